This design comes from an exercise in tuning for small area on the open sky130 flow, not from production work. Only simulation tests tie the RTL to the original design; equivalence was not proved. The runs stand in the order in which they began. Some may have run side by side, so a run need not build on the results above it, and the first need not be the original design. The series may have gaps, and a smaller design here may also do less where the tests do not look. The clock port is modelled as an ideal driver; clocking choices that lean on that would not hold on a real chip.

`flow/run.sh`:
```
#!/bin/bash
# synth_recipe.tcl (not shown) runs the flow's synth.tcl, then flattens the netlist and writes it again
# the make line also repeats each setting of config.mk as NAME=value (left out here)
make -C /OpenROAD-flow-scripts/flow DESIGN_CONFIG=/design/flow/config.mk WORK_HOME=/design/flow/orfs CLKGATE_MAP_FILE= SYNTH_SCRIPT=/design/flow/synth_recipe.tcl finish
```
`flow/config.mk`:
```
export PLATFORM = sky130hd
export DESIGN_NAME = LeNet_C1_layer
export DESIGN_NICKNAME = LeNet_C1_layer
export VERILOG_FILES = /design/flow/design.v
export SDC_FILE = /design/flow/constraint.sdc
export NUM_CORES = 4
export LEC_CHECK = 0
export CAP_MARGIN = 20
export CORE_MARGIN = 2
export CORE_UTILIZATION = 40
export PLACE_DENSITY = 0.6
export SLEW_MARGIN = 20
export SYNTH_HIERARCHICAL = 1
```
`flow/constraint.sdc`:
```
create_clock -name core_clock -period 6.0 [get_ports {i_sclk}]
set_input_delay 1.2000 -clock core_clock [delete_from_list [all_inputs] [get_ports {i_sclk}]]
set_output_delay 1.2000 -clock core_clock [all_outputs]
set_load 0.01 [all_outputs]
```
`flow/design.v`:
```
module LeNet_C1_layer(
	input	wire		i_sclk,
	input	wire		i_rstn,
	input	wire		i_vsync,
	input	wire		i_hsync,
	input	wire		i_valid,
	input	wire		i_tdata,
	input	wire[5:0]	i_W_en,
	input	wire[7:0]	i_Weight_1,
	input	wire[7:0]	i_Weight_2,
	input	wire[7:0]	i_Weight_3,
	input	wire[7:0]	i_Weight_4,
	input	wire[7:0]	i_Weight_5,
	input	wire[7:0]	i_Weight_6,
	input	wire[4:0]	i_W_addr,
	input	wire[7:0]	i_Bias_1,
	input	wire[7:0]	i_Bias_2,
	input	wire[7:0]	i_Bias_3,
	input	wire[7:0]	i_Bias_4,
	input	wire[7:0]	i_Bias_5,
	input	wire[7:0]	i_Bias_6,
	output	reg 		o_hsync,
	output	reg 		o_valid,
	output	reg [5:0]	o_tdata
);
wire[7:0]	wt[5:0];
wire[7:0]	bs[5:0];
assign wt[0] = i_Weight_1;
assign wt[1] = i_Weight_2;
assign wt[2] = i_Weight_3;
assign wt[3] = i_Weight_4;
assign wt[4] = i_Weight_5;
assign wt[5] = i_Weight_6;
assign bs[0] = i_Bias_1;
assign bs[1] = i_Bias_2;
assign bs[2] = i_Bias_3;
assign bs[3] = i_Bias_4;
assign bs[4] = i_Bias_5;
assign bs[5] = i_Bias_6;
reg		hs_d1, hs_d2;
reg [2:0]	rows;
always @(posedge i_sclk) begin
	hs_d1 <= i_hsync;
	hs_d2 <= hs_d1;
end
always @(posedge i_sclk)
	if (!i_rstn || i_vsync)		rows <= 3'd0;
	else if (hs_d2 && rows != 3'd5)	rows <= rows + 3'd1;
always @(posedge i_sclk)
	o_hsync <= hs_d2 && (rows > 3'd3);
reg [5:1]	pix_d;
reg [7:1]	val_d;
always @(posedge i_sclk) begin
	pix_d <= {pix_d[4:1], i_tdata};
	val_d <= {val_d[6:1], i_valid};
end
reg [6:4]	res_d;
always @(posedge i_sclk) begin
	res_d[4] <= val_d[3] && val_d[7] && (rows == 3'd5) && i_rstn;
	res_d[5] <= res_d[4];
	res_d[6] <= res_d[5];
	o_valid  <= res_d[6];
end
reg [116:0]	lb;
always @(posedge i_sclk)
	if (val_d[5])	lb <= {lb[115:0], pix_d[5]};
wire[7:0]	wd[5:0];
reg [1199:0]	wr;	 
genvar g, a;
generate
	for (g = 0; g < 6; g = g + 1) begin: wgt
		assign wd[g] = wt[g] & {8{i_rstn}};
		for (a = 0; a < 25; a = a + 1) begin: adr
			always @(posedge i_sclk)
				if (!i_rstn || (i_W_en[g] && i_W_addr == a))
					wr[8*(25*g+a) +: 8] <= wd[g];
		end
	end
endgenerate
wire m0_1 = ~(wr[0] & lb[116]);
wire m0_2 = ~(wr[1] & lb[116]);
wire m0_3 = ~(wr[2] & lb[116]);
wire m0_4 = ~(wr[3] & lb[116]);
wire m0_5 = ~(wr[4] & lb[116]);
wire m0_6 = ~(wr[5] & lb[116]);
wire m0_7 = ~(wr[6] & lb[116]);
wire m0_8 = wr[7] & lb[116];
wire m0_9 = ~(wr[8] & lb[115]);
wire m0_10 = ~(wr[9] & lb[115]);
wire m0_11 = ~(wr[10] & lb[115]);
wire m0_12 = ~(wr[11] & lb[115]);
wire m0_13 = ~(wr[12] & lb[115]);
wire m0_14 = ~(wr[13] & lb[115]);
wire m0_15 = ~(wr[14] & lb[115]);
wire m0_16 = wr[15] & lb[115];
wire m0_17 = ~(wr[16] & lb[114]);
wire m0_18 = ~(wr[17] & lb[114]);
wire m0_19 = ~(wr[18] & lb[114]);
wire m0_20 = ~(wr[19] & lb[114]);
wire m0_21 = ~(wr[20] & lb[114]);
wire m0_22 = ~(wr[21] & lb[114]);
wire m0_23 = ~(wr[22] & lb[114]);
wire m0_24 = wr[23] & lb[114];
wire m0_25 = ~(wr[24] & lb[113]);
wire m0_26 = ~(wr[25] & lb[113]);
wire m0_27 = ~(wr[26] & lb[113]);
wire m0_28 = ~(wr[27] & lb[113]);
wire m0_29 = ~(wr[28] & lb[113]);
wire m0_30 = ~(wr[29] & lb[113]);
wire m0_31 = ~(wr[30] & lb[113]);
wire m0_32 = wr[31] & lb[113];
wire m0_33 = ~(wr[32] & lb[112]);
wire m0_34 = ~(wr[33] & lb[112]);
wire m0_35 = ~(wr[34] & lb[112]);
wire m0_36 = ~(wr[35] & lb[112]);
wire m0_37 = ~(wr[36] & lb[112]);
wire m0_38 = ~(wr[37] & lb[112]);
wire m0_39 = ~(wr[38] & lb[112]);
wire m0_40 = wr[39] & lb[112];
wire m0_41 = ~(wr[40] & lb[88]);
wire m0_42 = ~(wr[41] & lb[88]);
wire m0_43 = ~(wr[42] & lb[88]);
wire m0_44 = ~(wr[43] & lb[88]);
wire m0_45 = ~(wr[44] & lb[88]);
wire m0_46 = ~(wr[45] & lb[88]);
wire m0_47 = ~(wr[46] & lb[88]);
wire m0_48 = wr[47] & lb[88];
wire m0_49 = ~(wr[48] & lb[87]);
wire m0_50 = ~(wr[49] & lb[87]);
wire m0_51 = ~(wr[50] & lb[87]);
wire m0_52 = ~(wr[51] & lb[87]);
wire m0_53 = ~(wr[52] & lb[87]);
wire m0_54 = ~(wr[53] & lb[87]);
wire m0_55 = ~(wr[54] & lb[87]);
wire m0_56 = wr[55] & lb[87];
wire m0_57 = ~(wr[56] & lb[86]);
wire m0_58 = ~(wr[57] & lb[86]);
wire m0_59 = ~(wr[58] & lb[86]);
wire m0_60 = ~(wr[59] & lb[86]);
wire m0_61 = ~(wr[60] & lb[86]);
wire m0_62 = ~(wr[61] & lb[86]);
wire m0_63 = ~(wr[62] & lb[86]);
wire m0_64 = wr[63] & lb[86];
wire m0_65 = ~(wr[64] & lb[85]);
wire m0_66 = ~(wr[65] & lb[85]);
wire m0_67 = ~(wr[66] & lb[85]);
wire m0_68 = ~(wr[67] & lb[85]);
wire m0_69 = ~(wr[68] & lb[85]);
wire m0_70 = ~(wr[69] & lb[85]);
wire m0_71 = ~(wr[70] & lb[85]);
wire m0_72 = wr[71] & lb[85];
wire m0_73 = ~(wr[72] & lb[84]);
wire m0_74 = ~(wr[73] & lb[84]);
wire m0_75 = ~(wr[74] & lb[84]);
wire m0_76 = ~(wr[75] & lb[84]);
wire m0_77 = ~(wr[76] & lb[84]);
wire m0_78 = ~(wr[77] & lb[84]);
wire m0_79 = ~(wr[78] & lb[84]);
wire m0_80 = wr[79] & lb[84];
wire m0_81 = ~(wr[80] & lb[60]);
wire m0_82 = ~(wr[81] & lb[60]);
wire m0_83 = ~(wr[82] & lb[60]);
wire m0_84 = ~(wr[83] & lb[60]);
wire m0_85 = ~(wr[84] & lb[60]);
wire m0_86 = ~(wr[85] & lb[60]);
wire m0_87 = ~(wr[86] & lb[60]);
wire m0_88 = wr[87] & lb[60];
wire m0_89 = ~(wr[88] & lb[59]);
wire m0_90 = ~(wr[89] & lb[59]);
wire m0_91 = ~(wr[90] & lb[59]);
wire m0_92 = ~(wr[91] & lb[59]);
wire m0_93 = ~(wr[92] & lb[59]);
wire m0_94 = ~(wr[93] & lb[59]);
wire m0_95 = ~(wr[94] & lb[59]);
wire m0_96 = wr[95] & lb[59];
wire m0_97 = ~(wr[96] & lb[58]);
wire m0_98 = ~(wr[97] & lb[58]);
wire m0_99 = ~(wr[98] & lb[58]);
wire m0_100 = ~(wr[99] & lb[58]);
wire m0_101 = ~(wr[100] & lb[58]);
wire m0_102 = ~(wr[101] & lb[58]);
wire m0_103 = ~(wr[102] & lb[58]);
wire m0_104 = wr[103] & lb[58];
wire m0_105 = ~(wr[104] & lb[57]);
wire m0_106 = ~(wr[105] & lb[57]);
wire m0_107 = ~(wr[106] & lb[57]);
wire m0_108 = ~(wr[107] & lb[57]);
wire m0_109 = ~(wr[108] & lb[57]);
wire m0_110 = ~(wr[109] & lb[57]);
wire m0_111 = ~(wr[110] & lb[57]);
wire m0_112 = wr[111] & lb[57];
wire m0_113 = ~(wr[112] & lb[56]);
wire m0_114 = ~(wr[113] & lb[56]);
wire m0_115 = ~(wr[114] & lb[56]);
wire m0_116 = ~(wr[115] & lb[56]);
wire m0_117 = ~(wr[116] & lb[56]);
wire m0_118 = ~(wr[117] & lb[56]);
wire m0_119 = ~(wr[118] & lb[56]);
wire m0_120 = wr[119] & lb[56];
wire m0_121 = ~(wr[120] & lb[32]);
wire m0_122 = ~(wr[121] & lb[32]);
wire m0_123 = ~(wr[122] & lb[32]);
wire m0_124 = ~(wr[123] & lb[32]);
wire m0_125 = ~(wr[124] & lb[32]);
wire m0_126 = ~(wr[125] & lb[32]);
wire m0_127 = ~(wr[126] & lb[32]);
wire m0_128 = wr[127] & lb[32];
wire m0_129 = ~(wr[128] & lb[31]);
wire m0_130 = ~(wr[129] & lb[31]);
wire m0_131 = ~(wr[130] & lb[31]);
wire m0_132 = ~(wr[131] & lb[31]);
wire m0_133 = ~(wr[132] & lb[31]);
wire m0_134 = ~(wr[133] & lb[31]);
wire m0_135 = ~(wr[134] & lb[31]);
wire m0_136 = wr[135] & lb[31];
wire m0_137 = ~(wr[136] & lb[30]);
wire m0_138 = ~(wr[137] & lb[30]);
wire m0_139 = ~(wr[138] & lb[30]);
wire m0_140 = ~(wr[139] & lb[30]);
wire m0_141 = ~(wr[140] & lb[30]);
wire m0_142 = ~(wr[141] & lb[30]);
wire m0_143 = ~(wr[142] & lb[30]);
wire m0_144 = wr[143] & lb[30];
wire m0_145 = ~(wr[144] & lb[29]);
wire m0_146 = ~(wr[145] & lb[29]);
wire m0_147 = ~(wr[146] & lb[29]);
wire m0_148 = ~(wr[147] & lb[29]);
wire m0_149 = ~(wr[148] & lb[29]);
wire m0_150 = ~(wr[149] & lb[29]);
wire m0_151 = ~(wr[150] & lb[29]);
wire m0_152 = wr[151] & lb[29];
wire m0_153 = ~(wr[152] & lb[28]);
wire m0_154 = ~(wr[153] & lb[28]);
wire m0_155 = ~(wr[154] & lb[28]);
wire m0_156 = ~(wr[155] & lb[28]);
wire m0_157 = ~(wr[156] & lb[28]);
wire m0_158 = ~(wr[157] & lb[28]);
wire m0_159 = ~(wr[158] & lb[28]);
wire m0_160 = wr[159] & lb[28];
wire m0_161 = ~(wr[160] & lb[4]);
wire m0_162 = ~(wr[161] & lb[4]);
wire m0_163 = ~(wr[162] & lb[4]);
wire m0_164 = ~(wr[163] & lb[4]);
wire m0_165 = ~(wr[164] & lb[4]);
wire m0_166 = ~(wr[165] & lb[4]);
wire m0_167 = ~(wr[166] & lb[4]);
wire m0_168 = wr[167] & lb[4];
wire m0_169 = ~(wr[168] & lb[3]);
wire m0_170 = ~(wr[169] & lb[3]);
wire m0_171 = ~(wr[170] & lb[3]);
wire m0_172 = ~(wr[171] & lb[3]);
wire m0_173 = ~(wr[172] & lb[3]);
wire m0_174 = ~(wr[173] & lb[3]);
wire m0_175 = ~(wr[174] & lb[3]);
wire m0_176 = wr[175] & lb[3];
wire m0_177 = ~(wr[176] & lb[2]);
wire m0_178 = ~(wr[177] & lb[2]);
wire m0_179 = ~(wr[178] & lb[2]);
wire m0_180 = ~(wr[179] & lb[2]);
wire m0_181 = ~(wr[180] & lb[2]);
wire m0_182 = ~(wr[181] & lb[2]);
wire m0_183 = ~(wr[182] & lb[2]);
wire m0_184 = wr[183] & lb[2];
wire m0_185 = ~(wr[184] & lb[1]);
wire m0_186 = ~(wr[185] & lb[1]);
wire m0_187 = ~(wr[186] & lb[1]);
wire m0_188 = ~(wr[187] & lb[1]);
wire m0_189 = ~(wr[188] & lb[1]);
wire m0_190 = ~(wr[189] & lb[1]);
wire m0_191 = ~(wr[190] & lb[1]);
wire m0_192 = wr[191] & lb[1];
wire m0_193 = ~(wr[192] & lb[0]);
wire m0_194 = ~(wr[193] & lb[0]);
wire m0_195 = ~(wr[194] & lb[0]);
wire m0_196 = ~(wr[195] & lb[0]);
wire m0_197 = ~(wr[196] & lb[0]);
wire m0_198 = ~(wr[197] & lb[0]);
wire m0_199 = ~(wr[198] & lb[0]);
wire m0_200 = wr[199] & lb[0];
wire m0_201, m0_202;
c1_fa um0_201 (.a(m0_1), .b(m0_105), .c(m0_113), .s(m0_201), .co(m0_202));
wire m0_203, m0_204;
c1_fa um0_203 (.a(m0_121), .b(m0_129), .c(m0_137), .s(m0_203), .co(m0_204));
wire m0_205, m0_206;
c1_fa um0_205 (.a(m0_145), .b(m0_153), .c(m0_161), .s(m0_205), .co(m0_206));
wire m0_207, m0_208;
c1_fa um0_207 (.a(m0_169), .b(m0_17), .c(m0_177), .s(m0_207), .co(m0_208));
wire m0_209, m0_210;
c1_fa um0_209 (.a(m0_185), .b(m0_193), .c(m0_25), .s(m0_209), .co(m0_210));
wire m0_211, m0_212;
c1_fa um0_211 (.a(m0_33), .b(m0_41), .c(m0_49), .s(m0_211), .co(m0_212));
wire m0_213, m0_214;
c1_fa um0_213 (.a(m0_57), .b(m0_65), .c(m0_73), .s(m0_213), .co(m0_214));
wire m0_215, m0_216;
c1_fa um0_215 (.a(m0_81), .b(m0_89), .c(m0_9), .s(m0_215), .co(m0_216));
wire m0_217, m0_218;
c1_fa um0_217 (.a(m0_97), .b(m0_201), .c(m0_203), .s(m0_217), .co(m0_218));
wire m0_219, m0_220;
c1_fa um0_219 (.a(m0_205), .b(m0_207), .c(m0_209), .s(m0_219), .co(m0_220));
wire m0_221, m0_222;
c1_fa um0_221 (.a(m0_211), .b(m0_213), .c(m0_215), .s(m0_221), .co(m0_222));
wire m0_223, m0_224;
c1_fa um0_223 (.a(~bs[0][0]), .b(m0_217), .c(m0_219), .s(m0_223), .co(m0_224));
wire m0_225, m0_226;
c1_fa um0_225 (.a(m0_10), .b(m0_106), .c(m0_114), .s(m0_225), .co(m0_226));
wire m0_227, m0_228;
c1_fa um0_227 (.a(m0_122), .b(m0_130), .c(m0_138), .s(m0_227), .co(m0_228));
wire m0_229, m0_230;
c1_fa um0_229 (.a(m0_146), .b(m0_154), .c(m0_162), .s(m0_229), .co(m0_230));
wire m0_231, m0_232;
c1_fa um0_231 (.a(m0_170), .b(m0_178), .c(m0_18), .s(m0_231), .co(m0_232));
wire m0_233, m0_234;
c1_fa um0_233 (.a(m0_186), .b(m0_194), .c(m0_2), .s(m0_233), .co(m0_234));
wire m0_235, m0_236;
c1_fa um0_235 (.a(m0_26), .b(m0_34), .c(m0_42), .s(m0_235), .co(m0_236));
wire m0_237, m0_238;
c1_fa um0_237 (.a(m0_50), .b(m0_58), .c(m0_66), .s(m0_237), .co(m0_238));
wire m0_239, m0_240;
c1_fa um0_239 (.a(m0_74), .b(m0_82), .c(m0_90), .s(m0_239), .co(m0_240));
wire m0_241, m0_242;
c1_fa um0_241 (.a(m0_98), .b(m0_202), .c(m0_204), .s(m0_241), .co(m0_242));
wire m0_243, m0_244;
c1_fa um0_243 (.a(m0_206), .b(m0_208), .c(m0_210), .s(m0_243), .co(m0_244));
wire m0_245, m0_246;
c1_fa um0_245 (.a(m0_212), .b(m0_214), .c(m0_216), .s(m0_245), .co(m0_246));
wire m0_247, m0_248;
c1_fa um0_247 (.a(m0_225), .b(m0_227), .c(m0_229), .s(m0_247), .co(m0_248));
wire m0_249, m0_250;
c1_fa um0_249 (.a(m0_231), .b(m0_233), .c(m0_235), .s(m0_249), .co(m0_250));
wire m0_251, m0_252;
c1_fa um0_251 (.a(m0_237), .b(m0_239), .c(~bs[0][1]), .s(m0_251), .co(m0_252));
wire m0_253, m0_254;
c1_fa um0_253 (.a(m0_218), .b(m0_220), .c(m0_222), .s(m0_253), .co(m0_254));
wire m0_255, m0_256;
c1_fa um0_255 (.a(m0_241), .b(m0_243), .c(m0_245), .s(m0_255), .co(m0_256));
wire m0_257, m0_258;
c1_fa um0_257 (.a(m0_247), .b(m0_249), .c(m0_251), .s(m0_257), .co(m0_258));
wire m0_259, m0_260;
c1_fa um0_259 (.a(m0_224), .b(m0_253), .c(m0_255), .s(m0_259), .co(m0_260));
wire m0_261, m0_262;
c1_fa um0_261 (.a(m0_107), .b(m0_11), .c(m0_115), .s(m0_261), .co(m0_262));
wire m0_263, m0_264;
c1_fa um0_263 (.a(m0_123), .b(m0_131), .c(m0_139), .s(m0_263), .co(m0_264));
wire m0_265, m0_266;
c1_fa um0_265 (.a(m0_147), .b(m0_155), .c(m0_163), .s(m0_265), .co(m0_266));
wire m0_267, m0_268;
c1_fa um0_267 (.a(m0_171), .b(m0_179), .c(m0_187), .s(m0_267), .co(m0_268));
wire m0_269, m0_270;
c1_fa um0_269 (.a(m0_19), .b(m0_195), .c(m0_27), .s(m0_269), .co(m0_270));
wire m0_271, m0_272;
c1_fa um0_271 (.a(m0_3), .b(m0_35), .c(m0_43), .s(m0_271), .co(m0_272));
wire m0_273, m0_274;
c1_fa um0_273 (.a(m0_51), .b(m0_59), .c(m0_67), .s(m0_273), .co(m0_274));
wire m0_275, m0_276;
c1_fa um0_275 (.a(m0_75), .b(m0_83), .c(m0_91), .s(m0_275), .co(m0_276));
wire m0_277, m0_278;
c1_fa um0_277 (.a(m0_99), .b(m0_226), .c(m0_228), .s(m0_277), .co(m0_278));
wire m0_279, m0_280;
c1_fa um0_279 (.a(m0_230), .b(m0_232), .c(m0_234), .s(m0_279), .co(m0_280));
wire m0_281, m0_282;
c1_fa um0_281 (.a(m0_236), .b(m0_238), .c(m0_240), .s(m0_281), .co(m0_282));
wire m0_283, m0_284;
c1_fa um0_283 (.a(m0_261), .b(m0_263), .c(m0_265), .s(m0_283), .co(m0_284));
wire m0_285, m0_286;
c1_fa um0_285 (.a(m0_267), .b(m0_269), .c(m0_271), .s(m0_285), .co(m0_286));
wire m0_287, m0_288;
c1_fa um0_287 (.a(m0_273), .b(m0_275), .c(~bs[0][2]), .s(m0_287), .co(m0_288));
wire m0_289, m0_290;
c1_fa um0_289 (.a(m0_242), .b(m0_244), .c(m0_246), .s(m0_289), .co(m0_290));
wire m0_291, m0_292;
c1_fa um0_291 (.a(m0_248), .b(m0_250), .c(m0_277), .s(m0_291), .co(m0_292));
wire m0_293, m0_294;
c1_fa um0_293 (.a(m0_279), .b(m0_281), .c(m0_283), .s(m0_293), .co(m0_294));
wire m0_295, m0_296;
c1_fa um0_295 (.a(m0_285), .b(m0_252), .c(m0_287), .s(m0_295), .co(m0_296));
wire m0_297, m0_298;
c1_fa um0_297 (.a(m0_254), .b(m0_256), .c(m0_289), .s(m0_297), .co(m0_298));
wire m0_299, m0_300;
c1_fa um0_299 (.a(m0_291), .b(m0_293), .c(m0_258), .s(m0_299), .co(m0_300));
wire m0_301, m0_302;
c1_fa um0_301 (.a(m0_295), .b(m0_260), .c(m0_297), .s(m0_301), .co(m0_302));
wire m0_303, m0_304;
c1_fa um0_303 (.a(m0_100), .b(m0_108), .c(m0_116), .s(m0_303), .co(m0_304));
wire m0_305, m0_306;
c1_fa um0_305 (.a(m0_12), .b(m0_124), .c(m0_132), .s(m0_305), .co(m0_306));
wire m0_307, m0_308;
c1_fa um0_307 (.a(m0_140), .b(m0_148), .c(m0_156), .s(m0_307), .co(m0_308));
wire m0_309, m0_310;
c1_fa um0_309 (.a(m0_164), .b(m0_172), .c(m0_180), .s(m0_309), .co(m0_310));
wire m0_311, m0_312;
c1_fa um0_311 (.a(m0_188), .b(m0_196), .c(m0_20), .s(m0_311), .co(m0_312));
wire m0_313, m0_314;
c1_fa um0_313 (.a(m0_28), .b(m0_36), .c(m0_4), .s(m0_313), .co(m0_314));
wire m0_315, m0_316;
c1_fa um0_315 (.a(m0_44), .b(m0_52), .c(m0_60), .s(m0_315), .co(m0_316));
wire m0_317, m0_318;
c1_fa um0_317 (.a(m0_68), .b(m0_76), .c(m0_84), .s(m0_317), .co(m0_318));
wire m0_319, m0_320;
c1_fa um0_319 (.a(m0_92), .b(m0_262), .c(m0_264), .s(m0_319), .co(m0_320));
wire m0_321, m0_322;
c1_fa um0_321 (.a(m0_266), .b(m0_268), .c(m0_270), .s(m0_321), .co(m0_322));
wire m0_323, m0_324;
c1_fa um0_323 (.a(m0_272), .b(m0_274), .c(m0_276), .s(m0_323), .co(m0_324));
wire m0_325, m0_326;
c1_fa um0_325 (.a(m0_303), .b(m0_305), .c(m0_307), .s(m0_325), .co(m0_326));
wire m0_327, m0_328;
c1_fa um0_327 (.a(m0_309), .b(m0_311), .c(m0_313), .s(m0_327), .co(m0_328));
wire m0_329, m0_330;
c1_fa um0_329 (.a(m0_315), .b(m0_317), .c(~bs[0][3]), .s(m0_329), .co(m0_330));
wire m0_331, m0_332;
c1_fa um0_331 (.a(m0_278), .b(m0_280), .c(m0_282), .s(m0_331), .co(m0_332));
wire m0_333, m0_334;
c1_fa um0_333 (.a(m0_284), .b(m0_286), .c(m0_319), .s(m0_333), .co(m0_334));
wire m0_335, m0_336;
c1_fa um0_335 (.a(m0_321), .b(m0_323), .c(m0_325), .s(m0_335), .co(m0_336));
wire m0_337, m0_338;
c1_fa um0_337 (.a(m0_327), .b(m0_288), .c(m0_329), .s(m0_337), .co(m0_338));
wire m0_339, m0_340;
c1_fa um0_339 (.a(m0_290), .b(m0_292), .c(m0_331), .s(m0_339), .co(m0_340));
wire m0_341, m0_342;
c1_fa um0_341 (.a(m0_294), .b(m0_333), .c(m0_335), .s(m0_341), .co(m0_342));
wire m0_343, m0_344;
c1_fa um0_343 (.a(m0_296), .b(m0_337), .c(m0_298), .s(m0_343), .co(m0_344));
wire m0_345, m0_346;
c1_fa um0_345 (.a(m0_339), .b(m0_341), .c(m0_300), .s(m0_345), .co(m0_346));
wire m0_347, m0_348;
c1_fa um0_347 (.a(m0_302), .b(m0_343), .c(m0_345), .s(m0_347), .co(m0_348));
wire m0_349, m0_350;
c1_fa um0_349 (.a(m0_101), .b(m0_109), .c(m0_117), .s(m0_349), .co(m0_350));
wire m0_351, m0_352;
c1_fa um0_351 (.a(m0_125), .b(m0_13), .c(m0_133), .s(m0_351), .co(m0_352));
wire m0_353, m0_354;
c1_fa um0_353 (.a(m0_141), .b(m0_149), .c(m0_157), .s(m0_353), .co(m0_354));
wire m0_355, m0_356;
c1_fa um0_355 (.a(m0_165), .b(m0_173), .c(m0_181), .s(m0_355), .co(m0_356));
wire m0_357, m0_358;
c1_fa um0_357 (.a(m0_189), .b(m0_197), .c(m0_21), .s(m0_357), .co(m0_358));
wire m0_359, m0_360;
c1_fa um0_359 (.a(m0_29), .b(m0_37), .c(m0_45), .s(m0_359), .co(m0_360));
wire m0_361, m0_362;
c1_fa um0_361 (.a(m0_5), .b(m0_53), .c(m0_61), .s(m0_361), .co(m0_362));
wire m0_363, m0_364;
c1_fa um0_363 (.a(m0_69), .b(m0_77), .c(m0_85), .s(m0_363), .co(m0_364));
wire m0_365, m0_366;
c1_fa um0_365 (.a(m0_93), .b(m0_304), .c(m0_306), .s(m0_365), .co(m0_366));
wire m0_367, m0_368;
c1_fa um0_367 (.a(m0_308), .b(m0_310), .c(m0_312), .s(m0_367), .co(m0_368));
wire m0_369, m0_370;
c1_fa um0_369 (.a(m0_314), .b(m0_316), .c(m0_318), .s(m0_369), .co(m0_370));
wire m0_371, m0_372;
c1_fa um0_371 (.a(m0_349), .b(m0_351), .c(m0_353), .s(m0_371), .co(m0_372));
wire m0_373, m0_374;
c1_fa um0_373 (.a(m0_355), .b(m0_357), .c(m0_359), .s(m0_373), .co(m0_374));
wire m0_375, m0_376;
c1_fa um0_375 (.a(m0_361), .b(m0_363), .c(~bs[0][4]), .s(m0_375), .co(m0_376));
wire m0_377, m0_378;
c1_fa um0_377 (.a(m0_320), .b(m0_322), .c(m0_324), .s(m0_377), .co(m0_378));
wire m0_379, m0_380;
c1_fa um0_379 (.a(m0_326), .b(m0_328), .c(m0_365), .s(m0_379), .co(m0_380));
wire m0_381, m0_382;
c1_fa um0_381 (.a(m0_367), .b(m0_369), .c(m0_371), .s(m0_381), .co(m0_382));
wire m0_383, m0_384;
c1_fa um0_383 (.a(m0_373), .b(m0_330), .c(m0_375), .s(m0_383), .co(m0_384));
wire m0_385, m0_386;
c1_fa um0_385 (.a(m0_332), .b(m0_334), .c(m0_377), .s(m0_385), .co(m0_386));
wire m0_387, m0_388;
c1_fa um0_387 (.a(m0_336), .b(m0_379), .c(m0_381), .s(m0_387), .co(m0_388));
wire m0_389, m0_390;
c1_fa um0_389 (.a(m0_338), .b(m0_383), .c(m0_340), .s(m0_389), .co(m0_390));
wire m0_391, m0_392;
c1_fa um0_391 (.a(m0_385), .b(m0_342), .c(m0_387), .s(m0_391), .co(m0_392));
wire m0_393, m0_394;
c1_fa um0_393 (.a(m0_344), .b(m0_389), .c(m0_391), .s(m0_393), .co(m0_394));
wire m0_395, m0_396;
c1_fa um0_395 (.a(m0_346), .b(m0_393), .c(m0_348), .s(m0_395), .co(m0_396));
wire m0_397, m0_398;
c1_fa um0_397 (.a(m0_102), .b(m0_110), .c(m0_118), .s(m0_397), .co(m0_398));
wire m0_399, m0_400;
c1_fa um0_399 (.a(m0_126), .b(m0_134), .c(m0_14), .s(m0_399), .co(m0_400));
wire m0_401, m0_402;
c1_fa um0_401 (.a(m0_142), .b(m0_150), .c(m0_158), .s(m0_401), .co(m0_402));
wire m0_403, m0_404;
c1_fa um0_403 (.a(m0_166), .b(m0_174), .c(m0_182), .s(m0_403), .co(m0_404));
wire m0_405, m0_406;
c1_fa um0_405 (.a(m0_190), .b(m0_198), .c(m0_22), .s(m0_405), .co(m0_406));
wire m0_407, m0_408;
c1_fa um0_407 (.a(m0_30), .b(m0_38), .c(m0_46), .s(m0_407), .co(m0_408));
wire m0_409, m0_410;
c1_fa um0_409 (.a(m0_54), .b(m0_6), .c(m0_62), .s(m0_409), .co(m0_410));
wire m0_411, m0_412;
c1_fa um0_411 (.a(m0_70), .b(m0_78), .c(m0_86), .s(m0_411), .co(m0_412));
wire m0_413, m0_414;
c1_fa um0_413 (.a(m0_94), .b(m0_350), .c(m0_352), .s(m0_413), .co(m0_414));
wire m0_415, m0_416;
c1_fa um0_415 (.a(m0_354), .b(m0_356), .c(m0_358), .s(m0_415), .co(m0_416));
wire m0_417, m0_418;
c1_fa um0_417 (.a(m0_360), .b(m0_362), .c(m0_364), .s(m0_417), .co(m0_418));
wire m0_419, m0_420;
c1_fa um0_419 (.a(m0_397), .b(m0_399), .c(m0_401), .s(m0_419), .co(m0_420));
wire m0_421, m0_422;
c1_fa um0_421 (.a(m0_403), .b(m0_405), .c(m0_407), .s(m0_421), .co(m0_422));
wire m0_423, m0_424;
c1_fa um0_423 (.a(m0_409), .b(m0_411), .c(~bs[0][5]), .s(m0_423), .co(m0_424));
wire m0_425, m0_426;
c1_fa um0_425 (.a(m0_366), .b(m0_368), .c(m0_370), .s(m0_425), .co(m0_426));
wire m0_427, m0_428;
c1_fa um0_427 (.a(m0_372), .b(m0_374), .c(m0_413), .s(m0_427), .co(m0_428));
wire m0_429, m0_430;
c1_fa um0_429 (.a(m0_415), .b(m0_417), .c(m0_419), .s(m0_429), .co(m0_430));
wire m0_431, m0_432;
c1_fa um0_431 (.a(m0_421), .b(m0_376), .c(m0_423), .s(m0_431), .co(m0_432));
wire m0_433, m0_434;
c1_fa um0_433 (.a(m0_378), .b(m0_380), .c(m0_425), .s(m0_433), .co(m0_434));
wire m0_435, m0_436;
c1_fa um0_435 (.a(m0_382), .b(m0_427), .c(m0_429), .s(m0_435), .co(m0_436));
wire m0_437, m0_438;
c1_fa um0_437 (.a(m0_384), .b(m0_431), .c(m0_386), .s(m0_437), .co(m0_438));
wire m0_439, m0_440;
c1_fa um0_439 (.a(m0_433), .b(m0_388), .c(m0_435), .s(m0_439), .co(m0_440));
wire m0_441, m0_442;
c1_fa um0_441 (.a(m0_390), .b(m0_437), .c(m0_392), .s(m0_441), .co(m0_442));
wire m0_443, m0_444;
c1_fa um0_443 (.a(m0_439), .b(m0_394), .c(m0_441), .s(m0_443), .co(m0_444));
wire m0_445, m0_446;
c1_fa um0_445 (.a(m0_103), .b(m0_111), .c(m0_119), .s(m0_445), .co(m0_446));
wire m0_447, m0_448;
c1_fa um0_447 (.a(m0_127), .b(m0_135), .c(m0_143), .s(m0_447), .co(m0_448));
wire m0_449, m0_450;
c1_fa um0_449 (.a(m0_15), .b(m0_151), .c(m0_159), .s(m0_449), .co(m0_450));
wire m0_451, m0_452;
c1_fa um0_451 (.a(m0_167), .b(m0_175), .c(m0_183), .s(m0_451), .co(m0_452));
wire m0_453, m0_454;
c1_fa um0_453 (.a(m0_191), .b(m0_199), .c(m0_23), .s(m0_453), .co(m0_454));
wire m0_455, m0_456;
c1_fa um0_455 (.a(m0_31), .b(m0_39), .c(m0_47), .s(m0_455), .co(m0_456));
wire m0_457, m0_458;
c1_fa um0_457 (.a(m0_55), .b(m0_63), .c(m0_7), .s(m0_457), .co(m0_458));
wire m0_459, m0_460;
c1_fa um0_459 (.a(m0_71), .b(m0_79), .c(m0_87), .s(m0_459), .co(m0_460));
wire m0_461, m0_462;
c1_fa um0_461 (.a(m0_95), .b(m0_398), .c(m0_400), .s(m0_461), .co(m0_462));
wire m0_463, m0_464;
c1_fa um0_463 (.a(m0_402), .b(m0_404), .c(m0_406), .s(m0_463), .co(m0_464));
wire m0_465, m0_466;
c1_fa um0_465 (.a(m0_408), .b(m0_410), .c(m0_412), .s(m0_465), .co(m0_466));
wire m0_467, m0_468;
c1_fa um0_467 (.a(m0_445), .b(m0_447), .c(m0_449), .s(m0_467), .co(m0_468));
wire m0_469, m0_470;
c1_fa um0_469 (.a(m0_451), .b(m0_453), .c(m0_455), .s(m0_469), .co(m0_470));
wire m0_471, m0_472;
c1_fa um0_471 (.a(m0_457), .b(m0_459), .c(~bs[0][6]), .s(m0_471), .co(m0_472));
wire m0_473, m0_474;
c1_fa um0_473 (.a(m0_414), .b(m0_416), .c(m0_418), .s(m0_473), .co(m0_474));
wire m0_475, m0_476;
c1_fa um0_475 (.a(m0_420), .b(m0_422), .c(m0_461), .s(m0_475), .co(m0_476));
wire m0_477, m0_478;
c1_fa um0_477 (.a(m0_463), .b(m0_465), .c(m0_467), .s(m0_477), .co(m0_478));
wire m0_479, m0_480;
c1_fa um0_479 (.a(m0_469), .b(m0_424), .c(m0_471), .s(m0_479), .co(m0_480));
wire m0_481, m0_482;
c1_fa um0_481 (.a(m0_426), .b(m0_428), .c(m0_473), .s(m0_481), .co(m0_482));
wire m0_483, m0_484;
c1_fa um0_483 (.a(m0_430), .b(m0_475), .c(m0_477), .s(m0_483), .co(m0_484));
wire m0_485, m0_486;
c1_fa um0_485 (.a(m0_432), .b(m0_479), .c(m0_434), .s(m0_485), .co(m0_486));
wire m0_487, m0_488;
c1_fa um0_487 (.a(m0_481), .b(m0_436), .c(m0_483), .s(m0_487), .co(m0_488));
wire m0_489, m0_490;
c1_fa um0_489 (.a(m0_438), .b(m0_485), .c(m0_440), .s(m0_489), .co(m0_490));
wire m0_491, m0_492;
c1_fa um0_491 (.a(m0_487), .b(m0_442), .c(m0_489), .s(m0_491), .co(m0_492));
wire m0_493, m0_494;
c1_fa um0_493 (.a(m0_104), .b(m0_112), .c(m0_120), .s(m0_493), .co(m0_494));
wire m0_495, m0_496;
c1_fa um0_495 (.a(m0_128), .b(m0_136), .c(m0_144), .s(m0_495), .co(m0_496));
wire m0_497, m0_498;
c1_fa um0_497 (.a(m0_152), .b(m0_16), .c(m0_160), .s(m0_497), .co(m0_498));
wire m0_499, m0_500;
c1_fa um0_499 (.a(m0_168), .b(m0_176), .c(m0_184), .s(m0_499), .co(m0_500));
wire m0_501, m0_502;
c1_fa um0_501 (.a(m0_192), .b(m0_200), .c(m0_24), .s(m0_501), .co(m0_502));
wire m0_503, m0_504;
c1_fa um0_503 (.a(m0_32), .b(m0_40), .c(m0_48), .s(m0_503), .co(m0_504));
wire m0_505, m0_506;
c1_fa um0_505 (.a(m0_56), .b(m0_64), .c(m0_72), .s(m0_505), .co(m0_506));
wire m0_507, m0_508;
c1_fa um0_507 (.a(m0_8), .b(m0_80), .c(m0_88), .s(m0_507), .co(m0_508));
wire m0_509, m0_510;
c1_fa um0_509 (.a(m0_96), .b(m0_446), .c(m0_448), .s(m0_509), .co(m0_510));
wire m0_511, m0_512;
c1_fa um0_511 (.a(m0_450), .b(m0_452), .c(m0_454), .s(m0_511), .co(m0_512));
wire m0_513, m0_514;
c1_fa um0_513 (.a(m0_456), .b(m0_458), .c(m0_460), .s(m0_513), .co(m0_514));
wire m0_515, m0_516;
c1_fa um0_515 (.a(m0_493), .b(m0_495), .c(m0_497), .s(m0_515), .co(m0_516));
wire m0_517, m0_518;
c1_fa um0_517 (.a(m0_499), .b(m0_501), .c(m0_503), .s(m0_517), .co(m0_518));
wire m0_519, m0_520;
c1_fa um0_519 (.a(m0_505), .b(m0_507), .c(bs[0][7]), .s(m0_519), .co(m0_520));
wire m0_521, m0_522;
c1_fa um0_521 (.a(m0_462), .b(m0_464), .c(m0_466), .s(m0_521), .co(m0_522));
wire m0_523, m0_524;
c1_fa um0_523 (.a(m0_468), .b(m0_470), .c(m0_509), .s(m0_523), .co(m0_524));
wire m0_525, m0_526;
c1_fa um0_525 (.a(m0_511), .b(m0_513), .c(m0_515), .s(m0_525), .co(m0_526));
wire m0_527, m0_528;
c1_fa um0_527 (.a(m0_517), .b(m0_472), .c(m0_519), .s(m0_527), .co(m0_528));
wire m0_529, m0_530;
c1_fa um0_529 (.a(m0_474), .b(m0_476), .c(m0_521), .s(m0_529), .co(m0_530));
wire m0_531, m0_532;
c1_fa um0_531 (.a(m0_478), .b(m0_523), .c(m0_525), .s(m0_531), .co(m0_532));
wire m0_533, m0_534;
c1_fa um0_533 (.a(m0_480), .b(m0_527), .c(m0_482), .s(m0_533), .co(m0_534));
wire m0_535, m0_536;
c1_fa um0_535 (.a(m0_529), .b(m0_484), .c(m0_531), .s(m0_535), .co(m0_536));
wire m0_537, m0_538;
c1_fa um0_537 (.a(m0_486), .b(m0_533), .c(m0_488), .s(m0_537), .co(m0_538));
wire m0_539, m0_540;
c1_fa um0_539 (.a(m0_535), .b(m0_490), .c(m0_537), .s(m0_539), .co(m0_540));
wire m0_541, m0_542;
c1_fa um0_541 (.a(m0_494), .b(m0_496), .c(m0_498), .s(m0_541), .co(m0_542));
wire m0_543, m0_544;
c1_fa um0_543 (.a(m0_500), .b(m0_502), .c(m0_504), .s(m0_543), .co(m0_544));
wire m0_545, m0_546;
c1_fa um0_545 (.a(m0_506), .b(m0_508), .c(m0_510), .s(m0_545), .co(m0_546));
wire m0_547, m0_548;
c1_fa um0_547 (.a(m0_512), .b(m0_514), .c(m0_516), .s(m0_547), .co(m0_548));
wire m0_549, m0_550;
c1_fa um0_549 (.a(m0_518), .b(m0_541), .c(m0_543), .s(m0_549), .co(m0_550));
wire m0_551, m0_552;
c1_fa um0_551 (.a(m0_520), .b(m0_522), .c(m0_524), .s(m0_551), .co(m0_552));
wire m0_553, m0_554;
c1_fa um0_553 (.a(m0_545), .b(m0_526), .c(m0_547), .s(m0_553), .co(m0_554));
wire m0_555, m0_556;
c1_fa um0_555 (.a(m0_549), .b(m0_528), .c(m0_530), .s(m0_555), .co(m0_556));
wire m0_557, m0_558;
c1_fa um0_557 (.a(m0_551), .b(m0_532), .c(m0_553), .s(m0_557), .co(m0_558));
wire m0_559, m0_560;
c1_fa um0_559 (.a(m0_534), .b(m0_555), .c(m0_536), .s(m0_559), .co(m0_560));
wire m0_561, m0_562;
c1_fa um0_561 (.a(m0_557), .b(m0_538), .c(m0_559), .s(m0_561), .co(m0_562));
wire m0_563 = m0_540 ^ m0_561;
wire m0_564 = m0_540 & m0_561;
wire m0_565, m0_566;
c1_fa um0_565 (.a(m0_542), .b(m0_544), .c(m0_546), .s(m0_565), .co(m0_566));
wire m0_567, m0_568;
c1_fa um0_567 (.a(m0_548), .b(m0_550), .c(m0_552), .s(m0_567), .co(m0_568));
wire m0_569, m0_570;
c1_fa um0_569 (.a(m0_565), .b(m0_554), .c(m0_556), .s(m0_569), .co(m0_570));
wire m0_571, m0_572;
c1_fa um0_571 (.a(m0_567), .b(m0_558), .c(m0_569), .s(m0_571), .co(m0_572));
wire m0_573, m0_574;
c1_fa um0_573 (.a(m0_560), .b(m0_571), .c(m0_562), .s(m0_573), .co(m0_574));
wire m0_575 = m0_564 ^ m0_573;
wire m0_576 = m0_564 & m0_573;
wire m0_577, m0_578;
c1_fa um0_577 (.a(m0_566), .b(m0_568), .c(m0_570), .s(m0_577), .co(m0_578));
wire m0_579, m0_580;
c1_fa um0_579 (.a(m0_572), .b(m0_577), .c(m0_574), .s(m0_579), .co(m0_580));
wire m0_581 = ~(m0_221 | m0_223);
wire m0_582 = ~(m0_221 & m0_223);
wire m0_583 = ~(m0_257 | m0_259);
wire m0_584 = ~(m0_257 & m0_259);
wire m0_585 = ~(m0_299 | m0_301);
wire m0_586 = ~(m0_299 & m0_301);
wire m0_587 = ~m0_347;
wire m0_588 = ~m0_395;
wire m0_589 = ~(m0_396 | m0_443);
wire m0_590 = ~(m0_396 & m0_443);
wire m0_591 = ~(m0_444 | m0_491);
wire m0_592 = ~(m0_444 & m0_491);
wire m0_593 = ~(m0_492 | m0_539);
wire m0_594 = ~(m0_492 & m0_539);
wire m0_595 = ~m0_563;
wire m0_596 = ~m0_575;
wire m0_597 = ~(m0_576 | m0_579);
wire m0_598 = ~(m0_576 & m0_579);
wire m0_599 = ~(m0_578 | m0_580);
wire m0_600 = ~(m0_578 & m0_580);
wire m0_601 = m0_583 | (m0_584 & m0_581);
wire m0_602 = m0_585 | (m0_586 & m0_601);
wire m0_603 = 1'b0 | (m0_587 & m0_602);
wire m0_604 = 1'b0 | (m0_588 & m0_603);
wire m0_605 = m0_593 | (m0_594 & m0_591);
wire m0_606 = m0_594 & m0_592;
wire m0_607 = m0_589 | (m0_590 & m0_604);
wire m0_608 = 1'b0 | (m0_595 & m0_605);
wire m0_609 = m0_595 & m0_606;
wire m0_610 = m0_608 | (m0_609 & m0_607);
wire m0_611 = 1'b0 | (m0_596 & m0_610);
wire m0_612 = 1'b0 | (1'b1 & m0_599);
wire m0_613 = 1'b1 & m0_600;
wire m0_614 = m0_597 | (m0_598 & m0_611);
wire m0_615 = m0_612 | (m0_613 & m0_614);
wire res_0 = (m0_615);
wire m1_1 = ~(wr[200] & lb[116]);
wire m1_2 = ~(wr[201] & lb[116]);
wire m1_3 = ~(wr[202] & lb[116]);
wire m1_4 = ~(wr[203] & lb[116]);
wire m1_5 = ~(wr[204] & lb[116]);
wire m1_6 = ~(wr[205] & lb[116]);
wire m1_7 = ~(wr[206] & lb[116]);
wire m1_8 = wr[207] & lb[116];
wire m1_9 = ~(wr[208] & lb[115]);
wire m1_10 = ~(wr[209] & lb[115]);
wire m1_11 = ~(wr[210] & lb[115]);
wire m1_12 = ~(wr[211] & lb[115]);
wire m1_13 = ~(wr[212] & lb[115]);
wire m1_14 = ~(wr[213] & lb[115]);
wire m1_15 = ~(wr[214] & lb[115]);
wire m1_16 = wr[215] & lb[115];
wire m1_17 = ~(wr[216] & lb[114]);
wire m1_18 = ~(wr[217] & lb[114]);
wire m1_19 = ~(wr[218] & lb[114]);
wire m1_20 = ~(wr[219] & lb[114]);
wire m1_21 = ~(wr[220] & lb[114]);
wire m1_22 = ~(wr[221] & lb[114]);
wire m1_23 = ~(wr[222] & lb[114]);
wire m1_24 = wr[223] & lb[114];
wire m1_25 = ~(wr[224] & lb[113]);
wire m1_26 = ~(wr[225] & lb[113]);
wire m1_27 = ~(wr[226] & lb[113]);
wire m1_28 = ~(wr[227] & lb[113]);
wire m1_29 = ~(wr[228] & lb[113]);
wire m1_30 = ~(wr[229] & lb[113]);
wire m1_31 = ~(wr[230] & lb[113]);
wire m1_32 = wr[231] & lb[113];
wire m1_33 = ~(wr[232] & lb[112]);
wire m1_34 = ~(wr[233] & lb[112]);
wire m1_35 = ~(wr[234] & lb[112]);
wire m1_36 = ~(wr[235] & lb[112]);
wire m1_37 = ~(wr[236] & lb[112]);
wire m1_38 = ~(wr[237] & lb[112]);
wire m1_39 = ~(wr[238] & lb[112]);
wire m1_40 = wr[239] & lb[112];
wire m1_41 = ~(wr[240] & lb[88]);
wire m1_42 = ~(wr[241] & lb[88]);
wire m1_43 = ~(wr[242] & lb[88]);
wire m1_44 = ~(wr[243] & lb[88]);
wire m1_45 = ~(wr[244] & lb[88]);
wire m1_46 = ~(wr[245] & lb[88]);
wire m1_47 = ~(wr[246] & lb[88]);
wire m1_48 = wr[247] & lb[88];
wire m1_49 = ~(wr[248] & lb[87]);
wire m1_50 = ~(wr[249] & lb[87]);
wire m1_51 = ~(wr[250] & lb[87]);
wire m1_52 = ~(wr[251] & lb[87]);
wire m1_53 = ~(wr[252] & lb[87]);
wire m1_54 = ~(wr[253] & lb[87]);
wire m1_55 = ~(wr[254] & lb[87]);
wire m1_56 = wr[255] & lb[87];
wire m1_57 = ~(wr[256] & lb[86]);
wire m1_58 = ~(wr[257] & lb[86]);
wire m1_59 = ~(wr[258] & lb[86]);
wire m1_60 = ~(wr[259] & lb[86]);
wire m1_61 = ~(wr[260] & lb[86]);
wire m1_62 = ~(wr[261] & lb[86]);
wire m1_63 = ~(wr[262] & lb[86]);
wire m1_64 = wr[263] & lb[86];
wire m1_65 = ~(wr[264] & lb[85]);
wire m1_66 = ~(wr[265] & lb[85]);
wire m1_67 = ~(wr[266] & lb[85]);
wire m1_68 = ~(wr[267] & lb[85]);
wire m1_69 = ~(wr[268] & lb[85]);
wire m1_70 = ~(wr[269] & lb[85]);
wire m1_71 = ~(wr[270] & lb[85]);
wire m1_72 = wr[271] & lb[85];
wire m1_73 = ~(wr[272] & lb[84]);
wire m1_74 = ~(wr[273] & lb[84]);
wire m1_75 = ~(wr[274] & lb[84]);
wire m1_76 = ~(wr[275] & lb[84]);
wire m1_77 = ~(wr[276] & lb[84]);
wire m1_78 = ~(wr[277] & lb[84]);
wire m1_79 = ~(wr[278] & lb[84]);
wire m1_80 = wr[279] & lb[84];
wire m1_81 = ~(wr[280] & lb[60]);
wire m1_82 = ~(wr[281] & lb[60]);
wire m1_83 = ~(wr[282] & lb[60]);
wire m1_84 = ~(wr[283] & lb[60]);
wire m1_85 = ~(wr[284] & lb[60]);
wire m1_86 = ~(wr[285] & lb[60]);
wire m1_87 = ~(wr[286] & lb[60]);
wire m1_88 = wr[287] & lb[60];
wire m1_89 = ~(wr[288] & lb[59]);
wire m1_90 = ~(wr[289] & lb[59]);
wire m1_91 = ~(wr[290] & lb[59]);
wire m1_92 = ~(wr[291] & lb[59]);
wire m1_93 = ~(wr[292] & lb[59]);
wire m1_94 = ~(wr[293] & lb[59]);
wire m1_95 = ~(wr[294] & lb[59]);
wire m1_96 = wr[295] & lb[59];
wire m1_97 = ~(wr[296] & lb[58]);
wire m1_98 = ~(wr[297] & lb[58]);
wire m1_99 = ~(wr[298] & lb[58]);
wire m1_100 = ~(wr[299] & lb[58]);
wire m1_101 = ~(wr[300] & lb[58]);
wire m1_102 = ~(wr[301] & lb[58]);
wire m1_103 = ~(wr[302] & lb[58]);
wire m1_104 = wr[303] & lb[58];
wire m1_105 = ~(wr[304] & lb[57]);
wire m1_106 = ~(wr[305] & lb[57]);
wire m1_107 = ~(wr[306] & lb[57]);
wire m1_108 = ~(wr[307] & lb[57]);
wire m1_109 = ~(wr[308] & lb[57]);
wire m1_110 = ~(wr[309] & lb[57]);
wire m1_111 = ~(wr[310] & lb[57]);
wire m1_112 = wr[311] & lb[57];
wire m1_113 = ~(wr[312] & lb[56]);
wire m1_114 = ~(wr[313] & lb[56]);
wire m1_115 = ~(wr[314] & lb[56]);
wire m1_116 = ~(wr[315] & lb[56]);
wire m1_117 = ~(wr[316] & lb[56]);
wire m1_118 = ~(wr[317] & lb[56]);
wire m1_119 = ~(wr[318] & lb[56]);
wire m1_120 = wr[319] & lb[56];
wire m1_121 = ~(wr[320] & lb[32]);
wire m1_122 = ~(wr[321] & lb[32]);
wire m1_123 = ~(wr[322] & lb[32]);
wire m1_124 = ~(wr[323] & lb[32]);
wire m1_125 = ~(wr[324] & lb[32]);
wire m1_126 = ~(wr[325] & lb[32]);
wire m1_127 = ~(wr[326] & lb[32]);
wire m1_128 = wr[327] & lb[32];
wire m1_129 = ~(wr[328] & lb[31]);
wire m1_130 = ~(wr[329] & lb[31]);
wire m1_131 = ~(wr[330] & lb[31]);
wire m1_132 = ~(wr[331] & lb[31]);
wire m1_133 = ~(wr[332] & lb[31]);
wire m1_134 = ~(wr[333] & lb[31]);
wire m1_135 = ~(wr[334] & lb[31]);
wire m1_136 = wr[335] & lb[31];
wire m1_137 = ~(wr[336] & lb[30]);
wire m1_138 = ~(wr[337] & lb[30]);
wire m1_139 = ~(wr[338] & lb[30]);
wire m1_140 = ~(wr[339] & lb[30]);
wire m1_141 = ~(wr[340] & lb[30]);
wire m1_142 = ~(wr[341] & lb[30]);
wire m1_143 = ~(wr[342] & lb[30]);
wire m1_144 = wr[343] & lb[30];
wire m1_145 = ~(wr[344] & lb[29]);
wire m1_146 = ~(wr[345] & lb[29]);
wire m1_147 = ~(wr[346] & lb[29]);
wire m1_148 = ~(wr[347] & lb[29]);
wire m1_149 = ~(wr[348] & lb[29]);
wire m1_150 = ~(wr[349] & lb[29]);
wire m1_151 = ~(wr[350] & lb[29]);
wire m1_152 = wr[351] & lb[29];
wire m1_153 = ~(wr[352] & lb[28]);
wire m1_154 = ~(wr[353] & lb[28]);
wire m1_155 = ~(wr[354] & lb[28]);
wire m1_156 = ~(wr[355] & lb[28]);
wire m1_157 = ~(wr[356] & lb[28]);
wire m1_158 = ~(wr[357] & lb[28]);
wire m1_159 = ~(wr[358] & lb[28]);
wire m1_160 = wr[359] & lb[28];
wire m1_161 = ~(wr[360] & lb[4]);
wire m1_162 = ~(wr[361] & lb[4]);
wire m1_163 = ~(wr[362] & lb[4]);
wire m1_164 = ~(wr[363] & lb[4]);
wire m1_165 = ~(wr[364] & lb[4]);
wire m1_166 = ~(wr[365] & lb[4]);
wire m1_167 = ~(wr[366] & lb[4]);
wire m1_168 = wr[367] & lb[4];
wire m1_169 = ~(wr[368] & lb[3]);
wire m1_170 = ~(wr[369] & lb[3]);
wire m1_171 = ~(wr[370] & lb[3]);
wire m1_172 = ~(wr[371] & lb[3]);
wire m1_173 = ~(wr[372] & lb[3]);
wire m1_174 = ~(wr[373] & lb[3]);
wire m1_175 = ~(wr[374] & lb[3]);
wire m1_176 = wr[375] & lb[3];
wire m1_177 = ~(wr[376] & lb[2]);
wire m1_178 = ~(wr[377] & lb[2]);
wire m1_179 = ~(wr[378] & lb[2]);
wire m1_180 = ~(wr[379] & lb[2]);
wire m1_181 = ~(wr[380] & lb[2]);
wire m1_182 = ~(wr[381] & lb[2]);
wire m1_183 = ~(wr[382] & lb[2]);
wire m1_184 = wr[383] & lb[2];
wire m1_185 = ~(wr[384] & lb[1]);
wire m1_186 = ~(wr[385] & lb[1]);
wire m1_187 = ~(wr[386] & lb[1]);
wire m1_188 = ~(wr[387] & lb[1]);
wire m1_189 = ~(wr[388] & lb[1]);
wire m1_190 = ~(wr[389] & lb[1]);
wire m1_191 = ~(wr[390] & lb[1]);
wire m1_192 = wr[391] & lb[1];
wire m1_193 = ~(wr[392] & lb[0]);
wire m1_194 = ~(wr[393] & lb[0]);
wire m1_195 = ~(wr[394] & lb[0]);
wire m1_196 = ~(wr[395] & lb[0]);
wire m1_197 = ~(wr[396] & lb[0]);
wire m1_198 = ~(wr[397] & lb[0]);
wire m1_199 = ~(wr[398] & lb[0]);
wire m1_200 = wr[399] & lb[0];
wire m1_201, m1_202;
c1_fa um1_201 (.a(m1_1), .b(m1_105), .c(m1_113), .s(m1_201), .co(m1_202));
wire m1_203, m1_204;
c1_fa um1_203 (.a(m1_121), .b(m1_129), .c(m1_137), .s(m1_203), .co(m1_204));
wire m1_205, m1_206;
c1_fa um1_205 (.a(m1_145), .b(m1_153), .c(m1_161), .s(m1_205), .co(m1_206));
wire m1_207, m1_208;
c1_fa um1_207 (.a(m1_169), .b(m1_17), .c(m1_177), .s(m1_207), .co(m1_208));
wire m1_209, m1_210;
c1_fa um1_209 (.a(m1_185), .b(m1_193), .c(m1_25), .s(m1_209), .co(m1_210));
wire m1_211, m1_212;
c1_fa um1_211 (.a(m1_33), .b(m1_41), .c(m1_49), .s(m1_211), .co(m1_212));
wire m1_213, m1_214;
c1_fa um1_213 (.a(m1_57), .b(m1_65), .c(m1_73), .s(m1_213), .co(m1_214));
wire m1_215, m1_216;
c1_fa um1_215 (.a(m1_81), .b(m1_89), .c(m1_9), .s(m1_215), .co(m1_216));
wire m1_217, m1_218;
c1_fa um1_217 (.a(m1_97), .b(m1_201), .c(m1_203), .s(m1_217), .co(m1_218));
wire m1_219, m1_220;
c1_fa um1_219 (.a(m1_205), .b(m1_207), .c(m1_209), .s(m1_219), .co(m1_220));
wire m1_221, m1_222;
c1_fa um1_221 (.a(m1_211), .b(m1_213), .c(m1_215), .s(m1_221), .co(m1_222));
wire m1_223, m1_224;
c1_fa um1_223 (.a(~bs[1][0]), .b(m1_217), .c(m1_219), .s(m1_223), .co(m1_224));
wire m1_225, m1_226;
c1_fa um1_225 (.a(m1_10), .b(m1_106), .c(m1_114), .s(m1_225), .co(m1_226));
wire m1_227, m1_228;
c1_fa um1_227 (.a(m1_122), .b(m1_130), .c(m1_138), .s(m1_227), .co(m1_228));
wire m1_229, m1_230;
c1_fa um1_229 (.a(m1_146), .b(m1_154), .c(m1_162), .s(m1_229), .co(m1_230));
wire m1_231, m1_232;
c1_fa um1_231 (.a(m1_170), .b(m1_178), .c(m1_18), .s(m1_231), .co(m1_232));
wire m1_233, m1_234;
c1_fa um1_233 (.a(m1_186), .b(m1_194), .c(m1_2), .s(m1_233), .co(m1_234));
wire m1_235, m1_236;
c1_fa um1_235 (.a(m1_26), .b(m1_34), .c(m1_42), .s(m1_235), .co(m1_236));
wire m1_237, m1_238;
c1_fa um1_237 (.a(m1_50), .b(m1_58), .c(m1_66), .s(m1_237), .co(m1_238));
wire m1_239, m1_240;
c1_fa um1_239 (.a(m1_74), .b(m1_82), .c(m1_90), .s(m1_239), .co(m1_240));
wire m1_241, m1_242;
c1_fa um1_241 (.a(m1_98), .b(m1_202), .c(m1_204), .s(m1_241), .co(m1_242));
wire m1_243, m1_244;
c1_fa um1_243 (.a(m1_206), .b(m1_208), .c(m1_210), .s(m1_243), .co(m1_244));
wire m1_245, m1_246;
c1_fa um1_245 (.a(m1_212), .b(m1_214), .c(m1_216), .s(m1_245), .co(m1_246));
wire m1_247, m1_248;
c1_fa um1_247 (.a(m1_225), .b(m1_227), .c(m1_229), .s(m1_247), .co(m1_248));
wire m1_249, m1_250;
c1_fa um1_249 (.a(m1_231), .b(m1_233), .c(m1_235), .s(m1_249), .co(m1_250));
wire m1_251, m1_252;
c1_fa um1_251 (.a(m1_237), .b(m1_239), .c(~bs[1][1]), .s(m1_251), .co(m1_252));
wire m1_253, m1_254;
c1_fa um1_253 (.a(m1_218), .b(m1_220), .c(m1_222), .s(m1_253), .co(m1_254));
wire m1_255, m1_256;
c1_fa um1_255 (.a(m1_241), .b(m1_243), .c(m1_245), .s(m1_255), .co(m1_256));
wire m1_257, m1_258;
c1_fa um1_257 (.a(m1_247), .b(m1_249), .c(m1_251), .s(m1_257), .co(m1_258));
wire m1_259, m1_260;
c1_fa um1_259 (.a(m1_224), .b(m1_253), .c(m1_255), .s(m1_259), .co(m1_260));
wire m1_261, m1_262;
c1_fa um1_261 (.a(m1_107), .b(m1_11), .c(m1_115), .s(m1_261), .co(m1_262));
wire m1_263, m1_264;
c1_fa um1_263 (.a(m1_123), .b(m1_131), .c(m1_139), .s(m1_263), .co(m1_264));
wire m1_265, m1_266;
c1_fa um1_265 (.a(m1_147), .b(m1_155), .c(m1_163), .s(m1_265), .co(m1_266));
wire m1_267, m1_268;
c1_fa um1_267 (.a(m1_171), .b(m1_179), .c(m1_187), .s(m1_267), .co(m1_268));
wire m1_269, m1_270;
c1_fa um1_269 (.a(m1_19), .b(m1_195), .c(m1_27), .s(m1_269), .co(m1_270));
wire m1_271, m1_272;
c1_fa um1_271 (.a(m1_3), .b(m1_35), .c(m1_43), .s(m1_271), .co(m1_272));
wire m1_273, m1_274;
c1_fa um1_273 (.a(m1_51), .b(m1_59), .c(m1_67), .s(m1_273), .co(m1_274));
wire m1_275, m1_276;
c1_fa um1_275 (.a(m1_75), .b(m1_83), .c(m1_91), .s(m1_275), .co(m1_276));
wire m1_277, m1_278;
c1_fa um1_277 (.a(m1_99), .b(m1_226), .c(m1_228), .s(m1_277), .co(m1_278));
wire m1_279, m1_280;
c1_fa um1_279 (.a(m1_230), .b(m1_232), .c(m1_234), .s(m1_279), .co(m1_280));
wire m1_281, m1_282;
c1_fa um1_281 (.a(m1_236), .b(m1_238), .c(m1_240), .s(m1_281), .co(m1_282));
wire m1_283, m1_284;
c1_fa um1_283 (.a(m1_261), .b(m1_263), .c(m1_265), .s(m1_283), .co(m1_284));
wire m1_285, m1_286;
c1_fa um1_285 (.a(m1_267), .b(m1_269), .c(m1_271), .s(m1_285), .co(m1_286));
wire m1_287, m1_288;
c1_fa um1_287 (.a(m1_273), .b(m1_275), .c(~bs[1][2]), .s(m1_287), .co(m1_288));
wire m1_289, m1_290;
c1_fa um1_289 (.a(m1_242), .b(m1_244), .c(m1_246), .s(m1_289), .co(m1_290));
wire m1_291, m1_292;
c1_fa um1_291 (.a(m1_248), .b(m1_250), .c(m1_277), .s(m1_291), .co(m1_292));
wire m1_293, m1_294;
c1_fa um1_293 (.a(m1_279), .b(m1_281), .c(m1_283), .s(m1_293), .co(m1_294));
wire m1_295, m1_296;
c1_fa um1_295 (.a(m1_285), .b(m1_252), .c(m1_287), .s(m1_295), .co(m1_296));
wire m1_297, m1_298;
c1_fa um1_297 (.a(m1_254), .b(m1_256), .c(m1_289), .s(m1_297), .co(m1_298));
wire m1_299, m1_300;
c1_fa um1_299 (.a(m1_291), .b(m1_293), .c(m1_258), .s(m1_299), .co(m1_300));
wire m1_301, m1_302;
c1_fa um1_301 (.a(m1_295), .b(m1_260), .c(m1_297), .s(m1_301), .co(m1_302));
wire m1_303, m1_304;
c1_fa um1_303 (.a(m1_100), .b(m1_108), .c(m1_116), .s(m1_303), .co(m1_304));
wire m1_305, m1_306;
c1_fa um1_305 (.a(m1_12), .b(m1_124), .c(m1_132), .s(m1_305), .co(m1_306));
wire m1_307, m1_308;
c1_fa um1_307 (.a(m1_140), .b(m1_148), .c(m1_156), .s(m1_307), .co(m1_308));
wire m1_309, m1_310;
c1_fa um1_309 (.a(m1_164), .b(m1_172), .c(m1_180), .s(m1_309), .co(m1_310));
wire m1_311, m1_312;
c1_fa um1_311 (.a(m1_188), .b(m1_196), .c(m1_20), .s(m1_311), .co(m1_312));
wire m1_313, m1_314;
c1_fa um1_313 (.a(m1_28), .b(m1_36), .c(m1_4), .s(m1_313), .co(m1_314));
wire m1_315, m1_316;
c1_fa um1_315 (.a(m1_44), .b(m1_52), .c(m1_60), .s(m1_315), .co(m1_316));
wire m1_317, m1_318;
c1_fa um1_317 (.a(m1_68), .b(m1_76), .c(m1_84), .s(m1_317), .co(m1_318));
wire m1_319, m1_320;
c1_fa um1_319 (.a(m1_92), .b(m1_262), .c(m1_264), .s(m1_319), .co(m1_320));
wire m1_321, m1_322;
c1_fa um1_321 (.a(m1_266), .b(m1_268), .c(m1_270), .s(m1_321), .co(m1_322));
wire m1_323, m1_324;
c1_fa um1_323 (.a(m1_272), .b(m1_274), .c(m1_276), .s(m1_323), .co(m1_324));
wire m1_325, m1_326;
c1_fa um1_325 (.a(m1_303), .b(m1_305), .c(m1_307), .s(m1_325), .co(m1_326));
wire m1_327, m1_328;
c1_fa um1_327 (.a(m1_309), .b(m1_311), .c(m1_313), .s(m1_327), .co(m1_328));
wire m1_329, m1_330;
c1_fa um1_329 (.a(m1_315), .b(m1_317), .c(~bs[1][3]), .s(m1_329), .co(m1_330));
wire m1_331, m1_332;
c1_fa um1_331 (.a(m1_278), .b(m1_280), .c(m1_282), .s(m1_331), .co(m1_332));
wire m1_333, m1_334;
c1_fa um1_333 (.a(m1_284), .b(m1_286), .c(m1_319), .s(m1_333), .co(m1_334));
wire m1_335, m1_336;
c1_fa um1_335 (.a(m1_321), .b(m1_323), .c(m1_325), .s(m1_335), .co(m1_336));
wire m1_337, m1_338;
c1_fa um1_337 (.a(m1_327), .b(m1_288), .c(m1_329), .s(m1_337), .co(m1_338));
wire m1_339, m1_340;
c1_fa um1_339 (.a(m1_290), .b(m1_292), .c(m1_331), .s(m1_339), .co(m1_340));
wire m1_341, m1_342;
c1_fa um1_341 (.a(m1_294), .b(m1_333), .c(m1_335), .s(m1_341), .co(m1_342));
wire m1_343, m1_344;
c1_fa um1_343 (.a(m1_296), .b(m1_337), .c(m1_298), .s(m1_343), .co(m1_344));
wire m1_345, m1_346;
c1_fa um1_345 (.a(m1_339), .b(m1_341), .c(m1_300), .s(m1_345), .co(m1_346));
wire m1_347, m1_348;
c1_fa um1_347 (.a(m1_302), .b(m1_343), .c(m1_345), .s(m1_347), .co(m1_348));
wire m1_349, m1_350;
c1_fa um1_349 (.a(m1_101), .b(m1_109), .c(m1_117), .s(m1_349), .co(m1_350));
wire m1_351, m1_352;
c1_fa um1_351 (.a(m1_125), .b(m1_13), .c(m1_133), .s(m1_351), .co(m1_352));
wire m1_353, m1_354;
c1_fa um1_353 (.a(m1_141), .b(m1_149), .c(m1_157), .s(m1_353), .co(m1_354));
wire m1_355, m1_356;
c1_fa um1_355 (.a(m1_165), .b(m1_173), .c(m1_181), .s(m1_355), .co(m1_356));
wire m1_357, m1_358;
c1_fa um1_357 (.a(m1_189), .b(m1_197), .c(m1_21), .s(m1_357), .co(m1_358));
wire m1_359, m1_360;
c1_fa um1_359 (.a(m1_29), .b(m1_37), .c(m1_45), .s(m1_359), .co(m1_360));
wire m1_361, m1_362;
c1_fa um1_361 (.a(m1_5), .b(m1_53), .c(m1_61), .s(m1_361), .co(m1_362));
wire m1_363, m1_364;
c1_fa um1_363 (.a(m1_69), .b(m1_77), .c(m1_85), .s(m1_363), .co(m1_364));
wire m1_365, m1_366;
c1_fa um1_365 (.a(m1_93), .b(m1_304), .c(m1_306), .s(m1_365), .co(m1_366));
wire m1_367, m1_368;
c1_fa um1_367 (.a(m1_308), .b(m1_310), .c(m1_312), .s(m1_367), .co(m1_368));
wire m1_369, m1_370;
c1_fa um1_369 (.a(m1_314), .b(m1_316), .c(m1_318), .s(m1_369), .co(m1_370));
wire m1_371, m1_372;
c1_fa um1_371 (.a(m1_349), .b(m1_351), .c(m1_353), .s(m1_371), .co(m1_372));
wire m1_373, m1_374;
c1_fa um1_373 (.a(m1_355), .b(m1_357), .c(m1_359), .s(m1_373), .co(m1_374));
wire m1_375, m1_376;
c1_fa um1_375 (.a(m1_361), .b(m1_363), .c(~bs[1][4]), .s(m1_375), .co(m1_376));
wire m1_377, m1_378;
c1_fa um1_377 (.a(m1_320), .b(m1_322), .c(m1_324), .s(m1_377), .co(m1_378));
wire m1_379, m1_380;
c1_fa um1_379 (.a(m1_326), .b(m1_328), .c(m1_365), .s(m1_379), .co(m1_380));
wire m1_381, m1_382;
c1_fa um1_381 (.a(m1_367), .b(m1_369), .c(m1_371), .s(m1_381), .co(m1_382));
wire m1_383, m1_384;
c1_fa um1_383 (.a(m1_373), .b(m1_330), .c(m1_375), .s(m1_383), .co(m1_384));
wire m1_385, m1_386;
c1_fa um1_385 (.a(m1_332), .b(m1_334), .c(m1_377), .s(m1_385), .co(m1_386));
wire m1_387, m1_388;
c1_fa um1_387 (.a(m1_336), .b(m1_379), .c(m1_381), .s(m1_387), .co(m1_388));
wire m1_389, m1_390;
c1_fa um1_389 (.a(m1_338), .b(m1_383), .c(m1_340), .s(m1_389), .co(m1_390));
wire m1_391, m1_392;
c1_fa um1_391 (.a(m1_385), .b(m1_342), .c(m1_387), .s(m1_391), .co(m1_392));
wire m1_393, m1_394;
c1_fa um1_393 (.a(m1_344), .b(m1_389), .c(m1_391), .s(m1_393), .co(m1_394));
wire m1_395, m1_396;
c1_fa um1_395 (.a(m1_346), .b(m1_393), .c(m1_348), .s(m1_395), .co(m1_396));
wire m1_397, m1_398;
c1_fa um1_397 (.a(m1_102), .b(m1_110), .c(m1_118), .s(m1_397), .co(m1_398));
wire m1_399, m1_400;
c1_fa um1_399 (.a(m1_126), .b(m1_134), .c(m1_14), .s(m1_399), .co(m1_400));
wire m1_401, m1_402;
c1_fa um1_401 (.a(m1_142), .b(m1_150), .c(m1_158), .s(m1_401), .co(m1_402));
wire m1_403, m1_404;
c1_fa um1_403 (.a(m1_166), .b(m1_174), .c(m1_182), .s(m1_403), .co(m1_404));
wire m1_405, m1_406;
c1_fa um1_405 (.a(m1_190), .b(m1_198), .c(m1_22), .s(m1_405), .co(m1_406));
wire m1_407, m1_408;
c1_fa um1_407 (.a(m1_30), .b(m1_38), .c(m1_46), .s(m1_407), .co(m1_408));
wire m1_409, m1_410;
c1_fa um1_409 (.a(m1_54), .b(m1_6), .c(m1_62), .s(m1_409), .co(m1_410));
wire m1_411, m1_412;
c1_fa um1_411 (.a(m1_70), .b(m1_78), .c(m1_86), .s(m1_411), .co(m1_412));
wire m1_413, m1_414;
c1_fa um1_413 (.a(m1_94), .b(m1_350), .c(m1_352), .s(m1_413), .co(m1_414));
wire m1_415, m1_416;
c1_fa um1_415 (.a(m1_354), .b(m1_356), .c(m1_358), .s(m1_415), .co(m1_416));
wire m1_417, m1_418;
c1_fa um1_417 (.a(m1_360), .b(m1_362), .c(m1_364), .s(m1_417), .co(m1_418));
wire m1_419, m1_420;
c1_fa um1_419 (.a(m1_397), .b(m1_399), .c(m1_401), .s(m1_419), .co(m1_420));
wire m1_421, m1_422;
c1_fa um1_421 (.a(m1_403), .b(m1_405), .c(m1_407), .s(m1_421), .co(m1_422));
wire m1_423, m1_424;
c1_fa um1_423 (.a(m1_409), .b(m1_411), .c(~bs[1][5]), .s(m1_423), .co(m1_424));
wire m1_425, m1_426;
c1_fa um1_425 (.a(m1_366), .b(m1_368), .c(m1_370), .s(m1_425), .co(m1_426));
wire m1_427, m1_428;
c1_fa um1_427 (.a(m1_372), .b(m1_374), .c(m1_413), .s(m1_427), .co(m1_428));
wire m1_429, m1_430;
c1_fa um1_429 (.a(m1_415), .b(m1_417), .c(m1_419), .s(m1_429), .co(m1_430));
wire m1_431, m1_432;
c1_fa um1_431 (.a(m1_421), .b(m1_376), .c(m1_423), .s(m1_431), .co(m1_432));
wire m1_433, m1_434;
c1_fa um1_433 (.a(m1_378), .b(m1_380), .c(m1_425), .s(m1_433), .co(m1_434));
wire m1_435, m1_436;
c1_fa um1_435 (.a(m1_382), .b(m1_427), .c(m1_429), .s(m1_435), .co(m1_436));
wire m1_437, m1_438;
c1_fa um1_437 (.a(m1_384), .b(m1_431), .c(m1_386), .s(m1_437), .co(m1_438));
wire m1_439, m1_440;
c1_fa um1_439 (.a(m1_433), .b(m1_388), .c(m1_435), .s(m1_439), .co(m1_440));
wire m1_441, m1_442;
c1_fa um1_441 (.a(m1_390), .b(m1_437), .c(m1_392), .s(m1_441), .co(m1_442));
wire m1_443, m1_444;
c1_fa um1_443 (.a(m1_439), .b(m1_394), .c(m1_441), .s(m1_443), .co(m1_444));
wire m1_445, m1_446;
c1_fa um1_445 (.a(m1_103), .b(m1_111), .c(m1_119), .s(m1_445), .co(m1_446));
wire m1_447, m1_448;
c1_fa um1_447 (.a(m1_127), .b(m1_135), .c(m1_143), .s(m1_447), .co(m1_448));
wire m1_449, m1_450;
c1_fa um1_449 (.a(m1_15), .b(m1_151), .c(m1_159), .s(m1_449), .co(m1_450));
wire m1_451, m1_452;
c1_fa um1_451 (.a(m1_167), .b(m1_175), .c(m1_183), .s(m1_451), .co(m1_452));
wire m1_453, m1_454;
c1_fa um1_453 (.a(m1_191), .b(m1_199), .c(m1_23), .s(m1_453), .co(m1_454));
wire m1_455, m1_456;
c1_fa um1_455 (.a(m1_31), .b(m1_39), .c(m1_47), .s(m1_455), .co(m1_456));
wire m1_457, m1_458;
c1_fa um1_457 (.a(m1_55), .b(m1_63), .c(m1_7), .s(m1_457), .co(m1_458));
wire m1_459, m1_460;
c1_fa um1_459 (.a(m1_71), .b(m1_79), .c(m1_87), .s(m1_459), .co(m1_460));
wire m1_461, m1_462;
c1_fa um1_461 (.a(m1_95), .b(m1_398), .c(m1_400), .s(m1_461), .co(m1_462));
wire m1_463, m1_464;
c1_fa um1_463 (.a(m1_402), .b(m1_404), .c(m1_406), .s(m1_463), .co(m1_464));
wire m1_465, m1_466;
c1_fa um1_465 (.a(m1_408), .b(m1_410), .c(m1_412), .s(m1_465), .co(m1_466));
wire m1_467, m1_468;
c1_fa um1_467 (.a(m1_445), .b(m1_447), .c(m1_449), .s(m1_467), .co(m1_468));
wire m1_469, m1_470;
c1_fa um1_469 (.a(m1_451), .b(m1_453), .c(m1_455), .s(m1_469), .co(m1_470));
wire m1_471, m1_472;
c1_fa um1_471 (.a(m1_457), .b(m1_459), .c(~bs[1][6]), .s(m1_471), .co(m1_472));
wire m1_473, m1_474;
c1_fa um1_473 (.a(m1_414), .b(m1_416), .c(m1_418), .s(m1_473), .co(m1_474));
wire m1_475, m1_476;
c1_fa um1_475 (.a(m1_420), .b(m1_422), .c(m1_461), .s(m1_475), .co(m1_476));
wire m1_477, m1_478;
c1_fa um1_477 (.a(m1_463), .b(m1_465), .c(m1_467), .s(m1_477), .co(m1_478));
wire m1_479, m1_480;
c1_fa um1_479 (.a(m1_469), .b(m1_424), .c(m1_471), .s(m1_479), .co(m1_480));
wire m1_481, m1_482;
c1_fa um1_481 (.a(m1_426), .b(m1_428), .c(m1_473), .s(m1_481), .co(m1_482));
wire m1_483, m1_484;
c1_fa um1_483 (.a(m1_430), .b(m1_475), .c(m1_477), .s(m1_483), .co(m1_484));
wire m1_485, m1_486;
c1_fa um1_485 (.a(m1_432), .b(m1_479), .c(m1_434), .s(m1_485), .co(m1_486));
wire m1_487, m1_488;
c1_fa um1_487 (.a(m1_481), .b(m1_436), .c(m1_483), .s(m1_487), .co(m1_488));
wire m1_489, m1_490;
c1_fa um1_489 (.a(m1_438), .b(m1_485), .c(m1_440), .s(m1_489), .co(m1_490));
wire m1_491, m1_492;
c1_fa um1_491 (.a(m1_487), .b(m1_442), .c(m1_489), .s(m1_491), .co(m1_492));
wire m1_493, m1_494;
c1_fa um1_493 (.a(m1_104), .b(m1_112), .c(m1_120), .s(m1_493), .co(m1_494));
wire m1_495, m1_496;
c1_fa um1_495 (.a(m1_128), .b(m1_136), .c(m1_144), .s(m1_495), .co(m1_496));
wire m1_497, m1_498;
c1_fa um1_497 (.a(m1_152), .b(m1_16), .c(m1_160), .s(m1_497), .co(m1_498));
wire m1_499, m1_500;
c1_fa um1_499 (.a(m1_168), .b(m1_176), .c(m1_184), .s(m1_499), .co(m1_500));
wire m1_501, m1_502;
c1_fa um1_501 (.a(m1_192), .b(m1_200), .c(m1_24), .s(m1_501), .co(m1_502));
wire m1_503, m1_504;
c1_fa um1_503 (.a(m1_32), .b(m1_40), .c(m1_48), .s(m1_503), .co(m1_504));
wire m1_505, m1_506;
c1_fa um1_505 (.a(m1_56), .b(m1_64), .c(m1_72), .s(m1_505), .co(m1_506));
wire m1_507, m1_508;
c1_fa um1_507 (.a(m1_8), .b(m1_80), .c(m1_88), .s(m1_507), .co(m1_508));
wire m1_509, m1_510;
c1_fa um1_509 (.a(m1_96), .b(m1_446), .c(m1_448), .s(m1_509), .co(m1_510));
wire m1_511, m1_512;
c1_fa um1_511 (.a(m1_450), .b(m1_452), .c(m1_454), .s(m1_511), .co(m1_512));
wire m1_513, m1_514;
c1_fa um1_513 (.a(m1_456), .b(m1_458), .c(m1_460), .s(m1_513), .co(m1_514));
wire m1_515, m1_516;
c1_fa um1_515 (.a(m1_493), .b(m1_495), .c(m1_497), .s(m1_515), .co(m1_516));
wire m1_517, m1_518;
c1_fa um1_517 (.a(m1_499), .b(m1_501), .c(m1_503), .s(m1_517), .co(m1_518));
wire m1_519, m1_520;
c1_fa um1_519 (.a(m1_505), .b(m1_507), .c(bs[1][7]), .s(m1_519), .co(m1_520));
wire m1_521, m1_522;
c1_fa um1_521 (.a(m1_462), .b(m1_464), .c(m1_466), .s(m1_521), .co(m1_522));
wire m1_523, m1_524;
c1_fa um1_523 (.a(m1_468), .b(m1_470), .c(m1_509), .s(m1_523), .co(m1_524));
wire m1_525, m1_526;
c1_fa um1_525 (.a(m1_511), .b(m1_513), .c(m1_515), .s(m1_525), .co(m1_526));
wire m1_527, m1_528;
c1_fa um1_527 (.a(m1_517), .b(m1_472), .c(m1_519), .s(m1_527), .co(m1_528));
wire m1_529, m1_530;
c1_fa um1_529 (.a(m1_474), .b(m1_476), .c(m1_521), .s(m1_529), .co(m1_530));
wire m1_531, m1_532;
c1_fa um1_531 (.a(m1_478), .b(m1_523), .c(m1_525), .s(m1_531), .co(m1_532));
wire m1_533, m1_534;
c1_fa um1_533 (.a(m1_480), .b(m1_527), .c(m1_482), .s(m1_533), .co(m1_534));
wire m1_535, m1_536;
c1_fa um1_535 (.a(m1_529), .b(m1_484), .c(m1_531), .s(m1_535), .co(m1_536));
wire m1_537, m1_538;
c1_fa um1_537 (.a(m1_486), .b(m1_533), .c(m1_488), .s(m1_537), .co(m1_538));
wire m1_539, m1_540;
c1_fa um1_539 (.a(m1_535), .b(m1_490), .c(m1_537), .s(m1_539), .co(m1_540));
wire m1_541, m1_542;
c1_fa um1_541 (.a(m1_494), .b(m1_496), .c(m1_498), .s(m1_541), .co(m1_542));
wire m1_543, m1_544;
c1_fa um1_543 (.a(m1_500), .b(m1_502), .c(m1_504), .s(m1_543), .co(m1_544));
wire m1_545, m1_546;
c1_fa um1_545 (.a(m1_506), .b(m1_508), .c(m1_510), .s(m1_545), .co(m1_546));
wire m1_547, m1_548;
c1_fa um1_547 (.a(m1_512), .b(m1_514), .c(m1_516), .s(m1_547), .co(m1_548));
wire m1_549, m1_550;
c1_fa um1_549 (.a(m1_518), .b(m1_541), .c(m1_543), .s(m1_549), .co(m1_550));
wire m1_551, m1_552;
c1_fa um1_551 (.a(m1_520), .b(m1_522), .c(m1_524), .s(m1_551), .co(m1_552));
wire m1_553, m1_554;
c1_fa um1_553 (.a(m1_545), .b(m1_526), .c(m1_547), .s(m1_553), .co(m1_554));
wire m1_555, m1_556;
c1_fa um1_555 (.a(m1_549), .b(m1_528), .c(m1_530), .s(m1_555), .co(m1_556));
wire m1_557, m1_558;
c1_fa um1_557 (.a(m1_551), .b(m1_532), .c(m1_553), .s(m1_557), .co(m1_558));
wire m1_559, m1_560;
c1_fa um1_559 (.a(m1_534), .b(m1_555), .c(m1_536), .s(m1_559), .co(m1_560));
wire m1_561, m1_562;
c1_fa um1_561 (.a(m1_557), .b(m1_538), .c(m1_559), .s(m1_561), .co(m1_562));
wire m1_563 = m1_540 ^ m1_561;
wire m1_564 = m1_540 & m1_561;
wire m1_565, m1_566;
c1_fa um1_565 (.a(m1_542), .b(m1_544), .c(m1_546), .s(m1_565), .co(m1_566));
wire m1_567, m1_568;
c1_fa um1_567 (.a(m1_548), .b(m1_550), .c(m1_552), .s(m1_567), .co(m1_568));
wire m1_569, m1_570;
c1_fa um1_569 (.a(m1_565), .b(m1_554), .c(m1_556), .s(m1_569), .co(m1_570));
wire m1_571, m1_572;
c1_fa um1_571 (.a(m1_567), .b(m1_558), .c(m1_569), .s(m1_571), .co(m1_572));
wire m1_573, m1_574;
c1_fa um1_573 (.a(m1_560), .b(m1_571), .c(m1_562), .s(m1_573), .co(m1_574));
wire m1_575 = m1_564 ^ m1_573;
wire m1_576 = m1_564 & m1_573;
wire m1_577, m1_578;
c1_fa um1_577 (.a(m1_566), .b(m1_568), .c(m1_570), .s(m1_577), .co(m1_578));
wire m1_579, m1_580;
c1_fa um1_579 (.a(m1_572), .b(m1_577), .c(m1_574), .s(m1_579), .co(m1_580));
wire m1_581 = ~(m1_221 | m1_223);
wire m1_582 = ~(m1_221 & m1_223);
wire m1_583 = ~(m1_257 | m1_259);
wire m1_584 = ~(m1_257 & m1_259);
wire m1_585 = ~(m1_299 | m1_301);
wire m1_586 = ~(m1_299 & m1_301);
wire m1_587 = ~m1_347;
wire m1_588 = ~m1_395;
wire m1_589 = ~(m1_396 | m1_443);
wire m1_590 = ~(m1_396 & m1_443);
wire m1_591 = ~(m1_444 | m1_491);
wire m1_592 = ~(m1_444 & m1_491);
wire m1_593 = ~(m1_492 | m1_539);
wire m1_594 = ~(m1_492 & m1_539);
wire m1_595 = ~m1_563;
wire m1_596 = ~m1_575;
wire m1_597 = ~(m1_576 | m1_579);
wire m1_598 = ~(m1_576 & m1_579);
wire m1_599 = ~(m1_578 | m1_580);
wire m1_600 = ~(m1_578 & m1_580);
wire m1_601 = m1_583 | (m1_584 & m1_581);
wire m1_602 = m1_585 | (m1_586 & m1_601);
wire m1_603 = 1'b0 | (m1_587 & m1_602);
wire m1_604 = 1'b0 | (m1_588 & m1_603);
wire m1_605 = m1_593 | (m1_594 & m1_591);
wire m1_606 = m1_594 & m1_592;
wire m1_607 = m1_589 | (m1_590 & m1_604);
wire m1_608 = 1'b0 | (m1_595 & m1_605);
wire m1_609 = m1_595 & m1_606;
wire m1_610 = m1_608 | (m1_609 & m1_607);
wire m1_611 = 1'b0 | (m1_596 & m1_610);
wire m1_612 = 1'b0 | (1'b1 & m1_599);
wire m1_613 = 1'b1 & m1_600;
wire m1_614 = m1_597 | (m1_598 & m1_611);
wire m1_615 = m1_612 | (m1_613 & m1_614);
wire res_1 = (m1_615);
wire m2_1 = ~(wr[400] & lb[116]);
wire m2_2 = ~(wr[401] & lb[116]);
wire m2_3 = ~(wr[402] & lb[116]);
wire m2_4 = ~(wr[403] & lb[116]);
wire m2_5 = ~(wr[404] & lb[116]);
wire m2_6 = ~(wr[405] & lb[116]);
wire m2_7 = ~(wr[406] & lb[116]);
wire m2_8 = wr[407] & lb[116];
wire m2_9 = ~(wr[408] & lb[115]);
wire m2_10 = ~(wr[409] & lb[115]);
wire m2_11 = ~(wr[410] & lb[115]);
wire m2_12 = ~(wr[411] & lb[115]);
wire m2_13 = ~(wr[412] & lb[115]);
wire m2_14 = ~(wr[413] & lb[115]);
wire m2_15 = ~(wr[414] & lb[115]);
wire m2_16 = wr[415] & lb[115];
wire m2_17 = ~(wr[416] & lb[114]);
wire m2_18 = ~(wr[417] & lb[114]);
wire m2_19 = ~(wr[418] & lb[114]);
wire m2_20 = ~(wr[419] & lb[114]);
wire m2_21 = ~(wr[420] & lb[114]);
wire m2_22 = ~(wr[421] & lb[114]);
wire m2_23 = ~(wr[422] & lb[114]);
wire m2_24 = wr[423] & lb[114];
wire m2_25 = ~(wr[424] & lb[113]);
wire m2_26 = ~(wr[425] & lb[113]);
wire m2_27 = ~(wr[426] & lb[113]);
wire m2_28 = ~(wr[427] & lb[113]);
wire m2_29 = ~(wr[428] & lb[113]);
wire m2_30 = ~(wr[429] & lb[113]);
wire m2_31 = ~(wr[430] & lb[113]);
wire m2_32 = wr[431] & lb[113];
wire m2_33 = ~(wr[432] & lb[112]);
wire m2_34 = ~(wr[433] & lb[112]);
wire m2_35 = ~(wr[434] & lb[112]);
wire m2_36 = ~(wr[435] & lb[112]);
wire m2_37 = ~(wr[436] & lb[112]);
wire m2_38 = ~(wr[437] & lb[112]);
wire m2_39 = ~(wr[438] & lb[112]);
wire m2_40 = wr[439] & lb[112];
wire m2_41 = ~(wr[440] & lb[88]);
wire m2_42 = ~(wr[441] & lb[88]);
wire m2_43 = ~(wr[442] & lb[88]);
wire m2_44 = ~(wr[443] & lb[88]);
wire m2_45 = ~(wr[444] & lb[88]);
wire m2_46 = ~(wr[445] & lb[88]);
wire m2_47 = ~(wr[446] & lb[88]);
wire m2_48 = wr[447] & lb[88];
wire m2_49 = ~(wr[448] & lb[87]);
wire m2_50 = ~(wr[449] & lb[87]);
wire m2_51 = ~(wr[450] & lb[87]);
wire m2_52 = ~(wr[451] & lb[87]);
wire m2_53 = ~(wr[452] & lb[87]);
wire m2_54 = ~(wr[453] & lb[87]);
wire m2_55 = ~(wr[454] & lb[87]);
wire m2_56 = wr[455] & lb[87];
wire m2_57 = ~(wr[456] & lb[86]);
wire m2_58 = ~(wr[457] & lb[86]);
wire m2_59 = ~(wr[458] & lb[86]);
wire m2_60 = ~(wr[459] & lb[86]);
wire m2_61 = ~(wr[460] & lb[86]);
wire m2_62 = ~(wr[461] & lb[86]);
wire m2_63 = ~(wr[462] & lb[86]);
wire m2_64 = wr[463] & lb[86];
wire m2_65 = ~(wr[464] & lb[85]);
wire m2_66 = ~(wr[465] & lb[85]);
wire m2_67 = ~(wr[466] & lb[85]);
wire m2_68 = ~(wr[467] & lb[85]);
wire m2_69 = ~(wr[468] & lb[85]);
wire m2_70 = ~(wr[469] & lb[85]);
wire m2_71 = ~(wr[470] & lb[85]);
wire m2_72 = wr[471] & lb[85];
wire m2_73 = ~(wr[472] & lb[84]);
wire m2_74 = ~(wr[473] & lb[84]);
wire m2_75 = ~(wr[474] & lb[84]);
wire m2_76 = ~(wr[475] & lb[84]);
wire m2_77 = ~(wr[476] & lb[84]);
wire m2_78 = ~(wr[477] & lb[84]);
wire m2_79 = ~(wr[478] & lb[84]);
wire m2_80 = wr[479] & lb[84];
wire m2_81 = ~(wr[480] & lb[60]);
wire m2_82 = ~(wr[481] & lb[60]);
wire m2_83 = ~(wr[482] & lb[60]);
wire m2_84 = ~(wr[483] & lb[60]);
wire m2_85 = ~(wr[484] & lb[60]);
wire m2_86 = ~(wr[485] & lb[60]);
wire m2_87 = ~(wr[486] & lb[60]);
wire m2_88 = wr[487] & lb[60];
wire m2_89 = ~(wr[488] & lb[59]);
wire m2_90 = ~(wr[489] & lb[59]);
wire m2_91 = ~(wr[490] & lb[59]);
wire m2_92 = ~(wr[491] & lb[59]);
wire m2_93 = ~(wr[492] & lb[59]);
wire m2_94 = ~(wr[493] & lb[59]);
wire m2_95 = ~(wr[494] & lb[59]);
wire m2_96 = wr[495] & lb[59];
wire m2_97 = ~(wr[496] & lb[58]);
wire m2_98 = ~(wr[497] & lb[58]);
wire m2_99 = ~(wr[498] & lb[58]);
wire m2_100 = ~(wr[499] & lb[58]);
wire m2_101 = ~(wr[500] & lb[58]);
wire m2_102 = ~(wr[501] & lb[58]);
wire m2_103 = ~(wr[502] & lb[58]);
wire m2_104 = wr[503] & lb[58];
wire m2_105 = ~(wr[504] & lb[57]);
wire m2_106 = ~(wr[505] & lb[57]);
wire m2_107 = ~(wr[506] & lb[57]);
wire m2_108 = ~(wr[507] & lb[57]);
wire m2_109 = ~(wr[508] & lb[57]);
wire m2_110 = ~(wr[509] & lb[57]);
wire m2_111 = ~(wr[510] & lb[57]);
wire m2_112 = wr[511] & lb[57];
wire m2_113 = ~(wr[512] & lb[56]);
wire m2_114 = ~(wr[513] & lb[56]);
wire m2_115 = ~(wr[514] & lb[56]);
wire m2_116 = ~(wr[515] & lb[56]);
wire m2_117 = ~(wr[516] & lb[56]);
wire m2_118 = ~(wr[517] & lb[56]);
wire m2_119 = ~(wr[518] & lb[56]);
wire m2_120 = wr[519] & lb[56];
wire m2_121 = ~(wr[520] & lb[32]);
wire m2_122 = ~(wr[521] & lb[32]);
wire m2_123 = ~(wr[522] & lb[32]);
wire m2_124 = ~(wr[523] & lb[32]);
wire m2_125 = ~(wr[524] & lb[32]);
wire m2_126 = ~(wr[525] & lb[32]);
wire m2_127 = ~(wr[526] & lb[32]);
wire m2_128 = wr[527] & lb[32];
wire m2_129 = ~(wr[528] & lb[31]);
wire m2_130 = ~(wr[529] & lb[31]);
wire m2_131 = ~(wr[530] & lb[31]);
wire m2_132 = ~(wr[531] & lb[31]);
wire m2_133 = ~(wr[532] & lb[31]);
wire m2_134 = ~(wr[533] & lb[31]);
wire m2_135 = ~(wr[534] & lb[31]);
wire m2_136 = wr[535] & lb[31];
wire m2_137 = ~(wr[536] & lb[30]);
wire m2_138 = ~(wr[537] & lb[30]);
wire m2_139 = ~(wr[538] & lb[30]);
wire m2_140 = ~(wr[539] & lb[30]);
wire m2_141 = ~(wr[540] & lb[30]);
wire m2_142 = ~(wr[541] & lb[30]);
wire m2_143 = ~(wr[542] & lb[30]);
wire m2_144 = wr[543] & lb[30];
wire m2_145 = ~(wr[544] & lb[29]);
wire m2_146 = ~(wr[545] & lb[29]);
wire m2_147 = ~(wr[546] & lb[29]);
wire m2_148 = ~(wr[547] & lb[29]);
wire m2_149 = ~(wr[548] & lb[29]);
wire m2_150 = ~(wr[549] & lb[29]);
wire m2_151 = ~(wr[550] & lb[29]);
wire m2_152 = wr[551] & lb[29];
wire m2_153 = ~(wr[552] & lb[28]);
wire m2_154 = ~(wr[553] & lb[28]);
wire m2_155 = ~(wr[554] & lb[28]);
wire m2_156 = ~(wr[555] & lb[28]);
wire m2_157 = ~(wr[556] & lb[28]);
wire m2_158 = ~(wr[557] & lb[28]);
wire m2_159 = ~(wr[558] & lb[28]);
wire m2_160 = wr[559] & lb[28];
wire m2_161 = ~(wr[560] & lb[4]);
wire m2_162 = ~(wr[561] & lb[4]);
wire m2_163 = ~(wr[562] & lb[4]);
wire m2_164 = ~(wr[563] & lb[4]);
wire m2_165 = ~(wr[564] & lb[4]);
wire m2_166 = ~(wr[565] & lb[4]);
wire m2_167 = ~(wr[566] & lb[4]);
wire m2_168 = wr[567] & lb[4];
wire m2_169 = ~(wr[568] & lb[3]);
wire m2_170 = ~(wr[569] & lb[3]);
wire m2_171 = ~(wr[570] & lb[3]);
wire m2_172 = ~(wr[571] & lb[3]);
wire m2_173 = ~(wr[572] & lb[3]);
wire m2_174 = ~(wr[573] & lb[3]);
wire m2_175 = ~(wr[574] & lb[3]);
wire m2_176 = wr[575] & lb[3];
wire m2_177 = ~(wr[576] & lb[2]);
wire m2_178 = ~(wr[577] & lb[2]);
wire m2_179 = ~(wr[578] & lb[2]);
wire m2_180 = ~(wr[579] & lb[2]);
wire m2_181 = ~(wr[580] & lb[2]);
wire m2_182 = ~(wr[581] & lb[2]);
wire m2_183 = ~(wr[582] & lb[2]);
wire m2_184 = wr[583] & lb[2];
wire m2_185 = ~(wr[584] & lb[1]);
wire m2_186 = ~(wr[585] & lb[1]);
wire m2_187 = ~(wr[586] & lb[1]);
wire m2_188 = ~(wr[587] & lb[1]);
wire m2_189 = ~(wr[588] & lb[1]);
wire m2_190 = ~(wr[589] & lb[1]);
wire m2_191 = ~(wr[590] & lb[1]);
wire m2_192 = wr[591] & lb[1];
wire m2_193 = ~(wr[592] & lb[0]);
wire m2_194 = ~(wr[593] & lb[0]);
wire m2_195 = ~(wr[594] & lb[0]);
wire m2_196 = ~(wr[595] & lb[0]);
wire m2_197 = ~(wr[596] & lb[0]);
wire m2_198 = ~(wr[597] & lb[0]);
wire m2_199 = ~(wr[598] & lb[0]);
wire m2_200 = wr[599] & lb[0];
wire m2_201, m2_202;
c1_fa um2_201 (.a(m2_1), .b(m2_105), .c(m2_113), .s(m2_201), .co(m2_202));
wire m2_203, m2_204;
c1_fa um2_203 (.a(m2_121), .b(m2_129), .c(m2_137), .s(m2_203), .co(m2_204));
wire m2_205, m2_206;
c1_fa um2_205 (.a(m2_145), .b(m2_153), .c(m2_161), .s(m2_205), .co(m2_206));
wire m2_207, m2_208;
c1_fa um2_207 (.a(m2_169), .b(m2_17), .c(m2_177), .s(m2_207), .co(m2_208));
wire m2_209, m2_210;
c1_fa um2_209 (.a(m2_185), .b(m2_193), .c(m2_25), .s(m2_209), .co(m2_210));
wire m2_211, m2_212;
c1_fa um2_211 (.a(m2_33), .b(m2_41), .c(m2_49), .s(m2_211), .co(m2_212));
wire m2_213, m2_214;
c1_fa um2_213 (.a(m2_57), .b(m2_65), .c(m2_73), .s(m2_213), .co(m2_214));
wire m2_215, m2_216;
c1_fa um2_215 (.a(m2_81), .b(m2_89), .c(m2_9), .s(m2_215), .co(m2_216));
wire m2_217, m2_218;
c1_fa um2_217 (.a(m2_97), .b(m2_201), .c(m2_203), .s(m2_217), .co(m2_218));
wire m2_219, m2_220;
c1_fa um2_219 (.a(m2_205), .b(m2_207), .c(m2_209), .s(m2_219), .co(m2_220));
wire m2_221, m2_222;
c1_fa um2_221 (.a(m2_211), .b(m2_213), .c(m2_215), .s(m2_221), .co(m2_222));
wire m2_223, m2_224;
c1_fa um2_223 (.a(~bs[2][0]), .b(m2_217), .c(m2_219), .s(m2_223), .co(m2_224));
wire m2_225, m2_226;
c1_fa um2_225 (.a(m2_10), .b(m2_106), .c(m2_114), .s(m2_225), .co(m2_226));
wire m2_227, m2_228;
c1_fa um2_227 (.a(m2_122), .b(m2_130), .c(m2_138), .s(m2_227), .co(m2_228));
wire m2_229, m2_230;
c1_fa um2_229 (.a(m2_146), .b(m2_154), .c(m2_162), .s(m2_229), .co(m2_230));
wire m2_231, m2_232;
c1_fa um2_231 (.a(m2_170), .b(m2_178), .c(m2_18), .s(m2_231), .co(m2_232));
wire m2_233, m2_234;
c1_fa um2_233 (.a(m2_186), .b(m2_194), .c(m2_2), .s(m2_233), .co(m2_234));
wire m2_235, m2_236;
c1_fa um2_235 (.a(m2_26), .b(m2_34), .c(m2_42), .s(m2_235), .co(m2_236));
wire m2_237, m2_238;
c1_fa um2_237 (.a(m2_50), .b(m2_58), .c(m2_66), .s(m2_237), .co(m2_238));
wire m2_239, m2_240;
c1_fa um2_239 (.a(m2_74), .b(m2_82), .c(m2_90), .s(m2_239), .co(m2_240));
wire m2_241, m2_242;
c1_fa um2_241 (.a(m2_98), .b(m2_202), .c(m2_204), .s(m2_241), .co(m2_242));
wire m2_243, m2_244;
c1_fa um2_243 (.a(m2_206), .b(m2_208), .c(m2_210), .s(m2_243), .co(m2_244));
wire m2_245, m2_246;
c1_fa um2_245 (.a(m2_212), .b(m2_214), .c(m2_216), .s(m2_245), .co(m2_246));
wire m2_247, m2_248;
c1_fa um2_247 (.a(m2_225), .b(m2_227), .c(m2_229), .s(m2_247), .co(m2_248));
wire m2_249, m2_250;
c1_fa um2_249 (.a(m2_231), .b(m2_233), .c(m2_235), .s(m2_249), .co(m2_250));
wire m2_251, m2_252;
c1_fa um2_251 (.a(m2_237), .b(m2_239), .c(~bs[2][1]), .s(m2_251), .co(m2_252));
wire m2_253, m2_254;
c1_fa um2_253 (.a(m2_218), .b(m2_220), .c(m2_222), .s(m2_253), .co(m2_254));
wire m2_255, m2_256;
c1_fa um2_255 (.a(m2_241), .b(m2_243), .c(m2_245), .s(m2_255), .co(m2_256));
wire m2_257, m2_258;
c1_fa um2_257 (.a(m2_247), .b(m2_249), .c(m2_251), .s(m2_257), .co(m2_258));
wire m2_259, m2_260;
c1_fa um2_259 (.a(m2_224), .b(m2_253), .c(m2_255), .s(m2_259), .co(m2_260));
wire m2_261, m2_262;
c1_fa um2_261 (.a(m2_107), .b(m2_11), .c(m2_115), .s(m2_261), .co(m2_262));
wire m2_263, m2_264;
c1_fa um2_263 (.a(m2_123), .b(m2_131), .c(m2_139), .s(m2_263), .co(m2_264));
wire m2_265, m2_266;
c1_fa um2_265 (.a(m2_147), .b(m2_155), .c(m2_163), .s(m2_265), .co(m2_266));
wire m2_267, m2_268;
c1_fa um2_267 (.a(m2_171), .b(m2_179), .c(m2_187), .s(m2_267), .co(m2_268));
wire m2_269, m2_270;
c1_fa um2_269 (.a(m2_19), .b(m2_195), .c(m2_27), .s(m2_269), .co(m2_270));
wire m2_271, m2_272;
c1_fa um2_271 (.a(m2_3), .b(m2_35), .c(m2_43), .s(m2_271), .co(m2_272));
wire m2_273, m2_274;
c1_fa um2_273 (.a(m2_51), .b(m2_59), .c(m2_67), .s(m2_273), .co(m2_274));
wire m2_275, m2_276;
c1_fa um2_275 (.a(m2_75), .b(m2_83), .c(m2_91), .s(m2_275), .co(m2_276));
wire m2_277, m2_278;
c1_fa um2_277 (.a(m2_99), .b(m2_226), .c(m2_228), .s(m2_277), .co(m2_278));
wire m2_279, m2_280;
c1_fa um2_279 (.a(m2_230), .b(m2_232), .c(m2_234), .s(m2_279), .co(m2_280));
wire m2_281, m2_282;
c1_fa um2_281 (.a(m2_236), .b(m2_238), .c(m2_240), .s(m2_281), .co(m2_282));
wire m2_283, m2_284;
c1_fa um2_283 (.a(m2_261), .b(m2_263), .c(m2_265), .s(m2_283), .co(m2_284));
wire m2_285, m2_286;
c1_fa um2_285 (.a(m2_267), .b(m2_269), .c(m2_271), .s(m2_285), .co(m2_286));
wire m2_287, m2_288;
c1_fa um2_287 (.a(m2_273), .b(m2_275), .c(~bs[2][2]), .s(m2_287), .co(m2_288));
wire m2_289, m2_290;
c1_fa um2_289 (.a(m2_242), .b(m2_244), .c(m2_246), .s(m2_289), .co(m2_290));
wire m2_291, m2_292;
c1_fa um2_291 (.a(m2_248), .b(m2_250), .c(m2_277), .s(m2_291), .co(m2_292));
wire m2_293, m2_294;
c1_fa um2_293 (.a(m2_279), .b(m2_281), .c(m2_283), .s(m2_293), .co(m2_294));
wire m2_295, m2_296;
c1_fa um2_295 (.a(m2_285), .b(m2_252), .c(m2_287), .s(m2_295), .co(m2_296));
wire m2_297, m2_298;
c1_fa um2_297 (.a(m2_254), .b(m2_256), .c(m2_289), .s(m2_297), .co(m2_298));
wire m2_299, m2_300;
c1_fa um2_299 (.a(m2_291), .b(m2_293), .c(m2_258), .s(m2_299), .co(m2_300));
wire m2_301, m2_302;
c1_fa um2_301 (.a(m2_295), .b(m2_260), .c(m2_297), .s(m2_301), .co(m2_302));
wire m2_303, m2_304;
c1_fa um2_303 (.a(m2_100), .b(m2_108), .c(m2_116), .s(m2_303), .co(m2_304));
wire m2_305, m2_306;
c1_fa um2_305 (.a(m2_12), .b(m2_124), .c(m2_132), .s(m2_305), .co(m2_306));
wire m2_307, m2_308;
c1_fa um2_307 (.a(m2_140), .b(m2_148), .c(m2_156), .s(m2_307), .co(m2_308));
wire m2_309, m2_310;
c1_fa um2_309 (.a(m2_164), .b(m2_172), .c(m2_180), .s(m2_309), .co(m2_310));
wire m2_311, m2_312;
c1_fa um2_311 (.a(m2_188), .b(m2_196), .c(m2_20), .s(m2_311), .co(m2_312));
wire m2_313, m2_314;
c1_fa um2_313 (.a(m2_28), .b(m2_36), .c(m2_4), .s(m2_313), .co(m2_314));
wire m2_315, m2_316;
c1_fa um2_315 (.a(m2_44), .b(m2_52), .c(m2_60), .s(m2_315), .co(m2_316));
wire m2_317, m2_318;
c1_fa um2_317 (.a(m2_68), .b(m2_76), .c(m2_84), .s(m2_317), .co(m2_318));
wire m2_319, m2_320;
c1_fa um2_319 (.a(m2_92), .b(m2_262), .c(m2_264), .s(m2_319), .co(m2_320));
wire m2_321, m2_322;
c1_fa um2_321 (.a(m2_266), .b(m2_268), .c(m2_270), .s(m2_321), .co(m2_322));
wire m2_323, m2_324;
c1_fa um2_323 (.a(m2_272), .b(m2_274), .c(m2_276), .s(m2_323), .co(m2_324));
wire m2_325, m2_326;
c1_fa um2_325 (.a(m2_303), .b(m2_305), .c(m2_307), .s(m2_325), .co(m2_326));
wire m2_327, m2_328;
c1_fa um2_327 (.a(m2_309), .b(m2_311), .c(m2_313), .s(m2_327), .co(m2_328));
wire m2_329, m2_330;
c1_fa um2_329 (.a(m2_315), .b(m2_317), .c(~bs[2][3]), .s(m2_329), .co(m2_330));
wire m2_331, m2_332;
c1_fa um2_331 (.a(m2_278), .b(m2_280), .c(m2_282), .s(m2_331), .co(m2_332));
wire m2_333, m2_334;
c1_fa um2_333 (.a(m2_284), .b(m2_286), .c(m2_319), .s(m2_333), .co(m2_334));
wire m2_335, m2_336;
c1_fa um2_335 (.a(m2_321), .b(m2_323), .c(m2_325), .s(m2_335), .co(m2_336));
wire m2_337, m2_338;
c1_fa um2_337 (.a(m2_327), .b(m2_288), .c(m2_329), .s(m2_337), .co(m2_338));
wire m2_339, m2_340;
c1_fa um2_339 (.a(m2_290), .b(m2_292), .c(m2_331), .s(m2_339), .co(m2_340));
wire m2_341, m2_342;
c1_fa um2_341 (.a(m2_294), .b(m2_333), .c(m2_335), .s(m2_341), .co(m2_342));
wire m2_343, m2_344;
c1_fa um2_343 (.a(m2_296), .b(m2_337), .c(m2_298), .s(m2_343), .co(m2_344));
wire m2_345, m2_346;
c1_fa um2_345 (.a(m2_339), .b(m2_341), .c(m2_300), .s(m2_345), .co(m2_346));
wire m2_347, m2_348;
c1_fa um2_347 (.a(m2_302), .b(m2_343), .c(m2_345), .s(m2_347), .co(m2_348));
wire m2_349, m2_350;
c1_fa um2_349 (.a(m2_101), .b(m2_109), .c(m2_117), .s(m2_349), .co(m2_350));
wire m2_351, m2_352;
c1_fa um2_351 (.a(m2_125), .b(m2_13), .c(m2_133), .s(m2_351), .co(m2_352));
wire m2_353, m2_354;
c1_fa um2_353 (.a(m2_141), .b(m2_149), .c(m2_157), .s(m2_353), .co(m2_354));
wire m2_355, m2_356;
c1_fa um2_355 (.a(m2_165), .b(m2_173), .c(m2_181), .s(m2_355), .co(m2_356));
wire m2_357, m2_358;
c1_fa um2_357 (.a(m2_189), .b(m2_197), .c(m2_21), .s(m2_357), .co(m2_358));
wire m2_359, m2_360;
c1_fa um2_359 (.a(m2_29), .b(m2_37), .c(m2_45), .s(m2_359), .co(m2_360));
wire m2_361, m2_362;
c1_fa um2_361 (.a(m2_5), .b(m2_53), .c(m2_61), .s(m2_361), .co(m2_362));
wire m2_363, m2_364;
c1_fa um2_363 (.a(m2_69), .b(m2_77), .c(m2_85), .s(m2_363), .co(m2_364));
wire m2_365, m2_366;
c1_fa um2_365 (.a(m2_93), .b(m2_304), .c(m2_306), .s(m2_365), .co(m2_366));
wire m2_367, m2_368;
c1_fa um2_367 (.a(m2_308), .b(m2_310), .c(m2_312), .s(m2_367), .co(m2_368));
wire m2_369, m2_370;
c1_fa um2_369 (.a(m2_314), .b(m2_316), .c(m2_318), .s(m2_369), .co(m2_370));
wire m2_371, m2_372;
c1_fa um2_371 (.a(m2_349), .b(m2_351), .c(m2_353), .s(m2_371), .co(m2_372));
wire m2_373, m2_374;
c1_fa um2_373 (.a(m2_355), .b(m2_357), .c(m2_359), .s(m2_373), .co(m2_374));
wire m2_375, m2_376;
c1_fa um2_375 (.a(m2_361), .b(m2_363), .c(~bs[2][4]), .s(m2_375), .co(m2_376));
wire m2_377, m2_378;
c1_fa um2_377 (.a(m2_320), .b(m2_322), .c(m2_324), .s(m2_377), .co(m2_378));
wire m2_379, m2_380;
c1_fa um2_379 (.a(m2_326), .b(m2_328), .c(m2_365), .s(m2_379), .co(m2_380));
wire m2_381, m2_382;
c1_fa um2_381 (.a(m2_367), .b(m2_369), .c(m2_371), .s(m2_381), .co(m2_382));
wire m2_383, m2_384;
c1_fa um2_383 (.a(m2_373), .b(m2_330), .c(m2_375), .s(m2_383), .co(m2_384));
wire m2_385, m2_386;
c1_fa um2_385 (.a(m2_332), .b(m2_334), .c(m2_377), .s(m2_385), .co(m2_386));
wire m2_387, m2_388;
c1_fa um2_387 (.a(m2_336), .b(m2_379), .c(m2_381), .s(m2_387), .co(m2_388));
wire m2_389, m2_390;
c1_fa um2_389 (.a(m2_338), .b(m2_383), .c(m2_340), .s(m2_389), .co(m2_390));
wire m2_391, m2_392;
c1_fa um2_391 (.a(m2_385), .b(m2_342), .c(m2_387), .s(m2_391), .co(m2_392));
wire m2_393, m2_394;
c1_fa um2_393 (.a(m2_344), .b(m2_389), .c(m2_391), .s(m2_393), .co(m2_394));
wire m2_395, m2_396;
c1_fa um2_395 (.a(m2_346), .b(m2_393), .c(m2_348), .s(m2_395), .co(m2_396));
wire m2_397, m2_398;
c1_fa um2_397 (.a(m2_102), .b(m2_110), .c(m2_118), .s(m2_397), .co(m2_398));
wire m2_399, m2_400;
c1_fa um2_399 (.a(m2_126), .b(m2_134), .c(m2_14), .s(m2_399), .co(m2_400));
wire m2_401, m2_402;
c1_fa um2_401 (.a(m2_142), .b(m2_150), .c(m2_158), .s(m2_401), .co(m2_402));
wire m2_403, m2_404;
c1_fa um2_403 (.a(m2_166), .b(m2_174), .c(m2_182), .s(m2_403), .co(m2_404));
wire m2_405, m2_406;
c1_fa um2_405 (.a(m2_190), .b(m2_198), .c(m2_22), .s(m2_405), .co(m2_406));
wire m2_407, m2_408;
c1_fa um2_407 (.a(m2_30), .b(m2_38), .c(m2_46), .s(m2_407), .co(m2_408));
wire m2_409, m2_410;
c1_fa um2_409 (.a(m2_54), .b(m2_6), .c(m2_62), .s(m2_409), .co(m2_410));
wire m2_411, m2_412;
c1_fa um2_411 (.a(m2_70), .b(m2_78), .c(m2_86), .s(m2_411), .co(m2_412));
wire m2_413, m2_414;
c1_fa um2_413 (.a(m2_94), .b(m2_350), .c(m2_352), .s(m2_413), .co(m2_414));
wire m2_415, m2_416;
c1_fa um2_415 (.a(m2_354), .b(m2_356), .c(m2_358), .s(m2_415), .co(m2_416));
wire m2_417, m2_418;
c1_fa um2_417 (.a(m2_360), .b(m2_362), .c(m2_364), .s(m2_417), .co(m2_418));
wire m2_419, m2_420;
c1_fa um2_419 (.a(m2_397), .b(m2_399), .c(m2_401), .s(m2_419), .co(m2_420));
wire m2_421, m2_422;
c1_fa um2_421 (.a(m2_403), .b(m2_405), .c(m2_407), .s(m2_421), .co(m2_422));
wire m2_423, m2_424;
c1_fa um2_423 (.a(m2_409), .b(m2_411), .c(~bs[2][5]), .s(m2_423), .co(m2_424));
wire m2_425, m2_426;
c1_fa um2_425 (.a(m2_366), .b(m2_368), .c(m2_370), .s(m2_425), .co(m2_426));
wire m2_427, m2_428;
c1_fa um2_427 (.a(m2_372), .b(m2_374), .c(m2_413), .s(m2_427), .co(m2_428));
wire m2_429, m2_430;
c1_fa um2_429 (.a(m2_415), .b(m2_417), .c(m2_419), .s(m2_429), .co(m2_430));
wire m2_431, m2_432;
c1_fa um2_431 (.a(m2_421), .b(m2_376), .c(m2_423), .s(m2_431), .co(m2_432));
wire m2_433, m2_434;
c1_fa um2_433 (.a(m2_378), .b(m2_380), .c(m2_425), .s(m2_433), .co(m2_434));
wire m2_435, m2_436;
c1_fa um2_435 (.a(m2_382), .b(m2_427), .c(m2_429), .s(m2_435), .co(m2_436));
wire m2_437, m2_438;
c1_fa um2_437 (.a(m2_384), .b(m2_431), .c(m2_386), .s(m2_437), .co(m2_438));
wire m2_439, m2_440;
c1_fa um2_439 (.a(m2_433), .b(m2_388), .c(m2_435), .s(m2_439), .co(m2_440));
wire m2_441, m2_442;
c1_fa um2_441 (.a(m2_390), .b(m2_437), .c(m2_392), .s(m2_441), .co(m2_442));
wire m2_443, m2_444;
c1_fa um2_443 (.a(m2_439), .b(m2_394), .c(m2_441), .s(m2_443), .co(m2_444));
wire m2_445, m2_446;
c1_fa um2_445 (.a(m2_103), .b(m2_111), .c(m2_119), .s(m2_445), .co(m2_446));
wire m2_447, m2_448;
c1_fa um2_447 (.a(m2_127), .b(m2_135), .c(m2_143), .s(m2_447), .co(m2_448));
wire m2_449, m2_450;
c1_fa um2_449 (.a(m2_15), .b(m2_151), .c(m2_159), .s(m2_449), .co(m2_450));
wire m2_451, m2_452;
c1_fa um2_451 (.a(m2_167), .b(m2_175), .c(m2_183), .s(m2_451), .co(m2_452));
wire m2_453, m2_454;
c1_fa um2_453 (.a(m2_191), .b(m2_199), .c(m2_23), .s(m2_453), .co(m2_454));
wire m2_455, m2_456;
c1_fa um2_455 (.a(m2_31), .b(m2_39), .c(m2_47), .s(m2_455), .co(m2_456));
wire m2_457, m2_458;
c1_fa um2_457 (.a(m2_55), .b(m2_63), .c(m2_7), .s(m2_457), .co(m2_458));
wire m2_459, m2_460;
c1_fa um2_459 (.a(m2_71), .b(m2_79), .c(m2_87), .s(m2_459), .co(m2_460));
wire m2_461, m2_462;
c1_fa um2_461 (.a(m2_95), .b(m2_398), .c(m2_400), .s(m2_461), .co(m2_462));
wire m2_463, m2_464;
c1_fa um2_463 (.a(m2_402), .b(m2_404), .c(m2_406), .s(m2_463), .co(m2_464));
wire m2_465, m2_466;
c1_fa um2_465 (.a(m2_408), .b(m2_410), .c(m2_412), .s(m2_465), .co(m2_466));
wire m2_467, m2_468;
c1_fa um2_467 (.a(m2_445), .b(m2_447), .c(m2_449), .s(m2_467), .co(m2_468));
wire m2_469, m2_470;
c1_fa um2_469 (.a(m2_451), .b(m2_453), .c(m2_455), .s(m2_469), .co(m2_470));
wire m2_471, m2_472;
c1_fa um2_471 (.a(m2_457), .b(m2_459), .c(~bs[2][6]), .s(m2_471), .co(m2_472));
wire m2_473, m2_474;
c1_fa um2_473 (.a(m2_414), .b(m2_416), .c(m2_418), .s(m2_473), .co(m2_474));
wire m2_475, m2_476;
c1_fa um2_475 (.a(m2_420), .b(m2_422), .c(m2_461), .s(m2_475), .co(m2_476));
wire m2_477, m2_478;
c1_fa um2_477 (.a(m2_463), .b(m2_465), .c(m2_467), .s(m2_477), .co(m2_478));
wire m2_479, m2_480;
c1_fa um2_479 (.a(m2_469), .b(m2_424), .c(m2_471), .s(m2_479), .co(m2_480));
wire m2_481, m2_482;
c1_fa um2_481 (.a(m2_426), .b(m2_428), .c(m2_473), .s(m2_481), .co(m2_482));
wire m2_483, m2_484;
c1_fa um2_483 (.a(m2_430), .b(m2_475), .c(m2_477), .s(m2_483), .co(m2_484));
wire m2_485, m2_486;
c1_fa um2_485 (.a(m2_432), .b(m2_479), .c(m2_434), .s(m2_485), .co(m2_486));
wire m2_487, m2_488;
c1_fa um2_487 (.a(m2_481), .b(m2_436), .c(m2_483), .s(m2_487), .co(m2_488));
wire m2_489, m2_490;
c1_fa um2_489 (.a(m2_438), .b(m2_485), .c(m2_440), .s(m2_489), .co(m2_490));
wire m2_491, m2_492;
c1_fa um2_491 (.a(m2_487), .b(m2_442), .c(m2_489), .s(m2_491), .co(m2_492));
wire m2_493, m2_494;
c1_fa um2_493 (.a(m2_104), .b(m2_112), .c(m2_120), .s(m2_493), .co(m2_494));
wire m2_495, m2_496;
c1_fa um2_495 (.a(m2_128), .b(m2_136), .c(m2_144), .s(m2_495), .co(m2_496));
wire m2_497, m2_498;
c1_fa um2_497 (.a(m2_152), .b(m2_16), .c(m2_160), .s(m2_497), .co(m2_498));
wire m2_499, m2_500;
c1_fa um2_499 (.a(m2_168), .b(m2_176), .c(m2_184), .s(m2_499), .co(m2_500));
wire m2_501, m2_502;
c1_fa um2_501 (.a(m2_192), .b(m2_200), .c(m2_24), .s(m2_501), .co(m2_502));
wire m2_503, m2_504;
c1_fa um2_503 (.a(m2_32), .b(m2_40), .c(m2_48), .s(m2_503), .co(m2_504));
wire m2_505, m2_506;
c1_fa um2_505 (.a(m2_56), .b(m2_64), .c(m2_72), .s(m2_505), .co(m2_506));
wire m2_507, m2_508;
c1_fa um2_507 (.a(m2_8), .b(m2_80), .c(m2_88), .s(m2_507), .co(m2_508));
wire m2_509, m2_510;
c1_fa um2_509 (.a(m2_96), .b(m2_446), .c(m2_448), .s(m2_509), .co(m2_510));
wire m2_511, m2_512;
c1_fa um2_511 (.a(m2_450), .b(m2_452), .c(m2_454), .s(m2_511), .co(m2_512));
wire m2_513, m2_514;
c1_fa um2_513 (.a(m2_456), .b(m2_458), .c(m2_460), .s(m2_513), .co(m2_514));
wire m2_515, m2_516;
c1_fa um2_515 (.a(m2_493), .b(m2_495), .c(m2_497), .s(m2_515), .co(m2_516));
wire m2_517, m2_518;
c1_fa um2_517 (.a(m2_499), .b(m2_501), .c(m2_503), .s(m2_517), .co(m2_518));
wire m2_519, m2_520;
c1_fa um2_519 (.a(m2_505), .b(m2_507), .c(bs[2][7]), .s(m2_519), .co(m2_520));
wire m2_521, m2_522;
c1_fa um2_521 (.a(m2_462), .b(m2_464), .c(m2_466), .s(m2_521), .co(m2_522));
wire m2_523, m2_524;
c1_fa um2_523 (.a(m2_468), .b(m2_470), .c(m2_509), .s(m2_523), .co(m2_524));
wire m2_525, m2_526;
c1_fa um2_525 (.a(m2_511), .b(m2_513), .c(m2_515), .s(m2_525), .co(m2_526));
wire m2_527, m2_528;
c1_fa um2_527 (.a(m2_517), .b(m2_472), .c(m2_519), .s(m2_527), .co(m2_528));
wire m2_529, m2_530;
c1_fa um2_529 (.a(m2_474), .b(m2_476), .c(m2_521), .s(m2_529), .co(m2_530));
wire m2_531, m2_532;
c1_fa um2_531 (.a(m2_478), .b(m2_523), .c(m2_525), .s(m2_531), .co(m2_532));
wire m2_533, m2_534;
c1_fa um2_533 (.a(m2_480), .b(m2_527), .c(m2_482), .s(m2_533), .co(m2_534));
wire m2_535, m2_536;
c1_fa um2_535 (.a(m2_529), .b(m2_484), .c(m2_531), .s(m2_535), .co(m2_536));
wire m2_537, m2_538;
c1_fa um2_537 (.a(m2_486), .b(m2_533), .c(m2_488), .s(m2_537), .co(m2_538));
wire m2_539, m2_540;
c1_fa um2_539 (.a(m2_535), .b(m2_490), .c(m2_537), .s(m2_539), .co(m2_540));
wire m2_541, m2_542;
c1_fa um2_541 (.a(m2_494), .b(m2_496), .c(m2_498), .s(m2_541), .co(m2_542));
wire m2_543, m2_544;
c1_fa um2_543 (.a(m2_500), .b(m2_502), .c(m2_504), .s(m2_543), .co(m2_544));
wire m2_545, m2_546;
c1_fa um2_545 (.a(m2_506), .b(m2_508), .c(m2_510), .s(m2_545), .co(m2_546));
wire m2_547, m2_548;
c1_fa um2_547 (.a(m2_512), .b(m2_514), .c(m2_516), .s(m2_547), .co(m2_548));
wire m2_549, m2_550;
c1_fa um2_549 (.a(m2_518), .b(m2_541), .c(m2_543), .s(m2_549), .co(m2_550));
wire m2_551, m2_552;
c1_fa um2_551 (.a(m2_520), .b(m2_522), .c(m2_524), .s(m2_551), .co(m2_552));
wire m2_553, m2_554;
c1_fa um2_553 (.a(m2_545), .b(m2_526), .c(m2_547), .s(m2_553), .co(m2_554));
wire m2_555, m2_556;
c1_fa um2_555 (.a(m2_549), .b(m2_528), .c(m2_530), .s(m2_555), .co(m2_556));
wire m2_557, m2_558;
c1_fa um2_557 (.a(m2_551), .b(m2_532), .c(m2_553), .s(m2_557), .co(m2_558));
wire m2_559, m2_560;
c1_fa um2_559 (.a(m2_534), .b(m2_555), .c(m2_536), .s(m2_559), .co(m2_560));
wire m2_561, m2_562;
c1_fa um2_561 (.a(m2_557), .b(m2_538), .c(m2_559), .s(m2_561), .co(m2_562));
wire m2_563 = m2_540 ^ m2_561;
wire m2_564 = m2_540 & m2_561;
wire m2_565, m2_566;
c1_fa um2_565 (.a(m2_542), .b(m2_544), .c(m2_546), .s(m2_565), .co(m2_566));
wire m2_567, m2_568;
c1_fa um2_567 (.a(m2_548), .b(m2_550), .c(m2_552), .s(m2_567), .co(m2_568));
wire m2_569, m2_570;
c1_fa um2_569 (.a(m2_565), .b(m2_554), .c(m2_556), .s(m2_569), .co(m2_570));
wire m2_571, m2_572;
c1_fa um2_571 (.a(m2_567), .b(m2_558), .c(m2_569), .s(m2_571), .co(m2_572));
wire m2_573, m2_574;
c1_fa um2_573 (.a(m2_560), .b(m2_571), .c(m2_562), .s(m2_573), .co(m2_574));
wire m2_575 = m2_564 ^ m2_573;
wire m2_576 = m2_564 & m2_573;
wire m2_577, m2_578;
c1_fa um2_577 (.a(m2_566), .b(m2_568), .c(m2_570), .s(m2_577), .co(m2_578));
wire m2_579, m2_580;
c1_fa um2_579 (.a(m2_572), .b(m2_577), .c(m2_574), .s(m2_579), .co(m2_580));
wire m2_581 = ~(m2_221 | m2_223);
wire m2_582 = ~(m2_221 & m2_223);
wire m2_583 = ~(m2_257 | m2_259);
wire m2_584 = ~(m2_257 & m2_259);
wire m2_585 = ~(m2_299 | m2_301);
wire m2_586 = ~(m2_299 & m2_301);
wire m2_587 = ~m2_347;
wire m2_588 = ~m2_395;
wire m2_589 = ~(m2_396 | m2_443);
wire m2_590 = ~(m2_396 & m2_443);
wire m2_591 = ~(m2_444 | m2_491);
wire m2_592 = ~(m2_444 & m2_491);
wire m2_593 = ~(m2_492 | m2_539);
wire m2_594 = ~(m2_492 & m2_539);
wire m2_595 = ~m2_563;
wire m2_596 = ~m2_575;
wire m2_597 = ~(m2_576 | m2_579);
wire m2_598 = ~(m2_576 & m2_579);
wire m2_599 = ~(m2_578 | m2_580);
wire m2_600 = ~(m2_578 & m2_580);
wire m2_601 = m2_583 | (m2_584 & m2_581);
wire m2_602 = m2_585 | (m2_586 & m2_601);
wire m2_603 = 1'b0 | (m2_587 & m2_602);
wire m2_604 = 1'b0 | (m2_588 & m2_603);
wire m2_605 = m2_593 | (m2_594 & m2_591);
wire m2_606 = m2_594 & m2_592;
wire m2_607 = m2_589 | (m2_590 & m2_604);
wire m2_608 = 1'b0 | (m2_595 & m2_605);
wire m2_609 = m2_595 & m2_606;
wire m2_610 = m2_608 | (m2_609 & m2_607);
wire m2_611 = 1'b0 | (m2_596 & m2_610);
wire m2_612 = 1'b0 | (1'b1 & m2_599);
wire m2_613 = 1'b1 & m2_600;
wire m2_614 = m2_597 | (m2_598 & m2_611);
wire m2_615 = m2_612 | (m2_613 & m2_614);
wire res_2 = (m2_615);
wire m3_1 = ~(wr[600] & lb[116]);
wire m3_2 = ~(wr[601] & lb[116]);
wire m3_3 = ~(wr[602] & lb[116]);
wire m3_4 = ~(wr[603] & lb[116]);
wire m3_5 = ~(wr[604] & lb[116]);
wire m3_6 = ~(wr[605] & lb[116]);
wire m3_7 = ~(wr[606] & lb[116]);
wire m3_8 = wr[607] & lb[116];
wire m3_9 = ~(wr[608] & lb[115]);
wire m3_10 = ~(wr[609] & lb[115]);
wire m3_11 = ~(wr[610] & lb[115]);
wire m3_12 = ~(wr[611] & lb[115]);
wire m3_13 = ~(wr[612] & lb[115]);
wire m3_14 = ~(wr[613] & lb[115]);
wire m3_15 = ~(wr[614] & lb[115]);
wire m3_16 = wr[615] & lb[115];
wire m3_17 = ~(wr[616] & lb[114]);
wire m3_18 = ~(wr[617] & lb[114]);
wire m3_19 = ~(wr[618] & lb[114]);
wire m3_20 = ~(wr[619] & lb[114]);
wire m3_21 = ~(wr[620] & lb[114]);
wire m3_22 = ~(wr[621] & lb[114]);
wire m3_23 = ~(wr[622] & lb[114]);
wire m3_24 = wr[623] & lb[114];
wire m3_25 = ~(wr[624] & lb[113]);
wire m3_26 = ~(wr[625] & lb[113]);
wire m3_27 = ~(wr[626] & lb[113]);
wire m3_28 = ~(wr[627] & lb[113]);
wire m3_29 = ~(wr[628] & lb[113]);
wire m3_30 = ~(wr[629] & lb[113]);
wire m3_31 = ~(wr[630] & lb[113]);
wire m3_32 = wr[631] & lb[113];
wire m3_33 = ~(wr[632] & lb[112]);
wire m3_34 = ~(wr[633] & lb[112]);
wire m3_35 = ~(wr[634] & lb[112]);
wire m3_36 = ~(wr[635] & lb[112]);
wire m3_37 = ~(wr[636] & lb[112]);
wire m3_38 = ~(wr[637] & lb[112]);
wire m3_39 = ~(wr[638] & lb[112]);
wire m3_40 = wr[639] & lb[112];
wire m3_41 = ~(wr[640] & lb[88]);
wire m3_42 = ~(wr[641] & lb[88]);
wire m3_43 = ~(wr[642] & lb[88]);
wire m3_44 = ~(wr[643] & lb[88]);
wire m3_45 = ~(wr[644] & lb[88]);
wire m3_46 = ~(wr[645] & lb[88]);
wire m3_47 = ~(wr[646] & lb[88]);
wire m3_48 = wr[647] & lb[88];
wire m3_49 = ~(wr[648] & lb[87]);
wire m3_50 = ~(wr[649] & lb[87]);
wire m3_51 = ~(wr[650] & lb[87]);
wire m3_52 = ~(wr[651] & lb[87]);
wire m3_53 = ~(wr[652] & lb[87]);
wire m3_54 = ~(wr[653] & lb[87]);
wire m3_55 = ~(wr[654] & lb[87]);
wire m3_56 = wr[655] & lb[87];
wire m3_57 = ~(wr[656] & lb[86]);
wire m3_58 = ~(wr[657] & lb[86]);
wire m3_59 = ~(wr[658] & lb[86]);
wire m3_60 = ~(wr[659] & lb[86]);
wire m3_61 = ~(wr[660] & lb[86]);
wire m3_62 = ~(wr[661] & lb[86]);
wire m3_63 = ~(wr[662] & lb[86]);
wire m3_64 = wr[663] & lb[86];
wire m3_65 = ~(wr[664] & lb[85]);
wire m3_66 = ~(wr[665] & lb[85]);
wire m3_67 = ~(wr[666] & lb[85]);
wire m3_68 = ~(wr[667] & lb[85]);
wire m3_69 = ~(wr[668] & lb[85]);
wire m3_70 = ~(wr[669] & lb[85]);
wire m3_71 = ~(wr[670] & lb[85]);
wire m3_72 = wr[671] & lb[85];
wire m3_73 = ~(wr[672] & lb[84]);
wire m3_74 = ~(wr[673] & lb[84]);
wire m3_75 = ~(wr[674] & lb[84]);
wire m3_76 = ~(wr[675] & lb[84]);
wire m3_77 = ~(wr[676] & lb[84]);
wire m3_78 = ~(wr[677] & lb[84]);
wire m3_79 = ~(wr[678] & lb[84]);
wire m3_80 = wr[679] & lb[84];
wire m3_81 = ~(wr[680] & lb[60]);
wire m3_82 = ~(wr[681] & lb[60]);
wire m3_83 = ~(wr[682] & lb[60]);
wire m3_84 = ~(wr[683] & lb[60]);
wire m3_85 = ~(wr[684] & lb[60]);
wire m3_86 = ~(wr[685] & lb[60]);
wire m3_87 = ~(wr[686] & lb[60]);
wire m3_88 = wr[687] & lb[60];
wire m3_89 = ~(wr[688] & lb[59]);
wire m3_90 = ~(wr[689] & lb[59]);
wire m3_91 = ~(wr[690] & lb[59]);
wire m3_92 = ~(wr[691] & lb[59]);
wire m3_93 = ~(wr[692] & lb[59]);
wire m3_94 = ~(wr[693] & lb[59]);
wire m3_95 = ~(wr[694] & lb[59]);
wire m3_96 = wr[695] & lb[59];
wire m3_97 = ~(wr[696] & lb[58]);
wire m3_98 = ~(wr[697] & lb[58]);
wire m3_99 = ~(wr[698] & lb[58]);
wire m3_100 = ~(wr[699] & lb[58]);
wire m3_101 = ~(wr[700] & lb[58]);
wire m3_102 = ~(wr[701] & lb[58]);
wire m3_103 = ~(wr[702] & lb[58]);
wire m3_104 = wr[703] & lb[58];
wire m3_105 = ~(wr[704] & lb[57]);
wire m3_106 = ~(wr[705] & lb[57]);
wire m3_107 = ~(wr[706] & lb[57]);
wire m3_108 = ~(wr[707] & lb[57]);
wire m3_109 = ~(wr[708] & lb[57]);
wire m3_110 = ~(wr[709] & lb[57]);
wire m3_111 = ~(wr[710] & lb[57]);
wire m3_112 = wr[711] & lb[57];
wire m3_113 = ~(wr[712] & lb[56]);
wire m3_114 = ~(wr[713] & lb[56]);
wire m3_115 = ~(wr[714] & lb[56]);
wire m3_116 = ~(wr[715] & lb[56]);
wire m3_117 = ~(wr[716] & lb[56]);
wire m3_118 = ~(wr[717] & lb[56]);
wire m3_119 = ~(wr[718] & lb[56]);
wire m3_120 = wr[719] & lb[56];
wire m3_121 = ~(wr[720] & lb[32]);
wire m3_122 = ~(wr[721] & lb[32]);
wire m3_123 = ~(wr[722] & lb[32]);
wire m3_124 = ~(wr[723] & lb[32]);
wire m3_125 = ~(wr[724] & lb[32]);
wire m3_126 = ~(wr[725] & lb[32]);
wire m3_127 = ~(wr[726] & lb[32]);
wire m3_128 = wr[727] & lb[32];
wire m3_129 = ~(wr[728] & lb[31]);
wire m3_130 = ~(wr[729] & lb[31]);
wire m3_131 = ~(wr[730] & lb[31]);
wire m3_132 = ~(wr[731] & lb[31]);
wire m3_133 = ~(wr[732] & lb[31]);
wire m3_134 = ~(wr[733] & lb[31]);
wire m3_135 = ~(wr[734] & lb[31]);
wire m3_136 = wr[735] & lb[31];
wire m3_137 = ~(wr[736] & lb[30]);
wire m3_138 = ~(wr[737] & lb[30]);
wire m3_139 = ~(wr[738] & lb[30]);
wire m3_140 = ~(wr[739] & lb[30]);
wire m3_141 = ~(wr[740] & lb[30]);
wire m3_142 = ~(wr[741] & lb[30]);
wire m3_143 = ~(wr[742] & lb[30]);
wire m3_144 = wr[743] & lb[30];
wire m3_145 = ~(wr[744] & lb[29]);
wire m3_146 = ~(wr[745] & lb[29]);
wire m3_147 = ~(wr[746] & lb[29]);
wire m3_148 = ~(wr[747] & lb[29]);
wire m3_149 = ~(wr[748] & lb[29]);
wire m3_150 = ~(wr[749] & lb[29]);
wire m3_151 = ~(wr[750] & lb[29]);
wire m3_152 = wr[751] & lb[29];
wire m3_153 = ~(wr[752] & lb[28]);
wire m3_154 = ~(wr[753] & lb[28]);
wire m3_155 = ~(wr[754] & lb[28]);
wire m3_156 = ~(wr[755] & lb[28]);
wire m3_157 = ~(wr[756] & lb[28]);
wire m3_158 = ~(wr[757] & lb[28]);
wire m3_159 = ~(wr[758] & lb[28]);
wire m3_160 = wr[759] & lb[28];
wire m3_161 = ~(wr[760] & lb[4]);
wire m3_162 = ~(wr[761] & lb[4]);
wire m3_163 = ~(wr[762] & lb[4]);
wire m3_164 = ~(wr[763] & lb[4]);
wire m3_165 = ~(wr[764] & lb[4]);
wire m3_166 = ~(wr[765] & lb[4]);
wire m3_167 = ~(wr[766] & lb[4]);
wire m3_168 = wr[767] & lb[4];
wire m3_169 = ~(wr[768] & lb[3]);
wire m3_170 = ~(wr[769] & lb[3]);
wire m3_171 = ~(wr[770] & lb[3]);
wire m3_172 = ~(wr[771] & lb[3]);
wire m3_173 = ~(wr[772] & lb[3]);
wire m3_174 = ~(wr[773] & lb[3]);
wire m3_175 = ~(wr[774] & lb[3]);
wire m3_176 = wr[775] & lb[3];
wire m3_177 = ~(wr[776] & lb[2]);
wire m3_178 = ~(wr[777] & lb[2]);
wire m3_179 = ~(wr[778] & lb[2]);
wire m3_180 = ~(wr[779] & lb[2]);
wire m3_181 = ~(wr[780] & lb[2]);
wire m3_182 = ~(wr[781] & lb[2]);
wire m3_183 = ~(wr[782] & lb[2]);
wire m3_184 = wr[783] & lb[2];
wire m3_185 = ~(wr[784] & lb[1]);
wire m3_186 = ~(wr[785] & lb[1]);
wire m3_187 = ~(wr[786] & lb[1]);
wire m3_188 = ~(wr[787] & lb[1]);
wire m3_189 = ~(wr[788] & lb[1]);
wire m3_190 = ~(wr[789] & lb[1]);
wire m3_191 = ~(wr[790] & lb[1]);
wire m3_192 = wr[791] & lb[1];
wire m3_193 = ~(wr[792] & lb[0]);
wire m3_194 = ~(wr[793] & lb[0]);
wire m3_195 = ~(wr[794] & lb[0]);
wire m3_196 = ~(wr[795] & lb[0]);
wire m3_197 = ~(wr[796] & lb[0]);
wire m3_198 = ~(wr[797] & lb[0]);
wire m3_199 = ~(wr[798] & lb[0]);
wire m3_200 = wr[799] & lb[0];
wire m3_201, m3_202;
c1_fa um3_201 (.a(m3_1), .b(m3_105), .c(m3_113), .s(m3_201), .co(m3_202));
wire m3_203, m3_204;
c1_fa um3_203 (.a(m3_121), .b(m3_129), .c(m3_137), .s(m3_203), .co(m3_204));
wire m3_205, m3_206;
c1_fa um3_205 (.a(m3_145), .b(m3_153), .c(m3_161), .s(m3_205), .co(m3_206));
wire m3_207, m3_208;
c1_fa um3_207 (.a(m3_169), .b(m3_17), .c(m3_177), .s(m3_207), .co(m3_208));
wire m3_209, m3_210;
c1_fa um3_209 (.a(m3_185), .b(m3_193), .c(m3_25), .s(m3_209), .co(m3_210));
wire m3_211, m3_212;
c1_fa um3_211 (.a(m3_33), .b(m3_41), .c(m3_49), .s(m3_211), .co(m3_212));
wire m3_213, m3_214;
c1_fa um3_213 (.a(m3_57), .b(m3_65), .c(m3_73), .s(m3_213), .co(m3_214));
wire m3_215, m3_216;
c1_fa um3_215 (.a(m3_81), .b(m3_89), .c(m3_9), .s(m3_215), .co(m3_216));
wire m3_217, m3_218;
c1_fa um3_217 (.a(m3_97), .b(m3_201), .c(m3_203), .s(m3_217), .co(m3_218));
wire m3_219, m3_220;
c1_fa um3_219 (.a(m3_205), .b(m3_207), .c(m3_209), .s(m3_219), .co(m3_220));
wire m3_221, m3_222;
c1_fa um3_221 (.a(m3_211), .b(m3_213), .c(m3_215), .s(m3_221), .co(m3_222));
wire m3_223, m3_224;
c1_fa um3_223 (.a(~bs[3][0]), .b(m3_217), .c(m3_219), .s(m3_223), .co(m3_224));
wire m3_225, m3_226;
c1_fa um3_225 (.a(m3_10), .b(m3_106), .c(m3_114), .s(m3_225), .co(m3_226));
wire m3_227, m3_228;
c1_fa um3_227 (.a(m3_122), .b(m3_130), .c(m3_138), .s(m3_227), .co(m3_228));
wire m3_229, m3_230;
c1_fa um3_229 (.a(m3_146), .b(m3_154), .c(m3_162), .s(m3_229), .co(m3_230));
wire m3_231, m3_232;
c1_fa um3_231 (.a(m3_170), .b(m3_178), .c(m3_18), .s(m3_231), .co(m3_232));
wire m3_233, m3_234;
c1_fa um3_233 (.a(m3_186), .b(m3_194), .c(m3_2), .s(m3_233), .co(m3_234));
wire m3_235, m3_236;
c1_fa um3_235 (.a(m3_26), .b(m3_34), .c(m3_42), .s(m3_235), .co(m3_236));
wire m3_237, m3_238;
c1_fa um3_237 (.a(m3_50), .b(m3_58), .c(m3_66), .s(m3_237), .co(m3_238));
wire m3_239, m3_240;
c1_fa um3_239 (.a(m3_74), .b(m3_82), .c(m3_90), .s(m3_239), .co(m3_240));
wire m3_241, m3_242;
c1_fa um3_241 (.a(m3_98), .b(m3_202), .c(m3_204), .s(m3_241), .co(m3_242));
wire m3_243, m3_244;
c1_fa um3_243 (.a(m3_206), .b(m3_208), .c(m3_210), .s(m3_243), .co(m3_244));
wire m3_245, m3_246;
c1_fa um3_245 (.a(m3_212), .b(m3_214), .c(m3_216), .s(m3_245), .co(m3_246));
wire m3_247, m3_248;
c1_fa um3_247 (.a(m3_225), .b(m3_227), .c(m3_229), .s(m3_247), .co(m3_248));
wire m3_249, m3_250;
c1_fa um3_249 (.a(m3_231), .b(m3_233), .c(m3_235), .s(m3_249), .co(m3_250));
wire m3_251, m3_252;
c1_fa um3_251 (.a(m3_237), .b(m3_239), .c(~bs[3][1]), .s(m3_251), .co(m3_252));
wire m3_253, m3_254;
c1_fa um3_253 (.a(m3_218), .b(m3_220), .c(m3_222), .s(m3_253), .co(m3_254));
wire m3_255, m3_256;
c1_fa um3_255 (.a(m3_241), .b(m3_243), .c(m3_245), .s(m3_255), .co(m3_256));
wire m3_257, m3_258;
c1_fa um3_257 (.a(m3_247), .b(m3_249), .c(m3_251), .s(m3_257), .co(m3_258));
wire m3_259, m3_260;
c1_fa um3_259 (.a(m3_224), .b(m3_253), .c(m3_255), .s(m3_259), .co(m3_260));
wire m3_261, m3_262;
c1_fa um3_261 (.a(m3_107), .b(m3_11), .c(m3_115), .s(m3_261), .co(m3_262));
wire m3_263, m3_264;
c1_fa um3_263 (.a(m3_123), .b(m3_131), .c(m3_139), .s(m3_263), .co(m3_264));
wire m3_265, m3_266;
c1_fa um3_265 (.a(m3_147), .b(m3_155), .c(m3_163), .s(m3_265), .co(m3_266));
wire m3_267, m3_268;
c1_fa um3_267 (.a(m3_171), .b(m3_179), .c(m3_187), .s(m3_267), .co(m3_268));
wire m3_269, m3_270;
c1_fa um3_269 (.a(m3_19), .b(m3_195), .c(m3_27), .s(m3_269), .co(m3_270));
wire m3_271, m3_272;
c1_fa um3_271 (.a(m3_3), .b(m3_35), .c(m3_43), .s(m3_271), .co(m3_272));
wire m3_273, m3_274;
c1_fa um3_273 (.a(m3_51), .b(m3_59), .c(m3_67), .s(m3_273), .co(m3_274));
wire m3_275, m3_276;
c1_fa um3_275 (.a(m3_75), .b(m3_83), .c(m3_91), .s(m3_275), .co(m3_276));
wire m3_277, m3_278;
c1_fa um3_277 (.a(m3_99), .b(m3_226), .c(m3_228), .s(m3_277), .co(m3_278));
wire m3_279, m3_280;
c1_fa um3_279 (.a(m3_230), .b(m3_232), .c(m3_234), .s(m3_279), .co(m3_280));
wire m3_281, m3_282;
c1_fa um3_281 (.a(m3_236), .b(m3_238), .c(m3_240), .s(m3_281), .co(m3_282));
wire m3_283, m3_284;
c1_fa um3_283 (.a(m3_261), .b(m3_263), .c(m3_265), .s(m3_283), .co(m3_284));
wire m3_285, m3_286;
c1_fa um3_285 (.a(m3_267), .b(m3_269), .c(m3_271), .s(m3_285), .co(m3_286));
wire m3_287, m3_288;
c1_fa um3_287 (.a(m3_273), .b(m3_275), .c(~bs[3][2]), .s(m3_287), .co(m3_288));
wire m3_289, m3_290;
c1_fa um3_289 (.a(m3_242), .b(m3_244), .c(m3_246), .s(m3_289), .co(m3_290));
wire m3_291, m3_292;
c1_fa um3_291 (.a(m3_248), .b(m3_250), .c(m3_277), .s(m3_291), .co(m3_292));
wire m3_293, m3_294;
c1_fa um3_293 (.a(m3_279), .b(m3_281), .c(m3_283), .s(m3_293), .co(m3_294));
wire m3_295, m3_296;
c1_fa um3_295 (.a(m3_285), .b(m3_252), .c(m3_287), .s(m3_295), .co(m3_296));
wire m3_297, m3_298;
c1_fa um3_297 (.a(m3_254), .b(m3_256), .c(m3_289), .s(m3_297), .co(m3_298));
wire m3_299, m3_300;
c1_fa um3_299 (.a(m3_291), .b(m3_293), .c(m3_258), .s(m3_299), .co(m3_300));
wire m3_301, m3_302;
c1_fa um3_301 (.a(m3_295), .b(m3_260), .c(m3_297), .s(m3_301), .co(m3_302));
wire m3_303, m3_304;
c1_fa um3_303 (.a(m3_100), .b(m3_108), .c(m3_116), .s(m3_303), .co(m3_304));
wire m3_305, m3_306;
c1_fa um3_305 (.a(m3_12), .b(m3_124), .c(m3_132), .s(m3_305), .co(m3_306));
wire m3_307, m3_308;
c1_fa um3_307 (.a(m3_140), .b(m3_148), .c(m3_156), .s(m3_307), .co(m3_308));
wire m3_309, m3_310;
c1_fa um3_309 (.a(m3_164), .b(m3_172), .c(m3_180), .s(m3_309), .co(m3_310));
wire m3_311, m3_312;
c1_fa um3_311 (.a(m3_188), .b(m3_196), .c(m3_20), .s(m3_311), .co(m3_312));
wire m3_313, m3_314;
c1_fa um3_313 (.a(m3_28), .b(m3_36), .c(m3_4), .s(m3_313), .co(m3_314));
wire m3_315, m3_316;
c1_fa um3_315 (.a(m3_44), .b(m3_52), .c(m3_60), .s(m3_315), .co(m3_316));
wire m3_317, m3_318;
c1_fa um3_317 (.a(m3_68), .b(m3_76), .c(m3_84), .s(m3_317), .co(m3_318));
wire m3_319, m3_320;
c1_fa um3_319 (.a(m3_92), .b(m3_262), .c(m3_264), .s(m3_319), .co(m3_320));
wire m3_321, m3_322;
c1_fa um3_321 (.a(m3_266), .b(m3_268), .c(m3_270), .s(m3_321), .co(m3_322));
wire m3_323, m3_324;
c1_fa um3_323 (.a(m3_272), .b(m3_274), .c(m3_276), .s(m3_323), .co(m3_324));
wire m3_325, m3_326;
c1_fa um3_325 (.a(m3_303), .b(m3_305), .c(m3_307), .s(m3_325), .co(m3_326));
wire m3_327, m3_328;
c1_fa um3_327 (.a(m3_309), .b(m3_311), .c(m3_313), .s(m3_327), .co(m3_328));
wire m3_329, m3_330;
c1_fa um3_329 (.a(m3_315), .b(m3_317), .c(~bs[3][3]), .s(m3_329), .co(m3_330));
wire m3_331, m3_332;
c1_fa um3_331 (.a(m3_278), .b(m3_280), .c(m3_282), .s(m3_331), .co(m3_332));
wire m3_333, m3_334;
c1_fa um3_333 (.a(m3_284), .b(m3_286), .c(m3_319), .s(m3_333), .co(m3_334));
wire m3_335, m3_336;
c1_fa um3_335 (.a(m3_321), .b(m3_323), .c(m3_325), .s(m3_335), .co(m3_336));
wire m3_337, m3_338;
c1_fa um3_337 (.a(m3_327), .b(m3_288), .c(m3_329), .s(m3_337), .co(m3_338));
wire m3_339, m3_340;
c1_fa um3_339 (.a(m3_290), .b(m3_292), .c(m3_331), .s(m3_339), .co(m3_340));
wire m3_341, m3_342;
c1_fa um3_341 (.a(m3_294), .b(m3_333), .c(m3_335), .s(m3_341), .co(m3_342));
wire m3_343, m3_344;
c1_fa um3_343 (.a(m3_296), .b(m3_337), .c(m3_298), .s(m3_343), .co(m3_344));
wire m3_345, m3_346;
c1_fa um3_345 (.a(m3_339), .b(m3_341), .c(m3_300), .s(m3_345), .co(m3_346));
wire m3_347, m3_348;
c1_fa um3_347 (.a(m3_302), .b(m3_343), .c(m3_345), .s(m3_347), .co(m3_348));
wire m3_349, m3_350;
c1_fa um3_349 (.a(m3_101), .b(m3_109), .c(m3_117), .s(m3_349), .co(m3_350));
wire m3_351, m3_352;
c1_fa um3_351 (.a(m3_125), .b(m3_13), .c(m3_133), .s(m3_351), .co(m3_352));
wire m3_353, m3_354;
c1_fa um3_353 (.a(m3_141), .b(m3_149), .c(m3_157), .s(m3_353), .co(m3_354));
wire m3_355, m3_356;
c1_fa um3_355 (.a(m3_165), .b(m3_173), .c(m3_181), .s(m3_355), .co(m3_356));
wire m3_357, m3_358;
c1_fa um3_357 (.a(m3_189), .b(m3_197), .c(m3_21), .s(m3_357), .co(m3_358));
wire m3_359, m3_360;
c1_fa um3_359 (.a(m3_29), .b(m3_37), .c(m3_45), .s(m3_359), .co(m3_360));
wire m3_361, m3_362;
c1_fa um3_361 (.a(m3_5), .b(m3_53), .c(m3_61), .s(m3_361), .co(m3_362));
wire m3_363, m3_364;
c1_fa um3_363 (.a(m3_69), .b(m3_77), .c(m3_85), .s(m3_363), .co(m3_364));
wire m3_365, m3_366;
c1_fa um3_365 (.a(m3_93), .b(m3_304), .c(m3_306), .s(m3_365), .co(m3_366));
wire m3_367, m3_368;
c1_fa um3_367 (.a(m3_308), .b(m3_310), .c(m3_312), .s(m3_367), .co(m3_368));
wire m3_369, m3_370;
c1_fa um3_369 (.a(m3_314), .b(m3_316), .c(m3_318), .s(m3_369), .co(m3_370));
wire m3_371, m3_372;
c1_fa um3_371 (.a(m3_349), .b(m3_351), .c(m3_353), .s(m3_371), .co(m3_372));
wire m3_373, m3_374;
c1_fa um3_373 (.a(m3_355), .b(m3_357), .c(m3_359), .s(m3_373), .co(m3_374));
wire m3_375, m3_376;
c1_fa um3_375 (.a(m3_361), .b(m3_363), .c(~bs[3][4]), .s(m3_375), .co(m3_376));
wire m3_377, m3_378;
c1_fa um3_377 (.a(m3_320), .b(m3_322), .c(m3_324), .s(m3_377), .co(m3_378));
wire m3_379, m3_380;
c1_fa um3_379 (.a(m3_326), .b(m3_328), .c(m3_365), .s(m3_379), .co(m3_380));
wire m3_381, m3_382;
c1_fa um3_381 (.a(m3_367), .b(m3_369), .c(m3_371), .s(m3_381), .co(m3_382));
wire m3_383, m3_384;
c1_fa um3_383 (.a(m3_373), .b(m3_330), .c(m3_375), .s(m3_383), .co(m3_384));
wire m3_385, m3_386;
c1_fa um3_385 (.a(m3_332), .b(m3_334), .c(m3_377), .s(m3_385), .co(m3_386));
wire m3_387, m3_388;
c1_fa um3_387 (.a(m3_336), .b(m3_379), .c(m3_381), .s(m3_387), .co(m3_388));
wire m3_389, m3_390;
c1_fa um3_389 (.a(m3_338), .b(m3_383), .c(m3_340), .s(m3_389), .co(m3_390));
wire m3_391, m3_392;
c1_fa um3_391 (.a(m3_385), .b(m3_342), .c(m3_387), .s(m3_391), .co(m3_392));
wire m3_393, m3_394;
c1_fa um3_393 (.a(m3_344), .b(m3_389), .c(m3_391), .s(m3_393), .co(m3_394));
wire m3_395, m3_396;
c1_fa um3_395 (.a(m3_346), .b(m3_393), .c(m3_348), .s(m3_395), .co(m3_396));
wire m3_397, m3_398;
c1_fa um3_397 (.a(m3_102), .b(m3_110), .c(m3_118), .s(m3_397), .co(m3_398));
wire m3_399, m3_400;
c1_fa um3_399 (.a(m3_126), .b(m3_134), .c(m3_14), .s(m3_399), .co(m3_400));
wire m3_401, m3_402;
c1_fa um3_401 (.a(m3_142), .b(m3_150), .c(m3_158), .s(m3_401), .co(m3_402));
wire m3_403, m3_404;
c1_fa um3_403 (.a(m3_166), .b(m3_174), .c(m3_182), .s(m3_403), .co(m3_404));
wire m3_405, m3_406;
c1_fa um3_405 (.a(m3_190), .b(m3_198), .c(m3_22), .s(m3_405), .co(m3_406));
wire m3_407, m3_408;
c1_fa um3_407 (.a(m3_30), .b(m3_38), .c(m3_46), .s(m3_407), .co(m3_408));
wire m3_409, m3_410;
c1_fa um3_409 (.a(m3_54), .b(m3_6), .c(m3_62), .s(m3_409), .co(m3_410));
wire m3_411, m3_412;
c1_fa um3_411 (.a(m3_70), .b(m3_78), .c(m3_86), .s(m3_411), .co(m3_412));
wire m3_413, m3_414;
c1_fa um3_413 (.a(m3_94), .b(m3_350), .c(m3_352), .s(m3_413), .co(m3_414));
wire m3_415, m3_416;
c1_fa um3_415 (.a(m3_354), .b(m3_356), .c(m3_358), .s(m3_415), .co(m3_416));
wire m3_417, m3_418;
c1_fa um3_417 (.a(m3_360), .b(m3_362), .c(m3_364), .s(m3_417), .co(m3_418));
wire m3_419, m3_420;
c1_fa um3_419 (.a(m3_397), .b(m3_399), .c(m3_401), .s(m3_419), .co(m3_420));
wire m3_421, m3_422;
c1_fa um3_421 (.a(m3_403), .b(m3_405), .c(m3_407), .s(m3_421), .co(m3_422));
wire m3_423, m3_424;
c1_fa um3_423 (.a(m3_409), .b(m3_411), .c(~bs[3][5]), .s(m3_423), .co(m3_424));
wire m3_425, m3_426;
c1_fa um3_425 (.a(m3_366), .b(m3_368), .c(m3_370), .s(m3_425), .co(m3_426));
wire m3_427, m3_428;
c1_fa um3_427 (.a(m3_372), .b(m3_374), .c(m3_413), .s(m3_427), .co(m3_428));
wire m3_429, m3_430;
c1_fa um3_429 (.a(m3_415), .b(m3_417), .c(m3_419), .s(m3_429), .co(m3_430));
wire m3_431, m3_432;
c1_fa um3_431 (.a(m3_421), .b(m3_376), .c(m3_423), .s(m3_431), .co(m3_432));
wire m3_433, m3_434;
c1_fa um3_433 (.a(m3_378), .b(m3_380), .c(m3_425), .s(m3_433), .co(m3_434));
wire m3_435, m3_436;
c1_fa um3_435 (.a(m3_382), .b(m3_427), .c(m3_429), .s(m3_435), .co(m3_436));
wire m3_437, m3_438;
c1_fa um3_437 (.a(m3_384), .b(m3_431), .c(m3_386), .s(m3_437), .co(m3_438));
wire m3_439, m3_440;
c1_fa um3_439 (.a(m3_433), .b(m3_388), .c(m3_435), .s(m3_439), .co(m3_440));
wire m3_441, m3_442;
c1_fa um3_441 (.a(m3_390), .b(m3_437), .c(m3_392), .s(m3_441), .co(m3_442));
wire m3_443, m3_444;
c1_fa um3_443 (.a(m3_439), .b(m3_394), .c(m3_441), .s(m3_443), .co(m3_444));
wire m3_445, m3_446;
c1_fa um3_445 (.a(m3_103), .b(m3_111), .c(m3_119), .s(m3_445), .co(m3_446));
wire m3_447, m3_448;
c1_fa um3_447 (.a(m3_127), .b(m3_135), .c(m3_143), .s(m3_447), .co(m3_448));
wire m3_449, m3_450;
c1_fa um3_449 (.a(m3_15), .b(m3_151), .c(m3_159), .s(m3_449), .co(m3_450));
wire m3_451, m3_452;
c1_fa um3_451 (.a(m3_167), .b(m3_175), .c(m3_183), .s(m3_451), .co(m3_452));
wire m3_453, m3_454;
c1_fa um3_453 (.a(m3_191), .b(m3_199), .c(m3_23), .s(m3_453), .co(m3_454));
wire m3_455, m3_456;
c1_fa um3_455 (.a(m3_31), .b(m3_39), .c(m3_47), .s(m3_455), .co(m3_456));
wire m3_457, m3_458;
c1_fa um3_457 (.a(m3_55), .b(m3_63), .c(m3_7), .s(m3_457), .co(m3_458));
wire m3_459, m3_460;
c1_fa um3_459 (.a(m3_71), .b(m3_79), .c(m3_87), .s(m3_459), .co(m3_460));
wire m3_461, m3_462;
c1_fa um3_461 (.a(m3_95), .b(m3_398), .c(m3_400), .s(m3_461), .co(m3_462));
wire m3_463, m3_464;
c1_fa um3_463 (.a(m3_402), .b(m3_404), .c(m3_406), .s(m3_463), .co(m3_464));
wire m3_465, m3_466;
c1_fa um3_465 (.a(m3_408), .b(m3_410), .c(m3_412), .s(m3_465), .co(m3_466));
wire m3_467, m3_468;
c1_fa um3_467 (.a(m3_445), .b(m3_447), .c(m3_449), .s(m3_467), .co(m3_468));
wire m3_469, m3_470;
c1_fa um3_469 (.a(m3_451), .b(m3_453), .c(m3_455), .s(m3_469), .co(m3_470));
wire m3_471, m3_472;
c1_fa um3_471 (.a(m3_457), .b(m3_459), .c(~bs[3][6]), .s(m3_471), .co(m3_472));
wire m3_473, m3_474;
c1_fa um3_473 (.a(m3_414), .b(m3_416), .c(m3_418), .s(m3_473), .co(m3_474));
wire m3_475, m3_476;
c1_fa um3_475 (.a(m3_420), .b(m3_422), .c(m3_461), .s(m3_475), .co(m3_476));
wire m3_477, m3_478;
c1_fa um3_477 (.a(m3_463), .b(m3_465), .c(m3_467), .s(m3_477), .co(m3_478));
wire m3_479, m3_480;
c1_fa um3_479 (.a(m3_469), .b(m3_424), .c(m3_471), .s(m3_479), .co(m3_480));
wire m3_481, m3_482;
c1_fa um3_481 (.a(m3_426), .b(m3_428), .c(m3_473), .s(m3_481), .co(m3_482));
wire m3_483, m3_484;
c1_fa um3_483 (.a(m3_430), .b(m3_475), .c(m3_477), .s(m3_483), .co(m3_484));
wire m3_485, m3_486;
c1_fa um3_485 (.a(m3_432), .b(m3_479), .c(m3_434), .s(m3_485), .co(m3_486));
wire m3_487, m3_488;
c1_fa um3_487 (.a(m3_481), .b(m3_436), .c(m3_483), .s(m3_487), .co(m3_488));
wire m3_489, m3_490;
c1_fa um3_489 (.a(m3_438), .b(m3_485), .c(m3_440), .s(m3_489), .co(m3_490));
wire m3_491, m3_492;
c1_fa um3_491 (.a(m3_487), .b(m3_442), .c(m3_489), .s(m3_491), .co(m3_492));
wire m3_493, m3_494;
c1_fa um3_493 (.a(m3_104), .b(m3_112), .c(m3_120), .s(m3_493), .co(m3_494));
wire m3_495, m3_496;
c1_fa um3_495 (.a(m3_128), .b(m3_136), .c(m3_144), .s(m3_495), .co(m3_496));
wire m3_497, m3_498;
c1_fa um3_497 (.a(m3_152), .b(m3_16), .c(m3_160), .s(m3_497), .co(m3_498));
wire m3_499, m3_500;
c1_fa um3_499 (.a(m3_168), .b(m3_176), .c(m3_184), .s(m3_499), .co(m3_500));
wire m3_501, m3_502;
c1_fa um3_501 (.a(m3_192), .b(m3_200), .c(m3_24), .s(m3_501), .co(m3_502));
wire m3_503, m3_504;
c1_fa um3_503 (.a(m3_32), .b(m3_40), .c(m3_48), .s(m3_503), .co(m3_504));
wire m3_505, m3_506;
c1_fa um3_505 (.a(m3_56), .b(m3_64), .c(m3_72), .s(m3_505), .co(m3_506));
wire m3_507, m3_508;
c1_fa um3_507 (.a(m3_8), .b(m3_80), .c(m3_88), .s(m3_507), .co(m3_508));
wire m3_509, m3_510;
c1_fa um3_509 (.a(m3_96), .b(m3_446), .c(m3_448), .s(m3_509), .co(m3_510));
wire m3_511, m3_512;
c1_fa um3_511 (.a(m3_450), .b(m3_452), .c(m3_454), .s(m3_511), .co(m3_512));
wire m3_513, m3_514;
c1_fa um3_513 (.a(m3_456), .b(m3_458), .c(m3_460), .s(m3_513), .co(m3_514));
wire m3_515, m3_516;
c1_fa um3_515 (.a(m3_493), .b(m3_495), .c(m3_497), .s(m3_515), .co(m3_516));
wire m3_517, m3_518;
c1_fa um3_517 (.a(m3_499), .b(m3_501), .c(m3_503), .s(m3_517), .co(m3_518));
wire m3_519, m3_520;
c1_fa um3_519 (.a(m3_505), .b(m3_507), .c(bs[3][7]), .s(m3_519), .co(m3_520));
wire m3_521, m3_522;
c1_fa um3_521 (.a(m3_462), .b(m3_464), .c(m3_466), .s(m3_521), .co(m3_522));
wire m3_523, m3_524;
c1_fa um3_523 (.a(m3_468), .b(m3_470), .c(m3_509), .s(m3_523), .co(m3_524));
wire m3_525, m3_526;
c1_fa um3_525 (.a(m3_511), .b(m3_513), .c(m3_515), .s(m3_525), .co(m3_526));
wire m3_527, m3_528;
c1_fa um3_527 (.a(m3_517), .b(m3_472), .c(m3_519), .s(m3_527), .co(m3_528));
wire m3_529, m3_530;
c1_fa um3_529 (.a(m3_474), .b(m3_476), .c(m3_521), .s(m3_529), .co(m3_530));
wire m3_531, m3_532;
c1_fa um3_531 (.a(m3_478), .b(m3_523), .c(m3_525), .s(m3_531), .co(m3_532));
wire m3_533, m3_534;
c1_fa um3_533 (.a(m3_480), .b(m3_527), .c(m3_482), .s(m3_533), .co(m3_534));
wire m3_535, m3_536;
c1_fa um3_535 (.a(m3_529), .b(m3_484), .c(m3_531), .s(m3_535), .co(m3_536));
wire m3_537, m3_538;
c1_fa um3_537 (.a(m3_486), .b(m3_533), .c(m3_488), .s(m3_537), .co(m3_538));
wire m3_539, m3_540;
c1_fa um3_539 (.a(m3_535), .b(m3_490), .c(m3_537), .s(m3_539), .co(m3_540));
wire m3_541, m3_542;
c1_fa um3_541 (.a(m3_494), .b(m3_496), .c(m3_498), .s(m3_541), .co(m3_542));
wire m3_543, m3_544;
c1_fa um3_543 (.a(m3_500), .b(m3_502), .c(m3_504), .s(m3_543), .co(m3_544));
wire m3_545, m3_546;
c1_fa um3_545 (.a(m3_506), .b(m3_508), .c(m3_510), .s(m3_545), .co(m3_546));
wire m3_547, m3_548;
c1_fa um3_547 (.a(m3_512), .b(m3_514), .c(m3_516), .s(m3_547), .co(m3_548));
wire m3_549, m3_550;
c1_fa um3_549 (.a(m3_518), .b(m3_541), .c(m3_543), .s(m3_549), .co(m3_550));
wire m3_551, m3_552;
c1_fa um3_551 (.a(m3_520), .b(m3_522), .c(m3_524), .s(m3_551), .co(m3_552));
wire m3_553, m3_554;
c1_fa um3_553 (.a(m3_545), .b(m3_526), .c(m3_547), .s(m3_553), .co(m3_554));
wire m3_555, m3_556;
c1_fa um3_555 (.a(m3_549), .b(m3_528), .c(m3_530), .s(m3_555), .co(m3_556));
wire m3_557, m3_558;
c1_fa um3_557 (.a(m3_551), .b(m3_532), .c(m3_553), .s(m3_557), .co(m3_558));
wire m3_559, m3_560;
c1_fa um3_559 (.a(m3_534), .b(m3_555), .c(m3_536), .s(m3_559), .co(m3_560));
wire m3_561, m3_562;
c1_fa um3_561 (.a(m3_557), .b(m3_538), .c(m3_559), .s(m3_561), .co(m3_562));
wire m3_563 = m3_540 ^ m3_561;
wire m3_564 = m3_540 & m3_561;
wire m3_565, m3_566;
c1_fa um3_565 (.a(m3_542), .b(m3_544), .c(m3_546), .s(m3_565), .co(m3_566));
wire m3_567, m3_568;
c1_fa um3_567 (.a(m3_548), .b(m3_550), .c(m3_552), .s(m3_567), .co(m3_568));
wire m3_569, m3_570;
c1_fa um3_569 (.a(m3_565), .b(m3_554), .c(m3_556), .s(m3_569), .co(m3_570));
wire m3_571, m3_572;
c1_fa um3_571 (.a(m3_567), .b(m3_558), .c(m3_569), .s(m3_571), .co(m3_572));
wire m3_573, m3_574;
c1_fa um3_573 (.a(m3_560), .b(m3_571), .c(m3_562), .s(m3_573), .co(m3_574));
wire m3_575 = m3_564 ^ m3_573;
wire m3_576 = m3_564 & m3_573;
wire m3_577, m3_578;
c1_fa um3_577 (.a(m3_566), .b(m3_568), .c(m3_570), .s(m3_577), .co(m3_578));
wire m3_579, m3_580;
c1_fa um3_579 (.a(m3_572), .b(m3_577), .c(m3_574), .s(m3_579), .co(m3_580));
wire m3_581 = ~(m3_221 | m3_223);
wire m3_582 = ~(m3_221 & m3_223);
wire m3_583 = ~(m3_257 | m3_259);
wire m3_584 = ~(m3_257 & m3_259);
wire m3_585 = ~(m3_299 | m3_301);
wire m3_586 = ~(m3_299 & m3_301);
wire m3_587 = ~m3_347;
wire m3_588 = ~m3_395;
wire m3_589 = ~(m3_396 | m3_443);
wire m3_590 = ~(m3_396 & m3_443);
wire m3_591 = ~(m3_444 | m3_491);
wire m3_592 = ~(m3_444 & m3_491);
wire m3_593 = ~(m3_492 | m3_539);
wire m3_594 = ~(m3_492 & m3_539);
wire m3_595 = ~m3_563;
wire m3_596 = ~m3_575;
wire m3_597 = ~(m3_576 | m3_579);
wire m3_598 = ~(m3_576 & m3_579);
wire m3_599 = ~(m3_578 | m3_580);
wire m3_600 = ~(m3_578 & m3_580);
wire m3_601 = m3_583 | (m3_584 & m3_581);
wire m3_602 = m3_585 | (m3_586 & m3_601);
wire m3_603 = 1'b0 | (m3_587 & m3_602);
wire m3_604 = 1'b0 | (m3_588 & m3_603);
wire m3_605 = m3_593 | (m3_594 & m3_591);
wire m3_606 = m3_594 & m3_592;
wire m3_607 = m3_589 | (m3_590 & m3_604);
wire m3_608 = 1'b0 | (m3_595 & m3_605);
wire m3_609 = m3_595 & m3_606;
wire m3_610 = m3_608 | (m3_609 & m3_607);
wire m3_611 = 1'b0 | (m3_596 & m3_610);
wire m3_612 = 1'b0 | (1'b1 & m3_599);
wire m3_613 = 1'b1 & m3_600;
wire m3_614 = m3_597 | (m3_598 & m3_611);
wire m3_615 = m3_612 | (m3_613 & m3_614);
wire res_3 = (m3_615);
wire m4_1 = ~(wr[800] & lb[116]);
wire m4_2 = ~(wr[801] & lb[116]);
wire m4_3 = ~(wr[802] & lb[116]);
wire m4_4 = ~(wr[803] & lb[116]);
wire m4_5 = ~(wr[804] & lb[116]);
wire m4_6 = ~(wr[805] & lb[116]);
wire m4_7 = ~(wr[806] & lb[116]);
wire m4_8 = wr[807] & lb[116];
wire m4_9 = ~(wr[808] & lb[115]);
wire m4_10 = ~(wr[809] & lb[115]);
wire m4_11 = ~(wr[810] & lb[115]);
wire m4_12 = ~(wr[811] & lb[115]);
wire m4_13 = ~(wr[812] & lb[115]);
wire m4_14 = ~(wr[813] & lb[115]);
wire m4_15 = ~(wr[814] & lb[115]);
wire m4_16 = wr[815] & lb[115];
wire m4_17 = ~(wr[816] & lb[114]);
wire m4_18 = ~(wr[817] & lb[114]);
wire m4_19 = ~(wr[818] & lb[114]);
wire m4_20 = ~(wr[819] & lb[114]);
wire m4_21 = ~(wr[820] & lb[114]);
wire m4_22 = ~(wr[821] & lb[114]);
wire m4_23 = ~(wr[822] & lb[114]);
wire m4_24 = wr[823] & lb[114];
wire m4_25 = ~(wr[824] & lb[113]);
wire m4_26 = ~(wr[825] & lb[113]);
wire m4_27 = ~(wr[826] & lb[113]);
wire m4_28 = ~(wr[827] & lb[113]);
wire m4_29 = ~(wr[828] & lb[113]);
wire m4_30 = ~(wr[829] & lb[113]);
wire m4_31 = ~(wr[830] & lb[113]);
wire m4_32 = wr[831] & lb[113];
wire m4_33 = ~(wr[832] & lb[112]);
wire m4_34 = ~(wr[833] & lb[112]);
wire m4_35 = ~(wr[834] & lb[112]);
wire m4_36 = ~(wr[835] & lb[112]);
wire m4_37 = ~(wr[836] & lb[112]);
wire m4_38 = ~(wr[837] & lb[112]);
wire m4_39 = ~(wr[838] & lb[112]);
wire m4_40 = wr[839] & lb[112];
wire m4_41 = ~(wr[840] & lb[88]);
wire m4_42 = ~(wr[841] & lb[88]);
wire m4_43 = ~(wr[842] & lb[88]);
wire m4_44 = ~(wr[843] & lb[88]);
wire m4_45 = ~(wr[844] & lb[88]);
wire m4_46 = ~(wr[845] & lb[88]);
wire m4_47 = ~(wr[846] & lb[88]);
wire m4_48 = wr[847] & lb[88];
wire m4_49 = ~(wr[848] & lb[87]);
wire m4_50 = ~(wr[849] & lb[87]);
wire m4_51 = ~(wr[850] & lb[87]);
wire m4_52 = ~(wr[851] & lb[87]);
wire m4_53 = ~(wr[852] & lb[87]);
wire m4_54 = ~(wr[853] & lb[87]);
wire m4_55 = ~(wr[854] & lb[87]);
wire m4_56 = wr[855] & lb[87];
wire m4_57 = ~(wr[856] & lb[86]);
wire m4_58 = ~(wr[857] & lb[86]);
wire m4_59 = ~(wr[858] & lb[86]);
wire m4_60 = ~(wr[859] & lb[86]);
wire m4_61 = ~(wr[860] & lb[86]);
wire m4_62 = ~(wr[861] & lb[86]);
wire m4_63 = ~(wr[862] & lb[86]);
wire m4_64 = wr[863] & lb[86];
wire m4_65 = ~(wr[864] & lb[85]);
wire m4_66 = ~(wr[865] & lb[85]);
wire m4_67 = ~(wr[866] & lb[85]);
wire m4_68 = ~(wr[867] & lb[85]);
wire m4_69 = ~(wr[868] & lb[85]);
wire m4_70 = ~(wr[869] & lb[85]);
wire m4_71 = ~(wr[870] & lb[85]);
wire m4_72 = wr[871] & lb[85];
wire m4_73 = ~(wr[872] & lb[84]);
wire m4_74 = ~(wr[873] & lb[84]);
wire m4_75 = ~(wr[874] & lb[84]);
wire m4_76 = ~(wr[875] & lb[84]);
wire m4_77 = ~(wr[876] & lb[84]);
wire m4_78 = ~(wr[877] & lb[84]);
wire m4_79 = ~(wr[878] & lb[84]);
wire m4_80 = wr[879] & lb[84];
wire m4_81 = ~(wr[880] & lb[60]);
wire m4_82 = ~(wr[881] & lb[60]);
wire m4_83 = ~(wr[882] & lb[60]);
wire m4_84 = ~(wr[883] & lb[60]);
wire m4_85 = ~(wr[884] & lb[60]);
wire m4_86 = ~(wr[885] & lb[60]);
wire m4_87 = ~(wr[886] & lb[60]);
wire m4_88 = wr[887] & lb[60];
wire m4_89 = ~(wr[888] & lb[59]);
wire m4_90 = ~(wr[889] & lb[59]);
wire m4_91 = ~(wr[890] & lb[59]);
wire m4_92 = ~(wr[891] & lb[59]);
wire m4_93 = ~(wr[892] & lb[59]);
wire m4_94 = ~(wr[893] & lb[59]);
wire m4_95 = ~(wr[894] & lb[59]);
wire m4_96 = wr[895] & lb[59];
wire m4_97 = ~(wr[896] & lb[58]);
wire m4_98 = ~(wr[897] & lb[58]);
wire m4_99 = ~(wr[898] & lb[58]);
wire m4_100 = ~(wr[899] & lb[58]);
wire m4_101 = ~(wr[900] & lb[58]);
wire m4_102 = ~(wr[901] & lb[58]);
wire m4_103 = ~(wr[902] & lb[58]);
wire m4_104 = wr[903] & lb[58];
wire m4_105 = ~(wr[904] & lb[57]);
wire m4_106 = ~(wr[905] & lb[57]);
wire m4_107 = ~(wr[906] & lb[57]);
wire m4_108 = ~(wr[907] & lb[57]);
wire m4_109 = ~(wr[908] & lb[57]);
wire m4_110 = ~(wr[909] & lb[57]);
wire m4_111 = ~(wr[910] & lb[57]);
wire m4_112 = wr[911] & lb[57];
wire m4_113 = ~(wr[912] & lb[56]);
wire m4_114 = ~(wr[913] & lb[56]);
wire m4_115 = ~(wr[914] & lb[56]);
wire m4_116 = ~(wr[915] & lb[56]);
wire m4_117 = ~(wr[916] & lb[56]);
wire m4_118 = ~(wr[917] & lb[56]);
wire m4_119 = ~(wr[918] & lb[56]);
wire m4_120 = wr[919] & lb[56];
wire m4_121 = ~(wr[920] & lb[32]);
wire m4_122 = ~(wr[921] & lb[32]);
wire m4_123 = ~(wr[922] & lb[32]);
wire m4_124 = ~(wr[923] & lb[32]);
wire m4_125 = ~(wr[924] & lb[32]);
wire m4_126 = ~(wr[925] & lb[32]);
wire m4_127 = ~(wr[926] & lb[32]);
wire m4_128 = wr[927] & lb[32];
wire m4_129 = ~(wr[928] & lb[31]);
wire m4_130 = ~(wr[929] & lb[31]);
wire m4_131 = ~(wr[930] & lb[31]);
wire m4_132 = ~(wr[931] & lb[31]);
wire m4_133 = ~(wr[932] & lb[31]);
wire m4_134 = ~(wr[933] & lb[31]);
wire m4_135 = ~(wr[934] & lb[31]);
wire m4_136 = wr[935] & lb[31];
wire m4_137 = ~(wr[936] & lb[30]);
wire m4_138 = ~(wr[937] & lb[30]);
wire m4_139 = ~(wr[938] & lb[30]);
wire m4_140 = ~(wr[939] & lb[30]);
wire m4_141 = ~(wr[940] & lb[30]);
wire m4_142 = ~(wr[941] & lb[30]);
wire m4_143 = ~(wr[942] & lb[30]);
wire m4_144 = wr[943] & lb[30];
wire m4_145 = ~(wr[944] & lb[29]);
wire m4_146 = ~(wr[945] & lb[29]);
wire m4_147 = ~(wr[946] & lb[29]);
wire m4_148 = ~(wr[947] & lb[29]);
wire m4_149 = ~(wr[948] & lb[29]);
wire m4_150 = ~(wr[949] & lb[29]);
wire m4_151 = ~(wr[950] & lb[29]);
wire m4_152 = wr[951] & lb[29];
wire m4_153 = ~(wr[952] & lb[28]);
wire m4_154 = ~(wr[953] & lb[28]);
wire m4_155 = ~(wr[954] & lb[28]);
wire m4_156 = ~(wr[955] & lb[28]);
wire m4_157 = ~(wr[956] & lb[28]);
wire m4_158 = ~(wr[957] & lb[28]);
wire m4_159 = ~(wr[958] & lb[28]);
wire m4_160 = wr[959] & lb[28];
wire m4_161 = ~(wr[960] & lb[4]);
wire m4_162 = ~(wr[961] & lb[4]);
wire m4_163 = ~(wr[962] & lb[4]);
wire m4_164 = ~(wr[963] & lb[4]);
wire m4_165 = ~(wr[964] & lb[4]);
wire m4_166 = ~(wr[965] & lb[4]);
wire m4_167 = ~(wr[966] & lb[4]);
wire m4_168 = wr[967] & lb[4];
wire m4_169 = ~(wr[968] & lb[3]);
wire m4_170 = ~(wr[969] & lb[3]);
wire m4_171 = ~(wr[970] & lb[3]);
wire m4_172 = ~(wr[971] & lb[3]);
wire m4_173 = ~(wr[972] & lb[3]);
wire m4_174 = ~(wr[973] & lb[3]);
wire m4_175 = ~(wr[974] & lb[3]);
wire m4_176 = wr[975] & lb[3];
wire m4_177 = ~(wr[976] & lb[2]);
wire m4_178 = ~(wr[977] & lb[2]);
wire m4_179 = ~(wr[978] & lb[2]);
wire m4_180 = ~(wr[979] & lb[2]);
wire m4_181 = ~(wr[980] & lb[2]);
wire m4_182 = ~(wr[981] & lb[2]);
wire m4_183 = ~(wr[982] & lb[2]);
wire m4_184 = wr[983] & lb[2];
wire m4_185 = ~(wr[984] & lb[1]);
wire m4_186 = ~(wr[985] & lb[1]);
wire m4_187 = ~(wr[986] & lb[1]);
wire m4_188 = ~(wr[987] & lb[1]);
wire m4_189 = ~(wr[988] & lb[1]);
wire m4_190 = ~(wr[989] & lb[1]);
wire m4_191 = ~(wr[990] & lb[1]);
wire m4_192 = wr[991] & lb[1];
wire m4_193 = ~(wr[992] & lb[0]);
wire m4_194 = ~(wr[993] & lb[0]);
wire m4_195 = ~(wr[994] & lb[0]);
wire m4_196 = ~(wr[995] & lb[0]);
wire m4_197 = ~(wr[996] & lb[0]);
wire m4_198 = ~(wr[997] & lb[0]);
wire m4_199 = ~(wr[998] & lb[0]);
wire m4_200 = wr[999] & lb[0];
wire m4_201, m4_202;
c1_fa um4_201 (.a(m4_1), .b(m4_105), .c(m4_113), .s(m4_201), .co(m4_202));
wire m4_203, m4_204;
c1_fa um4_203 (.a(m4_121), .b(m4_129), .c(m4_137), .s(m4_203), .co(m4_204));
wire m4_205, m4_206;
c1_fa um4_205 (.a(m4_145), .b(m4_153), .c(m4_161), .s(m4_205), .co(m4_206));
wire m4_207, m4_208;
c1_fa um4_207 (.a(m4_169), .b(m4_17), .c(m4_177), .s(m4_207), .co(m4_208));
wire m4_209, m4_210;
c1_fa um4_209 (.a(m4_185), .b(m4_193), .c(m4_25), .s(m4_209), .co(m4_210));
wire m4_211, m4_212;
c1_fa um4_211 (.a(m4_33), .b(m4_41), .c(m4_49), .s(m4_211), .co(m4_212));
wire m4_213, m4_214;
c1_fa um4_213 (.a(m4_57), .b(m4_65), .c(m4_73), .s(m4_213), .co(m4_214));
wire m4_215, m4_216;
c1_fa um4_215 (.a(m4_81), .b(m4_89), .c(m4_9), .s(m4_215), .co(m4_216));
wire m4_217, m4_218;
c1_fa um4_217 (.a(m4_97), .b(m4_201), .c(m4_203), .s(m4_217), .co(m4_218));
wire m4_219, m4_220;
c1_fa um4_219 (.a(m4_205), .b(m4_207), .c(m4_209), .s(m4_219), .co(m4_220));
wire m4_221, m4_222;
c1_fa um4_221 (.a(m4_211), .b(m4_213), .c(m4_215), .s(m4_221), .co(m4_222));
wire m4_223, m4_224;
c1_fa um4_223 (.a(~bs[4][0]), .b(m4_217), .c(m4_219), .s(m4_223), .co(m4_224));
wire m4_225, m4_226;
c1_fa um4_225 (.a(m4_10), .b(m4_106), .c(m4_114), .s(m4_225), .co(m4_226));
wire m4_227, m4_228;
c1_fa um4_227 (.a(m4_122), .b(m4_130), .c(m4_138), .s(m4_227), .co(m4_228));
wire m4_229, m4_230;
c1_fa um4_229 (.a(m4_146), .b(m4_154), .c(m4_162), .s(m4_229), .co(m4_230));
wire m4_231, m4_232;
c1_fa um4_231 (.a(m4_170), .b(m4_178), .c(m4_18), .s(m4_231), .co(m4_232));
wire m4_233, m4_234;
c1_fa um4_233 (.a(m4_186), .b(m4_194), .c(m4_2), .s(m4_233), .co(m4_234));
wire m4_235, m4_236;
c1_fa um4_235 (.a(m4_26), .b(m4_34), .c(m4_42), .s(m4_235), .co(m4_236));
wire m4_237, m4_238;
c1_fa um4_237 (.a(m4_50), .b(m4_58), .c(m4_66), .s(m4_237), .co(m4_238));
wire m4_239, m4_240;
c1_fa um4_239 (.a(m4_74), .b(m4_82), .c(m4_90), .s(m4_239), .co(m4_240));
wire m4_241, m4_242;
c1_fa um4_241 (.a(m4_98), .b(m4_202), .c(m4_204), .s(m4_241), .co(m4_242));
wire m4_243, m4_244;
c1_fa um4_243 (.a(m4_206), .b(m4_208), .c(m4_210), .s(m4_243), .co(m4_244));
wire m4_245, m4_246;
c1_fa um4_245 (.a(m4_212), .b(m4_214), .c(m4_216), .s(m4_245), .co(m4_246));
wire m4_247, m4_248;
c1_fa um4_247 (.a(m4_225), .b(m4_227), .c(m4_229), .s(m4_247), .co(m4_248));
wire m4_249, m4_250;
c1_fa um4_249 (.a(m4_231), .b(m4_233), .c(m4_235), .s(m4_249), .co(m4_250));
wire m4_251, m4_252;
c1_fa um4_251 (.a(m4_237), .b(m4_239), .c(~bs[4][1]), .s(m4_251), .co(m4_252));
wire m4_253, m4_254;
c1_fa um4_253 (.a(m4_218), .b(m4_220), .c(m4_222), .s(m4_253), .co(m4_254));
wire m4_255, m4_256;
c1_fa um4_255 (.a(m4_241), .b(m4_243), .c(m4_245), .s(m4_255), .co(m4_256));
wire m4_257, m4_258;
c1_fa um4_257 (.a(m4_247), .b(m4_249), .c(m4_251), .s(m4_257), .co(m4_258));
wire m4_259, m4_260;
c1_fa um4_259 (.a(m4_224), .b(m4_253), .c(m4_255), .s(m4_259), .co(m4_260));
wire m4_261, m4_262;
c1_fa um4_261 (.a(m4_107), .b(m4_11), .c(m4_115), .s(m4_261), .co(m4_262));
wire m4_263, m4_264;
c1_fa um4_263 (.a(m4_123), .b(m4_131), .c(m4_139), .s(m4_263), .co(m4_264));
wire m4_265, m4_266;
c1_fa um4_265 (.a(m4_147), .b(m4_155), .c(m4_163), .s(m4_265), .co(m4_266));
wire m4_267, m4_268;
c1_fa um4_267 (.a(m4_171), .b(m4_179), .c(m4_187), .s(m4_267), .co(m4_268));
wire m4_269, m4_270;
c1_fa um4_269 (.a(m4_19), .b(m4_195), .c(m4_27), .s(m4_269), .co(m4_270));
wire m4_271, m4_272;
c1_fa um4_271 (.a(m4_3), .b(m4_35), .c(m4_43), .s(m4_271), .co(m4_272));
wire m4_273, m4_274;
c1_fa um4_273 (.a(m4_51), .b(m4_59), .c(m4_67), .s(m4_273), .co(m4_274));
wire m4_275, m4_276;
c1_fa um4_275 (.a(m4_75), .b(m4_83), .c(m4_91), .s(m4_275), .co(m4_276));
wire m4_277, m4_278;
c1_fa um4_277 (.a(m4_99), .b(m4_226), .c(m4_228), .s(m4_277), .co(m4_278));
wire m4_279, m4_280;
c1_fa um4_279 (.a(m4_230), .b(m4_232), .c(m4_234), .s(m4_279), .co(m4_280));
wire m4_281, m4_282;
c1_fa um4_281 (.a(m4_236), .b(m4_238), .c(m4_240), .s(m4_281), .co(m4_282));
wire m4_283, m4_284;
c1_fa um4_283 (.a(m4_261), .b(m4_263), .c(m4_265), .s(m4_283), .co(m4_284));
wire m4_285, m4_286;
c1_fa um4_285 (.a(m4_267), .b(m4_269), .c(m4_271), .s(m4_285), .co(m4_286));
wire m4_287, m4_288;
c1_fa um4_287 (.a(m4_273), .b(m4_275), .c(~bs[4][2]), .s(m4_287), .co(m4_288));
wire m4_289, m4_290;
c1_fa um4_289 (.a(m4_242), .b(m4_244), .c(m4_246), .s(m4_289), .co(m4_290));
wire m4_291, m4_292;
c1_fa um4_291 (.a(m4_248), .b(m4_250), .c(m4_277), .s(m4_291), .co(m4_292));
wire m4_293, m4_294;
c1_fa um4_293 (.a(m4_279), .b(m4_281), .c(m4_283), .s(m4_293), .co(m4_294));
wire m4_295, m4_296;
c1_fa um4_295 (.a(m4_285), .b(m4_252), .c(m4_287), .s(m4_295), .co(m4_296));
wire m4_297, m4_298;
c1_fa um4_297 (.a(m4_254), .b(m4_256), .c(m4_289), .s(m4_297), .co(m4_298));
wire m4_299, m4_300;
c1_fa um4_299 (.a(m4_291), .b(m4_293), .c(m4_258), .s(m4_299), .co(m4_300));
wire m4_301, m4_302;
c1_fa um4_301 (.a(m4_295), .b(m4_260), .c(m4_297), .s(m4_301), .co(m4_302));
wire m4_303, m4_304;
c1_fa um4_303 (.a(m4_100), .b(m4_108), .c(m4_116), .s(m4_303), .co(m4_304));
wire m4_305, m4_306;
c1_fa um4_305 (.a(m4_12), .b(m4_124), .c(m4_132), .s(m4_305), .co(m4_306));
wire m4_307, m4_308;
c1_fa um4_307 (.a(m4_140), .b(m4_148), .c(m4_156), .s(m4_307), .co(m4_308));
wire m4_309, m4_310;
c1_fa um4_309 (.a(m4_164), .b(m4_172), .c(m4_180), .s(m4_309), .co(m4_310));
wire m4_311, m4_312;
c1_fa um4_311 (.a(m4_188), .b(m4_196), .c(m4_20), .s(m4_311), .co(m4_312));
wire m4_313, m4_314;
c1_fa um4_313 (.a(m4_28), .b(m4_36), .c(m4_4), .s(m4_313), .co(m4_314));
wire m4_315, m4_316;
c1_fa um4_315 (.a(m4_44), .b(m4_52), .c(m4_60), .s(m4_315), .co(m4_316));
wire m4_317, m4_318;
c1_fa um4_317 (.a(m4_68), .b(m4_76), .c(m4_84), .s(m4_317), .co(m4_318));
wire m4_319, m4_320;
c1_fa um4_319 (.a(m4_92), .b(m4_262), .c(m4_264), .s(m4_319), .co(m4_320));
wire m4_321, m4_322;
c1_fa um4_321 (.a(m4_266), .b(m4_268), .c(m4_270), .s(m4_321), .co(m4_322));
wire m4_323, m4_324;
c1_fa um4_323 (.a(m4_272), .b(m4_274), .c(m4_276), .s(m4_323), .co(m4_324));
wire m4_325, m4_326;
c1_fa um4_325 (.a(m4_303), .b(m4_305), .c(m4_307), .s(m4_325), .co(m4_326));
wire m4_327, m4_328;
c1_fa um4_327 (.a(m4_309), .b(m4_311), .c(m4_313), .s(m4_327), .co(m4_328));
wire m4_329, m4_330;
c1_fa um4_329 (.a(m4_315), .b(m4_317), .c(~bs[4][3]), .s(m4_329), .co(m4_330));
wire m4_331, m4_332;
c1_fa um4_331 (.a(m4_278), .b(m4_280), .c(m4_282), .s(m4_331), .co(m4_332));
wire m4_333, m4_334;
c1_fa um4_333 (.a(m4_284), .b(m4_286), .c(m4_319), .s(m4_333), .co(m4_334));
wire m4_335, m4_336;
c1_fa um4_335 (.a(m4_321), .b(m4_323), .c(m4_325), .s(m4_335), .co(m4_336));
wire m4_337, m4_338;
c1_fa um4_337 (.a(m4_327), .b(m4_288), .c(m4_329), .s(m4_337), .co(m4_338));
wire m4_339, m4_340;
c1_fa um4_339 (.a(m4_290), .b(m4_292), .c(m4_331), .s(m4_339), .co(m4_340));
wire m4_341, m4_342;
c1_fa um4_341 (.a(m4_294), .b(m4_333), .c(m4_335), .s(m4_341), .co(m4_342));
wire m4_343, m4_344;
c1_fa um4_343 (.a(m4_296), .b(m4_337), .c(m4_298), .s(m4_343), .co(m4_344));
wire m4_345, m4_346;
c1_fa um4_345 (.a(m4_339), .b(m4_341), .c(m4_300), .s(m4_345), .co(m4_346));
wire m4_347, m4_348;
c1_fa um4_347 (.a(m4_302), .b(m4_343), .c(m4_345), .s(m4_347), .co(m4_348));
wire m4_349, m4_350;
c1_fa um4_349 (.a(m4_101), .b(m4_109), .c(m4_117), .s(m4_349), .co(m4_350));
wire m4_351, m4_352;
c1_fa um4_351 (.a(m4_125), .b(m4_13), .c(m4_133), .s(m4_351), .co(m4_352));
wire m4_353, m4_354;
c1_fa um4_353 (.a(m4_141), .b(m4_149), .c(m4_157), .s(m4_353), .co(m4_354));
wire m4_355, m4_356;
c1_fa um4_355 (.a(m4_165), .b(m4_173), .c(m4_181), .s(m4_355), .co(m4_356));
wire m4_357, m4_358;
c1_fa um4_357 (.a(m4_189), .b(m4_197), .c(m4_21), .s(m4_357), .co(m4_358));
wire m4_359, m4_360;
c1_fa um4_359 (.a(m4_29), .b(m4_37), .c(m4_45), .s(m4_359), .co(m4_360));
wire m4_361, m4_362;
c1_fa um4_361 (.a(m4_5), .b(m4_53), .c(m4_61), .s(m4_361), .co(m4_362));
wire m4_363, m4_364;
c1_fa um4_363 (.a(m4_69), .b(m4_77), .c(m4_85), .s(m4_363), .co(m4_364));
wire m4_365, m4_366;
c1_fa um4_365 (.a(m4_93), .b(m4_304), .c(m4_306), .s(m4_365), .co(m4_366));
wire m4_367, m4_368;
c1_fa um4_367 (.a(m4_308), .b(m4_310), .c(m4_312), .s(m4_367), .co(m4_368));
wire m4_369, m4_370;
c1_fa um4_369 (.a(m4_314), .b(m4_316), .c(m4_318), .s(m4_369), .co(m4_370));
wire m4_371, m4_372;
c1_fa um4_371 (.a(m4_349), .b(m4_351), .c(m4_353), .s(m4_371), .co(m4_372));
wire m4_373, m4_374;
c1_fa um4_373 (.a(m4_355), .b(m4_357), .c(m4_359), .s(m4_373), .co(m4_374));
wire m4_375, m4_376;
c1_fa um4_375 (.a(m4_361), .b(m4_363), .c(~bs[4][4]), .s(m4_375), .co(m4_376));
wire m4_377, m4_378;
c1_fa um4_377 (.a(m4_320), .b(m4_322), .c(m4_324), .s(m4_377), .co(m4_378));
wire m4_379, m4_380;
c1_fa um4_379 (.a(m4_326), .b(m4_328), .c(m4_365), .s(m4_379), .co(m4_380));
wire m4_381, m4_382;
c1_fa um4_381 (.a(m4_367), .b(m4_369), .c(m4_371), .s(m4_381), .co(m4_382));
wire m4_383, m4_384;
c1_fa um4_383 (.a(m4_373), .b(m4_330), .c(m4_375), .s(m4_383), .co(m4_384));
wire m4_385, m4_386;
c1_fa um4_385 (.a(m4_332), .b(m4_334), .c(m4_377), .s(m4_385), .co(m4_386));
wire m4_387, m4_388;
c1_fa um4_387 (.a(m4_336), .b(m4_379), .c(m4_381), .s(m4_387), .co(m4_388));
wire m4_389, m4_390;
c1_fa um4_389 (.a(m4_338), .b(m4_383), .c(m4_340), .s(m4_389), .co(m4_390));
wire m4_391, m4_392;
c1_fa um4_391 (.a(m4_385), .b(m4_342), .c(m4_387), .s(m4_391), .co(m4_392));
wire m4_393, m4_394;
c1_fa um4_393 (.a(m4_344), .b(m4_389), .c(m4_391), .s(m4_393), .co(m4_394));
wire m4_395, m4_396;
c1_fa um4_395 (.a(m4_346), .b(m4_393), .c(m4_348), .s(m4_395), .co(m4_396));
wire m4_397, m4_398;
c1_fa um4_397 (.a(m4_102), .b(m4_110), .c(m4_118), .s(m4_397), .co(m4_398));
wire m4_399, m4_400;
c1_fa um4_399 (.a(m4_126), .b(m4_134), .c(m4_14), .s(m4_399), .co(m4_400));
wire m4_401, m4_402;
c1_fa um4_401 (.a(m4_142), .b(m4_150), .c(m4_158), .s(m4_401), .co(m4_402));
wire m4_403, m4_404;
c1_fa um4_403 (.a(m4_166), .b(m4_174), .c(m4_182), .s(m4_403), .co(m4_404));
wire m4_405, m4_406;
c1_fa um4_405 (.a(m4_190), .b(m4_198), .c(m4_22), .s(m4_405), .co(m4_406));
wire m4_407, m4_408;
c1_fa um4_407 (.a(m4_30), .b(m4_38), .c(m4_46), .s(m4_407), .co(m4_408));
wire m4_409, m4_410;
c1_fa um4_409 (.a(m4_54), .b(m4_6), .c(m4_62), .s(m4_409), .co(m4_410));
wire m4_411, m4_412;
c1_fa um4_411 (.a(m4_70), .b(m4_78), .c(m4_86), .s(m4_411), .co(m4_412));
wire m4_413, m4_414;
c1_fa um4_413 (.a(m4_94), .b(m4_350), .c(m4_352), .s(m4_413), .co(m4_414));
wire m4_415, m4_416;
c1_fa um4_415 (.a(m4_354), .b(m4_356), .c(m4_358), .s(m4_415), .co(m4_416));
wire m4_417, m4_418;
c1_fa um4_417 (.a(m4_360), .b(m4_362), .c(m4_364), .s(m4_417), .co(m4_418));
wire m4_419, m4_420;
c1_fa um4_419 (.a(m4_397), .b(m4_399), .c(m4_401), .s(m4_419), .co(m4_420));
wire m4_421, m4_422;
c1_fa um4_421 (.a(m4_403), .b(m4_405), .c(m4_407), .s(m4_421), .co(m4_422));
wire m4_423, m4_424;
c1_fa um4_423 (.a(m4_409), .b(m4_411), .c(~bs[4][5]), .s(m4_423), .co(m4_424));
wire m4_425, m4_426;
c1_fa um4_425 (.a(m4_366), .b(m4_368), .c(m4_370), .s(m4_425), .co(m4_426));
wire m4_427, m4_428;
c1_fa um4_427 (.a(m4_372), .b(m4_374), .c(m4_413), .s(m4_427), .co(m4_428));
wire m4_429, m4_430;
c1_fa um4_429 (.a(m4_415), .b(m4_417), .c(m4_419), .s(m4_429), .co(m4_430));
wire m4_431, m4_432;
c1_fa um4_431 (.a(m4_421), .b(m4_376), .c(m4_423), .s(m4_431), .co(m4_432));
wire m4_433, m4_434;
c1_fa um4_433 (.a(m4_378), .b(m4_380), .c(m4_425), .s(m4_433), .co(m4_434));
wire m4_435, m4_436;
c1_fa um4_435 (.a(m4_382), .b(m4_427), .c(m4_429), .s(m4_435), .co(m4_436));
wire m4_437, m4_438;
c1_fa um4_437 (.a(m4_384), .b(m4_431), .c(m4_386), .s(m4_437), .co(m4_438));
wire m4_439, m4_440;
c1_fa um4_439 (.a(m4_433), .b(m4_388), .c(m4_435), .s(m4_439), .co(m4_440));
wire m4_441, m4_442;
c1_fa um4_441 (.a(m4_390), .b(m4_437), .c(m4_392), .s(m4_441), .co(m4_442));
wire m4_443, m4_444;
c1_fa um4_443 (.a(m4_439), .b(m4_394), .c(m4_441), .s(m4_443), .co(m4_444));
wire m4_445, m4_446;
c1_fa um4_445 (.a(m4_103), .b(m4_111), .c(m4_119), .s(m4_445), .co(m4_446));
wire m4_447, m4_448;
c1_fa um4_447 (.a(m4_127), .b(m4_135), .c(m4_143), .s(m4_447), .co(m4_448));
wire m4_449, m4_450;
c1_fa um4_449 (.a(m4_15), .b(m4_151), .c(m4_159), .s(m4_449), .co(m4_450));
wire m4_451, m4_452;
c1_fa um4_451 (.a(m4_167), .b(m4_175), .c(m4_183), .s(m4_451), .co(m4_452));
wire m4_453, m4_454;
c1_fa um4_453 (.a(m4_191), .b(m4_199), .c(m4_23), .s(m4_453), .co(m4_454));
wire m4_455, m4_456;
c1_fa um4_455 (.a(m4_31), .b(m4_39), .c(m4_47), .s(m4_455), .co(m4_456));
wire m4_457, m4_458;
c1_fa um4_457 (.a(m4_55), .b(m4_63), .c(m4_7), .s(m4_457), .co(m4_458));
wire m4_459, m4_460;
c1_fa um4_459 (.a(m4_71), .b(m4_79), .c(m4_87), .s(m4_459), .co(m4_460));
wire m4_461, m4_462;
c1_fa um4_461 (.a(m4_95), .b(m4_398), .c(m4_400), .s(m4_461), .co(m4_462));
wire m4_463, m4_464;
c1_fa um4_463 (.a(m4_402), .b(m4_404), .c(m4_406), .s(m4_463), .co(m4_464));
wire m4_465, m4_466;
c1_fa um4_465 (.a(m4_408), .b(m4_410), .c(m4_412), .s(m4_465), .co(m4_466));
wire m4_467, m4_468;
c1_fa um4_467 (.a(m4_445), .b(m4_447), .c(m4_449), .s(m4_467), .co(m4_468));
wire m4_469, m4_470;
c1_fa um4_469 (.a(m4_451), .b(m4_453), .c(m4_455), .s(m4_469), .co(m4_470));
wire m4_471, m4_472;
c1_fa um4_471 (.a(m4_457), .b(m4_459), .c(~bs[4][6]), .s(m4_471), .co(m4_472));
wire m4_473, m4_474;
c1_fa um4_473 (.a(m4_414), .b(m4_416), .c(m4_418), .s(m4_473), .co(m4_474));
wire m4_475, m4_476;
c1_fa um4_475 (.a(m4_420), .b(m4_422), .c(m4_461), .s(m4_475), .co(m4_476));
wire m4_477, m4_478;
c1_fa um4_477 (.a(m4_463), .b(m4_465), .c(m4_467), .s(m4_477), .co(m4_478));
wire m4_479, m4_480;
c1_fa um4_479 (.a(m4_469), .b(m4_424), .c(m4_471), .s(m4_479), .co(m4_480));
wire m4_481, m4_482;
c1_fa um4_481 (.a(m4_426), .b(m4_428), .c(m4_473), .s(m4_481), .co(m4_482));
wire m4_483, m4_484;
c1_fa um4_483 (.a(m4_430), .b(m4_475), .c(m4_477), .s(m4_483), .co(m4_484));
wire m4_485, m4_486;
c1_fa um4_485 (.a(m4_432), .b(m4_479), .c(m4_434), .s(m4_485), .co(m4_486));
wire m4_487, m4_488;
c1_fa um4_487 (.a(m4_481), .b(m4_436), .c(m4_483), .s(m4_487), .co(m4_488));
wire m4_489, m4_490;
c1_fa um4_489 (.a(m4_438), .b(m4_485), .c(m4_440), .s(m4_489), .co(m4_490));
wire m4_491, m4_492;
c1_fa um4_491 (.a(m4_487), .b(m4_442), .c(m4_489), .s(m4_491), .co(m4_492));
wire m4_493, m4_494;
c1_fa um4_493 (.a(m4_104), .b(m4_112), .c(m4_120), .s(m4_493), .co(m4_494));
wire m4_495, m4_496;
c1_fa um4_495 (.a(m4_128), .b(m4_136), .c(m4_144), .s(m4_495), .co(m4_496));
wire m4_497, m4_498;
c1_fa um4_497 (.a(m4_152), .b(m4_16), .c(m4_160), .s(m4_497), .co(m4_498));
wire m4_499, m4_500;
c1_fa um4_499 (.a(m4_168), .b(m4_176), .c(m4_184), .s(m4_499), .co(m4_500));
wire m4_501, m4_502;
c1_fa um4_501 (.a(m4_192), .b(m4_200), .c(m4_24), .s(m4_501), .co(m4_502));
wire m4_503, m4_504;
c1_fa um4_503 (.a(m4_32), .b(m4_40), .c(m4_48), .s(m4_503), .co(m4_504));
wire m4_505, m4_506;
c1_fa um4_505 (.a(m4_56), .b(m4_64), .c(m4_72), .s(m4_505), .co(m4_506));
wire m4_507, m4_508;
c1_fa um4_507 (.a(m4_8), .b(m4_80), .c(m4_88), .s(m4_507), .co(m4_508));
wire m4_509, m4_510;
c1_fa um4_509 (.a(m4_96), .b(m4_446), .c(m4_448), .s(m4_509), .co(m4_510));
wire m4_511, m4_512;
c1_fa um4_511 (.a(m4_450), .b(m4_452), .c(m4_454), .s(m4_511), .co(m4_512));
wire m4_513, m4_514;
c1_fa um4_513 (.a(m4_456), .b(m4_458), .c(m4_460), .s(m4_513), .co(m4_514));
wire m4_515, m4_516;
c1_fa um4_515 (.a(m4_493), .b(m4_495), .c(m4_497), .s(m4_515), .co(m4_516));
wire m4_517, m4_518;
c1_fa um4_517 (.a(m4_499), .b(m4_501), .c(m4_503), .s(m4_517), .co(m4_518));
wire m4_519, m4_520;
c1_fa um4_519 (.a(m4_505), .b(m4_507), .c(bs[4][7]), .s(m4_519), .co(m4_520));
wire m4_521, m4_522;
c1_fa um4_521 (.a(m4_462), .b(m4_464), .c(m4_466), .s(m4_521), .co(m4_522));
wire m4_523, m4_524;
c1_fa um4_523 (.a(m4_468), .b(m4_470), .c(m4_509), .s(m4_523), .co(m4_524));
wire m4_525, m4_526;
c1_fa um4_525 (.a(m4_511), .b(m4_513), .c(m4_515), .s(m4_525), .co(m4_526));
wire m4_527, m4_528;
c1_fa um4_527 (.a(m4_517), .b(m4_472), .c(m4_519), .s(m4_527), .co(m4_528));
wire m4_529, m4_530;
c1_fa um4_529 (.a(m4_474), .b(m4_476), .c(m4_521), .s(m4_529), .co(m4_530));
wire m4_531, m4_532;
c1_fa um4_531 (.a(m4_478), .b(m4_523), .c(m4_525), .s(m4_531), .co(m4_532));
wire m4_533, m4_534;
c1_fa um4_533 (.a(m4_480), .b(m4_527), .c(m4_482), .s(m4_533), .co(m4_534));
wire m4_535, m4_536;
c1_fa um4_535 (.a(m4_529), .b(m4_484), .c(m4_531), .s(m4_535), .co(m4_536));
wire m4_537, m4_538;
c1_fa um4_537 (.a(m4_486), .b(m4_533), .c(m4_488), .s(m4_537), .co(m4_538));
wire m4_539, m4_540;
c1_fa um4_539 (.a(m4_535), .b(m4_490), .c(m4_537), .s(m4_539), .co(m4_540));
wire m4_541, m4_542;
c1_fa um4_541 (.a(m4_494), .b(m4_496), .c(m4_498), .s(m4_541), .co(m4_542));
wire m4_543, m4_544;
c1_fa um4_543 (.a(m4_500), .b(m4_502), .c(m4_504), .s(m4_543), .co(m4_544));
wire m4_545, m4_546;
c1_fa um4_545 (.a(m4_506), .b(m4_508), .c(m4_510), .s(m4_545), .co(m4_546));
wire m4_547, m4_548;
c1_fa um4_547 (.a(m4_512), .b(m4_514), .c(m4_516), .s(m4_547), .co(m4_548));
wire m4_549, m4_550;
c1_fa um4_549 (.a(m4_518), .b(m4_541), .c(m4_543), .s(m4_549), .co(m4_550));
wire m4_551, m4_552;
c1_fa um4_551 (.a(m4_520), .b(m4_522), .c(m4_524), .s(m4_551), .co(m4_552));
wire m4_553, m4_554;
c1_fa um4_553 (.a(m4_545), .b(m4_526), .c(m4_547), .s(m4_553), .co(m4_554));
wire m4_555, m4_556;
c1_fa um4_555 (.a(m4_549), .b(m4_528), .c(m4_530), .s(m4_555), .co(m4_556));
wire m4_557, m4_558;
c1_fa um4_557 (.a(m4_551), .b(m4_532), .c(m4_553), .s(m4_557), .co(m4_558));
wire m4_559, m4_560;
c1_fa um4_559 (.a(m4_534), .b(m4_555), .c(m4_536), .s(m4_559), .co(m4_560));
wire m4_561, m4_562;
c1_fa um4_561 (.a(m4_557), .b(m4_538), .c(m4_559), .s(m4_561), .co(m4_562));
wire m4_563 = m4_540 ^ m4_561;
wire m4_564 = m4_540 & m4_561;
wire m4_565, m4_566;
c1_fa um4_565 (.a(m4_542), .b(m4_544), .c(m4_546), .s(m4_565), .co(m4_566));
wire m4_567, m4_568;
c1_fa um4_567 (.a(m4_548), .b(m4_550), .c(m4_552), .s(m4_567), .co(m4_568));
wire m4_569, m4_570;
c1_fa um4_569 (.a(m4_565), .b(m4_554), .c(m4_556), .s(m4_569), .co(m4_570));
wire m4_571, m4_572;
c1_fa um4_571 (.a(m4_567), .b(m4_558), .c(m4_569), .s(m4_571), .co(m4_572));
wire m4_573, m4_574;
c1_fa um4_573 (.a(m4_560), .b(m4_571), .c(m4_562), .s(m4_573), .co(m4_574));
wire m4_575 = m4_564 ^ m4_573;
wire m4_576 = m4_564 & m4_573;
wire m4_577, m4_578;
c1_fa um4_577 (.a(m4_566), .b(m4_568), .c(m4_570), .s(m4_577), .co(m4_578));
wire m4_579, m4_580;
c1_fa um4_579 (.a(m4_572), .b(m4_577), .c(m4_574), .s(m4_579), .co(m4_580));
wire m4_581 = ~(m4_221 | m4_223);
wire m4_582 = ~(m4_221 & m4_223);
wire m4_583 = ~(m4_257 | m4_259);
wire m4_584 = ~(m4_257 & m4_259);
wire m4_585 = ~(m4_299 | m4_301);
wire m4_586 = ~(m4_299 & m4_301);
wire m4_587 = ~m4_347;
wire m4_588 = ~m4_395;
wire m4_589 = ~(m4_396 | m4_443);
wire m4_590 = ~(m4_396 & m4_443);
wire m4_591 = ~(m4_444 | m4_491);
wire m4_592 = ~(m4_444 & m4_491);
wire m4_593 = ~(m4_492 | m4_539);
wire m4_594 = ~(m4_492 & m4_539);
wire m4_595 = ~m4_563;
wire m4_596 = ~m4_575;
wire m4_597 = ~(m4_576 | m4_579);
wire m4_598 = ~(m4_576 & m4_579);
wire m4_599 = ~(m4_578 | m4_580);
wire m4_600 = ~(m4_578 & m4_580);
wire m4_601 = m4_583 | (m4_584 & m4_581);
wire m4_602 = m4_585 | (m4_586 & m4_601);
wire m4_603 = 1'b0 | (m4_587 & m4_602);
wire m4_604 = 1'b0 | (m4_588 & m4_603);
wire m4_605 = m4_593 | (m4_594 & m4_591);
wire m4_606 = m4_594 & m4_592;
wire m4_607 = m4_589 | (m4_590 & m4_604);
wire m4_608 = 1'b0 | (m4_595 & m4_605);
wire m4_609 = m4_595 & m4_606;
wire m4_610 = m4_608 | (m4_609 & m4_607);
wire m4_611 = 1'b0 | (m4_596 & m4_610);
wire m4_612 = 1'b0 | (1'b1 & m4_599);
wire m4_613 = 1'b1 & m4_600;
wire m4_614 = m4_597 | (m4_598 & m4_611);
wire m4_615 = m4_612 | (m4_613 & m4_614);
wire res_4 = (m4_615);
wire m5_1 = ~(wr[1000] & lb[116]);
wire m5_2 = ~(wr[1001] & lb[116]);
wire m5_3 = ~(wr[1002] & lb[116]);
wire m5_4 = ~(wr[1003] & lb[116]);
wire m5_5 = ~(wr[1004] & lb[116]);
wire m5_6 = ~(wr[1005] & lb[116]);
wire m5_7 = ~(wr[1006] & lb[116]);
wire m5_8 = wr[1007] & lb[116];
wire m5_9 = ~(wr[1008] & lb[115]);
wire m5_10 = ~(wr[1009] & lb[115]);
wire m5_11 = ~(wr[1010] & lb[115]);
wire m5_12 = ~(wr[1011] & lb[115]);
wire m5_13 = ~(wr[1012] & lb[115]);
wire m5_14 = ~(wr[1013] & lb[115]);
wire m5_15 = ~(wr[1014] & lb[115]);
wire m5_16 = wr[1015] & lb[115];
wire m5_17 = ~(wr[1016] & lb[114]);
wire m5_18 = ~(wr[1017] & lb[114]);
wire m5_19 = ~(wr[1018] & lb[114]);
wire m5_20 = ~(wr[1019] & lb[114]);
wire m5_21 = ~(wr[1020] & lb[114]);
wire m5_22 = ~(wr[1021] & lb[114]);
wire m5_23 = ~(wr[1022] & lb[114]);
wire m5_24 = wr[1023] & lb[114];
wire m5_25 = ~(wr[1024] & lb[113]);
wire m5_26 = ~(wr[1025] & lb[113]);
wire m5_27 = ~(wr[1026] & lb[113]);
wire m5_28 = ~(wr[1027] & lb[113]);
wire m5_29 = ~(wr[1028] & lb[113]);
wire m5_30 = ~(wr[1029] & lb[113]);
wire m5_31 = ~(wr[1030] & lb[113]);
wire m5_32 = wr[1031] & lb[113];
wire m5_33 = ~(wr[1032] & lb[112]);
wire m5_34 = ~(wr[1033] & lb[112]);
wire m5_35 = ~(wr[1034] & lb[112]);
wire m5_36 = ~(wr[1035] & lb[112]);
wire m5_37 = ~(wr[1036] & lb[112]);
wire m5_38 = ~(wr[1037] & lb[112]);
wire m5_39 = ~(wr[1038] & lb[112]);
wire m5_40 = wr[1039] & lb[112];
wire m5_41 = ~(wr[1040] & lb[88]);
wire m5_42 = ~(wr[1041] & lb[88]);
wire m5_43 = ~(wr[1042] & lb[88]);
wire m5_44 = ~(wr[1043] & lb[88]);
wire m5_45 = ~(wr[1044] & lb[88]);
wire m5_46 = ~(wr[1045] & lb[88]);
wire m5_47 = ~(wr[1046] & lb[88]);
wire m5_48 = wr[1047] & lb[88];
wire m5_49 = ~(wr[1048] & lb[87]);
wire m5_50 = ~(wr[1049] & lb[87]);
wire m5_51 = ~(wr[1050] & lb[87]);
wire m5_52 = ~(wr[1051] & lb[87]);
wire m5_53 = ~(wr[1052] & lb[87]);
wire m5_54 = ~(wr[1053] & lb[87]);
wire m5_55 = ~(wr[1054] & lb[87]);
wire m5_56 = wr[1055] & lb[87];
wire m5_57 = ~(wr[1056] & lb[86]);
wire m5_58 = ~(wr[1057] & lb[86]);
wire m5_59 = ~(wr[1058] & lb[86]);
wire m5_60 = ~(wr[1059] & lb[86]);
wire m5_61 = ~(wr[1060] & lb[86]);
wire m5_62 = ~(wr[1061] & lb[86]);
wire m5_63 = ~(wr[1062] & lb[86]);
wire m5_64 = wr[1063] & lb[86];
wire m5_65 = ~(wr[1064] & lb[85]);
wire m5_66 = ~(wr[1065] & lb[85]);
wire m5_67 = ~(wr[1066] & lb[85]);
wire m5_68 = ~(wr[1067] & lb[85]);
wire m5_69 = ~(wr[1068] & lb[85]);
wire m5_70 = ~(wr[1069] & lb[85]);
wire m5_71 = ~(wr[1070] & lb[85]);
wire m5_72 = wr[1071] & lb[85];
wire m5_73 = ~(wr[1072] & lb[84]);
wire m5_74 = ~(wr[1073] & lb[84]);
wire m5_75 = ~(wr[1074] & lb[84]);
wire m5_76 = ~(wr[1075] & lb[84]);
wire m5_77 = ~(wr[1076] & lb[84]);
wire m5_78 = ~(wr[1077] & lb[84]);
wire m5_79 = ~(wr[1078] & lb[84]);
wire m5_80 = wr[1079] & lb[84];
wire m5_81 = ~(wr[1080] & lb[60]);
wire m5_82 = ~(wr[1081] & lb[60]);
wire m5_83 = ~(wr[1082] & lb[60]);
wire m5_84 = ~(wr[1083] & lb[60]);
wire m5_85 = ~(wr[1084] & lb[60]);
wire m5_86 = ~(wr[1085] & lb[60]);
wire m5_87 = ~(wr[1086] & lb[60]);
wire m5_88 = wr[1087] & lb[60];
wire m5_89 = ~(wr[1088] & lb[59]);
wire m5_90 = ~(wr[1089] & lb[59]);
wire m5_91 = ~(wr[1090] & lb[59]);
wire m5_92 = ~(wr[1091] & lb[59]);
wire m5_93 = ~(wr[1092] & lb[59]);
wire m5_94 = ~(wr[1093] & lb[59]);
wire m5_95 = ~(wr[1094] & lb[59]);
wire m5_96 = wr[1095] & lb[59];
wire m5_97 = ~(wr[1096] & lb[58]);
wire m5_98 = ~(wr[1097] & lb[58]);
wire m5_99 = ~(wr[1098] & lb[58]);
wire m5_100 = ~(wr[1099] & lb[58]);
wire m5_101 = ~(wr[1100] & lb[58]);
wire m5_102 = ~(wr[1101] & lb[58]);
wire m5_103 = ~(wr[1102] & lb[58]);
wire m5_104 = wr[1103] & lb[58];
wire m5_105 = ~(wr[1104] & lb[57]);
wire m5_106 = ~(wr[1105] & lb[57]);
wire m5_107 = ~(wr[1106] & lb[57]);
wire m5_108 = ~(wr[1107] & lb[57]);
wire m5_109 = ~(wr[1108] & lb[57]);
wire m5_110 = ~(wr[1109] & lb[57]);
wire m5_111 = ~(wr[1110] & lb[57]);
wire m5_112 = wr[1111] & lb[57];
wire m5_113 = ~(wr[1112] & lb[56]);
wire m5_114 = ~(wr[1113] & lb[56]);
wire m5_115 = ~(wr[1114] & lb[56]);
wire m5_116 = ~(wr[1115] & lb[56]);
wire m5_117 = ~(wr[1116] & lb[56]);
wire m5_118 = ~(wr[1117] & lb[56]);
wire m5_119 = ~(wr[1118] & lb[56]);
wire m5_120 = wr[1119] & lb[56];
wire m5_121 = ~(wr[1120] & lb[32]);
wire m5_122 = ~(wr[1121] & lb[32]);
wire m5_123 = ~(wr[1122] & lb[32]);
wire m5_124 = ~(wr[1123] & lb[32]);
wire m5_125 = ~(wr[1124] & lb[32]);
wire m5_126 = ~(wr[1125] & lb[32]);
wire m5_127 = ~(wr[1126] & lb[32]);
wire m5_128 = wr[1127] & lb[32];
wire m5_129 = ~(wr[1128] & lb[31]);
wire m5_130 = ~(wr[1129] & lb[31]);
wire m5_131 = ~(wr[1130] & lb[31]);
wire m5_132 = ~(wr[1131] & lb[31]);
wire m5_133 = ~(wr[1132] & lb[31]);
wire m5_134 = ~(wr[1133] & lb[31]);
wire m5_135 = ~(wr[1134] & lb[31]);
wire m5_136 = wr[1135] & lb[31];
wire m5_137 = ~(wr[1136] & lb[30]);
wire m5_138 = ~(wr[1137] & lb[30]);
wire m5_139 = ~(wr[1138] & lb[30]);
wire m5_140 = ~(wr[1139] & lb[30]);
wire m5_141 = ~(wr[1140] & lb[30]);
wire m5_142 = ~(wr[1141] & lb[30]);
wire m5_143 = ~(wr[1142] & lb[30]);
wire m5_144 = wr[1143] & lb[30];
wire m5_145 = ~(wr[1144] & lb[29]);
wire m5_146 = ~(wr[1145] & lb[29]);
wire m5_147 = ~(wr[1146] & lb[29]);
wire m5_148 = ~(wr[1147] & lb[29]);
wire m5_149 = ~(wr[1148] & lb[29]);
wire m5_150 = ~(wr[1149] & lb[29]);
wire m5_151 = ~(wr[1150] & lb[29]);
wire m5_152 = wr[1151] & lb[29];
wire m5_153 = ~(wr[1152] & lb[28]);
wire m5_154 = ~(wr[1153] & lb[28]);
wire m5_155 = ~(wr[1154] & lb[28]);
wire m5_156 = ~(wr[1155] & lb[28]);
wire m5_157 = ~(wr[1156] & lb[28]);
wire m5_158 = ~(wr[1157] & lb[28]);
wire m5_159 = ~(wr[1158] & lb[28]);
wire m5_160 = wr[1159] & lb[28];
wire m5_161 = ~(wr[1160] & lb[4]);
wire m5_162 = ~(wr[1161] & lb[4]);
wire m5_163 = ~(wr[1162] & lb[4]);
wire m5_164 = ~(wr[1163] & lb[4]);
wire m5_165 = ~(wr[1164] & lb[4]);
wire m5_166 = ~(wr[1165] & lb[4]);
wire m5_167 = ~(wr[1166] & lb[4]);
wire m5_168 = wr[1167] & lb[4];
wire m5_169 = ~(wr[1168] & lb[3]);
wire m5_170 = ~(wr[1169] & lb[3]);
wire m5_171 = ~(wr[1170] & lb[3]);
wire m5_172 = ~(wr[1171] & lb[3]);
wire m5_173 = ~(wr[1172] & lb[3]);
wire m5_174 = ~(wr[1173] & lb[3]);
wire m5_175 = ~(wr[1174] & lb[3]);
wire m5_176 = wr[1175] & lb[3];
wire m5_177 = ~(wr[1176] & lb[2]);
wire m5_178 = ~(wr[1177] & lb[2]);
wire m5_179 = ~(wr[1178] & lb[2]);
wire m5_180 = ~(wr[1179] & lb[2]);
wire m5_181 = ~(wr[1180] & lb[2]);
wire m5_182 = ~(wr[1181] & lb[2]);
wire m5_183 = ~(wr[1182] & lb[2]);
wire m5_184 = wr[1183] & lb[2];
wire m5_185 = ~(wr[1184] & lb[1]);
wire m5_186 = ~(wr[1185] & lb[1]);
wire m5_187 = ~(wr[1186] & lb[1]);
wire m5_188 = ~(wr[1187] & lb[1]);
wire m5_189 = ~(wr[1188] & lb[1]);
wire m5_190 = ~(wr[1189] & lb[1]);
wire m5_191 = ~(wr[1190] & lb[1]);
wire m5_192 = wr[1191] & lb[1];
wire m5_193 = ~(wr[1192] & lb[0]);
wire m5_194 = ~(wr[1193] & lb[0]);
wire m5_195 = ~(wr[1194] & lb[0]);
wire m5_196 = ~(wr[1195] & lb[0]);
wire m5_197 = ~(wr[1196] & lb[0]);
wire m5_198 = ~(wr[1197] & lb[0]);
wire m5_199 = ~(wr[1198] & lb[0]);
wire m5_200 = wr[1199] & lb[0];
wire m5_201, m5_202;
c1_fa um5_201 (.a(m5_1), .b(m5_105), .c(m5_113), .s(m5_201), .co(m5_202));
wire m5_203, m5_204;
c1_fa um5_203 (.a(m5_121), .b(m5_129), .c(m5_137), .s(m5_203), .co(m5_204));
wire m5_205, m5_206;
c1_fa um5_205 (.a(m5_145), .b(m5_153), .c(m5_161), .s(m5_205), .co(m5_206));
wire m5_207, m5_208;
c1_fa um5_207 (.a(m5_169), .b(m5_17), .c(m5_177), .s(m5_207), .co(m5_208));
wire m5_209, m5_210;
c1_fa um5_209 (.a(m5_185), .b(m5_193), .c(m5_25), .s(m5_209), .co(m5_210));
wire m5_211, m5_212;
c1_fa um5_211 (.a(m5_33), .b(m5_41), .c(m5_49), .s(m5_211), .co(m5_212));
wire m5_213, m5_214;
c1_fa um5_213 (.a(m5_57), .b(m5_65), .c(m5_73), .s(m5_213), .co(m5_214));
wire m5_215, m5_216;
c1_fa um5_215 (.a(m5_81), .b(m5_89), .c(m5_9), .s(m5_215), .co(m5_216));
wire m5_217, m5_218;
c1_fa um5_217 (.a(m5_97), .b(m5_201), .c(m5_203), .s(m5_217), .co(m5_218));
wire m5_219, m5_220;
c1_fa um5_219 (.a(m5_205), .b(m5_207), .c(m5_209), .s(m5_219), .co(m5_220));
wire m5_221, m5_222;
c1_fa um5_221 (.a(m5_211), .b(m5_213), .c(m5_215), .s(m5_221), .co(m5_222));
wire m5_223, m5_224;
c1_fa um5_223 (.a(~bs[5][0]), .b(m5_217), .c(m5_219), .s(m5_223), .co(m5_224));
wire m5_225, m5_226;
c1_fa um5_225 (.a(m5_10), .b(m5_106), .c(m5_114), .s(m5_225), .co(m5_226));
wire m5_227, m5_228;
c1_fa um5_227 (.a(m5_122), .b(m5_130), .c(m5_138), .s(m5_227), .co(m5_228));
wire m5_229, m5_230;
c1_fa um5_229 (.a(m5_146), .b(m5_154), .c(m5_162), .s(m5_229), .co(m5_230));
wire m5_231, m5_232;
c1_fa um5_231 (.a(m5_170), .b(m5_178), .c(m5_18), .s(m5_231), .co(m5_232));
wire m5_233, m5_234;
c1_fa um5_233 (.a(m5_186), .b(m5_194), .c(m5_2), .s(m5_233), .co(m5_234));
wire m5_235, m5_236;
c1_fa um5_235 (.a(m5_26), .b(m5_34), .c(m5_42), .s(m5_235), .co(m5_236));
wire m5_237, m5_238;
c1_fa um5_237 (.a(m5_50), .b(m5_58), .c(m5_66), .s(m5_237), .co(m5_238));
wire m5_239, m5_240;
c1_fa um5_239 (.a(m5_74), .b(m5_82), .c(m5_90), .s(m5_239), .co(m5_240));
wire m5_241, m5_242;
c1_fa um5_241 (.a(m5_98), .b(m5_202), .c(m5_204), .s(m5_241), .co(m5_242));
wire m5_243, m5_244;
c1_fa um5_243 (.a(m5_206), .b(m5_208), .c(m5_210), .s(m5_243), .co(m5_244));
wire m5_245, m5_246;
c1_fa um5_245 (.a(m5_212), .b(m5_214), .c(m5_216), .s(m5_245), .co(m5_246));
wire m5_247, m5_248;
c1_fa um5_247 (.a(m5_225), .b(m5_227), .c(m5_229), .s(m5_247), .co(m5_248));
wire m5_249, m5_250;
c1_fa um5_249 (.a(m5_231), .b(m5_233), .c(m5_235), .s(m5_249), .co(m5_250));
wire m5_251, m5_252;
c1_fa um5_251 (.a(m5_237), .b(m5_239), .c(~bs[5][1]), .s(m5_251), .co(m5_252));
wire m5_253, m5_254;
c1_fa um5_253 (.a(m5_218), .b(m5_220), .c(m5_222), .s(m5_253), .co(m5_254));
wire m5_255, m5_256;
c1_fa um5_255 (.a(m5_241), .b(m5_243), .c(m5_245), .s(m5_255), .co(m5_256));
wire m5_257, m5_258;
c1_fa um5_257 (.a(m5_247), .b(m5_249), .c(m5_251), .s(m5_257), .co(m5_258));
wire m5_259, m5_260;
c1_fa um5_259 (.a(m5_224), .b(m5_253), .c(m5_255), .s(m5_259), .co(m5_260));
wire m5_261, m5_262;
c1_fa um5_261 (.a(m5_107), .b(m5_11), .c(m5_115), .s(m5_261), .co(m5_262));
wire m5_263, m5_264;
c1_fa um5_263 (.a(m5_123), .b(m5_131), .c(m5_139), .s(m5_263), .co(m5_264));
wire m5_265, m5_266;
c1_fa um5_265 (.a(m5_147), .b(m5_155), .c(m5_163), .s(m5_265), .co(m5_266));
wire m5_267, m5_268;
c1_fa um5_267 (.a(m5_171), .b(m5_179), .c(m5_187), .s(m5_267), .co(m5_268));
wire m5_269, m5_270;
c1_fa um5_269 (.a(m5_19), .b(m5_195), .c(m5_27), .s(m5_269), .co(m5_270));
wire m5_271, m5_272;
c1_fa um5_271 (.a(m5_3), .b(m5_35), .c(m5_43), .s(m5_271), .co(m5_272));
wire m5_273, m5_274;
c1_fa um5_273 (.a(m5_51), .b(m5_59), .c(m5_67), .s(m5_273), .co(m5_274));
wire m5_275, m5_276;
c1_fa um5_275 (.a(m5_75), .b(m5_83), .c(m5_91), .s(m5_275), .co(m5_276));
wire m5_277, m5_278;
c1_fa um5_277 (.a(m5_99), .b(m5_226), .c(m5_228), .s(m5_277), .co(m5_278));
wire m5_279, m5_280;
c1_fa um5_279 (.a(m5_230), .b(m5_232), .c(m5_234), .s(m5_279), .co(m5_280));
wire m5_281, m5_282;
c1_fa um5_281 (.a(m5_236), .b(m5_238), .c(m5_240), .s(m5_281), .co(m5_282));
wire m5_283, m5_284;
c1_fa um5_283 (.a(m5_261), .b(m5_263), .c(m5_265), .s(m5_283), .co(m5_284));
wire m5_285, m5_286;
c1_fa um5_285 (.a(m5_267), .b(m5_269), .c(m5_271), .s(m5_285), .co(m5_286));
wire m5_287, m5_288;
c1_fa um5_287 (.a(m5_273), .b(m5_275), .c(~bs[5][2]), .s(m5_287), .co(m5_288));
wire m5_289, m5_290;
c1_fa um5_289 (.a(m5_242), .b(m5_244), .c(m5_246), .s(m5_289), .co(m5_290));
wire m5_291, m5_292;
c1_fa um5_291 (.a(m5_248), .b(m5_250), .c(m5_277), .s(m5_291), .co(m5_292));
wire m5_293, m5_294;
c1_fa um5_293 (.a(m5_279), .b(m5_281), .c(m5_283), .s(m5_293), .co(m5_294));
wire m5_295, m5_296;
c1_fa um5_295 (.a(m5_285), .b(m5_252), .c(m5_287), .s(m5_295), .co(m5_296));
wire m5_297, m5_298;
c1_fa um5_297 (.a(m5_254), .b(m5_256), .c(m5_289), .s(m5_297), .co(m5_298));
wire m5_299, m5_300;
c1_fa um5_299 (.a(m5_291), .b(m5_293), .c(m5_258), .s(m5_299), .co(m5_300));
wire m5_301, m5_302;
c1_fa um5_301 (.a(m5_295), .b(m5_260), .c(m5_297), .s(m5_301), .co(m5_302));
wire m5_303, m5_304;
c1_fa um5_303 (.a(m5_100), .b(m5_108), .c(m5_116), .s(m5_303), .co(m5_304));
wire m5_305, m5_306;
c1_fa um5_305 (.a(m5_12), .b(m5_124), .c(m5_132), .s(m5_305), .co(m5_306));
wire m5_307, m5_308;
c1_fa um5_307 (.a(m5_140), .b(m5_148), .c(m5_156), .s(m5_307), .co(m5_308));
wire m5_309, m5_310;
c1_fa um5_309 (.a(m5_164), .b(m5_172), .c(m5_180), .s(m5_309), .co(m5_310));
wire m5_311, m5_312;
c1_fa um5_311 (.a(m5_188), .b(m5_196), .c(m5_20), .s(m5_311), .co(m5_312));
wire m5_313, m5_314;
c1_fa um5_313 (.a(m5_28), .b(m5_36), .c(m5_4), .s(m5_313), .co(m5_314));
wire m5_315, m5_316;
c1_fa um5_315 (.a(m5_44), .b(m5_52), .c(m5_60), .s(m5_315), .co(m5_316));
wire m5_317, m5_318;
c1_fa um5_317 (.a(m5_68), .b(m5_76), .c(m5_84), .s(m5_317), .co(m5_318));
wire m5_319, m5_320;
c1_fa um5_319 (.a(m5_92), .b(m5_262), .c(m5_264), .s(m5_319), .co(m5_320));
wire m5_321, m5_322;
c1_fa um5_321 (.a(m5_266), .b(m5_268), .c(m5_270), .s(m5_321), .co(m5_322));
wire m5_323, m5_324;
c1_fa um5_323 (.a(m5_272), .b(m5_274), .c(m5_276), .s(m5_323), .co(m5_324));
wire m5_325, m5_326;
c1_fa um5_325 (.a(m5_303), .b(m5_305), .c(m5_307), .s(m5_325), .co(m5_326));
wire m5_327, m5_328;
c1_fa um5_327 (.a(m5_309), .b(m5_311), .c(m5_313), .s(m5_327), .co(m5_328));
wire m5_329, m5_330;
c1_fa um5_329 (.a(m5_315), .b(m5_317), .c(~bs[5][3]), .s(m5_329), .co(m5_330));
wire m5_331, m5_332;
c1_fa um5_331 (.a(m5_278), .b(m5_280), .c(m5_282), .s(m5_331), .co(m5_332));
wire m5_333, m5_334;
c1_fa um5_333 (.a(m5_284), .b(m5_286), .c(m5_319), .s(m5_333), .co(m5_334));
wire m5_335, m5_336;
c1_fa um5_335 (.a(m5_321), .b(m5_323), .c(m5_325), .s(m5_335), .co(m5_336));
wire m5_337, m5_338;
c1_fa um5_337 (.a(m5_327), .b(m5_288), .c(m5_329), .s(m5_337), .co(m5_338));
wire m5_339, m5_340;
c1_fa um5_339 (.a(m5_290), .b(m5_292), .c(m5_331), .s(m5_339), .co(m5_340));
wire m5_341, m5_342;
c1_fa um5_341 (.a(m5_294), .b(m5_333), .c(m5_335), .s(m5_341), .co(m5_342));
wire m5_343, m5_344;
c1_fa um5_343 (.a(m5_296), .b(m5_337), .c(m5_298), .s(m5_343), .co(m5_344));
wire m5_345, m5_346;
c1_fa um5_345 (.a(m5_339), .b(m5_341), .c(m5_300), .s(m5_345), .co(m5_346));
wire m5_347, m5_348;
c1_fa um5_347 (.a(m5_302), .b(m5_343), .c(m5_345), .s(m5_347), .co(m5_348));
wire m5_349, m5_350;
c1_fa um5_349 (.a(m5_101), .b(m5_109), .c(m5_117), .s(m5_349), .co(m5_350));
wire m5_351, m5_352;
c1_fa um5_351 (.a(m5_125), .b(m5_13), .c(m5_133), .s(m5_351), .co(m5_352));
wire m5_353, m5_354;
c1_fa um5_353 (.a(m5_141), .b(m5_149), .c(m5_157), .s(m5_353), .co(m5_354));
wire m5_355, m5_356;
c1_fa um5_355 (.a(m5_165), .b(m5_173), .c(m5_181), .s(m5_355), .co(m5_356));
wire m5_357, m5_358;
c1_fa um5_357 (.a(m5_189), .b(m5_197), .c(m5_21), .s(m5_357), .co(m5_358));
wire m5_359, m5_360;
c1_fa um5_359 (.a(m5_29), .b(m5_37), .c(m5_45), .s(m5_359), .co(m5_360));
wire m5_361, m5_362;
c1_fa um5_361 (.a(m5_5), .b(m5_53), .c(m5_61), .s(m5_361), .co(m5_362));
wire m5_363, m5_364;
c1_fa um5_363 (.a(m5_69), .b(m5_77), .c(m5_85), .s(m5_363), .co(m5_364));
wire m5_365, m5_366;
c1_fa um5_365 (.a(m5_93), .b(m5_304), .c(m5_306), .s(m5_365), .co(m5_366));
wire m5_367, m5_368;
c1_fa um5_367 (.a(m5_308), .b(m5_310), .c(m5_312), .s(m5_367), .co(m5_368));
wire m5_369, m5_370;
c1_fa um5_369 (.a(m5_314), .b(m5_316), .c(m5_318), .s(m5_369), .co(m5_370));
wire m5_371, m5_372;
c1_fa um5_371 (.a(m5_349), .b(m5_351), .c(m5_353), .s(m5_371), .co(m5_372));
wire m5_373, m5_374;
c1_fa um5_373 (.a(m5_355), .b(m5_357), .c(m5_359), .s(m5_373), .co(m5_374));
wire m5_375, m5_376;
c1_fa um5_375 (.a(m5_361), .b(m5_363), .c(~bs[5][4]), .s(m5_375), .co(m5_376));
wire m5_377, m5_378;
c1_fa um5_377 (.a(m5_320), .b(m5_322), .c(m5_324), .s(m5_377), .co(m5_378));
wire m5_379, m5_380;
c1_fa um5_379 (.a(m5_326), .b(m5_328), .c(m5_365), .s(m5_379), .co(m5_380));
wire m5_381, m5_382;
c1_fa um5_381 (.a(m5_367), .b(m5_369), .c(m5_371), .s(m5_381), .co(m5_382));
wire m5_383, m5_384;
c1_fa um5_383 (.a(m5_373), .b(m5_330), .c(m5_375), .s(m5_383), .co(m5_384));
wire m5_385, m5_386;
c1_fa um5_385 (.a(m5_332), .b(m5_334), .c(m5_377), .s(m5_385), .co(m5_386));
wire m5_387, m5_388;
c1_fa um5_387 (.a(m5_336), .b(m5_379), .c(m5_381), .s(m5_387), .co(m5_388));
wire m5_389, m5_390;
c1_fa um5_389 (.a(m5_338), .b(m5_383), .c(m5_340), .s(m5_389), .co(m5_390));
wire m5_391, m5_392;
c1_fa um5_391 (.a(m5_385), .b(m5_342), .c(m5_387), .s(m5_391), .co(m5_392));
wire m5_393, m5_394;
c1_fa um5_393 (.a(m5_344), .b(m5_389), .c(m5_391), .s(m5_393), .co(m5_394));
wire m5_395, m5_396;
c1_fa um5_395 (.a(m5_346), .b(m5_393), .c(m5_348), .s(m5_395), .co(m5_396));
wire m5_397, m5_398;
c1_fa um5_397 (.a(m5_102), .b(m5_110), .c(m5_118), .s(m5_397), .co(m5_398));
wire m5_399, m5_400;
c1_fa um5_399 (.a(m5_126), .b(m5_134), .c(m5_14), .s(m5_399), .co(m5_400));
wire m5_401, m5_402;
c1_fa um5_401 (.a(m5_142), .b(m5_150), .c(m5_158), .s(m5_401), .co(m5_402));
wire m5_403, m5_404;
c1_fa um5_403 (.a(m5_166), .b(m5_174), .c(m5_182), .s(m5_403), .co(m5_404));
wire m5_405, m5_406;
c1_fa um5_405 (.a(m5_190), .b(m5_198), .c(m5_22), .s(m5_405), .co(m5_406));
wire m5_407, m5_408;
c1_fa um5_407 (.a(m5_30), .b(m5_38), .c(m5_46), .s(m5_407), .co(m5_408));
wire m5_409, m5_410;
c1_fa um5_409 (.a(m5_54), .b(m5_6), .c(m5_62), .s(m5_409), .co(m5_410));
wire m5_411, m5_412;
c1_fa um5_411 (.a(m5_70), .b(m5_78), .c(m5_86), .s(m5_411), .co(m5_412));
wire m5_413, m5_414;
c1_fa um5_413 (.a(m5_94), .b(m5_350), .c(m5_352), .s(m5_413), .co(m5_414));
wire m5_415, m5_416;
c1_fa um5_415 (.a(m5_354), .b(m5_356), .c(m5_358), .s(m5_415), .co(m5_416));
wire m5_417, m5_418;
c1_fa um5_417 (.a(m5_360), .b(m5_362), .c(m5_364), .s(m5_417), .co(m5_418));
wire m5_419, m5_420;
c1_fa um5_419 (.a(m5_397), .b(m5_399), .c(m5_401), .s(m5_419), .co(m5_420));
wire m5_421, m5_422;
c1_fa um5_421 (.a(m5_403), .b(m5_405), .c(m5_407), .s(m5_421), .co(m5_422));
wire m5_423, m5_424;
c1_fa um5_423 (.a(m5_409), .b(m5_411), .c(~bs[5][5]), .s(m5_423), .co(m5_424));
wire m5_425, m5_426;
c1_fa um5_425 (.a(m5_366), .b(m5_368), .c(m5_370), .s(m5_425), .co(m5_426));
wire m5_427, m5_428;
c1_fa um5_427 (.a(m5_372), .b(m5_374), .c(m5_413), .s(m5_427), .co(m5_428));
wire m5_429, m5_430;
c1_fa um5_429 (.a(m5_415), .b(m5_417), .c(m5_419), .s(m5_429), .co(m5_430));
wire m5_431, m5_432;
c1_fa um5_431 (.a(m5_421), .b(m5_376), .c(m5_423), .s(m5_431), .co(m5_432));
wire m5_433, m5_434;
c1_fa um5_433 (.a(m5_378), .b(m5_380), .c(m5_425), .s(m5_433), .co(m5_434));
wire m5_435, m5_436;
c1_fa um5_435 (.a(m5_382), .b(m5_427), .c(m5_429), .s(m5_435), .co(m5_436));
wire m5_437, m5_438;
c1_fa um5_437 (.a(m5_384), .b(m5_431), .c(m5_386), .s(m5_437), .co(m5_438));
wire m5_439, m5_440;
c1_fa um5_439 (.a(m5_433), .b(m5_388), .c(m5_435), .s(m5_439), .co(m5_440));
wire m5_441, m5_442;
c1_fa um5_441 (.a(m5_390), .b(m5_437), .c(m5_392), .s(m5_441), .co(m5_442));
wire m5_443, m5_444;
c1_fa um5_443 (.a(m5_439), .b(m5_394), .c(m5_441), .s(m5_443), .co(m5_444));
wire m5_445, m5_446;
c1_fa um5_445 (.a(m5_103), .b(m5_111), .c(m5_119), .s(m5_445), .co(m5_446));
wire m5_447, m5_448;
c1_fa um5_447 (.a(m5_127), .b(m5_135), .c(m5_143), .s(m5_447), .co(m5_448));
wire m5_449, m5_450;
c1_fa um5_449 (.a(m5_15), .b(m5_151), .c(m5_159), .s(m5_449), .co(m5_450));
wire m5_451, m5_452;
c1_fa um5_451 (.a(m5_167), .b(m5_175), .c(m5_183), .s(m5_451), .co(m5_452));
wire m5_453, m5_454;
c1_fa um5_453 (.a(m5_191), .b(m5_199), .c(m5_23), .s(m5_453), .co(m5_454));
wire m5_455, m5_456;
c1_fa um5_455 (.a(m5_31), .b(m5_39), .c(m5_47), .s(m5_455), .co(m5_456));
wire m5_457, m5_458;
c1_fa um5_457 (.a(m5_55), .b(m5_63), .c(m5_7), .s(m5_457), .co(m5_458));
wire m5_459, m5_460;
c1_fa um5_459 (.a(m5_71), .b(m5_79), .c(m5_87), .s(m5_459), .co(m5_460));
wire m5_461, m5_462;
c1_fa um5_461 (.a(m5_95), .b(m5_398), .c(m5_400), .s(m5_461), .co(m5_462));
wire m5_463, m5_464;
c1_fa um5_463 (.a(m5_402), .b(m5_404), .c(m5_406), .s(m5_463), .co(m5_464));
wire m5_465, m5_466;
c1_fa um5_465 (.a(m5_408), .b(m5_410), .c(m5_412), .s(m5_465), .co(m5_466));
wire m5_467, m5_468;
c1_fa um5_467 (.a(m5_445), .b(m5_447), .c(m5_449), .s(m5_467), .co(m5_468));
wire m5_469, m5_470;
c1_fa um5_469 (.a(m5_451), .b(m5_453), .c(m5_455), .s(m5_469), .co(m5_470));
wire m5_471, m5_472;
c1_fa um5_471 (.a(m5_457), .b(m5_459), .c(~bs[5][6]), .s(m5_471), .co(m5_472));
wire m5_473, m5_474;
c1_fa um5_473 (.a(m5_414), .b(m5_416), .c(m5_418), .s(m5_473), .co(m5_474));
wire m5_475, m5_476;
c1_fa um5_475 (.a(m5_420), .b(m5_422), .c(m5_461), .s(m5_475), .co(m5_476));
wire m5_477, m5_478;
c1_fa um5_477 (.a(m5_463), .b(m5_465), .c(m5_467), .s(m5_477), .co(m5_478));
wire m5_479, m5_480;
c1_fa um5_479 (.a(m5_469), .b(m5_424), .c(m5_471), .s(m5_479), .co(m5_480));
wire m5_481, m5_482;
c1_fa um5_481 (.a(m5_426), .b(m5_428), .c(m5_473), .s(m5_481), .co(m5_482));
wire m5_483, m5_484;
c1_fa um5_483 (.a(m5_430), .b(m5_475), .c(m5_477), .s(m5_483), .co(m5_484));
wire m5_485, m5_486;
c1_fa um5_485 (.a(m5_432), .b(m5_479), .c(m5_434), .s(m5_485), .co(m5_486));
wire m5_487, m5_488;
c1_fa um5_487 (.a(m5_481), .b(m5_436), .c(m5_483), .s(m5_487), .co(m5_488));
wire m5_489, m5_490;
c1_fa um5_489 (.a(m5_438), .b(m5_485), .c(m5_440), .s(m5_489), .co(m5_490));
wire m5_491, m5_492;
c1_fa um5_491 (.a(m5_487), .b(m5_442), .c(m5_489), .s(m5_491), .co(m5_492));
wire m5_493, m5_494;
c1_fa um5_493 (.a(m5_104), .b(m5_112), .c(m5_120), .s(m5_493), .co(m5_494));
wire m5_495, m5_496;
c1_fa um5_495 (.a(m5_128), .b(m5_136), .c(m5_144), .s(m5_495), .co(m5_496));
wire m5_497, m5_498;
c1_fa um5_497 (.a(m5_152), .b(m5_16), .c(m5_160), .s(m5_497), .co(m5_498));
wire m5_499, m5_500;
c1_fa um5_499 (.a(m5_168), .b(m5_176), .c(m5_184), .s(m5_499), .co(m5_500));
wire m5_501, m5_502;
c1_fa um5_501 (.a(m5_192), .b(m5_200), .c(m5_24), .s(m5_501), .co(m5_502));
wire m5_503, m5_504;
c1_fa um5_503 (.a(m5_32), .b(m5_40), .c(m5_48), .s(m5_503), .co(m5_504));
wire m5_505, m5_506;
c1_fa um5_505 (.a(m5_56), .b(m5_64), .c(m5_72), .s(m5_505), .co(m5_506));
wire m5_507, m5_508;
c1_fa um5_507 (.a(m5_8), .b(m5_80), .c(m5_88), .s(m5_507), .co(m5_508));
wire m5_509, m5_510;
c1_fa um5_509 (.a(m5_96), .b(m5_446), .c(m5_448), .s(m5_509), .co(m5_510));
wire m5_511, m5_512;
c1_fa um5_511 (.a(m5_450), .b(m5_452), .c(m5_454), .s(m5_511), .co(m5_512));
wire m5_513, m5_514;
c1_fa um5_513 (.a(m5_456), .b(m5_458), .c(m5_460), .s(m5_513), .co(m5_514));
wire m5_515, m5_516;
c1_fa um5_515 (.a(m5_493), .b(m5_495), .c(m5_497), .s(m5_515), .co(m5_516));
wire m5_517, m5_518;
c1_fa um5_517 (.a(m5_499), .b(m5_501), .c(m5_503), .s(m5_517), .co(m5_518));
wire m5_519, m5_520;
c1_fa um5_519 (.a(m5_505), .b(m5_507), .c(bs[5][7]), .s(m5_519), .co(m5_520));
wire m5_521, m5_522;
c1_fa um5_521 (.a(m5_462), .b(m5_464), .c(m5_466), .s(m5_521), .co(m5_522));
wire m5_523, m5_524;
c1_fa um5_523 (.a(m5_468), .b(m5_470), .c(m5_509), .s(m5_523), .co(m5_524));
wire m5_525, m5_526;
c1_fa um5_525 (.a(m5_511), .b(m5_513), .c(m5_515), .s(m5_525), .co(m5_526));
wire m5_527, m5_528;
c1_fa um5_527 (.a(m5_517), .b(m5_472), .c(m5_519), .s(m5_527), .co(m5_528));
wire m5_529, m5_530;
c1_fa um5_529 (.a(m5_474), .b(m5_476), .c(m5_521), .s(m5_529), .co(m5_530));
wire m5_531, m5_532;
c1_fa um5_531 (.a(m5_478), .b(m5_523), .c(m5_525), .s(m5_531), .co(m5_532));
wire m5_533, m5_534;
c1_fa um5_533 (.a(m5_480), .b(m5_527), .c(m5_482), .s(m5_533), .co(m5_534));
wire m5_535, m5_536;
c1_fa um5_535 (.a(m5_529), .b(m5_484), .c(m5_531), .s(m5_535), .co(m5_536));
wire m5_537, m5_538;
c1_fa um5_537 (.a(m5_486), .b(m5_533), .c(m5_488), .s(m5_537), .co(m5_538));
wire m5_539, m5_540;
c1_fa um5_539 (.a(m5_535), .b(m5_490), .c(m5_537), .s(m5_539), .co(m5_540));
wire m5_541, m5_542;
c1_fa um5_541 (.a(m5_494), .b(m5_496), .c(m5_498), .s(m5_541), .co(m5_542));
wire m5_543, m5_544;
c1_fa um5_543 (.a(m5_500), .b(m5_502), .c(m5_504), .s(m5_543), .co(m5_544));
wire m5_545, m5_546;
c1_fa um5_545 (.a(m5_506), .b(m5_508), .c(m5_510), .s(m5_545), .co(m5_546));
wire m5_547, m5_548;
c1_fa um5_547 (.a(m5_512), .b(m5_514), .c(m5_516), .s(m5_547), .co(m5_548));
wire m5_549, m5_550;
c1_fa um5_549 (.a(m5_518), .b(m5_541), .c(m5_543), .s(m5_549), .co(m5_550));
wire m5_551, m5_552;
c1_fa um5_551 (.a(m5_520), .b(m5_522), .c(m5_524), .s(m5_551), .co(m5_552));
wire m5_553, m5_554;
c1_fa um5_553 (.a(m5_545), .b(m5_526), .c(m5_547), .s(m5_553), .co(m5_554));
wire m5_555, m5_556;
c1_fa um5_555 (.a(m5_549), .b(m5_528), .c(m5_530), .s(m5_555), .co(m5_556));
wire m5_557, m5_558;
c1_fa um5_557 (.a(m5_551), .b(m5_532), .c(m5_553), .s(m5_557), .co(m5_558));
wire m5_559, m5_560;
c1_fa um5_559 (.a(m5_534), .b(m5_555), .c(m5_536), .s(m5_559), .co(m5_560));
wire m5_561, m5_562;
c1_fa um5_561 (.a(m5_557), .b(m5_538), .c(m5_559), .s(m5_561), .co(m5_562));
wire m5_563 = m5_540 ^ m5_561;
wire m5_564 = m5_540 & m5_561;
wire m5_565, m5_566;
c1_fa um5_565 (.a(m5_542), .b(m5_544), .c(m5_546), .s(m5_565), .co(m5_566));
wire m5_567, m5_568;
c1_fa um5_567 (.a(m5_548), .b(m5_550), .c(m5_552), .s(m5_567), .co(m5_568));
wire m5_569, m5_570;
c1_fa um5_569 (.a(m5_565), .b(m5_554), .c(m5_556), .s(m5_569), .co(m5_570));
wire m5_571, m5_572;
c1_fa um5_571 (.a(m5_567), .b(m5_558), .c(m5_569), .s(m5_571), .co(m5_572));
wire m5_573, m5_574;
c1_fa um5_573 (.a(m5_560), .b(m5_571), .c(m5_562), .s(m5_573), .co(m5_574));
wire m5_575 = m5_564 ^ m5_573;
wire m5_576 = m5_564 & m5_573;
wire m5_577, m5_578;
c1_fa um5_577 (.a(m5_566), .b(m5_568), .c(m5_570), .s(m5_577), .co(m5_578));
wire m5_579, m5_580;
c1_fa um5_579 (.a(m5_572), .b(m5_577), .c(m5_574), .s(m5_579), .co(m5_580));
wire m5_581 = ~(m5_221 | m5_223);
wire m5_582 = ~(m5_221 & m5_223);
wire m5_583 = ~(m5_257 | m5_259);
wire m5_584 = ~(m5_257 & m5_259);
wire m5_585 = ~(m5_299 | m5_301);
wire m5_586 = ~(m5_299 & m5_301);
wire m5_587 = ~m5_347;
wire m5_588 = ~m5_395;
wire m5_589 = ~(m5_396 | m5_443);
wire m5_590 = ~(m5_396 & m5_443);
wire m5_591 = ~(m5_444 | m5_491);
wire m5_592 = ~(m5_444 & m5_491);
wire m5_593 = ~(m5_492 | m5_539);
wire m5_594 = ~(m5_492 & m5_539);
wire m5_595 = ~m5_563;
wire m5_596 = ~m5_575;
wire m5_597 = ~(m5_576 | m5_579);
wire m5_598 = ~(m5_576 & m5_579);
wire m5_599 = ~(m5_578 | m5_580);
wire m5_600 = ~(m5_578 & m5_580);
wire m5_601 = m5_583 | (m5_584 & m5_581);
wire m5_602 = m5_585 | (m5_586 & m5_601);
wire m5_603 = 1'b0 | (m5_587 & m5_602);
wire m5_604 = 1'b0 | (m5_588 & m5_603);
wire m5_605 = m5_593 | (m5_594 & m5_591);
wire m5_606 = m5_594 & m5_592;
wire m5_607 = m5_589 | (m5_590 & m5_604);
wire m5_608 = 1'b0 | (m5_595 & m5_605);
wire m5_609 = m5_595 & m5_606;
wire m5_610 = m5_608 | (m5_609 & m5_607);
wire m5_611 = 1'b0 | (m5_596 & m5_610);
wire m5_612 = 1'b0 | (1'b1 & m5_599);
wire m5_613 = 1'b1 & m5_600;
wire m5_614 = m5_597 | (m5_598 & m5_611);
wire m5_615 = m5_612 | (m5_613 & m5_614);
wire res_5 = (m5_615);
always @(posedge i_sclk)
	o_tdata <= {res_5, res_4, res_3, res_2, res_1, res_0};
endmodule
module c1_fa(
	input	wire	a,
	input	wire	b,
	input	wire	c,
	output	wire	s,
	output	wire	co
);
assign s = a ^ b ^ c;
assign co = (a & b) | (a & c) | (b & c);
endmodule
```
==> results by group, run 1 <==
Status
  • Status: timing/DRC/antenna clean

Clock network
  • Clock sinks: 1345
  • Clk root buf: clkbuf_16
  • Clock Tree Buf Depth: 3
  • CTS tree: done
  • Worst-path clk slew: 60 ps
  • H-tree depth: 4
  • Worst-Skew Late Latency: 800 ps
  • Hold Buf Count CTS: 0
  • Total CTS buffers: 142

Floorplan
  • DIE AREA: 0.180 sq mm
  • Core box area: 0.176 sq mm
  • Die height: 425 um
  • Top Ports: 121
  • Row Count: 154
  • Initial core utilization: 40.2%
  • Die Width: 425 um

Synth
  • Sequential area share after synthesis: 56.6%
  • Ys flop type: edfxtp_1
  • Mean post-synth cell area: 16.4 sq um
  • Post-Syn Instances: 4324
  • Synth cell types: 38
  • Post-synth EDFFs: 1317
  • Post-synthesis register bit count: 1345
  • Post-synth ARST share: 0%
  • Post-synthesis net count: 5580
  • Synth Cell Area: 0.0708 sq mm
  • Warnings from Yosys: 7

GRT
  • Wire length of the first global-routing pass: 274000 um
  • Gr usage total: 21.5%
  • Remaining global-route overflow: 0
  • Initial antenna violation count: 9
  • Number of global-route vias before repair: 39600
  • Largest net degree at the start of global routing: 75

Placed design
  • Pre-CTS WS: -121 ps
  • # port buffers: 120
  • Hpwl dp: 138000 um
  • Gp weighted congestion: 0.875

STA
  • Final Hold Vio Count: 0
  • RSZ-0062 raised after global routing: true
  • Slew headroom: 21.1%
  • Slew @ Worst Pin: 1180 ps
  • Worst path setup slack after routing: 137 ps
  • Sum of negative setup slack: 0 ps
  • Final Max Slew Viols: 0
  • Period minus WS final: 5860 ps
  • Final Cycle Share: 97.7%
  • Setup-failing EPs final: 0
  • Clock skew: 25.7 ps
  • Peak Freq: 171 MHz

Finish
  • Syn-to-layout area delta: 15.6%
  • Layout cells sized above 1: 10.5%
  • Multi-input logic area: 0.0301 sq mm
  • Number of fill cells in the layout: 15100
  • Nets@finish: 5905
  • FF/Latch Area: 0.0401 sq mm
  • Post-layout util: 46.5%

Setup path
  • Arrival time worst endpoint: 6540 ps
  • CP Launch Type: flip-flop
  • Critical path class: flip-flop to flip-flop
  • Worst-path fanout max: 7
  • Worst EP required: 6680 ps
  • CP endpoint kind: flip-flop

Drt
  • TritonRoute pass-1 iters: 6
  • Drt initial violations: 4114
  • Vias per cell: 5.17
  • Wire length per cell: 27.1 um
  • Drt drc: 0
  • Antenna Nets Post-Route: 0
  • DR vias: 36700
  • Post-Route WL: 193000 um

Flow run
  • Max Cap Viol: 0

Worst hold path
  • Path type of the worst min-delay path: flip-flop to flip-flop
==> layout make-up <==
cell class                      instances  share of cell area (%)
Tap cell                             2340                    3.58
Clock inverter                         88                    1.35
Timing Repair Buffer                  347                    4.58
Sequential cell                      1345                    49.0
Clock buffer                          172                    4.52
Inverter                               51                   0.234
Antenna cell                            6                  0.0183
Multi-Input combinational cell       2762                    36.7
==> critical path, stage by stage, from the launching register on <==
cell and delay [ps]:
edfxtp_1 510, buf_12 210, and2_1 170, fa_1 510, fa_2 660, fa_1 450
fa_1 500, fa_2 350, fa_1 450, fa_2 360, fa_1 480, ha_1 310
a211oi_2 40, buf_4 140, a2bb2oi_2 160, a221oi_2 40, or3_1 370
==> what timing repair did <==
action                                 4_1_cts  5_1_grt
endpoints found under the hold margin        0        0
resized for setup                            1       45
buffers inserted                             3       36
pin swaps                                    0       36
gates cloned                                 0       10
setup endpoints to repair                    1        6
==> per-module statistics from Yosys (local to each module, per instance) <==
module	flops+latches	copies in the design	cells inside
LeNet_C1_layer	1345	1	3196
c1_fa	0	1128	1
==> metrics by stage <==
step	hold WS [ps]	std cells	area, sq um
after floorplan	310	4324	70800
after global placement	310	6795	76300
after detailed placement	312	6795	76300
after CTS	324	7058	81100
after global routing	327	7110	81800
final	323	7111	81800
==> kinds of logic after synthesis <==
family / after synthesis / synth area share (%)
simple gates: 1475 / 8.67
fa+ha+maj: 1143 / 32.2
xor+xnor: 1 / 0.0124
buf+inv: 217 / 1.19
compound gates: 143 / 1.34
flops: 1345 / 56.6
==> metal layers <==
| layer | up-vias | wire (um) | global-route usage (%) |
|---|---|---|---|
| li1 | 15200 | - | - |
| met1 | 19800 | 79700 | 30.0 |
| met2 | 1424 | 93300 | 34.7 |
| met3 | 285 | 13200 | 3.33 |
| met4 | 0 | 6720 | 7.28 |
| met5 | - | 0 | 0 |
==> layout by cell type, fill, tap and decap left out, types with 18 or more instances in the layout <==
cell type	netlist	routed
and2_1	199	197
inv_1	51	51
clkdlybuf4s50_1	0	119
clkinv_1	0	22
nor2_1	20	20
o21ai_0	78	60
buf_4	0	160
bufinv_16	0	18
clkbuf_1	148	27
buf_12	0	51
dfxtp_1	28	27
nand2_1	1222	1222
edfxtp_1	1317	1317
fa_1	1128	1102
fa_2	0	26
clkbuf_16	0	152
a211oi_1	24	18
==> state kept, by name (all words and copies together) (netlist names), 3 cells and up <==
name	flops
res_d	3
pix_d	5
val_d	7
rows	3
o_tdata	6
lb	117
wr	1200
==> path summary, 6_finish.rpt <==
path,startpoint,slack (ps),end,cells after the start
hold / removal,val_d[4]$_DFF_P_,320,val_d[5]$_DFF_P_,0
setup reg to reg,lb[29]$_DFFE_PP_,140,o_tdata[2]$_DFF_P_,16
setup / recovery,lb[29]$_DFFE_PP_,140,o_tdata[2]$_DFF_P_,16
hold reg to reg,val_d[4]$_DFF_P_,320,val_d[5]$_DFF_P_,0
==> synth_stat cells (3+ instances only) <==
library cell,number,area (sq um)
nor2_1,20,75.1
fa_1,1128,22600
clkbuf_1,148,556
nand3_1,8,40.0
o31ai_1,6,45.0
a221oi_1,6,52.6
and3_1,3,18.8
nand2_1,1222,4590
o22ai_1,6,37.5
or3_1,6,37.5
edfxtp_1,1317,39500
a2bb2oi_1,6,52.6
ha_1,15,188
nor3_1,3,15.0
a2bb2o_4,6,120
dfxtp_1,28,561
a211oi_1,24,180
a21oi_1,3,15.0
inv_1,51,191
buf_2,15,75.1
a22oi_1,6,45.0
o21ai_0,78,390
and2_1,199,1240
Power of run 1 is not shown: the default activity estimate is doubtful for this run.
==> run 2, diff against run 1 <==
--- a/flow/design.v
+++ b/flow/design.v
@@ -63,6 +63,10 @@
 end
 reg [116:0]	lb;
+wire[116:0]	lb_nx;
+wire		lb_e = val_d[5];
+wire		lb_ne = ~val_d[5];
+c1_hold lb_hold[116:0] (.e(lb_e), .ne(lb_ne), .d({lb[115:0], pix_d[5]}), .q(lb), .y(lb_nx));
 always @(posedge i_sclk)
-	if (val_d[5])	lb <= {lb[115:0], pix_d[5]};
+	lb <= lb_nx;
 wire[7:0]	wd[5:0];
 reg [1199:0]	wr;	 
@@ -72,7 +76,10 @@
 		assign wd[g] = wt[g] & {8{i_rstn}};
 		for (a = 0; a < 25; a = a + 1) begin: adr
+			wire e = !i_rstn || (i_W_en[g] && i_W_addr == a);
+			wire ne = ~e;
+			wire[7:0] nx;
+			c1_hold h[7:0] (.e(e), .ne(ne), .d(wd[g]), .q(wr[8*(25*g+a) +: 8]), .y(nx));
 			always @(posedge i_sclk)
-				if (!i_rstn || (i_W_en[g] && i_W_addr == a))
-					wr[8*(25*g+a) +: 8] <= wd[g];
+				wr[8*(25*g+a) +: 8] <= nx;
 		end
 	end
@@ -3777,4 +3784,13 @@
 	o_tdata <= {res_5, res_4, res_3, res_2, res_1, res_0};
 endmodule
+module c1_hold(
+	input	wire	e,
+	input	wire	ne,
+	input	wire	d,
+	input	wire	q,
+	output	wire	y
+);
+assign y = (e & d) | (ne & q);
+endmodule
 module c1_fa(
 	input	wire	a,
--- a/flow/config.mk
+++ b/flow/config.mk
@@ -8,6 +8,7 @@
 export CAP_MARGIN = 20
 export CORE_MARGIN = 2
-export CORE_UTILIZATION = 40
-export PLACE_DENSITY = 0.6
+export CORE_UTILIZATION = 60
+export CTS_BUF_LIST = sky130_fd_sc_hd__clkbuf_8
+export PLACE_DENSITY = 0.7
 export SLEW_MARGIN = 20
 export SYNTH_HIERARCHICAL = 1
==> results by group, run 2 <==
Status
  • Status: timing/DRC/antenna clean

Setup path
  • Worst-path fanout max: 17
  • R2r endpoint: o_tdata[1]$_DFF_P_
  • Worst R2R Path Depth: 16
  • Worst EP required: 6890 ps
  • Critical path class: flip-flop to flip-flop
  • Worst flop-to-flop path startpoint: lb[58]$_DFF_P_
  • CP Launch Type: flip-flop
  • Reg2Reg Setup Slack: 170 ps
  • Critical path startpoint: lb[58]$_DFF_P_
  • Arrival time worst endpoint: 6720 ps
  • Setup crit end: o_tdata[1]$_DFF_P_
  • CP endpoint kind: flip-flop

Synth
  • Mean post-synth cell area: 11.9 sq um
  • Mux share of post-synthesis cell area: 0%
  • Synth Cell Area: 0.0699 sq mm
  • Synth top area share: 38.5%
  • Sequential area share after synthesis: 38.5%
  • Commonest cells post-synth: nand2_1, dfxtp_1, a22o_1
  • Cell type with the largest total area after synthesis: dfxtp_1
  • Ys flop type: dfxtp_1
  • Largest cells by area after synthesis: dfxtp_1, fa_1, a22o_1
  • Main combinational cell family by area after synthesis: adder cells
  • Post-Syn Instances: 5859
  • Post-synthesis xor/xnor area fraction: 0.0125%
  • Post-synthesis register bit count: 1345
  • Post-synth EDFFs: 0
  • Warnings from Yosys: 7
  • Post-synthesis compound-gate area fraction: 17.3%
  • Post-synth ARST share: 0%
  • Adder-Cell Fraction of Synth Area: 32.6%
  • Post-synthesis net count: 7115
  • Simple-gate portion of the synthesized area: 9.79%
  • Synth cell types: 33
  • Cell with the most instances after synthesis: nand2_1

Clock network
  • Total CTS buffers: 218
  • Worst-path clk slew: 70 ps
  • Clk root buf: clkbuf_8
  • Clock sinks: 1345
  • Hold Buf Count CTS: 0
  • Clock Tree Buf Depth: 3
  • H-tree depth: 4
  • Worst-Skew Late Latency: 970 ps
  • CTS tree: done

STA
  • Slew headroom: 24.3%
  • Clock skew: 40.6 ps
  • Final hold slack: 329 ps
  • Peak Freq: 172 MHz
  • Final Hold Vio Count: 0
  • Slew @ Worst Pin: 1130 ps
  • Setup-failing EPs final: 0
  • Final Max Slew Viols: 0
  • Period minus WS final: 5830 ps
  • Final Cycle Share: 97.1%
  • RSZ-0062 raised after global routing: true

Worst hold path
  • Path type of the worst min-delay path: flip-flop to flip-flop

Finish
  • Largest register FFs: 1200
  • Layout cells sized above 1: 9.03%
  • Post-layout util: 68.2%
  • Commonest non-fill, non-tap cell in the layout: nand2_1
  • Largest regs: wr (1200), lb (117), val_d (7)
  • Commonest cells after routing, fill and taps aside: nand2_1, dfxtp_1, a22o_1
  • Final cell count without fillers: 7877
  • Final instance area: 0.0790 sq mm
  • Nets@finish: 7422
  • Syn-to-layout area delta: 13.0%
  • Biggest register: wr
  • Number of fill cells in the layout: 8686

Floorplan
  • Die Width: 345 um
  • Core box area: 0.116 sq mm
  • DIE AREA: 0.119 sq mm
  • Die height: 345 um
  • Initial core utilization: 60.3%
  • Top Ports: 121
  • Row Count: 125

Drt
  • Wire length per cell: 27.8 um
  • Drt drc: 0
  • Antenna Nets Post-Route: 0
  • TritonRoute pass-1 iters: 7
  • Drt initial violations: 5386
  • Vias per cell: 6.30
  • DR vias: 49600
  • Post-Route WL: 219000 um

Placed design
  • # port buffers: 120
  • Gp weighted congestion: 0.966
  • Hpwl dp: 156000 um
  • Area post-placement: 0.0739 sq mm
  • Placed insts: 7463

Flow run
  • Max Cap Viol: 0

GRT
  • Initial antenna violation count: 6
  • Number of global-route vias before repair: 50300
  • Gr usage total: 36.9%
  • Largest net degree at the start of global routing: 102
  • Wire length of the first global-routing pass: 326000 um
  • Remaining global-route overflow: 0
run 2: changes by cell type in the layout (fill, tap and decap cells not counted), sizes merged, moves of 7 or more:
cell    before   now
nand2     1222  1355
nor2        20    39
and2       199   222
dfxtp       28  1345
clkinv      51    44
a22o         0  1317
edfxtp    1317     0
o21ai       79     7
inv         61   223
clkbuf     182   280
buf        218   134
run 2: timing repair:
item | CTS | global route
buffers inserted | 0 | 5
resized for setup | 0 | 11
hold endpoints to repair | 0 | 0
setup endpoints to repair | 0 | 6
run 2: worst min-delay path by stage:
stage / start / to / slack, ps / cells after the start
global route: res_d[5]$_DFF_P_ / res_d[6]$_DFF_P_ / 340 / 0
global placement: val_d[6]$_DFF_P_ / val_d[7]$_DFF_P_ / 310 / 0
detailed placement: val_d[6]$_DFF_P_ / val_d[7]$_DFF_P_ / 310 / 0
CTS: val_d[2]$_DFF_P_ / val_d[3]$_DFF_P_ / 330 / 0
finish: val_d[2]$_DFF_P_ / val_d[3]$_DFF_P_ / 330 / 0
floorplan: hs_d1$_DFF_P_ / hs_d2$_DFF_P_ / 310 / 0
run 2: area by class of cell:
class / count / area, sq um / area share (%)
timing repair buffer: 256 / 2810 / 3.55
sequential: 1345 / 27000 / 34.1
clock inverter: 122 / 1140 / 1.44
inverter: 172 / 647 / 0.818
clock buffer: 277 / 3810 / 4.82
tap: 1524 / 1910 / 2.41
multi-input combinational: 4173 / 41800 / 52.8
antenna: 8 / 20.0 / 0.0253
run 2: modules after synthesis (local to each module, per instance):
module / flops+latches / cell area (sq um) / copies in the design / cells
c1_fa: 0 / 20.0 / 1128 / 1
c1_hold: 0 / 8.76 / 1317 / 1
LeNet_C1_layer: 1345 / 35800 / 1 / 3414
run 2: cell families after synthesis:
| kind of cell | after synthesis |
|---|---|
| flip-flops | 1345 |
| AO/OA/AOI/OAI | 1388 |
| XOR/XNOR | 1 |
| AND/OR/NAND/NOR | 1641 |
| buffers and inverters | 341 |
| adder cells (fa/ha/maj) | 1143 |
run 2: worst max-delay path, cell delays in order (launching register included):
cell,delay [ps]
dfxtp_4,390
buf_12,180
and2_1,170
fa_1,540
fa_1,650
fa_1,460
fa_1,470
fa_1,400
fa_1,460
fa_1,390
fa_1,460
ha_1,340
a211oi_2,250
nand3_1,100
a2bb2oi_1,150
a221oi_1,190
or3_1,140
run 2: layer usage:
metal	global-route usage, %	part of all wire [%]	vias up
li1	-	-	21000
met1	53.2	42	25500
met2	53.3	43	2713
met3	10.3	11	399
met4	14.3	4.1	2
met5	0	0.0082	-
run 2: through the flow:
step / TNS, ps / setup WS [ps]
floorplan: 0 / 283
global placement: 0 / 99.7
detailed placement: 0 / 80.3
CTS: 0 / 45.5
global route: -54.2 / -32.3
finish: 0 / 173
Power of run 2 is not shown: the default activity estimate is doubtful for this run.
==> run 3, diff against run 2 <==
--- a/flow/design.v
+++ b/flow/design.v
@@ -69,15 +69,14 @@
 always @(posedge i_sclk)
 	lb <= lb_nx;
-wire[7:0]	wd[5:0];
 reg [1199:0]	wr;	 
 genvar g, a;
 generate
 	for (g = 0; g < 6; g = g + 1) begin: wgt
-		assign wd[g] = wt[g] & {8{i_rstn}};
 		for (a = 0; a < 25; a = a + 1) begin: adr
-			wire e = !i_rstn || (i_W_en[g] && i_W_addr == a);
-			wire ne = ~e;
+			wire we = i_W_en[g] && i_W_addr == a;
+			wire e = i_rstn && we;
+			wire ne = i_rstn && !we;
 			wire[7:0] nx;
-			c1_hold h[7:0] (.e(e), .ne(ne), .d(wd[g]), .q(wr[8*(25*g+a) +: 8]), .y(nx));
+			c1_hold h[7:0] (.e(e), .ne(ne), .d(wt[g]), .q(wr[8*(25*g+a) +: 8]), .y(nx));
 			always @(posedge i_sclk)
 				wr[8*(25*g+a) +: 8] <= nx;
--- a/flow/config.mk
+++ b/flow/config.mk
@@ -9,5 +9,6 @@
 export CORE_MARGIN = 2
 export CORE_UTILIZATION = 60
-export CTS_BUF_LIST = sky130_fd_sc_hd__clkbuf_8
+export CTS_CLUSTER_DIAMETER = 100
+export CTS_CLUSTER_SIZE = 25
 export PLACE_DENSITY = 0.7
 export SLEW_MARGIN = 20
==> results by group, run 3 <==
Finish
  • Number of fill cells in the layout: 8921
  • Post-layout util: 65.8%
  • Commonest cells after routing, fill and taps aside: dfxtp_1, a22o_1, fa_1
  • Nets@finish: 7170
  • Largest register FFs: 1200
  • Multi-input logic area: 0.0420 sq mm
  • Syn-to-layout area delta: 9.16%
  • Layout cells sized above 1: 5.60%
  • FF/Latch Area: 0.0270 sq mm
  • Commonest non-fill, non-tap cell in the layout: dfxtp_1
  • Largest regs: wr (1200), lb (117), val_d (7)
  • Biggest register: wr
  • Final cell count without fillers: 7462

Floorplan
  • Die height: 345 um
  • Row Count: 125
  • Initial core utilization: 60.2%
  • DIE AREA: 0.119 sq mm
  • Core box area: 0.116 sq mm
  • Top Ports: 121
  • Die Width: 345 um

Status
  • Status: timing/DRC/antenna clean

Setup path
  • Most frequent cell on the critical path: fa_1
  • Worst R2R Path Depth: 16
  • Reg2Reg Setup Slack: 230 ps
  • Critical path cell sequence: buf_12 -> nand2_1 -> fa_1 -> fa_2 -> fa_1 -> fa_1 -> fa_1 -> fa_1 -> fa_1 -> fa_1 -> ha_1 -> a211oi_2 -> nand3_1 -> a2bb2oi_1 -> a221oi_1 -> or3_1
  • Worst-path fanout max: 25
  • Arrival time worst endpoint: 6470 ps
  • CP endpoint kind: flip-flop
  • Setup crit end: o_tdata[0]$_DFF_P_
  • Critical path startpoint: lb[113]$_DFF_P_
  • Critical path class: flip-flop to flip-flop
  • Worst EP required: 6700 ps
  • Worst flop-to-flop path startpoint: lb[113]$_DFF_P_
  • R2r endpoint: o_tdata[0]$_DFF_P_
  • CP max stage cell: fa_2
  • CP Launch Type: flip-flop
  • Largest stage delay, worst path: 650 ps

Synth
  • Synth cell types: 38
  • Post-synth ARST share: 0%
  • Cell with the most instances after synthesis: dfxtp_1
  • Largest cells by area after synthesis: dfxtp_1, fa_1, a22o_1
  • Commonest cells post-synth: dfxtp_1, a22o_1, fa_1
  • Post-synth EDFFs: 0
  • Synth Cell Area: 0.0697 sq mm
  • Mean post-synth cell area: 12.2 sq um
  • Post-Syn Instances: 5711
  • Ys flop type: dfxtp_1
  • Sequential area share after synthesis: 38.6%
  • Cell type with the largest total area after synthesis: dfxtp_1
  • Warnings from Yosys: 7
  • Post-synthesis register bit count: 1345
  • Post-synthesis net count: 6967
  • Synth top area share: 38.6%

Worst hold path
  • Path type of the worst min-delay path: flip-flop to flip-flop

Placed design
  • # port buffers: 120
  • Gp weighted congestion: 0.972
  • Placed insts: 7364
  • Hpwl dp: 172000 um
  • Pre-CTS WS: 179 ps

Clock network
  • Worst-path clk slew: 110 ps
  • Clk root buf: clkbuf_16
  • Clock sinks: 1345
  • H-tree depth: 2
  • Total CTS buffers: 61
  • Worst-Skew Late Latency: 770 ps
  • CTS tree: done
  • Clock Tree Buf Depth: 3

STA
  • Peak Freq: 173 MHz
  • Clock skew: 32.3 ps
  • Slew headroom: 12.5%
  • Sum of negative setup slack: 0 ps
  • Final Cycle Share: 96.2%
  • Setup-failing EPs final: 0
  • Slew @ Worst Pin: 1310 ps
  • Period minus WS final: 5770 ps
  • Final Hold Vio Count: 0
  • Worst path setup slack after routing: 228 ps
  • Final Max Slew Viols: 0

Drt
  • Wire length per cell: 31.9 um
  • Vias per cell: 6.74
  • Antenna Nets Post-Route: 0
  • Post-Route WL: 238000 um
  • DR vias: 50300
  • Drt drc: 0
  • Drt initial violations: 6851
  • TritonRoute pass-1 iters: 6

GRT
  • Remaining global-route overflow: 0
  • Initial antenna violation count: 12
  • Largest net degree at the start of global routing: 80
  • Gr usage total: 40.2%
  • Wire length of the first global-routing pass: 345000 um
  • Number of global-route vias before repair: 50400

Flow run
  • Max Cap Viol: 0
## run 3: changes by cell type after synthesis, moves of 17 or more
cell	delta
a21boi_0	+143
and2_1	-71
buf_2	-17
clkbuf_1	+27
inv_1	-101
inv_2	-25
nand2_1	-270
nor2_1	+152
## run 3: timing repair
action / in CTS / in global routing
gates resized for setup: 0 / 23
hold buffers: 0 / 0
endpoints found under the setup margin: 0 / 5
buffers inserted: 0 / 4
## run 3: area by class of cell
type,instances,share of cell area [%]
multi-input combinational,4142,55.2
sequential,1345,35.4
timing repair buffer,318,4.35
tap,1524,2.51
clock buffer,64,2.02
inverter,46,0.230
clock inverter,9,0.204
antenna,14,0.0460
## run 3: critical path, delay by kind of cell, from the launching register on
family          cells  cell delay (ps)
simple gates        3              350
fa+ha+maj           9             4120
buf+inv             1              200
compound gates      3              600
flops               1              400
## run 3: modules after synthesis, one instance, submodules excluded
| module | area (sq um) | cells |
|---|---|---|
| LeNet_C1_layer | 35600 | 3266 |
| c1_fa | 20.0 | 1 |
| c1_hold | 8.76 | 1 |
## run 3: logic make-up (layout without fill, tap and decap cells)
group           after synthesis  count (layout)  synth area share (%)
other cells                   0              14                     0
flops                      1345            1345                  38.6
fa+ha+maj                  1143            1143                  32.7
simple gates               1460            1460                  8.56
buf+inv                     224             437                  1.23
xor+xnor                      1               1                0.0126
compound gates             1538            1538                  18.9
## run 3: worst min path at each step
stage / startpoint / endpoint / slack (ps) / depth (start not counted)
after floorplan: hs_d1$_DFF_P_ / hs_d2$_DFF_P_ / 310 / 0
after global placement: pix_d[1]$_DFF_P_ / pix_d[2]$_DFF_P_ / 310 / 0
after detailed placement: pix_d[3]$_DFF_P_ / pix_d[4]$_DFF_P_ / 310 / 0
after CTS: val_d[4]$_DFF_P_ / val_d[5]$_DFF_P_ / 330 / 0
after global routing: pix_d[1]$_DFF_P_ / pix_d[2]$_DFF_P_ / 340 / 0
final: val_d[4]$_DFF_P_ / val_d[5]$_DFF_P_ / 320 / 0
## run 3: routing by layer
layer | vias up | wire length, um | GRT usage [%]
li1 | 20400 | - | -
met1 | 25900 | 93000 | 56.7
met2 | 3340 | 103000 | 58.2
met3 | 572 | 28100 | 10.4
met4 | 28 | 13900 | 19.4
met5 | - | 193 | 0
## run 3: through the flow
step                area [sq um]  hold WS, ps
floorplan                  69700          310
global placement           74100          310
detailed placement         74100          312
CTS                        75800          327
global route               76100          338
finish                     76100          325
Power of run 3 is not shown: the default activity estimate is doubtful for this run.
==> run 4, diff against run 3 <==
==> flow/flow/run.sh (new file) <==
#!/bin/bash
# The standard layout (standard.sh) with two changes: the port buffers use the
# smallest buffer cell, and clock tree synthesis adds no dummy loads and
# clusters up to 25 sinks within 100 um. Each step's full log stays under
# orfs/logs; make's own output goes to standard.log.
set -euo pipefail
export BUFFER_PORTS_ARGS="-buffer_cell sky130_fd_sc_hd__buf_1"
export CTS_ARGS="-sink_clustering_enable -repair_clock_nets -dont_use_dummy_load -sink_clustering_size 25 -sink_clustering_max_diameter 100"
bash standard.sh > standard.log 2>&1
==> flow/standard.sh (new file) <==
#!/bin/bash
# synth_recipe.tcl (not shown) runs the flow's synth.tcl, then flattens the netlist and writes it again
# the make line also repeats each setting of config.mk as NAME=value (left out here)
make -C /OpenROAD-flow-scripts/flow DESIGN_CONFIG=/design/flow/config.mk WORK_HOME=/design/flow/orfs CLKGATE_MAP_FILE= SYNTH_SCRIPT=/design/flow/synth_recipe.tcl "${@:-finish}"
removed: flow/run.sh
==> results by group, run 4 <==
Worst hold path
  • Path type of the worst min-delay path: flip-flop to flip-flop
  • Min-Delay Path Depth: 0

Finish
  • Commonest non-fill, non-tap cell in the layout: dfxtp_1
  • Nets@finish: 7140
  • Final cell count without fillers: 7420
  • Biggest register: wr
  • Largest regs: wr (1200), lb (117), val_d (7)
  • Largest register FFs: 1200
  • Commonest cells after routing, fill and taps aside: dfxtp_1, a22o_1, fa_1
  • Number of fill cells in the layout: 9081
  • Layout cells sized above 1: 5.08%
  • Syn-to-layout area delta: 7.46%

Floorplan
  • DIE AREA: 0.119 sq mm
  • Row Count: 125
  • Top Ports: 121
  • Die Width: 345 um
  • Die height: 345 um
  • Core box area: 0.116 sq mm
  • Initial core utilization: 60.2%

Placed design
  • Hpwl dp: 170000 um
  • # port buffers: 120
  • Gp weighted congestion: 0.993
  • Placed insts: 7340

STA
  • Slew @ Worst Pin: 1370 ps
  • Period minus WS final: 5890 ps
  • Setup-failing EPs final: 0
  • Slew headroom: 8.28%
  • RSZ-0062 raised after global routing: true
  • Final Hold Vio Count: 0
  • Peak Freq: 170 MHz
  • Final Cycle Share: 98.1%
  • Clock skew: 52.6 ps
  • Final Max Slew Viols: 0

Synth
  • Post-synthesis net count: 6967
  • Sequential area share after synthesis: 38.6%
  • Cell with the most instances after synthesis: dfxtp_1
  • Mean post-synth cell area: 12.2 sq um
  • Synth Cell Area: 0.0697 sq mm
  • Synth cell types: 38
  • Commonest cells post-synth: dfxtp_1, a22o_1, fa_1
  • Post-synth EDFFs: 0
  • Synth top area share: 38.6%
  • Largest cells by area after synthesis: dfxtp_1, fa_1, a22o_1
  • Post-synth ARST share: 0%
  • Post-Syn Instances: 5711
  • Warnings from Yosys: 7
  • Ys flop type: dfxtp_1
  • Cell type with the largest total area after synthesis: dfxtp_1
  • Post-synthesis register bit count: 1345

GRT
  • Gr usage total: 39.6%
  • GRT met1 Usage: 56.8%
  • Largest net degree at the start of global routing: 112
  • Wire length of the first global-routing pass: 340000 um
  • Remaining global-route overflow: 0
  • GR Util met3: 9.82%
  • Initial antenna violation count: 20
  • Number of global-route vias before repair: 49800
  • Gr busiest metal: met2
  • M2 GR Usage: 57.5%

Drt
  • TritonRoute pass-1 iters: 6
  • DR vias: 50200
  • Drt drc: 0
  • Drt initial violations: 6998
  • Wire length per cell: 31.6 um
  • Post-Route WL: 235000 um
  • Antenna Nets Post-Route: 0
  • Vias per cell: 6.76

Clock network
  • Worst-Skew Late Latency: 740 ps
  • Hold Buf Count CTS: 0
  • Clock Tree Buf Depth: 3
  • CTS tree: done
  • Total CTS buffers: 61
  • Clock sinks: 1345
  • Clk root buf: clkbuf_16
  • Worst-path clk slew: 100 ps
  • H-tree depth: 2

Setup path
  • CP endpoint kind: flip-flop
  • Worst-path fanout max: 9
  • CP Launch Type: flip-flop
  • Critical path class: flip-flop to flip-flop
  • Arrival time worst endpoint: 6560 ps
  • Worst R2R Path Depth: 17
  • Worst EP required: 6670 ps

Flow run
  • Max Cap Viol: 0

Status
  • Status: timing/DRC/antenna clean
[run 4: cell types whose count changed in the layout (fill, tap and decap cells not counted), moves of 4 or more]
cell	before	now
clkbuf_2	1	5
nor2_1	175	171
clkdlybuf4s50_1	113	0
a21boi_0	94	117
buf_2	7	0
a21boi_1	55	33
buf_6	2	7
buf_12	45	35
buf_4	145	121
buf_1	0	114
[run 4: final timing paths]
kind	startpoint	to	slack, ps
max	lb[58]$_DFF_P_	o_tdata[3]$_DFF_P_	110
min reg2reg	val_d[4]$_DFF_P_	val_d[5]$_DFF_P_	330
max reg2reg	lb[58]$_DFF_P_	o_tdata[3]$_DFF_P_	110
min	val_d[4]$_DFF_P_	val_d[5]$_DFF_P_	330
[run 4: cell families after synthesis]
group	after synthesis	synth area share (%)
AOI/OAI and AO/OA	1538	18.9
xor gates and xnor gates	1	0.0126
adders and majority gates	1143	32.7
buffers and inverters	224	1.23
DFF	1345	38.6
and+or+nand+nor	1460	8.56
[run 4: repair_timing]
action                     in CTS  in global routing
resized for setup               0                 29
setup endpoints to repair       0                  6
setup buffers                   0                  3
[run 4: per-layer routing]
metal / routed length, um / vias up
met1: 92400 / 25900
met5: 148 / -
met2: 101000 / 3393
li1: - / 20400
met3: 28800 / 506
met4: 12200 / 22
[run 4: cell type report]
cell class	instances	area [sq um]	area share, %
antenna	14	35.0	0.0468
clock buffer	61	1530	2.04
inverter	46	175	0.234
multi-input combinational	4142	42000	56.1
sequential	1345	27000	36.0
tap	1524	1910	2.54
timing repair buffer	288	2270	3.03
[run 4: modules after synthesis, one instance, submodules excluded]
module,times used,area [sq um],flip-flops and latches
LeNet_C1_layer,1,35600,1345
c1_fa,1128,20.0,0
c1_hold,1317,8.76,0
[run 4: worst max-delay path, stage by stage (launching register included)]
cell and delay [ps]:
dfxtp_4 460, buf_12 190, buf_12 130, nand2_1 80, fa_1 560, fa_1 540
fa_1 470, fa_1 430, fa_1 410, fa_1 460, fa_1 410, fa_1 490
ha_1 320, a211oi_2 220, nand3_1 100, a2bb2oi_1 140, a221oi_1 230, or3_1 150
[run 4: stage by stage]
stage / util (%) / TNS [ps] / instance area [sq um] / setup slack, ps / hold slack, ps
after global routing: 64.7 / -106 / 74900 / -43.2 / 332
after detailed placement: 63.2 / 0 / 73200 / 142 / 312
final: 64.7 / 0 / 74900 / 111 / 329
after floorplan: - / 0 / 69700 / 283 / 310
after CTS: 64.5 / 0 / 74700 / 67.7 / 330
after global placement: 63.2 / 0 / 73200 / 182 / 310
Power of run 4 is not shown: the default activity estimate is doubtful for this run.
==> run 5, diff against run 4 <==
--- a/flow/design.v
+++ b/flow/design.v
@@ -69,12 +69,20 @@
 always @(posedge i_sclk)
 	lb <= lb_nx;
-reg [1199:0]	wr;	 
+wire[24:0]	dec, ndec;
+wire		nrst = ~i_rstn;
+wire[5:0]	nwr = ~(i_W_en & {6{i_rstn}});
 genvar g, a;
 generate
+	for (a = 0; a < 25; a = a + 1) begin: adec
+		assign dec[a] = i_W_addr == a;
+		assign ndec[a] = ~dec[a];
+	end
+endgenerate
+reg [1199:0]	wr;	 
+generate
 	for (g = 0; g < 6; g = g + 1) begin: wgt
 		for (a = 0; a < 25; a = a + 1) begin: adr
-			wire we = i_W_en[g] && i_W_addr == a;
-			wire e = i_rstn && we;
-			wire ne = i_rstn && !we;
+			wire e, ne;
+			c1_sel sel (.nwr(nwr[g]), .ndec(ndec[a]), .wen(i_W_en[g]), .dec(dec[a]), .nrst(nrst), .e(e), .ne(ne));
 			wire[7:0] nx;
 			c1_hold h[7:0] (.e(e), .ne(ne), .d(wt[g]), .q(wr[8*(25*g+a) +: 8]), .y(nx));
@@ -3792,4 +3800,16 @@
 assign y = (e & d) | (ne & q);
 endmodule
+module c1_sel(
+	input	wire	nwr,	 
+	input	wire	ndec,	 
+	input	wire	wen,	 
+	input	wire	dec,	 
+	input	wire	nrst,	 
+	output	wire	e,
+	output	wire	ne
+);
+assign e = ~(nwr | ndec);
+assign ne = ~((wen & dec) | nrst);
+endmodule
 module c1_fa(
 	input	wire	a,
==> flow/run.sh (new file) <==
#!/bin/bash
# synth_recipe.tcl (not shown) runs the flow's synth.tcl, then flattens the netlist and writes it again
# the make line also repeats each setting of config.mk as NAME=value (left out here)
make -C /OpenROAD-flow-scripts/flow DESIGN_CONFIG=/design/flow/config.mk WORK_HOME=/design/flow/orfs CLKGATE_MAP_FILE= SYNTH_SCRIPT=/design/flow/synth_recipe.tcl finish
--- a/flow/config.mk
+++ b/flow/config.mk
@@ -6,5 +6,5 @@
 export NUM_CORES = 4
 export LEC_CHECK = 0
-export CAP_MARGIN = 20
+export CAP_MARGIN = 10
 export CORE_MARGIN = 2
 export CORE_UTILIZATION = 60
@@ -12,4 +12,4 @@
 export CTS_CLUSTER_SIZE = 25
 export PLACE_DENSITY = 0.7
-export SLEW_MARGIN = 20
+export SLEW_MARGIN = 10
 export SYNTH_HIERARCHICAL = 1
removed: flow/flow/run.sh
removed: flow/standard.sh
==> results by group, run 5 <==
Status
  • Status: timing/DRC/antenna clean

Drt
  • Antenna Nets Post-Route: 0
  • Wire length per cell: 31.6 um
  • Vias per cell: 6.71
  • DR vias: 49900
  • Drt drc: 0
  • Drt initial violations: 6642
  • TritonRoute pass-1 iters: 6
  • Post-Route WL: 235000 um

Finish
  • Largest register FFs: 1200
  • Syn-to-layout area delta: 9.16%
  • Biggest register: wr
  • Post-layout util: 65.7%
  • Commonest cells after routing, fill and taps aside: dfxtp_1, a22o_1, fa_1
  • Commonest non-fill, non-tap cell in the layout: dfxtp_1
  • Nets@finish: 7143
  • Largest regs: wr (1200), lb (117), val_d (7)
  • Layout cells sized above 1: 7.76%

Floorplan
  • DIE AREA: 0.119 sq mm
  • Die Width: 345 um
  • Die height: 345 um
  • Initial core utilization: 60.2%
  • Core box area: 0.116 sq mm
  • Row Count: 125
  • Top Ports: 121

Setup path
  • Critical path cell sequence: buf_12 -> buf_12 -> and2_1 -> fa_1 -> fa_1 -> fa_1 -> fa_1 -> fa_1 -> fa_1 -> fa_1 -> fa_1 -> ha_1 -> a211oi_1 -> nand3_1 -> a2bb2oi_1 -> a221oi_1 -> or3_1
  • Delay-heaviest family, CP: adder cells
  • CP endpoint kind: flip-flop
  • Critical path class: flip-flop to flip-flop
  • CP max stage cell: fa_1
  • Arrival time worst endpoint: 6490 ps
  • Worst Path Buf+Inv: 2
  • Largest stage delay, worst path: 550 ps
  • CP Launch Type: flip-flop
  • Worst-path fanout max: 38
  • Worst EP required: 6650 ps
  • Most frequent cell on the critical path: fa_1

STA
  • Setup-failing EPs final: 0
  • RSZ-0062 raised after global routing: false
  • Period minus WS final: 5830 ps
  • Final Cycle Share: 97.2%
  • Peak Freq: 171 MHz
  • Sum of negative setup slack: 0 ps
  • Final hold slack: 332 ps
  • Slew @ Worst Pin: 1320 ps
  • Final Max Slew Viols: 0
  • Final Hold Vio Count: 0
  • Slew headroom: 11.8%
  • Clock skew: 15.9 ps

GRT
  • Remaining global-route overflow: 0
  • Largest net degree at the start of global routing: 94
  • Initial antenna violation count: 8
  • Gr usage total: 40.0%
  • Number of global-route vias before repair: 50000
  • Wire length of the first global-routing pass: 342000 um

Placed design
  • Gp weighted congestion: 0.985
  • Hpwl dp: 170000 um
  • # port buffers: 120

Synth
  • Synth cell types: 29
  • Post-synthesis net count: 6908
  • Post-synth ARST share: 0%
  • Ys flop type: dfxtp_1
  • Cell with the most instances after synthesis: dfxtp_1
  • Synth Cell Area: 0.0697 sq mm
  • Mean post-synth cell area: 12.3 sq um
  • Cell type with the largest total area after synthesis: dfxtp_1
  • Warnings from Yosys: 7
  • Post-synth EDFFs: 0
  • Post-synthesis register bit count: 1345
  • Post-Syn Instances: 5652
  • Sequential area share after synthesis: 38.6%
  • Synth top area share: 38.6%
  • Largest cells by area after synthesis: dfxtp_1, fa_1, a22o_1
  • Commonest cells post-synth: dfxtp_1, a22o_1, fa_1

Clock network
  • Clock Tree Buf Depth: 3
  • Clock sinks: 1345
  • Total CTS buffers: 66
  • Clk root buf: clkbuf_16
  • Worst-Skew Late Latency: 700 ps
  • Worst-path clk slew: 110 ps
  • CTS tree: done
  • H-tree depth: 3
  • Hold Buf Count CTS: 0

Worst hold path
  • Path type of the worst min-delay path: flip-flop to flip-flop

Flow run
  • Max Cap Viol: 0
## run 5: changes by cell type after synthesis, moves of 3 or more
cell and change:
a21oi_2 +150, a21boi_0 -143, clkbuf_1 -45, inv_1 +26, nor2_1 -16, nand2_1 -9
a21boi_1 -7, a2bb2o_1 -6, a2bb2o_4 +6, nand3_1 +6, nor2_2 -6, buf_2 -3
## run 5: final timing paths
| check | from | end | slack, ps | depth (start not counted) |
|---|---|---|---|---|
| worst max-delay path | lb[28]$_DFF_P_ | o_tdata[2]$_DFF_P_ | 170 | 17 |
| worst min register to register | res_d[5]$_DFF_P_ | res_d[6]$_DFF_P_ | 330 | 0 |
| worst min-delay path | res_d[5]$_DFF_P_ | res_d[6]$_DFF_P_ | 330 | 0 |
| worst max register to register | lb[28]$_DFF_P_ | o_tdata[2]$_DFF_P_ | 170 | 17 |
## run 5: cell type report
type,instances,area [sq um]
Fill cell,8932,39700
Sequential cell,1345,27000
Clock inverter,14,169
Clock buffer,69,1680
Antenna cell,5,12.5
Multi-Input combinational cell,4107,42000
Inverter,72,277
Tap cell,1524,1910
Timing Repair Buffer,295,3010
## run 5: worst reg2reg max path, delay by kind of cell, from the launching register on
family	cells	cell delay, ps
adder cells (fa/ha/maj)	9	3880
AO/OA/AOI/OAI	3	660
buffers and inverters	2	460
AND/OR/NAND/NOR	3	440
flip-flops	1	360
## run 5: repair_timing
action,4_1_cts,5_1_grt
resized for setup,0,13
setup endpoints to repair,0,5
buffers inserted,0,0
## run 5: kinds of logic after synthesis
logic type               after synthesis  synth area share (%)
XOR/XNOR                               1                0.0126
AND/OR/NAND/NOR                     1425                  8.31
buffers and inverters                200                  1.08
flip-flops                          1345                  38.6
AO/OA/AOI/OAI                       1538                  19.3
adder cells (fa/ha/maj)             1143                  32.7
## run 5: modules after synthesis, one instance, submodules excluded
module / cell area (sq um) / copies in the design / flops+latches / cells inside
c1_fa: 20.0 / 1128 / 0 / 1
LeNet_C1_layer: 33700 / 1 / 1345 / 2907
c1_sel: 12.5 / 150 / 0 / 2
c1_hold: 8.76 / 1317 / 0 / 1
## run 5: stage by stage
stage	cells	instance area, sq um	worst slack [ps]
2_1_floorplan	5652	69700	283
3_3_place_gp	7343	74200	207
3_5_place_dp	7343	74200	153
4_1_cts	7426	76000	81.6
5_1_grt	7426	76100	9.01
6_report	7431	76100	166
## run 5: layer usage
metal | vias up | wire length, um | GRT usage (%)
li1 | 20300 | - | -
met1 | 25800 | 93600 | 56.9
met2 | 3203 | 101000 | 57.8
met3 | 543 | 27200 | 10.4
met4 | 14 | 13000 | 18.4
met5 | - | 90 | 0
Power of run 5 is not shown: the default activity estimate is doubtful for this run.
==> run 6, diff against run 5 <==
==> flow/flow/run.sh (new file) <==
#!/bin/bash
# The standard layout (standard.sh) with two changes: the port buffers use the
# smallest buffer cell, and clock tree synthesis adds no dummy loads and
# clusters up to 25 sinks within 100 um. Each step's full log stays under
# orfs/logs; make's own output goes to standard.log.
set -euo pipefail
export BUFFER_PORTS_ARGS="-buffer_cell sky130_fd_sc_hd__buf_1"
export CTS_ARGS="-sink_clustering_enable -repair_clock_nets -dont_use_dummy_load -sink_clustering_size 25 -sink_clustering_max_diameter 100"
bash standard.sh > standard.log 2>&1
==> flow/standard.sh (new file) <==
#!/bin/bash
# synth_recipe.tcl (not shown) runs the flow's synth.tcl, then flattens the netlist and writes it again
# the make line also repeats each setting of config.mk as NAME=value (left out here)
make -C /OpenROAD-flow-scripts/flow DESIGN_CONFIG=/design/flow/config.mk WORK_HOME=/design/flow/orfs CLKGATE_MAP_FILE= SYNTH_SCRIPT=/design/flow/synth_recipe.tcl "${@:-finish}"
--- a/flow/config.mk
+++ b/flow/config.mk
@@ -6,5 +6,5 @@
 export NUM_CORES = 4
 export LEC_CHECK = 0
-export CAP_MARGIN = 10
+export CAP_MARGIN = 20
 export CORE_MARGIN = 2
 export CORE_UTILIZATION = 60
@@ -12,4 +12,4 @@
 export CTS_CLUSTER_SIZE = 25
 export PLACE_DENSITY = 0.7
-export SLEW_MARGIN = 10
+export SLEW_MARGIN = 20
 export SYNTH_HIERARCHICAL = 1
removed: flow/run.sh
==> results by group, run 6 <==
Setup path
  • Reg2Reg Setup Slack: 110 ps
  • Arrival time worst endpoint: 6550 ps
  • CP Launch Type: flip-flop
  • CP endpoint kind: flip-flop
  • Worst EP required: 6660 ps
  • R2r endpoint: o_tdata[0]$_DFF_P_
  • Worst flop-to-flop path startpoint: lb[88]$_DFF_P_
  • Critical path class: flip-flop to flip-flop
  • Worst-path fanout max: 10
  • Worst R2R Path Depth: 16

Finish
  • Commonest cells after routing, fill and taps aside: dfxtp_1, a22o_1, fa_1
  • Largest regs: wr (1200), lb (117), val_d (7)
  • Final instance area: 0.0750 sq mm
  • Layout cells sized above 1: 7.45%
  • Nets@finish: 7125
  • Final cell count without fillers: 7397
  • Syn-to-layout area delta: 7.56%
  • Biggest register: wr
  • Largest register FFs: 1200
  • Commonest non-fill, non-tap cell in the layout: dfxtp_1
  • Number of fill cells in the layout: 9093

STA
  • Period minus WS final: 5890 ps
  • Final Hold Vio Count: 0
  • Slew @ Worst Pin: 1130 ps
  • Final Max Slew Viols: 0
  • Worst path setup slack after routing: 113 ps
  • Slew headroom: 24.1%
  • Final Cycle Share: 98.1%
  • Peak Freq: 170 MHz
  • Clock skew: 60.8 ps
  • Setup-failing EPs final: 0

Synth
  • Post-synthesis net count: 6908
  • Synth Cell Area: 0.0697 sq mm
  • Commonest cells post-synth: dfxtp_1, a22o_1, fa_1
  • Cell type with the largest total area after synthesis: dfxtp_1
  • Synth cell types: 29
  • Synth top area share: 38.6%
  • Largest cells by area after synthesis: dfxtp_1, fa_1, a22o_1
  • Post-Syn Instances: 5652
  • Ys flop type: dfxtp_1
  • Mean post-synth cell area: 12.3 sq um
  • Post-synth EDFFs: 0
  • Warnings from Yosys: 7
  • Post-synthesis register bit count: 1345
  • Sequential area share after synthesis: 38.6%
  • Post-synth ARST share: 0%
  • Cell with the most instances after synthesis: dfxtp_1

Clock network
  • CTS tree: done
  • Worst-path clk slew: 110 ps
  • Clk root buf: clkbuf_16
  • Clock sinks: 1345
  • Post-CTS Setup Inserts: 0
  • Total CTS buffers: 61
  • H-tree depth: 2
  • Clock Tree Buf Depth: 3
  • Worst-Skew Late Latency: 750 ps

Drt
  • Antenna Nets Post-Route: 0
  • Drt drc: 0
  • DR vias: 50200
  • Wire length per cell: 32.2 um
  • Post-Route WL: 238000 um
  • TritonRoute pass-1 iters: 6
  • Drt initial violations: 6526
  • Vias per cell: 6.78

GRT
  • Remaining global-route overflow: 0
  • Gr usage total: 40.2%
  • Number of global-route vias before repair: 49800
  • Wire length of the first global-routing pass: 344000 um
  • Initial antenna violation count: 11
  • Largest net degree at the start of global routing: 103

Placed design
  • Placed insts: 7328
  • Hpwl dp: 171000 um
  • # port buffers: 120
  • Area post-placement: 0.0733 sq mm
  • Gp weighted congestion: 1.01
  • Pre-CTS WS: 177 ps

Floorplan
  • Core box area: 0.116 sq mm
  • Row Count: 125
  • DIE AREA: 0.119 sq mm
  • Initial core utilization: 60.2%
  • Top Ports: 121
  • Die Width: 345 um
  • Die height: 345 um

Flow run
  • Max Cap Viol: 0

Worst hold path
  • Critical hold path startpoint: val_d[4]$_DFF_P_
  • WHS Endpoint: val_d[5]$_DFF_P_
  • Min-Delay Path Depth: 0
  • Path type of the worst min-delay path: flip-flop to flip-flop

Status
  • Status: timing/DRC/antenna clean
run 6: through the flow:
stage | hold slack [ps] | utilization [%] | setup TNS, ps
floorplan | 310 | - | 0
global placement | 311 | 63.3 | 0
detailed placement | 312 | 63.3 | 0
CTS | 330 | 64.7 | 0
global route | 333 | 64.8 | -45.7
finish | 329 | 64.8 | 0
run 6: final cells by class:
cell class / instances / area (sq um) / area share, %
diodes: 6 / 15.0 / 0.0200
clock buffers: 61 / 1530 / 2.04
inverters: 72 / 277 / 0.369
multi-input cells: 4107 / 42000 / 56.1
flip-flops and latches: 1345 / 27000 / 36.0
well taps: 1524 / 1910 / 2.54
repair buffers: 282 / 2230 / 2.97
run 6: worst max-delay path by stage:
stage / startpoint / end / slack, ps / cells past startpoint
4_1_cts: lb[84]$_DFF_P_ / o_tdata[0]$_DFF_P_ / 100 / 16
5_1_grt: lb[88]$_DFF_P_ / o_tdata[0]$_DFF_P_ / -30 / 16
3_5_place_dp: lb[84]$_DFF_P_ / o_tdata[0]$_DFF_P_ / 180 / 16
2_1_floorplan: lb[58]$_DFF_P_ / o_tdata[0]$_DFF_P_ / 280 / 17
3_3_place_gp: lb[31]$_DFF_P_ / o_tdata[0]$_DFF_P_ / 260 / 16
6_report: lb[88]$_DFF_P_ / o_tdata[0]$_DFF_P_ / 110 / 16
run 6: kinds of logic (layout without fill, tap and decap cells):
logic type / count (synthesis) / after routing / share of synthesized area [%]
compound gates: 1538 / 1538 / 19.3
simple gates: 1425 / 1425 / 8.31
flops: 1345 / 1345 / 38.6
fa+ha+maj: 1143 / 1143 / 32.7
buf+inv: 200 / 415 / 1.08
xor+xnor: 1 / 1 / 0.0126
other cells: 0 / 6 / 0
run 6: repair_timing:
item / 4_1_cts / 5_1_grt
resized for setup: 0 / 13
endpoints found under the setup margin: 0 / 5
hold buffers: 0 / 0
run 6: worst max-delay path, stage by stage (launching register included):
cell and delay (ps):
dfxtp_4 480, buf_12 260, nand2_1 130, fa_1 440
fa_1 510, fa_1 430, fa_1 470, fa_1 400
fa_1 520, fa_1 440, fa_1 480, ha_1 330
a211oi_2 250, nand3_1 110, a2bb2oi_1 160, a221oi_1 240
or3_1 150
run 6: Yosys stat by module (local to each module, per instance):
module,times used,area [sq um]
LeNet_C1_layer,1,33700
c1_sel,150,12.5
c1_fa,1128,20.0
c1_hold,1317,8.76
run 6: per-layer routing:
metal	global-route usage (%)	up-vias	routed length [um]	share of wire (%)
met4	19.2	18	13600	5.7
li1	-	20300	-	-
met1	57.7	25900	94800	40
met2	57.4	3369	102000	43
met5	0	-	106	0.044
met3	10.2	573	28300	12
Power of run 6 is not shown: the default activity estimate is doubtful for this run.
==> run 7, diff against run 6 <==
--- a/flow/design.v
+++ b/flow/design.v
@@ -69,20 +69,12 @@
 always @(posedge i_sclk)
 	lb <= lb_nx;
-wire[24:0]	dec, ndec;
-wire		nrst = ~i_rstn;
-wire[5:0]	nwr = ~(i_W_en & {6{i_rstn}});
-genvar g, a;
-generate
-	for (a = 0; a < 25; a = a + 1) begin: adec
-		assign dec[a] = i_W_addr == a;
-		assign ndec[a] = ~dec[a];
-	end
-endgenerate
 reg [1199:0]	wr;	 
+genvar g, a;
 generate
 	for (g = 0; g < 6; g = g + 1) begin: wgt
 		for (a = 0; a < 25; a = a + 1) begin: adr
-			wire e, ne;
-			c1_sel sel (.nwr(nwr[g]), .ndec(ndec[a]), .wen(i_W_en[g]), .dec(dec[a]), .nrst(nrst), .e(e), .ne(ne));
+			wire we = i_W_en[g] && i_W_addr == a;
+			wire e = i_rstn && we;
+			wire ne = i_rstn && !we;
 			wire[7:0] nx;
 			c1_hold h[7:0] (.e(e), .ne(ne), .d(wt[g]), .q(wr[8*(25*g+a) +: 8]), .y(nx));
@@ -3800,16 +3792,4 @@
 assign y = (e & d) | (ne & q);
 endmodule
-module c1_sel(
-	input	wire	nwr,	 
-	input	wire	ndec,	 
-	input	wire	wen,	 
-	input	wire	dec,	 
-	input	wire	nrst,	 
-	output	wire	e,
-	output	wire	ne
-);
-assign e = ~(nwr | ndec);
-assign ne = ~((wen & dec) | nrst);
-endmodule
 module c1_fa(
 	input	wire	a,
--- a/flow/config.mk
+++ b/flow/config.mk
@@ -8,8 +8,8 @@
 export CAP_MARGIN = 20
 export CORE_MARGIN = 2
-export CORE_UTILIZATION = 60
+export CORE_UTILIZATION = 66
 export CTS_CLUSTER_DIAMETER = 100
 export CTS_CLUSTER_SIZE = 25
-export PLACE_DENSITY = 0.7
+export PLACE_DENSITY = 0.76
 export SLEW_MARGIN = 20
 export SYNTH_HIERARCHICAL = 1
==> results by group, run 7 <==
STA
  • Peak Freq: 172 MHz
  • Setup-failing EPs final: 0
  • Slew @ Worst Pin: 1310 ps
  • Final Hold Vio Count: 0
  • Final Max Slew Viols: 0
  • Clock skew: 63.8 ps
  • Sum of negative setup slack: 0 ps
  • Slew headroom: 12.0%
  • Period minus WS final: 5800 ps
  • Final Cycle Share: 96.7%

Synth
  • Cell type with the largest total area after synthesis: dfxtp_1
  • Ys flop type: dfxtp_1
  • Largest cells by area after synthesis: dfxtp_1, fa_1, a22o_1
  • Post-Syn Instances: 5711
  • Sequential area share after synthesis: 38.6%
  • Post-synth EDFFs: 0
  • Post-synthesis register bit count: 1345
  • Synth cell types: 38
  • Synth top area share: 38.6%
  • Post-synthesis net count: 6967
  • Warnings from Yosys: 7
  • Post-synth ARST share: 0%
  • Synth Cell Area: 0.0697 sq mm
  • Commonest cells post-synth: dfxtp_1, a22o_1, fa_1
  • Cell with the most instances after synthesis: dfxtp_1
  • Mean post-synth cell area: 12.2 sq um

Floorplan
  • Row Count: 119
  • DIE AREA: 0.108 sq mm
  • Initial core utilization: 66.4%
  • Top Ports: 121
  • Die Width: 329 um
  • Die height: 329 um
  • Core box area: 0.105 sq mm

Clock network
  • Clock Tree Buf Depth: 3
  • Clock sinks: 1345
  • Worst-Skew Late Latency: 750 ps
  • CTS tree: done
  • Worst-path clk slew: 100 ps
  • H-tree depth: 2
  • Clk root buf: clkbuf_16
  • Total CTS buffers: 61
  • Hold Buf Count CTS: 0

Worst hold path
  • Critical hold path startpoint: val_d[1]$_DFF_P_
  • WHS Endpoint: val_d[2]$_DFF_P_
  • Min-Delay Path Depth: 0
  • Path type of the worst min-delay path: flip-flop to flip-flop

Finish
  • Biggest register: wr
  • Commonest cells after routing, fill and taps aside: dfxtp_1, a22o_1, fa_1
  • Number of fill cells in the layout: 7448
  • Syn-to-layout area delta: 7.04%
  • Layout cells sized above 1: 4.89%
  • Largest regs: wr (1200), lb (117), val_d (7)
  • Largest register FFs: 1200
  • Commonest non-fill, non-tap cell in the layout: dfxtp_1
  • Nets@finish: 7131

Status
  • Status: timing/DRC/antenna clean

Placed design
  • Hpwl dp: 167000 um
  • # port buffers: 120
  • Gp weighted congestion: 1.04

GRT
  • Remaining global-route overflow: 0
  • Initial antenna violation count: 16
  • Gr usage total: 43.0%
  • Largest net degree at the start of global routing: 86
  • Number of global-route vias before repair: 51000
  • Wire length of the first global-routing pass: 338000 um

Setup path
  • R2r endpoint: o_tdata[0]$_DFF_P_
  • Worst EP required: 6650 ps
  • Arrival time worst endpoint: 6450 ps
  • CP endpoint kind: flip-flop
  • Worst-path fanout max: 22
  • Critical path class: flip-flop to flip-flop
  • Worst R2R Path Depth: 16
  • Worst flop-to-flop path startpoint: lb[113]$_DFF_P_
  • CP Launch Type: flip-flop
  • Reg2Reg Setup Slack: 200 ps

Drt
  • Drt drc: 0
  • Vias per cell: 6.97
  • Drt initial violations: 7411
  • Post-Route WL: 231000 um
  • DR vias: 50700
  • Wire length per cell: 31.7 um
  • Antenna Nets Post-Route: 0
  • TritonRoute pass-1 iters: 6

Flow run
  • Max Cap Viol: 0
==> run 7: cell count changes in the layout (fill, tap and decap cells not counted), moves of 7 or more <==
cell      change
a21oi_2     -150
a21boi_0    +105
a21boi_1     +45
inv_1        -25
buf_1        +16
nor2_2       +16
clkbuf_2     -12
buf_4         -8
nand2_1       +8
diode_2       +7
==> run 7: logic make-up (layout without fill, tap and decap cells) <==
logic type | Yosys count | after routing | synth area share, %
xor+xnor | 1 | 1 | 0.0126
buf+inv | 224 | 386 | 1.23
other cells | 0 | 13 | 0
fa+ha+maj | 1143 | 1143 | 32.7
simple gates | 1460 | 1460 | 8.56
compound gates | 1538 | 1538 | 18.9
flops | 1345 | 1345 | 38.6
==> run 7: repair_timing <==
action | 4_1_cts | 5_1_grt
gates resized for setup | 0 | 21
endpoints found under the setup margin | 0 | 4
setup buffers | 0 | 2
==> run 7: per-layer routing <==
layer  track usage [%]  wire length, um
met1              58.5            86300
met2              62.1            99000
met3              13.3            30300
met4              23.3            15200
met5             0.696              141
==> run 7: worst max path at each step <==
stage / start / to / slack [ps] / depth (start not counted)
3_3_place_gp: lb[58]$_DFF_P_ / o_tdata[4]$_DFF_P_ / 190 / 16
6_report: lb[113]$_DFF_P_ / o_tdata[0]$_DFF_P_ / 200 / 16
3_5_place_dp: lb[58]$_DFF_P_ / o_tdata[1]$_DFF_P_ / 60 / 16
2_1_floorplan: lb[58]$_DFF_P_ / o_tdata[0]$_DFF_P_ / 280 / 17
4_1_cts: lb[58]$_DFF_P_ / o_tdata[5]$_DFF_P_ / 10 / 16
5_1_grt: lb[0]$_DFF_P_ / o_tdata[1]$_DFF_P_ / -6 / 16
==> run 7: critical path, stage by stage, from the launching register on <==
cell and delay, ps:
dfxtp_2 390, buf_12 210, nand2_1 110, fa_1 520, fa_1 640, fa_1 450
fa_1 460, fa_1 410, fa_1 460, fa_1 380, fa_1 440, ha_1 320
a211oi_2 250, nand3_1 120, a2bb2oi_1 150, a221oi_1 220, or3_1 150
==> run 7: per-stage QoR <==
stage	worst slack (ps)	hold slack (ps)	std cells	util [%]	cell area (sq um)
after global placement	191	310	7193	69.4	72900
final	200	336	7277	71.1	74600
after floorplan	283	310	5711	-	69700
after CTS	10.6	337	7256	70.9	74400
after global routing	-5.99	339	7264	71.1	74600
after detailed placement	63.9	312	7195	69.5	72900
==> run 7: cell type report <==
type | count | area (sq um) | share of cell area [%]
sequential | 1345 | 27000 | 36.1
multi-input combinational | 4142 | 42000 | 56.3
inverter | 46 | 175 | 0.235
clock buffer | 61 | 1530 | 2.05
timing repair buffer | 279 | 2170 | 2.91
antenna | 13 | 32.5 | 0.0436
tap | 1391 | 1740 | 2.33
==> run 7: per-module statistics from Yosys (local to each module, per instance) <==
| module | flip-flops and latches | area, sq um |
|---|---|---|
| c1_fa | 0 | 20.0 |
| c1_hold | 0 | 8.76 |
| LeNet_C1_layer | 1345 | 35600 |
Power of run 7 is not shown: the default activity estimate is doubtful for this run.
==> run 8, diff against run 7 <==
==> flow/flow/run.sh (replaced) <==
#!/bin/bash
# The standard layout (standard.sh) with two changes: the port buffers use the
# smallest buffer cell, and clock tree synthesis adds no dummy loads and
# clusters up to 28 sinks within 90 um. Each step's full log stays under
# orfs/logs; make's own output goes to standard.log.
set -euo pipefail
export BUFFER_PORTS_ARGS="-buffer_cell sky130_fd_sc_hd__buf_1"
export CTS_ARGS="-sink_clustering_enable -repair_clock_nets -dont_use_dummy_load -sink_clustering_size 28 -sink_clustering_max_diameter 90"
bash standard.sh > standard.log 2>&1
--- a/flow/config.mk
+++ b/flow/config.mk
@@ -8,8 +8,8 @@
 export CAP_MARGIN = 20
 export CORE_MARGIN = 2
-export CORE_UTILIZATION = 66
-export CTS_CLUSTER_DIAMETER = 100
-export CTS_CLUSTER_SIZE = 25
-export PLACE_DENSITY = 0.76
+export CORE_UTILIZATION = 60
+export CTS_CLUSTER_DIAMETER = 90
+export CTS_CLUSTER_SIZE = 28
+export PLACE_DENSITY = 0.7
 export SLEW_MARGIN = 20
 export SYNTH_HIERARCHICAL = 1
==> results by group, run 8 <==
Drt
  • Drt drc: 0
  • Wire length per cell: 31.8 um
  • DR vias: 50200
  • Drt initial violations: 6925
  • Post-Route WL: 236000 um
  • Vias per cell: 6.77
  • TritonRoute pass-1 iters: 6
  • Antenna Nets Post-Route: 0

GRT
  • Wire length of the first global-routing pass: 340000 um
  • Gr usage total: 39.6%
  • Largest net degree at the start of global routing: 112
  • Remaining global-route overflow: 0
  • Number of global-route vias before repair: 49900
  • Initial antenna violation count: 16

Finish
  • Biggest register: wr
  • Commonest non-fill, non-tap cell in the layout: dfxtp_1
  • Final cell count without fillers: 7421
  • Largest regs: wr (1200), lb (117), val_d (7)
  • Nets@finish: 7141
  • Layout cells sized above 1: 5.05%
  • Commonest cells after routing, fill and taps aside: dfxtp_1, a22o_1, fa_1
  • Largest register FFs: 1200
  • Syn-to-layout area delta: 7.54%

STA
  • Setup-failing EPs final: 0
  • Final Max Slew Viols: 0
  • Period minus WS final: 5860 ps
  • Clock skew: 91.7 ps
  • Final Cycle Share: 97.6%
  • Final hold slack: 331 ps
  • Slew headroom: 9.50%
  • RSZ-0062 raised after global routing: true
  • Final Hold Vio Count: 0
  • Sum of negative setup slack: 0 ps
  • Peak Freq: 171 MHz
  • Slew @ Worst Pin: 1360 ps

Setup path
  • CP endpoint kind: flip-flop
  • Arrival time worst endpoint: 6500 ps
  • Worst EP required: 6640 ps
  • CP Launch Type: flip-flop
  • Worst-path fanout max: 13
  • Critical path class: flip-flop to flip-flop

Synth
  • Synth top area share: 38.6%
  • Mean post-synth cell area: 12.2 sq um
  • Post-synthesis net count: 6967
  • Post-synthesis register bit count: 1345
  • Post-synth ARST share: 0%
  • Post-synth EDFFs: 0
  • Synth cell types: 38
  • Synth Cell Area: 0.0697 sq mm
  • Ys flop type: dfxtp_1
  • Commonest cells post-synth: dfxtp_1, a22o_1, fa_1
  • Largest cells by area after synthesis: dfxtp_1, fa_1, a22o_1
  • Post-Syn Instances: 5711
  • Cell with the most instances after synthesis: dfxtp_1
  • Sequential area share after synthesis: 38.6%
  • Cell type with the largest total area after synthesis: dfxtp_1
  • Warnings from Yosys: 7

Floorplan
  • Row Count: 125
  • Die Width: 345 um
  • Initial core utilization: 60.2%
  • Core box area: 0.116 sq mm
  • Top Ports: 121
  • Die height: 345 um
  • DIE AREA: 0.119 sq mm

Clock network
  • Clock Tree Buf Depth: 3
  • Clock sinks: 1345
  • Clk root buf: clkbuf_16
  • Hold Buf Count CTS: 0
  • Total CTS buffers: 59
  • CTS tree: done
  • Worst-path clk slew: 110 ps
  • Worst-Skew Late Latency: 760 ps
  • H-tree depth: 2

Worst hold path
  • Path type of the worst min-delay path: flip-flop to flip-flop

Placed design
  • Placed insts: 7340
  • Gp weighted congestion: 0.993
  • Hpwl dp: 170000 um
  • # port buffers: 120

Status
  • Status: timing/DRC/antenna clean

Flow run
  • Max Cap Viol: 0
==> run 8: cell counts after synthesis <==
No cell type changed its count.
==> run 8: final cells by class <==
type | instances | area [sq um]
Clock buffer | 59 | 1480
Antenna cell | 14 | 35.0
Sequential cell | 1345 | 27000
Multi-Input combinational cell | 4142 | 42000
Timing Repair Buffer | 291 | 2370
Fill cell | 9080 | 40800
Tap cell | 1524 | 1910
Inverter | 46 | 175
==> run 8: cell families after synthesis <==
family          count (synthesis)  share of synthesized area, %
xor+xnor                        1                        0.0126
fa+ha+maj                    1143                          32.7
buf+inv                       224                          1.23
flops                        1345                          38.6
simple gates                 1460                          8.56
compound gates               1538                          18.9
==> run 8: final timing paths <==
| check | startpoint | slack [ps] | cells after the start | to |
|---|---|---|---|---|
| worst min-delay path | val_d[4]$_DFF_P_ | 330 | 0 | val_d[5]$_DFF_P_ |
| worst max register to register | lb[58]$_DFF_P_ | 140 | 17 | o_tdata[3]$_DFF_P_ |
| worst min register to register | val_d[4]$_DFF_P_ | 330 | 0 | val_d[5]$_DFF_P_ |
| worst max-delay path | lb[58]$_DFF_P_ | 140 | 17 | o_tdata[3]$_DFF_P_ |
==> run 8: worst max-delay path, cell delays in order, from the launching register on <==
cell,delay [ps]
dfxtp_4,400
buf_12,120
clkbuf_16,210
nand2_1,110
fa_1,530
fa_1,500
fa_1,460
fa_1,420
fa_1,390
fa_1,510
fa_1,440
fa_1,520
ha_1,320
a211oi_2,180
nand3_1,100
a2bb2oi_1,140
a221oi_1,230
or3_1,150
==> run 8: layer usage <==
layer  share of wire (%)  up-vias  track usage [%]
met2                  43     3396             57.6
met5               0.053        -                0
met1                  40    25900             56.5
met3                  12      534             10.3
met4                 5.0       16             16.7
li1                    -    20400                -
==> run 8: timing repair <==
action | in CTS | in global routing
hold endpoints to repair | 0 | 0
gates resized for setup | 0 | 34
setup endpoints to repair | 0 | 6
buffers inserted | 0 | 2
==> run 8: per-stage QoR <==
step | instance area [sq um] | setup slack (ps) | util, %
6_report | 75000 | 143 | 64.8
5_1_grt | 74900 | -69.1 | 64.8
4_1_cts | 74600 | 44.5 | 64.5
3_5_place_dp | 73200 | 142 | 63.2
3_3_place_gp | 73200 | 182 | 63.2
2_1_floorplan | 69700 | 283 | -
==> run 8: modules after synthesis (local to each module, per instance) <==
module	cell area (sq um)	cells inside	copies in the design	flip-flops and latches
c1_hold	8.76	1	1317	0
c1_fa	20.0	1	1128	0
LeNet_C1_layer	35600	3266	1	1345
Power of run 8 is not shown: the default activity estimate is doubtful for this run.
==> run 9, diff against run 8 <==
--- a/flow/design.v
+++ b/flow/design.v
@@ -69,12 +69,20 @@
 always @(posedge i_sclk)
 	lb <= lb_nx;
-reg [1199:0]	wr;	 
+wire[24:0]	ndec;
+wire		nrst = ~i_rstn;
+wire[5:0]	nwr = ~(i_W_en & {6{i_rstn}});	 
 genvar g, a;
 generate
+	for (a = 0; a < 25; a = a + 1) begin: adec
+		assign ndec[a] = i_W_addr != a;
+	end
+endgenerate
+reg [1199:0]	wr;	 
+generate
 	for (g = 0; g < 6; g = g + 1) begin: wgt
 		for (a = 0; a < 25; a = a + 1) begin: adr
-			wire we = i_W_en[g] && i_W_addr == a;
-			wire e = i_rstn && we;
-			wire ne = i_rstn && !we;
+			wire e, ne;
+			c1_nor2 sel_e (.a(nwr[g]), .b(ndec[a]), .y(e));
+			c1_nor2 sel_ne (.a(e), .b(nrst), .y(ne));
 			wire[7:0] nx;
 			c1_hold h[7:0] (.e(e), .ne(ne), .d(wt[g]), .q(wr[8*(25*g+a) +: 8]), .y(nx));
@@ -3792,4 +3800,11 @@
 assign y = (e & d) | (ne & q);
 endmodule
+module c1_nor2(
+	input	wire	a,
+	input	wire	b,
+	output	wire	y
+);
+assign y = ~(a | b);
+endmodule
 module c1_fa(
 	input	wire	a,
==> flow/flow/run.sh (replaced) <==
#!/bin/bash
# The standard layout (standard.sh) with two changes: the port buffers use the
# smallest buffer cell, and clock tree synthesis adds no dummy loads and
# clusters up to 25 sinks within 100 um. Each step's full log stays under
# orfs/logs; make's own output goes to standard.log.
set -euo pipefail
export BUFFER_PORTS_ARGS="-buffer_cell sky130_fd_sc_hd__buf_1"
export CTS_ARGS="-sink_clustering_enable -repair_clock_nets -dont_use_dummy_load -sink_clustering_size 25 -sink_clustering_max_diameter 100"
bash standard.sh > standard.log 2>&1
--- a/flow/config.mk
+++ b/flow/config.mk
@@ -8,8 +8,8 @@
 export CAP_MARGIN = 20
 export CORE_MARGIN = 2
-export CORE_UTILIZATION = 60
-export CTS_CLUSTER_DIAMETER = 90
-export CTS_CLUSTER_SIZE = 28
-export PLACE_DENSITY = 0.7
+export CORE_UTILIZATION = 66
+export CTS_CLUSTER_DIAMETER = 100
+export CTS_CLUSTER_SIZE = 25
+export PLACE_DENSITY = 0.76
 export SLEW_MARGIN = 20
 export SYNTH_HIERARCHICAL = 1
==> results by group, run 9 <==
Status
  • Status: timing/DRC/antenna clean

Setup path
  • CP max stage cell: fa_1
  • Critical path class: flip-flop to flip-flop
  • Worst-path fanout max: 16
  • Worst EP required: 6630 ps
  • CP endpoint kind: flip-flop
  • Arrival time worst endpoint: 6530 ps
  • Most frequent cell on the critical path: fa_1
  • Largest stage delay, worst path: 620 ps
  • CP Launch Type: flip-flop
  • Critical path cell sequence: buf_12 -> nand2_1 -> fa_1 -> fa_1 -> fa_1 -> fa_1 -> fa_1 -> fa_1 -> fa_1 -> fa_1 -> ha_1 -> a211oi_2 -> nand3_1 -> a2bb2oi_1 -> a221oi_1 -> or3_1

STA
  • Slew headroom: 20.6%
  • Final Max Slew Viols: 0
  • Worst path setup slack after routing: 98.3 ps
  • Slew @ Worst Pin: 1190 ps
  • Clock skew: 68.0 ps
  • Final Cycle Share: 98.4%
  • Setup-failing EPs final: 0
  • Peak Freq: 169 MHz
  • Final Hold Vio Count: 0
  • Period minus WS final: 5900 ps

Drt
  • TritonRoute pass-1 iters: 6
  • Wire length per cell: 29.2 um
  • Post-Route WL: 210000 um
  • Antenna Nets Post-Route: 0
  • Drt drc: 0
  • Drt initial violations: 6062
  • Vias per cell: 6.70
  • DR vias: 48200

Synth
  • Sequential area share after synthesis: 39.1%
  • Synth top area share: 39.1%
  • Ys flop type: dfxtp_1
  • Synth cell types: 29
  • Cell with the most instances after synthesis: dfxtp_1
  • Commonest cells post-synth: dfxtp_1, a22o_1, fa_1
  • Post-synth ARST share: 0%
  • Mean post-synth cell area: 12.2 sq um
  • Cell type with the largest total area after synthesis: dfxtp_1
  • Warnings from Yosys: 7
  • Post-synthesis register bit count: 1345
  • Largest cells by area after synthesis: dfxtp_1, fa_1, a22o_1
  • Synth Cell Area: 0.0688 sq mm
  • Post-synthesis net count: 6881
  • Post-Syn Instances: 5625
  • Post-synth EDFFs: 0

Clock network
  • Worst-Skew Late Latency: 740 ps
  • Clock sinks: 1345
  • Clk root buf: clkbuf_16
  • Total CTS buffers: 61
  • Post-CTS Setup Inserts: 0
  • H-tree depth: 2
  • CTS tree: done
  • Clock Tree Buf Depth: 3
  • Hold Buf Count CTS: 0
  • Worst-path clk slew: 100 ps

Finish
  • Layout cells sized above 1: 4.13%
  • Syn-to-layout area delta: 6.97%
  • Multi-input logic area: 0.0413 sq mm
  • FF/Latch Area: 0.0270 sq mm
  • Nets@finish: 7064
  • Number of fill cells in the layout: 7445
  • Biggest register: wr
  • Commonest cells after routing, fill and taps aside: dfxtp_1, a22o_1, fa_1
  • Commonest non-fill, non-tap cell in the layout: dfxtp_1
  • Largest regs: wr (1200), lb (117), val_d (7)
  • Largest register FFs: 1200

Floorplan
  • Top Ports: 121
  • Core box area: 0.103 sq mm
  • Die height: 327 um
  • Row Count: 118
  • DIE AREA: 0.107 sq mm
  • Die Width: 327 um
  • Initial core utilization: 66.5%

GRT
  • Largest net degree at the start of global routing: 87
  • Remaining global-route overflow: 0
  • Gr usage total: 39.6%
  • Number of global-route vias before repair: 48500
  • Initial antenna violation count: 5
  • Wire length of the first global-routing pass: 313000 um

Placed design
  • Hpwl dp: 152000 um
  • Pre-CTS WS: 135 ps
  • # port buffers: 120
  • Gp weighted congestion: 0.974

Worst hold path
  • Path type of the worst min-delay path: flip-flop to flip-flop

Flow run
  • Max Cap Viol: 0
## run 9: changes by cell type after synthesis, moves of 3 or more
cell | before | now
nor2_1 | 183 | 316
a2bb2o_1 | 6 | 0
nor2_2 | 6 | 0
a21boi_0 | 143 | 0
a21boi_1 | 7 | 0
buf_2 | 3 | 0
a2bb2o_4 | 0 | 6
clkbuf_1 | 173 | 127
## run 9: critical path: cells and delay by family (launching register included)
kind / cells / cell delay, ps
AO/OA/AOI/OAI: 3 / 600
AND/OR/NAND/NOR: 3 / 360
buffers and inverters: 1 / 220
flip-flops: 1 / 450
adder cells (fa/ha/maj): 9 / 4140
## run 9: cell families (layout without fill, tap and decap cells)
family	after synthesis	after routing	synth area share, %
AO/OA/AOI/OAI	1388	1388	17.6
other	0	1	0
adder cells (fa/ha/maj)	1143	1143	33.1
XOR/XNOR	1	1	0.0127
buffers and inverters	174	355	0.949
flip-flops	1345	1345	39.1
AND/OR/NAND/NOR	1574	1574	9.22
## run 9: area by class of cell
type / count / area share (%)
Inverter: 47 / 0.248
Clock buffer: 61 / 2.07
Tap cell: 1380 / 2.35
Timing Repair Buffer: 247 / 2.63
Antenna cell: 1 / 0.00340
Multi-Input combinational cell: 4106 / 56.1
Sequential cell: 1345 / 36.6
## run 9: final timing paths
kind	start	end	slack (ps)	depth (start not counted)
min	val_d[6]$_DFF_P_	val_d[7]$_DFF_P_	320	0
min reg2reg	val_d[6]$_DFF_P_	val_d[7]$_DFF_P_	320	0
max reg2reg	lb[113]$_DFF_P_	o_tdata[4]$_DFF_P_	100	16
max	lb[113]$_DFF_P_	o_tdata[4]$_DFF_P_	100	16
## run 9: through the flow
stage	cell area, sq um	TNS [ps]	hold slack, ps	instances	util (%)
finish	73600	0	323	7187	71.1
global route	73600	-72.4	341	7186	71.1
CTS	73500	0	326	7185	71.1
detailed placement	72000	0	313	7124	69.6
global placement	72000	0	310	7124	69.6
floorplan	68800	0	310	5625	-
## run 9: what timing repair did
action | in CTS | in global routing
gates resized for setup | 0 | 18
endpoints found under the setup margin | 0 | 5
hold endpoints to repair | 0 | 0
## run 9: metal layers
metal  vias up  wire length, um  GRT usage [%]
met3       379            24800           10.6
met1     24900            84100           57.6
met4         6            10600           16.2
met2      2874            90300           57.1
li1      20100                -              -
met5         -               32              0
## run 9: modules after synthesis (local to each module, per instance)
module          copies in the design  cells  flops+latches
LeNet_C1_layer                     1   2880           1345
c1_hold                         1317      1              0
c1_nor2                          300      1              0
c1_fa                           1128      1              0
Power of run 9 is not shown: the default activity estimate is doubtful for this run.
==> run 10, diff against run 9 <==
--- a/flow/config.mk
+++ b/flow/config.mk
@@ -8,8 +8,8 @@
 export CAP_MARGIN = 20
 export CORE_MARGIN = 2
-export CORE_UTILIZATION = 66
+export CORE_UTILIZATION = 70
 export CTS_CLUSTER_DIAMETER = 100
 export CTS_CLUSTER_SIZE = 25
-export PLACE_DENSITY = 0.76
+export PLACE_DENSITY = 0.8
 export SLEW_MARGIN = 20
 export SYNTH_HIERARCHICAL = 1
==> results by group, run 10 <==
Status
  • Status: timing/DRC/antenna clean

Clock network
  • CTS tree: done
  • Worst-path clk slew: 100 ps
  • Hold Buf Count CTS: 0
  • Clock sinks: 1345
  • Total CTS buffers: 61
  • Clk root buf: clkbuf_16
  • Clock Tree Buf Depth: 3
  • Worst-Skew Late Latency: 730 ps
  • H-tree depth: 2

Synth
  • Post-synth EDFFs: 0
  • Post-synthesis net count: 6881
  • Cell with the most instances after synthesis: dfxtp_1
  • Post-Syn Instances: 5625
  • Cell type with the largest total area after synthesis: dfxtp_1
  • Ys flop type: dfxtp_1
  • Sequential area share after synthesis: 39.1%
  • Synth Cell Area: 0.0688 sq mm
  • Warnings from Yosys: 7
  • Synth cell types: 29
  • Synth top area share: 39.1%
  • Post-synth ARST share: 0%
  • Post-synthesis register bit count: 1345
  • Largest cells by area after synthesis: dfxtp_1, fa_1, a22o_1
  • Commonest cells post-synth: dfxtp_1, a22o_1, fa_1
  • Mean post-synth cell area: 12.2 sq um

Finish
  • Syn-to-layout area delta: 7.50%
  • Nets@finish: 7120
  • Post-layout util: 75.5%
  • Biggest register: wr
  • Largest register FFs: 1200
  • Number of fill cells in the layout: 6480
  • Commonest non-fill, non-tap cell in the layout: dfxtp_1
  • Commonest cells after routing, fill and taps aside: dfxtp_1, a22o_1, fa_1
  • Largest regs: wr (1200), lb (117), val_d (7)
  • Layout cells sized above 1: 5.03%

GRT
  • Gr usage total: 41.5%
  • Largest net degree at the start of global routing: 86
  • Wire length of the first global-routing pass: 312000 um
  • Initial antenna violation count: 6
  • Remaining global-route overflow: 0
  • Number of global-route vias before repair: 49400

Drt
  • Drt drc: 0
  • Wire length per cell: 29.3 um
  • DR vias: 49300
  • TritonRoute pass-1 iters: 6
  • Drt initial violations: 6541
  • Post-Route WL: 209000 um
  • Vias per cell: 6.88
  • Antenna Nets Post-Route: 0

Placed design
  • Hpwl dp: 149000 um
  • Gp weighted congestion: 0.980
  • Pre-CTS WS: 87.0 ps
  • # port buffers: 120

STA
  • Final Max Slew Viols: 0
  • Worst path setup slack after routing: 124 ps
  • Final Hold Vio Count: 0
  • Slew headroom: 12.3%
  • Period minus WS final: 5880 ps
  • Final hold slack: 330 ps
  • Final Cycle Share: 97.9%
  • Slew @ Worst Pin: 1310 ps
  • Setup-failing EPs final: 0
  • Clock skew: 66.7 ps
  • Sum of negative setup slack: 0 ps
  • Peak Freq: 170 MHz

Worst hold path
  • Path type of the worst min-delay path: flip-flop to flip-flop

Setup path
  • Arrival time worst endpoint: 6560 ps
  • Critical path startpoint: lb[58]$_DFF_P_
  • Worst-path fanout max: 17
  • Worst EP required: 6680 ps
  • R2r endpoint: o_tdata[1]$_DFF_P_
  • Critical path class: flip-flop to flip-flop
  • Reg2Reg Setup Slack: 120 ps
  • CP Launch Type: flip-flop
  • CP endpoint kind: flip-flop
  • Worst flop-to-flop path startpoint: lb[58]$_DFF_P_
  • Worst R2R Path Depth: 17
  • Setup crit end: o_tdata[1]$_DFF_P_

Floorplan
  • DIE AREA: 0.101 sq mm
  • Core box area: 0.0980 sq mm
  • Die height: 318 um
  • Die Width: 318 um
  • Top Ports: 121
  • Row Count: 115
  • Initial core utilization: 70.2%

Flow run
  • Max Cap Viol: 0
run 10: layer usage:
layer | vias up | share of wire [%] | track usage [%]
met5 | - | 0.016 | 0
met4 | 6 | 5.4 | 18.4
met3 | 489 | 13 | 11.9
met2 | 3455 | 43 | 60.0
met1 | 25100 | 38 | 59.1
li1 | 20200 | - | -
run 10: cells by family after synthesis:
group / after synthesis / synth area share [%]
adders and majority gates: 1143 / 33.1
and+or+nand+nor: 1574 / 9.22
AOI/OAI and AO/OA: 1388 / 17.6
buffers and inverters: 174 / 0.949
xor gates and xnor gates: 1 / 0.0127
DFF: 1345 / 39.1
run 10: repair_timing:
item                                    4_1_cts  5_1_grt
resized for setup                             0       17
setup buffers                                 0        5
endpoints found under the setup margin        0        6
run 10: critical path: stages (launching register included):
cell and delay [ps]:
dfxtp_2 360, buf_12 160, buf_12 160, and2_1 170, fa_1 520, fa_1 570
fa_1 430, fa_1 480, fa_1 400, fa_1 470, fa_1 400, fa_1 450
ha_1 330, a211oi_2 290, nand3_1 140, a2bb2oi_1 150, a221oi_1 190, or3_1 140
run 10: final cells by class:
cell class	instances	area (sq um)	area share, %
well taps	1287	1610	2.18
repair buffers	303	2400	3.24
multi-input cells	4106	41300	55.8
flip-flops and latches	1345	27000	36.5
inverters	47	183	0.247
clock buffers	61	1530	2.06
diodes	8	20.0	0.0271
run 10: Yosys stat by module, one instance, submodules excluded:
| module | area [sq um] | flops+latches |
|---|---|---|
| LeNet_C1_layer | 33600 | 1345 |
| c1_fa | 20.0 | 0 |
| c1_hold | 8.76 | 0 |
| c1_nor2 | 3.75 | 0 |
run 10: how the worst min path moves through the flow:
stage                     startpoint  cells past startpoint  slack [ps]          endpoint
finish              res_d[6]$_DFF_P_                      0         330   o_valid$_DFF_P_
detailed placement  val_d[4]$_DFF_P_                      0         310  val_d[5]$_DFF_P_
CTS                 res_d[6]$_DFF_P_                      0         330   o_valid$_DFF_P_
global placement       hs_d1$_DFF_P_                      0         310     hs_d2$_DFF_P_
floorplan              hs_d1$_DFF_P_                      0         310     hs_d2$_DFF_P_
global route        res_d[6]$_DFF_P_                      0         330   o_valid$_DFF_P_
run 10: metrics by stage:
stage	instances	area, sq um
floorplan	5625	68800
global placement	7077	72200
detailed placement	7078	72200
CTS	7139	73700
global route	7149	74000
finish	7157	74000
Power of run 10 is not shown: the default activity estimate is doubtful for this run.
==> run 11, diff against run 10 <==
==> flow/flow/run.sh (replaced) <==
#!/bin/bash
# The standard layout (standard.sh) with two changes: the port buffers use the
# smallest buffer cell, and clock tree synthesis adds no dummy loads and
# clusters up to 30 sinks within 100 um. Each step's full log stays under
# orfs/logs; make's own output goes to standard.log.
set -euo pipefail
export BUFFER_PORTS_ARGS="-buffer_cell sky130_fd_sc_hd__buf_1"
export CTS_ARGS="-sink_clustering_enable -repair_clock_nets -dont_use_dummy_load -sink_clustering_size 30 -sink_clustering_max_diameter 100"
bash standard.sh > standard.log 2>&1
--- a/flow/config.mk
+++ b/flow/config.mk
@@ -8,8 +8,8 @@
 export CAP_MARGIN = 20
 export CORE_MARGIN = 2
-export CORE_UTILIZATION = 70
+export CORE_UTILIZATION = 66
 export CTS_CLUSTER_DIAMETER = 100
-export CTS_CLUSTER_SIZE = 25
-export PLACE_DENSITY = 0.8
+export CTS_CLUSTER_SIZE = 30
+export PLACE_DENSITY = 0.76
 export SLEW_MARGIN = 20
 export SYNTH_HIERARCHICAL = 1
==> results by group, run 11 <==
STA
  • Slew @ Worst Pin: 1210 ps
  • Final hold slack: 294 ps
  • Final Max Slew Viols: 0
  • Worst path setup slack after routing: 147 ps
  • Final Cycle Share: 97.5%
  • Slew headroom: 19.3%
  • Peak Freq: 171 MHz
  • Clock skew: 49.7 ps
  • Final Hold Vio Count: 0
  • Setup-failing EPs final: 0
  • Period minus WS final: 5850 ps

Finish
  • Commonest cells after routing, fill and taps aside: dfxtp_1, a22o_1, fa_1
  • Commonest non-fill, non-tap cell in the layout: dfxtp_1
  • Largest register FFs: 1200
  • Largest regs: wr (1200), lb (117), val_d (7)
  • Number of fill cells in the layout: 7455
  • Nets@finish: 7055
  • Layout cells sized above 1: 3.90%
  • Syn-to-layout area delta: 6.63%
  • Post-layout util: 70.9%
  • Biggest register: wr
  • Final cell count without fillers: 7178

Floorplan
  • Initial core utilization: 66.5%
  • Row Count: 118
  • DIE AREA: 0.107 sq mm
  • Core box area: 0.103 sq mm
  • Die height: 327 um
  • Top Ports: 121
  • Die Width: 327 um

Setup path
  • Worst flop-to-flop path startpoint: lb[113]$_DFF_P_
  • Worst-path fanout max: 16
  • CP endpoint kind: flip-flop
  • Worst R2R Path Depth: 16
  • Reg2Reg Setup Slack: 150 ps
  • R2r endpoint: o_tdata[4]$_DFF_P_
  • Arrival time worst endpoint: 6480 ps
  • Worst EP required: 6620 ps
  • CP Launch Type: flip-flop
  • Critical path class: flip-flop to flip-flop

Synth
  • Largest cells by area after synthesis: dfxtp_1, fa_1, a22o_1
  • Synth cell types: 29
  • Post-synthesis compound-gate area fraction: 17.6%
  • Post-Syn Instances: 5625
  • Post-synthesis net count: 6881
  • Post-synthesis xor/xnor area fraction: 0.0127%
  • Adder-Cell Fraction of Synth Area: 33.1%
  • Post-synth ARST share: 0%
  • Synth top area share: 39.1%
  • Sequential area share after synthesis: 39.1%
  • Simple-gate portion of the synthesized area: 9.22%
  • Ys flop type: dfxtp_1
  • Post-synth EDFFs: 0
  • Mean post-synth cell area: 12.2 sq um
  • Mux share of post-synthesis cell area: 0%
  • Post-synthesis register bit count: 1345
  • Cell with the most instances after synthesis: dfxtp_1
  • Commonest cells post-synth: dfxtp_1, a22o_1, fa_1
  • Cell type with the largest total area after synthesis: dfxtp_1
  • Synth Cell Area: 0.0688 sq mm
  • Main combinational cell family by area after synthesis: adder cells
  • Warnings from Yosys: 7

Clock network
  • Hold Buf Count CTS: 0
  • Post-CTS Setup Inserts: 0
  • H-tree depth: 2
  • Clock sinks: 1345
  • Total CTS buffers: 52
  • Clk root buf: clkbuf_16
  • Worst-path clk slew: 110 ps
  • CTS tree: done
  • Clock Tree Buf Depth: 3
  • Worst-Skew Late Latency: 720 ps

Drt
  • Post-Route WL: 210000 um
  • Drt initial violations: 6313
  • DR vias: 48300
  • Drt drc: 0
  • Vias per cell: 6.72
  • Antenna Nets Post-Route: 0
  • TritonRoute pass-1 iters: 6
  • Wire length per cell: 29.2 um

Worst hold path
  • WHS Endpoint: o_valid$_DFF_P_
  • Critical hold path startpoint: res_d[6]$_DFF_P_
  • Path type of the worst min-delay path: flip-flop to flip-flop
  • Min-Delay Path Depth: 0

GRT
  • Wire length of the first global-routing pass: 312000 um
  • Initial antenna violation count: 3
  • Largest net degree at the start of global routing: 87
  • Gr usage total: 39.6%
  • Number of global-route vias before repair: 48300
  • Remaining global-route overflow: 0

Placed design
  • Pre-CTS WS: 135 ps
  • # port buffers: 120
  • Gp weighted congestion: 0.974
  • Placed insts: 7124
  • Hpwl dp: 152000 um

Status
  • Status: timing/DRC/antenna clean

Flow run
  • Max Cap Viol: 0
## run 11: layout make-up
| class | count | area [sq um] | share of cell area (%) |
|---|---|---|---|
| clock buffers | 52 | 1300 | 1.77 |
| diodes | 1 | 2.50 | 0.00341 |
| repair buffers | 247 | 1930 | 2.64 |
| inverters | 47 | 183 | 0.249 |
| flip-flops and latches | 1345 | 27000 | 36.7 |
| multi-input cells | 4106 | 41300 | 56.2 |
| well taps | 1380 | 1730 | 2.35 |
## run 11: metrics by stage
step / cell area [sq um] / TNS, ps
floorplan: 68800 / 0
global placement: 72000 / 0
detailed placement: 72000 / 0
CTS: 73300 / 0
global route: 73400 / -72.5
finish: 73400 / 0
## run 11: worst max path at each step
stage	startpoint	endpoint	slack [ps]	depth (start not counted)
2_1_floorplan	lb[58]$_DFF_P_	o_tdata[0]$_DFF_P_	280	17
3_3_place_gp	lb[58]$_DFF_P_	o_tdata[2]$_DFF_P_	260	16
3_5_place_dp	lb[58]$_DFF_P_	o_tdata[3]$_DFF_P_	130	16
4_1_cts	lb[58]$_DFF_P_	o_tdata[3]$_DFF_P_	80	16
5_1_grt	lb[113]$_DFF_P_	o_tdata[3]$_DFF_P_	-40	16
6_report	lb[113]$_DFF_P_	o_tdata[4]$_DFF_P_	150	16
## run 11: per-module statistics from Yosys (local to each module, per instance)
module | flops+latches | copies in the design
c1_hold | 0 | 1317
c1_fa | 0 | 1128
LeNet_C1_layer | 1345 | 1
c1_nor2 | 0 | 300
## run 11: logic make-up after synthesis
family	count (synthesis)
flip-flops	1345
buffers and inverters	174
AO/OA/AOI/OAI	1388
XOR/XNOR	1
AND/OR/NAND/NOR	1574
adder cells (fa/ha/maj)	1143
## run 11: timing repair
item | CTS | global route
gates resized for setup | 0 | 12
setup endpoints to repair | 0 | 5
hold endpoints to repair | 0 | 0
## run 11: layer usage
metal / vias to the layer above / share of wire, % / wire length, um / track usage (%)
met5: - / 0.015 / 31 / 0
met4: 6 / 5.0 / 10500 / 17.0
met3: 379 / 12 / 24700 / 9.45
met2: 2917 / 43 / 90300 / 56.9
met1: 24900 / 40 / 84000 / 57.9
li1: 20000 / - / - / -
## run 11: worst max-delay path: stages (launching register included)
cell and delay [ps]:
dfxtp_4 460, buf_12 220, nand2_1 110, fa_1 610, fa_1 440, fa_1 430, fa_1 500, fa_1 510
fa_1 460, fa_1 420, fa_1 450, ha_1 310, a211oi_2 240, nand3_1 100, a2bb2oi_1 140, a221oi_1 220
or3_1 150
Power of run 11 is not shown: the default activity estimate is doubtful for this run.

==> static timing again, ports no longer ideal <==
The flow's constraints put no driver on any port. The routed layouts listed below were extracted and timed again, unchanged, in two steps.
Step 1, drivers: a clkbuf_16 drives i_sclk and a buf_2 each remaining input, both assumed.
Step 2 moves the port delays by t, midway between the first and last clock arrival at a register: inputs arrive t later, outputs are due t later. That takes back most of the time a late clock gives input paths.
Three values: no drivers, after step 1, after step 2; two values: the first two.
run	t, ns	slack for setup (ns)	hold slack, ns	slew at the worst register clock pin (ns)	worst slew at a driven data input, ns
run 1	0.872	0.137 / 0.137 / 0.044	0.323 / 0.323 / 0.323	0.07 / 0.07	0.18
run 2	1.027	0.173 / 0.173 / 0.173	0.329 / 0.329 / 0.329	0.07 / 0.07	0.16
run 3	0.832	0.228 / 0.228 / 0.219	0.325 / 0.325 / 0.325	0.11 / 0.11	0.18
run 4	0.797	0.111 / 0.111 / 0.111	0.329 / 0.329 / 0.329	0.11 / 0.11	0.14
run 5	0.760	0.166 / 0.166 / 0.166	0.332 / 0.332 / 0.332	0.11 / 0.11	0.11
run 6	0.813	0.113 / 0.113 / 0.113	0.329 / 0.329 / 0.329	0.11 / 0.11	0.13
run 7	0.793	0.200 / 0.200 / 0.200	0.336 / 0.336 / 0.336	0.11 / 0.11	0.23
run 8	0.791	0.143 / 0.143 / 0.143	0.331 / 0.331 / 0.331	0.12 / 0.12	0.14
run 9	0.791	0.098 / 0.098 / 0.098	0.323 / 0.323 / 0.323	0.10 / 0.10	0.18
run 10	0.770	0.124 / 0.124 / 0.124	0.330 / 0.330 / 0.330	0.11 / 0.11	0.19
run 11	0.775	0.147 / 0.147 / 0.147	0.294 / 0.294 / 0.294	0.12 / 0.12	0.19
After both steps every run listed still meets setup and hold. The setup slack of run 1, which loses most, moves by 0.000 ns with the drivers and by -0.093 ns with both steps.
